From an optimization exercise on the open Yosys and OpenROAD flow, aimed at small area; shortcuts taken in it are not production practice. Function was checked by simulation only, so behaviour that the tests miss may differ from the original. Runs are listed by start time; runs that overlapped did not see each other's results, and the first one shown may already differ from the original design. Some runs may be left out. An edit can pass the tests and still lose a function that they never use.

`flow/design.v`:
```
(* use_dsp = "yes" *) module MAC_DSP# (
    parameter SIZEIN = 16,    
    parameter SIZEOUT = 40    
    )(
    input         clk,
    input         ce,
    input         sload,
    input signed  [SIZEIN   -1:0] a,
    input signed  [SIZEIN   -1:0] b,
    output signed [SIZEOUT  -1:0] accum_out
    );
    reg signed [SIZEIN-1:0]   a_reg, b_reg;
    reg                       sload_reg;
    reg signed [2*SIZEIN-1:0] mult_reg;
    reg signed [SIZEOUT-1:0]  adder_out, old_result;
    always @(sload_reg or adder_out) begin
        if (sload_reg)
            old_result <= 0;
        else
            old_result <= adder_out;
    end
    always @(posedge clk) begin
        if (ce) begin
            a_reg     <= a;
            b_reg     <= b;
            mult_reg  <= a_reg * b_reg;
            sload_reg <= sload;
            adder_out <= old_result + mult_reg;
        end
    end
    assign accum_out = adder_out;
endmodule
module adder_tree#(
    parameter   DATA_W  = 16,
    parameter   DATA_N  = 32,
    parameter   RES_W   = $clog2(DATA_N) + DATA_W
    )(
    input   clk,
    input   [DATA_N -1 : 0][DATA_W  -1 : 0] vec,
    output  [RES_W  -1 : 0] sum
    );
    reg         [DATA_N*2-2 : 0][RES_W  -1 : 0] local_res;
    assign  sum = local_res[0];
    generate
        genvar i;
        for (i = 0; i < DATA_N - 1; i = i + 1) begin: HEAP
            always @ (posedge clk) begin
                local_res[i] <= local_res[i*2+1] + local_res[i*2+2];
            end
        end
        for (i = 0; i < DATA_N; i = i + 1) begin: INPUT
            wire    [DATA_W -1 : 0] op = vec[i];
            always @ (posedge clk) begin
                local_res[i+DATA_N-1] <= $signed(op);
            end
        end
    endgenerate
endmodule
module mac_array#(
    parameter   BATCH   = 32,
    parameter   DATA_W  = 8,
    parameter   RES_W   = 32
    )(
    input   clk,
    input   rst,
    input   new_acc,
    input   [BATCH  -1 : 0][DATA_W  -1 : 0] vec_a,
    input   [BATCH  -1 : 0][DATA_W  -1 : 0] vec_b,
    output  [BATCH  -1 : 0][RES_W   -1 : 0] vec_out,
    output  [RES_W  -1 : 0] sca_out
    );
    generate
        genvar i;
        for (i = 0; i < BATCH; i = i + 1) begin: ARR
            wire    [DATA_W -1 : 0] op_a, op_b;
            wire    [RES_W  -1 : 0] res;
            MAC_DSP#(
                .SIZEIN (DATA_W ),
                .SIZEOUT(RES_W  )
            ) mac_unit (
                .clk        (clk        ),
                .ce         (1'b1       ),
                .sload      (new_acc    ),
                .a          (vec_a[i]   ),
                .b          (vec_b[i]   ),
                .accum_out  (vec_out[i] )
            );
        end
    endgenerate
    adder_tree#(
        .DATA_W (RES_W      ),
        .DATA_N (BATCH      ),
        .RES_W  (RES_W      )
    ) adder_tree_inst (
        .clk    (clk        ),
        .vec    (vec_out    ),
        .sum    (sca_out    )
    );
endmodule
```
`flow/run.sh`:
```
#!/bin/bash
# synth_recipe.tcl (not shown) runs the flow's synth.tcl, then flattens the netlist and writes it again
# the make line also repeats each setting of config.mk as NAME=value (left out here)
make -C /OpenROAD-flow-scripts/flow DESIGN_CONFIG=/design/flow/config.mk WORK_HOME=/design/flow/orfs CLKGATE_MAP_FILE= SYNTH_SCRIPT=/design/flow/synth_recipe.tcl finish
```
`flow/config.mk`:
```
export PLATFORM = sky130hd
export DESIGN_NAME = mac_array
export DESIGN_NICKNAME = mac_array
export VERILOG_FILES = /design/flow/design.v
export SDC_FILE = /design/flow/constraint.sdc
export NUM_CORES = 4
export LEC_CHECK = 0
export CAP_MARGIN = 35
export CORE_MARGIN = 2
export CORE_UTILIZATION = 40
export SLEW_MARGIN = 35
```
`flow/constraint.sdc`:
```
create_clock -name core_clock -period 6.0 [get_ports {clk}]
set_input_delay 1.2000 -clock core_clock [delete_from_list [all_inputs] [get_ports {clk}]]
set_output_delay 1.2000 -clock core_clock [all_outputs]
set_load 0.01 [all_outputs]
```
==> results of run 1 <==
==> layout make-up <==
class / count / area [um2]
antenna: 56 / 140
tap: 8642 / 10800
clock inverter: 280 / 3760
inverter: 3400 / 12800
sequential: 4065 / 81400
multi-input combinational: 19600 / 165000
clock buffer: 601 / 13100
timing repair buffer: 1636 / 16400
fill: 61500 / 345000
==> synthesized netlist by cell type, types with 73 or more instances <==
| cell | n |
|---|---|
| nand3_1 | 312 |
| ha_1 | 2881 |
| a21o_1 | 935 |
| nand2b_1 | 452 |
| fa_1 | 1823 |
| o31ai_1 | 120 |
| o21a_1 | 284 |
| xor2_1 | 518 |
| nand2_1 | 1267 |
| o211ai_1 | 73 |
| nor3_1 | 300 |
| o21ai_1 | 116 |
| o21ai_0 | 1015 |
| nand4_1 | 245 |
| nor2b_1 | 1410 |
| and2_1 | 1445 |
| inv_1 | 3399 |
| clkbuf_1 | 230 |
| dfxtp_1 | 4065 |
| nor2_1 | 1242 |
| and3_1 | 191 |
| xnor2_1 | 1658 |
| a31oi_1 | 127 |
| or3_1 | 81 |
| o21bai_1 | 252 |
| a21boi_0 | 89 |
| a21oi_1 | 1718 |
| a211oi_1 | 192 |
==> how the worst min path moves through the flow <==
stage	startpoint	endpoint	slack (ns)	cells after the start
2_1_floorplan	ARR[0].mac_unit.adder_out[8]$_DFF_P_	adder_tree_inst.local_res[1000]$_DFF_P_	0.39	0
4_1_cts	ARR[1].mac_unit.adder_out[24]$_DFF_P_	adder_tree_inst.local_res[1048]$_DFF_P_	0.32	0
3_3_place_gp	ARR[18].mac_unit.adder_out[17]$_DFF_P_	adder_tree_inst.local_res[1585]$_DFF_P_	0.35	0
6_report	ARR[1].mac_unit.adder_out[24]$_DFF_P_	adder_tree_inst.local_res[1048]$_DFF_P_	0.32	0
3_5_place_dp	ARR[19].mac_unit.adder_out[29]$_DFF_P_	adder_tree_inst.local_res[1629]$_DFF_P_	0.35	0
5_1_grt	ARR[1].mac_unit.adder_out[24]$_DFF_P_	adder_tree_inst.local_res[1048]$_DFF_P_	0.35	0
==> critical path, delay by kind of cell (launching register included) <==
family	cells	cell delay [ns]
xor+xnor	1	0.17
buf+inv	3	0.51
fa+ha+maj	2	0.62
simple gates	2	0.35
compound gates	8	2.65
flops	1	0.47
==> through the flow <==
stage	area (um2)	utilization	hold slack (ns)
floorplan	260000	-	0.389
global placement	286000	0.441	0.351
detailed placement	286000	0.441	0.354
CTS	303000	0.467	0.318
global route	303000	0.467	0.348
finish	303000	0.467	0.325
==> logic make-up after synthesis <==
logic type	Yosys count
fa+ha+maj	4704
compound gates	5423
simple gates	7215
xor+xnor	2176
flops	4065
buf+inv	3666
mux	46
==> routing by layer <==
layer | up-vias | GRT usage | part of all wire
li1 | 94800 | - | -
met1 | 92600 | 0.313 | 0.44
met2 | 4417 | 0.375 | 0.43
met3 | 1285 | 0.0410 | 0.058
met4 | 40 | 0.146 | 0.074
met5 | - | 0 | 0.00032
==> reports/metrics.yaml, run 1 <==
outcome:
  status: "complete, no violations"
timing:
  finalSetupTns_ns: 0
  period_share: 0.836
  max_freq_mhz: 199
  fin_ws_ns: 0.984
  finalHoldViolations: 0
  tightest_slew_ns: 1.09
  skew_ns: 0.0789
  post-route-min-period_ns: 5.02
  setup_viol: 0
  final_max_slew_viol_count: 0
  maxSlewHeadroom: 0.269
  rsz0062_at_grt: "false"
clock_network:
  clkSinkCount: 4065
  path_clk_slew_ns: 0.06
  postCtsResizedCells: 0
  tritoncts: "built"
  clkLatencyLatePin_ns: 1.06
  clock-root-buffer: "clkbuf_16"
  htree_levels: 5
  cts_buffers: 468
  hold_buffers: 0
  cts_setup_buffers: 0
  clk_path_buf_depth: 4
placement:
  port_buffers: 1569
  place_inst: 37300
  gp_congestion: 0.940
  hpwl_um: 677000
  place_ws_ns: 1.07
global_route:
  antenna_found_initial: 111
  grt_first_pass_wirelength_um: 1200000
  grt_pass1_vias: 192000
  grt_max_degree: 55
  overflow: 0
  grt.total_usage: 0.241
setup_path:
  crit_chain: "buf_16 -> buf_12 -> nor2b_1 -> ha_1 -> inv_1 -> fa_1 -> nor2b_1 -> o31ai_1 -> a211oi_1 -> o211ai_1 -> a2111oi_1 -> o41ai_2 -> o211ai_1 -> a21oi_1 -> o21bai_1 -> xor2_1"
  cp_slowest_cell: "a2111oi_1"
  slowest_delay_ns: 0.91
  reg2regPathDepth: 16
  r2r_end: "ARR[29].mac_unit.adder_out[30]$_DFF_P_"
  rrSetupSlack_ns: 0.98
  worstPathArrival_ns: 5.95
  crit_required_ns: 6.93
  criticalPathCategory: "reg -> reg"
  worstSetupEndpoint: "ARR[29].mac_unit.adder_out[30]$_DFF_P_"
  cp-startpoint: "ARR[19].mac_unit.sload_reg$_DFF_P_"
  worst_setup_path_start_kind: "flop"
  endpoint_kind: "flop"
  reg2reg_from: "ARR[19].mac_unit.sload_reg$_DFF_P_"
  crit_fanout: 30
routing:
  via_count: 193000
  dr.first_iter.drc_count: 11600
  viasPerCell: 5.05
  wirelength_um: 812000
  avgRoutedWirePerCell_um: 21.2
  drtAntennaViolNets: 0
  dr.pass1.iters: 7
  route.detailed.drc: 0
synthesis:
  synth_top_family_by_area: "adder cells"
  ys_ff_latch: 4065
  ys.flop_type: "dfxtp_1"
  synth-edff-count: 0
  syn_avg_cell_area_um2: 9.52
  synthAdderAreaFrac: 0.279
  synth-compound-area-share: 0.132
  synthSimpleGateAreaFrac: 0.148
  async_flop_share: 0
  yosysSeqAreaShare: 0.313
  synth_area_leaders: "dfxtp_1 (31%), fa_1 (14%), ha_1 (14%)"
  yosys_warnings: 2
  synth_xor_area_frac: 0.0733
  synth.cell_area_um2: 260000
  postSynthCellCount: 27300
  syn_nets: 32500
  synth_top_area_cell: "dfxtp_1"
  synth_top_cell_area_share: 0.313
  muxShareOfSynthArea: 0.00193
  synth_cell_type_count: 98
floorplanning:
  die_x_um: 810
  pin_count: 1571
  dieArea_um2: 656000
  start_util: 0.401
  die_h_um: 810
  coreArea_um2: 648000
  fp-row-count: 296
layout:
  stdcell_count: 38200
  largest_reg_flops: 2016
  drive_gt1_frac: 0.0356
  nets: 34400
  area_delta_synth_final_pct: 16.6
  final_common_cell: "dfxtp_1"
  final_cell_mix: "dfxtp_1 (4,053), inv_1 (3,399), ha_1 (2,881)"
min_path:
  worst_hold_path_type: "reg -> reg"
job:
  drv_cap: 0
Power of run 1 is not shown: the default activity estimate is doubtful for this run.
==> run 2: changes to the inputs <==
==> flow/design.v (replaced) <==
module MAC_DSP (
    input         clk,
    input         sload_reg,
    input  [7:0]  a,
    input  [7:0]  b,
    output [15:0] prod,
    output [31:0] accum_out
    );
    reg [7:0]  a_reg, b_reg;
    reg [15:0] mult_reg;
    reg [10:0] lo;
    reg [20:0] hi;
    reg [4:0] ph;
    reg        cy;
    wire [20:0] upper;
    wire m0;
    wire m1;
    wire m2;
    wire m3;
    wire m4;
    wire m5;
    wire m6;
    wire m7;
    wire m8;
    wire m9;
    wire m10;
    wire m11;
    wire m12;
    wire m13;
    wire m14;
    wire m15;
    wire m16;
    wire m17;
    wire m18;
    wire m19;
    wire m20;
    wire m21;
    wire m22;
    wire m23;
    wire m24;
    wire m25;
    wire m26;
    wire m27;
    wire m28;
    wire m29;
    wire m30;
    wire m31;
    wire m32;
    wire m33;
    wire m34;
    wire m35;
    wire m36;
    wire m37;
    wire m38;
    wire m39;
    wire m40;
    wire m41;
    wire m42;
    wire m43;
    wire m44;
    wire m45;
    wire m46;
    wire m47;
    wire m48;
    wire m49;
    wire m50;
    wire m51;
    wire m52;
    wire m53;
    wire m54;
    wire m55;
    wire m56;
    wire m57;
    wire m58;
    wire m59;
    wire m60;
    wire m61;
    wire m62;
    wire m63;
    wire m64;
    wire m65;
    wire m66;
    wire m67;
    wire m68;
    wire m69;
    wire m70;
    wire m71;
    wire m72;
    wire m73;
    wire m74;
    wire m75;
    wire m76;
    wire m77;
    wire m78;
    wire m79;
    wire m80;
    wire m81;
    wire m82;
    wire m83;
    wire m84;
    wire m85;
    wire m86;
    wire m87;
    wire m88;
    wire m89;
    wire m90;
    wire m91;
    wire m92;
    wire m93;
    wire m94;
    wire m95;
    wire m96;
    wire m97;
    wire m98;
    wire m99;
    wire m100;
    wire m101;
    wire m102;
    wire m103;
    wire m104;
    wire m105;
    wire m106;
    wire m107;
    wire m108;
    wire m109;
    wire m110;
    wire m111;
    wire m112;
    wire m113;
    wire m114;
    wire m115;
    wire m116;
    wire m117;
    wire m118;
    wire m119;
    wire m120;
    wire m121;
    wire m122;
    wire m123;
    wire m124;
    wire m125;
    wire m126;
    wire m127;
    wire m128;
    wire m129;
    wire m130;
    wire m131;
    wire m132;
    wire m133;
    wire m134;
    wire m135;
    wire m136;
    wire m137;
    wire m138;
    wire m139;
    wire m140;
    wire m141;
    wire m142;
    wire m143;
    wire m144;
    wire m145;
    wire m146;
    wire m147;
    wire m148;
    wire m149;
    wire m150;
    wire m151;
    wire m152;
    wire m153;
    wire m154;
    wire m155;
    wire m156;
    wire m157;
    wire m158;
    wire m159;
    wire m160;
    wire m161;
    wire m162;
    wire m163;
    wire m164;
    wire m165;
    wire m166;
    wire m167;
    wire m168;
    wire m169;
    wire m170;
    wire m171;
    wire m172;
    wire m173;
    wire m174;
    wire m175;
    wire m176;
    wire m177;
    wire m178;
    wire m179;
    wire m180;
    wire m181;
    wire m182;
    wire m183;
    wire m184;
    wire m185;
    wire m186;
    wire m187;
    wire m188;
    wire m189;
    wire m190;
    wire m191;
    wire m192;
    wire m193;
    wire m194;
    wire m195;
    wire m196;
    wire m197;
    wire m198;
    wire m199;
    wire m200;
    wire m201;
    wire m202;
    wire m203;
    wire m204;
    wire m205;
    wire m206;
    wire m207;
    wire m208;
    wire m209;
    wire m210;
    wire m211;
    wire m212;
    wire m213;
    wire m214;
    wire m215;
    wire m216;
    wire m217;
    wire m218;
    wire m219;
    wire m220;
    wire m221;
    wire m222;
    wire m223;
    wire m224;
    wire m225;
    wire m226;
    wire m227;
    wire m228;
    wire m229;
    wire m230;
    wire m231;
    wire m232;
    wire m233;
    wire m234;
    wire m235;
    wire m236;
    wire m237;
    wire m238;
    wire m239;
    wire m240;
    wire m241;
    wire m242;
    wire m243;
    wire m244;
    wire m245;
    wire m246;
    wire m247;
    wire m248;
    wire m249;
    wire m250;
    wire m251;
    wire m252;
    wire m253;
    wire m254;
    wire m255;
    wire m256;
    wire m257;
    wire m258;
    wire m259;
    wire m260;
    wire m261;
    wire m262;
    wire m263;
    wire m264;
    wire m265;
    wire m266;
    wire m267;
    wire m268;
    wire m269;
    wire m270;
    wire m271;
    assign m0 = a_reg[0] & b_reg[0];
    assign m1 = a_reg[0] & b_reg[1];
    assign m2 = a_reg[0] & b_reg[2];
    assign m3 = a_reg[0] & b_reg[3];
    assign m4 = a_reg[0] & b_reg[4];
    assign m5 = a_reg[0] & b_reg[5];
    assign m6 = a_reg[0] & b_reg[6];
    assign m7 = ~(a_reg[0] & b_reg[7]);
    assign m8 = a_reg[1] & b_reg[0];
    assign m9 = a_reg[1] & b_reg[1];
    assign m10 = a_reg[1] & b_reg[2];
    assign m11 = a_reg[1] & b_reg[3];
    assign m12 = a_reg[1] & b_reg[4];
    assign m13 = a_reg[1] & b_reg[5];
    assign m14 = a_reg[1] & b_reg[6];
    assign m15 = ~(a_reg[1] & b_reg[7]);
    assign m16 = a_reg[2] & b_reg[0];
    assign m17 = a_reg[2] & b_reg[1];
    assign m18 = a_reg[2] & b_reg[2];
    assign m19 = a_reg[2] & b_reg[3];
    assign m20 = a_reg[2] & b_reg[4];
    assign m21 = a_reg[2] & b_reg[5];
    assign m22 = a_reg[2] & b_reg[6];
    assign m23 = ~(a_reg[2] & b_reg[7]);
    assign m24 = a_reg[3] & b_reg[0];
    assign m25 = a_reg[3] & b_reg[1];
    assign m26 = a_reg[3] & b_reg[2];
    assign m27 = a_reg[3] & b_reg[3];
    assign m28 = a_reg[3] & b_reg[4];
    assign m29 = a_reg[3] & b_reg[5];
    assign m30 = a_reg[3] & b_reg[6];
    assign m31 = ~(a_reg[3] & b_reg[7]);
    assign m32 = a_reg[4] & b_reg[0];
    assign m33 = a_reg[4] & b_reg[1];
    assign m34 = a_reg[4] & b_reg[2];
    assign m35 = a_reg[4] & b_reg[3];
    assign m36 = a_reg[4] & b_reg[4];
    assign m37 = a_reg[4] & b_reg[5];
    assign m38 = a_reg[4] & b_reg[6];
    assign m39 = ~(a_reg[4] & b_reg[7]);
    assign m40 = a_reg[5] & b_reg[0];
    assign m41 = a_reg[5] & b_reg[1];
    assign m42 = a_reg[5] & b_reg[2];
    assign m43 = a_reg[5] & b_reg[3];
    assign m44 = a_reg[5] & b_reg[4];
    assign m45 = a_reg[5] & b_reg[5];
    assign m46 = a_reg[5] & b_reg[6];
    assign m47 = ~(a_reg[5] & b_reg[7]);
    assign m48 = a_reg[6] & b_reg[0];
    assign m49 = a_reg[6] & b_reg[1];
    assign m50 = a_reg[6] & b_reg[2];
    assign m51 = a_reg[6] & b_reg[3];
    assign m52 = a_reg[6] & b_reg[4];
    assign m53 = a_reg[6] & b_reg[5];
    assign m54 = a_reg[6] & b_reg[6];
    assign m55 = ~(a_reg[6] & b_reg[7]);
    assign m56 = ~(a_reg[7] & b_reg[0]);
    assign m57 = ~(a_reg[7] & b_reg[1]);
    assign m58 = ~(a_reg[7] & b_reg[2]);
    assign m59 = ~(a_reg[7] & b_reg[3]);
    assign m60 = ~(a_reg[7] & b_reg[4]);
    assign m61 = ~(a_reg[7] & b_reg[5]);
    assign m62 = ~(a_reg[7] & b_reg[6]);
    assign m63 = a_reg[7] & b_reg[7];
    assign m64 = m13 ^ m20;
    assign m65 = m13 & m20;
    assign m66 = m14 ^ m21 ^ m28;
    assign m67 = (m14 & m21) | (m14 & m28) | (m21 & m28);
    assign m68 = m35 ^ m42;
    assign m69 = m35 & m42;
    assign m70 = 1'b1 ^ m15 ^ m22;
    assign m71 = (1'b1 & m15) | (1'b1 & m22) | (m15 & m22);
    assign m72 = m29 ^ m36 ^ m43;
    assign m73 = (m29 & m36) | (m29 & m43) | (m36 & m43);
    assign m74 = m23 ^ m30 ^ m37;
    assign m75 = (m23 & m30) | (m23 & m37) | (m30 & m37);
    assign m76 = m11 ^ m18;
    assign m77 = m11 & m18;
    assign m78 = m12 ^ m19 ^ m26;
    assign m79 = (m12 & m19) | (m12 & m26) | (m19 & m26);
    assign m80 = m33 ^ m40;
    assign m81 = m33 & m40;
    assign m82 = m27 ^ m34 ^ m41;
    assign m83 = (m27 & m34) | (m27 & m41) | (m34 & m41);
    assign m84 = m48 ^ m6 ^ m64;
    assign m85 = (m48 & m6) | (m48 & m64) | (m6 & m64);
    assign m86 = m49 ^ m56 ^ m7;
    assign m87 = (m49 & m56) | (m49 & m7) | (m56 & m7);
    assign m88 = m65 ^ m68 ^ m66;
    assign m89 = (m65 & m68) | (m65 & m66) | (m68 & m66);
    assign m90 = m50 ^ m57 ^ m69;
    assign m91 = (m50 & m57) | (m50 & m69) | (m57 & m69);
    assign m92 = m67 ^ m70 ^ m72;
    assign m93 = (m67 & m70) | (m67 & m72) | (m70 & m72);
    assign m94 = m44 ^ m51 ^ m58;
    assign m95 = (m44 & m51) | (m44 & m58) | (m51 & m58);
    assign m96 = m71 ^ m73 ^ m74;
    assign m97 = (m71 & m73) | (m71 & m74) | (m73 & m74);
    assign m98 = m31 ^ m38 ^ m45;
    assign m99 = (m31 & m38) | (m31 & m45) | (m38 & m45);
    assign m100 = m52 ^ m59 ^ m75;
    assign m101 = (m52 & m59) | (m52 & m75) | (m59 & m75);
    assign m102 = m39 ^ m46 ^ m53;
    assign m103 = (m39 & m46) | (m39 & m53) | (m46 & m53);
    assign m104 = m10 ^ m17;
    assign m105 = m10 & m17;
    assign m106 = m25 ^ m32 ^ m4;
    assign m107 = (m25 & m32) | (m25 & m4) | (m32 & m4);
    assign m108 = m5 ^ m77 ^ m80;
    assign m109 = (m5 & m77) | (m5 & m80) | (m77 & m80);
    assign m110 = m81 ^ m79 ^ m82;
    assign m111 = (m81 & m79) | (m81 & m82) | (m79 & m82);
    assign m112 = m83 ^ m86 ^ m85;
    assign m113 = (m83 & m86) | (m83 & m85) | (m86 & m85);
    assign m114 = m87 ^ m90 ^ m89;
    assign m115 = (m87 & m90) | (m87 & m89) | (m90 & m89);
    assign m116 = m91 ^ m94 ^ m93;
    assign m117 = (m91 & m94) | (m91 & m93) | (m94 & m93);
    assign m118 = m95 ^ m98 ^ m100;
    assign m119 = (m95 & m98) | (m95 & m100) | (m98 & m100);
    assign m120 = m60 ^ m99 ^ m102;
    assign m121 = (m60 & m99) | (m60 & m102) | (m99 & m102);
    assign m122 = m47 ^ m54 ^ m61;
    assign m123 = (m47 & m54) | (m47 & m61) | (m54 & m61);
    assign m124 = m16 ^ m2;
    assign m125 = m16 & m2;
    assign m126 = m24 ^ m3 ^ m104;
    assign m127 = (m24 & m3) | (m24 & m104) | (m3 & m104);
    assign m128 = m105 ^ m76 ^ m106;
    assign m129 = (m105 & m76) | (m105 & m106) | (m76 & m106);
    assign m130 = m107 ^ m78 ^ m108;
    assign m131 = (m107 & m78) | (m107 & m108) | (m78 & m108);
    assign m132 = m109 ^ m84 ^ m110;
    assign m133 = (m109 & m84) | (m109 & m110) | (m84 & m110);
    assign m134 = m111 ^ m88 ^ m112;
    assign m135 = (m111 & m88) | (m111 & m112) | (m88 & m112);
    assign m136 = m113 ^ m92 ^ m114;
    assign m137 = (m113 & m92) | (m113 & m114) | (m92 & m114);
    assign m138 = m96 ^ m115 ^ m116;
    assign m139 = (m96 & m115) | (m96 & m116) | (m115 & m116);
    assign m140 = m97 ^ m117 ^ m118;
    assign m141 = (m97 & m117) | (m97 & m118) | (m117 & m118);
    assign m142 = m101 ^ m120 ^ m119;
    assign m143 = (m101 & m120) | (m101 & m119) | (m120 & m119);
    assign m144 = m103 ^ m122 ^ m121;
    assign m145 = (m103 & m122) | (m103 & m121) | (m122 & m121);
    assign m146 = m55 ^ m62 ^ m123;
    assign m147 = (m55 & m62) | (m55 & m123) | (m62 & m123);
    assign m148 = m1 ^ m8;
    assign m149 = m1 & m8;
    assign m150 = m9 ^ m124 ^ m149;
    assign m151 = (m9 & m124) | (m9 & m149) | (m124 & m149);
    assign m152 = m125 ^ m126 ^ m151;
    assign m153 = (m125 & m126) | (m125 & m151) | (m126 & m151);
    assign m154 = m127 ^ m128 ^ m153;
    assign m155 = (m127 & m128) | (m127 & m153) | (m128 & m153);
    assign m156 = m129 ^ m130 ^ m155;
    assign m157 = (m129 & m130) | (m129 & m155) | (m130 & m155);
    assign m158 = m131 ^ m132 ^ m157;
    assign m159 = (m131 & m132) | (m131 & m157) | (m132 & m157);
    assign m160 = m133 ^ m134 ^ m159;
    assign m161 = (m133 & m134) | (m133 & m159) | (m134 & m159);
    assign m162 = m135 ^ m136 ^ m161;
    assign m163 = (m135 & m136) | (m135 & m161) | (m136 & m161);
    assign m164 = m137 ^ m138 ^ m163;
    assign m165 = (m137 & m138) | (m137 & m163) | (m138 & m163);
    assign m166 = m139 ^ m140;
    assign m167 = m139 & m140;
    assign m168 = m141 ^ m142 ^ m167;
    assign m169 = (m141 & m142) | (m141 & m167) | (m142 & m167);
    assign m170 = m144 ^ m143 ^ m169;
    assign m171 = (m144 & m143) | (m144 & m169) | (m143 & m169);
    assign m172 = m146 ^ m145 ^ m171;
    assign m173 = (m146 & m145) | (m146 & m171) | (m145 & m171);
    assign m174 = m63 ^ m147 ^ m173;
    assign m175 = (m63 & m147) | (m63 & m173) | (m147 & m173);
    assign m176 = 1'b1 ^ m175;
    assign m177 = 1'b1 & m175;
    assign m178 = m166 ^ m165;
    assign m179 = m165 & m166;
    assign m180 = m168 ^ m179;
    assign m181 = m166 & m168;
    assign m182 = m165 & m181;
    assign m183 = m170 ^ m182;
    assign m184 = m181 & m170;
    assign m185 = m165 & m184;
    assign m186 = m172 ^ m185;
    assign m187 = m184 & m172;
    assign m188 = m165 & m187;
    assign m189 = m174 ^ m188;
    assign m190 = m187 & m174;
    assign m191 = m165 & m190;
    assign m192 = m176 ^ m191;
    assign m193 = lo[0] & ~sload_reg;
    assign m194 = lo[1] & ~sload_reg;
    assign m195 = lo[2] & ~sload_reg;
    assign m196 = lo[3] & ~sload_reg;
    assign m197 = lo[4] & ~sload_reg;
    assign m198 = lo[5] & ~sload_reg;
    assign m199 = lo[6] & ~sload_reg;
    assign m200 = lo[7] & ~sload_reg;
    assign m201 = lo[8] & ~sload_reg;
    assign m202 = lo[9] & ~sload_reg;
    assign m203 = lo[10] & ~sload_reg;
    assign m204 = m193 ^ mult_reg[0];
    assign m205 = m193 & mult_reg[0];
    assign m206 = m194 ^ mult_reg[1] ^ m205;
    assign m207 = (m194 & mult_reg[1]) | (m194 & m205) | (mult_reg[1] & m205);
    assign m208 = m195 ^ mult_reg[2] ^ m207;
    assign m209 = (m195 & mult_reg[2]) | (m195 & m207) | (mult_reg[2] & m207);
    assign m210 = m196 ^ mult_reg[3] ^ m209;
    assign m211 = (m196 & mult_reg[3]) | (m196 & m209) | (mult_reg[3] & m209);
    assign m212 = m197 ^ mult_reg[4] ^ m211;
    assign m213 = (m197 & mult_reg[4]) | (m197 & m211) | (mult_reg[4] & m211);
    assign m214 = m198 ^ mult_reg[5] ^ m213;
    assign m215 = (m198 & mult_reg[5]) | (m198 & m213) | (mult_reg[5] & m213);
    assign m216 = m199 ^ mult_reg[6] ^ m215;
    assign m217 = (m199 & mult_reg[6]) | (m199 & m215) | (mult_reg[6] & m215);
    assign m218 = m200 ^ mult_reg[7] ^ m217;
    assign m219 = (m200 & mult_reg[7]) | (m200 & m217) | (mult_reg[7] & m217);
    assign m220 = m201 ^ mult_reg[8] ^ m219;
    assign m221 = (m201 & mult_reg[8]) | (m201 & m219) | (mult_reg[8] & m219);
    assign m222 = m202 ^ mult_reg[9] ^ m221;
    assign m223 = (m202 & mult_reg[9]) | (m202 & m221) | (mult_reg[9] & m221);
    assign m224 = m203 ^ mult_reg[10] ^ m223;
    assign m225 = (m203 & mult_reg[10]) | (m203 & m223) | (mult_reg[10] & m223);
    assign m226 = ~ph[4];
    assign m227 = hi[0] ^ ph[0] ^ cy;
    assign m228 = (hi[0] & ph[0]) | (hi[0] & cy) | (ph[0] & cy);
    assign m229 = hi[1] ^ ph[1] ^ m228;
    assign m230 = (hi[1] & ph[1]) | (hi[1] & m228) | (ph[1] & m228);
    assign m231 = hi[2] ^ ph[2] ^ m230;
    assign m232 = (hi[2] & ph[2]) | (hi[2] & m230) | (ph[2] & m230);
    assign m233 = hi[3] ^ ph[3] ^ m232;
    assign m234 = (hi[3] & ph[3]) | (hi[3] & m232) | (ph[3] & m232);
    assign m235 = hi[4] ^ m226 ^ m234;
    assign m236 = (hi[4] & m226) | (hi[4] & m234) | (m226 & m234);
    assign m237 = ~ph[4];
    assign m238 = m236 & ~m237;
    assign m239 = ~m236 & m237;
    assign m240 = m238 | m239;
    assign m241 = hi[5] ^ m240;
    assign m242 = m240 & (hi[5] ^ m239);
    assign m243 = hi[6] ^ m242;
    assign m244 = m242 & (hi[6] ^ m239);
    assign m245 = hi[7] ^ m244;
    assign m246 = m244 & (hi[7] ^ m239);
    assign m247 = hi[8] ^ m246;
    assign m248 = m246 & (hi[8] ^ m239);
    assign m249 = hi[9] ^ m248;
    assign m250 = m248 & (hi[9] ^ m239);
    assign m251 = hi[10] ^ m250;
    assign m252 = m250 & (hi[10] ^ m239);
    assign m253 = hi[11] ^ m252;
    assign m254 = m252 & (hi[11] ^ m239);
    assign m255 = hi[12] ^ m254;
    assign m256 = m254 & (hi[12] ^ m239);
    assign m257 = hi[13] ^ m256;
    assign m258 = m256 & (hi[13] ^ m239);
    assign m259 = hi[14] ^ m258;
    assign m260 = m258 & (hi[14] ^ m239);
    assign m261 = hi[15] ^ m260;
    assign m262 = m260 & (hi[15] ^ m239);
    assign m263 = hi[16] ^ m262;
    assign m264 = m262 & (hi[16] ^ m239);
    assign m265 = hi[17] ^ m264;
    assign m266 = m264 & (hi[17] ^ m239);
    assign m267 = hi[18] ^ m266;
    assign m268 = m266 & (hi[18] ^ m239);
    assign m269 = hi[19] ^ m268;
    assign m270 = m268 & (hi[19] ^ m239);
    assign m271 = hi[20] ^ m270;
    assign upper = {m271, m269, m267, m265, m263, m261, m259, m257, m255, m253, m251, m249, m247, m245, m243, m241, m235, m233, m231, m229, m227};
    always @(posedge clk) begin
        a_reg     <= a;
        b_reg     <= b;
        mult_reg  <= {~m192, m189, m186, m183, m180, m178, m164, m162, m160, m158, m156, m154, m152, m150, m148, m0};
        lo        <= {m224, m222, m220, m218, m216, m214, m212, m210, m208, m206, m204};
        cy        <= m225;
        ph        <= mult_reg[15:11];
        hi        <= upper & {21{~sload_reg}};
    end
    assign prod      = mult_reg;
    assign accum_out = {upper, lo};
endmodule
module adder_tree (
    input          clk,
    input          sload_reg,
    input  [511:0] prod,
    output [31:0]  sum
    );
    reg [20:0] cs0, cs1;
    reg [20:0] d1, d2, d3, d4, d5;
    reg [5:0]  f;
    reg [31:0] s;
    wire t0;
    wire t1;
    wire t2;
    wire t3;
    wire t4;
    wire t5;
    wire t6;
    wire t7;
    wire t8;
    wire t9;
    wire t10;
    wire t11;
    wire t12;
    wire t13;
    wire t14;
    wire t15;
    wire t16;
    wire t17;
    wire t18;
    wire t19;
    wire t20;
    wire t21;
    wire t22;
    wire t23;
    wire t24;
    wire t25;
    wire t26;
    wire t27;
    wire t28;
    wire t29;
    wire t30;
    wire t31;
    wire t32;
    wire t33;
    wire t34;
    wire t35;
    wire t36;
    wire t37;
    wire t38;
    wire t39;
    wire t40;
    wire t41;
    wire t42;
    wire t43;
    wire t44;
    wire t45;
    wire t46;
    wire t47;
    wire t48;
    wire t49;
    wire t50;
    wire t51;
    wire t52;
    wire t53;
    wire t54;
    wire t55;
    wire t56;
    wire t57;
    wire t58;
    wire t59;
    wire t60;
    wire t61;
    wire t62;
    wire t63;
    wire t64;
    wire t65;
    wire t66;
    wire t67;
    wire t68;
    wire t69;
    wire t70;
    wire t71;
    wire t72;
    wire t73;
    wire t74;
    wire t75;
    wire t76;
    wire t77;
    wire t78;
    wire t79;
    wire t80;
    wire t81;
    wire t82;
    wire t83;
    wire t84;
    wire t85;
    wire t86;
    wire t87;
    wire t88;
    wire t89;
    wire t90;
    wire t91;
    wire t92;
    wire t93;
    wire t94;
    wire t95;
    wire t96;
    wire t97;
    wire t98;
    wire t99;
    wire t100;
    wire t101;
    wire t102;
    wire t103;
    wire t104;
    wire t105;
    wire t106;
    wire t107;
    wire t108;
    wire t109;
    wire t110;
    wire t111;
    wire t112;
    wire t113;
    wire t114;
    wire t115;
    wire t116;
    wire t117;
    wire t118;
    wire t119;
    wire t120;
    wire t121;
    wire t122;
    wire t123;
    wire t124;
    wire t125;
    wire t126;
    wire t127;
    wire t128;
    wire t129;
    wire t130;
    wire t131;
    wire t132;
    wire t133;
    wire t134;
    wire t135;
    wire t136;
    wire t137;
    wire t138;
    wire t139;
    wire t140;
    wire t141;
    wire t142;
    wire t143;
    wire t144;
    wire t145;
    wire t146;
    wire t147;
    wire t148;
    wire t149;
    wire t150;
    wire t151;
    wire t152;
    wire t153;
    wire t154;
    wire t155;
    wire t156;
    wire t157;
    wire t158;
    wire t159;
    wire t160;
    wire t161;
    wire t162;
    wire t163;
    wire t164;
    wire t165;
    wire t166;
    wire t167;
    wire t168;
    wire t169;
    wire t170;
    wire t171;
    wire t172;
    wire t173;
    wire t174;
    wire t175;
    wire t176;
    wire t177;
    wire t178;
    wire t179;
    wire t180;
    wire t181;
    wire t182;
    wire t183;
    wire t184;
    wire t185;
    wire t186;
    wire t187;
    wire t188;
    wire t189;
    wire t190;
    wire t191;
    wire t192;
    wire t193;
    wire t194;
    wire t195;
    wire t196;
    wire t197;
    wire t198;
    wire t199;
    wire t200;
    wire t201;
    wire t202;
    wire t203;
    wire t204;
    wire t205;
    wire t206;
    wire t207;
    wire t208;
    wire t209;
    wire t210;
    wire t211;
    wire t212;
    wire t213;
    wire t214;
    wire t215;
    wire t216;
    wire t217;
    wire t218;
    wire t219;
    wire t220;
    wire t221;
    wire t222;
    wire t223;
    wire t224;
    wire t225;
    wire t226;
    wire t227;
    wire t228;
    wire t229;
    wire t230;
    wire t231;
    wire t232;
    wire t233;
    wire t234;
    wire t235;
    wire t236;
    wire t237;
    wire t238;
    wire t239;
    wire t240;
    wire t241;
    wire t242;
    wire t243;
    wire t244;
    wire t245;
    wire t246;
    wire t247;
    wire t248;
    wire t249;
    wire t250;
    wire t251;
    wire t252;
    wire t253;
    wire t254;
    wire t255;
    wire t256;
    wire t257;
    wire t258;
    wire t259;
    wire t260;
    wire t261;
    wire t262;
    wire t263;
    wire t264;
    wire t265;
    wire t266;
    wire t267;
    wire t268;
    wire t269;
    wire t270;
    wire t271;
    wire t272;
    wire t273;
    wire t274;
    wire t275;
    wire t276;
    wire t277;
    wire t278;
    wire t279;
    wire t280;
    wire t281;
    wire t282;
    wire t283;
    wire t284;
    wire t285;
    wire t286;
    wire t287;
    wire t288;
    wire t289;
    wire t290;
    wire t291;
    wire t292;
    wire t293;
    wire t294;
    wire t295;
    wire t296;
    wire t297;
    wire t298;
    wire t299;
    wire t300;
    wire t301;
    wire t302;
    wire t303;
    wire t304;
    wire t305;
    wire t306;
    wire t307;
    wire t308;
    wire t309;
    wire t310;
    wire t311;
    wire t312;
    wire t313;
    wire t314;
    wire t315;
    wire t316;
    wire t317;
    wire t318;
    wire t319;
    wire t320;
    wire t321;
    wire t322;
    wire t323;
    wire t324;
    wire t325;
    wire t326;
    wire t327;
    wire t328;
    wire t329;
    wire t330;
    wire t331;
    wire t332;
    wire t333;
    wire t334;
    wire t335;
    wire t336;
    wire t337;
    wire t338;
    wire t339;
    wire t340;
    wire t341;
    wire t342;
    wire t343;
    wire t344;
    wire t345;
    wire t346;
    wire t347;
    wire t348;
    wire t349;
    wire t350;
    wire t351;
    wire t352;
    wire t353;
    wire t354;
    wire t355;
    wire t356;
    wire t357;
    wire t358;
    wire t359;
    wire t360;
    wire t361;
    wire t362;
    wire t363;
    wire t364;
    wire t365;
    wire t366;
    wire t367;
    wire t368;
    wire t369;
    wire t370;
    wire t371;
    wire t372;
    wire t373;
    wire t374;
    wire t375;
    wire t376;
    wire t377;
    wire t378;
    wire t379;
    wire t380;
    wire t381;
    wire t382;
    wire t383;
    wire t384;
    wire t385;
    wire t386;
    wire t387;
    wire t388;
    wire t389;
    wire t390;
    wire t391;
    wire t392;
    wire t393;
    wire t394;
    wire t395;
    wire t396;
    wire t397;
    wire t398;
    wire t399;
    wire t400;
    wire t401;
    wire t402;
    wire t403;
    wire t404;
    wire t405;
    wire t406;
    wire t407;
    wire t408;
    wire t409;
    wire t410;
    wire t411;
    wire t412;
    wire t413;
    wire t414;
    wire t415;
    wire t416;
    wire t417;
    wire t418;
    wire t419;
    wire t420;
    wire t421;
    wire t422;
    wire t423;
    wire t424;
    wire t425;
    wire t426;
    wire t427;
    wire t428;
    wire t429;
    wire t430;
    wire t431;
    wire t432;
    wire t433;
    wire t434;
    wire t435;
    wire t436;
    wire t437;
    wire t438;
    wire t439;
    wire t440;
    wire t441;
    wire t442;
    wire t443;
    wire t444;
    wire t445;
    wire t446;
    wire t447;
    wire t448;
    wire t449;
    wire t450;
    wire t451;
    wire t452;
    wire t453;
    wire t454;
    wire t455;
    wire t456;
    wire t457;
    wire t458;
    wire t459;
    wire t460;
    wire t461;
    wire t462;
    wire t463;
    wire t464;
    wire t465;
    wire t466;
    wire t467;
    wire t468;
    wire t469;
    wire t470;
    wire t471;
    wire t472;
    wire t473;
    wire t474;
    wire t475;
    wire t476;
    wire t477;
    wire t478;
    wire t479;
    wire t480;
    wire t481;
    wire t482;
    wire t483;
    wire t484;
    wire t485;
    wire t486;
    wire t487;
    wire t488;
    wire t489;
    wire t490;
    wire t491;
    wire t492;
    wire t493;
    wire t494;
    wire t495;
    wire t496;
    wire t497;
    wire t498;
    wire t499;
    wire t500;
    wire t501;
    wire t502;
    wire t503;
    wire t504;
    wire t505;
    wire t506;
    wire t507;
    wire t508;
    wire t509;
    wire t510;
    wire t511;
    wire t512;
    wire t513;
    wire t514;
    wire t515;
    wire t516;
    wire t517;
    wire t518;
    wire t519;
    wire t520;
    wire t521;
    wire t522;
    wire t523;
    wire t524;
    wire t525;
    wire t526;
    wire t527;
    wire t528;
    wire t529;
    wire t530;
    wire t531;
    wire t532;
    wire t533;
    wire t534;
    wire t535;
    wire t536;
    wire t537;
    wire t538;
    wire t539;
    wire t540;
    wire t541;
    wire t542;
    wire t543;
    wire t544;
    wire t545;
    wire t546;
    wire t547;
    wire t548;
    wire t549;
    wire t550;
    wire t551;
    wire t552;
    wire t553;
    wire t554;
    wire t555;
    wire t556;
    wire t557;
    wire t558;
    wire t559;
    wire t560;
    wire t561;
    wire t562;
    wire t563;
    wire t564;
    wire t565;
    wire t566;
    wire t567;
    wire t568;
    wire t569;
    wire t570;
    wire t571;
    wire t572;
    wire t573;
    wire t574;
    wire t575;
    wire t576;
    wire t577;
    wire t578;
    wire t579;
    wire t580;
    wire t581;
    wire t582;
    wire t583;
    wire t584;
    wire t585;
    wire t586;
    wire t587;
    wire t588;
    wire t589;
    wire t590;
    wire t591;
    wire t592;
    wire t593;
    wire t594;
    wire t595;
    wire t596;
    wire t597;
    wire t598;
    wire t599;
    wire t600;
    wire t601;
    wire t602;
    wire t603;
    wire t604;
    wire t605;
    wire t606;
    wire t607;
    wire t608;
    wire t609;
    wire t610;
    wire t611;
    wire t612;
    wire t613;
    wire t614;
    wire t615;
    wire t616;
    wire t617;
    wire t618;
    wire t619;
    wire t620;
    wire t621;
    wire t622;
    wire t623;
    wire t624;
    wire t625;
    wire t626;
    wire t627;
    wire t628;
    wire t629;
    wire t630;
    wire t631;
    wire t632;
    wire t633;
    wire t634;
    wire t635;
    wire t636;
    wire t637;
    wire t638;
    wire t639;
    wire t640;
    wire t641;
    wire t642;
    wire t643;
    wire t644;
    wire t645;
    wire t646;
    wire t647;
    wire t648;
    wire t649;
    wire t650;
    wire t651;
    wire t652;
    wire t653;
    wire t654;
    wire t655;
    wire t656;
    wire t657;
    wire t658;
    wire t659;
    wire t660;
    wire t661;
    wire t662;
    wire t663;
    wire t664;
    wire t665;
    wire t666;
    wire t667;
    wire t668;
    wire t669;
    wire t670;
    wire t671;
    wire t672;
    wire t673;
    wire t674;
    wire t675;
    wire t676;
    wire t677;
    wire t678;
    wire t679;
    wire t680;
    wire t681;
    wire t682;
    wire t683;
    wire t684;
    wire t685;
    wire t686;
    wire t687;
    wire t688;
    wire t689;
    wire t690;
    wire t691;
    wire t692;
    wire t693;
    wire t694;
    wire t695;
    wire t696;
    wire t697;
    wire t698;
    wire t699;
    wire t700;
    wire t701;
    wire t702;
    wire t703;
    wire t704;
    wire t705;
    wire t706;
    wire t707;
    wire t708;
    wire t709;
    wire t710;
    wire t711;
    wire t712;
    wire t713;
    wire t714;
    wire t715;
    wire t716;
    wire t717;
    wire t718;
    wire t719;
    wire t720;
    wire t721;
    wire t722;
    wire t723;
    wire t724;
    wire t725;
    wire t726;
    wire t727;
    wire t728;
    wire t729;
    wire t730;
    wire t731;
    wire t732;
    wire t733;
    wire t734;
    wire t735;
    wire t736;
    wire t737;
    wire t738;
    wire t739;
    wire t740;
    wire t741;
    wire t742;
    wire t743;
    wire t744;
    wire t745;
    wire t746;
    wire t747;
    wire t748;
    wire t749;
    wire t750;
    wire t751;
    wire t752;
    wire t753;
    wire t754;
    wire t755;
    wire t756;
    wire t757;
    wire t758;
    wire t759;
    wire t760;
    wire t761;
    wire t762;
    wire t763;
    wire t764;
    wire t765;
    wire t766;
    wire t767;
    wire t768;
    wire t769;
    wire t770;
    wire t771;
    wire t772;
    wire t773;
    wire t774;
    wire t775;
    wire t776;
    wire t777;
    wire t778;
    wire t779;
    wire t780;
    wire t781;
    wire t782;
    wire t783;
    wire t784;
    wire t785;
    wire t786;
    wire t787;
    wire t788;
    wire t789;
    wire t790;
    wire t791;
    wire t792;
    wire t793;
    wire t794;
    wire t795;
    wire t796;
    wire t797;
    wire t798;
    wire t799;
    wire t800;
    wire t801;
    wire t802;
    wire t803;
    wire t804;
    wire t805;
    wire t806;
    wire t807;
    wire t808;
    wire t809;
    wire t810;
    wire t811;
    wire t812;
    wire t813;
    wire t814;
    wire t815;
    wire t816;
    wire t817;
    wire t818;
    wire t819;
    wire t820;
    wire t821;
    wire t822;
    wire t823;
    wire t824;
    wire t825;
    wire t826;
    wire t827;
    wire t828;
    wire t829;
    wire t830;
    wire t831;
    wire t832;
    wire t833;
    wire t834;
    wire t835;
    wire t836;
    wire t837;
    wire t838;
    wire t839;
    wire t840;
    wire t841;
    wire t842;
    wire t843;
    wire t844;
    wire t845;
    wire t846;
    wire t847;
    wire t848;
    wire t849;
    wire t850;
    wire t851;
    wire t852;
    wire t853;
    wire t854;
    wire t855;
    wire t856;
    wire t857;
    wire t858;
    wire t859;
    wire t860;
    wire t861;
    wire t862;
    wire t863;
    wire t864;
    wire t865;
    wire t866;
    wire t867;
    wire t868;
    wire t869;
    wire t870;
    wire t871;
    wire t872;
    wire t873;
    wire t874;
    wire t875;
    wire t876;
    wire t877;
    wire t878;
    wire t879;
    wire t880;
    wire t881;
    wire t882;
    wire t883;
    wire t884;
    wire t885;
    wire t886;
    wire t887;
    wire t888;
    wire t889;
    wire t890;
    wire t891;
    wire t892;
    wire t893;
    wire t894;
    wire t895;
    wire t896;
    wire t897;
    wire t898;
    wire t899;
    wire t900;
    wire t901;
    wire t902;
    wire t903;
    wire t904;
    wire t905;
    wire t906;
    wire t907;
    wire t908;
    wire t909;
    wire t910;
    wire t911;
    wire t912;
    wire t913;
    wire t914;
    wire t915;
    wire t916;
    wire t917;
    wire t918;
    wire t919;
    wire t920;
    wire t921;
    wire t922;
    wire t923;
    wire t924;
    wire t925;
    wire t926;
    wire t927;
    wire t928;
    wire t929;
    wire t930;
    wire t931;
    wire t932;
    wire t933;
    wire t934;
    wire t935;
    wire t936;
    wire t937;
    wire t938;
    wire t939;
    wire t940;
    wire t941;
    wire t942;
    wire t943;
    wire t944;
    wire t945;
    wire t946;
    wire t947;
    wire t948;
    wire t949;
    wire t950;
    wire t951;
    wire t952;
    wire t953;
    wire t954;
    wire t955;
    wire t956;
    wire t957;
    wire t958;
    wire t959;
    wire t960;
    wire t961;
    wire t962;
    wire t963;
    wire t964;
    wire t965;
    assign t0 = prod[0] ^ prod[112] ^ prod[128];
    assign t1 = (prod[0] & prod[112]) | (prod[0] & prod[128]) | (prod[112] & prod[128]);
    assign t2 = prod[144] ^ prod[160] ^ prod[16];
    assign t3 = (prod[144] & prod[160]) | (prod[144] & prod[16]) | (prod[160] & prod[16]);
    assign t4 = prod[113] ^ prod[129] ^ prod[145];
    assign t5 = (prod[113] & prod[129]) | (prod[113] & prod[145]) | (prod[129] & prod[145]);
    assign t6 = prod[161] ^ prod[177] ^ prod[17];
    assign t7 = (prod[161] & prod[177]) | (prod[161] & prod[17]) | (prod[177] & prod[17]);
    assign t8 = prod[193] ^ prod[1] ^ prod[209];
    assign t9 = (prod[193] & prod[1]) | (prod[193] & prod[209]) | (prod[1] & prod[209]);
    assign t10 = prod[114] ^ prod[130] ^ prod[146];
    assign t11 = (prod[114] & prod[130]) | (prod[114] & prod[146]) | (prod[130] & prod[146]);
    assign t12 = prod[162] ^ prod[178] ^ prod[18];
    assign t13 = (prod[162] & prod[178]) | (prod[162] & prod[18]) | (prod[178] & prod[18]);
    assign t14 = prod[194] ^ prod[210] ^ prod[226];
    assign t15 = (prod[194] & prod[210]) | (prod[194] & prod[226]) | (prod[210] & prod[226]);
    assign t16 = prod[242] ^ prod[258];
    assign t17 = prod[242] & prod[258];
    assign t18 = prod[115] ^ prod[131] ^ prod[147];
    assign t19 = (prod[115] & prod[131]) | (prod[115] & prod[147]) | (prod[131] & prod[147]);
    assign t20 = prod[163] ^ prod[179] ^ prod[195];
    assign t21 = (prod[163] & prod[179]) | (prod[163] & prod[195]) | (prod[179] & prod[195]);
    assign t22 = prod[19] ^ prod[211] ^ prod[227];
    assign t23 = (prod[19] & prod[211]) | (prod[19] & prod[227]) | (prod[211] & prod[227]);
    assign t24 = prod[243] ^ prod[259] ^ prod[275];
    assign t25 = (prod[243] & prod[259]) | (prod[243] & prod[275]) | (prod[259] & prod[275]);
    assign t26 = prod[100] ^ prod[116] ^ prod[132];
    assign t27 = (prod[100] & prod[116]) | (prod[100] & prod[132]) | (prod[116] & prod[132]);
    assign t28 = prod[148] ^ prod[164] ^ prod[180];
    assign t29 = (prod[148] & prod[164]) | (prod[148] & prod[180]) | (prod[164] & prod[180]);
    assign t30 = prod[196] ^ prod[20] ^ prod[212];
    assign t31 = (prod[196] & prod[20]) | (prod[196] & prod[212]) | (prod[20] & prod[212]);
    assign t32 = prod[228] ^ prod[244] ^ prod[260];
    assign t33 = (prod[228] & prod[244]) | (prod[228] & prod[260]) | (prod[244] & prod[260]);
    assign t34 = prod[101] ^ prod[117] ^ prod[133];
    assign t35 = (prod[101] & prod[117]) | (prod[101] & prod[133]) | (prod[117] & prod[133]);
    assign t36 = prod[149] ^ prod[165] ^ prod[181];
    assign t37 = (prod[149] & prod[165]) | (prod[149] & prod[181]) | (prod[165] & prod[181]);
    assign t38 = prod[197] ^ prod[213] ^ prod[21];
    assign t39 = (prod[197] & prod[213]) | (prod[197] & prod[21]) | (prod[213] & prod[21]);
    assign t40 = prod[229] ^ prod[245] ^ prod[261];
    assign t41 = (prod[229] & prod[245]) | (prod[229] & prod[261]) | (prod[245] & prod[261]);
    assign t42 = prod[102] ^ prod[118] ^ prod[134];
    assign t43 = (prod[102] & prod[118]) | (prod[102] & prod[134]) | (prod[118] & prod[134]);
    assign t44 = prod[150] ^ prod[166] ^ prod[182];
    assign t45 = (prod[150] & prod[166]) | (prod[150] & prod[182]) | (prod[166] & prod[182]);
    assign t46 = prod[198] ^ prod[214] ^ prod[22];
    assign t47 = (prod[198] & prod[214]) | (prod[198] & prod[22]) | (prod[214] & prod[22]);
    assign t48 = prod[230] ^ prod[246] ^ prod[262];
    assign t49 = (prod[230] & prod[246]) | (prod[230] & prod[262]) | (prod[246] & prod[262]);
    assign t50 = prod[103] ^ prod[119] ^ prod[135];
    assign t51 = (prod[103] & prod[119]) | (prod[103] & prod[135]) | (prod[119] & prod[135]);
    assign t52 = prod[151] ^ prod[167] ^ prod[183];
    assign t53 = (prod[151] & prod[167]) | (prod[151] & prod[183]) | (prod[167] & prod[183]);
    assign t54 = prod[199] ^ prod[215] ^ prod[231];
    assign t55 = (prod[199] & prod[215]) | (prod[199] & prod[231]) | (prod[215] & prod[231]);
    assign t56 = prod[23] ^ prod[247] ^ prod[263];
    assign t57 = (prod[23] & prod[247]) | (prod[23] & prod[263]) | (prod[247] & prod[263]);
    assign t58 = prod[104] ^ prod[120] ^ prod[136];
    assign t59 = (prod[104] & prod[120]) | (prod[104] & prod[136]) | (prod[120] & prod[136]);
    assign t60 = prod[152] ^ prod[168] ^ prod[184];
    assign t61 = (prod[152] & prod[168]) | (prod[152] & prod[184]) | (prod[168] & prod[184]);
    assign t62 = prod[200] ^ prod[216] ^ prod[232];
    assign t63 = (prod[200] & prod[216]) | (prod[200] & prod[232]) | (prod[216] & prod[232]);
    assign t64 = prod[248] ^ prod[24] ^ prod[264];
    assign t65 = (prod[248] & prod[24]) | (prod[248] & prod[264]) | (prod[24] & prod[264]);
    assign t66 = prod[105] ^ prod[121] ^ prod[137];
    assign t67 = (prod[105] & prod[121]) | (prod[105] & prod[137]) | (prod[121] & prod[137]);
    assign t68 = prod[153] ^ prod[169] ^ prod[185];
    assign t69 = (prod[153] & prod[169]) | (prod[153] & prod[185]) | (prod[169] & prod[185]);
    assign t70 = prod[201] ^ prod[217] ^ prod[233];
    assign t71 = (prod[201] & prod[217]) | (prod[201] & prod[233]) | (prod[217] & prod[233]);
    assign t72 = prod[249] ^ prod[25] ^ prod[265];
    assign t73 = (prod[249] & prod[25]) | (prod[249] & prod[265]) | (prod[25] & prod[265]);
    assign t74 = prod[106] ^ prod[10] ^ prod[122];
    assign t75 = (prod[106] & prod[10]) | (prod[106] & prod[122]) | (prod[10] & prod[122]);
    assign t76 = prod[138] ^ prod[154] ^ prod[170];
    assign t77 = (prod[138] & prod[154]) | (prod[138] & prod[170]) | (prod[154] & prod[170]);
    assign t78 = prod[186] ^ prod[202] ^ prod[218];
    assign t79 = (prod[186] & prod[202]) | (prod[186] & prod[218]) | (prod[202] & prod[218]);
    assign t80 = prod[234] ^ prod[250] ^ prod[266];
    assign t81 = (prod[234] & prod[250]) | (prod[234] & prod[266]) | (prod[250] & prod[266]);
    assign t82 = prod[107] ^ prod[11] ^ prod[123];
    assign t83 = (prod[107] & prod[11]) | (prod[107] & prod[123]) | (prod[11] & prod[123]);
    assign t84 = prod[139] ^ prod[155] ^ prod[171];
    assign t85 = (prod[139] & prod[155]) | (prod[139] & prod[171]) | (prod[155] & prod[171]);
    assign t86 = prod[187] ^ prod[203] ^ prod[219];
    assign t87 = (prod[187] & prod[203]) | (prod[187] & prod[219]) | (prod[203] & prod[219]);
    assign t88 = prod[235] ^ prod[251] ^ prod[267];
    assign t89 = (prod[235] & prod[251]) | (prod[235] & prod[267]) | (prod[251] & prod[267]);
    assign t90 = prod[108] ^ prod[124] ^ prod[12];
    assign t91 = (prod[108] & prod[124]) | (prod[108] & prod[12]) | (prod[124] & prod[12]);
    assign t92 = prod[140] ^ prod[156] ^ prod[172];
    assign t93 = (prod[140] & prod[156]) | (prod[140] & prod[172]) | (prod[156] & prod[172]);
    assign t94 = prod[188] ^ prod[204] ^ prod[220];
    assign t95 = (prod[188] & prod[204]) | (prod[188] & prod[220]) | (prod[204] & prod[220]);
    assign t96 = prod[236] ^ prod[252] ^ prod[268];
    assign t97 = (prod[236] & prod[252]) | (prod[236] & prod[268]) | (prod[252] & prod[268]);
    assign t98 = prod[109] ^ prod[125] ^ prod[13];
    assign t99 = (prod[109] & prod[125]) | (prod[109] & prod[13]) | (prod[125] & prod[13]);
    assign t100 = prod[141] ^ prod[157] ^ prod[173];
    assign t101 = (prod[141] & prod[157]) | (prod[141] & prod[173]) | (prod[157] & prod[173]);
    assign t102 = prod[189] ^ prod[205] ^ prod[221];
    assign t103 = (prod[189] & prod[205]) | (prod[189] & prod[221]) | (prod[205] & prod[221]);
    assign t104 = prod[237] ^ prod[253] ^ prod[269];
    assign t105 = (prod[237] & prod[253]) | (prod[237] & prod[269]) | (prod[253] & prod[269]);
    assign t106 = prod[110] ^ prod[126] ^ prod[142];
    assign t107 = (prod[110] & prod[126]) | (prod[110] & prod[142]) | (prod[126] & prod[142]);
    assign t108 = prod[14] ^ prod[158] ^ prod[174];
    assign t109 = (prod[14] & prod[158]) | (prod[14] & prod[174]) | (prod[158] & prod[174]);
    assign t110 = prod[190] ^ prod[206] ^ prod[222];
    assign t111 = (prod[190] & prod[206]) | (prod[190] & prod[222]) | (prod[206] & prod[222]);
    assign t112 = prod[238] ^ prod[254] ^ prod[270];
    assign t113 = (prod[238] & prod[254]) | (prod[238] & prod[270]) | (prod[254] & prod[270]);
    assign t114 = prod[111] ^ prod[127] ^ prod[143];
    assign t115 = (prod[111] & prod[127]) | (prod[111] & prod[143]) | (prod[127] & prod[143]);
    assign t116 = prod[159] ^ prod[15] ^ prod[175];
    assign t117 = (prod[159] & prod[15]) | (prod[159] & prod[175]) | (prod[15] & prod[175]);
    assign t118 = prod[191] ^ prod[207] ^ prod[223];
    assign t119 = (prod[191] & prod[207]) | (prod[191] & prod[223]) | (prod[207] & prod[223]);
    assign t120 = prod[239] ^ prod[255] ^ prod[271];
    assign t121 = (prod[239] & prod[255]) | (prod[239] & prod[271]) | (prod[255] & prod[271]);
    assign t122 = prod[176] ^ prod[192] ^ prod[208];
    assign t123 = (prod[176] & prod[192]) | (prod[176] & prod[208]) | (prod[192] & prod[208]);
    assign t124 = prod[224] ^ prod[240] ^ prod[256];
    assign t125 = (prod[224] & prod[240]) | (prod[224] & prod[256]) | (prod[240] & prod[256]);
    assign t126 = prod[272] ^ prod[288] ^ prod[304];
    assign t127 = (prod[272] & prod[288]) | (prod[272] & prod[304]) | (prod[288] & prod[304]);
    assign t128 = prod[320] ^ prod[32] ^ prod[336];
    assign t129 = (prod[320] & prod[32]) | (prod[320] & prod[336]) | (prod[32] & prod[336]);
    assign t130 = prod[352] ^ prod[368];
    assign t131 = prod[352] & prod[368];
    assign t132 = prod[225] ^ prod[241] ^ prod[257];
    assign t133 = (prod[225] & prod[241]) | (prod[225] & prod[257]) | (prod[241] & prod[257]);
    assign t134 = prod[273] ^ prod[289] ^ prod[305];
    assign t135 = (prod[273] & prod[289]) | (prod[273] & prod[305]) | (prod[289] & prod[305]);
    assign t136 = prod[321] ^ prod[337] ^ prod[33];
    assign t137 = (prod[321] & prod[337]) | (prod[321] & prod[33]) | (prod[337] & prod[33]);
    assign t138 = prod[353] ^ prod[369] ^ prod[385];
    assign t139 = (prod[353] & prod[369]) | (prod[353] & prod[385]) | (prod[369] & prod[385]);
    assign t140 = prod[401] ^ prod[417] ^ prod[433];
    assign t141 = (prod[401] & prod[417]) | (prod[401] & prod[433]) | (prod[417] & prod[433]);
    assign t142 = prod[449] ^ prod[465] ^ prod[481];
    assign t143 = (prod[449] & prod[465]) | (prod[449] & prod[481]) | (prod[465] & prod[481]);
    assign t144 = prod[497] ^ prod[49] ^ prod[65];
    assign t145 = (prod[497] & prod[49]) | (prod[497] & prod[65]) | (prod[49] & prod[65]);
    assign t146 = prod[274] ^ prod[290] ^ prod[2];
    assign t147 = (prod[274] & prod[290]) | (prod[274] & prod[2]) | (prod[290] & prod[2]);
    assign t148 = prod[306] ^ prod[322] ^ prod[338];
    assign t149 = (prod[306] & prod[322]) | (prod[306] & prod[338]) | (prod[322] & prod[338]);
    assign t150 = prod[34] ^ prod[354] ^ prod[370];
    assign t151 = (prod[34] & prod[354]) | (prod[34] & prod[370]) | (prod[354] & prod[370]);
    assign t152 = prod[386] ^ prod[402] ^ prod[418];
    assign t153 = (prod[386] & prod[402]) | (prod[386] & prod[418]) | (prod[402] & prod[418]);
    assign t154 = prod[434] ^ prod[450] ^ prod[466];
    assign t155 = (prod[434] & prod[450]) | (prod[434] & prod[466]) | (prod[450] & prod[466]);
    assign t156 = prod[482] ^ prod[498] ^ prod[50];
    assign t157 = (prod[482] & prod[498]) | (prod[482] & prod[50]) | (prod[498] & prod[50]);
    assign t158 = prod[66] ^ prod[82] ^ prod[98];
    assign t159 = (prod[66] & prod[82]) | (prod[66] & prod[98]) | (prod[82] & prod[98]);
    assign t160 = t16 ^ t5 ^ t7;
    assign t161 = (t16 & t5) | (t16 & t7) | (t5 & t7);
    assign t162 = prod[291] ^ prod[307] ^ prod[323];
    assign t163 = (prod[291] & prod[307]) | (prod[291] & prod[323]) | (prod[307] & prod[323]);
    assign t164 = prod[339] ^ prod[355] ^ prod[35];
    assign t165 = (prod[339] & prod[355]) | (prod[339] & prod[35]) | (prod[355] & prod[35]);
    assign t166 = prod[371] ^ prod[387] ^ prod[3];
    assign t167 = (prod[371] & prod[387]) | (prod[371] & prod[3]) | (prod[387] & prod[3]);
    assign t168 = prod[403] ^ prod[419] ^ prod[435];
    assign t169 = (prod[403] & prod[419]) | (prod[403] & prod[435]) | (prod[419] & prod[435]);
    assign t170 = prod[451] ^ prod[467] ^ prod[483];
    assign t171 = (prod[451] & prod[467]) | (prod[451] & prod[483]) | (prod[467] & prod[483]);
    assign t172 = prod[499] ^ prod[51] ^ prod[67];
    assign t173 = (prod[499] & prod[51]) | (prod[499] & prod[67]) | (prod[51] & prod[67]);
    assign t174 = prod[83] ^ prod[99] ^ t17;
    assign t175 = (prod[83] & prod[99]) | (prod[83] & t17) | (prod[99] & t17);
    assign t176 = t11 ^ t13 ^ t15;
    assign t177 = (t11 & t13) | (t11 & t15) | (t13 & t15);
    assign t178 = t18 ^ t20;
    assign t179 = t18 & t20;
    assign t180 = prod[276] ^ prod[292] ^ prod[308];
    assign t181 = (prod[276] & prod[292]) | (prod[276] & prod[308]) | (prod[292] & prod[308]);
    assign t182 = prod[324] ^ prod[340] ^ prod[356];
    assign t183 = (prod[324] & prod[340]) | (prod[324] & prod[356]) | (prod[340] & prod[356]);
    assign t184 = prod[36] ^ prod[372] ^ prod[388];
    assign t185 = (prod[36] & prod[372]) | (prod[36] & prod[388]) | (prod[372] & prod[388]);
    assign t186 = prod[404] ^ prod[420] ^ prod[436];
    assign t187 = (prod[404] & prod[420]) | (prod[404] & prod[436]) | (prod[420] & prod[436]);
    assign t188 = prod[452] ^ prod[468] ^ prod[484];
    assign t189 = (prod[452] & prod[468]) | (prod[452] & prod[484]) | (prod[468] & prod[484]);
    assign t190 = prod[4] ^ prod[500] ^ prod[52];
    assign t191 = (prod[4] & prod[500]) | (prod[4] & prod[52]) | (prod[500] & prod[52]);
    assign t192 = prod[68] ^ prod[84] ^ t19;
    assign t193 = (prod[68] & prod[84]) | (prod[68] & t19) | (prod[84] & t19);
    assign t194 = t21 ^ t23 ^ t25;
    assign t195 = (t21 & t23) | (t21 & t25) | (t23 & t25);
    assign t196 = t26 ^ t28 ^ t30;
    assign t197 = (t26 & t28) | (t26 & t30) | (t28 & t30);
    assign t198 = prod[277] ^ prod[293] ^ prod[309];
    assign t199 = (prod[277] & prod[293]) | (prod[277] & prod[309]) | (prod[293] & prod[309]);
    assign t200 = prod[325] ^ prod[341] ^ prod[357];
    assign t201 = (prod[325] & prod[341]) | (prod[325] & prod[357]) | (prod[341] & prod[357]);
    assign t202 = prod[373] ^ prod[37] ^ prod[389];
    assign t203 = (prod[373] & prod[37]) | (prod[373] & prod[389]) | (prod[37] & prod[389]);
    assign t204 = prod[405] ^ prod[421] ^ prod[437];
    assign t205 = (prod[405] & prod[421]) | (prod[405] & prod[437]) | (prod[421] & prod[437]);
    assign t206 = prod[453] ^ prod[469] ^ prod[485];
    assign t207 = (prod[453] & prod[469]) | (prod[453] & prod[485]) | (prod[469] & prod[485]);
    assign t208 = prod[501] ^ prod[53] ^ prod[5];
    assign t209 = (prod[501] & prod[53]) | (prod[501] & prod[5]) | (prod[53] & prod[5]);
    assign t210 = prod[69] ^ prod[85] ^ t27;
    assign t211 = (prod[69] & prod[85]) | (prod[69] & t27) | (prod[85] & t27);
    assign t212 = t29 ^ t31 ^ t33;
    assign t213 = (t29 & t31) | (t29 & t33) | (t31 & t33);
    assign t214 = t34 ^ t36 ^ t38;
    assign t215 = (t34 & t36) | (t34 & t38) | (t36 & t38);
    assign t216 = prod[278] ^ prod[294] ^ prod[310];
    assign t217 = (prod[278] & prod[294]) | (prod[278] & prod[310]) | (prod[294] & prod[310]);
    assign t218 = prod[326] ^ prod[342] ^ prod[358];
    assign t219 = (prod[326] & prod[342]) | (prod[326] & prod[358]) | (prod[342] & prod[358]);
    assign t220 = prod[374] ^ prod[38] ^ prod[390];
    assign t221 = (prod[374] & prod[38]) | (prod[374] & prod[390]) | (prod[38] & prod[390]);
    assign t222 = prod[406] ^ prod[422] ^ prod[438];
    assign t223 = (prod[406] & prod[422]) | (prod[406] & prod[438]) | (prod[422] & prod[438]);
    assign t224 = prod[454] ^ prod[470] ^ prod[486];
    assign t225 = (prod[454] & prod[470]) | (prod[454] & prod[486]) | (prod[470] & prod[486]);
    assign t226 = prod[502] ^ prod[54] ^ prod[6];
    assign t227 = (prod[502] & prod[54]) | (prod[502] & prod[6]) | (prod[54] & prod[6]);
    assign t228 = prod[70] ^ prod[86] ^ t35;
    assign t229 = (prod[70] & prod[86]) | (prod[70] & t35) | (prod[86] & t35);
    assign t230 = t37 ^ t39 ^ t41;
    assign t231 = (t37 & t39) | (t37 & t41) | (t39 & t41);
    assign t232 = t42 ^ t44 ^ t46;
    assign t233 = (t42 & t44) | (t42 & t46) | (t44 & t46);
    assign t234 = prod[279] ^ prod[295] ^ prod[311];
    assign t235 = (prod[279] & prod[295]) | (prod[279] & prod[311]) | (prod[295] & prod[311]);
    assign t236 = prod[327] ^ prod[343] ^ prod[359];
    assign t237 = (prod[327] & prod[343]) | (prod[327] & prod[359]) | (prod[343] & prod[359]);
    assign t238 = prod[375] ^ prod[391] ^ prod[39];
    assign t239 = (prod[375] & prod[391]) | (prod[375] & prod[39]) | (prod[391] & prod[39]);
    assign t240 = prod[407] ^ prod[423] ^ prod[439];
    assign t241 = (prod[407] & prod[423]) | (prod[407] & prod[439]) | (prod[423] & prod[439]);
    assign t242 = prod[455] ^ prod[471] ^ prod[487];
    assign t243 = (prod[455] & prod[471]) | (prod[455] & prod[487]) | (prod[471] & prod[487]);
    assign t244 = prod[503] ^ prod[55] ^ prod[71];
    assign t245 = (prod[503] & prod[55]) | (prod[503] & prod[71]) | (prod[55] & prod[71]);
    assign t246 = prod[7] ^ prod[87] ^ t43;
    assign t247 = (prod[7] & prod[87]) | (prod[7] & t43) | (prod[87] & t43);
    assign t248 = t45 ^ t47 ^ t49;
    assign t249 = (t45 & t47) | (t45 & t49) | (t47 & t49);
    assign t250 = t50 ^ t52 ^ t54;
    assign t251 = (t50 & t52) | (t50 & t54) | (t52 & t54);
    assign t252 = prod[280] ^ prod[296] ^ prod[312];
    assign t253 = (prod[280] & prod[296]) | (prod[280] & prod[312]) | (prod[296] & prod[312]);
    assign t254 = prod[328] ^ prod[344] ^ prod[360];
    assign t255 = (prod[328] & prod[344]) | (prod[328] & prod[360]) | (prod[344] & prod[360]);
    assign t256 = prod[376] ^ prod[392] ^ prod[408];
    assign t257 = (prod[376] & prod[392]) | (prod[376] & prod[408]) | (prod[392] & prod[408]);
    assign t258 = prod[40] ^ prod[424] ^ prod[440];
    assign t259 = (prod[40] & prod[424]) | (prod[40] & prod[440]) | (prod[424] & prod[440]);
    assign t260 = prod[456] ^ prod[472] ^ prod[488];
    assign t261 = (prod[456] & prod[472]) | (prod[456] & prod[488]) | (prod[472] & prod[488]);
    assign t262 = prod[504] ^ prod[56] ^ prod[72];
    assign t263 = (prod[504] & prod[56]) | (prod[504] & prod[72]) | (prod[56] & prod[72]);
    assign t264 = prod[88] ^ prod[8] ^ t51;
    assign t265 = (prod[88] & prod[8]) | (prod[88] & t51) | (prod[8] & t51);
    assign t266 = t53 ^ t55 ^ t57;
    assign t267 = (t53 & t55) | (t53 & t57) | (t55 & t57);
    assign t268 = t58 ^ t60 ^ t62;
    assign t269 = (t58 & t60) | (t58 & t62) | (t60 & t62);
    assign t270 = prod[281] ^ prod[297] ^ prod[313];
    assign t271 = (prod[281] & prod[297]) | (prod[281] & prod[313]) | (prod[297] & prod[313]);
    assign t272 = prod[329] ^ prod[345] ^ prod[361];
    assign t273 = (prod[329] & prod[345]) | (prod[329] & prod[361]) | (prod[345] & prod[361]);
    assign t274 = prod[377] ^ prod[393] ^ prod[409];
    assign t275 = (prod[377] & prod[393]) | (prod[377] & prod[409]) | (prod[393] & prod[409]);
    assign t276 = prod[41] ^ prod[425] ^ prod[441];
    assign t277 = (prod[41] & prod[425]) | (prod[41] & prod[441]) | (prod[425] & prod[441]);
    assign t278 = prod[457] ^ prod[473] ^ prod[489];
    assign t279 = (prod[457] & prod[473]) | (prod[457] & prod[489]) | (prod[473] & prod[489]);
    assign t280 = prod[505] ^ prod[57] ^ prod[73];
    assign t281 = (prod[505] & prod[57]) | (prod[505] & prod[73]) | (prod[57] & prod[73]);
    assign t282 = prod[89] ^ prod[9] ^ t59;
    assign t283 = (prod[89] & prod[9]) | (prod[89] & t59) | (prod[9] & t59);
    assign t284 = t61 ^ t63 ^ t65;
    assign t285 = (t61 & t63) | (t61 & t65) | (t63 & t65);
    assign t286 = t66 ^ t68 ^ t70;
    assign t287 = (t66 & t68) | (t66 & t70) | (t68 & t70);
    assign t288 = prod[26] ^ prod[282] ^ prod[298];
    assign t289 = (prod[26] & prod[282]) | (prod[26] & prod[298]) | (prod[282] & prod[298]);
    assign t290 = prod[314] ^ prod[330] ^ prod[346];
    assign t291 = (prod[314] & prod[330]) | (prod[314] & prod[346]) | (prod[330] & prod[346]);
    assign t292 = prod[362] ^ prod[378] ^ prod[394];
    assign t293 = (prod[362] & prod[378]) | (prod[362] & prod[394]) | (prod[378] & prod[394]);
    assign t294 = prod[410] ^ prod[426] ^ prod[42];
    assign t295 = (prod[410] & prod[426]) | (prod[410] & prod[42]) | (prod[426] & prod[42]);
    assign t296 = prod[442] ^ prod[458] ^ prod[474];
    assign t297 = (prod[442] & prod[458]) | (prod[442] & prod[474]) | (prod[458] & prod[474]);
    assign t298 = prod[490] ^ prod[506] ^ prod[58];
    assign t299 = (prod[490] & prod[506]) | (prod[490] & prod[58]) | (prod[506] & prod[58]);
    assign t300 = prod[74] ^ prod[90] ^ t67;
    assign t301 = (prod[74] & prod[90]) | (prod[74] & t67) | (prod[90] & t67);
    assign t302 = t69 ^ t71 ^ t73;
    assign t303 = (t69 & t71) | (t69 & t73) | (t71 & t73);
    assign t304 = t74 ^ t76 ^ t78;
    assign t305 = (t74 & t76) | (t74 & t78) | (t76 & t78);
    assign t306 = prod[27] ^ prod[283] ^ prod[299];
    assign t307 = (prod[27] & prod[283]) | (prod[27] & prod[299]) | (prod[283] & prod[299]);
    assign t308 = prod[315] ^ prod[331] ^ prod[347];
    assign t309 = (prod[315] & prod[331]) | (prod[315] & prod[347]) | (prod[331] & prod[347]);
    assign t310 = prod[363] ^ prod[379] ^ prod[395];
    assign t311 = (prod[363] & prod[379]) | (prod[363] & prod[395]) | (prod[379] & prod[395]);
    assign t312 = prod[411] ^ prod[427] ^ prod[43];
    assign t313 = (prod[411] & prod[427]) | (prod[411] & prod[43]) | (prod[427] & prod[43]);
    assign t314 = prod[443] ^ prod[459] ^ prod[475];
    assign t315 = (prod[443] & prod[459]) | (prod[443] & prod[475]) | (prod[459] & prod[475]);
    assign t316 = prod[491] ^ prod[507] ^ prod[59];
    assign t317 = (prod[491] & prod[507]) | (prod[491] & prod[59]) | (prod[507] & prod[59]);
    assign t318 = prod[75] ^ prod[91] ^ t75;
    assign t319 = (prod[75] & prod[91]) | (prod[75] & t75) | (prod[91] & t75);
    assign t320 = t77 ^ t79 ^ t81;
    assign t321 = (t77 & t79) | (t77 & t81) | (t79 & t81);
    assign t322 = t82 ^ t84 ^ t86;
    assign t323 = (t82 & t84) | (t82 & t86) | (t84 & t86);
    assign t324 = prod[284] ^ prod[28] ^ prod[300];
    assign t325 = (prod[284] & prod[28]) | (prod[284] & prod[300]) | (prod[28] & prod[300]);
    assign t326 = prod[316] ^ prod[332] ^ prod[348];
    assign t327 = (prod[316] & prod[332]) | (prod[316] & prod[348]) | (prod[332] & prod[348]);
    assign t328 = prod[364] ^ prod[380] ^ prod[396];
    assign t329 = (prod[364] & prod[380]) | (prod[364] & prod[396]) | (prod[380] & prod[396]);
    assign t330 = prod[412] ^ prod[428] ^ prod[444];
    assign t331 = (prod[412] & prod[428]) | (prod[412] & prod[444]) | (prod[428] & prod[444]);
    assign t332 = prod[44] ^ prod[460] ^ prod[476];
    assign t333 = (prod[44] & prod[460]) | (prod[44] & prod[476]) | (prod[460] & prod[476]);
    assign t334 = prod[492] ^ prod[508] ^ prod[60];
    assign t335 = (prod[492] & prod[508]) | (prod[492] & prod[60]) | (prod[508] & prod[60]);
    assign t336 = prod[76] ^ prod[92] ^ t83;
    assign t337 = (prod[76] & prod[92]) | (prod[76] & t83) | (prod[92] & t83);
    assign t338 = t85 ^ t87 ^ t89;
    assign t339 = (t85 & t87) | (t85 & t89) | (t87 & t89);
    assign t340 = t90 ^ t92 ^ t94;
    assign t341 = (t90 & t92) | (t90 & t94) | (t92 & t94);
    assign t342 = prod[285] ^ prod[29] ^ prod[301];
    assign t343 = (prod[285] & prod[29]) | (prod[285] & prod[301]) | (prod[29] & prod[301]);
    assign t344 = prod[317] ^ prod[333] ^ prod[349];
    assign t345 = (prod[317] & prod[333]) | (prod[317] & prod[349]) | (prod[333] & prod[349]);
    assign t346 = prod[365] ^ prod[381] ^ prod[397];
    assign t347 = (prod[365] & prod[381]) | (prod[365] & prod[397]) | (prod[381] & prod[397]);
    assign t348 = prod[413] ^ prod[429] ^ prod[445];
    assign t349 = (prod[413] & prod[429]) | (prod[413] & prod[445]) | (prod[429] & prod[445]);
    assign t350 = prod[45] ^ prod[461] ^ prod[477];
    assign t351 = (prod[45] & prod[461]) | (prod[45] & prod[477]) | (prod[461] & prod[477]);
    assign t352 = prod[493] ^ prod[509] ^ prod[61];
    assign t353 = (prod[493] & prod[509]) | (prod[493] & prod[61]) | (prod[509] & prod[61]);
    assign t354 = prod[77] ^ prod[93] ^ t91;
    assign t355 = (prod[77] & prod[93]) | (prod[77] & t91) | (prod[93] & t91);
    assign t356 = t93 ^ t95 ^ t97;
    assign t357 = (t93 & t95) | (t93 & t97) | (t95 & t97);
    assign t358 = t100 ^ t102 ^ t104;
    assign t359 = (t100 & t102) | (t100 & t104) | (t102 & t104);
    assign t360 = prod[286] ^ prod[302] ^ prod[30];
    assign t361 = (prod[286] & prod[302]) | (prod[286] & prod[30]) | (prod[302] & prod[30]);
    assign t362 = prod[318] ^ prod[334] ^ prod[350];
    assign t363 = (prod[318] & prod[334]) | (prod[318] & prod[350]) | (prod[334] & prod[350]);
    assign t364 = prod[366] ^ prod[382] ^ prod[398];
    assign t365 = (prod[366] & prod[382]) | (prod[366] & prod[398]) | (prod[382] & prod[398]);
    assign t366 = prod[414] ^ prod[430] ^ prod[446];
    assign t367 = (prod[414] & prod[430]) | (prod[414] & prod[446]) | (prod[430] & prod[446]);
    assign t368 = prod[462] ^ prod[46] ^ prod[478];
    assign t369 = (prod[462] & prod[46]) | (prod[462] & prod[478]) | (prod[46] & prod[478]);
    assign t370 = prod[494] ^ prod[510] ^ prod[62];
    assign t371 = (prod[494] & prod[510]) | (prod[494] & prod[62]) | (prod[510] & prod[62]);
    assign t372 = prod[78] ^ prod[94] ^ t101;
    assign t373 = (prod[78] & prod[94]) | (prod[78] & t101) | (prod[94] & t101);
    assign t374 = t103 ^ t105 ^ t99;
    assign t375 = (t103 & t105) | (t103 & t99) | (t105 & t99);
    assign t376 = t106 ^ t108 ^ t110;
    assign t377 = (t106 & t108) | (t106 & t110) | (t108 & t110);
    assign t378 = prod[287] ^ prod[303] ^ prod[319];
    assign t379 = (prod[287] & prod[303]) | (prod[287] & prod[319]) | (prod[303] & prod[319]);
    assign t380 = prod[31] ^ prod[335] ^ prod[351];
    assign t381 = (prod[31] & prod[335]) | (prod[31] & prod[351]) | (prod[335] & prod[351]);
    assign t382 = prod[367] ^ prod[383] ^ prod[399];
    assign t383 = (prod[367] & prod[383]) | (prod[367] & prod[399]) | (prod[383] & prod[399]);
    assign t384 = prod[415] ^ prod[431] ^ prod[447];
    assign t385 = (prod[415] & prod[431]) | (prod[415] & prod[447]) | (prod[431] & prod[447]);
    assign t386 = prod[463] ^ prod[479] ^ prod[47];
    assign t387 = (prod[463] & prod[479]) | (prod[463] & prod[47]) | (prod[479] & prod[47]);
    assign t388 = prod[495] ^ prod[511] ^ prod[63];
    assign t389 = (prod[495] & prod[511]) | (prod[495] & prod[63]) | (prod[511] & prod[63]);
    assign t390 = prod[79] ^ prod[95] ^ t107;
    assign t391 = (prod[79] & prod[95]) | (prod[79] & t107) | (prod[95] & t107);
    assign t392 = t109 ^ t111 ^ t113;
    assign t393 = (t109 & t111) | (t109 & t113) | (t111 & t113);
    assign t394 = t114 ^ t116 ^ t118;
    assign t395 = (t114 & t116) | (t114 & t118) | (t116 & t118);
    assign t396 = prod[384] ^ prod[400] ^ prod[416];
    assign t397 = (prod[384] & prod[400]) | (prod[384] & prod[416]) | (prod[400] & prod[416]);
    assign t398 = prod[432] ^ prod[448] ^ prod[464];
    assign t399 = (prod[432] & prod[448]) | (prod[432] & prod[464]) | (prod[448] & prod[464]);
    assign t400 = prod[480] ^ prod[48] ^ prod[496];
    assign t401 = (prod[480] & prod[48]) | (prod[480] & prod[496]) | (prod[48] & prod[496]);
    assign t402 = prod[81] ^ prod[97] ^ t131;
    assign t403 = (prod[81] & prod[97]) | (prod[81] & t131) | (prod[97] & t131);
    assign t404 = t1 ^ t123 ^ t125;
    assign t405 = (t1 & t123) | (t1 & t125) | (t123 & t125);
    assign t406 = t127 ^ t129 ^ t3;
    assign t407 = (t127 & t129) | (t127 & t3) | (t129 & t3);
    assign t408 = t132 ^ t134 ^ t136;
    assign t409 = (t132 & t134) | (t132 & t136) | (t134 & t136);
    assign t410 = t138 ^ t140;
    assign t411 = t138 & t140;
    assign t412 = t133 ^ t135 ^ t137;
    assign t413 = (t133 & t135) | (t133 & t137) | (t135 & t137);
    assign t414 = t139 ^ t141 ^ t143;
    assign t415 = (t139 & t141) | (t139 & t143) | (t141 & t143);
    assign t416 = t145 ^ t9 ^ t10;
    assign t417 = (t145 & t9) | (t145 & t10) | (t9 & t10);
    assign t418 = t12 ^ t14 ^ t146;
    assign t419 = (t12 & t14) | (t12 & t146) | (t14 & t146);
    assign t420 = t148 ^ t150 ^ t152;
    assign t421 = (t148 & t150) | (t148 & t152) | (t150 & t152);
    assign t422 = t154 ^ t156;
    assign t423 = t154 & t156;
    assign t424 = t147 ^ t149 ^ t151;
    assign t425 = (t147 & t149) | (t147 & t151) | (t149 & t151);
    assign t426 = t153 ^ t155 ^ t157;
    assign t427 = (t153 & t155) | (t153 & t157) | (t155 & t157);
    assign t428 = t159 ^ t162 ^ t164;
    assign t429 = (t159 & t162) | (t159 & t164) | (t162 & t164);
    assign t430 = t166 ^ t168 ^ t170;
    assign t431 = (t166 & t168) | (t166 & t170) | (t168 & t170);
    assign t432 = t172 ^ t22 ^ t24;
    assign t433 = (t172 & t22) | (t172 & t24) | (t22 & t24);
    assign t434 = t161 ^ t174 ^ t178;
    assign t435 = (t161 & t174) | (t161 & t178) | (t174 & t178);
    assign t436 = t163 ^ t165 ^ t167;
    assign t437 = (t163 & t165) | (t163 & t167) | (t165 & t167);
    assign t438 = t169 ^ t171 ^ t173;
    assign t439 = (t169 & t171) | (t169 & t173) | (t171 & t173);
    assign t440 = t175 ^ t180 ^ t182;
    assign t441 = (t175 & t180) | (t175 & t182) | (t180 & t182);
    assign t442 = t184 ^ t186 ^ t188;
    assign t443 = (t184 & t186) | (t184 & t188) | (t186 & t188);
    assign t444 = t190 ^ t32 ^ t177;
    assign t445 = (t190 & t32) | (t190 & t177) | (t32 & t177);
    assign t446 = t179 ^ t192 ^ t194;
    assign t447 = (t179 & t192) | (t179 & t194) | (t192 & t194);
    assign t448 = t181 ^ t183 ^ t185;
    assign t449 = (t181 & t183) | (t181 & t185) | (t183 & t185);
    assign t450 = t187 ^ t189 ^ t191;
    assign t451 = (t187 & t189) | (t187 & t191) | (t189 & t191);
    assign t452 = t198 ^ t200 ^ t202;
    assign t453 = (t198 & t200) | (t198 & t202) | (t200 & t202);
    assign t454 = t204 ^ t206 ^ t208;
    assign t455 = (t204 & t206) | (t204 & t208) | (t206 & t208);
    assign t456 = t40 ^ t193 ^ t195;
    assign t457 = (t40 & t193) | (t40 & t195) | (t193 & t195);
    assign t458 = t197 ^ t210 ^ t212;
    assign t459 = (t197 & t210) | (t197 & t212) | (t210 & t212);
    assign t460 = t199 ^ t201 ^ t203;
    assign t461 = (t199 & t201) | (t199 & t203) | (t201 & t203);
    assign t462 = t205 ^ t207 ^ t209;
    assign t463 = (t205 & t207) | (t205 & t209) | (t207 & t209);
    assign t464 = t216 ^ t218 ^ t220;
    assign t465 = (t216 & t218) | (t216 & t220) | (t218 & t220);
    assign t466 = t222 ^ t224 ^ t226;
    assign t467 = (t222 & t224) | (t222 & t226) | (t224 & t226);
    assign t468 = t48 ^ t211 ^ t213;
    assign t469 = (t48 & t211) | (t48 & t213) | (t211 & t213);
    assign t470 = t215 ^ t228 ^ t230;
    assign t471 = (t215 & t228) | (t215 & t230) | (t228 & t230);
    assign t472 = t217 ^ t219 ^ t221;
    assign t473 = (t217 & t219) | (t217 & t221) | (t219 & t221);
    assign t474 = t223 ^ t225 ^ t227;
    assign t475 = (t223 & t225) | (t223 & t227) | (t225 & t227);
    assign t476 = t234 ^ t236 ^ t238;
    assign t477 = (t234 & t236) | (t234 & t238) | (t236 & t238);
    assign t478 = t240 ^ t242 ^ t244;
    assign t479 = (t240 & t242) | (t240 & t244) | (t242 & t244);
    assign t480 = t56 ^ t229 ^ t231;
    assign t481 = (t56 & t229) | (t56 & t231) | (t229 & t231);
    assign t482 = t233 ^ t246 ^ t248;
    assign t483 = (t233 & t246) | (t233 & t248) | (t246 & t248);
    assign t484 = t235 ^ t237 ^ t239;
    assign t485 = (t235 & t237) | (t235 & t239) | (t237 & t239);
    assign t486 = t241 ^ t243 ^ t245;
    assign t487 = (t241 & t243) | (t241 & t245) | (t243 & t245);
    assign t488 = t252 ^ t254 ^ t256;
    assign t489 = (t252 & t254) | (t252 & t256) | (t254 & t256);
    assign t490 = t258 ^ t260 ^ t262;
    assign t491 = (t258 & t260) | (t258 & t262) | (t260 & t262);
    assign t492 = t64 ^ t247 ^ t249;
    assign t493 = (t64 & t247) | (t64 & t249) | (t247 & t249);
    assign t494 = t251 ^ t264 ^ t266;
    assign t495 = (t251 & t264) | (t251 & t266) | (t264 & t266);
    assign t496 = t253 ^ t255 ^ t257;
    assign t497 = (t253 & t255) | (t253 & t257) | (t255 & t257);
    assign t498 = t259 ^ t261 ^ t263;
    assign t499 = (t259 & t261) | (t259 & t263) | (t261 & t263);
    assign t500 = t270 ^ t272 ^ t274;
    assign t501 = (t270 & t272) | (t270 & t274) | (t272 & t274);
    assign t502 = t276 ^ t278 ^ t280;
    assign t503 = (t276 & t278) | (t276 & t280) | (t278 & t280);
    assign t504 = t72 ^ t265 ^ t267;
    assign t505 = (t72 & t265) | (t72 & t267) | (t265 & t267);
    assign t506 = t269 ^ t282 ^ t284;
    assign t507 = (t269 & t282) | (t269 & t284) | (t282 & t284);
    assign t508 = t271 ^ t273 ^ t275;
    assign t509 = (t271 & t273) | (t271 & t275) | (t273 & t275);
    assign t510 = t277 ^ t279 ^ t281;
    assign t511 = (t277 & t279) | (t277 & t281) | (t279 & t281);
    assign t512 = t288 ^ t290 ^ t292;
    assign t513 = (t288 & t290) | (t288 & t292) | (t290 & t292);
    assign t514 = t294 ^ t296 ^ t298;
    assign t515 = (t294 & t296) | (t294 & t298) | (t296 & t298);
    assign t516 = t80 ^ t283 ^ t285;
    assign t517 = (t80 & t283) | (t80 & t285) | (t283 & t285);
    assign t518 = t287 ^ t300 ^ t302;
    assign t519 = (t287 & t300) | (t287 & t302) | (t300 & t302);
    assign t520 = t289 ^ t291 ^ t293;
    assign t521 = (t289 & t291) | (t289 & t293) | (t291 & t293);
    assign t522 = t295 ^ t297 ^ t299;
    assign t523 = (t295 & t297) | (t295 & t299) | (t297 & t299);
    assign t524 = t306 ^ t308 ^ t310;
    assign t525 = (t306 & t308) | (t306 & t310) | (t308 & t310);
    assign t526 = t312 ^ t314 ^ t316;
    assign t527 = (t312 & t314) | (t312 & t316) | (t314 & t316);
    assign t528 = t88 ^ t301 ^ t303;
    assign t529 = (t88 & t301) | (t88 & t303) | (t301 & t303);
    assign t530 = t305 ^ t318 ^ t320;
    assign t531 = (t305 & t318) | (t305 & t320) | (t318 & t320);
    assign t532 = t307 ^ t309 ^ t311;
    assign t533 = (t307 & t309) | (t307 & t311) | (t309 & t311);
    assign t534 = t313 ^ t315 ^ t317;
    assign t535 = (t313 & t315) | (t313 & t317) | (t315 & t317);
    assign t536 = t324 ^ t326 ^ t328;
    assign t537 = (t324 & t326) | (t324 & t328) | (t326 & t328);
    assign t538 = t330 ^ t332 ^ t334;
    assign t539 = (t330 & t332) | (t330 & t334) | (t332 & t334);
    assign t540 = t96 ^ t319 ^ t321;
    assign t541 = (t96 & t319) | (t96 & t321) | (t319 & t321);
    assign t542 = t323 ^ t336 ^ t338;
    assign t543 = (t323 & t336) | (t323 & t338) | (t336 & t338);
    assign t544 = t325 ^ t327 ^ t329;
    assign t545 = (t325 & t327) | (t325 & t329) | (t327 & t329);
    assign t546 = t331 ^ t333 ^ t335;
    assign t547 = (t331 & t333) | (t331 & t335) | (t333 & t335);
    assign t548 = t342 ^ t344 ^ t346;
    assign t549 = (t342 & t344) | (t342 & t346) | (t344 & t346);
    assign t550 = t348 ^ t350 ^ t352;
    assign t551 = (t348 & t350) | (t348 & t352) | (t350 & t352);
    assign t552 = t98 ^ t337 ^ t339;
    assign t553 = (t98 & t337) | (t98 & t339) | (t337 & t339);
    assign t554 = t341 ^ t354 ^ t356;
    assign t555 = (t341 & t354) | (t341 & t356) | (t354 & t356);
    assign t556 = t343 ^ t345 ^ t347;
    assign t557 = (t343 & t345) | (t343 & t347) | (t345 & t347);
    assign t558 = t349 ^ t351 ^ t353;
    assign t559 = (t349 & t351) | (t349 & t353) | (t351 & t353);
    assign t560 = t112 ^ t360 ^ t362;
    assign t561 = (t112 & t360) | (t112 & t362) | (t360 & t362);
    assign t562 = t364 ^ t366 ^ t368;
    assign t563 = (t364 & t366) | (t364 & t368) | (t366 & t368);
    assign t564 = t370 ^ t355 ^ t357;
    assign t565 = (t370 & t355) | (t370 & t357) | (t355 & t357);
    assign t566 = t359 ^ t372 ^ t374;
    assign t567 = (t359 & t372) | (t359 & t374) | (t372 & t374);
    assign t568 = t361 ^ t363 ^ t365;
    assign t569 = (t361 & t363) | (t361 & t365) | (t363 & t365);
    assign t570 = t367 ^ t369 ^ t371;
    assign t571 = (t367 & t369) | (t367 & t371) | (t369 & t371);
    assign t572 = t120 ^ t378 ^ t380;
    assign t573 = (t120 & t378) | (t120 & t380) | (t378 & t380);
    assign t574 = t382 ^ t384 ^ t386;
    assign t575 = (t382 & t384) | (t382 & t386) | (t384 & t386);
    assign t576 = t388 ^ t373 ^ t375;
    assign t577 = (t388 & t373) | (t388 & t375) | (t373 & t375);
    assign t578 = t377 ^ t390 ^ t392;
    assign t579 = (t377 & t390) | (t377 & t392) | (t390 & t392);
    assign t580 = t115 ^ t117 ^ t119;
    assign t581 = (t115 & t117) | (t115 & t119) | (t117 & t119);
    assign t582 = t121 ^ t379 ^ t381;
    assign t583 = (t121 & t379) | (t121 & t381) | (t379 & t381);
    assign t584 = t383 ^ t385 ^ t387;
    assign t585 = (t383 & t385) | (t383 & t387) | (t385 & t387);
    assign t586 = prod[64] ^ prod[80] ^ prod[96];
    assign t587 = (prod[64] & prod[80]) | (prod[64] & prod[96]) | (prod[80] & prod[96]);
    assign t588 = t130 ^ t0 ^ t122;
    assign t589 = (t130 & t0) | (t130 & t122) | (t0 & t122);
    assign t590 = t397 ^ t399 ^ t401;
    assign t591 = (t397 & t399) | (t397 & t401) | (t399 & t401);
    assign t592 = t142 ^ t144 ^ t4;
    assign t593 = (t142 & t144) | (t142 & t4) | (t144 & t4);
    assign t594 = t6 ^ t8 ^ t402;
    assign t595 = (t6 & t8) | (t6 & t402) | (t8 & t402);
    assign t596 = t158 ^ t403 ^ t405;
    assign t597 = (t158 & t403) | (t158 & t405) | (t403 & t405);
    assign t598 = t407 ^ t411 ^ t422;
    assign t599 = (t407 & t411) | (t407 & t422) | (t411 & t422);
    assign t600 = t160 ^ t409 ^ t412;
    assign t601 = (t160 & t409) | (t160 & t412) | (t409 & t412);
    assign t602 = t414 ^ t416;
    assign t603 = t414 & t416;
    assign t604 = t413 ^ t415 ^ t423;
    assign t605 = (t413 & t415) | (t413 & t423) | (t415 & t423);
    assign t606 = t176 ^ t417 ^ t419;
    assign t607 = (t176 & t417) | (t176 & t419) | (t417 & t419);
    assign t608 = t421 ^ t424 ^ t426;
    assign t609 = (t421 & t424) | (t421 & t426) | (t424 & t426);
    assign t610 = t428 ^ t430 ^ t432;
    assign t611 = (t428 & t430) | (t428 & t432) | (t430 & t432);
    assign t612 = t425 ^ t427 ^ t429;
    assign t613 = (t425 & t427) | (t425 & t429) | (t427 & t429);
    assign t614 = t431 ^ t433 ^ t436;
    assign t615 = (t431 & t433) | (t431 & t436) | (t433 & t436);
    assign t616 = t438 ^ t196 ^ t440;
    assign t617 = (t438 & t196) | (t438 & t440) | (t196 & t440);
    assign t618 = t442 ^ t435 ^ t444;
    assign t619 = (t442 & t435) | (t442 & t444) | (t435 & t444);
    assign t620 = t437 ^ t439 ^ t441;
    assign t621 = (t437 & t439) | (t437 & t441) | (t439 & t441);
    assign t622 = t443 ^ t448 ^ t450;
    assign t623 = (t443 & t448) | (t443 & t450) | (t448 & t450);
    assign t624 = t214 ^ t445 ^ t452;
    assign t625 = (t214 & t445) | (t214 & t452) | (t445 & t452);
    assign t626 = t454 ^ t456 ^ t447;
    assign t627 = (t454 & t456) | (t454 & t447) | (t456 & t447);
    assign t628 = t449 ^ t451 ^ t453;
    assign t629 = (t449 & t451) | (t449 & t453) | (t451 & t453);
    assign t630 = t455 ^ t460 ^ t462;
    assign t631 = (t455 & t460) | (t455 & t462) | (t460 & t462);
    assign t632 = t232 ^ t457 ^ t464;
    assign t633 = (t232 & t457) | (t232 & t464) | (t457 & t464);
    assign t634 = t466 ^ t468 ^ t459;
    assign t635 = (t466 & t468) | (t466 & t459) | (t468 & t459);
    assign t636 = t461 ^ t463 ^ t465;
    assign t637 = (t461 & t463) | (t461 & t465) | (t463 & t465);
    assign t638 = t467 ^ t472 ^ t474;
    assign t639 = (t467 & t472) | (t467 & t474) | (t472 & t474);
    assign t640 = t250 ^ t469 ^ t476;
    assign t641 = (t250 & t469) | (t250 & t476) | (t469 & t476);
    assign t642 = t478 ^ t480 ^ t471;
    assign t643 = (t478 & t480) | (t478 & t471) | (t480 & t471);
    assign t644 = t473 ^ t475 ^ t477;
    assign t645 = (t473 & t475) | (t473 & t477) | (t475 & t477);
    assign t646 = t479 ^ t484 ^ t486;
    assign t647 = (t479 & t484) | (t479 & t486) | (t484 & t486);
    assign t648 = t268 ^ t481 ^ t488;
    assign t649 = (t268 & t481) | (t268 & t488) | (t481 & t488);
    assign t650 = t490 ^ t492 ^ t483;
    assign t651 = (t490 & t492) | (t490 & t483) | (t492 & t483);
    assign t652 = t485 ^ t487 ^ t489;
    assign t653 = (t485 & t487) | (t485 & t489) | (t487 & t489);
    assign t654 = t491 ^ t496 ^ t498;
    assign t655 = (t491 & t496) | (t491 & t498) | (t496 & t498);
    assign t656 = t286 ^ t493 ^ t500;
    assign t657 = (t286 & t493) | (t286 & t500) | (t493 & t500);
    assign t658 = t502 ^ t504 ^ t495;
    assign t659 = (t502 & t504) | (t502 & t495) | (t504 & t495);
    assign t660 = t497 ^ t499 ^ t501;
    assign t661 = (t497 & t499) | (t497 & t501) | (t499 & t501);
    assign t662 = t503 ^ t508 ^ t510;
    assign t663 = (t503 & t508) | (t503 & t510) | (t508 & t510);
    assign t664 = t304 ^ t505 ^ t512;
    assign t665 = (t304 & t505) | (t304 & t512) | (t505 & t512);
    assign t666 = t514 ^ t516 ^ t507;
    assign t667 = (t514 & t516) | (t514 & t507) | (t516 & t507);
    assign t668 = t509 ^ t511 ^ t513;
    assign t669 = (t509 & t511) | (t509 & t513) | (t511 & t513);
    assign t670 = t515 ^ t520 ^ t522;
    assign t671 = (t515 & t520) | (t515 & t522) | (t520 & t522);
    assign t672 = t322 ^ t517 ^ t524;
    assign t673 = (t322 & t517) | (t322 & t524) | (t517 & t524);
    assign t674 = t526 ^ t528 ^ t519;
    assign t675 = (t526 & t528) | (t526 & t519) | (t528 & t519);
    assign t676 = t521 ^ t523 ^ t525;
    assign t677 = (t521 & t523) | (t521 & t525) | (t523 & t525);
    assign t678 = t527 ^ t532 ^ t534;
    assign t679 = (t527 & t532) | (t527 & t534) | (t532 & t534);
    assign t680 = t340 ^ t529 ^ t536;
    assign t681 = (t340 & t529) | (t340 & t536) | (t529 & t536);
    assign t682 = t538 ^ t540 ^ t531;
    assign t683 = (t538 & t540) | (t538 & t531) | (t540 & t531);
    assign t684 = t533 ^ t535 ^ t537;
    assign t685 = (t533 & t535) | (t533 & t537) | (t535 & t537);
    assign t686 = t539 ^ t544 ^ t546;
    assign t687 = (t539 & t544) | (t539 & t546) | (t544 & t546);
    assign t688 = t358 ^ t541 ^ t548;
    assign t689 = (t358 & t541) | (t358 & t548) | (t541 & t548);
    assign t690 = t550 ^ t552 ^ t543;
    assign t691 = (t550 & t552) | (t550 & t543) | (t552 & t543);
    assign t692 = t545 ^ t547 ^ t549;
    assign t693 = (t545 & t547) | (t545 & t549) | (t547 & t549);
    assign t694 = t551 ^ t556 ^ t558;
    assign t695 = (t551 & t556) | (t551 & t558) | (t556 & t558);
    assign t696 = t376 ^ t553 ^ t560;
    assign t697 = (t376 & t553) | (t376 & t560) | (t553 & t560);
    assign t698 = t562 ^ t564 ^ t555;
    assign t699 = (t562 & t564) | (t562 & t555) | (t564 & t555);
    assign t700 = t557 ^ t559 ^ t561;
    assign t701 = (t557 & t559) | (t557 & t561) | (t559 & t561);
    assign t702 = t563 ^ t568 ^ t570;
    assign t703 = (t563 & t568) | (t563 & t570) | (t568 & t570);
    assign t704 = t394 ^ t565 ^ t572;
    assign t705 = (t394 & t565) | (t394 & t572) | (t565 & t572);
    assign t706 = t574 ^ t576 ^ t567;
    assign t707 = (t574 & t576) | (t574 & t567) | (t576 & t567);
    assign t708 = t389 ^ t391 ^ t393;
    assign t709 = (t389 & t391) | (t389 & t393) | (t391 & t393);
    assign t710 = t569 ^ t571 ^ t395;
    assign t711 = (t569 & t571) | (t569 & t395) | (t571 & t395);
    assign t712 = t573 ^ t575 ^ t580;
    assign t713 = (t573 & t575) | (t573 & t580) | (t575 & t580);
    assign t714 = t582 ^ t584 ^ t577;
    assign t715 = (t582 & t584) | (t582 & t577) | (t584 & t577);
    assign t716 = t124 ^ t126 ^ t128;
    assign t717 = (t124 & t126) | (t124 & t128) | (t126 & t128);
    assign t718 = t2 ^ t396;
    assign t719 = t2 & t396;
    assign t720 = t587 ^ t410 ^ t404;
    assign t721 = (t587 & t410) | (t587 & t404) | (t410 & t404);
    assign t722 = t406 ^ t589 ^ t590;
    assign t723 = (t406 & t589) | (t406 & t590) | (t589 & t590);
    assign t724 = t408 ^ t592;
    assign t725 = t408 & t592;
    assign t726 = t591 ^ t593 ^ t418;
    assign t727 = (t591 & t593) | (t591 & t418) | (t593 & t418);
    assign t728 = t420 ^ t595 ^ t596;
    assign t729 = (t420 & t595) | (t420 & t596) | (t595 & t596);
    assign t730 = t598 ^ t602 ^ t600;
    assign t731 = (t598 & t602) | (t598 & t600) | (t602 & t600);
    assign t732 = t597 ^ t599 ^ t603;
    assign t733 = (t597 & t599) | (t597 & t603) | (t599 & t603);
    assign t734 = t601 ^ t604 ^ t434;
    assign t735 = (t601 & t604) | (t601 & t434) | (t604 & t434);
    assign t736 = t606 ^ t608 ^ t610;
    assign t737 = (t606 & t608) | (t606 & t610) | (t608 & t610);
    assign t738 = t605 ^ t607 ^ t609;
    assign t739 = (t605 & t607) | (t605 & t609) | (t607 & t609);
    assign t740 = t446 ^ t611 ^ t612;
    assign t741 = (t446 & t611) | (t446 & t612) | (t611 & t612);
    assign t742 = t614 ^ t616 ^ t618;
    assign t743 = (t614 & t616) | (t614 & t618) | (t616 & t618);
    assign t744 = t613 ^ t615 ^ t458;
    assign t745 = (t613 & t615) | (t613 & t458) | (t615 & t458);
    assign t746 = t617 ^ t620 ^ t622;
    assign t747 = (t617 & t620) | (t617 & t622) | (t620 & t622);
    assign t748 = t619 ^ t624 ^ t626;
    assign t749 = (t619 & t624) | (t619 & t626) | (t624 & t626);
    assign t750 = t621 ^ t623 ^ t470;
    assign t751 = (t621 & t623) | (t621 & t470) | (t623 & t470);
    assign t752 = t625 ^ t628 ^ t630;
    assign t753 = (t625 & t628) | (t625 & t630) | (t628 & t630);
    assign t754 = t632 ^ t627 ^ t634;
    assign t755 = (t632 & t627) | (t632 & t634) | (t627 & t634);
    assign t756 = t629 ^ t631 ^ t482;
    assign t757 = (t629 & t631) | (t629 & t482) | (t631 & t482);
    assign t758 = t633 ^ t636 ^ t638;
    assign t759 = (t633 & t636) | (t633 & t638) | (t636 & t638);
    assign t760 = t640 ^ t635 ^ t642;
    assign t761 = (t640 & t635) | (t640 & t642) | (t635 & t642);
    assign t762 = t637 ^ t639 ^ t494;
    assign t763 = (t637 & t639) | (t637 & t494) | (t639 & t494);
    assign t764 = t641 ^ t644 ^ t646;
    assign t765 = (t641 & t644) | (t641 & t646) | (t644 & t646);
    assign t766 = t648 ^ t643 ^ t650;
    assign t767 = (t648 & t643) | (t648 & t650) | (t643 & t650);
    assign t768 = t645 ^ t647 ^ t506;
    assign t769 = (t645 & t647) | (t645 & t506) | (t647 & t506);
    assign t770 = t649 ^ t652 ^ t654;
    assign t771 = (t649 & t652) | (t649 & t654) | (t652 & t654);
    assign t772 = t656 ^ t651 ^ t658;
    assign t773 = (t656 & t651) | (t656 & t658) | (t651 & t658);
    assign t774 = t653 ^ t655 ^ t518;
    assign t775 = (t653 & t655) | (t653 & t518) | (t655 & t518);
    assign t776 = t657 ^ t660 ^ t662;
    assign t777 = (t657 & t660) | (t657 & t662) | (t660 & t662);
    assign t778 = t664 ^ t659 ^ t666;
    assign t779 = (t664 & t659) | (t664 & t666) | (t659 & t666);
    assign t780 = t661 ^ t663 ^ t530;
    assign t781 = (t661 & t663) | (t661 & t530) | (t663 & t530);
    assign t782 = t665 ^ t668 ^ t670;
    assign t783 = (t665 & t668) | (t665 & t670) | (t668 & t670);
    assign t784 = t672 ^ t667 ^ t674;
    assign t785 = (t672 & t667) | (t672 & t674) | (t667 & t674);
    assign t786 = t669 ^ t671 ^ t542;
    assign t787 = (t669 & t671) | (t669 & t542) | (t671 & t542);
    assign t788 = t673 ^ t676 ^ t678;
    assign t789 = (t673 & t676) | (t673 & t678) | (t676 & t678);
    assign t790 = t680 ^ t675 ^ t682;
    assign t791 = (t680 & t675) | (t680 & t682) | (t675 & t682);
    assign t792 = t677 ^ t679 ^ t554;
    assign t793 = (t677 & t679) | (t677 & t554) | (t679 & t554);
    assign t794 = t681 ^ t684 ^ t686;
    assign t795 = (t681 & t684) | (t681 & t686) | (t684 & t686);
    assign t796 = t688 ^ t683 ^ t690;
    assign t797 = (t688 & t683) | (t688 & t690) | (t683 & t690);
    assign t798 = t685 ^ t687 ^ t566;
    assign t799 = (t685 & t687) | (t685 & t566) | (t687 & t566);
    assign t800 = t689 ^ t692 ^ t694;
    assign t801 = (t689 & t692) | (t689 & t694) | (t692 & t694);
    assign t802 = t696 ^ t691 ^ t698;
    assign t803 = (t696 & t691) | (t696 & t698) | (t691 & t698);
    assign t804 = t693 ^ t695 ^ t578;
    assign t805 = (t693 & t695) | (t693 & t578) | (t695 & t578);
    assign t806 = t697 ^ t700 ^ t702;
    assign t807 = (t697 & t700) | (t697 & t702) | (t700 & t702);
    assign t808 = t704 ^ t699 ^ t706;
    assign t809 = (t704 & t699) | (t704 & t706) | (t699 & t706);
    assign t810 = t708 ^ t579 ^ t701;
    assign t811 = (t708 & t579) | (t708 & t701) | (t579 & t701);
    assign t812 = t703 ^ t705 ^ t710;
    assign t813 = (t703 & t705) | (t703 & t710) | (t705 & t710);
    assign t814 = t712 ^ t714 ^ t707;
    assign t815 = (t712 & t714) | (t712 & t707) | (t714 & t707);
    assign t816 = t581 ^ t583 ^ t585;
    assign t817 = (t581 & t583) | (t581 & t585) | (t583 & t585);
    assign t818 = t709 ^ t711 ^ t713;
    assign t819 = (t709 & t711) | (t709 & t713) | (t711 & t713);
    assign t820 = t398 ^ t400 ^ t586;
    assign t821 = (t398 & t400) | (t398 & t586) | (t400 & t586);
    assign t822 = t719 ^ t717 ^ t594;
    assign t823 = (t719 & t717) | (t719 & t594) | (t717 & t594);
    assign t824 = t724 ^ t720;
    assign t825 = t724 & t720;
    assign t826 = t725 ^ t721 ^ t723;
    assign t827 = (t725 & t721) | (t725 & t723) | (t721 & t723);
    assign t828 = t726 ^ t728 ^ t730;
    assign t829 = (t726 & t728) | (t726 & t730) | (t728 & t730);
    assign t830 = t727 ^ t729 ^ t732;
    assign t831 = (t727 & t729) | (t727 & t732) | (t729 & t732);
    assign t832 = t731 ^ t734 ^ t736;
    assign t833 = (t731 & t734) | (t731 & t736) | (t734 & t736);
    assign t834 = t733 ^ t735 ^ t738;
    assign t835 = (t733 & t735) | (t733 & t738) | (t735 & t738);
    assign t836 = t737 ^ t740 ^ t742;
    assign t837 = (t737 & t740) | (t737 & t742) | (t740 & t742);
    assign t838 = t739 ^ t741 ^ t744;
    assign t839 = (t739 & t741) | (t739 & t744) | (t741 & t744);
    assign t840 = t746 ^ t743 ^ t748;
    assign t841 = (t746 & t743) | (t746 & t748) | (t743 & t748);
    assign t842 = t745 ^ t747 ^ t750;
    assign t843 = (t745 & t747) | (t745 & t750) | (t747 & t750);
    assign t844 = t752 ^ t749 ^ t754;
    assign t845 = (t752 & t749) | (t752 & t754) | (t749 & t754);
    assign t846 = t751 ^ t753 ^ t756;
    assign t847 = (t751 & t753) | (t751 & t756) | (t753 & t756);
    assign t848 = t758 ^ t755 ^ t760;
    assign t849 = (t758 & t755) | (t758 & t760) | (t755 & t760);
    assign t850 = t757 ^ t759 ^ t762;
    assign t851 = (t757 & t759) | (t757 & t762) | (t759 & t762);
    assign t852 = t764 ^ t761 ^ t766;
    assign t853 = (t764 & t761) | (t764 & t766) | (t761 & t766);
    assign t854 = t763 ^ t765 ^ t768;
    assign t855 = (t763 & t765) | (t763 & t768) | (t765 & t768);
    assign t856 = t770 ^ t767 ^ t772;
    assign t857 = (t770 & t767) | (t770 & t772) | (t767 & t772);
    assign t858 = t769 ^ t771 ^ t774;
    assign t859 = (t769 & t771) | (t769 & t774) | (t771 & t774);
    assign t860 = t776 ^ t773 ^ t778;
    assign t861 = (t776 & t773) | (t776 & t778) | (t773 & t778);
    assign t862 = t775 ^ t777 ^ t780;
    assign t863 = (t775 & t777) | (t775 & t780) | (t777 & t780);
    assign t864 = t782 ^ t779 ^ t784;
    assign t865 = (t782 & t779) | (t782 & t784) | (t779 & t784);
    assign t866 = t781 ^ t783 ^ t786;
    assign t867 = (t781 & t783) | (t781 & t786) | (t783 & t786);
    assign t868 = t788 ^ t785 ^ t790;
    assign t869 = (t788 & t785) | (t788 & t790) | (t785 & t790);
    assign t870 = t787 ^ t789 ^ t792;
    assign t871 = (t787 & t789) | (t787 & t792) | (t789 & t792);
    assign t872 = t794 ^ t791 ^ t796;
    assign t873 = (t794 & t791) | (t794 & t796) | (t791 & t796);
    assign t874 = t793 ^ t795 ^ t798;
    assign t875 = (t793 & t795) | (t793 & t798) | (t795 & t798);
    assign t876 = t800 ^ t797 ^ t802;
    assign t877 = (t800 & t797) | (t800 & t802) | (t797 & t802);
    assign t878 = t799 ^ t801 ^ t804;
    assign t879 = (t799 & t801) | (t799 & t804) | (t801 & t804);
    assign t880 = t806 ^ t803 ^ t808;
    assign t881 = (t806 & t803) | (t806 & t808) | (t803 & t808);
    assign t882 = t805 ^ t807 ^ t810;
    assign t883 = (t805 & t807) | (t805 & t810) | (t807 & t810);
    assign t884 = t812 ^ t809 ^ t814;
    assign t885 = (t812 & t809) | (t812 & t814) | (t809 & t814);
    assign t886 = t816 ^ t715 ^ t811;
    assign t887 = (t816 & t715) | (t816 & t811) | (t715 & t811);
    assign t888 = t813 ^ t818 ^ t815;
    assign t889 = (t813 & t818) | (t813 & t815) | (t818 & t815);
    assign t890 = t718 ^ t588;
    assign t891 = t718 & t588;
    assign t892 = t821 ^ t722 ^ t824;
    assign t893 = (t821 & t722) | (t821 & t824) | (t722 & t824);
    assign t894 = t823 ^ t825 ^ t826;
    assign t895 = (t823 & t825) | (t823 & t826) | (t825 & t826);
    assign t896 = t827 ^ t829 ^ t830;
    assign t897 = (t827 & t829) | (t827 & t830) | (t829 & t830);
    assign t898 = t831 ^ t834 ^ t833;
    assign t899 = (t831 & t834) | (t831 & t833) | (t834 & t833);
    assign t900 = t835 ^ t838 ^ t837;
    assign t901 = (t835 & t838) | (t835 & t837) | (t838 & t837);
    assign t902 = t839 ^ t842 ^ t841;
    assign t903 = (t839 & t842) | (t839 & t841) | (t842 & t841);
    assign t904 = t843 ^ t846 ^ t845;
    assign t905 = (t843 & t846) | (t843 & t845) | (t846 & t845);
    assign t906 = t847 ^ t850 ^ t849;
    assign t907 = (t847 & t850) | (t847 & t849) | (t850 & t849);
    assign t908 = t851 ^ t854 ^ t853;
    assign t909 = (t851 & t854) | (t851 & t853) | (t854 & t853);
    assign t910 = t855 ^ t858 ^ t857;
    assign t911 = (t855 & t858) | (t855 & t857) | (t858 & t857);
    assign t912 = t859 ^ t862 ^ t861;
    assign t913 = (t859 & t862) | (t859 & t861) | (t862 & t861);
    assign t914 = t863 ^ t866 ^ t865;
    assign t915 = (t863 & t866) | (t863 & t865) | (t866 & t865);
    assign t916 = t867 ^ t870 ^ t869;
    assign t917 = (t867 & t870) | (t867 & t869) | (t870 & t869);
    assign t918 = t871 ^ t874 ^ t873;
    assign t919 = (t871 & t874) | (t871 & t873) | (t874 & t873);
    assign t920 = t875 ^ t878 ^ t877;
    assign t921 = (t875 & t878) | (t875 & t877) | (t878 & t877);
    assign t922 = t879 ^ t882 ^ t881;
    assign t923 = (t879 & t882) | (t879 & t881) | (t882 & t881);
    assign t924 = t883 ^ t886 ^ t885;
    assign t925 = (t883 & t886) | (t883 & t885) | (t886 & t885);
    assign t926 = t817 ^ t819 ^ t887;
    assign t927 = (t817 & t819) | (t817 & t887) | (t819 & t887);
    assign t928 = t716 ^ t820;
    assign t929 = t716 & t820;
    assign t930 = t891 ^ t822 ^ t892;
    assign t931 = (t891 & t822) | (t891 & t892) | (t822 & t892);
    assign t932 = t893 ^ t894 ^ t828;
    assign t933 = (t893 & t894) | (t893 & t828) | (t894 & t828);
    assign t934 = t895 ^ t832 ^ t896;
    assign t935 = (t895 & t832) | (t895 & t896) | (t832 & t896);
    assign t936 = t897 ^ t836 ^ t898;
    assign t937 = (t897 & t836) | (t897 & t898) | (t836 & t898);
    assign t938 = t899 ^ t840 ^ t900;
    assign t939 = (t899 & t840) | (t899 & t900) | (t840 & t900);
    assign t940 = t844 ^ t901 ^ t902;
    assign t941 = (t844 & t901) | (t844 & t902) | (t901 & t902);
    assign t942 = t848 ^ t903 ^ t904;
    assign t943 = (t848 & t903) | (t848 & t904) | (t903 & t904);
    assign t944 = t852 ^ t905 ^ t906;
    assign t945 = (t852 & t905) | (t852 & t906) | (t905 & t906);
    assign t946 = t856 ^ t907 ^ t908;
    assign t947 = (t856 & t907) | (t856 & t908) | (t907 & t908);
    assign t948 = t860 ^ t909 ^ t910;
    assign t949 = (t860 & t909) | (t860 & t910) | (t909 & t910);
    assign t950 = t864 ^ t911 ^ t912;
    assign t951 = (t864 & t911) | (t864 & t912) | (t911 & t912);
    assign t952 = t868 ^ t913 ^ t914;
    assign t953 = (t868 & t913) | (t868 & t914) | (t913 & t914);
    assign t954 = t872 ^ t915 ^ t916;
    assign t955 = (t872 & t915) | (t872 & t916) | (t915 & t916);
    assign t956 = t876 ^ t917 ^ t918;
    assign t957 = (t876 & t917) | (t876 & t918) | (t917 & t918);
    assign t958 = t880 ^ t919 ^ t920;
    assign t959 = (t880 & t919) | (t880 & t920) | (t919 & t920);
    assign t960 = t884 ^ t921 ^ t922;
    assign t961 = (t884 & t921) | (t884 & t922) | (t921 & t922);
    assign t962 = t888 ^ t923 ^ t924;
    assign t963 = (t888 & t923) | (t888 & t924) | (t923 & t924);
    assign t964 = t889 ^ t926 ^ t925;
    assign t965 = (t889 & t926) | (t889 & t925) | (t926 & t925);
    always @(posedge clk) begin
        cs0 <= {1'b1, t927, t963, t961, t959, t957, t955, t953, t951, t949, t947, t945, t943, t941, t939, t937, t935, t933, t931, t929, t890};
        cs1 <= {1'b0, t965, t964, t962, t960, t958, t956, t954, t952, t950, t948, t946, t944, t942, t940, t938, t936, t934, t932, t930, t928};
        d1  <= cs0 + cs1;
        d2  <= d1;
        d3  <= d2;
        d4  <= d3;
        d5  <= d4;
        f   <= {f[4:0], sload_reg};
        s   <= (f[5] ? 32'd0 : s) + {{11{d5[20]}}, d5};
    end
    assign sum = s;
endmodule
module mac_array#(
    parameter   BATCH   = 32,
    parameter   DATA_W  = 8,
    parameter   RES_W   = 32
    )(
    input   clk,
    input   rst,
    input   new_acc,
    input   [BATCH  -1 : 0][DATA_W  -1 : 0] vec_a,
    input   [BATCH  -1 : 0][DATA_W  -1 : 0] vec_b,
    output  [BATCH  -1 : 0][RES_W   -1 : 0] vec_out,
    output  [RES_W  -1 : 0] sca_out
    );
    reg sload_reg;
    always @(posedge clk) sload_reg <= new_acc;
    wire [BATCH*16-1:0] prod;
    generate
        genvar i;
        for (i = 0; i < BATCH; i = i + 1) begin: ARR
            MAC_DSP mac_unit (
                .clk        (clk                ),
                .sload_reg  (sload_reg          ),
                .a          (vec_a[i]           ),
                .b          (vec_b[i]           ),
                .prod       (prod[16*i +: 16]   ),
                .accum_out  (vec_out[i]         )
            );
        end
    endgenerate
    adder_tree adder_tree_inst (
        .clk        (clk        ),
        .sload_reg  (sload_reg  ),
        .prod       (prod       ),
        .sum        (sca_out    )
    );
endmodule
==> run 2 against run 1 <==
  * Now fails the layout checks on negative setup slack
  * Die area shrank 41%
  * Synthesized cell count shrank 46%
  * Worst setup slack worse by 1.1 ns
  * Routed wire length down 36%
  * Register-to-register slack worse by 0.73 ns
  * First-iteration DRC count decreased by 57%
  * Critical path depth increased by 2
  * Area after synthesis shrank 41%
==> reports/metrics.yaml, run 2 <==
outcome:
  status: "failed layout checks"
  failed_checks: "negative setup slack"
routing:
  wirelength_um: 518000
  avgRoutedWirePerCell_um: 24.2
  dr.pass1.iters: 7
  route.detailed.drc: 0
  dr.first_iter.drc_count: 5034
  drtAntennaViolNets: 0
  via_count: 98800
  viasPerCell: 4.62
layout:
  nets: 19400
  drive_gt1_frac: 0.117
  multi_input_area_um2: 92200
  stdcell_count: 21400
  seqCellArea_um2: 48600
  largest_reg_flops: 672
  area_delta_synth_final_pct: 20.7
  final_cell_mix: "inv_1 (2,682), dfxtp_1 (2,372), fa_1 (2,309)"
  final_common_cell: "inv_1"
  nFillCells: 35200
setup_path:
  crit_required_ns: 4.80
  slowest_delay_ns: 0.48
  worst_setup_path_start_kind: "flop"
  endpoint_kind: "output port"
  criticalPathCategory: "reg -> out"
  crit_fanout: 6
  cp_slowest_cell: "or4b_4"
  cpMostUsedCell: "fa_2"
  worstPathArrival_ns: 4.88
  crit_chain: "fa_2 -> inv_2 -> fa_2 -> fa_2 -> fa_2 -> buf_12 -> clkinv_4 -> fa_2 -> inv_2 -> ha_4 -> or4b_4 -> a221oi_4 -> nand2_2 -> nor2_4 -> nand2_4 -> nor2_4 -> xor2_2 -> buf_2"
clock_network:
  tritoncts: "built"
  path_clk_slew_ns: 0.06
  clkLatencyLatePin_ns: 0.95
  clkSinkCount: 2424
  clock-root-buffer: "clkbuf_16"
  htree_levels: 5
  cts_buffers: 295
  clk_path_buf_depth: 4
job:
  drv_cap: 0
synthesis:
  postSynthCellCount: 14700
  synth.cell_area_um2: 154000
  ys.flop_type: "dfxtp_1"
  ys_ff_latch: 2424
  yosys.cell_count.top_type: "inv_1"
  synth_area_leaders: "fa_1 (32%), dfxtp_1 (32%), inv_1 (6.8%)"
  async_flop_share: 0
  yosysSeqAreaShare: 0.315
  synth_top_area_cell: "fa_1"
  synth_cell_type_count: 72
  yosys-top-cells-count: "inv_1 (2,768), fa_1 (2,458), dfxtp_1 (2,424)"
  synth-edff-count: 0
  yosys_warnings: 3
  syn_nets: 18100
  syn_avg_cell_area_um2: 10.5
  synth_top_cell_area_share: 0.320
global_route:
  grt_max_degree: 95
  gr-usage-met1: 0.326
  top_usage_layer: "met2"
  grt_use_met3: 0.0456
  antenna_found_initial: 112
  grt_pass1_vias: 104000
  overflow: 0
  grt.total_usage: 0.265
  grtUsageMet2: 0.432
  grt_first_pass_wirelength_um: 736000
floorplanning:
  die_x_um: 624
  fp-row-count: 227
  coreArea_um2: 383000
  start_util: 0.402
  die_h_um: 624
  pin_count: 1571
  dieArea_um2: 390000
placement:
  hpwl_um: 437000
  port_buffers: 1569
  place_inst: 20600
  gp_congestion: 0.938
timing:
  setup_viol: 15
  period_share: 1.01
  fin_ws_ns: -0.0755
  post-route-min-period_ns: 6.08
  finalHoldViolations: 0
  max_freq_mhz: 165
  tightest_slew_ns: 0.966
  rsz0062_at_grt: "true"
  maxSlewHeadroom: 0.355
  final_max_slew_viol_count: 0
  skew_ns: 0.0680
min_path:
  worst_hold_path_type: "reg -> reg"
run 2: cell types whose count changed after synthesis, moves of 817 or more:
cell | before | now
dfxtp_1 | 4065 | 2424
xnor2_1 | 1658 | 485
a21oi_1 | 1718 | 138
a21o_1 | 935 | 24
o21ai_0 | 1015 | 139
ha_1 | 2881 | 446
nor2_1 | 1242 | 425
run 2: per-stage QoR:
stage               TNS (ns)   util  worst slack (ns)  cell area [um2]  hold WS, ns
finish                -0.699  0.485           -0.0755           186000        0.319
global route          -13.14  0.485            -0.311           186000        0.327
CTS                    -4.58  0.480            -0.222           184000        0.325
detailed placement         0  0.449            0.0727           172000        0.312
global placement           0  0.449            0.0703           172000        0.311
floorplan                  0      -            0.0909           154000        0.310
run 2: cell families (layout without fill, tap and decap cells):
group / Yosys count / after routing / synth area share
adders and majority gates: 2904 / 2904 / 0.356
muxes: 34 / 34 / 0.00247
other: 0 / 84 / 0
xor gates and xnor gates: 838 / 838 / 0.0480
buffers and inverters: 3623 / 5228 / 0.105
DFF: 2424 / 2424 / 0.315
AOI/OAI and AO/OA: 455 / 455 / 0.0201
and+or+nand+nor: 4373 / 4373 / 0.153
run 2: final timing paths:
| check | startpoint | to | slack [ns] | depth (start not counted) |
|---|---|---|---|---|
| min | adder_tree_inst.d3[20]$_DFF_P_ | adder_tree_inst.d4[20]$_DFF_P_ | 0.32 | 0 |
| min reg2reg | adder_tree_inst.d3[20]$_DFF_P_ | adder_tree_inst.d4[20]$_DFF_P_ | 0.32 | 0 |
| max reg2reg | sload_reg$_DFF_P_ | ARR[20].mac_unit.lo[10]$_DFF_P_ | 0.25 | 16 |
| max | ARR[22].mac_unit.hi[0]$_DFF_P_ | vec_out[735] | -0.08 | 18 |
run 2: area by class of cell:
| type | instances | share of cell area |
|---|---|---|
| well taps | 5038 | 0.0339 |
| multi-input cells | 8604 | 0.496 |
| repair buffers | 1931 | 0.0961 |
| flip-flops and latches | 2424 | 0.262 |
| clock inverters | 120 | 0.00909 |
| diodes | 84 | 0.00113 |
| inverters | 2768 | 0.0562 |
| clock buffers | 409 | 0.0454 |
run 2: critical path, delay by kind of cell (launching register included):
| kind | cells | cell delay, ns |
|---|---|---|
| DFF | 1 | 0.32 |
| and+or+nand+nor | 5 | 1.03 |
| xor gates and xnor gates | 1 | 0.15 |
| buffers and inverters | 5 | 0.50 |
| AOI/OAI and AO/OA | 1 | 0.35 |
| adders and majority gates | 6 | 1.54 |
run 2: timing repair:
action                                  in CTS  in global routing
endpoints found under the setup margin     435                345
buffers inserted                            98                 94
hold buffers                                 0                  0
cloned                                       1                  0
pin swaps                                  277                279
gates resized for setup                   1546                509
run 2: per-layer routing:
layer | wire length (um) | share of wire | vias up
li1 | - | - | 45200
met1 | 208000 | 0.40 | 49900
met2 | 243000 | 0.47 | 2691
met3 | 28300 | 0.055 | 919
met4 | 38700 | 0.075 | 18
met5 | 100 | 0.00019 | -
Power of run 2 is left out: the tool's default activity adds up to more than one toggle a clock period on the data nets, which glitch-free logic cannot reach.
==> run 3: changes to the inputs <==
--- a/flow/design.v
+++ b/flow/design.v
@@ -9,9 +9,8 @@
     reg [7:0]  a_reg, b_reg;
     reg [15:0] mult_reg;
-    reg [10:0] lo;
-    reg [20:0] hi;
-    reg [4:0] ph;
-    reg        cy;
-    wire [20:0] upper;
+    reg [15:0] lo;
+    reg [15:0] hi;
+    reg        inc, dec;
+    wire [15:0] upper;
     wire m0;
     wire m1;
@@ -286,4 +285,68 @@
     wire m270;
     wire m271;
+    wire m272;
+    wire m273;
+    wire m274;
+    wire m275;
+    wire m276;
+    wire m277;
+    wire m278;
+    wire m279;
+    wire m280;
+    wire m281;
+    wire m282;
+    wire m283;
+    wire m284;
+    wire m285;
+    wire m286;
+    wire m287;
+    wire m288;
+    wire m289;
+    wire m290;
+    wire m291;
+    wire m292;
+    wire m293;
+    wire m294;
+    wire m295;
+    wire m296;
+    wire m297;
+    wire m298;
+    wire m299;
+    wire m300;
+    wire m301;
+    wire m302;
+    wire m303;
+    wire m304;
+    wire m305;
+    wire m306;
+    wire m307;
+    wire m308;
+    wire m309;
+    wire m310;
+    wire m311;
+    wire m312;
+    wire m313;
+    wire m314;
+    wire m315;
+    wire m316;
+    wire m317;
+    wire m318;
+    wire m319;
+    wire m320;
+    wire m321;
+    wire m322;
+    wire m323;
+    wire m324;
+    wire m325;
+    wire m326;
+    wire m327;
+    wire m328;
+    wire m329;
+    wire m330;
+    wire m331;
+    wire m332;
+    wire m333;
+    wire m334;
+    wire m335;
     assign m0 = a_reg[0] & b_reg[0];
     assign m1 = a_reg[0] & b_reg[1];
@@ -350,221 +413,285 @@
     assign m62 = ~(a_reg[7] & b_reg[6]);
     assign m63 = a_reg[7] & b_reg[7];
-    assign m64 = m13 ^ m20;
-    assign m65 = m13 & m20;
-    assign m66 = m14 ^ m21 ^ m28;
-    assign m67 = (m14 & m21) | (m14 & m28) | (m21 & m28);
-    assign m68 = m35 ^ m42;
-    assign m69 = m35 & m42;
-    assign m70 = 1'b1 ^ m15 ^ m22;
-    assign m71 = (1'b1 & m15) | (1'b1 & m22) | (m15 & m22);
-    assign m72 = m29 ^ m36 ^ m43;
-    assign m73 = (m29 & m36) | (m29 & m43) | (m36 & m43);
-    assign m74 = m23 ^ m30 ^ m37;
-    assign m75 = (m23 & m30) | (m23 & m37) | (m30 & m37);
-    assign m76 = m11 ^ m18;
-    assign m77 = m11 & m18;
-    assign m78 = m12 ^ m19 ^ m26;
-    assign m79 = (m12 & m19) | (m12 & m26) | (m19 & m26);
-    assign m80 = m33 ^ m40;
-    assign m81 = m33 & m40;
-    assign m82 = m27 ^ m34 ^ m41;
-    assign m83 = (m27 & m34) | (m27 & m41) | (m34 & m41);
-    assign m84 = m48 ^ m6 ^ m64;
-    assign m85 = (m48 & m6) | (m48 & m64) | (m6 & m64);
-    assign m86 = m49 ^ m56 ^ m7;
-    assign m87 = (m49 & m56) | (m49 & m7) | (m56 & m7);
-    assign m88 = m65 ^ m68 ^ m66;
-    assign m89 = (m65 & m68) | (m65 & m66) | (m68 & m66);
-    assign m90 = m50 ^ m57 ^ m69;
-    assign m91 = (m50 & m57) | (m50 & m69) | (m57 & m69);
-    assign m92 = m67 ^ m70 ^ m72;
-    assign m93 = (m67 & m70) | (m67 & m72) | (m70 & m72);
-    assign m94 = m44 ^ m51 ^ m58;
-    assign m95 = (m44 & m51) | (m44 & m58) | (m51 & m58);
-    assign m96 = m71 ^ m73 ^ m74;
-    assign m97 = (m71 & m73) | (m71 & m74) | (m73 & m74);
-    assign m98 = m31 ^ m38 ^ m45;
-    assign m99 = (m31 & m38) | (m31 & m45) | (m38 & m45);
-    assign m100 = m52 ^ m59 ^ m75;
-    assign m101 = (m52 & m59) | (m52 & m75) | (m59 & m75);
-    assign m102 = m39 ^ m46 ^ m53;
-    assign m103 = (m39 & m46) | (m39 & m53) | (m46 & m53);
-    assign m104 = m10 ^ m17;
-    assign m105 = m10 & m17;
-    assign m106 = m25 ^ m32 ^ m4;
-    assign m107 = (m25 & m32) | (m25 & m4) | (m32 & m4);
-    assign m108 = m5 ^ m77 ^ m80;
-    assign m109 = (m5 & m77) | (m5 & m80) | (m77 & m80);
-    assign m110 = m81 ^ m79 ^ m82;
-    assign m111 = (m81 & m79) | (m81 & m82) | (m79 & m82);
-    assign m112 = m83 ^ m86 ^ m85;
-    assign m113 = (m83 & m86) | (m83 & m85) | (m86 & m85);
-    assign m114 = m87 ^ m90 ^ m89;
-    assign m115 = (m87 & m90) | (m87 & m89) | (m90 & m89);
-    assign m116 = m91 ^ m94 ^ m93;
-    assign m117 = (m91 & m94) | (m91 & m93) | (m94 & m93);
-    assign m118 = m95 ^ m98 ^ m100;
-    assign m119 = (m95 & m98) | (m95 & m100) | (m98 & m100);
-    assign m120 = m60 ^ m99 ^ m102;
-    assign m121 = (m60 & m99) | (m60 & m102) | (m99 & m102);
-    assign m122 = m47 ^ m54 ^ m61;
-    assign m123 = (m47 & m54) | (m47 & m61) | (m54 & m61);
-    assign m124 = m16 ^ m2;
-    assign m125 = m16 & m2;
-    assign m126 = m24 ^ m3 ^ m104;
-    assign m127 = (m24 & m3) | (m24 & m104) | (m3 & m104);
-    assign m128 = m105 ^ m76 ^ m106;
-    assign m129 = (m105 & m76) | (m105 & m106) | (m76 & m106);
-    assign m130 = m107 ^ m78 ^ m108;
-    assign m131 = (m107 & m78) | (m107 & m108) | (m78 & m108);
-    assign m132 = m109 ^ m84 ^ m110;
-    assign m133 = (m109 & m84) | (m109 & m110) | (m84 & m110);
-    assign m134 = m111 ^ m88 ^ m112;
-    assign m135 = (m111 & m88) | (m111 & m112) | (m88 & m112);
-    assign m136 = m113 ^ m92 ^ m114;
-    assign m137 = (m113 & m92) | (m113 & m114) | (m92 & m114);
-    assign m138 = m96 ^ m115 ^ m116;
-    assign m139 = (m96 & m115) | (m96 & m116) | (m115 & m116);
-    assign m140 = m97 ^ m117 ^ m118;
-    assign m141 = (m97 & m117) | (m97 & m118) | (m117 & m118);
-    assign m142 = m101 ^ m120 ^ m119;
-    assign m143 = (m101 & m120) | (m101 & m119) | (m120 & m119);
-    assign m144 = m103 ^ m122 ^ m121;
-    assign m145 = (m103 & m122) | (m103 & m121) | (m122 & m121);
-    assign m146 = m55 ^ m62 ^ m123;
-    assign m147 = (m55 & m62) | (m55 & m123) | (m62 & m123);
-    assign m148 = m1 ^ m8;
-    assign m149 = m1 & m8;
-    assign m150 = m9 ^ m124 ^ m149;
-    assign m151 = (m9 & m124) | (m9 & m149) | (m124 & m149);
-    assign m152 = m125 ^ m126 ^ m151;
-    assign m153 = (m125 & m126) | (m125 & m151) | (m126 & m151);
-    assign m154 = m127 ^ m128 ^ m153;
-    assign m155 = (m127 & m128) | (m127 & m153) | (m128 & m153);
-    assign m156 = m129 ^ m130 ^ m155;
-    assign m157 = (m129 & m130) | (m129 & m155) | (m130 & m155);
-    assign m158 = m131 ^ m132 ^ m157;
-    assign m159 = (m131 & m132) | (m131 & m157) | (m132 & m157);
-    assign m160 = m133 ^ m134 ^ m159;
-    assign m161 = (m133 & m134) | (m133 & m159) | (m134 & m159);
-    assign m162 = m135 ^ m136 ^ m161;
-    assign m163 = (m135 & m136) | (m135 & m161) | (m136 & m161);
-    assign m164 = m137 ^ m138 ^ m163;
-    assign m165 = (m137 & m138) | (m137 & m163) | (m138 & m163);
-    assign m166 = m139 ^ m140;
-    assign m167 = m139 & m140;
-    assign m168 = m141 ^ m142 ^ m167;
-    assign m169 = (m141 & m142) | (m141 & m167) | (m142 & m167);
-    assign m170 = m144 ^ m143 ^ m169;
-    assign m171 = (m144 & m143) | (m144 & m169) | (m143 & m169);
-    assign m172 = m146 ^ m145 ^ m171;
-    assign m173 = (m146 & m145) | (m146 & m171) | (m145 & m171);
-    assign m174 = m63 ^ m147 ^ m173;
-    assign m175 = (m63 & m147) | (m63 & m173) | (m147 & m173);
-    assign m176 = 1'b1 ^ m175;
-    assign m177 = 1'b1 & m175;
-    assign m178 = m166 ^ m165;
-    assign m179 = m165 & m166;
-    assign m180 = m168 ^ m179;
-    assign m181 = m166 & m168;
-    assign m182 = m165 & m181;
-    assign m183 = m170 ^ m182;
-    assign m184 = m181 & m170;
-    assign m185 = m165 & m184;
-    assign m186 = m172 ^ m185;
-    assign m187 = m184 & m172;
-    assign m188 = m165 & m187;
-    assign m189 = m174 ^ m188;
-    assign m190 = m187 & m174;
-    assign m191 = m165 & m190;
-    assign m192 = m176 ^ m191;
-    assign m193 = lo[0] & ~sload_reg;
-    assign m194 = lo[1] & ~sload_reg;
-    assign m195 = lo[2] & ~sload_reg;
-    assign m196 = lo[3] & ~sload_reg;
-    assign m197 = lo[4] & ~sload_reg;
-    assign m198 = lo[5] & ~sload_reg;
-    assign m199 = lo[6] & ~sload_reg;
-    assign m200 = lo[7] & ~sload_reg;
-    assign m201 = lo[8] & ~sload_reg;
-    assign m202 = lo[9] & ~sload_reg;
-    assign m203 = lo[10] & ~sload_reg;
-    assign m204 = m193 ^ mult_reg[0];
-    assign m205 = m193 & mult_reg[0];
-    assign m206 = m194 ^ mult_reg[1] ^ m205;
-    assign m207 = (m194 & mult_reg[1]) | (m194 & m205) | (mult_reg[1] & m205);
-    assign m208 = m195 ^ mult_reg[2] ^ m207;
-    assign m209 = (m195 & mult_reg[2]) | (m195 & m207) | (mult_reg[2] & m207);
-    assign m210 = m196 ^ mult_reg[3] ^ m209;
-    assign m211 = (m196 & mult_reg[3]) | (m196 & m209) | (mult_reg[3] & m209);
-    assign m212 = m197 ^ mult_reg[4] ^ m211;
-    assign m213 = (m197 & mult_reg[4]) | (m197 & m211) | (mult_reg[4] & m211);
-    assign m214 = m198 ^ mult_reg[5] ^ m213;
-    assign m215 = (m198 & mult_reg[5]) | (m198 & m213) | (mult_reg[5] & m213);
-    assign m216 = m199 ^ mult_reg[6] ^ m215;
-    assign m217 = (m199 & mult_reg[6]) | (m199 & m215) | (mult_reg[6] & m215);
-    assign m218 = m200 ^ mult_reg[7] ^ m217;
-    assign m219 = (m200 & mult_reg[7]) | (m200 & m217) | (mult_reg[7] & m217);
-    assign m220 = m201 ^ mult_reg[8] ^ m219;
-    assign m221 = (m201 & mult_reg[8]) | (m201 & m219) | (mult_reg[8] & m219);
-    assign m222 = m202 ^ mult_reg[9] ^ m221;
-    assign m223 = (m202 & mult_reg[9]) | (m202 & m221) | (mult_reg[9] & m221);
-    assign m224 = m203 ^ mult_reg[10] ^ m223;
-    assign m225 = (m203 & mult_reg[10]) | (m203 & m223) | (mult_reg[10] & m223);
-    assign m226 = ~ph[4];
-    assign m227 = hi[0] ^ ph[0] ^ cy;
-    assign m228 = (hi[0] & ph[0]) | (hi[0] & cy) | (ph[0] & cy);
-    assign m229 = hi[1] ^ ph[1] ^ m228;
-    assign m230 = (hi[1] & ph[1]) | (hi[1] & m228) | (ph[1] & m228);
-    assign m231 = hi[2] ^ ph[2] ^ m230;
-    assign m232 = (hi[2] & ph[2]) | (hi[2] & m230) | (ph[2] & m230);
-    assign m233 = hi[3] ^ ph[3] ^ m232;
-    assign m234 = (hi[3] & ph[3]) | (hi[3] & m232) | (ph[3] & m232);
-    assign m235 = hi[4] ^ m226 ^ m234;
-    assign m236 = (hi[4] & m226) | (hi[4] & m234) | (m226 & m234);
-    assign m237 = ~ph[4];
-    assign m238 = m236 & ~m237;
-    assign m239 = ~m236 & m237;
-    assign m240 = m238 | m239;
-    assign m241 = hi[5] ^ m240;
-    assign m242 = m240 & (hi[5] ^ m239);
-    assign m243 = hi[6] ^ m242;
-    assign m244 = m242 & (hi[6] ^ m239);
-    assign m245 = hi[7] ^ m244;
-    assign m246 = m244 & (hi[7] ^ m239);
-    assign m247 = hi[8] ^ m246;
-    assign m248 = m246 & (hi[8] ^ m239);
-    assign m249 = hi[9] ^ m248;
-    assign m250 = m248 & (hi[9] ^ m239);
-    assign m251 = hi[10] ^ m250;
-    assign m252 = m250 & (hi[10] ^ m239);
-    assign m253 = hi[11] ^ m252;
-    assign m254 = m252 & (hi[11] ^ m239);
-    assign m255 = hi[12] ^ m254;
-    assign m256 = m254 & (hi[12] ^ m239);
-    assign m257 = hi[13] ^ m256;
-    assign m258 = m256 & (hi[13] ^ m239);
-    assign m259 = hi[14] ^ m258;
-    assign m260 = m258 & (hi[14] ^ m239);
-    assign m261 = hi[15] ^ m260;
-    assign m262 = m260 & (hi[15] ^ m239);
-    assign m263 = hi[16] ^ m262;
-    assign m264 = m262 & (hi[16] ^ m239);
-    assign m265 = hi[17] ^ m264;
-    assign m266 = m264 & (hi[17] ^ m239);
-    assign m267 = hi[18] ^ m266;
-    assign m268 = m266 & (hi[18] ^ m239);
-    assign m269 = hi[19] ^ m268;
-    assign m270 = m268 & (hi[19] ^ m239);
-    assign m271 = hi[20] ^ m270;
-    assign upper = {m271, m269, m267, m265, m263, m261, m259, m257, m255, m253, m251, m249, m247, m245, m243, m241, m235, m233, m231, m229, m227};
+    assign m64 = a_reg[1] & b_reg[7];
+    assign m65 = m13 ^ m20;
+    assign m66 = m13 & m20;
+    assign m67 = m14 ^ m21 ^ m28;
+    assign m68 = (m14 & m21) | (m14 & m28) | (m21 & m28);
+    assign m69 = m35 ^ m42;
+    assign m70 = m35 & m42;
+    assign m71 = m22 ^ m29 ^ m36;
+    assign m72 = (m22 & m29) | (m22 & m36) | (m29 & m36);
+    assign m73 = m43 ^ m50;
+    assign m74 = m43 & m50;
+    assign m75 = m15 ^ m23 ^ m30;
+    assign m76 = (m15 & m23) | (m15 & m30) | (m23 & m30);
+    assign m77 = m37 ^ m44;
+    assign m78 = m37 & m44;
+    assign m79 = m31 ^ m38;
+    assign m80 = m31 & m38;
+    assign m81 = m11 ^ m18;
+    assign m82 = m11 & m18;
+    assign m83 = m12 ^ m19 ^ m26;
+    assign m84 = (m12 & m19) | (m12 & m26) | (m19 & m26);
+    assign m85 = m33 ^ m40;
+    assign m86 = m33 & m40;
+    assign m87 = m27 ^ m34 ^ m41;
+    assign m88 = (m27 & m34) | (m27 & m41) | (m34 & m41);
+    assign m89 = m48 ^ m6 ^ m65;
+    assign m90 = (m48 & m6) | (m48 & m65) | (m6 & m65);
+    assign m91 = m49 ^ m56 ^ m7;
+    assign m92 = (m49 & m56) | (m49 & m7) | (m56 & m7);
+    assign m93 = m66 ^ m69 ^ m67;
+    assign m94 = (m66 & m69) | (m66 & m67) | (m69 & m67);
+    assign m95 = m57 ^ m64 ^ m70;
+    assign m96 = (m57 & m64) | (m57 & m70) | (m64 & m70);
+    assign m97 = m73 ^ m68 ^ m71;
+    assign m98 = (m73 & m68) | (m73 & m71) | (m68 & m71);
+    assign m99 = m51 ^ m58 ^ m74;
+    assign m100 = (m51 & m58) | (m51 & m74) | (m58 & m74);
+    assign m101 = m77 ^ m72 ^ m75;
+    assign m102 = (m77 & m72) | (m77 & m75) | (m72 & m75);
+    assign m103 = m45 ^ m52 ^ m59;
+    assign m104 = (m45 & m52) | (m45 & m59) | (m52 & m59);
+    assign m105 = m78 ^ m79 ^ m76;
+    assign m106 = (m78 & m79) | (m78 & m76) | (m79 & m76);
+    assign m107 = m39 ^ m46 ^ m53;
+    assign m108 = (m39 & m46) | (m39 & m53) | (m46 & m53);
+    assign m109 = m60 ^ m80;
+    assign m110 = m60 & m80;
+    assign m111 = m47 ^ m54;
+    assign m112 = m47 & m54;
+    assign m113 = m10 ^ m17;
+    assign m114 = m10 & m17;
+    assign m115 = m25 ^ m32 ^ m4;
+    assign m116 = (m25 & m32) | (m25 & m4) | (m32 & m4);
+    assign m117 = m5 ^ m82 ^ m85;
+    assign m118 = (m5 & m82) | (m5 & m85) | (m82 & m85);
+    assign m119 = m86 ^ m84 ^ m87;
+    assign m120 = (m86 & m84) | (m86 & m87) | (m84 & m87);
+    assign m121 = m88 ^ m91 ^ m90;
+    assign m122 = (m88 & m91) | (m88 & m90) | (m91 & m90);
+    assign m123 = m92 ^ m95 ^ m94;
+    assign m124 = (m92 & m95) | (m92 & m94) | (m95 & m94);
+    assign m125 = m96 ^ m99 ^ m98;
+    assign m126 = (m96 & m99) | (m96 & m98) | (m99 & m98);
+    assign m127 = m100 ^ m103 ^ m102;
+    assign m128 = (m100 & m103) | (m100 & m102) | (m103 & m102);
+    assign m129 = m104 ^ m109 ^ m107;
+    assign m130 = (m104 & m109) | (m104 & m107) | (m109 & m107);
+    assign m131 = m61 ^ m111 ^ m108;
+    assign m132 = (m61 & m111) | (m61 & m108) | (m111 & m108);
+    assign m133 = m55 ^ m62;
+    assign m134 = m55 & m62;
+    assign m135 = m16 ^ m2;
+    assign m136 = m16 & m2;
+    assign m137 = m24 ^ m3 ^ m113;
+    assign m138 = (m24 & m3) | (m24 & m113) | (m3 & m113);
+    assign m139 = m114 ^ m81 ^ m115;
+    assign m140 = (m114 & m81) | (m114 & m115) | (m81 & m115);
+    assign m141 = m116 ^ m83 ^ m117;
+    assign m142 = (m116 & m83) | (m116 & m117) | (m83 & m117);
+    assign m143 = m118 ^ m89 ^ m119;
+    assign m144 = (m118 & m89) | (m118 & m119) | (m89 & m119);
+    assign m145 = m120 ^ m93 ^ m121;
+    assign m146 = (m120 & m93) | (m120 & m121) | (m93 & m121);
+    assign m147 = m122 ^ m97 ^ m123;
+    assign m148 = (m122 & m97) | (m122 & m123) | (m97 & m123);
+    assign m149 = m101 ^ m124 ^ m125;
+    assign m150 = (m101 & m124) | (m101 & m125) | (m124 & m125);
+    assign m151 = m105 ^ m126 ^ m127;
+    assign m152 = (m105 & m126) | (m105 & m127) | (m126 & m127);
+    assign m153 = m106 ^ m129 ^ m128;
+    assign m154 = (m106 & m129) | (m106 & m128) | (m129 & m128);
+    assign m155 = m110 ^ m130 ^ m131;
+    assign m156 = (m110 & m130) | (m110 & m131) | (m130 & m131);
+    assign m157 = m112 ^ m133 ^ m132;
+    assign m158 = (m112 & m133) | (m112 & m132) | (m133 & m132);
+    assign m159 = m63 ^ m134;
+    assign m160 = m63 & m134;
+    assign m161 = m1 ^ m8;
+    assign m162 = m1 & m8;
+    assign m163 = m9 ^ m135 ^ m162;
+    assign m164 = (m9 & m135) | (m9 & m162) | (m135 & m162);
+    assign m165 = m136 ^ m137 ^ m164;
+    assign m166 = (m136 & m137) | (m136 & m164) | (m137 & m164);
+    assign m167 = m138 ^ m139 ^ m166;
+    assign m168 = (m138 & m139) | (m138 & m166) | (m139 & m166);
+    assign m169 = m140 ^ m141 ^ m168;
+    assign m170 = (m140 & m141) | (m140 & m168) | (m141 & m168);
+    assign m171 = m142 ^ m143 ^ m170;
+    assign m172 = (m142 & m143) | (m142 & m170) | (m143 & m170);
+    assign m173 = m144 ^ m145 ^ m172;
+    assign m174 = (m144 & m145) | (m144 & m172) | (m145 & m172);
+    assign m175 = m146 ^ m147 ^ m174;
+    assign m176 = (m146 & m147) | (m146 & m174) | (m147 & m174);
+    assign m177 = m148 ^ m149 ^ m176;
+    assign m178 = (m148 & m149) | (m148 & m176) | (m149 & m176);
+    assign m179 = m150 ^ m151;
+    assign m180 = m150 & m151;
+    assign m181 = m152 ^ m153 ^ m180;
+    assign m182 = (m152 & m153) | (m152 & m180) | (m153 & m180);
+    assign m183 = m155 ^ m154 ^ m182;
+    assign m184 = (m155 & m154) | (m155 & m182) | (m154 & m182);
+    assign m185 = m156 ^ m157 ^ m184;
+    assign m186 = (m156 & m157) | (m156 & m184) | (m157 & m184);
+    assign m187 = m159 ^ m158 ^ m186;
+    assign m188 = (m159 & m158) | (m159 & m186) | (m158 & m186);
+    assign m189 = m160 ^ m188;
+    assign m190 = m160 & m188;
+    assign m191 = m179 ^ m178;
+    assign m192 = m178 & m179;
+    assign m193 = m181 ^ m192;
+    assign m194 = m179 & m181;
+    assign m195 = m178 & m194;
+    assign m196 = m183 ^ m195;
+    assign m197 = m194 & m183;
+    assign m198 = m178 & m197;
+    assign m199 = m185 ^ m198;
+    assign m200 = m197 & m185;
+    assign m201 = m178 & m200;
+    assign m202 = m187 ^ m201;
+    assign m203 = m200 & m187;
+    assign m204 = m178 & m203;
+    assign m205 = m189 ^ m204;
+    assign m206 = ~mult_reg[15];
+    assign m207 = lo[0] ^ mult_reg[0];
+    assign m208 = lo[0] & mult_reg[0];
+    assign m209 = lo[1] ^ mult_reg[1] ^ m208;
+    assign m210 = (lo[1] & mult_reg[1]) | (lo[1] & m208) | (mult_reg[1] & m208);
+    assign m211 = lo[2] ^ mult_reg[2] ^ m210;
+    assign m212 = (lo[2] & mult_reg[2]) | (lo[2] & m210) | (mult_reg[2] & m210);
+    assign m213 = lo[3] ^ mult_reg[3] ^ m212;
+    assign m214 = (lo[3] & mult_reg[3]) | (lo[3] & m212) | (mult_reg[3] & m212);
+    assign m215 = lo[4] ^ mult_reg[4] ^ m214;
+    assign m216 = (lo[4] & mult_reg[4]) | (lo[4] & m214) | (mult_reg[4] & m214);
+    assign m217 = lo[5] ^ mult_reg[5] ^ m216;
+    assign m218 = (lo[5] & mult_reg[5]) | (lo[5] & m216) | (mult_reg[5] & m216);
+    assign m219 = lo[6] ^ mult_reg[6] ^ m218;
+    assign m220 = (lo[6] & mult_reg[6]) | (lo[6] & m218) | (mult_reg[6] & m218);
+    assign m221 = lo[7] ^ mult_reg[7] ^ m220;
+    assign m222 = (lo[7] & mult_reg[7]) | (lo[7] & m220) | (mult_reg[7] & m220);
+    assign m223 = lo[8] ^ mult_reg[8] ^ m222;
+    assign m224 = (lo[8] & mult_reg[8]) | (lo[8] & m222) | (mult_reg[8] & m222);
+    assign m225 = lo[9] ^ mult_reg[9] ^ m224;
+    assign m226 = (lo[9] & mult_reg[9]) | (lo[9] & m224) | (mult_reg[9] & m224);
+    assign m227 = lo[10] ^ mult_reg[10];
+    assign m228 = lo[10] & mult_reg[10];
+    assign m229 = lo[11] ^ mult_reg[11] ^ m228;
+    assign m230 = (lo[11] & mult_reg[11]) | (lo[11] & m228) | (mult_reg[11] & m228);
+    assign m231 = lo[12] ^ mult_reg[12] ^ m230;
+    assign m232 = (lo[12] & mult_reg[12]) | (lo[12] & m230) | (mult_reg[12] & m230);
+    assign m233 = lo[13] ^ mult_reg[13] ^ m232;
+    assign m234 = (lo[13] & mult_reg[13]) | (lo[13] & m232) | (mult_reg[13] & m232);
+    assign m235 = lo[14] ^ mult_reg[14] ^ m234;
+    assign m236 = (lo[14] & mult_reg[14]) | (lo[14] & m234) | (mult_reg[14] & m234);
+    assign m237 = lo[15] ^ m206 ^ m236;
+    assign m238 = (lo[15] & m206) | (lo[15] & m236) | (m206 & m236);
+    assign m239 = m227 ^ m226;
+    assign m240 = m226 & m227;
+    assign m241 = m229 ^ m240;
+    assign m242 = m227 & m229;
+    assign m243 = m226 & m242;
+    assign m244 = m231 ^ m243;
+    assign m245 = m242 & m231;
+    assign m246 = m226 & m245;
+    assign m247 = m233 ^ m246;
+    assign m248 = m245 & m233;
+    assign m249 = m226 & m248;
+    assign m250 = m235 ^ m249;
+    assign m251 = m248 & m235;
+    assign m252 = m226 & m251;
+    assign m253 = m237 ^ m252;
+    assign m254 = m251 & m237;
+    assign m255 = (m238 | (m226 & m254)) & ~sload_reg;
+    assign m256 = sload_reg ? mult_reg[0] : m207;
+    assign m257 = sload_reg ? mult_reg[1] : m209;
+    assign m258 = sload_reg ? mult_reg[2] : m211;
+    assign m259 = sload_reg ? mult_reg[3] : m213;
+    assign m260 = sload_reg ? mult_reg[4] : m215;
+    assign m261 = sload_reg ? mult_reg[5] : m217;
+    assign m262 = sload_reg ? mult_reg[6] : m219;
+    assign m263 = sload_reg ? mult_reg[7] : m221;
+    assign m264 = sload_reg ? mult_reg[8] : m223;
+    assign m265 = sload_reg ? mult_reg[9] : m225;
+    assign m266 = sload_reg ? mult_reg[10] : m239;
+    assign m267 = sload_reg ? mult_reg[11] : m241;
+    assign m268 = sload_reg ? mult_reg[12] : m244;
+    assign m269 = sload_reg ? mult_reg[13] : m247;
+    assign m270 = sload_reg ? mult_reg[14] : m250;
+    assign m271 = sload_reg ? m206 : m253;
+    assign m272 = m255 & ~m206;
+    assign m273 = ~m255 & m206;
+    assign m274 = inc | dec;
+    assign m275 = hi[0] ^ m274;
+    assign m276 = (inc & hi[0]) | (dec & ~hi[0]);
+    assign m277 = hi[1] ^ m276;
+    assign m278 = hi[0] & hi[1];
+    assign m279 = ~hi[0] & ~hi[1];
+    assign m280 = (inc & m278) | (dec & m279);
+    assign m281 = hi[2] ^ m280;
+    assign m282 = m278 & hi[2];
+    assign m283 = m279 & ~hi[2];
+    assign m284 = (inc & m282) | (dec & m283);
+    assign m285 = hi[3] ^ m284;
+    assign m286 = m282 & hi[3];
+    assign m287 = m283 & ~hi[3];
+    assign m288 = (inc & m286) | (dec & m287);
+    assign m289 = hi[4] ^ m288;
+    assign m290 = m286 & hi[4];
+    assign m291 = m287 & ~hi[4];
+    assign m292 = (inc & m290) | (dec & m291);
+    assign m293 = hi[5] ^ m292;
+    assign m294 = m290 & hi[5];
+    assign m295 = m291 & ~hi[5];
+    assign m296 = (inc & m294) | (dec & m295);
+    assign m297 = hi[6] ^ m296;
+    assign m298 = m294 & hi[6];
+    assign m299 = m295 & ~hi[6];
+    assign m300 = (inc & m298) | (dec & m299);
+    assign m301 = hi[7] ^ m300;
+    assign m302 = m298 & hi[7];
+    assign m303 = m299 & ~hi[7];
+    assign m304 = (inc & m302) | (dec & m303);
+    assign m305 = hi[8] ^ m304;
+    assign m306 = m302 & hi[8];
+    assign m307 = m303 & ~hi[8];
+    assign m308 = (inc & m306) | (dec & m307);
+    assign m309 = hi[9] ^ m308;
+    assign m310 = m306 & hi[9];
+    assign m311 = m307 & ~hi[9];
+    assign m312 = (inc & m310) | (dec & m311);
+    assign m313 = hi[10] ^ m312;
+    assign m314 = m310 & hi[10];
+    assign m315 = m311 & ~hi[10];
+    assign m316 = (inc & m314) | (dec & m315);
+    assign m317 = hi[11] ^ m316;
+    assign m318 = m314 & hi[11];
+    assign m319 = m315 & ~hi[11];
+    assign m320 = (inc & m318) | (dec & m319);
+    assign m321 = hi[12] ^ m320;
+    assign m322 = m318 & hi[12];
+    assign m323 = m319 & ~hi[12];
+    assign m324 = (inc & m322) | (dec & m323);
+    assign m325 = hi[13] ^ m324;
+    assign m326 = m322 & hi[13];
+    assign m327 = m323 & ~hi[13];
+    assign m328 = (inc & m326) | (dec & m327);
+    assign m329 = hi[14] ^ m328;
+    assign m330 = m326 & hi[14];
+    assign m331 = m327 & ~hi[14];
+    assign m332 = (inc & m330) | (dec & m331);
+    assign m333 = hi[15] ^ m332;
+    assign m334 = m330 & hi[15];
+    assign m335 = m331 & ~hi[15];
+    assign upper = {m333, m329, m325, m321, m317, m313, m309, m305, m301, m297, m293, m289, m285, m281, m277, m275};
     always @(posedge clk) begin
         a_reg     <= a;
         b_reg     <= b;
-        mult_reg  <= {~m192, m189, m186, m183, m180, m178, m164, m162, m160, m158, m156, m154, m152, m150, m148, m0};
-        lo        <= {m224, m222, m220, m218, m216, m214, m212, m210, m208, m206, m204};
-        cy        <= m225;
-        ph        <= mult_reg[15:11];
-        hi        <= upper & {21{~sload_reg}};
+        mult_reg  <= {m205, m202, m199, m196, m193, m191, m177, m175, m173, m171, m169, m167, m165, m163, m161, m0};
+        lo        <= {m271, m270, m269, m268, m267, m266, m265, m264, m263, m262, m261, m260, m259, m258, m257, m256};
+        inc       <= m272;
+        dec       <= m273;
+        hi        <= upper & {16{~sload_reg}};
     end
     assign prod      = mult_reg;
==> run 3 against run 2 <==
  * Now clean on timing, DRC and antenna
  * Routed wire length is 2.9% higher
  * Count of clock-buffer cells in the layout is 24 lower
  * Synthesized cell count is 0.14% higher
  * Critical path depth is 9 lower
  * Worst setup slack better by 0.17 ns
  * Utilization is 1.1 points lower
  * Die area is 0.69% higher
==> reports/metrics.yaml, run 3 <==
outcome:
  status: "complete, no violations"
layout:
  nFillCells: 35800
  final_common_cell: "inv_1"
  final_cell_mix: "inv_1 (2,653), fa_1 (2,426), dfxtp_1 (2,288)"
  nets: 19500
  seqCellArea_um2: 46000
  area_delta_synth_final_pct: 18.2
  multi_input_area_um2: 94700
  drive_gt1_frac: 0.0575
  stdcell_count: 21300
setup_path:
  crit_fanout: 4
  endpoint_kind: "output port"
  criticalPathCategory: "reg -> out"
  worst_setup_path_start_kind: "flop"
  worstPathArrival_ns: 4.71
  crit_required_ns: 4.80
synthesis:
  yosys.cell_count.top_type: "inv_1"
  synth.cell_area_um2: 155000
  synth-compound-area-share: 0.0240
  yosysSeqAreaShare: 0.297
  synthSimpleGateAreaFrac: 0.144
  syn_nets: 18300
  synth_area_leaders: "fa_1 (31%), dfxtp_1 (30%), inv_1 (6.4%)"
  synthAdderAreaFrac: 0.368
  async_flop_share: 0
  synth_xor_area_frac: 0.0469
  synth_top_area_cell: "fa_1"
  synth-edff-count: 0
  ys.flop_type: "dfxtp_1"
  synth_cell_type_count: 62
  postSynthCellCount: 14700
  yosys-top-cells-count: "inv_1 (2,653), fa_1 (2,426), dfxtp_1 (2,296)"
  ys_ff_latch: 2296
  syn_avg_cell_area_um2: 10.6
  synth_top_cell_area_share: 0.313
  muxShareOfSynthArea: 0.0283
  yosys_warnings: 3
  synth_top_family_by_area: "adder cells"
routing:
  avgRoutedWirePerCell_um: 25.0
  viasPerCell: 4.70
  dr.pass1.iters: 6
  via_count: 100000
  dr.first_iter.drc_count: 5268
  drtAntennaViolNets: 0
  wirelength_um: 533000
  route.detailed.drc: 0
timing:
  maxSlewHeadroom: 0.317
  tightest_slew_ns: 1.02
  post-route-min-period_ns: 5.91
  period_share: 0.985
  rsz0062_at_grt: "true"
  final_max_slew_viol_count: 0
  max_freq_mhz: 169
  finalHoldViolations: 0
  finalSetupTns_ns: 0
  setup_viol: 0
  skew_ns: 0.0608
placement:
  port_buffers: 1569
  gp_congestion: 0.942
  hpwl_um: 458000
  place_inst: 20800
job:
  drv_cap: 0
floorplanning:
  pin_count: 1571
  fp-row-count: 228
  start_util: 0.402
  die_x_um: 626
  die_h_um: 626
  dieArea_um2: 392000
  coreArea_um2: 386000
clock_network:
  hold_buffers: 0
  htree_levels: 5
  clkLatencyLatePin_ns: 0.94
  clkSinkCount: 2296
  path_clk_slew_ns: 0.06
  tritoncts: "built"
  clock-root-buffer: "clkbuf_16"
  cts_buffers: 285
  clk_path_buf_depth: 4
global_route:
  grt_first_pass_wirelength_um: 754000
  grt_max_degree: 194
  grt_pass1_vias: 104000
  antenna_found_initial: 62
  overflow: 0
  grt.total_usage: 0.271
min_path:
  worst_hold_path_type: "reg -> reg"
## run 3: cell count changes in the layout (fill, tap and decap cells not counted), moves of 156 or more
cell,before,now
nor2b_1,948,578
ha_1,414,670
and2_1,1105,1399
mux2_2,32,321
buf_4,301,34
clkdlybuf4s50_1,1152,1562
nand2_1,1279,1011
buf_2,156,0
## run 3: layout make-up
| cell class | instances | share of cell area |
|---|---|---|
| multi-input cells | 9049 | 0.517 |
| flip-flops and latches | 2296 | 0.251 |
| repair buffers | 1614 | 0.0883 |
| inverters | 2653 | 0.0544 |
| clock buffers | 385 | 0.0445 |
| well taps | 5175 | 0.0354 |
| clock inverters | 123 | 0.00877 |
| diodes | 39 | 0.000533 |
## run 3: worst max-delay path: stages (launching register included)
cell,delay [ns]
dfxtp_2,0.50
or4b_1,0.52
nor3_1,0.32
or4b_1,0.54
or4_1,0.47
or3_1,0.38
nor3_1,0.17
a21oi_1,0.08
xnor2_1,0.18
clkdlybuf4s50_1,0.59
## run 3: timing repair
item	CTS	global route
hold endpoints to repair	0	0
endpoints found under the setup margin	24	26
setup buffers	0	0
gates resized for setup	21	19
## run 3: worst paths after layout
path | to | slack [ns] | startpoint | cells after the start
setup / recovery | vec_out[671] | 0.09 | ARR[20].mac_unit.dec$_DFF_P_ | 9
hold / removal | adder_tree_inst.d4[12]$_DFF_P_ | 0.31 | adder_tree_inst.d3[12]$_DFF_P_ | 0
setup reg to reg | ARR[25].mac_unit.lo[15]$_DFF_P_ | 0.54 | ARR[25].mac_unit.mult_reg[0]$_DFF_P_ | 17
hold reg to reg | adder_tree_inst.d4[12]$_DFF_P_ | 0.31 | adder_tree_inst.d3[12]$_DFF_P_ | 0
## run 3: kinds of logic (layout without fill, tap and decap cells)
family          count (synthesis)  count (layout)
compound gates                622             622
xor+xnor                      830             830
fa+ha+maj                    3096            3096
buf+inv                      3326            4775
flops                        2296            2296
mux                           398             398
other cells                     0              39
simple gates                 4103            4103
## run 3: through the flow
step,cell area [um2],hold WS (ns),util,setup slack (ns)
CTS,183000,0.312,0.474,0.00288
global route,183000,0.326,0.475,-0.0602
detailed placement,173000,0.312,0.449,0.555
finish,183000,0.310,0.475,0.0898
floorplan,155000,0.310,-,1.20
global placement,173000,0.311,0.449,0.617
## run 3: layer usage
metal / part of all wire / up-vias / wire length, um / global-route usage
met5: 0.00029 / - / 157 / 0
met4: 0.074 / 24 / 39500 / 0.162
met3: 0.061 / 816 / 32700 / 0.0550
met2: 0.47 / 2525 / 253000 / 0.453
met1: 0.39 / 50400 / 208000 / 0.322
li1: - / 46500 / - / -
Power of run 3 is left out for the same reason.
==> run 4: changes to the inputs <==
--- a/flow/config.mk
+++ b/flow/config.mk
@@ -8,4 +8,6 @@
 export CAP_MARGIN = 35
 export CORE_MARGIN = 2
-export CORE_UTILIZATION = 40
+export CORE_UTILIZATION = 55
+export CTS_BUF_LIST = sky130_fd_sc_hd__clkbuf_4 sky130_fd_sc_hd__clkbuf_8
+export CTS_CLUSTER_SIZE = 30
 export SLEW_MARGIN = 35
==> run 4 against run 3 <==
  * Synthesized cell count is the same
  * Die area shrank 27%
  * Cell count shrank 5.8%
  * Sequential share of layout area grew 0.33 points
  * Utilization grew 17 points
  * Non-clock buffer count shrank 18
  * Clock skew grew 0.0017 ns
  * Routed wire length shrank 2.2%
  * Register-to-register slack lost 0.21 ns
  * Via count grew 4.4%
  * Cell area shrank 1.3%
  * Area after synthesis is the same
  * Largest cell class unchanged
  * Highest routed layer unchanged
==> reports/metrics.yaml, run 4 <==
min_path:
  worst_hold_path_type: "reg -> reg"
synthesis:
  ys_ff_latch: 2296
  yosys_warnings: 3
  synth-edff-count: 0
  synth_top_area_cell: "fa_1"
  synth_cell_type_count: 62
  syn_nets: 18300
  syn_avg_cell_area_um2: 10.6
  yosys.cell_count.top_type: "inv_1"
  synth.cell_area_um2: 155000
  yosysSeqAreaShare: 0.297
  synth_top_cell_area_share: 0.313
  synth_area_leaders: "fa_1 (31%), dfxtp_1 (30%), inv_1 (6.4%)"
  async_flop_share: 0
  yosys-top-cells-count: "inv_1 (2,653), fa_1 (2,426), dfxtp_1 (2,296)"
  ys.flop_type: "dfxtp_1"
  postSynthCellCount: 14700
setup_path:
  worstSetupEndpoint: "vec_out[831]"
  crit_required_ns: 4.80
  worstPathArrival_ns: 4.69
  worst_setup_path_start_kind: "flop"
  critPathTopFamily: "simple AND/OR/NAND/NOR gates"
  endpoint_kind: "output port"
  cp_slowest_cell: "or4_1"
  r2r_end: "ARR[31].mac_unit.dec$_DFF_P_"
  reg2reg_from: "ARR[31].mac_unit.mult_reg[0]$_DFF_P_"
  rrSetupSlack_ns: 0.33
  worst-path-stages: 10
  cp-startpoint: "ARR[25].mac_unit.dec$_DFF_P_"
  cpMostUsedCell: "or4_1"
  reg2regPathDepth: 17
  crit_fanout: 5
  criticalPathCategory: "reg -> out"
  slowest_delay_ns: 0.54
  crit_chain: "buf_8 -> or4b_4 -> or4_1 -> nor2_1 -> nand2_1 -> or4_1 -> nor3_1 -> a21oi_1 -> xnor2_1 -> buf_4"
  cp_num_buf_inv: 2
floorplanning:
  start_util: 0.554
  coreArea_um2: 280000
  die_h_um: 535
  dieArea_um2: 286000
  pin_count: 1571
  die_x_um: 535
  fp-row-count: 194
routing:
  dr.pass1.iters: 8
  avgRoutedWirePerCell_um: 26.0
  dr.first_iter.drc_count: 6658
  via_count: 105000
  route.detailed.drc: 0
  drtAntennaViolNets: 0
  wirelength_um: 522000
  viasPerCell: 5.21
timing:
  fin_ws_ns: 0.109
  finalHoldViolations: 0
  final_max_slew_viol_count: 0
  setup_viol: 0
  maxSlewHeadroom: 0.347
  max_freq_mhz: 170
  tightest_slew_ns: 0.979
  skew_ns: 0.0625
  post-route-min-period_ns: 5.89
  period_share: 0.982
job:
  drv_cap: 0
outcome:
  status: "complete, no violations"
clock_network:
  clkSinkCount: 2296
  tritoncts: "built"
  clock-root-buffer: "clkbuf_8"
  path_clk_slew_ns: 0.06
  cts_buffers: 402
  htree_levels: 5
  clk_path_buf_depth: 4
  clkLatencyLatePin_ns: 1.13
global_route:
  antenna_found_initial: 72
  grt_max_degree: 152
  grt.total_usage: 0.365
  grt_pass1_vias: 112000
  overflow: 0
  grt_first_pass_wirelength_um: 753000
placement:
  hpwl_um: 443000
  gp_congestion: 0.984
  place_inst: 19300
  place_area_um2: 171000
  port_buffers: 1569
  place_ws_ns: 0.299
layout:
  stdcell_count: 20100
  area_delta_synth_final_pct: 16.7
  final_cell_area_um2: 181000
  nFillCells: 22400
  final_cell_mix: "inv_1 (2,653), fa_1 (2,426), dfxtp_1 (2,280)"
  nets: 19600
  drive_gt1_frac: 0.0733
  final_common_cell: "inv_1"
run 4: cell counts after synthesis:
Identical to the previous run, type by type.
run 4: how the worst min path moves through the flow:
| stage | slack [ns] | start | depth (start not counted) | end |
|---|---|---|---|---|
| after floorplan | 0.31 | adder_tree_inst.d1[0]$_DFF_P_ | 0 | adder_tree_inst.d2[0]$_DFF_P_ |
| after global placement | 0.31 | adder_tree_inst.f[0]$_DFF_P_ | 0 | adder_tree_inst.f[1]$_DFF_P_ |
| after detailed placement | 0.31 | adder_tree_inst.d3[1]$_DFF_P_ | 0 | adder_tree_inst.d4[1]$_DFF_P_ |
| after CTS | 0.29 | adder_tree_inst.d1[4]$_DFF_P_ | 0 | adder_tree_inst.d2[4]$_DFF_P_ |
| after global routing | 0.30 | adder_tree_inst.d1[4]$_DFF_P_ | 0 | adder_tree_inst.d2[4]$_DFF_P_ |
| final | 0.29 | adder_tree_inst.d1[4]$_DFF_P_ | 0 | adder_tree_inst.d2[4]$_DFF_P_ |
run 4: logic make-up after synthesis:
| logic type | share of synthesized area |
|---|---|
| simple gates | 0.144 |
| buf+inv | 0.0930 |
| fa+ha+maj | 0.368 |
| flops | 0.297 |
| xor+xnor | 0.0469 |
| compound gates | 0.0240 |
| mux | 0.0283 |
run 4: repair_timing:
item	4_1_cts	5_1_grt
pin swaps	0	2
setup buffers	0	1
hold buffers	0	0
resized for setup	42	41
hold endpoints to repair	0	0
setup endpoints to repair	55	34
run 4: worst reg2reg max path, delay by kind of cell (launching register included):
kind	cells	cell delay, ns
compound gates	1	0.39
fa+ha+maj	10	3.96
buf+inv	1	0.09
flops	1	0.40
simple gates	5	0.72
run 4: metal layers:
metal  vias to the layer above  global-route usage  wire, um
met4                        26               0.254     43600
met2                      3584               0.582    239000
met5                         -                   0       209
met3                      1115              0.0961     42300
li1                      46700                   -         -
met1                     53300               0.431    197000
run 4: cell type report:
type                    instances  area, um2  share of cell area
multi-input cells            9049      94800               0.524
repair buffers               1596      16000              0.0885
flip-flops and latches       2296      46000               0.254
diodes                         48        120            0.000664
well taps                    3724       4660              0.0258
clock inverters               126       1520             0.00838
clock buffers                 602       7770              0.0430
inverters                    2653       9960              0.0551
run 4: per-stage QoR:
stage | utilization | TNS [ns] | hold WS, ns
floorplan | - | 0 | 0.310
global placement | 0.611 | 0 | 0.312
finish | 0.646 | 0 | 0.289
global route | 0.646 | -0.0320 | 0.299
detailed placement | 0.612 | 0 | 0.312
CTS | 0.645 | 0 | 0.288
Power of run 4 is left out for the same reason.
==> run 5: changes to the inputs <==
--- a/flow/design.v
+++ b/flow/design.v
@@ -335,18 +335,4 @@
     wire m320;
     wire m321;
-    wire m322;
-    wire m323;
-    wire m324;
-    wire m325;
-    wire m326;
-    wire m327;
-    wire m328;
-    wire m329;
-    wire m330;
-    wire m331;
-    wire m332;
-    wire m333;
-    wire m334;
-    wire m335;
     assign m0 = a_reg[0] & b_reg[0];
     assign m1 = a_reg[0] & b_reg[1];
@@ -413,284 +399,270 @@
     assign m62 = ~(a_reg[7] & b_reg[6]);
     assign m63 = a_reg[7] & b_reg[7];
-    assign m64 = a_reg[1] & b_reg[7];
-    assign m65 = m13 ^ m20;
-    assign m66 = m13 & m20;
-    assign m67 = m14 ^ m21 ^ m28;
-    assign m68 = (m14 & m21) | (m14 & m28) | (m21 & m28);
-    assign m69 = m35 ^ m42;
-    assign m70 = m35 & m42;
-    assign m71 = m22 ^ m29 ^ m36;
-    assign m72 = (m22 & m29) | (m22 & m36) | (m29 & m36);
-    assign m73 = m43 ^ m50;
-    assign m74 = m43 & m50;
-    assign m75 = m15 ^ m23 ^ m30;
-    assign m76 = (m15 & m23) | (m15 & m30) | (m23 & m30);
-    assign m77 = m37 ^ m44;
-    assign m78 = m37 & m44;
-    assign m79 = m31 ^ m38;
-    assign m80 = m31 & m38;
-    assign m81 = m11 ^ m18;
-    assign m82 = m11 & m18;
-    assign m83 = m12 ^ m19 ^ m26;
-    assign m84 = (m12 & m19) | (m12 & m26) | (m19 & m26);
-    assign m85 = m33 ^ m40;
-    assign m86 = m33 & m40;
-    assign m87 = m27 ^ m34 ^ m41;
-    assign m88 = (m27 & m34) | (m27 & m41) | (m34 & m41);
-    assign m89 = m48 ^ m6 ^ m65;
-    assign m90 = (m48 & m6) | (m48 & m65) | (m6 & m65);
-    assign m91 = m49 ^ m56 ^ m7;
-    assign m92 = (m49 & m56) | (m49 & m7) | (m56 & m7);
-    assign m93 = m66 ^ m69 ^ m67;
-    assign m94 = (m66 & m69) | (m66 & m67) | (m69 & m67);
-    assign m95 = m57 ^ m64 ^ m70;
-    assign m96 = (m57 & m64) | (m57 & m70) | (m64 & m70);
-    assign m97 = m73 ^ m68 ^ m71;
-    assign m98 = (m73 & m68) | (m73 & m71) | (m68 & m71);
-    assign m99 = m51 ^ m58 ^ m74;
-    assign m100 = (m51 & m58) | (m51 & m74) | (m58 & m74);
-    assign m101 = m77 ^ m72 ^ m75;
-    assign m102 = (m77 & m72) | (m77 & m75) | (m72 & m75);
-    assign m103 = m45 ^ m52 ^ m59;
-    assign m104 = (m45 & m52) | (m45 & m59) | (m52 & m59);
-    assign m105 = m78 ^ m79 ^ m76;
-    assign m106 = (m78 & m79) | (m78 & m76) | (m79 & m76);
-    assign m107 = m39 ^ m46 ^ m53;
-    assign m108 = (m39 & m46) | (m39 & m53) | (m46 & m53);
-    assign m109 = m60 ^ m80;
-    assign m110 = m60 & m80;
-    assign m111 = m47 ^ m54;
-    assign m112 = m47 & m54;
-    assign m113 = m10 ^ m17;
-    assign m114 = m10 & m17;
-    assign m115 = m25 ^ m32 ^ m4;
-    assign m116 = (m25 & m32) | (m25 & m4) | (m32 & m4);
-    assign m117 = m5 ^ m82 ^ m85;
-    assign m118 = (m5 & m82) | (m5 & m85) | (m82 & m85);
-    assign m119 = m86 ^ m84 ^ m87;
-    assign m120 = (m86 & m84) | (m86 & m87) | (m84 & m87);
-    assign m121 = m88 ^ m91 ^ m90;
-    assign m122 = (m88 & m91) | (m88 & m90) | (m91 & m90);
-    assign m123 = m92 ^ m95 ^ m94;
-    assign m124 = (m92 & m95) | (m92 & m94) | (m95 & m94);
-    assign m125 = m96 ^ m99 ^ m98;
-    assign m126 = (m96 & m99) | (m96 & m98) | (m99 & m98);
-    assign m127 = m100 ^ m103 ^ m102;
-    assign m128 = (m100 & m103) | (m100 & m102) | (m103 & m102);
-    assign m129 = m104 ^ m109 ^ m107;
-    assign m130 = (m104 & m109) | (m104 & m107) | (m109 & m107);
-    assign m131 = m61 ^ m111 ^ m108;
-    assign m132 = (m61 & m111) | (m61 & m108) | (m111 & m108);
-    assign m133 = m55 ^ m62;
-    assign m134 = m55 & m62;
-    assign m135 = m16 ^ m2;
-    assign m136 = m16 & m2;
-    assign m137 = m24 ^ m3 ^ m113;
-    assign m138 = (m24 & m3) | (m24 & m113) | (m3 & m113);
-    assign m139 = m114 ^ m81 ^ m115;
-    assign m140 = (m114 & m81) | (m114 & m115) | (m81 & m115);
-    assign m141 = m116 ^ m83 ^ m117;
-    assign m142 = (m116 & m83) | (m116 & m117) | (m83 & m117);
-    assign m143 = m118 ^ m89 ^ m119;
-    assign m144 = (m118 & m89) | (m118 & m119) | (m89 & m119);
-    assign m145 = m120 ^ m93 ^ m121;
-    assign m146 = (m120 & m93) | (m120 & m121) | (m93 & m121);
-    assign m147 = m122 ^ m97 ^ m123;
-    assign m148 = (m122 & m97) | (m122 & m123) | (m97 & m123);
-    assign m149 = m101 ^ m124 ^ m125;
-    assign m150 = (m101 & m124) | (m101 & m125) | (m124 & m125);
-    assign m151 = m105 ^ m126 ^ m127;
-    assign m152 = (m105 & m126) | (m105 & m127) | (m126 & m127);
-    assign m153 = m106 ^ m129 ^ m128;
-    assign m154 = (m106 & m129) | (m106 & m128) | (m129 & m128);
-    assign m155 = m110 ^ m130 ^ m131;
-    assign m156 = (m110 & m130) | (m110 & m131) | (m130 & m131);
-    assign m157 = m112 ^ m133 ^ m132;
-    assign m158 = (m112 & m133) | (m112 & m132) | (m133 & m132);
-    assign m159 = m63 ^ m134;
-    assign m160 = m63 & m134;
-    assign m161 = m1 ^ m8;
-    assign m162 = m1 & m8;
-    assign m163 = m9 ^ m135 ^ m162;
-    assign m164 = (m9 & m135) | (m9 & m162) | (m135 & m162);
-    assign m165 = m136 ^ m137 ^ m164;
-    assign m166 = (m136 & m137) | (m136 & m164) | (m137 & m164);
-    assign m167 = m138 ^ m139 ^ m166;
-    assign m168 = (m138 & m139) | (m138 & m166) | (m139 & m166);
-    assign m169 = m140 ^ m141 ^ m168;
-    assign m170 = (m140 & m141) | (m140 & m168) | (m141 & m168);
-    assign m171 = m142 ^ m143 ^ m170;
-    assign m172 = (m142 & m143) | (m142 & m170) | (m143 & m170);
-    assign m173 = m144 ^ m145 ^ m172;
-    assign m174 = (m144 & m145) | (m144 & m172) | (m145 & m172);
-    assign m175 = m146 ^ m147 ^ m174;
-    assign m176 = (m146 & m147) | (m146 & m174) | (m147 & m174);
-    assign m177 = m148 ^ m149 ^ m176;
-    assign m178 = (m148 & m149) | (m148 & m176) | (m149 & m176);
-    assign m179 = m150 ^ m151;
-    assign m180 = m150 & m151;
-    assign m181 = m152 ^ m153 ^ m180;
-    assign m182 = (m152 & m153) | (m152 & m180) | (m153 & m180);
-    assign m183 = m155 ^ m154 ^ m182;
-    assign m184 = (m155 & m154) | (m155 & m182) | (m154 & m182);
-    assign m185 = m156 ^ m157 ^ m184;
-    assign m186 = (m156 & m157) | (m156 & m184) | (m157 & m184);
-    assign m187 = m159 ^ m158 ^ m186;
-    assign m188 = (m159 & m158) | (m159 & m186) | (m158 & m186);
-    assign m189 = m160 ^ m188;
-    assign m190 = m160 & m188;
-    assign m191 = m179 ^ m178;
-    assign m192 = m178 & m179;
-    assign m193 = m181 ^ m192;
-    assign m194 = m179 & m181;
-    assign m195 = m178 & m194;
-    assign m196 = m183 ^ m195;
-    assign m197 = m194 & m183;
-    assign m198 = m178 & m197;
-    assign m199 = m185 ^ m198;
-    assign m200 = m197 & m185;
-    assign m201 = m178 & m200;
-    assign m202 = m187 ^ m201;
-    assign m203 = m200 & m187;
-    assign m204 = m178 & m203;
-    assign m205 = m189 ^ m204;
-    assign m206 = ~mult_reg[15];
-    assign m207 = lo[0] ^ mult_reg[0];
-    assign m208 = lo[0] & mult_reg[0];
-    assign m209 = lo[1] ^ mult_reg[1] ^ m208;
-    assign m210 = (lo[1] & mult_reg[1]) | (lo[1] & m208) | (mult_reg[1] & m208);
-    assign m211 = lo[2] ^ mult_reg[2] ^ m210;
-    assign m212 = (lo[2] & mult_reg[2]) | (lo[2] & m210) | (mult_reg[2] & m210);
-    assign m213 = lo[3] ^ mult_reg[3] ^ m212;
-    assign m214 = (lo[3] & mult_reg[3]) | (lo[3] & m212) | (mult_reg[3] & m212);
-    assign m215 = lo[4] ^ mult_reg[4] ^ m214;
-    assign m216 = (lo[4] & mult_reg[4]) | (lo[4] & m214) | (mult_reg[4] & m214);
-    assign m217 = lo[5] ^ mult_reg[5] ^ m216;
-    assign m218 = (lo[5] & mult_reg[5]) | (lo[5] & m216) | (mult_reg[5] & m216);
-    assign m219 = lo[6] ^ mult_reg[6] ^ m218;
-    assign m220 = (lo[6] & mult_reg[6]) | (lo[6] & m218) | (mult_reg[6] & m218);
-    assign m221 = lo[7] ^ mult_reg[7] ^ m220;
-    assign m222 = (lo[7] & mult_reg[7]) | (lo[7] & m220) | (mult_reg[7] & m220);
-    assign m223 = lo[8] ^ mult_reg[8] ^ m222;
-    assign m224 = (lo[8] & mult_reg[8]) | (lo[8] & m222) | (mult_reg[8] & m222);
-    assign m225 = lo[9] ^ mult_reg[9] ^ m224;
-    assign m226 = (lo[9] & mult_reg[9]) | (lo[9] & m224) | (mult_reg[9] & m224);
-    assign m227 = lo[10] ^ mult_reg[10];
-    assign m228 = lo[10] & mult_reg[10];
-    assign m229 = lo[11] ^ mult_reg[11] ^ m228;
-    assign m230 = (lo[11] & mult_reg[11]) | (lo[11] & m228) | (mult_reg[11] & m228);
-    assign m231 = lo[12] ^ mult_reg[12] ^ m230;
-    assign m232 = (lo[12] & mult_reg[12]) | (lo[12] & m230) | (mult_reg[12] & m230);
-    assign m233 = lo[13] ^ mult_reg[13] ^ m232;
-    assign m234 = (lo[13] & mult_reg[13]) | (lo[13] & m232) | (mult_reg[13] & m232);
-    assign m235 = lo[14] ^ mult_reg[14] ^ m234;
-    assign m236 = (lo[14] & mult_reg[14]) | (lo[14] & m234) | (mult_reg[14] & m234);
-    assign m237 = lo[15] ^ m206 ^ m236;
-    assign m238 = (lo[15] & m206) | (lo[15] & m236) | (m206 & m236);
-    assign m239 = m227 ^ m226;
-    assign m240 = m226 & m227;
-    assign m241 = m229 ^ m240;
-    assign m242 = m227 & m229;
-    assign m243 = m226 & m242;
-    assign m244 = m231 ^ m243;
-    assign m245 = m242 & m231;
-    assign m246 = m226 & m245;
-    assign m247 = m233 ^ m246;
-    assign m248 = m245 & m233;
-    assign m249 = m226 & m248;
-    assign m250 = m235 ^ m249;
-    assign m251 = m248 & m235;
-    assign m252 = m226 & m251;
-    assign m253 = m237 ^ m252;
-    assign m254 = m251 & m237;
-    assign m255 = (m238 | (m226 & m254)) & ~sload_reg;
-    assign m256 = sload_reg ? mult_reg[0] : m207;
-    assign m257 = sload_reg ? mult_reg[1] : m209;
-    assign m258 = sload_reg ? mult_reg[2] : m211;
-    assign m259 = sload_reg ? mult_reg[3] : m213;
-    assign m260 = sload_reg ? mult_reg[4] : m215;
-    assign m261 = sload_reg ? mult_reg[5] : m217;
-    assign m262 = sload_reg ? mult_reg[6] : m219;
-    assign m263 = sload_reg ? mult_reg[7] : m221;
-    assign m264 = sload_reg ? mult_reg[8] : m223;
-    assign m265 = sload_reg ? mult_reg[9] : m225;
-    assign m266 = sload_reg ? mult_reg[10] : m239;
-    assign m267 = sload_reg ? mult_reg[11] : m241;
-    assign m268 = sload_reg ? mult_reg[12] : m244;
-    assign m269 = sload_reg ? mult_reg[13] : m247;
-    assign m270 = sload_reg ? mult_reg[14] : m250;
-    assign m271 = sload_reg ? m206 : m253;
-    assign m272 = m255 & ~m206;
-    assign m273 = ~m255 & m206;
-    assign m274 = inc | dec;
-    assign m275 = hi[0] ^ m274;
-    assign m276 = (inc & hi[0]) | (dec & ~hi[0]);
-    assign m277 = hi[1] ^ m276;
-    assign m278 = hi[0] & hi[1];
-    assign m279 = ~hi[0] & ~hi[1];
-    assign m280 = (inc & m278) | (dec & m279);
-    assign m281 = hi[2] ^ m280;
-    assign m282 = m278 & hi[2];
-    assign m283 = m279 & ~hi[2];
-    assign m284 = (inc & m282) | (dec & m283);
-    assign m285 = hi[3] ^ m284;
-    assign m286 = m282 & hi[3];
-    assign m287 = m283 & ~hi[3];
-    assign m288 = (inc & m286) | (dec & m287);
-    assign m289 = hi[4] ^ m288;
-    assign m290 = m286 & hi[4];
-    assign m291 = m287 & ~hi[4];
-    assign m292 = (inc & m290) | (dec & m291);
-    assign m293 = hi[5] ^ m292;
-    assign m294 = m290 & hi[5];
-    assign m295 = m291 & ~hi[5];
-    assign m296 = (inc & m294) | (dec & m295);
-    assign m297 = hi[6] ^ m296;
-    assign m298 = m294 & hi[6];
-    assign m299 = m295 & ~hi[6];
-    assign m300 = (inc & m298) | (dec & m299);
-    assign m301 = hi[7] ^ m300;
-    assign m302 = m298 & hi[7];
-    assign m303 = m299 & ~hi[7];
-    assign m304 = (inc & m302) | (dec & m303);
-    assign m305 = hi[8] ^ m304;
-    assign m306 = m302 & hi[8];
-    assign m307 = m303 & ~hi[8];
-    assign m308 = (inc & m306) | (dec & m307);
-    assign m309 = hi[9] ^ m308;
-    assign m310 = m306 & hi[9];
-    assign m311 = m307 & ~hi[9];
-    assign m312 = (inc & m310) | (dec & m311);
-    assign m313 = hi[10] ^ m312;
-    assign m314 = m310 & hi[10];
-    assign m315 = m311 & ~hi[10];
-    assign m316 = (inc & m314) | (dec & m315);
-    assign m317 = hi[11] ^ m316;
-    assign m318 = m314 & hi[11];
-    assign m319 = m315 & ~hi[11];
-    assign m320 = (inc & m318) | (dec & m319);
-    assign m321 = hi[12] ^ m320;
-    assign m322 = m318 & hi[12];
-    assign m323 = m319 & ~hi[12];
-    assign m324 = (inc & m322) | (dec & m323);
-    assign m325 = hi[13] ^ m324;
-    assign m326 = m322 & hi[13];
-    assign m327 = m323 & ~hi[13];
-    assign m328 = (inc & m326) | (dec & m327);
-    assign m329 = hi[14] ^ m328;
-    assign m330 = m326 & hi[14];
-    assign m331 = m327 & ~hi[14];
-    assign m332 = (inc & m330) | (dec & m331);
-    assign m333 = hi[15] ^ m332;
-    assign m334 = m330 & hi[15];
-    assign m335 = m331 & ~hi[15];
-    assign upper = {m333, m329, m325, m321, m317, m313, m309, m305, m301, m297, m293, m289, m285, m281, m277, m275};
+    assign m64 = m13 ^ m20;
+    assign m65 = m13 & m20;
+    assign m66 = m14 ^ m21 ^ m28;
+    assign m67 = (m14 & m21) | (m14 & m28) | (m21 & m28);
+    assign m68 = m35 ^ m42;
+    assign m69 = m35 & m42;
+    assign m70 = 1'b1 ^ m15 ^ m22;
+    assign m71 = (1'b1 & m15) | (1'b1 & m22) | (m15 & m22);
+    assign m72 = m29 ^ m36 ^ m43;
+    assign m73 = (m29 & m36) | (m29 & m43) | (m36 & m43);
+    assign m74 = m23 ^ m30 ^ m37;
+    assign m75 = (m23 & m30) | (m23 & m37) | (m30 & m37);
+    assign m76 = m11 ^ m18;
+    assign m77 = m11 & m18;
+    assign m78 = m12 ^ m19 ^ m26;
+    assign m79 = (m12 & m19) | (m12 & m26) | (m19 & m26);
+    assign m80 = m33 ^ m40;
+    assign m81 = m33 & m40;
+    assign m82 = m27 ^ m34 ^ m41;
+    assign m83 = (m27 & m34) | (m27 & m41) | (m34 & m41);
+    assign m84 = m48 ^ m6 ^ m64;
+    assign m85 = (m48 & m6) | (m48 & m64) | (m6 & m64);
+    assign m86 = m49 ^ m56 ^ m7;
+    assign m87 = (m49 & m56) | (m49 & m7) | (m56 & m7);
+    assign m88 = m65 ^ m68 ^ m66;
+    assign m89 = (m65 & m68) | (m65 & m66) | (m68 & m66);
+    assign m90 = m50 ^ m57 ^ m69;
+    assign m91 = (m50 & m57) | (m50 & m69) | (m57 & m69);
+    assign m92 = m67 ^ m70 ^ m72;
+    assign m93 = (m67 & m70) | (m67 & m72) | (m70 & m72);
+    assign m94 = m44 ^ m51 ^ m58;
+    assign m95 = (m44 & m51) | (m44 & m58) | (m51 & m58);
+    assign m96 = m71 ^ m73 ^ m74;
+    assign m97 = (m71 & m73) | (m71 & m74) | (m73 & m74);
+    assign m98 = m31 ^ m38 ^ m45;
+    assign m99 = (m31 & m38) | (m31 & m45) | (m38 & m45);
+    assign m100 = m52 ^ m59 ^ m75;
+    assign m101 = (m52 & m59) | (m52 & m75) | (m59 & m75);
+    assign m102 = m39 ^ m46 ^ m53;
+    assign m103 = (m39 & m46) | (m39 & m53) | (m46 & m53);
+    assign m104 = m10 ^ m17;
+    assign m105 = m10 & m17;
+    assign m106 = m25 ^ m32 ^ m4;
+    assign m107 = (m25 & m32) | (m25 & m4) | (m32 & m4);
+    assign m108 = m5 ^ m77 ^ m80;
+    assign m109 = (m5 & m77) | (m5 & m80) | (m77 & m80);
+    assign m110 = m81 ^ m79 ^ m82;
+    assign m111 = (m81 & m79) | (m81 & m82) | (m79 & m82);
+    assign m112 = m83 ^ m86 ^ m85;
+    assign m113 = (m83 & m86) | (m83 & m85) | (m86 & m85);
+    assign m114 = m87 ^ m90 ^ m89;
+    assign m115 = (m87 & m90) | (m87 & m89) | (m90 & m89);
+    assign m116 = m91 ^ m94 ^ m93;
+    assign m117 = (m91 & m94) | (m91 & m93) | (m94 & m93);
+    assign m118 = m95 ^ m98 ^ m100;
+    assign m119 = (m95 & m98) | (m95 & m100) | (m98 & m100);
+    assign m120 = m60 ^ m99 ^ m102;
+    assign m121 = (m60 & m99) | (m60 & m102) | (m99 & m102);
+    assign m122 = m47 ^ m54 ^ m61;
+    assign m123 = (m47 & m54) | (m47 & m61) | (m54 & m61);
+    assign m124 = m16 ^ m2;
+    assign m125 = m16 & m2;
+    assign m126 = m24 ^ m3 ^ m104;
+    assign m127 = (m24 & m3) | (m24 & m104) | (m3 & m104);
+    assign m128 = m105 ^ m76 ^ m106;
+    assign m129 = (m105 & m76) | (m105 & m106) | (m76 & m106);
+    assign m130 = m107 ^ m78 ^ m108;
+    assign m131 = (m107 & m78) | (m107 & m108) | (m78 & m108);
+    assign m132 = m109 ^ m84 ^ m110;
+    assign m133 = (m109 & m84) | (m109 & m110) | (m84 & m110);
+    assign m134 = m111 ^ m88 ^ m112;
+    assign m135 = (m111 & m88) | (m111 & m112) | (m88 & m112);
+    assign m136 = m113 ^ m92 ^ m114;
+    assign m137 = (m113 & m92) | (m113 & m114) | (m92 & m114);
+    assign m138 = m96 ^ m115 ^ m116;
+    assign m139 = (m96 & m115) | (m96 & m116) | (m115 & m116);
+    assign m140 = m97 ^ m117 ^ m118;
+    assign m141 = (m97 & m117) | (m97 & m118) | (m117 & m118);
+    assign m142 = m101 ^ m120 ^ m119;
+    assign m143 = (m101 & m120) | (m101 & m119) | (m120 & m119);
+    assign m144 = m103 ^ m122 ^ m121;
+    assign m145 = (m103 & m122) | (m103 & m121) | (m122 & m121);
+    assign m146 = m55 ^ m62 ^ m123;
+    assign m147 = (m55 & m62) | (m55 & m123) | (m62 & m123);
+    assign m148 = m1 ^ m8;
+    assign m149 = m1 & m8;
+    assign m150 = m9 ^ m124 ^ m149;
+    assign m151 = (m9 & m124) | (m9 & m149) | (m124 & m149);
+    assign m152 = m125 ^ m126 ^ m151;
+    assign m153 = (m125 & m126) | (m125 & m151) | (m126 & m151);
+    assign m154 = m127 ^ m128 ^ m153;
+    assign m155 = (m127 & m128) | (m127 & m153) | (m128 & m153);
+    assign m156 = m129 ^ m130 ^ m155;
+    assign m157 = (m129 & m130) | (m129 & m155) | (m130 & m155);
+    assign m158 = m131 ^ m132 ^ m157;
+    assign m159 = (m131 & m132) | (m131 & m157) | (m132 & m157);
+    assign m160 = m133 ^ m134 ^ m159;
+    assign m161 = (m133 & m134) | (m133 & m159) | (m134 & m159);
+    assign m162 = m135 ^ m136 ^ m161;
+    assign m163 = (m135 & m136) | (m135 & m161) | (m136 & m161);
+    assign m164 = m137 ^ m138 ^ m163;
+    assign m165 = (m137 & m138) | (m137 & m163) | (m138 & m163);
+    assign m166 = m139 ^ m140;
+    assign m167 = m139 & m140;
+    assign m168 = m141 ^ m142 ^ m167;
+    assign m169 = (m141 & m142) | (m141 & m167) | (m142 & m167);
+    assign m170 = m144 ^ m143 ^ m169;
+    assign m171 = (m144 & m143) | (m144 & m169) | (m143 & m169);
+    assign m172 = m146 ^ m145 ^ m171;
+    assign m173 = (m146 & m145) | (m146 & m171) | (m145 & m171);
+    assign m174 = m63 ^ m147 ^ m173;
+    assign m175 = (m63 & m147) | (m63 & m173) | (m147 & m173);
+    assign m176 = m166 ^ m165;
+    assign m177 = m165 & m166;
+    assign m178 = m168 ^ m177;
+    assign m179 = m166 & m168;
+    assign m180 = m165 & m179;
+    assign m181 = m170 ^ m180;
+    assign m182 = m179 & m170;
+    assign m183 = m165 & m182;
+    assign m184 = m172 ^ m183;
+    assign m185 = m182 & m172;
+    assign m186 = m165 & m185;
+    assign m187 = m174 ^ m186;
+    assign m188 = m185 & m174;
+    assign m189 = m165 & m188;
+    assign m190 = m175 ^ m189;
+    assign m191 = ~mult_reg[15];
+    assign m192 = lo[4] & ~sload_reg;
+    assign m193 = lo[5] & ~sload_reg;
+    assign m194 = lo[6] & ~sload_reg;
+    assign m195 = lo[7] & ~sload_reg;
+    assign m196 = lo[8] & ~sload_reg;
+    assign m197 = lo[9] & ~sload_reg;
+    assign m198 = lo[10] & ~sload_reg;
+    assign m199 = lo[11] & ~sload_reg;
+    assign m200 = lo[12] & ~sload_reg;
+    assign m201 = lo[13] & ~sload_reg;
+    assign m202 = lo[14] & ~sload_reg;
+    assign m203 = lo[15] & ~sload_reg;
+    assign m204 = lo[0] ^ mult_reg[0];
+    assign m205 = lo[0] & mult_reg[0];
+    assign m206 = lo[1] ^ mult_reg[1] ^ m205;
+    assign m207 = (lo[1] & mult_reg[1]) | (lo[1] & m205) | (mult_reg[1] & m205);
+    assign m208 = lo[2] ^ mult_reg[2] ^ m207;
+    assign m209 = (lo[2] & mult_reg[2]) | (lo[2] & m207) | (mult_reg[2] & m207);
+    assign m210 = lo[3] ^ mult_reg[3] ^ m209;
+    assign m211 = (lo[3] & mult_reg[3]) | (lo[3] & m209) | (mult_reg[3] & m209);
+    assign m212 = m211 & ~sload_reg;
+    assign m213 = m192 ^ mult_reg[4] ^ m212;
+    assign m214 = (m192 & mult_reg[4]) | (m192 & m212) | (mult_reg[4] & m212);
+    assign m215 = m193 ^ mult_reg[5] ^ m214;
+    assign m216 = (m193 & mult_reg[5]) | (m193 & m214) | (mult_reg[5] & m214);
+    assign m217 = m194 ^ mult_reg[6] ^ m216;
+    assign m218 = (m194 & mult_reg[6]) | (m194 & m216) | (mult_reg[6] & m216);
+    assign m219 = m195 ^ mult_reg[7] ^ m218;
+    assign m220 = (m195 & mult_reg[7]) | (m195 & m218) | (mult_reg[7] & m218);
+    assign m221 = m196 ^ mult_reg[8] ^ m220;
+    assign m222 = (m196 & mult_reg[8]) | (m196 & m220) | (mult_reg[8] & m220);
+    assign m223 = m197 ^ mult_reg[9] ^ m222;
+    assign m224 = (m197 & mult_reg[9]) | (m197 & m222) | (mult_reg[9] & m222);
+    assign m225 = m198 ^ mult_reg[10];
+    assign m226 = m198 & mult_reg[10];
+    assign m227 = m199 ^ mult_reg[11] ^ m226;
+    assign m228 = (m199 & mult_reg[11]) | (m199 & m226) | (mult_reg[11] & m226);
+    assign m229 = m200 ^ mult_reg[12] ^ m228;
+    assign m230 = (m200 & mult_reg[12]) | (m200 & m228) | (mult_reg[12] & m228);
+    assign m231 = m201 ^ mult_reg[13] ^ m230;
+    assign m232 = (m201 & mult_reg[13]) | (m201 & m230) | (mult_reg[13] & m230);
+    assign m233 = m202 ^ mult_reg[14] ^ m232;
+    assign m234 = (m202 & mult_reg[14]) | (m202 & m232) | (mult_reg[14] & m232);
+    assign m235 = m203 ^ m191 ^ m234;
+    assign m236 = (m203 & m191) | (m203 & m234) | (m191 & m234);
+    assign m237 = m225 ^ m224;
+    assign m238 = m224 & m225;
+    assign m239 = m227 ^ m238;
+    assign m240 = m225 & m227;
+    assign m241 = m224 & m240;
+    assign m242 = m229 ^ m241;
+    assign m243 = m240 & m229;
+    assign m244 = m224 & m243;
+    assign m245 = m231 ^ m244;
+    assign m246 = m243 & m231;
+    assign m247 = m224 & m246;
+    assign m248 = m233 ^ m247;
+    assign m249 = m246 & m233;
+    assign m250 = m224 & m249;
+    assign m251 = m235 ^ m250;
+    assign m252 = m249 & m235;
+    assign m253 = m236 | (m224 & m252);
+    assign m254 = sload_reg ? mult_reg[0] : m204;
+    assign m255 = sload_reg ? mult_reg[1] : m206;
+    assign m256 = sload_reg ? mult_reg[2] : m208;
+    assign m257 = sload_reg ? mult_reg[3] : m210;
+    assign m258 = m253 & ~m191;
+    assign m259 = ~m253 & m191;
+    assign m260 = inc | dec;
+    assign m261 = hi[0] ^ m260;
+    assign m262 = (inc & hi[0]) | (dec & ~hi[0]);
+    assign m263 = hi[1] ^ m262;
+    assign m264 = hi[0] & hi[1];
+    assign m265 = ~hi[0] & ~hi[1];
+    assign m266 = (inc & m264) | (dec & m265);
+    assign m267 = hi[2] ^ m266;
+    assign m268 = m264 & hi[2];
+    assign m269 = m265 & ~hi[2];
+    assign m270 = (inc & m268) | (dec & m269);
+    assign m271 = hi[3] ^ m270;
+    assign m272 = m268 & hi[3];
+    assign m273 = m269 & ~hi[3];
+    assign m274 = (inc & m272) | (dec & m273);
+    assign m275 = hi[4] ^ m274;
+    assign m276 = m272 & hi[4];
+    assign m277 = m273 & ~hi[4];
+    assign m278 = (inc & m276) | (dec & m277);
+    assign m279 = hi[5] ^ m278;
+    assign m280 = m276 & hi[5];
+    assign m281 = m277 & ~hi[5];
+    assign m282 = (inc & m280) | (dec & m281);
+    assign m283 = hi[6] ^ m282;
+    assign m284 = m280 & hi[6];
+    assign m285 = m281 & ~hi[6];
+    assign m286 = (inc & m284) | (dec & m285);
+    assign m287 = hi[7] ^ m286;
+    assign m288 = m284 & hi[7];
+    assign m289 = m285 & ~hi[7];
+    assign m290 = (inc & m288) | (dec & m289);
+    assign m291 = hi[8] ^ m290;
+    assign m292 = m288 & hi[8];
+    assign m293 = m289 & ~hi[8];
+    assign m294 = (inc & m292) | (dec & m293);
+    assign m295 = hi[9] ^ m294;
+    assign m296 = m292 & hi[9];
+    assign m297 = m293 & ~hi[9];
+    assign m298 = (inc & m296) | (dec & m297);
+    assign m299 = hi[10] ^ m298;
+    assign m300 = m296 & hi[10];
+    assign m301 = m297 & ~hi[10];
+    assign m302 = (inc & m300) | (dec & m301);
+    assign m303 = hi[11] ^ m302;
+    assign m304 = m300 & hi[11];
+    assign m305 = m301 & ~hi[11];
+    assign m306 = (inc & m304) | (dec & m305);
+    assign m307 = hi[12] ^ m306;
+    assign m308 = m304 & hi[12];
+    assign m309 = m305 & ~hi[12];
+    assign m310 = (inc & m308) | (dec & m309);
+    assign m311 = hi[13] ^ m310;
+    assign m312 = m308 & hi[13];
+    assign m313 = m309 & ~hi[13];
+    assign m314 = (inc & m312) | (dec & m313);
+    assign m315 = hi[14] ^ m314;
+    assign m316 = m312 & hi[14];
+    assign m317 = m313 & ~hi[14];
+    assign m318 = (inc & m316) | (dec & m317);
+    assign m319 = hi[15] ^ m318;
+    assign m320 = m316 & hi[15];
+    assign m321 = m317 & ~hi[15];
+    assign upper = {m319, m315, m311, m307, m303, m299, m295, m291, m287, m283, m279, m275, m271, m267, m263, m261};
     always @(posedge clk) begin
         a_reg     <= a;
         b_reg     <= b;
-        mult_reg  <= {m205, m202, m199, m196, m193, m191, m177, m175, m173, m171, m169, m167, m165, m163, m161, m0};
-        lo        <= {m271, m270, m269, m268, m267, m266, m265, m264, m263, m262, m261, m260, m259, m258, m257, m256};
-        inc       <= m272;
-        dec       <= m273;
+        mult_reg  <= {m190, m187, m184, m181, m178, m176, m164, m162, m160, m158, m156, m154, m152, m150, m148, m0};
+        lo        <= {m251, m248, m245, m242, m239, m237, m223, m221, m219, m217, m215, m213, m257, m256, m255, m254};
+        inc       <= m258;
+        dec       <= m259;
         hi        <= upper & {16{~sload_reg}};
     end
==> flow/flow/run.sh (new file) <==
#!/bin/bash
# The standard layout (standard synthesis, floorplan, placement, CTS,
# routing), with the port buffers that placement inserts on every input and
# output made with the smallest buffer cell instead of a delay buffer.
set -euo pipefail
export BUFFER_PORTS_ARGS="-buffer_cell sky130_fd_sc_hd__buf_1"
bash standard.sh > standard.log 2>&1
==> flow/standard.sh (new file) <==
#!/bin/bash
# synth_recipe.tcl (not shown) runs the flow's synth.tcl, then flattens the netlist and writes it again
# the make line also repeats each setting of config.mk as NAME=value (left out here)
make -C /OpenROAD-flow-scripts/flow DESIGN_CONFIG=/design/flow/config.mk WORK_HOME=/design/flow/orfs CLKGATE_MAP_FILE= SYNTH_SCRIPT=/design/flow/synth_recipe.tcl "${@:-finish}"
--- a/flow/config.mk
+++ b/flow/config.mk
@@ -8,6 +8,4 @@
 export CAP_MARGIN = 35
 export CORE_MARGIN = 2
-export CORE_UTILIZATION = 55
-export CTS_BUF_LIST = sky130_fd_sc_hd__clkbuf_4 sky130_fd_sc_hd__clkbuf_8
-export CTS_CLUSTER_SIZE = 30
+export CORE_UTILIZATION = 40
 export SLEW_MARGIN = 35
removed: flow/run.sh
==> run 5 against run 4 <==
  * Via count shrank 7.6%
  * Non-clock buffer count grew 8
  * Critical path type unchanged
  * First-iteration DRC count shrank 19%
  * Sequential share of layout area grew 1.9 points
  * Critical endpoint is now vec_out[63]
==> reports/metrics.yaml, run 5 <==
synthesis:
  synth-edff-count: 0
  ys.flop_type: "dfxtp_1"
  synth_top_cell_area_share: 0.323
  ys_ff_latch: 2296
  syn_avg_cell_area_um2: 10.7
  synth_top_area_cell: "fa_1"
  postSynthCellCount: 14000
  yosysSeqAreaShare: 0.306
  yosys_warnings: 3
  async_flop_share: 0
  synth_cell_type_count: 68
  synth_area_leaders: "fa_1 (32%), dfxtp_1 (31%), inv_1 (5.7%)"
  yosys.cell_count.top_type: "fa_1"
  yosys-top-cells-count: "fa_1 (2,426), inv_1 (2,301), dfxtp_1 (2,296)"
  synth.cell_area_um2: 150000
  syn_nets: 17400
setup_path:
  cpMostUsedCell: "or4b_4"
  cp_slowest_cell: "dfxtp_1"
  crit_fanout: 6
  crit_required_ns: 4.80
  worstPathArrival_ns: 4.62
  crit_chain: "or4b_4 -> nor3_2 -> or4b_4 -> or4_4 -> nor4_4 -> mux2i_1 -> xnor2_1 -> buf_1"
  criticalPathCategory: "reg -> out"
  endpoint_kind: "output port"
  reg2reg_from: "ARR[2].mac_unit.mult_reg[0]$_DFF_P_"
  rrSetupSlack_ns: 0.49
  reg2regPathDepth: 17
  worst_setup_path_start_kind: "flop"
  slowest_delay_ns: 0.94
  r2r_end: "ARR[2].mac_unit.dec$_DFF_P_"
floorplanning:
  die_x_um: 617
  die_h_um: 617
  dieArea_um2: 380000
  coreArea_um2: 375000
  pin_count: 1571
  start_util: 0.401
  fp-row-count: 225
layout:
  area_delta_synth_final_pct: 11.8
  final_cell_mix: "fa_1 (2,426), inv_1 (2,301), dfxtp_1 (2,293)"
  nFillCells: 35700
  stdcell_count: 20500
  nets: 18600
  final_common_cell: "fa_1"
  drive_gt1_frac: 0.0498
timing:
  finalHoldViolations: 0
  final_max_slew_viol_count: 0
  rsz0062_at_grt: "false"
  setup_viol: 0
  max_freq_mhz: 172
  maxSlewHeadroom: 0.355
  tightest_slew_ns: 0.968
  skew_ns: 0.0644
  finalSetupTns_ns: 0
  period_share: 0.969
  post-route-min-period_ns: 5.82
placement:
  place_inst: 19900
  gp_congestion: 0.959
  hpwl_um: 427000
  port_buffers: 1569
clock_network:
  hold_buffers: 0
  htree_levels: 5
  postCtsResizedCells: 0
  clk_path_buf_depth: 4
  clkSinkCount: 2296
  clock-root-buffer: "clkbuf_16"
  tritoncts: "built"
  cts_buffers: 279
  cts_setup_buffers: 0
  path_clk_slew_ns: 0.06
  clkLatencyLatePin_ns: 0.95
routing:
  dr.first_iter.drc_count: 5426
  via_count: 96800
  route.detailed.drc: 0
  dr.pass1.iters: 7
  drtAntennaViolNets: 0
  avgRoutedWirePerCell_um: 24.5
  wirelength_um: 500000
  viasPerCell: 4.73
global_route:
  antenna_found_initial: 52
  grt_pass1_vias: 101000
  grt_first_pass_wirelength_um: 714000
  grt_max_degree: 90
  overflow: 0
  grt.total_usage: 0.263
job:
  drv_cap: 0
min_path:
  hold_end: "adder_tree_inst.d4[13]$_DFF_P_"
  whs_path_depth: 0
  worst_hold_path_type: "reg -> reg"
  hold_start: "adder_tree_inst.d3[13]$_DFF_P_"
outcome:
  status: "complete, no violations"
run 5: cell count changes in the layout (fill, tap and decap cells not counted), moves of 58 or more:
cell             change
clkbuf_16          +281
ha_1               -192
nand2b_1            +88
clkdlybuf4s50_1   -1548
nor2b_1            +289
nand2_1             -58
buf_1             +1569
clkbuf_4            -82
nor2_1              -60
o21ai_0             -85
mux2_2             -192
clkbuf_8           -469
inv_1              -352
run 5: worst max-delay path by stage:
stage	startpoint	endpoint	slack (ns)
finish	ARR[1].mac_unit.dec$_DFF_P_	vec_out[63]	0.18
global route	ARR[1].mac_unit.dec$_DFF_P_	vec_out[63]	0.01
CTS	ARR[1].mac_unit.dec$_DFF_P_	vec_out[63]	0.08
detailed placement	ARR[2].mac_unit.mult_reg[0]$_DFF_P_	ARR[2].mac_unit.dec$_DFF_P_	0.52
global placement	ARR[30].mac_unit.mult_reg[0]$_DFF_P_	ARR[30].mac_unit.dec$_DFF_P_	0.50
floorplan	ARR[30].mac_unit.lo[0]$_DFF_P_	ARR[30].mac_unit.dec$_DFF_P_	1.20
run 5: logic make-up (layout without fill, tap and decap cells):
group | after synthesis | after routing | synth area share
other | 0 | 29 | 0
XOR/XNOR | 813 | 813 | 0.0474
AND/OR/NAND/NOR | 4377 | 4377 | 0.164
flip-flops | 2296 | 2296 | 0.306
multiplexers | 206 | 206 | 0.0148
AO/OA/AOI/OAI | 437 | 437 | 0.0178
adder cells (fa/ha/maj) | 2904 | 2904 | 0.363
buffers and inverters | 2952 | 4397 | 0.0866
run 5: layout make-up:
type                    instances  area (um2)  area share
multi-input cells            8737       91300       0.543
diodes                         29        72.6    0.000432
well taps                    4994        6250      0.0372
clock buffers                 381        7920      0.0471
flip-flops and latches       2296       46000       0.274
repair buffers               1604        6220      0.0370
inverters                    2301        8640      0.0514
clock inverters               111        1670     0.00996
run 5: critical path: cells and delay by family (launching register included):
kind,cells,cell delay [ns]
buf+inv,1,0.37
mux,1,0.17
flops,1,0.94
xor+xnor,1,0.23
simple gates,5,1.93
run 5: metrics by stage:
| stage | cell area (um2) | setup slack, ns | util | hold WS, ns |
|---|---|---|---|---|
| after global routing | 168000 | 0.0142 | 0.448 | 0.298 |
| final | 168000 | 0.184 | 0.448 | 0.303 |
| after global placement | 158000 | 0.496 | 0.423 | 0.314 |
| after floorplan | 150000 | 1.20 | - | 0.310 |
| after detailed placement | 158000 | 0.517 | 0.423 | 0.312 |
| after CTS | 168000 | 0.0754 | 0.448 | 0.268 |
run 5: per-layer routing:
layer	GRT usage	wire [um]
met5	0	52
met4	0.154	36000
met1	0.319	200000
met2	0.424	230000
met3	0.0634	34400
Power of run 5 is left out for the same reason.
==> run 6: changes to the inputs <==
==> flow/flow/run.sh (replaced) <==
#!/bin/bash
# The standard layout (standard synthesis, floorplan, placement, CTS,
# routing) with two changes:
# - the port buffers that placement inserts on every input and output use the
#   smallest buffer cell instead of a delay buffer;
# - CTS clusters more flip-flops per leaf buffer and adds no dummy loads.
set -euo pipefail
export BUFFER_PORTS_ARGS="-buffer_cell sky130_fd_sc_hd__buf_1"
export CTS_ARGS="-sink_clustering_enable -repair_clock_nets -dont_use_dummy_load -sink_clustering_size 24 -sink_clustering_max_diameter 120"
bash standard.sh > standard.log 2>&1
==> run 6 against run 5 <==
  * Area after synthesis stayed put
  * Die area unchanged
  * Cell area down 3.9%
  * Non-clock buffer count unchanged
  * Worst setup slack better by 0.042 ns
  * Global-route usage fell by 0.31 points
  * Count of clock-buffer cells in the layout decreased by 261
  * Cell count shrank 1.9%
  * Sequential cell count is the same
  * Synthesized cell count unchanged
  * Critical path depth unchanged
  * Largest cell class unchanged
==> reports/metrics.yaml, run 6 <==
outcome:
  status: "complete, no violations"
floorplanning:
  start_util: 0.401
  die_h_um: 617
  pin_count: 1571
  die_x_um: 617
  fp-row-count: 225
  dieArea_um2: 380000
  coreArea_um2: 375000
setup_path:
  criticalPathCategory: "reg -> out"
  worst_setup_path_start_kind: "flop"
  crit_required_ns: 4.80
  cpMostUsedCell: "or4b_4"
  r2r_end: "ARR[2].mac_unit.dec$_DFF_P_"
  cp_slowest_cell: "dfxtp_1"
  critPathTopFamily: "simple AND/OR/NAND/NOR gates"
  reg2regPathDepth: 17
  endpoint_kind: "output port"
  rrSetupSlack_ns: 0.46
  worstPathArrival_ns: 4.57
  worst-path-stages: 8
  crit_fanout: 4
  crit_chain: "or4b_4 -> nor3_2 -> or4b_4 -> or4_4 -> nor4_4 -> mux2i_1 -> xnor2_1 -> buf_1"
  cp_num_buf_inv: 1
  reg2reg_from: "ARR[2].mac_unit.mult_reg[0]$_DFF_P_"
  slowest_delay_ns: 0.91
global_route:
  overflow: 0
  grt_pass1_vias: 98800
  grt_first_pass_wirelength_um: 705000
  antenna_found_initial: 49
  grt.total_usage: 0.260
  grt_max_degree: 90
synthesis:
  syn_nets: 17400
  syn_avg_cell_area_um2: 10.7
  yosysSeqAreaShare: 0.306
  muxShareOfSynthArea: 0.0148
  synth_xor_area_frac: 0.0474
  synth.cell_area_um2: 150000
  ys_ff_latch: 2296
  synth-edff-count: 0
  synth-compound-area-share: 0.0178
  yosys.cell_count.top_type: "fa_1"
  synth_top_family_by_area: "adder cells"
  synth_top_area_cell: "fa_1"
  synth_top_cell_area_share: 0.323
  async_flop_share: 0
  synth_cell_type_count: 68
  postSynthCellCount: 14000
  yosys-top-cells-count: "fa_1 (2,426), inv_1 (2,301), dfxtp_1 (2,296)"
  synthSimpleGateAreaFrac: 0.164
  synthAdderAreaFrac: 0.363
  synth_area_leaders: "fa_1 (32%), dfxtp_1 (31%), inv_1 (5.7%)"
  yosys_warnings: 3
  ys.flop_type: "dfxtp_1"
layout:
  seqCellArea_um2: 46000
  nFillCells: 36300
  area_delta_synth_final_pct: 7.43
  final_cell_area_um2: 161000
  multi_input_area_um2: 91300
  drive_gt1_frac: 0.0295
  final_common_cell: "fa_1"
  final_cell_mix: "fa_1 (2,426), inv_1 (2,301), dfxtp_1 (2,294)"
  nets: 18500
clock_network:
  clock-root-buffer: "clkbuf_16"
  cts_buffers: 120
  clk_path_buf_depth: 4
  hold_buffers: 0
  htree_levels: 3
  clkLatencyLatePin_ns: 0.94
  postCtsResizedCells: 0
  clkSinkCount: 2296
  tritoncts: "built"
  path_clk_slew_ns: 0.10
  cts_setup_buffers: 0
routing:
  viasPerCell: 4.75
  avgRoutedWirePerCell_um: 24.7
  via_count: 95300
  routedLengthMet1_um: 201000
  dr.pass1.iters: 9
  dr.first_iter.drc_count: 5371
  wirelength_um: 495000
  dr_wl_met2_um: 228000
  drtAntennaViolNets: 0
  dr_wl_met3_um: 30900
  highest_layer: "met5"
  route.detailed.drc: 0
min_path:
  hold_end: "adder_tree_inst.f[5]$_DFF_P_"
  hold_start: "adder_tree_inst.f[4]$_DFF_P_"
  worst_hold_path_type: "reg -> reg"
  whs_path_depth: 0
timing:
  tightest_slew_ns: 0.947
  post-route-min-period_ns: 5.77
  final_max_slew_viol_count: 0
  max_freq_mhz: 173
  rsz0062_at_grt: "false"
  maxSlewHeadroom: 0.369
  finalHoldViolations: 0
  fin_ws_ns: 0.226
  period_share: 0.962
  setup_viol: 0
  skew_ns: 0.111
  hold_slack_ns: 0.332
  finalSetupTns_ns: 0
placement:
  hpwl_um: 427000
  port_buffers: 1569
  place_ws_ns: 0.517
  gp_congestion: 0.959
  place_area_um2: 158000
job:
  drv_cap: 0
-- run 6: cell type report --
class / count / area share
multi-input cells: 8737 / 0.566
flip-flops and latches: 2296 / 0.285
inverters: 2301 / 0.0535
well taps: 4994 / 0.0387
repair buffers: 1604 / 0.0385
clock buffers: 120 / 0.0186
diodes: 18 / 0.000279
-- run 6: per-stage QoR --
| stage | cells | utilization |
|---|---|---|
| after floorplan | 14000 | - |
| after global placement | 19900 | 0.423 |
| after detailed placement | 19900 | 0.423 |
| after CTS | 20100 | 0.431 |
| after global routing | 20100 | 0.431 |
| final | 20100 | 0.431 |
-- run 6: logic make-up after synthesis --
logic type               count (synthesis)
adder cells (fa/ha/maj)               2904
buffers and inverters                 2952
multiplexers                           206
XOR/XNOR                               813
AO/OA/AOI/OAI                          437
AND/OR/NAND/NOR                       4377
flip-flops                            2296
-- run 6: worst max path at each step --
stage | end | startpoint | slack (ns)
global placement | ARR[30].mac_unit.dec$_DFF_P_ | ARR[30].mac_unit.mult_reg[0]$_DFF_P_ | 0.50
detailed placement | ARR[2].mac_unit.dec$_DFF_P_ | ARR[2].mac_unit.mult_reg[0]$_DFF_P_ | 0.52
CTS | vec_out[63] | ARR[1].mac_unit.dec$_DFF_P_ | 0.12
finish | vec_out[63] | ARR[1].mac_unit.dec$_DFF_P_ | 0.23
floorplan | ARR[30].mac_unit.dec$_DFF_P_ | ARR[30].mac_unit.lo[0]$_DFF_P_ | 1.20
global route | vec_out[63] | ARR[1].mac_unit.dec$_DFF_P_ | 0.03
-- run 6: layer usage --
| metal | global-route usage | up-vias |
|---|---|---|
| li1 | - | 43600 |
| met3 | 0.0538 | 758 |
| met1 | 0.322 | 48400 |
| met2 | 0.422 | 2539 |
| met5 | 0 | - |
| met4 | 0.143 | 2 |
Power of run 6 is left out for the same reason.
==> run 7: changes to the inputs <==
--- a/flow/design.v
+++ b/flow/design.v
@@ -332,7 +332,4 @@
     wire m317;
     wire m318;
-    wire m319;
-    wire m320;
-    wire m321;
     assign m0 = a_reg[0] & b_reg[0];
     assign m1 = a_reg[0] & b_reg[1];
@@ -560,8 +557,8 @@
     assign m223 = m197 ^ mult_reg[9] ^ m222;
     assign m224 = (m197 & mult_reg[9]) | (m197 & m222) | (mult_reg[9] & m222);
-    assign m225 = m198 ^ mult_reg[10];
-    assign m226 = m198 & mult_reg[10];
-    assign m227 = m199 ^ mult_reg[11] ^ m226;
-    assign m228 = (m199 & mult_reg[11]) | (m199 & m226) | (mult_reg[11] & m226);
+    assign m225 = m198 ^ mult_reg[10] ^ m224;
+    assign m226 = (m198 & mult_reg[10]) | (m198 & m224) | (mult_reg[10] & m224);
+    assign m227 = m199 ^ mult_reg[11];
+    assign m228 = m199 & mult_reg[11];
     assign m229 = m200 ^ mult_reg[12] ^ m228;
     assign m230 = (m200 & mult_reg[12]) | (m200 & m228) | (mult_reg[12] & m228);
@@ -572,97 +569,94 @@
     assign m235 = m203 ^ m191 ^ m234;
     assign m236 = (m203 & m191) | (m203 & m234) | (m191 & m234);
-    assign m237 = m225 ^ m224;
-    assign m238 = m224 & m225;
-    assign m239 = m227 ^ m238;
-    assign m240 = m225 & m227;
-    assign m241 = m224 & m240;
-    assign m242 = m229 ^ m241;
-    assign m243 = m240 & m229;
-    assign m244 = m224 & m243;
-    assign m245 = m231 ^ m244;
-    assign m246 = m243 & m231;
-    assign m247 = m224 & m246;
-    assign m248 = m233 ^ m247;
-    assign m249 = m246 & m233;
-    assign m250 = m224 & m249;
-    assign m251 = m235 ^ m250;
-    assign m252 = m249 & m235;
-    assign m253 = m236 | (m224 & m252);
-    assign m254 = sload_reg ? mult_reg[0] : m204;
-    assign m255 = sload_reg ? mult_reg[1] : m206;
-    assign m256 = sload_reg ? mult_reg[2] : m208;
-    assign m257 = sload_reg ? mult_reg[3] : m210;
-    assign m258 = m253 & ~m191;
-    assign m259 = ~m253 & m191;
-    assign m260 = inc | dec;
-    assign m261 = hi[0] ^ m260;
-    assign m262 = (inc & hi[0]) | (dec & ~hi[0]);
-    assign m263 = hi[1] ^ m262;
-    assign m264 = hi[0] & hi[1];
-    assign m265 = ~hi[0] & ~hi[1];
-    assign m266 = (inc & m264) | (dec & m265);
-    assign m267 = hi[2] ^ m266;
-    assign m268 = m264 & hi[2];
-    assign m269 = m265 & ~hi[2];
-    assign m270 = (inc & m268) | (dec & m269);
-    assign m271 = hi[3] ^ m270;
-    assign m272 = m268 & hi[3];
-    assign m273 = m269 & ~hi[3];
-    assign m274 = (inc & m272) | (dec & m273);
-    assign m275 = hi[4] ^ m274;
-    assign m276 = m272 & hi[4];
-    assign m277 = m273 & ~hi[4];
-    assign m278 = (inc & m276) | (dec & m277);
-    assign m279 = hi[5] ^ m278;
-    assign m280 = m276 & hi[5];
-    assign m281 = m277 & ~hi[5];
-    assign m282 = (inc & m280) | (dec & m281);
-    assign m283 = hi[6] ^ m282;
-    assign m284 = m280 & hi[6];
-    assign m285 = m281 & ~hi[6];
-    assign m286 = (inc & m284) | (dec & m285);
-    assign m287 = hi[7] ^ m286;
-    assign m288 = m284 & hi[7];
-    assign m289 = m285 & ~hi[7];
-    assign m290 = (inc & m288) | (dec & m289);
-    assign m291 = hi[8] ^ m290;
-    assign m292 = m288 & hi[8];
-    assign m293 = m289 & ~hi[8];
-    assign m294 = (inc & m292) | (dec & m293);
-    assign m295 = hi[9] ^ m294;
-    assign m296 = m292 & hi[9];
-    assign m297 = m293 & ~hi[9];
-    assign m298 = (inc & m296) | (dec & m297);
-    assign m299 = hi[10] ^ m298;
-    assign m300 = m296 & hi[10];
-    assign m301 = m297 & ~hi[10];
-    assign m302 = (inc & m300) | (dec & m301);
-    assign m303 = hi[11] ^ m302;
-    assign m304 = m300 & hi[11];
-    assign m305 = m301 & ~hi[11];
-    assign m306 = (inc & m304) | (dec & m305);
-    assign m307 = hi[12] ^ m306;
-    assign m308 = m304 & hi[12];
-    assign m309 = m305 & ~hi[12];
-    assign m310 = (inc & m308) | (dec & m309);
-    assign m311 = hi[13] ^ m310;
-    assign m312 = m308 & hi[13];
-    assign m313 = m309 & ~hi[13];
-    assign m314 = (inc & m312) | (dec & m313);
-    assign m315 = hi[14] ^ m314;
-    assign m316 = m312 & hi[14];
-    assign m317 = m313 & ~hi[14];
-    assign m318 = (inc & m316) | (dec & m317);
-    assign m319 = hi[15] ^ m318;
-    assign m320 = m316 & hi[15];
-    assign m321 = m317 & ~hi[15];
-    assign upper = {m319, m315, m311, m307, m303, m299, m295, m291, m287, m283, m279, m275, m271, m267, m263, m261};
+    assign m237 = m227 ^ m226;
+    assign m238 = m226 & m227;
+    assign m239 = m229 ^ m238;
+    assign m240 = m227 & m229;
+    assign m241 = m226 & m240;
+    assign m242 = m231 ^ m241;
+    assign m243 = m240 & m231;
+    assign m244 = m226 & m243;
+    assign m245 = m233 ^ m244;
+    assign m246 = m243 & m233;
+    assign m247 = m226 & m246;
+    assign m248 = m235 ^ m247;
+    assign m249 = m246 & m235;
+    assign m250 = m236 | (m226 & m249);
+    assign m251 = sload_reg ? mult_reg[0] : m204;
+    assign m252 = sload_reg ? mult_reg[1] : m206;
+    assign m253 = sload_reg ? mult_reg[2] : m208;
+    assign m254 = sload_reg ? mult_reg[3] : m210;
+    assign m255 = m250 & ~m191;
+    assign m256 = ~m250 & m191;
+    assign m257 = inc | dec;
+    assign m258 = hi[0] ^ m257;
+    assign m259 = (inc & hi[0]) | (dec & ~hi[0]);
+    assign m260 = hi[1] ^ m259;
+    assign m261 = hi[0] & hi[1];
+    assign m262 = ~hi[0] & ~hi[1];
+    assign m263 = (inc & m261) | (dec & m262);
+    assign m264 = hi[2] ^ m263;
+    assign m265 = m261 & hi[2];
+    assign m266 = m262 & ~hi[2];
+    assign m267 = (inc & m265) | (dec & m266);
+    assign m268 = hi[3] ^ m267;
+    assign m269 = m265 & hi[3];
+    assign m270 = m266 & ~hi[3];
+    assign m271 = (inc & m269) | (dec & m270);
+    assign m272 = hi[4] ^ m271;
+    assign m273 = m269 & hi[4];
+    assign m274 = m270 & ~hi[4];
+    assign m275 = (inc & m273) | (dec & m274);
+    assign m276 = hi[5] ^ m275;
+    assign m277 = m273 & hi[5];
+    assign m278 = m274 & ~hi[5];
+    assign m279 = (inc & m277) | (dec & m278);
+    assign m280 = hi[6] ^ m279;
+    assign m281 = m277 & hi[6];
+    assign m282 = m278 & ~hi[6];
+    assign m283 = (inc & m281) | (dec & m282);
+    assign m284 = hi[7] ^ m283;
+    assign m285 = m281 & hi[7];
+    assign m286 = m282 & ~hi[7];
+    assign m287 = (inc & m285) | (dec & m286);
+    assign m288 = hi[8] ^ m287;
+    assign m289 = m285 & hi[8];
+    assign m290 = m286 & ~hi[8];
+    assign m291 = (inc & m289) | (dec & m290);
+    assign m292 = hi[9] ^ m291;
+    assign m293 = m289 & hi[9];
+    assign m294 = m290 & ~hi[9];
+    assign m295 = (inc & m293) | (dec & m294);
+    assign m296 = hi[10] ^ m295;
+    assign m297 = m293 & hi[10];
+    assign m298 = m294 & ~hi[10];
+    assign m299 = (inc & m297) | (dec & m298);
+    assign m300 = hi[11] ^ m299;
+    assign m301 = m297 & hi[11];
+    assign m302 = m298 & ~hi[11];
+    assign m303 = (inc & m301) | (dec & m302);
+    assign m304 = hi[12] ^ m303;
+    assign m305 = m301 & hi[12];
+    assign m306 = m302 & ~hi[12];
+    assign m307 = (inc & m305) | (dec & m306);
+    assign m308 = hi[13] ^ m307;
+    assign m309 = m305 & hi[13];
+    assign m310 = m306 & ~hi[13];
+    assign m311 = (inc & m309) | (dec & m310);
+    assign m312 = hi[14] ^ m311;
+    assign m313 = m309 & hi[14];
+    assign m314 = m310 & ~hi[14];
+    assign m315 = (inc & m313) | (dec & m314);
+    assign m316 = hi[15] ^ m315;
+    assign m317 = m313 & hi[15];
+    assign m318 = m314 & ~hi[15];
+    assign upper = {m316, m312, m308, m304, m300, m296, m292, m288, m284, m280, m276, m272, m268, m264, m260, m258};
     always @(posedge clk) begin
         a_reg     <= a;
         b_reg     <= b;
         mult_reg  <= {m190, m187, m184, m181, m178, m176, m164, m162, m160, m158, m156, m154, m152, m150, m148, m0};
-        lo        <= {m251, m248, m245, m242, m239, m237, m223, m221, m219, m217, m215, m213, m257, m256, m255, m254};
-        inc       <= m258;
-        dec       <= m259;
+        lo        <= {m248, m245, m242, m239, m237, m225, m223, m221, m219, m217, m215, m213, m254, m253, m252, m251};
+        inc       <= m255;
+        dec       <= m256;
         hi        <= upper & {16{~sload_reg}};
     end
==> run 7 against run 6 <==
  * Area after synthesis decreased by 0.68%
  * Clock skew increased by 0.027 ns
  * Maximum frequency increased by 0.92%
  * Still clean on timing, DRC and antenna
  * Hold slack got worse by 0.061 ns
  * Highest routed layer unchanged
==> reports/metrics.yaml, run 7 <==
setup_path:
  crit_fanout: 5
  worstPathArrival_ns: 4.52
  criticalPathCategory: "reg -> out"
  rrSetupSlack_ns: 0.28
  endpoint_kind: "output port"
  crit_required_ns: 4.80
  worst_setup_path_start_kind: "flop"
synthesis:
  synth_top_family_by_area: "adder cells"
  synth_area_leaders: "fa_1 (33%), dfxtp_1 (31%), and2_1 (5.8%)"
  synthAdderAreaFrac: 0.366
  yosysSeqAreaShare: 0.308
  syn_avg_cell_area_um2: 10.8
  ys.flop_type: "dfxtp_1"
  muxShareOfSynthArea: 0.0131
  synth_cell_type_count: 64
  synth-compound-area-share: 0.0192
  synth-edff-count: 0
  synth_top_area_cell: "fa_1"
  synth_xor_area_frac: 0.0459
  synthSimpleGateAreaFrac: 0.163
  yosys-top-cells-count: "fa_1 (2,426), dfxtp_1 (2,296), inv_1 (2,215)"
  yosys.cell_count.top_type: "fa_1"
  yosys_warnings: 3
  ys_ff_latch: 2296
  postSynthCellCount: 13800
  synth_top_cell_area_share: 0.326
  async_flop_share: 0
  syn_nets: 17300
  synth.cell_area_um2: 149000
clock_network:
  cts_setup_buffers: 0
  clkSinkCount: 2296
  clock-root-buffer: "clkbuf_16"
  path_clk_slew_ns: 0.10
  htree_levels: 3
  clk_path_buf_depth: 4
  hold_buffers: 0
  tritoncts: "built"
  cts_buffers: 122
  clkLatencyLatePin_ns: 0.99
timing:
  skew_ns: 0.138
  max_freq_mhz: 175
  finalHoldViolations: 0
  rsz0062_at_grt: "false"
  post-route-min-period_ns: 5.72
  period_share: 0.954
  setup_viol: 0
  finalSetupTns_ns: 0
  maxSlewHeadroom: 0.413
  fin_ws_ns: 0.279
  tightest_slew_ns: 0.873
  final_max_slew_viol_count: 0
floorplanning:
  pin_count: 1571
  dieArea_um2: 378000
  die_x_um: 615
  fp-row-count: 224
  die_h_um: 615
  start_util: 0.401
  coreArea_um2: 372000
global_route:
  antenna_found_initial: 40
  overflow: 0
  grt_max_degree: 105
  grt_pass1_vias: 98000
  grt_first_pass_wirelength_um: 704000
  grt.total_usage: 0.260
min_path:
  worst_hold_path_type: "reg -> reg"
placement:
  hpwl_um: 425000
  gp_congestion: 0.961
  port_buffers: 1569
  place_ws_ns: 0.268
layout:
  multi_input_area_um2: 90500
  final_cell_mix: "fa_1 (2,426), dfxtp_1 (2,292), inv_1 (2,215)"
  nets: 18300
  nFillCells: 35900
  drive_gt1_frac: 0.0266
  area_delta_synth_final_pct: 7.51
  seqCellArea_um2: 46000
  final_common_cell: "fa_1"
job:
  drv_cap: 0
routing:
  via_count: 94300
  viasPerCell: 4.74
  dr.first_iter.drc_count: 5600
  wirelength_um: 492000
  route.detailed.drc: 0
  dr.pass1.iters: 5
  avgRoutedWirePerCell_um: 24.7
  drtAntennaViolNets: 0
outcome:
  status: "complete, no violations"
==> run 7: cell count changes after synthesis, sizes merged, moves of 16 or more <==
cell / previous run / this run
and2: 1355 / 1382
nand3: 144 / 127
o21a: 67 / 46
xor2: 409 / 388
inv: 2301 / 2215
nor2b: 868 / 895
nor2: 325 / 344
clkbuf: 138 / 155
o31a: 8 / 24
or2: 69 / 46
mux2i: 77 / 51
nor3: 145 / 125
nand2: 953 / 905
==> run 7: critical path, cell delays in order, from the launching register on <==
cell,delay [ns]
dfxtp_2,0.55
or4b_1,0.66
nor3_2,0.33
nand3b_1,0.13
or3_1,0.36
or3_1,0.38
o41ai_1,0.49
xor2_1,0.25
buf_1,0.42
==> run 7: cell type report <==
class,count,share of cell area
flip-flops and latches,2296,0.287
well taps,4972,0.0388
clock buffers,122,0.0190
diodes,28,0.000437
inverters,2215,0.0518
multi-input cells,8653,0.564
repair buffers,1615,0.0392
==> run 7: path summary, 6_finish.rpt <==
check | from | endpoint | cells after the start
worst max-delay path | ARR[15].mac_unit.dec$_DFF_P_ | vec_out[511] | 8
worst min-delay path | adder_tree_inst.d1[13]$_DFF_P_ | adder_tree_inst.d2[13]$_DFF_P_ | 0
worst max register to register | ARR[2].mac_unit.mult_reg[0]$_DFF_P_ | ARR[2].mac_unit.lo[12]$_DFF_P_ | 16
worst min register to register | adder_tree_inst.d1[13]$_DFF_P_ | adder_tree_inst.d2[13]$_DFF_P_ | 0
==> run 7: what timing repair did <==
action | 4_1_cts | 5_1_grt
endpoints found under the setup margin | 1 | 0
resized for setup | 1 | 0
hold endpoints to repair | 0 | 0
==> run 7: logic make-up (layout without fill, tap and decap cells) <==
logic type               Yosys count  after routing
flip-flops                      2296           2296
adder cells (fa/ha/maj)         2904           2904
AO/OA/AOI/OAI                    463            463
XOR/XNOR                         779            779
multiplexers                     179            179
other                              0             28
AND/OR/NAND/NOR                 4328           4328
buffers and inverters           2884           3952
==> run 7: through the flow <==
stage                util  area, um2  hold slack (ns)  cells
global route        0.431     160000            0.265  19900
detailed placement  0.423     157000            0.312  19800
floorplan               -     149000            0.310  13800
CTS                 0.431     160000            0.250  19900
finish              0.431     160000            0.271  19900
global placement    0.423     157000            0.311  19800
==> run 7: layer usage <==
layer  GRT usage  share of wire  vias to the layer above
met4       0.158          0.077                        8
met1       0.331           0.41                    47800
met3      0.0463          0.059                      786
li1            -              -                    43200
met5           0       0.000093                        -
met2       0.413           0.45                     2499
Power of run 7 is left out for the same reason.
==> run 8: changes to the inputs <==
--- a/flow/config.mk
+++ b/flow/config.mk
@@ -8,4 +8,4 @@
 export CAP_MARGIN = 35
 export CORE_MARGIN = 2
-export CORE_UTILIZATION = 40
+export CORE_UTILIZATION = 60
 export SLEW_MARGIN = 35
==> run 8 against run 7 <==
  * Still clean
  * Count of clock-buffer cells in the layout down 16
  * Cell count down 8.3%
  * Utilization up 21 points
  * Cell area down 1.5%
  * Sequential share of layout area up 0.44 points
  * First-iteration DRC count up 15%
  * Largest cell class unchanged
  * Highest routed layer unchanged
==> reports/metrics.yaml, run 8 <==
clock_network:
  postCtsResizedCells: 0
  clkSinkCount: 2296
  clk_path_buf_depth: 3
  hold_buffers: 0
  clock-root-buffer: "clkbuf_16"
  tritoncts: "built"
  path_clk_slew_ns: 0.10
  cts_setup_buffers: 0
  clkLatencyLatePin_ns: 0.83
  htree_levels: 3
  cts_buffers: 106
global_route:
  grt_first_pass_wirelength_um: 687000
  grt_max_degree: 160
  overflow: 0
  antenna_found_initial: 64
  grt_pass1_vias: 102000
  grt.total_usage: 0.379
synthesis:
  synth-edff-count: 0
  synth_area_leaders: "fa_1 (33%), dfxtp_1 (31%), and2_1 (5.8%)"
  synth_top_cell_area_share: 0.326
  yosys_warnings: 3
  ys_ff_latch: 2296
  synth_cell_type_count: 64
  synth.cell_area_um2: 149000
  postSynthCellCount: 13800
  ys.flop_type: "dfxtp_1"
  syn_nets: 17300
  synth_top_area_cell: "fa_1"
  yosys-top-cells-count: "fa_1 (2,426), dfxtp_1 (2,296), inv_1 (2,215)"
  async_flop_share: 0
  yosysSeqAreaShare: 0.308
  syn_avg_cell_area_um2: 10.8
  yosys.cell_count.top_type: "fa_1"
routing:
  wirelength_um: 479000
  dr.first_iter.drc_count: 6465
  viasPerCell: 5.33
  dr.pass1.iters: 6
  avgRoutedWirePerCell_um: 26.3
  route.detailed.drc: 0
  drtAntennaViolNets: 0
  via_count: 97200
layout:
  drive_gt1_frac: 0.0250
  nets: 18300
  nFillCells: 20600
  final_cell_mix: "fa_1 (2,426), dfxtp_1 (2,295), inv_1 (2,215)"
  final_common_cell: "fa_1"
  area_delta_synth_final_pct: 5.87
floorplanning:
  pin_count: 1571
  fp-row-count: 183
  dieArea_um2: 253000
  coreArea_um2: 248000
  die_h_um: 503
  die_x_um: 503
  start_util: 0.602
placement:
  gp_congestion: 1.00
  port_buffers: 1569
  hpwl_um: 412000
setup_path:
  criticalPathCategory: "reg -> out"
  worstPathArrival_ns: 4.47
  crit_required_ns: 4.80
  crit_fanout: 4
  endpoint_kind: "output port"
  worst_setup_path_start_kind: "flop"
timing:
  hold_slack_ns: 0.321
  period_share: 0.946
  tightest_slew_ns: 0.928
  setup_viol: 0
  rsz0062_at_grt: "false"
  finalHoldViolations: 0
  maxSlewHeadroom: 0.381
  final_max_slew_viol_count: 0
  finalSetupTns_ns: 0
  post-route-min-period_ns: 5.67
  max_freq_mhz: 176
  skew_ns: 0.0596
min_path:
  worst_hold_path_type: "reg -> reg"
job:
  drv_cap: 0
outcome:
  status: "complete, no violations"
==> run 8: layout make-up <==
class                      instances  area [um2]  area share
multi-input combinational       8653       90500       0.573
clock buffer                     106        2650      0.0168
tap                             3330        4170      0.0264
sequential                      2296       46000       0.291
timing repair buffer            1605        6270      0.0397
antenna                           40         100    0.000634
inverter                        2215        8310      0.0526
==> run 8: worst max-delay path, stage by stage, from the launching register on <==
cell	delay (ns)
dfxtp_1	0.88
or4b_4	0.59
nor3_4	0.17
or3b_1	0.39
or3_4	0.36
or4_4	0.46
nor4_2	0.17
a41oi_1	0.09
xnor2_1	0.20
buf_1	0.34
==> run 8: final timing paths <==
kind                                        from                              to  slack [ns]  cells after the start
setup / recovery    ARR[16].mac_unit.dec$_DFF_P_                    vec_out[543]        0.33                      9
hold / removal    adder_tree_inst.d3[16]$_DFF_P_  adder_tree_inst.d4[16]$_DFF_P_        0.32                      0
setup reg to reg   ARR[2].mac_unit.lo[0]$_DFF_P_  ARR[2].mac_unit.lo[12]$_DFF_P_        0.34                     16
hold reg to reg   adder_tree_inst.d3[16]$_DFF_P_  adder_tree_inst.d4[16]$_DFF_P_        0.32                      0
==> run 8: stage by stage <==
step	setup WS (ns)	instances	area [um2]	util
2_1_floorplan	0.804	13800	149000	-
3_3_place_gp	0.404	18100	155000	0.626
3_5_place_dp	0.378	18100	155000	0.626
4_1_cts	0.255	18200	158000	0.636
5_1_grt	0.121	18200	158000	0.637
6_report	0.325	18200	158000	0.637
==> run 8: per-layer routing <==
layer	part of all wire	vias up	GRT usage	wire [um]
li1	-	43100	-	-
met1	0.38	49600	0.465	181000
met2	0.44	3556	0.577	211000
met3	0.10	965	0.127	49500
met4	0.079	24	0.238	37900
met5	0.00033	-	0	157
==> run 8: logic make-up (layout without fill, tap and decap cells) <==
logic type	Yosys count	count (layout)	synth area share
adder cells (fa/ha/maj)	2904	2904	0.366
AO/OA/AOI/OAI	463	463	0.0192
buffers and inverters	2884	3926	0.0855
XOR/XNOR	779	779	0.0459
AND/OR/NAND/NOR	4328	4328	0.163
flip-flops	2296	2296	0.308
other	0	40	0
multiplexers	179	179	0.0131
Power of run 8 is left out for the same reason.
--- run 9: outline of the changes from run 8 ---
flow/design.v: 2656 -> 2099 lines; modules unchanged: 0
  FA: new, 4 lines
  HA: new, 4 lines
  adder_tree: edited, 1955 -> 1472 lines, shown in part
  mac_array: edited, 36 -> 619 lines
  removed: MAC_DSP
==> module FA as of run 9 <==
module FA (input a, input b, input c, output s, output co);
    assign s  = a ^ b ^ c;
    assign co = (a & b) | (a & c) | (b & c);
endmodule
==> module HA as of run 9 <==
module HA (input a, input b, output s, output co);
    assign s  = a ^ b;
    assign co = a & b;
endmodule
==> module adder_tree as of run 9, first 122 of 1472 lines <==
module adder_tree (
    input          clk,
    input          sload_reg,
    input  [511:0] prod,
    output [31:0]  sum
    );
    reg [20:0] cs0, cs1;
    reg [20:0] d1, d2, d3, d4, d5;
    reg [5:0]  f;
    reg [31:0] s;
    wire t0;
    wire t1;
    wire t2;
    wire t3;
    wire t4;
    wire t5;
    wire t6;
    wire t7;
    wire t8;
    wire t9;
    wire t10;
    wire t11;
    wire t12;
    wire t13;
    wire t14;
    wire t15;
    wire t16;
    wire t17;
    wire t18;
    wire t19;
    wire t20;
    wire t21;
    wire t22;
    wire t23;
    wire t24;
    wire t25;
    wire t26;
    wire t27;
    wire t28;
    wire t29;
    wire t30;
    wire t31;
    wire t32;
    wire t33;
    wire t34;
    wire t35;
    wire t36;
    wire t37;
    wire t38;
    wire t39;
    wire t40;
    wire t41;
    wire t42;
    wire t43;
    wire t44;
    wire t45;
    wire t46;
    wire t47;
    wire t48;
    wire t49;
    wire t50;
    wire t51;
    wire t52;
    wire t53;
    wire t54;
    wire t55;
    wire t56;
    wire t57;
    wire t58;
    wire t59;
    wire t60;
    wire t61;
    wire t62;
    wire t63;
    wire t64;
    wire t65;
    wire t66;
    wire t67;
    wire t68;
    wire t69;
    wire t70;
    wire t71;
    wire t72;
    wire t73;
    wire t74;
    wire t75;
    wire t76;
    wire t77;
    wire t78;
    wire t79;
    wire t80;
    wire t81;
    wire t82;
    wire t83;
    wire t84;
    wire t85;
    wire t86;
    wire t87;
    wire t88;
    wire t89;
    wire t90;
    wire t91;
    wire t92;
    wire t93;
    wire t94;
    wire t95;
    wire t96;
    wire t97;
    wire t98;
    wire t99;
    wire t100;
    wire t101;
    wire t102;
    wire t103;
    wire t104;
    wire t105;
    wire t106;
    wire t107;
    wire t108;
    wire t109;
    wire t110;
    wire t111;
==> module mac_array as of run 9 <==
module mac_array#(
    parameter   BATCH   = 32,
    parameter   DATA_W  = 8,
    parameter   RES_W   = 32
    )(
    input   clk,
    input   rst,
    input   new_acc,
    input   [BATCH  -1 : 0][DATA_W  -1 : 0] vec_a,
    input   [BATCH  -1 : 0][DATA_W  -1 : 0] vec_b,
    output  [BATCH  -1 : 0][RES_W   -1 : 0] vec_out,
    output  [RES_W  -1 : 0] sca_out
    );
    reg sload_reg;
    always @(posedge clk) sload_reg <= new_acc;
    wire [BATCH*16-1:0] prod_all;
    generate
        genvar i;
        for (i = 0; i < BATCH; i = i + 1) begin: ARR
    wire [7:0]  a = vec_a[i];
    wire [7:0]  b = vec_b[i];
    wire [15:0] prod;
    wire [31:0] accum_out;
    reg [7:0]  a_reg, b_reg;
    reg [15:0] mult_reg;
    reg [15:0] lo;
    reg [15:0] hi;
    reg        inc, dec;
    wire [15:0] upper;
    wire m0;
    wire m1;
    wire m2;
    wire m3;
    wire m4;
    wire m5;
    wire m6;
    wire m7;
    wire m8;
    wire m9;
    wire m10;
    wire m11;
    wire m12;
    wire m13;
    wire m14;
    wire m15;
    wire m16;
    wire m17;
    wire m18;
    wire m19;
    wire m20;
    wire m21;
    wire m22;
    wire m23;
    wire m24;
    wire m25;
    wire m26;
    wire m27;
    wire m28;
    wire m29;
    wire m30;
    wire m31;
    wire m32;
    wire m33;
    wire m34;
    wire m35;
    wire m36;
    wire m37;
    wire m38;
    wire m39;
    wire m40;
    wire m41;
    wire m42;
    wire m43;
    wire m44;
    wire m45;
    wire m46;
    wire m47;
    wire m48;
    wire m49;
    wire m50;
    wire m51;
    wire m52;
    wire m53;
    wire m54;
    wire m55;
    wire m56;
    wire m57;
    wire m58;
    wire m59;
    wire m60;
    wire m61;
    wire m62;
    wire m63;
    wire m64;
    wire m65;
    wire m66;
    wire m67;
    wire m68;
    wire m69;
    wire m70;
    wire m71;
    wire m72;
    wire m73;
    wire m74;
    wire m75;
    wire m76;
    wire m77;
    wire m78;
    wire m79;
    wire m80;
    wire m81;
    wire m82;
    wire m83;
    wire m84;
    wire m85;
    wire m86;
    wire m87;
    wire m88;
    wire m89;
    wire m90;
    wire m91;
    wire m92;
    wire m93;
    wire m94;
    wire m95;
    wire m96;
    wire m97;
    wire m98;
    wire m99;
    wire m100;
    wire m101;
    wire m102;
    wire m103;
    wire m104;
    wire m105;
    wire m106;
    wire m107;
    wire m108;
    wire m109;
    wire m110;
    wire m111;
    wire m112;
    wire m113;
    wire m114;
    wire m115;
    wire m116;
    wire m117;
    wire m118;
    wire m119;
    wire m120;
    wire m121;
    wire m122;
    wire m123;
    wire m124;
    wire m125;
    wire m126;
    wire m127;
    wire m128;
    wire m129;
    wire m130;
    wire m131;
    wire m132;
    wire m133;
    wire m134;
    wire m135;
    wire m136;
    wire m137;
    wire m138;
    wire m139;
    wire m140;
    wire m141;
    wire m142;
    wire m143;
    wire m144;
    wire m145;
    wire m146;
    wire m147;
    wire m148;
    wire m149;
    wire m150;
    wire m151;
    wire m152;
    wire m153;
    wire m154;
    wire m155;
    wire m156;
    wire m157;
    wire m158;
    wire m159;
    wire m160;
    wire m161;
    wire m162;
    wire m163;
    wire m164;
    wire m165;
    wire m166;
    wire m167;
    wire m168;
    wire m169;
    wire m170;
    wire m171;
    wire m172;
    wire m173;
    wire m174;
    wire m175;
    wire m176;
    wire m177;
    wire m178;
    wire m179;
    wire m180;
    wire m181;
    wire m182;
    wire m183;
    wire m184;
    wire m185;
    wire m186;
    wire m187;
    wire m188;
    wire m189;
    wire m190;
    wire m191;
    wire m192;
    wire m193;
    wire m194;
    wire m195;
    wire m196;
    wire m197;
    wire m198;
    wire m199;
    wire m200;
    wire m201;
    wire m202;
    wire m203;
    wire m204;
    wire m205;
    wire m206;
    wire m207;
    wire m208;
    wire m209;
    wire m210;
    wire m211;
    wire m212;
    wire m213;
    wire m214;
    wire m215;
    wire m216;
    wire m217;
    wire m218;
    wire m219;
    wire m220;
    wire m221;
    wire m222;
    wire m223;
    wire m224;
    wire m225;
    wire m226;
    wire m227;
    wire m228;
    wire m229;
    wire m230;
    wire m231;
    wire m232;
    wire m233;
    wire m234;
    wire m235;
    wire m236;
    wire m237;
    wire m238;
    wire m239;
    wire m240;
    wire m241;
    wire m242;
    wire m243;
    wire m244;
    wire m245;
    wire m246;
    wire m247;
    wire m248;
    wire m249;
    wire m250;
    wire m251;
    wire m252;
    wire m253;
    wire m254;
    wire m255;
    wire m256;
    wire m257;
    wire m258;
    wire m259;
    wire m260;
    wire m261;
    wire m262;
    wire m263;
    wire m264;
    wire m265;
    wire m266;
    wire m267;
    wire m268;
    wire m269;
    wire m270;
    wire m271;
    wire m272;
    wire m273;
    wire m274;
    wire m275;
    wire m276;
    wire m277;
    wire m278;
    wire m279;
    wire m280;
    wire m281;
    wire m282;
    wire m283;
    wire m284;
    wire m285;
    wire m286;
    wire m287;
    wire m288;
    wire m289;
    wire m290;
    wire m291;
    wire m292;
    wire m293;
    wire m294;
    wire m295;
    wire m296;
    wire m297;
    wire m298;
    wire m299;
    wire m300;
    wire m301;
    wire m302;
    wire m303;
    wire m304;
    wire m305;
    wire m306;
    wire m307;
    wire m308;
    wire m309;
    wire m310;
    wire m311;
    wire m312;
    wire m313;
    wire m314;
    wire m315;
    wire m316;
    wire m317;
    wire m318;
    assign m0 = a_reg[0] & b_reg[0];
    assign m1 = a_reg[0] & b_reg[1];
    assign m2 = a_reg[0] & b_reg[2];
    assign m3 = a_reg[0] & b_reg[3];
    assign m4 = a_reg[0] & b_reg[4];
    assign m5 = a_reg[0] & b_reg[5];
    assign m6 = a_reg[0] & b_reg[6];
    assign m7 = ~(a_reg[0] & b_reg[7]);
    assign m8 = a_reg[1] & b_reg[0];
    assign m9 = a_reg[1] & b_reg[1];
    assign m10 = a_reg[1] & b_reg[2];
    assign m11 = a_reg[1] & b_reg[3];
    assign m12 = a_reg[1] & b_reg[4];
    assign m13 = a_reg[1] & b_reg[5];
    assign m14 = a_reg[1] & b_reg[6];
    assign m15 = ~(a_reg[1] & b_reg[7]);
    assign m16 = a_reg[2] & b_reg[0];
    assign m17 = a_reg[2] & b_reg[1];
    assign m18 = a_reg[2] & b_reg[2];
    assign m19 = a_reg[2] & b_reg[3];
    assign m20 = a_reg[2] & b_reg[4];
    assign m21 = a_reg[2] & b_reg[5];
    assign m22 = a_reg[2] & b_reg[6];
    assign m23 = ~(a_reg[2] & b_reg[7]);
    assign m24 = a_reg[3] & b_reg[0];
    assign m25 = a_reg[3] & b_reg[1];
    assign m26 = a_reg[3] & b_reg[2];
    assign m27 = a_reg[3] & b_reg[3];
    assign m28 = a_reg[3] & b_reg[4];
    assign m29 = a_reg[3] & b_reg[5];
    assign m30 = a_reg[3] & b_reg[6];
    assign m31 = ~(a_reg[3] & b_reg[7]);
    assign m32 = a_reg[4] & b_reg[0];
    assign m33 = a_reg[4] & b_reg[1];
    assign m34 = a_reg[4] & b_reg[2];
    assign m35 = a_reg[4] & b_reg[3];
    assign m36 = a_reg[4] & b_reg[4];
    assign m37 = a_reg[4] & b_reg[5];
    assign m38 = a_reg[4] & b_reg[6];
    assign m39 = ~(a_reg[4] & b_reg[7]);
    assign m40 = a_reg[5] & b_reg[0];
    assign m41 = a_reg[5] & b_reg[1];
    assign m42 = a_reg[5] & b_reg[2];
    assign m43 = a_reg[5] & b_reg[3];
    assign m44 = a_reg[5] & b_reg[4];
    assign m45 = a_reg[5] & b_reg[5];
    assign m46 = a_reg[5] & b_reg[6];
    assign m47 = ~(a_reg[5] & b_reg[7]);
    assign m48 = a_reg[6] & b_reg[0];
    assign m49 = a_reg[6] & b_reg[1];
    assign m50 = a_reg[6] & b_reg[2];
    assign m51 = a_reg[6] & b_reg[3];
    assign m52 = a_reg[6] & b_reg[4];
    assign m53 = a_reg[6] & b_reg[5];
    assign m54 = a_reg[6] & b_reg[6];
    assign m55 = ~(a_reg[6] & b_reg[7]);
    assign m56 = ~(a_reg[7] & b_reg[0]);
    assign m57 = ~(a_reg[7] & b_reg[1]);
    assign m58 = ~(a_reg[7] & b_reg[2]);
    assign m59 = ~(a_reg[7] & b_reg[3]);
    assign m60 = ~(a_reg[7] & b_reg[4]);
    assign m61 = ~(a_reg[7] & b_reg[5]);
    assign m62 = ~(a_reg[7] & b_reg[6]);
    assign m63 = a_reg[7] & b_reg[7];
    HA u_m64 (.a(m13), .b(m20), .s(m64), .co(m65));
    FA u_m66 (.a(m14), .b(m21), .c(m28), .s(m66), .co(m67));
    HA u_m68 (.a(m35), .b(m42), .s(m68), .co(m69));
    assign m70 = ~(m15 ^ m22);
    assign m71 = m15 | m22;
    FA u_m72 (.a(m29), .b(m36), .c(m43), .s(m72), .co(m73));
    FA u_m74 (.a(m23), .b(m30), .c(m37), .s(m74), .co(m75));
    HA u_m76 (.a(m11), .b(m18), .s(m76), .co(m77));
    FA u_m78 (.a(m12), .b(m19), .c(m26), .s(m78), .co(m79));
    HA u_m80 (.a(m33), .b(m40), .s(m80), .co(m81));
    FA u_m82 (.a(m27), .b(m34), .c(m41), .s(m82), .co(m83));
    FA u_m84 (.a(m48), .b(m6), .c(m64), .s(m84), .co(m85));
    FA u_m86 (.a(m49), .b(m56), .c(m7), .s(m86), .co(m87));
    FA u_m88 (.a(m65), .b(m68), .c(m66), .s(m88), .co(m89));
    FA u_m90 (.a(m50), .b(m57), .c(m69), .s(m90), .co(m91));
    FA u_m92 (.a(m67), .b(m70), .c(m72), .s(m92), .co(m93));
    FA u_m94 (.a(m44), .b(m51), .c(m58), .s(m94), .co(m95));
    FA u_m96 (.a(m71), .b(m73), .c(m74), .s(m96), .co(m97));
    FA u_m98 (.a(m31), .b(m38), .c(m45), .s(m98), .co(m99));
    FA u_m100 (.a(m52), .b(m59), .c(m75), .s(m100), .co(m101));
    FA u_m102 (.a(m39), .b(m46), .c(m53), .s(m102), .co(m103));
    HA u_m104 (.a(m10), .b(m17), .s(m104), .co(m105));
    FA u_m106 (.a(m25), .b(m32), .c(m4), .s(m106), .co(m107));
    FA u_m108 (.a(m5), .b(m77), .c(m80), .s(m108), .co(m109));
    FA u_m110 (.a(m81), .b(m79), .c(m82), .s(m110), .co(m111));
    FA u_m112 (.a(m83), .b(m86), .c(m85), .s(m112), .co(m113));
    FA u_m114 (.a(m87), .b(m90), .c(m89), .s(m114), .co(m115));
    FA u_m116 (.a(m91), .b(m94), .c(m93), .s(m116), .co(m117));
    FA u_m118 (.a(m95), .b(m98), .c(m100), .s(m118), .co(m119));
    FA u_m120 (.a(m60), .b(m99), .c(m102), .s(m120), .co(m121));
    FA u_m122 (.a(m47), .b(m54), .c(m61), .s(m122), .co(m123));
    HA u_m124 (.a(m16), .b(m2), .s(m124), .co(m125));
    FA u_m126 (.a(m24), .b(m3), .c(m104), .s(m126), .co(m127));
    FA u_m128 (.a(m105), .b(m76), .c(m106), .s(m128), .co(m129));
    FA u_m130 (.a(m107), .b(m78), .c(m108), .s(m130), .co(m131));
    FA u_m132 (.a(m109), .b(m84), .c(m110), .s(m132), .co(m133));
    FA u_m134 (.a(m111), .b(m88), .c(m112), .s(m134), .co(m135));
    FA u_m136 (.a(m113), .b(m92), .c(m114), .s(m136), .co(m137));
    FA u_m138 (.a(m96), .b(m115), .c(m116), .s(m138), .co(m139));
    FA u_m140 (.a(m97), .b(m117), .c(m118), .s(m140), .co(m141));
    FA u_m142 (.a(m101), .b(m120), .c(m119), .s(m142), .co(m143));
    FA u_m144 (.a(m103), .b(m122), .c(m121), .s(m144), .co(m145));
    FA u_m146 (.a(m55), .b(m62), .c(m123), .s(m146), .co(m147));
    HA u_m148 (.a(m1), .b(m8), .s(m148), .co(m149));
    FA u_m150 (.a(m9), .b(m124), .c(m149), .s(m150), .co(m151));
    FA u_m152 (.a(m125), .b(m126), .c(m151), .s(m152), .co(m153));
    FA u_m154 (.a(m127), .b(m128), .c(m153), .s(m154), .co(m155));
    FA u_m156 (.a(m129), .b(m130), .c(m155), .s(m156), .co(m157));
    FA u_m158 (.a(m131), .b(m132), .c(m157), .s(m158), .co(m159));
    FA u_m160 (.a(m133), .b(m134), .c(m159), .s(m160), .co(m161));
    FA u_m162 (.a(m135), .b(m136), .c(m161), .s(m162), .co(m163));
    FA u_m164 (.a(m137), .b(m138), .c(m163), .s(m164), .co(m165));
    HA u_m166 (.a(m139), .b(m140), .s(m166), .co(m167));
    FA u_m168 (.a(m141), .b(m142), .c(m167), .s(m168), .co(m169));
    FA u_m170 (.a(m144), .b(m143), .c(m169), .s(m170), .co(m171));
    FA u_m172 (.a(m146), .b(m145), .c(m171), .s(m172), .co(m173));
    FA u_m174 (.a(m63), .b(m147), .c(m173), .s(m174), .co(m175));
    assign m176 = m166 ^ m165;
    assign m177 = m165 & m166;
    assign m178 = m168 ^ m177;
    assign m179 = m166 & m168;
    assign m180 = m165 & m179;
    assign m181 = m170 ^ m180;
    assign m182 = m179 & m170;
    assign m183 = m165 & m182;
    assign m184 = m172 ^ m183;
    assign m185 = m182 & m172;
    assign m186 = m165 & m185;
    assign m187 = m174 ^ m186;
    assign m188 = m185 & m174;
    assign m189 = m165 & m188;
    assign m190 = m175 ^ m189;
    assign m191 = ~mult_reg[15];
    assign m192 = lo[4] & ~sload_reg;
    assign m193 = lo[5] & ~sload_reg;
    assign m194 = lo[6] & ~sload_reg;
    assign m195 = lo[7] & ~sload_reg;
    assign m196 = lo[8] & ~sload_reg;
    assign m197 = lo[9] & ~sload_reg;
    assign m198 = lo[10] & ~sload_reg;
    assign m199 = lo[11] & ~sload_reg;
    assign m200 = lo[12] & ~sload_reg;
    assign m201 = lo[13] & ~sload_reg;
    assign m202 = lo[14] & ~sload_reg;
    assign m203 = lo[15] & ~sload_reg;
    HA u_m204 (.a(lo[0]), .b(mult_reg[0]), .s(m204), .co(m205));
    FA u_m206 (.a(lo[1]), .b(mult_reg[1]), .c(m205), .s(m206), .co(m207));
    FA u_m208 (.a(lo[2]), .b(mult_reg[2]), .c(m207), .s(m208), .co(m209));
    FA u_m210 (.a(lo[3]), .b(mult_reg[3]), .c(m209), .s(m210), .co(m211));
    assign m212 = m211 & ~sload_reg;
    FA u_m213 (.a(m192), .b(mult_reg[4]), .c(m212), .s(m213), .co(m214));
    FA u_m215 (.a(m193), .b(mult_reg[5]), .c(m214), .s(m215), .co(m216));
    FA u_m217 (.a(m194), .b(mult_reg[6]), .c(m216), .s(m217), .co(m218));
    FA u_m219 (.a(m195), .b(mult_reg[7]), .c(m218), .s(m219), .co(m220));
    FA u_m221 (.a(m196), .b(mult_reg[8]), .c(m220), .s(m221), .co(m222));
    FA u_m223 (.a(m197), .b(mult_reg[9]), .c(m222), .s(m223), .co(m224));
    FA u_m225 (.a(m198), .b(mult_reg[10]), .c(m224), .s(m225), .co(m226));
    HA u_m227 (.a(m199), .b(mult_reg[11]), .s(m227), .co(m228));
    FA u_m229 (.a(m200), .b(mult_reg[12]), .c(m228), .s(m229), .co(m230));
    FA u_m231 (.a(m201), .b(mult_reg[13]), .c(m230), .s(m231), .co(m232));
    FA u_m233 (.a(m202), .b(mult_reg[14]), .c(m232), .s(m233), .co(m234));
    FA u_m235 (.a(m203), .b(m191), .c(m234), .s(m235), .co(m236));
    assign m237 = m227 ^ m226;
    assign m238 = m226 & m227;
    assign m239 = m229 ^ m238;
    assign m240 = m227 & m229;
    assign m241 = m226 & m240;
    assign m242 = m231 ^ m241;
    assign m243 = m240 & m231;
    assign m244 = m226 & m243;
    assign m245 = m233 ^ m244;
    assign m246 = m243 & m233;
    assign m247 = m226 & m246;
    assign m248 = m235 ^ m247;
    assign m249 = m246 & m235;
    assign m250 = m236 | (m226 & m249);
    assign m251 = sload_reg ? mult_reg[0] : m204;
    assign m252 = sload_reg ? mult_reg[1] : m206;
    assign m253 = sload_reg ? mult_reg[2] : m208;
    assign m254 = sload_reg ? mult_reg[3] : m210;
    assign m255 = m250 & ~m191;
    assign m256 = ~m250 & m191;
    assign m257 = inc | dec;
    assign m258 = hi[0] ^ m257;
    assign m259 = (inc & hi[0]) | (dec & ~hi[0]);
    assign m260 = hi[1] ^ m259;
    assign m261 = hi[0] & hi[1];
    assign m262 = ~hi[0] & ~hi[1];
    assign m263 = (inc & m261) | (dec & m262);
    assign m264 = hi[2] ^ m263;
    assign m265 = m261 & hi[2];
    assign m266 = m262 & ~hi[2];
    assign m267 = (inc & m265) | (dec & m266);
    assign m268 = hi[3] ^ m267;
    assign m269 = m265 & hi[3];
    assign m270 = m266 & ~hi[3];
    assign m271 = (inc & m269) | (dec & m270);
    assign m272 = hi[4] ^ m271;
    assign m273 = m269 & hi[4];
    assign m274 = m270 & ~hi[4];
    assign m275 = (inc & m273) | (dec & m274);
    assign m276 = hi[5] ^ m275;
    assign m277 = m273 & hi[5];
    assign m278 = m274 & ~hi[5];
    assign m279 = (inc & m277) | (dec & m278);
    assign m280 = hi[6] ^ m279;
    assign m281 = m277 & hi[6];
    assign m282 = m278 & ~hi[6];
    assign m283 = (inc & m281) | (dec & m282);
    assign m284 = hi[7] ^ m283;
    assign m285 = m281 & hi[7];
    assign m286 = m282 & ~hi[7];
    assign m287 = (inc & m285) | (dec & m286);
    assign m288 = hi[8] ^ m287;
    assign m289 = m285 & hi[8];
    assign m290 = m286 & ~hi[8];
    assign m291 = (inc & m289) | (dec & m290);
    assign m292 = hi[9] ^ m291;
    assign m293 = m289 & hi[9];
    assign m294 = m290 & ~hi[9];
    assign m295 = (inc & m293) | (dec & m294);
    assign m296 = hi[10] ^ m295;
    assign m297 = m293 & hi[10];
    assign m298 = m294 & ~hi[10];
    assign m299 = (inc & m297) | (dec & m298);
    assign m300 = hi[11] ^ m299;
    assign m301 = m297 & hi[11];
    assign m302 = m298 & ~hi[11];
    assign m303 = (inc & m301) | (dec & m302);
    assign m304 = hi[12] ^ m303;
    assign m305 = m301 & hi[12];
    assign m306 = m302 & ~hi[12];
    assign m307 = (inc & m305) | (dec & m306);
    assign m308 = hi[13] ^ m307;
    assign m309 = m305 & hi[13];
    assign m310 = m306 & ~hi[13];
    assign m311 = (inc & m309) | (dec & m310);
    assign m312 = hi[14] ^ m311;
    assign m313 = m309 & hi[14];
    assign m314 = m310 & ~hi[14];
    assign m315 = (inc & m313) | (dec & m314);
    assign m316 = hi[15] ^ m315;
    assign m317 = m313 & hi[15];
    assign m318 = m314 & ~hi[15];
    assign upper = {m316, m312, m308, m304, m300, m296, m292, m288, m284, m280, m276, m272, m268, m264, m260, m258};
    always @(posedge clk) begin
        a_reg     <= a;
        b_reg     <= b;
        mult_reg  <= {m190, m187, m184, m181, m178, m176, m164, m162, m160, m158, m156, m154, m152, m150, m148, m0};
        lo        <= {m248, m245, m242, m239, m237, m225, m223, m221, m219, m217, m215, m213, m254, m253, m252, m251};
        inc       <= m255;
        dec       <= m256;
        hi        <= upper & {16{~sload_reg}};
    end
    assign prod      = mult_reg;
    assign accum_out = {upper, lo};
    assign prod_all[16*i +: 16] = prod;
    assign vec_out[i] = accum_out;
        end
    endgenerate
    adder_tree adder_tree_inst (
        .clk        (clk        ),
        .sload_reg  (sload_reg  ),
        .prod       (prod_all   ),
        .sum        (sca_out    )
    );
endmodule
--- a/flow/config.mk
+++ b/flow/config.mk
@@ -8,4 +8,5 @@
 export CAP_MARGIN = 35
 export CORE_MARGIN = 2
-export CORE_UTILIZATION = 60
+export CORE_UTILIZATION = 40
 export SLEW_MARGIN = 35
+export SYNTH_HIERARCHICAL = 1
==> run 9 against run 8 <==
  * Still clean
  * Register-to-register slack lost 0.11 ns
  * Maximum frequency shrank 1.7%
  * Worst setup slack lost 0.099 ns
  * Highest routed layer unchanged
==> reports/metrics.yaml, run 9 <==
outcome:
  status: "complete, no violations"
global_route:
  overflow: 0
  antenna_found_initial: 79
  grt_first_pass_wirelength_um: 703000
  grt_pass1_vias: 94600
  grt_max_degree: 184
  grt.total_usage: 0.273
placement:
  port_buffers: 1569
  place_ws_ns: 0.276
  place_area_um2: 151000
  place_inst: 17600
  gp_congestion: 0.953
  hpwl_um: 430000
setup_path:
  worst_setup_path_start_kind: "flop"
  criticalPathCategory: "reg -> reg"
  endpoint_kind: "flop"
  crit_required_ns: 6.82
  crit_fanout: 4
  worstPathArrival_ns: 6.59
synthesis:
  yosys.cell_count.top_type: "fa_1"
  yosys-top-cells-count: "fa_1 (2,426), dfxtp_1 (2,296), and2_1 (1,680)"
  synth_top_area_cell: "fa_1"
  async_flop_share: 0
  synth.cell_area_um2: 144000
  synth-edff-count: 0
  ys.flop_type: "dfxtp_1"
  yosys_warnings: 8
  synth_top_cell_area_share: 0.337
  synth_cell_type_count: 88
  syn_avg_cell_area_um2: 12.0
  ys_ff_latch: 2296
  yosysSeqAreaShare: 0.319
  synth_area_leaders: "fa_1 (34%), dfxtp_1 (32%), and2_1 (7.3%)"
  syn_nets: 15400
  postSynthCellCount: 12000
timing:
  finalHoldViolations: 0
  period_share: 0.962
  fin_ws_ns: 0.227
  setup_viol: 0
  tightest_slew_ns: 1.01
  skew_ns: 0.154
  finalSetupTns_ns: 0
  max_freq_mhz: 173
  rsz0062_at_grt: "false"
  final_max_slew_viol_count: 0
  post-route-min-period_ns: 5.77
  maxSlewHeadroom: 0.324
clock_network:
  clk_path_buf_depth: 4
  clock-root-buffer: "clkbuf_16"
  cts_setup_buffers: 0
  clkLatencyLatePin_ns: 0.97
  htree_levels: 3
  cts_buffers: 124
  path_clk_slew_ns: 0.10
  tritoncts: "built"
  postCtsResizedCells: 0
  hold_buffers: 0
  clkSinkCount: 2296
layout:
  seqCellArea_um2: 46000
  final_cell_area_um2: 155000
  stdcell_count: 17800
  final_cell_mix: "fa_1 (2,426), dfxtp_1 (2,293), and2_1 (1,680)"
  nFillCells: 34200
  drive_gt1_frac: 0.0268
  area_delta_synth_final_pct: 7.38
  multi_input_area_um2: 92700
  nets: 16400
  final_common_cell: "fa_1"
floorplanning:
  coreArea_um2: 359000
  die_x_um: 604
  dieArea_um2: 365000
  die_h_um: 604
  pin_count: 1571
  start_util: 0.401
  fp-row-count: 220
job:
  drv_cap: 0
routing:
  route.detailed.drc: 0
  avgRoutedWirePerCell_um: 28.0
  drtAntennaViolNets: 0
  wirelength_um: 499000
  dr.first_iter.drc_count: 5882
  dr.pass1.iters: 5
  via_count: 90000
  viasPerCell: 5.06
min_path:
  worst_hold_path_type: "reg -> reg"
run 9: cell count changes after synthesis, moves of 47 or more:
cell and delta:
a22oi_1 +51, inv_1 -2061, nand4_1 +115, nor4_1 +51, nor2b_1 +74, nor2_1 -70, nand2b_1 -136, o21ai_0 -47
and2_1 +298, xor2_1 -103, nand2_1 -257, clkbuf_1 +85, xnor2_1 +168
run 9: cells by family after synthesis:
| family | synth area share |
|---|---|
| simple gates | 0.175 |
| fa+ha+maj | 0.379 |
| flops | 0.319 |
| buf+inv | 0.0373 |
| xor+xnor | 0.0512 |
| compound gates | 0.0232 |
| mux | 0.0158 |
run 9: path summary, 6_finish.rpt:
kind,slack (ns),startpoint,to,cells after the start
setup / recovery,0.23,ARR[0].mult_reg[0]$_DFF_P_,ARR[0].dec$_DFF_P_,15
hold / removal,0.30,adder_tree_inst.d3[4]$_DFF_P_,adder_tree_inst.d4[4]$_DFF_P_,0
setup reg to reg,0.23,ARR[0].mult_reg[0]$_DFF_P_,ARR[0].dec$_DFF_P_,15
hold reg to reg,0.30,adder_tree_inst.d3[4]$_DFF_P_,adder_tree_inst.d4[4]$_DFF_P_,0
run 9: final cells by class:
class | count | area share
multi-input cells | 8809 | 0.599
flip-flops and latches | 2296 | 0.297
repair buffers | 1604 | 0.0404
well taps | 4773 | 0.0386
clock buffers | 124 | 0.0201
inverters | 154 | 0.00374
diodes | 36 | 0.000583
run 9: Yosys stat by module (local to each module, per instance):
module      flip-flops and latches  times used  cells inside
HA                               0         331             1
FA                               0        2424             1
adder_tree                     183           1           559
mac_array                     2113           1          8706
run 9: metrics by stage:
step	util	hold slack (ns)
finish	0.431	0.303
global route	0.431	0.270
CTS	0.431	0.226
detailed placement	0.422	0.312
global placement	0.422	0.311
floorplan	-	0.310
run 9: routing by layer:
metal | track usage | vias to the layer above | share of wire
li1 | - | 40100 | -
met3 | 0.0624 | 828 | 0.067
met5 | 0 | - | 0.00037
met2 | 0.432 | 2589 | 0.46
met4 | 0.178 | 28 | 0.080
met1 | 0.335 | 46500 | 0.40
run 9: critical path, cell delays in order (launching register included):
cell,delay [ns]
dfxtp_1,0.52
ha_1,0.30
fa_1,0.38
fa_1,0.39
fa_1,0.47
nor2b_1,0.19
fa_1,0.38
fa_1,0.38
fa_1,0.39
fa_1,0.39
fa_1,0.43
fa_1,0.40
fa_1,0.40
and3_1,0.25
a41oi_1,0.27
and2_1,0.16
Power of run 9 is left out for the same reason.
==> run 10: changes to the inputs <==
--- a/flow/design.v
+++ b/flow/design.v
@@ -1818,13 +1818,4 @@
     wire m308;
     wire m309;
-    wire m310;
-    wire m311;
-    wire m312;
-    wire m313;
-    wire m314;
-    wire m315;
-    wire m316;
-    wire m317;
-    wire m318;
     assign m0 = a_reg[0] & b_reg[0];
     assign m1 = a_reg[0] & b_reg[1];
@@ -1943,144 +1934,135 @@
     FA u_m162 (.a(m135), .b(m136), .c(m161), .s(m162), .co(m163));
     FA u_m164 (.a(m137), .b(m138), .c(m163), .s(m164), .co(m165));
-    HA u_m166 (.a(m139), .b(m140), .s(m166), .co(m167));
+    FA u_m166 (.a(m139), .b(m140), .c(m165), .s(m166), .co(m167));
     FA u_m168 (.a(m141), .b(m142), .c(m167), .s(m168), .co(m169));
-    FA u_m170 (.a(m144), .b(m143), .c(m169), .s(m170), .co(m171));
+    HA u_m170 (.a(m144), .b(m143), .s(m170), .co(m171));
     FA u_m172 (.a(m146), .b(m145), .c(m171), .s(m172), .co(m173));
     FA u_m174 (.a(m63), .b(m147), .c(m173), .s(m174), .co(m175));
-    assign m176 = m166 ^ m165;
-    assign m177 = m165 & m166;
-    assign m178 = m168 ^ m177;
-    assign m179 = m166 & m168;
-    assign m180 = m165 & m179;
-    assign m181 = m170 ^ m180;
-    assign m182 = m179 & m170;
-    assign m183 = m165 & m182;
-    assign m184 = m172 ^ m183;
-    assign m185 = m182 & m172;
-    assign m186 = m165 & m185;
-    assign m187 = m174 ^ m186;
-    assign m188 = m185 & m174;
-    assign m189 = m165 & m188;
-    assign m190 = m175 ^ m189;
-    assign m191 = ~mult_reg[15];
-    assign m192 = lo[4] & ~sload_reg;
-    assign m193 = lo[5] & ~sload_reg;
-    assign m194 = lo[6] & ~sload_reg;
-    assign m195 = lo[7] & ~sload_reg;
-    assign m196 = lo[8] & ~sload_reg;
-    assign m197 = lo[9] & ~sload_reg;
-    assign m198 = lo[10] & ~sload_reg;
-    assign m199 = lo[11] & ~sload_reg;
-    assign m200 = lo[12] & ~sload_reg;
-    assign m201 = lo[13] & ~sload_reg;
-    assign m202 = lo[14] & ~sload_reg;
-    assign m203 = lo[15] & ~sload_reg;
-    HA u_m204 (.a(lo[0]), .b(mult_reg[0]), .s(m204), .co(m205));
-    FA u_m206 (.a(lo[1]), .b(mult_reg[1]), .c(m205), .s(m206), .co(m207));
-    FA u_m208 (.a(lo[2]), .b(mult_reg[2]), .c(m207), .s(m208), .co(m209));
-    FA u_m210 (.a(lo[3]), .b(mult_reg[3]), .c(m209), .s(m210), .co(m211));
-    assign m212 = m211 & ~sload_reg;
-    FA u_m213 (.a(m192), .b(mult_reg[4]), .c(m212), .s(m213), .co(m214));
-    FA u_m215 (.a(m193), .b(mult_reg[5]), .c(m214), .s(m215), .co(m216));
-    FA u_m217 (.a(m194), .b(mult_reg[6]), .c(m216), .s(m217), .co(m218));
-    FA u_m219 (.a(m195), .b(mult_reg[7]), .c(m218), .s(m219), .co(m220));
-    FA u_m221 (.a(m196), .b(mult_reg[8]), .c(m220), .s(m221), .co(m222));
-    FA u_m223 (.a(m197), .b(mult_reg[9]), .c(m222), .s(m223), .co(m224));
-    FA u_m225 (.a(m198), .b(mult_reg[10]), .c(m224), .s(m225), .co(m226));
-    HA u_m227 (.a(m199), .b(mult_reg[11]), .s(m227), .co(m228));
-    FA u_m229 (.a(m200), .b(mult_reg[12]), .c(m228), .s(m229), .co(m230));
-    FA u_m231 (.a(m201), .b(mult_reg[13]), .c(m230), .s(m231), .co(m232));
-    FA u_m233 (.a(m202), .b(mult_reg[14]), .c(m232), .s(m233), .co(m234));
-    FA u_m235 (.a(m203), .b(m191), .c(m234), .s(m235), .co(m236));
-    assign m237 = m227 ^ m226;
-    assign m238 = m226 & m227;
+    assign m176 = m170 ^ m169;
+    assign m177 = m169 & m170;
+    assign m178 = m172 ^ m177;
+    assign m179 = m170 & m172;
+    assign m180 = m169 & m179;
+    assign m181 = m174 ^ m180;
+    assign m182 = m179 & m174;
+    assign m183 = m169 & m182;
+    assign m184 = m175 ^ m183;
+    assign m185 = ~mult_reg[15];
+    assign m186 = lo[4] & ~sload_reg;
+    assign m187 = lo[5] & ~sload_reg;
+    assign m188 = lo[6] & ~sload_reg;
+    assign m189 = lo[7] & ~sload_reg;
+    assign m190 = lo[8] & ~sload_reg;
+    assign m191 = lo[9] & ~sload_reg;
+    assign m192 = lo[10] & ~sload_reg;
+    assign m193 = lo[11] & ~sload_reg;
+    assign m194 = lo[12] & ~sload_reg;
+    assign m195 = lo[13] & ~sload_reg;
+    assign m196 = lo[14] & ~sload_reg;
+    assign m197 = lo[15] & ~sload_reg;
+    HA u_m198 (.a(lo[0]), .b(mult_reg[0]), .s(m198), .co(m199));
+    FA u_m200 (.a(lo[1]), .b(mult_reg[1]), .c(m199), .s(m200), .co(m201));
+    FA u_m202 (.a(lo[2]), .b(mult_reg[2]), .c(m201), .s(m202), .co(m203));
+    FA u_m204 (.a(lo[3]), .b(mult_reg[3]), .c(m203), .s(m204), .co(m205));
+    assign m206 = m205 & ~sload_reg;
+    FA u_m207 (.a(m186), .b(mult_reg[4]), .c(m206), .s(m207), .co(m208));
+    FA u_m209 (.a(m187), .b(mult_reg[5]), .c(m208), .s(m209), .co(m210));
+    FA u_m211 (.a(m188), .b(mult_reg[6]), .c(m210), .s(m211), .co(m212));
+    FA u_m213 (.a(m189), .b(mult_reg[7]), .c(m212), .s(m213), .co(m214));
+    FA u_m215 (.a(m190), .b(mult_reg[8]), .c(m214), .s(m215), .co(m216));
+    FA u_m217 (.a(m191), .b(mult_reg[9]), .c(m216), .s(m217), .co(m218));
+    FA u_m219 (.a(m192), .b(mult_reg[10]), .c(m218), .s(m219), .co(m220));
+    FA u_m221 (.a(m193), .b(mult_reg[11]), .c(m220), .s(m221), .co(m222));
+    HA u_m223 (.a(m194), .b(mult_reg[12]), .s(m223), .co(m224));
+    FA u_m225 (.a(m195), .b(mult_reg[13]), .c(m224), .s(m225), .co(m226));
+    FA u_m227 (.a(m196), .b(mult_reg[14]), .c(m226), .s(m227), .co(m228));
+    FA u_m229 (.a(m197), .b(m185), .c(m228), .s(m229), .co(m230));
+    assign m231 = m223 ^ m222;
+    assign m232 = m222 & m223;
+    assign m233 = m225 ^ m232;
+    assign m234 = m223 & m225;
+    assign m235 = m222 & m234;
+    assign m236 = m227 ^ m235;
+    assign m237 = m234 & m227;
+    assign m238 = m222 & m237;
     assign m239 = m229 ^ m238;
-    assign m240 = m227 & m229;
-    assign m241 = m226 & m240;
-    assign m242 = m231 ^ m241;
-    assign m243 = m240 & m231;
-    assign m244 = m226 & m243;
-    assign m245 = m233 ^ m244;
-    assign m246 = m243 & m233;
-    assign m247 = m226 & m246;
-    assign m248 = m235 ^ m247;
-    assign m249 = m246 & m235;
-    assign m250 = m236 | (m226 & m249);
-    assign m251 = sload_reg ? mult_reg[0] : m204;
-    assign m252 = sload_reg ? mult_reg[1] : m206;
-    assign m253 = sload_reg ? mult_reg[2] : m208;
-    assign m254 = sload_reg ? mult_reg[3] : m210;
-    assign m255 = m250 & ~m191;
-    assign m256 = ~m250 & m191;
-    assign m257 = inc | dec;
-    assign m258 = hi[0] ^ m257;
-    assign m259 = (inc & hi[0]) | (dec & ~hi[0]);
-    assign m260 = hi[1] ^ m259;
-    assign m261 = hi[0] & hi[1];
-    assign m262 = ~hi[0] & ~hi[1];
-    assign m263 = (inc & m261) | (dec & m262);
-    assign m264 = hi[2] ^ m263;
-    assign m265 = m261 & hi[2];
-    assign m266 = m262 & ~hi[2];
-    assign m267 = (inc & m265) | (dec & m266);
-    assign m268 = hi[3] ^ m267;
-    assign m269 = m265 & hi[3];
-    assign m270 = m266 & ~hi[3];
-    assign m271 = (inc & m269) | (dec & m270);
-    assign m272 = hi[4] ^ m271;
-    assign m273 = m269 & hi[4];
-    assign m274 = m270 & ~hi[4];
-    assign m275 = (inc & m273) | (dec & m274);
-    assign m276 = hi[5] ^ m275;
-    assign m277 = m273 & hi[5];
-    assign m278 = m274 & ~hi[5];
-    assign m279 = (inc & m277) | (dec & m278);
-    assign m280 = hi[6] ^ m279;
-    assign m281 = m277 & hi[6];
-    assign m282 = m278 & ~hi[6];
-    assign m283 = (inc & m281) | (dec & m282);
-    assign m284 = hi[7] ^ m283;
-    assign m285 = m281 & hi[7];
-    assign m286 = m282 & ~hi[7];
-    assign m287 = (inc & m285) | (dec & m286);
-    assign m288 = hi[8] ^ m287;
-    assign m289 = m285 & hi[8];
-    assign m290 = m286 & ~hi[8];
-    assign m291 = (inc & m289) | (dec & m290);
-    assign m292 = hi[9] ^ m291;
-    assign m293 = m289 & hi[9];
-    assign m294 = m290 & ~hi[9];
-    assign m295 = (inc & m293) | (dec & m294);
-    assign m296 = hi[10] ^ m295;
-    assign m297 = m293 & hi[10];
-    assign m298 = m294 & ~hi[10];
-    assign m299 = (inc & m297) | (dec & m298);
-    assign m300 = hi[11] ^ m299;
-    assign m301 = m297 & hi[11];
-    assign m302 = m298 & ~hi[11];
-    assign m303 = (inc & m301) | (dec & m302);
-    assign m304 = hi[12] ^ m303;
-    assign m305 = m301 & hi[12];
-    assign m306 = m302 & ~hi[12];
-    assign m307 = (inc & m305) | (dec & m306);
-    assign m308 = hi[13] ^ m307;
-    assign m309 = m305 & hi[13];
-    assign m310 = m306 & ~hi[13];
-    assign m311 = (inc & m309) | (dec & m310);
-    assign m312 = hi[14] ^ m311;
-    assign m313 = m309 & hi[14];
-    assign m314 = m310 & ~hi[14];
-    assign m315 = (inc & m313) | (dec & m314);
-    assign m316 = hi[15] ^ m315;
-    assign m317 = m313 & hi[15];
-    assign m318 = m314 & ~hi[15];
-    assign upper = {m316, m312, m308, m304, m300, m296, m292, m288, m284, m280, m276, m272, m268, m264, m260, m258};
+    assign m240 = m237 & m229;
+    assign m241 = m230 | (m222 & m240);
+    assign m242 = sload_reg ? mult_reg[0] : m198;
+    assign m243 = sload_reg ? mult_reg[1] : m200;
+    assign m244 = sload_reg ? mult_reg[2] : m202;
+    assign m245 = sload_reg ? mult_reg[3] : m204;
+    assign m246 = m241 & ~m185;
+    assign m247 = ~m241 & m185;
+    assign m248 = inc | dec;
+    assign m249 = hi[0] ^ m248;
+    assign m250 = (inc & hi[0]) | (dec & ~hi[0]);
+    assign m251 = hi[1] ^ m250;
+    assign m252 = hi[0] & hi[1];
+    assign m253 = ~hi[0] & ~hi[1];
+    assign m254 = (inc & m252) | (dec & m253);
+    assign m255 = hi[2] ^ m254;
+    assign m256 = m252 & hi[2];
+    assign m257 = m253 & ~hi[2];
+    assign m258 = (inc & m256) | (dec & m257);
+    assign m259 = hi[3] ^ m258;
+    assign m260 = m256 & hi[3];
+    assign m261 = m257 & ~hi[3];
+    assign m262 = (inc & m260) | (dec & m261);
+    assign m263 = hi[4] ^ m262;
+    assign m264 = m260 & hi[4];
+    assign m265 = m261 & ~hi[4];
+    assign m266 = (inc & m264) | (dec & m265);
+    assign m267 = hi[5] ^ m266;
+    assign m268 = m264 & hi[5];
+    assign m269 = m265 & ~hi[5];
+    assign m270 = (inc & m268) | (dec & m269);
+    assign m271 = hi[6] ^ m270;
+    assign m272 = m268 & hi[6];
+    assign m273 = m269 & ~hi[6];
+    assign m274 = (inc & m272) | (dec & m273);
+    assign m275 = hi[7] ^ m274;
+    assign m276 = m272 & hi[7];
+    assign m277 = m273 & ~hi[7];
+    assign m278 = (inc & m276) | (dec & m277);
+    assign m279 = hi[8] ^ m278;
+    assign m280 = m276 & hi[8];
+    assign m281 = m277 & ~hi[8];
+    assign m282 = (inc & m280) | (dec & m281);
+    assign m283 = hi[9] ^ m282;
+    assign m284 = m280 & hi[9];
+    assign m285 = m281 & ~hi[9];
+    assign m286 = (inc & m284) | (dec & m285);
+    assign m287 = hi[10] ^ m286;
+    assign m288 = m284 & hi[10];
+    assign m289 = m285 & ~hi[10];
+    assign m290 = (inc & m288) | (dec & m289);
+    assign m291 = hi[11] ^ m290;
+    assign m292 = m288 & hi[11];
+    assign m293 = m289 & ~hi[11];
+    assign m294 = (inc & m292) | (dec & m293);
+    assign m295 = hi[12] ^ m294;
+    assign m296 = m292 & hi[12];
+    assign m297 = m293 & ~hi[12];
+    assign m298 = (inc & m296) | (dec & m297);
+    assign m299 = hi[13] ^ m298;
+    assign m300 = m296 & hi[13];
+    assign m301 = m297 & ~hi[13];
+    assign m302 = (inc & m300) | (dec & m301);
+    assign m303 = hi[14] ^ m302;
+    assign m304 = m300 & hi[14];
+    assign m305 = m301 & ~hi[14];
+    assign m306 = (inc & m304) | (dec & m305);
+    assign m307 = hi[15] ^ m306;
+    assign m308 = m304 & hi[15];
+    assign m309 = m305 & ~hi[15];
+    assign upper = {m307, m303, m299, m295, m291, m287, m283, m279, m275, m271, m267, m263, m259, m255, m251, m249};
     always @(posedge clk) begin
         a_reg     <= a;
         b_reg     <= b;
-        mult_reg  <= {m190, m187, m184, m181, m178, m176, m164, m162, m160, m158, m156, m154, m152, m150, m148, m0};
-        lo        <= {m248, m245, m242, m239, m237, m225, m223, m221, m219, m217, m215, m213, m254, m253, m252, m251};
-        inc       <= m255;
-        dec       <= m256;
+        mult_reg  <= {m184, m181, m178, m176, m168, m166, m164, m162, m160, m158, m156, m154, m152, m150, m148, m0};
+        lo        <= {m239, m236, m233, m231, m221, m219, m217, m215, m213, m211, m209, m207, m245, m244, m243, m242};
+        inc       <= m246;
+        dec       <= m247;
         hi        <= upper & {16{~sload_reg}};
     end
--- a/flow/config.mk
+++ b/flow/config.mk
@@ -8,5 +8,5 @@
 export CAP_MARGIN = 35
 export CORE_MARGIN = 2
-export CORE_UTILIZATION = 40
+export CORE_UTILIZATION = 60
 export SLEW_MARGIN = 35
 export SYNTH_HIERARCHICAL = 1
==> run 10 against run 9 <==
  * Routed wire length shrank 6.8%
  * Register-to-register slack got worse by 0.11 ns
  * Area after synthesis decreased by 0.81%
  * Largest cell class unchanged
==> reports/metrics.yaml, run 10 <==
routing:
  drtAntennaViolNets: 0
  wirelength_um: 465000
  dr.first_iter.drc_count: 6655
  avgRoutedWirePerCell_um: 28.9
  dr.pass1.iters: 8
  viasPerCell: 5.68
  via_count: 91500
  route.detailed.drc: 0
setup_path:
  worst_setup_path_start_kind: "flop"
  crit_fanout: 3
  reg2regPathDepth: 16
  criticalPathCategory: "reg -> reg"
  worstPathArrival_ns: 6.62
  cp_slowest_cell: "fa_1"
  worst-path-stages: 16
  crit_required_ns: 6.74
  critPathTopFamily: "adder cells"
  crit_chain: "ha_1 -> fa_1 -> fa_1 -> fa_1 -> nor2b_1 -> fa_1 -> fa_1 -> fa_1 -> fa_1 -> fa_1 -> fa_1 -> fa_1 -> fa_2 -> and3_1 -> a31oi_1 -> and2_1"
  slowest_delay_ns: 0.42
  endpoint_kind: "flop"
  cpMostUsedCell: "fa_1"
  cp_num_buf_inv: 0
outcome:
  status: "complete, no violations"
timing:
  max_freq_mhz: 170
  finalHoldViolations: 0
  maxSlewHeadroom: 0.365
  final_max_slew_viol_count: 0
  rsz0062_at_grt: "true"
  tightest_slew_ns: 0.946
  period_share: 0.981
  finalSetupTns_ns: 0
  skew_ns: 0.0336
  setup_viol: 0
  post-route-min-period_ns: 5.88
  fin_ws_ns: 0.116
floorplanning:
  dieArea_um2: 242000
  fp-row-count: 179
  die_x_um: 492
  coreArea_um2: 237000
  start_util: 0.602
  pin_count: 1571
  die_h_um: 492
global_route:
  antenna_found_initial: 118
  overflow: 0
  grt_pass1_vias: 95700
  grt_first_pass_wirelength_um: 668000
  grt.total_usage: 0.386
  grt_max_degree: 154
clock_network:
  htree_levels: 3
  clkLatencyLatePin_ns: 0.81
  cts_buffers: 105
  clk_path_buf_depth: 3
  path_clk_slew_ns: 0.10
  cts_setup_buffers: 0
  tritoncts: "built"
  clkSinkCount: 2296
  clock-root-buffer: "clkbuf_16"
placement:
  hpwl_um: 400000
  gp_congestion: 1.01
  place_ws_ns: 0.0644
  port_buffers: 1569
synthesis:
  syn_avg_cell_area_um2: 12.0
  ys.flop_type: "dfxtp_1"
  yosys.cell_count.top_type: "fa_1"
  synth_cell_type_count: 86
  postSynthCellCount: 11900
  synth_top_cell_area_share: 0.340
  synth.cell_area_um2: 143000
  ys_ff_latch: 2296
  yosys-top-cells-count: "fa_1 (2,426), dfxtp_1 (2,296), and2_1 (1,673)"
  yosysSeqAreaShare: 0.322
  synth-edff-count: 0
  yosys_warnings: 8
  synth_area_leaders: "fa_1 (34%), dfxtp_1 (32%), and2_1 (7.3%)"
  syn_nets: 15300
  async_flop_share: 0
  synth_top_area_cell: "fa_1"
job:
  drv_cap: 0
min_path:
  worst_hold_path_type: "reg -> reg"
  whs_path_depth: 0
layout:
  area_delta_synth_final_pct: 6.01
  final_cell_mix: "fa_1 (2,402), dfxtp_1 (2,289), and2_1 (1,673)"
  final_common_cell: "fa_1"
  postLayoutCoreUtil: 0.638
  drive_gt1_frac: 0.0320
  nets: 16300
## run 10: cell types whose count changed in the layout (fill, tap and decap cells not counted), sizes merged, moves of 19 or more
cell	delta
xnor2	-86
diode	+50
a41oi	-39
buf	+31
a31oi	+29
nand2	-21
clkbuf	-19
## run 10: logic make-up (layout without fill, tap and decap cells)
group	Yosys count	count (layout)	synth area share
and+or+nand+nor	4339	4339	0.175
xor gates and xnor gates	743	743	0.0456
DFF	2296	2296	0.322
adders and majority gates	2904	2904	0.382
muxes	209	209	0.0158
buffers and inverters	919	1887	0.0376
other	0	86	0
AOI/OAI and AO/OA	475	475	0.0227
## run 10: layer usage
metal  part of all wire  vias up  GRT usage  wire length [um]
met5            0.00059        -          0               276
met4              0.088       38      0.273             41000
met1               0.37    47200      0.471            172000
met3              0.093     1009      0.114             43400
met2               0.45     3564      0.588            209000
li1                   -    39700          -                 -
## run 10: path summary, 6_finish.rpt
path	startpoint	slack, ns	end
worst max-delay path	ARR[4].mult_reg[0]$_DFF_P_	0.12	ARR[4].dec$_DFF_P_
worst max register to register	ARR[4].mult_reg[0]$_DFF_P_	0.12	ARR[4].dec$_DFF_P_
worst min-delay path	adder_tree_inst.d2[20]$_DFF_P_	0.33	adder_tree_inst.d3[20]$_DFF_P_
worst min register to register	adder_tree_inst.d2[20]$_DFF_P_	0.33	adder_tree_inst.d3[20]$_DFF_P_
## run 10: cell type report
type	instances	area [um2]
Antenna cell	86	215
Clock buffer	105	2630
Fill cell	19100	86000
Inverter	147	552
Multi-Input combinational cell	8670	91600
Sequential cell	2296	46000
Tap cell	3167	3960
Timing Repair Buffer	1635	6470
## run 10: worst reg2reg max path, cell delays in order, from the launching register on
cell     delay (ns)
dfxtp_1        0.36
ha_1           0.21
fa_1           0.40
fa_1           0.39
fa_1           0.38
nor2b_1        0.16
fa_1           0.42
fa_1           0.41
fa_1           0.41
fa_1           0.40
fa_1           0.40
fa_1           0.41
fa_1           0.40
fa_2           0.42
and3_1         0.26
a31oi_1        0.22
and2_1         0.17
## run 10: Yosys stat by module (local to each module, per instance)
module / flops+latches / copies in the design
HA: 0 / 331
mac_array: 2113 / 1
FA: 0 / 2424
adder_tree: 183 / 1
## run 10: what timing repair did
item / in CTS / in global routing
hold buffers: 0 / 0
pin swaps: 0 / 3
endpoints found under the setup margin: 1 / 39
resized for setup: 1 / 35
## run 10: through the flow
stage	area, um2	hold WS (ns)	cells
3_5_place_dp	148000	0.312	15900
5_1_grt	151000	0.329	16100
6_report	151000	0.325	16100
4_1_cts	151000	0.321	16000
3_3_place_gp	148000	0.312	15900
2_1_floorplan	143000	0.310	11900
Power of run 10 is not shown: the default activity estimate is doubtful for this run.
==> run 11: changes to the inputs <==
--- a/flow/design.v
+++ b/flow/design.v
@@ -1818,68 +1818,71 @@
     wire m308;
     wire m309;
-    assign m0 = a_reg[0] & b_reg[0];
-    assign m1 = a_reg[0] & b_reg[1];
-    assign m2 = a_reg[0] & b_reg[2];
-    assign m3 = a_reg[0] & b_reg[3];
-    assign m4 = a_reg[0] & b_reg[4];
-    assign m5 = a_reg[0] & b_reg[5];
-    assign m6 = a_reg[0] & b_reg[6];
-    assign m7 = ~(a_reg[0] & b_reg[7]);
-    assign m8 = a_reg[1] & b_reg[0];
-    assign m9 = a_reg[1] & b_reg[1];
-    assign m10 = a_reg[1] & b_reg[2];
-    assign m11 = a_reg[1] & b_reg[3];
-    assign m12 = a_reg[1] & b_reg[4];
-    assign m13 = a_reg[1] & b_reg[5];
-    assign m14 = a_reg[1] & b_reg[6];
-    assign m15 = ~(a_reg[1] & b_reg[7]);
-    assign m16 = a_reg[2] & b_reg[0];
-    assign m17 = a_reg[2] & b_reg[1];
-    assign m18 = a_reg[2] & b_reg[2];
-    assign m19 = a_reg[2] & b_reg[3];
-    assign m20 = a_reg[2] & b_reg[4];
-    assign m21 = a_reg[2] & b_reg[5];
-    assign m22 = a_reg[2] & b_reg[6];
-    assign m23 = ~(a_reg[2] & b_reg[7]);
-    assign m24 = a_reg[3] & b_reg[0];
-    assign m25 = a_reg[3] & b_reg[1];
-    assign m26 = a_reg[3] & b_reg[2];
-    assign m27 = a_reg[3] & b_reg[3];
-    assign m28 = a_reg[3] & b_reg[4];
-    assign m29 = a_reg[3] & b_reg[5];
-    assign m30 = a_reg[3] & b_reg[6];
-    assign m31 = ~(a_reg[3] & b_reg[7]);
-    assign m32 = a_reg[4] & b_reg[0];
-    assign m33 = a_reg[4] & b_reg[1];
-    assign m34 = a_reg[4] & b_reg[2];
-    assign m35 = a_reg[4] & b_reg[3];
-    assign m36 = a_reg[4] & b_reg[4];
-    assign m37 = a_reg[4] & b_reg[5];
-    assign m38 = a_reg[4] & b_reg[6];
-    assign m39 = ~(a_reg[4] & b_reg[7]);
-    assign m40 = a_reg[5] & b_reg[0];
-    assign m41 = a_reg[5] & b_reg[1];
-    assign m42 = a_reg[5] & b_reg[2];
-    assign m43 = a_reg[5] & b_reg[3];
-    assign m44 = a_reg[5] & b_reg[4];
-    assign m45 = a_reg[5] & b_reg[5];
-    assign m46 = a_reg[5] & b_reg[6];
-    assign m47 = ~(a_reg[5] & b_reg[7]);
-    assign m48 = a_reg[6] & b_reg[0];
-    assign m49 = a_reg[6] & b_reg[1];
-    assign m50 = a_reg[6] & b_reg[2];
-    assign m51 = a_reg[6] & b_reg[3];
-    assign m52 = a_reg[6] & b_reg[4];
-    assign m53 = a_reg[6] & b_reg[5];
-    assign m54 = a_reg[6] & b_reg[6];
-    assign m55 = ~(a_reg[6] & b_reg[7]);
-    assign m56 = ~(a_reg[7] & b_reg[0]);
-    assign m57 = ~(a_reg[7] & b_reg[1]);
-    assign m58 = ~(a_reg[7] & b_reg[2]);
-    assign m59 = ~(a_reg[7] & b_reg[3]);
-    assign m60 = ~(a_reg[7] & b_reg[4]);
-    assign m61 = ~(a_reg[7] & b_reg[5]);
-    assign m62 = ~(a_reg[7] & b_reg[6]);
-    assign m63 = a_reg[7] & b_reg[7];
+    wire m310;
+    wire m311;
+    wire m312;
+    assign m0 = ~(a_reg[0] | b_reg[0]);
+    assign m1 = ~(a_reg[0] | b_reg[1]);
+    assign m2 = ~(a_reg[0] | b_reg[2]);
+    assign m3 = ~(a_reg[0] | b_reg[3]);
+    assign m4 = ~(a_reg[0] | b_reg[4]);
+    assign m5 = ~(a_reg[0] | b_reg[5]);
+    assign m6 = ~(a_reg[0] | b_reg[6]);
+    assign m7 = a_reg[0] | b_reg[7];
+    assign m8 = ~(a_reg[1] | b_reg[0]);
+    assign m9 = ~(a_reg[1] | b_reg[1]);
+    assign m10 = ~(a_reg[1] | b_reg[2]);
+    assign m11 = ~(a_reg[1] | b_reg[3]);
+    assign m12 = ~(a_reg[1] | b_reg[4]);
+    assign m13 = ~(a_reg[1] | b_reg[5]);
+    assign m14 = ~(a_reg[1] | b_reg[6]);
+    assign m15 = a_reg[1] | b_reg[7];
+    assign m16 = ~(a_reg[2] | b_reg[0]);
+    assign m17 = ~(a_reg[2] | b_reg[1]);
+    assign m18 = ~(a_reg[2] | b_reg[2]);
+    assign m19 = ~(a_reg[2] | b_reg[3]);
+    assign m20 = ~(a_reg[2] | b_reg[4]);
+    assign m21 = ~(a_reg[2] | b_reg[5]);
+    assign m22 = ~(a_reg[2] | b_reg[6]);
+    assign m23 = a_reg[2] | b_reg[7];
+    assign m24 = ~(a_reg[3] | b_reg[0]);
+    assign m25 = ~(a_reg[3] | b_reg[1]);
+    assign m26 = ~(a_reg[3] | b_reg[2]);
+    assign m27 = ~(a_reg[3] | b_reg[3]);
+    assign m28 = ~(a_reg[3] | b_reg[4]);
+    assign m29 = ~(a_reg[3] | b_reg[5]);
+    assign m30 = ~(a_reg[3] | b_reg[6]);
+    assign m31 = a_reg[3] | b_reg[7];
+    assign m32 = ~(a_reg[4] | b_reg[0]);
+    assign m33 = ~(a_reg[4] | b_reg[1]);
+    assign m34 = ~(a_reg[4] | b_reg[2]);
+    assign m35 = ~(a_reg[4] | b_reg[3]);
+    assign m36 = ~(a_reg[4] | b_reg[4]);
+    assign m37 = ~(a_reg[4] | b_reg[5]);
+    assign m38 = ~(a_reg[4] | b_reg[6]);
+    assign m39 = a_reg[4] | b_reg[7];
+    assign m40 = ~(a_reg[5] | b_reg[0]);
+    assign m41 = ~(a_reg[5] | b_reg[1]);
+    assign m42 = ~(a_reg[5] | b_reg[2]);
+    assign m43 = ~(a_reg[5] | b_reg[3]);
+    assign m44 = ~(a_reg[5] | b_reg[4]);
+    assign m45 = ~(a_reg[5] | b_reg[5]);
+    assign m46 = ~(a_reg[5] | b_reg[6]);
+    assign m47 = a_reg[5] | b_reg[7];
+    assign m48 = ~(a_reg[6] | b_reg[0]);
+    assign m49 = ~(a_reg[6] | b_reg[1]);
+    assign m50 = ~(a_reg[6] | b_reg[2]);
+    assign m51 = ~(a_reg[6] | b_reg[3]);
+    assign m52 = ~(a_reg[6] | b_reg[4]);
+    assign m53 = ~(a_reg[6] | b_reg[5]);
+    assign m54 = ~(a_reg[6] | b_reg[6]);
+    assign m55 = a_reg[6] | b_reg[7];
+    assign m56 = a_reg[7] | b_reg[0];
+    assign m57 = a_reg[7] | b_reg[1];
+    assign m58 = a_reg[7] | b_reg[2];
+    assign m59 = a_reg[7] | b_reg[3];
+    assign m60 = a_reg[7] | b_reg[4];
+    assign m61 = a_reg[7] | b_reg[5];
+    assign m62 = a_reg[7] | b_reg[6];
+    assign m63 = ~(a_reg[7] | b_reg[7]);
     HA u_m64 (.a(m13), .b(m20), .s(m64), .co(m65));
     FA u_m66 (.a(m14), .b(m21), .c(m28), .s(m66), .co(m67));
@@ -1973,96 +1976,99 @@
     FA u_m217 (.a(m191), .b(mult_reg[9]), .c(m216), .s(m217), .co(m218));
     FA u_m219 (.a(m192), .b(mult_reg[10]), .c(m218), .s(m219), .co(m220));
-    FA u_m221 (.a(m193), .b(mult_reg[11]), .c(m220), .s(m221), .co(m222));
-    HA u_m223 (.a(m194), .b(mult_reg[12]), .s(m223), .co(m224));
+    HA u_m221 (.a(m193), .b(mult_reg[11]), .s(m221), .co(m222));
+    FA u_m223 (.a(m194), .b(mult_reg[12]), .c(m222), .s(m223), .co(m224));
     FA u_m225 (.a(m195), .b(mult_reg[13]), .c(m224), .s(m225), .co(m226));
     FA u_m227 (.a(m196), .b(mult_reg[14]), .c(m226), .s(m227), .co(m228));
     FA u_m229 (.a(m197), .b(m185), .c(m228), .s(m229), .co(m230));
-    assign m231 = m223 ^ m222;
-    assign m232 = m222 & m223;
-    assign m233 = m225 ^ m232;
-    assign m234 = m223 & m225;
-    assign m235 = m222 & m234;
-    assign m236 = m227 ^ m235;
-    assign m237 = m234 & m227;
-    assign m238 = m222 & m237;
-    assign m239 = m229 ^ m238;
-    assign m240 = m237 & m229;
-    assign m241 = m230 | (m222 & m240);
-    assign m242 = sload_reg ? mult_reg[0] : m198;
-    assign m243 = sload_reg ? mult_reg[1] : m200;
-    assign m244 = sload_reg ? mult_reg[2] : m202;
-    assign m245 = sload_reg ? mult_reg[3] : m204;
-    assign m246 = m241 & ~m185;
-    assign m247 = ~m241 & m185;
-    assign m248 = inc | dec;
-    assign m249 = hi[0] ^ m248;
-    assign m250 = (inc & hi[0]) | (dec & ~hi[0]);
-    assign m251 = hi[1] ^ m250;
-    assign m252 = hi[0] & hi[1];
-    assign m253 = ~hi[0] & ~hi[1];
-    assign m254 = (inc & m252) | (dec & m253);
-    assign m255 = hi[2] ^ m254;
-    assign m256 = m252 & hi[2];
-    assign m257 = m253 & ~hi[2];
-    assign m258 = (inc & m256) | (dec & m257);
-    assign m259 = hi[3] ^ m258;
-    assign m260 = m256 & hi[3];
-    assign m261 = m257 & ~hi[3];
-    assign m262 = (inc & m260) | (dec & m261);
-    assign m263 = hi[4] ^ m262;
-    assign m264 = m260 & hi[4];
-    assign m265 = m261 & ~hi[4];
-    assign m266 = (inc & m264) | (dec & m265);
-    assign m267 = hi[5] ^ m266;
-    assign m268 = m264 & hi[5];
-    assign m269 = m265 & ~hi[5];
-    assign m270 = (inc & m268) | (dec & m269);
-    assign m271 = hi[6] ^ m270;
-    assign m272 = m268 & hi[6];
-    assign m273 = m269 & ~hi[6];
-    assign m274 = (inc & m272) | (dec & m273);
-    assign m275 = hi[7] ^ m274;
-    assign m276 = m272 & hi[7];
-    assign m277 = m273 & ~hi[7];
-    assign m278 = (inc & m276) | (dec & m277);
-    assign m279 = hi[8] ^ m278;
-    assign m280 = m276 & hi[8];
-    assign m281 = m277 & ~hi[8];
-    assign m282 = (inc & m280) | (dec & m281);
-    assign m283 = hi[9] ^ m282;
-    assign m284 = m280 & hi[9];
-    assign m285 = m281 & ~hi[9];
-    assign m286 = (inc & m284) | (dec & m285);
-    assign m287 = hi[10] ^ m286;
-    assign m288 = m284 & hi[10];
-    assign m289 = m285 & ~hi[10];
-    assign m290 = (inc & m288) | (dec & m289);
-    assign m291 = hi[11] ^ m290;
-    assign m292 = m288 & hi[11];
-    assign m293 = m289 & ~hi[11];
-    assign m294 = (inc & m292) | (dec & m293);
-    assign m295 = hi[12] ^ m294;
-    assign m296 = m292 & hi[12];
-    assign m297 = m293 & ~hi[12];
-    assign m298 = (inc & m296) | (dec & m297);
-    assign m299 = hi[13] ^ m298;
-    assign m300 = m296 & hi[13];
-    assign m301 = m297 & ~hi[13];
-    assign m302 = (inc & m300) | (dec & m301);
-    assign m303 = hi[14] ^ m302;
-    assign m304 = m300 & hi[14];
-    assign m305 = m301 & ~hi[14];
-    assign m306 = (inc & m304) | (dec & m305);
-    assign m307 = hi[15] ^ m306;
-    assign m308 = m304 & hi[15];
-    assign m309 = m305 & ~hi[15];
-    assign upper = {m307, m303, m299, m295, m291, m287, m283, m279, m275, m271, m267, m263, m259, m255, m251, m249};
+    assign m231 = m221 ^ m220;
+    assign m232 = m220 & m221;
+    assign m233 = m223 ^ m232;
+    assign m234 = m221 & m223;
+    assign m235 = m220 & m234;
+    assign m236 = m225 ^ m235;
+    assign m237 = m234 & m225;
+    assign m238 = m220 & m237;
+    assign m239 = m227 ^ m238;
+    assign m240 = m237 & m227;
+    assign m241 = m220 & m240;
+    assign m242 = m229 ^ m241;
+    assign m243 = m240 & m229;
+    assign m244 = m230 | (m220 & m243);
+    assign m245 = sload_reg ? mult_reg[0] : m198;
+    assign m246 = sload_reg ? mult_reg[1] : m200;
+    assign m247 = sload_reg ? mult_reg[2] : m202;
+    assign m248 = sload_reg ? mult_reg[3] : m204;
+    assign m249 = m244 & ~m185;
+    assign m250 = ~m244 & m185;
+    assign m251 = inc | dec;
+    assign m252 = hi[0] ^ m251;
+    assign m253 = (inc & hi[0]) | (dec & ~hi[0]);
+    assign m254 = hi[1] ^ m253;
+    assign m255 = hi[0] & hi[1];
+    assign m256 = ~hi[0] & ~hi[1];
+    assign m257 = (inc & m255) | (dec & m256);
+    assign m258 = hi[2] ^ m257;
+    assign m259 = m255 & hi[2];
+    assign m260 = m256 & ~hi[2];
+    assign m261 = (inc & m259) | (dec & m260);
+    assign m262 = hi[3] ^ m261;
+    assign m263 = m259 & hi[3];
+    assign m264 = m260 & ~hi[3];
+    assign m265 = (inc & m263) | (dec & m264);
+    assign m266 = hi[4] ^ m265;
+    assign m267 = m263 & hi[4];
+    assign m268 = m264 & ~hi[4];
+    assign m269 = (inc & m267) | (dec & m268);
+    assign m270 = hi[5] ^ m269;
+    assign m271 = m267 & hi[5];
+    assign m272 = m268 & ~hi[5];
+    assign m273 = (inc & m271) | (dec & m272);
+    assign m274 = hi[6] ^ m273;
+    assign m275 = m271 & hi[6];
+    assign m276 = m272 & ~hi[6];
+    assign m277 = (inc & m275) | (dec & m276);
+    assign m278 = hi[7] ^ m277;
+    assign m279 = m275 & hi[7];
+    assign m280 = m276 & ~hi[7];
+    assign m281 = (inc & m279) | (dec & m280);
+    assign m282 = hi[8] ^ m281;
+    assign m283 = m279 & hi[8];
+    assign m284 = m280 & ~hi[8];
+    assign m285 = (inc & m283) | (dec & m284);
+    assign m286 = hi[9] ^ m285;
+    assign m287 = m283 & hi[9];
+    assign m288 = m284 & ~hi[9];
+    assign m289 = (inc & m287) | (dec & m288);
+    assign m290 = hi[10] ^ m289;
+    assign m291 = m287 & hi[10];
+    assign m292 = m288 & ~hi[10];
+    assign m293 = (inc & m291) | (dec & m292);
+    assign m294 = hi[11] ^ m293;
+    assign m295 = m291 & hi[11];
+    assign m296 = m292 & ~hi[11];
+    assign m297 = (inc & m295) | (dec & m296);
+    assign m298 = hi[12] ^ m297;
+    assign m299 = m295 & hi[12];
+    assign m300 = m296 & ~hi[12];
+    assign m301 = (inc & m299) | (dec & m300);
+    assign m302 = hi[13] ^ m301;
+    assign m303 = m299 & hi[13];
+    assign m304 = m300 & ~hi[13];
+    assign m305 = (inc & m303) | (dec & m304);
+    assign m306 = hi[14] ^ m305;
+    assign m307 = m303 & hi[14];
+    assign m308 = m304 & ~hi[14];
+    assign m309 = (inc & m307) | (dec & m308);
+    assign m310 = hi[15] ^ m309;
+    assign m311 = m307 & hi[15];
+    assign m312 = m308 & ~hi[15];
+    assign upper = {m310, m306, m302, m298, m294, m290, m286, m282, m278, m274, m270, m266, m262, m258, m254, m252};
     always @(posedge clk) begin
-        a_reg     <= a;
-        b_reg     <= b;
+        a_reg     <= ~a;
+        b_reg     <= ~b;
         mult_reg  <= {m184, m181, m178, m176, m168, m166, m164, m162, m160, m158, m156, m154, m152, m150, m148, m0};
-        lo        <= {m239, m236, m233, m231, m221, m219, m217, m215, m213, m211, m209, m207, m245, m244, m243, m242};
-        inc       <= m246;
-        dec       <= m247;
+        lo        <= {m242, m239, m236, m233, m231, m219, m217, m215, m213, m211, m209, m207, m248, m247, m246, m245};
+        inc       <= m249;
+        dec       <= m250;
         hi        <= upper & {16{~sload_reg}};
     end
==> run 11 against run 10 <==
  * Cell area fell by 0.32%
  * Largest cell class unchanged
  * Global-route usage fell by 0.40 points
  * Hold slack got worse by 0.00071 ns
  * Register-to-register slack improved by 0.08 ns
  * Die area rose by 0.85%
  * Area after synthesis rose by 0.85%
  * Critical path depth fell by 2
  * Non-clock buffer count fell by 2
  * Utilization fell by 0.44 points
  * Synthesized cell count rose by 8.2%
  * Still clean on timing, DRC and antenna
  * Count of clock-buffer cells in the layout did not move
  * Worst setup slack improved by 0.084 ns
==> reports/metrics.yaml, run 11 <==
timing:
  period_share: 0.967
  max_freq_mhz: 172
  finalHoldViolations: 0
  skew_ns: 0.0554
  post-route-min-period_ns: 5.80
  finalSetupTns_ns: 0
  rsz0062_at_grt: "false"
  tightest_slew_ns: 1.02
  final_max_slew_viol_count: 0
  maxSlewHeadroom: 0.320
  setup_viol: 0
synthesis:
  synth.cell_area_um2: 144000
  ys_ff_latch: 2296
  async_flop_share: 0
  synth_top_cell_area_share: 0.337
  synth_cell_type_count: 89
  ys.flop_type: "dfxtp_1"
  yosys_warnings: 8
  synth_area_leaders: "fa_1 (34%), dfxtp_1 (32%), nor2_1 (4.9%)"
  synth-edff-count: 0
  yosysSeqAreaShare: 0.319
  syn_nets: 16300
  postSynthCellCount: 12900
  yosys.cell_count.top_type: "fa_1"
  synth_top_area_cell: "fa_1"
  syn_avg_cell_area_um2: 11.2
  yosys-top-cells-count: "fa_1 (2,426), dfxtp_1 (2,296), nor2_1 (1,866)"
global_route:
  overflow: 0
  antenna_found_initial: 54
  grt_pass1_vias: 99000
  grt_max_degree: 170
  grt.total_usage: 0.382
  grt_first_pass_wirelength_um: 671000
floorplanning:
  fp-row-count: 179
  start_util: 0.604
  dieArea_um2: 244000
  die_x_um: 494
  pin_count: 1571
  die_h_um: 494
  coreArea_um2: 238000
setup_path:
  worst_setup_path_start_kind: "flop"
  worstPathArrival_ns: 6.46
  rrSetupSlack_ns: 0.20
  crit_required_ns: 6.67
  crit_fanout: 8
  endpoint_kind: "flop"
  criticalPathCategory: "reg -> reg"
routing:
  wirelength_um: 466000
  dr.pass1.iters: 6
  via_count: 94700
  route.detailed.drc: 0
  drtAntennaViolNets: 0
  dr.first_iter.drc_count: 7247
  viasPerCell: 5.69
  avgRoutedWirePerCell_um: 28.0
layout:
  nets: 16900
  nFillCells: 19300
  area_delta_synth_final_pct: 4.78
  final_common_cell: "fa_1"
  final_cell_mix: "fa_1 (2,426), dfxtp_1 (2,295), nor2_1 (1,866)"
  drive_gt1_frac: 0.0609
clock_network:
  hold_buffers: 0
  path_clk_slew_ns: 0.10
  cts_buffers: 105
  clock-root-buffer: "clkbuf_16"
  tritoncts: "built"
  clk_path_buf_depth: 3
  cts_setup_buffers: 0
  postCtsResizedCells: 0
  clkSinkCount: 2296
  clkLatencyLatePin_ns: 0.82
  htree_levels: 3
job:
  drv_cap: 0
min_path:
  worst_hold_path_type: "reg -> reg"
outcome:
  status: "complete, no violations"
placement:
  port_buffers: 1569
  gp_congestion: 0.991
  hpwl_um: 399000
==> run 11: cell types whose count changed after synthesis, moves of 19 or more <==
cell,delta
nand3_1,+31
or2_2,+442
nor2_1,+1588
xnor2_1,+21
a41oi_1,+35
nand2_1,-427
clkbuf_1,+359
and2_1,-1601
a31oi_1,-27
or4b_1,+19
inv_1,+522
==> run 11: final timing paths <==
kind,cells after the start,end,startpoint
max,14,ARR[26].mult_reg[13]$_DFF_P_,ARR[26].b_reg[2]$_DFF_P_
min reg2reg,0,adder_tree_inst.f[2]$_DFF_P_,adder_tree_inst.f[1]$_DFF_P_
max reg2reg,14,ARR[26].mult_reg[13]$_DFF_P_,ARR[26].b_reg[2]$_DFF_P_
min,0,adder_tree_inst.f[2]$_DFF_P_,adder_tree_inst.f[1]$_DFF_P_
==> run 11: cell families after synthesis <==
group	Yosys count	share of synthesized area
and+or+nand+nor	4382	0.155
adders and majority gates	2904	0.379
DFF	2296	0.319
buffers and inverters	1811	0.0606
xor gates and xnor gates	771	0.0469
AOI/OAI and AO/OA	503	0.0244
muxes	196	0.0148
==> run 11: worst max-delay path, stage by stage (launching register included) <==
cell,delay (ns)
dfxtp_1,0.57
nor2_1,0.11
ha_1,0.34
fa_1,0.48
fa_1,0.43
fa_1,0.40
fa_1,0.41
fa_1,0.42
fa_1,0.40
fa_1,0.41
fa_1,0.41
fa_1,0.41
fa_1,0.45
ha_1,0.24
xor2_1,0.16
==> run 11: final cells by class <==
class / count / area, um2 / share of cell area
Clock buffer: 105 / 2630 / 0.0174
Sequential cell: 2296 / 46000 / 0.305
Multi-Input combinational cell: 8756 / 89400 / 0.592
Tap cell: 3167 / 3960 / 0.0263
Inverter: 669 / 2510 / 0.0166
Antenna cell: 29 / 72.6 / 0.000481
Timing Repair Buffer: 1633 / 6440 / 0.0426
==> run 11: per-layer routing <==
metal,GRT usage,wire length (um),vias to the layer above,share of wire
met5,0,198,-,0.00042
met4,0.257,39400,36,0.084
met3,0.117,44400,989,0.095
met2,0.582,207000,4004,0.44
met1,0.469,175000,48700,0.38
li1,-,-,41000,-
==> run 11: modules after synthesis (local to each module, per instance) <==
| module | copies in the design | flops+latches | cell area [um2] | cells inside |
|---|---|---|---|---|
| HA | 331 | 0 | 12.5 | 1 |
| mac_array | 1 | 2113 | 85100 | 9549 |
| FA | 2424 | 0 | 20.0 | 1 |
| adder_tree | 1 | 183 | 6330 | 559 |
==> run 11: metrics by stage <==
stage / utilization / instance area (um2) / setup slack (ns) / hold slack, ns / std cells
finish: 0.633 / 151000 / 0.201 / 0.324 / 16700
global route: 0.633 / 151000 / 0.0712 / 0.337 / 16600
CTS: 0.633 / 151000 / 0.272 / 0.324 / 16600
detailed placement: 0.622 / 148000 / 0.383 / 0.312 / 16500
global placement: 0.622 / 148000 / 0.433 / 0.310 / 16500
floorplan: - / 144000 / 0.720 / 0.310 / 12900
Power of run 11 is not shown: the default activity estimate is doubtful for this run.
==> run 12: changes to the inputs <==
--- a/flow/design.v
+++ b/flow/design.v
@@ -983,4 +983,256 @@
     wire t964;
     wire t965;
+    wire t966;
+    wire t967;
+    wire t968;
+    wire t969;
+    wire t970;
+    wire t971;
+    wire t972;
+    wire t973;
+    wire t974;
+    wire t975;
+    wire t976;
+    wire t977;
+    wire t978;
+    wire t979;
+    wire t980;
+    wire t981;
+    wire t982;
+    wire t983;
+    wire t984;
+    wire t985;
+    wire t986;
+    wire t987;
+    wire t988;
+    wire t989;
+    wire t990;
+    wire t991;
+    wire t992;
+    wire t993;
+    wire t994;
+    wire t995;
+    wire t996;
+    wire t997;
+    wire t998;
+    wire t999;
+    wire t1000;
+    wire t1001;
+    wire t1002;
+    wire t1003;
+    wire t1004;
+    wire t1005;
+    wire t1006;
+    wire t1007;
+    wire t1008;
+    wire t1009;
+    wire t1010;
+    wire t1011;
+    wire t1012;
+    wire t1013;
+    wire t1014;
+    wire t1015;
+    wire t1016;
+    wire t1017;
+    wire t1018;
+    wire t1019;
+    wire t1020;
+    wire t1021;
+    wire t1022;
+    wire t1023;
+    wire t1024;
+    wire t1025;
+    wire t1026;
+    wire t1027;
+    wire t1028;
+    wire t1029;
+    wire t1030;
+    wire t1031;
+    wire t1032;
+    wire t1033;
+    wire t1034;
+    wire t1035;
+    wire t1036;
+    wire t1037;
+    wire t1038;
+    wire t1039;
+    wire t1040;
+    wire t1041;
+    wire t1042;
+    wire t1043;
+    wire t1044;
+    wire t1045;
+    wire t1046;
+    wire t1047;
+    wire t1048;
+    wire t1049;
+    wire t1050;
+    wire t1051;
+    wire t1052;
+    wire t1053;
+    wire t1054;
+    wire t1055;
+    wire t1056;
+    wire t1057;
+    wire t1058;
+    wire t1059;
+    wire t1060;
+    wire t1061;
+    wire t1062;
+    wire t1063;
+    wire t1064;
+    wire t1065;
+    wire t1066;
+    wire t1067;
+    wire t1068;
+    wire t1069;
+    wire t1070;
+    wire t1071;
+    wire t1072;
+    wire t1073;
+    wire t1074;
+    wire t1075;
+    wire t1076;
+    wire t1077;
+    wire t1078;
+    wire t1079;
+    wire t1080;
+    wire t1081;
+    wire t1082;
+    wire t1083;
+    wire t1084;
+    wire t1085;
+    wire t1086;
+    wire t1087;
+    wire t1088;
+    wire t1089;
+    wire t1090;
+    wire t1091;
+    wire t1092;
+    wire t1093;
+    wire t1094;
+    wire t1095;
+    wire t1096;
+    wire t1097;
+    wire t1098;
+    wire t1099;
+    wire t1100;
+    wire t1101;
+    wire t1102;
+    wire t1103;
+    wire t1104;
+    wire t1105;
+    wire t1106;
+    wire t1107;
+    wire t1108;
+    wire t1109;
+    wire t1110;
+    wire t1111;
+    wire t1112;
+    wire t1113;
+    wire t1114;
+    wire t1115;
+    wire t1116;
+    wire t1117;
+    wire t1118;
+    wire t1119;
+    wire t1120;
+    wire t1121;
+    wire t1122;
+    wire t1123;
+    wire t1124;
+    wire t1125;
+    wire t1126;
+    wire t1127;
+    wire t1128;
+    wire t1129;
+    wire t1130;
+    wire t1131;
+    wire t1132;
+    wire t1133;
+    wire t1134;
+    wire t1135;
+    wire t1136;
+    wire t1137;
+    wire t1138;
+    wire t1139;
+    wire t1140;
+    wire t1141;
+    wire t1142;
+    wire t1143;
+    wire t1144;
+    wire t1145;
+    wire t1146;
+    wire t1147;
+    wire t1148;
+    wire t1149;
+    wire t1150;
+    wire t1151;
+    wire t1152;
+    wire t1153;
+    wire t1154;
+    wire t1155;
+    wire t1156;
+    wire t1157;
+    wire t1158;
+    wire t1159;
+    wire t1160;
+    wire t1161;
+    wire t1162;
+    wire t1163;
+    wire t1164;
+    wire t1165;
+    wire t1166;
+    wire t1167;
+    wire t1168;
+    wire t1169;
+    wire t1170;
+    wire t1171;
+    wire t1172;
+    wire t1173;
+    wire t1174;
+    wire t1175;
+    wire t1176;
+    wire t1177;
+    wire t1178;
+    wire t1179;
+    wire t1180;
+    wire t1181;
+    wire t1182;
+    wire t1183;
+    wire t1184;
+    wire t1185;
+    wire t1186;
+    wire t1187;
+    wire t1188;
+    wire t1189;
+    wire t1190;
+    wire t1191;
+    wire t1192;
+    wire t1193;
+    wire t1194;
+    wire t1195;
+    wire t1196;
+    wire t1197;
+    wire t1198;
+    wire t1199;
+    wire t1200;
+    wire t1201;
+    wire t1202;
+    wire t1203;
+    wire t1204;
+    wire t1205;
+    wire t1206;
+    wire t1207;
+    wire t1208;
+    wire t1209;
+    wire t1210;
+    wire t1211;
+    wire t1212;
+    wire t1213;
+    wire t1214;
+    wire t1215;
+    wire [20:0] d1_n;
+    wire [31:0] s_n;
     FA u_t0 (.a(prod[0]), .b(prod[112]), .c(prod[128]), .s(t0), .co(t1));
     FA u_t2 (.a(prod[144]), .b(prod[160]), .c(prod[16]), .s(t2), .co(t3));
@@ -1466,8 +1718,218 @@
     FA u_t962 (.a(t888), .b(t923), .c(t924), .s(t962), .co(t963));
     FA u_t964 (.a(t889), .b(t926), .c(t925), .s(t964), .co(t965));
+    HA u_t966 (.a(cs0[0]), .b(cs1[0]), .s(t966), .co(t967));
+    FA u_t968 (.a(cs0[1]), .b(cs1[1]), .c(t967), .s(t968), .co(t969));
+    FA u_t970 (.a(cs0[2]), .b(cs1[2]), .c(t969), .s(t970), .co(t971));
+    FA u_t972 (.a(cs0[3]), .b(cs1[3]), .c(t971), .s(t972), .co(t973));
+    FA u_t974 (.a(cs0[4]), .b(cs1[4]), .c(t973), .s(t974), .co(t975));
+    HA u_t976 (.a(cs0[5]), .b(cs1[5]), .s(t976), .co(t977));
+    FA u_t978 (.a(cs0[6]), .b(cs1[6]), .c(t977), .s(t978), .co(t979));
+    FA u_t980 (.a(cs0[7]), .b(cs1[7]), .c(t979), .s(t980), .co(t981));
+    FA u_t982 (.a(cs0[8]), .b(cs1[8]), .c(t981), .s(t982), .co(t983));
+    FA u_t984 (.a(cs0[9]), .b(cs1[9]), .c(t983), .s(t984), .co(t985));
+    assign t986 = t976 ^ t975;
+    assign t987 = t975 & t976;
+    assign t988 = t978 ^ t987;
+    assign t989 = t976 & t978;
+    assign t990 = t975 & t989;
+    assign t991 = t980 ^ t990;
+    assign t992 = t989 & t980;
+    assign t993 = t975 & t992;
+    assign t994 = t982 ^ t993;
+    assign t995 = t992 & t982;
+    assign t996 = t975 & t995;
+    assign t997 = t984 ^ t996;
+    assign t998 = t995 & t984;
+    assign t999 = t985 | (t975 & t998);
+    HA u_t1000 (.a(cs0[10]), .b(cs1[10]), .s(t1000), .co(t1001));
+    FA u_t1002 (.a(cs0[11]), .b(cs1[11]), .c(t1001), .s(t1002), .co(t1003));
+    FA u_t1004 (.a(cs0[12]), .b(cs1[12]), .c(t1003), .s(t1004), .co(t1005));
+    FA u_t1006 (.a(cs0[13]), .b(cs1[13]), .c(t1005), .s(t1006), .co(t1007));
+    FA u_t1008 (.a(cs0[14]), .b(cs1[14]), .c(t1007), .s(t1008), .co(t1009));
+    assign t1010 = t1000 ^ t999;
+    assign t1011 = t999 & t1000;
+    assign t1012 = t1002 ^ t1011;
+    assign t1013 = t1000 & t1002;
+    assign t1014 = t999 & t1013;
+    assign t1015 = t1004 ^ t1014;
+    assign t1016 = t1013 & t1004;
+    assign t1017 = t999 & t1016;
+    assign t1018 = t1006 ^ t1017;
+    assign t1019 = t1016 & t1006;
+    assign t1020 = t999 & t1019;
+    assign t1021 = t1008 ^ t1020;
+    assign t1022 = t1019 & t1008;
+    assign t1023 = t1009 | (t999 & t1022);
+    HA u_t1024 (.a(cs0[15]), .b(cs1[15]), .s(t1024), .co(t1025));
+    FA u_t1026 (.a(cs0[16]), .b(cs1[16]), .c(t1025), .s(t1026), .co(t1027));
+    FA u_t1028 (.a(cs0[17]), .b(cs1[17]), .c(t1027), .s(t1028), .co(t1029));
+    FA u_t1030 (.a(cs0[18]), .b(cs1[18]), .c(t1029), .s(t1030), .co(t1031));
+    FA u_t1032 (.a(cs0[19]), .b(cs1[19]), .c(t1031), .s(t1032), .co(t1033));
+    FA u_t1034 (.a(cs0[20]), .b(cs1[20]), .c(t1033), .s(t1034), .co(t1035));
+    assign t1036 = t1024 ^ t1023;
+    assign t1037 = t1023 & t1024;
+    assign t1038 = t1026 ^ t1037;
+    assign t1039 = t1024 & t1026;
+    assign t1040 = t1023 & t1039;
+    assign t1041 = t1028 ^ t1040;
+    assign t1042 = t1039 & t1028;
+    assign t1043 = t1023 & t1042;
+    assign t1044 = t1030 ^ t1043;
+    assign t1045 = t1042 & t1030;
+    assign t1046 = t1023 & t1045;
+    assign t1047 = t1032 ^ t1046;
+    assign t1048 = t1045 & t1032;
+    assign t1049 = t1023 & t1048;
+    assign t1050 = t1034 ^ t1049;
+    assign t1051 = t1048 & t1034;
+    assign t1052 = t1035 | (t1023 & t1051);
+    assign t1053 = s[0] & ~f[5];
+    assign t1054 = s[1] & ~f[5];
+    assign t1055 = s[2] & ~f[5];
+    assign t1056 = s[3] & ~f[5];
+    assign t1057 = s[4] & ~f[5];
+    assign t1058 = s[5] & ~f[5];
+    assign t1059 = s[6] & ~f[5];
+    assign t1060 = s[7] & ~f[5];
+    assign t1061 = s[8] & ~f[5];
+    assign t1062 = s[9] & ~f[5];
+    assign t1063 = s[10] & ~f[5];
+    assign t1064 = s[11] & ~f[5];
+    assign t1065 = s[12] & ~f[5];
+    assign t1066 = s[13] & ~f[5];
+    assign t1067 = s[14] & ~f[5];
+    assign t1068 = s[15] & ~f[5];
+    assign t1069 = s[16] & ~f[5];
+    assign t1070 = s[17] & ~f[5];
+    assign t1071 = s[18] & ~f[5];
+    assign t1072 = s[19] & ~f[5];
+    assign t1073 = s[20] & ~f[5];
+    assign t1074 = s[21] & ~f[5];
+    assign t1075 = s[22] & ~f[5];
+    assign t1076 = s[23] & ~f[5];
+    assign t1077 = s[24] & ~f[5];
+    assign t1078 = s[25] & ~f[5];
+    assign t1079 = s[26] & ~f[5];
+    assign t1080 = s[27] & ~f[5];
+    assign t1081 = s[28] & ~f[5];
+    assign t1082 = s[29] & ~f[5];
+    assign t1083 = s[30] & ~f[5];
+    assign t1084 = s[31] & ~f[5];
+    HA u_t1085 (.a(t1053), .b(d5[0]), .s(t1085), .co(t1086));
+    FA u_t1087 (.a(t1054), .b(d5[1]), .c(t1086), .s(t1087), .co(t1088));
+    FA u_t1089 (.a(t1055), .b(d5[2]), .c(t1088), .s(t1089), .co(t1090));
+    FA u_t1091 (.a(t1056), .b(d5[3]), .c(t1090), .s(t1091), .co(t1092));
+    FA u_t1093 (.a(t1057), .b(d5[4]), .c(t1092), .s(t1093), .co(t1094));
+    HA u_t1095 (.a(t1058), .b(d5[5]), .s(t1095), .co(t1096));
+    FA u_t1097 (.a(t1059), .b(d5[6]), .c(t1096), .s(t1097), .co(t1098));
+    FA u_t1099 (.a(t1060), .b(d5[7]), .c(t1098), .s(t1099), .co(t1100));
+    FA u_t1101 (.a(t1061), .b(d5[8]), .c(t1100), .s(t1101), .co(t1102));
+    FA u_t1103 (.a(t1062), .b(d5[9]), .c(t1102), .s(t1103), .co(t1104));
+    assign t1105 = t1095 ^ t1094;
+    assign t1106 = t1094 & t1095;
+    assign t1107 = t1097 ^ t1106;
+    assign t1108 = t1095 & t1097;
+    assign t1109 = t1094 & t1108;
+    assign t1110 = t1099 ^ t1109;
+    assign t1111 = t1108 & t1099;
+    assign t1112 = t1094 & t1111;
+    assign t1113 = t1101 ^ t1112;
+    assign t1114 = t1111 & t1101;
+    assign t1115 = t1094 & t1114;
+    assign t1116 = t1103 ^ t1115;
+    assign t1117 = t1114 & t1103;
+    assign t1118 = t1104 | (t1094 & t1117);
+    HA u_t1119 (.a(t1063), .b(d5[10]), .s(t1119), .co(t1120));
+    FA u_t1121 (.a(t1064), .b(d5[11]), .c(t1120), .s(t1121), .co(t1122));
+    FA u_t1123 (.a(t1065), .b(d5[12]), .c(t1122), .s(t1123), .co(t1124));
+    FA u_t1125 (.a(t1066), .b(d5[13]), .c(t1124), .s(t1125), .co(t1126));
+    FA u_t1127 (.a(t1067), .b(d5[14]), .c(t1126), .s(t1127), .co(t1128));
+    assign t1129 = t1119 ^ t1118;
+    assign t1130 = t1118 & t1119;
+    assign t1131 = t1121 ^ t1130;
+    assign t1132 = t1119 & t1121;
+    assign t1133 = t1118 & t1132;
+    assign t1134 = t1123 ^ t1133;
+    assign t1135 = t1132 & t1123;
+    assign t1136 = t1118 & t1135;
+    assign t1137 = t1125 ^ t1136;
+    assign t1138 = t1135 & t1125;
+    assign t1139 = t1118 & t1138;
+    assign t1140 = t1127 ^ t1139;
+    assign t1141 = t1138 & t1127;
+    assign t1142 = t1128 | (t1118 & t1141);
+    HA u_t1143 (.a(t1068), .b(d5[15]), .s(t1143), .co(t1144));
+    FA u_t1145 (.a(t1069), .b(d5[16]), .c(t1144), .s(t1145), .co(t1146));
+    FA u_t1147 (.a(t1070), .b(d5[17]), .c(t1146), .s(t1147), .co(t1148));
+    FA u_t1149 (.a(t1071), .b(d5[18]), .c(t1148), .s(t1149), .co(t1150));
+    FA u_t1151 (.a(t1072), .b(d5[19]), .c(t1150), .s(t1151), .co(t1152));
+    FA u_t1153 (.a(t1073), .b(d5[20]), .c(t1152), .s(t1153), .co(t1154));
+    assign t1155 = t1143 ^ t1142;
+    assign t1156 = t1142 & t1143;
+    assign t1157 = t1145 ^ t1156;
+    assign t1158 = t1143 & t1145;
+    assign t1159 = t1142 & t1158;
+    assign t1160 = t1147 ^ t1159;
+    assign t1161 = t1158 & t1147;
+    assign t1162 = t1142 & t1161;
+    assign t1163 = t1149 ^ t1162;
+    assign t1164 = t1161 & t1149;
+    assign t1165 = t1142 & t1164;
+    assign t1166 = t1151 ^ t1165;
+    assign t1167 = t1164 & t1151;
+    assign t1168 = t1142 & t1167;
+    assign t1169 = t1153 ^ t1168;
+    assign t1170 = t1167 & t1153;
+    assign t1171 = t1154 | (t1142 & t1170);
+    assign t1172 = t1171 & ~d5[20];
+    assign t1173 = ~t1171 & d5[20];
+    assign t1174 = t1172 | t1173;
+    assign t1175 = t1074 ^ t1174;
+    assign t1176 = (t1172 & t1074) | (t1173 & ~t1074);
+    assign t1177 = t1075 ^ t1176;
+    assign t1178 = t1074 & t1075;
+    assign t1179 = ~t1074 & ~t1075;
+    assign t1180 = (t1172 & t1178) | (t1173 & t1179);
+    assign t1181 = t1076 ^ t1180;
+    assign t1182 = t1178 & t1076;
+    assign t1183 = t1179 & ~t1076;
+    assign t1184 = (t1172 & t1182) | (t1173 & t1183);
+    assign t1185 = t1077 ^ t1184;
+    assign t1186 = t1182 & t1077;
+    assign t1187 = t1183 & ~t1077;
+    assign t1188 = (t1172 & t1186) | (t1173 & t1187);
+    assign t1189 = t1078 ^ t1188;
+    assign t1190 = t1186 & t1078;
+    assign t1191 = t1187 & ~t1078;
+    assign t1192 = (t1172 & t1190) | (t1173 & t1191);
+    assign t1193 = t1079 ^ t1192;
+    assign t1194 = t1190 & t1079;
+    assign t1195 = t1191 & ~t1079;
+    assign t1196 = (t1172 & t1194) | (t1173 & t1195);
+    assign t1197 = t1080 ^ t1196;
+    assign t1198 = t1194 & t1080;
+    assign t1199 = t1195 & ~t1080;
+    assign t1200 = (t1172 & t1198) | (t1173 & t1199);
+    assign t1201 = t1081 ^ t1200;
+    assign t1202 = t1198 & t1081;
+    assign t1203 = t1199 & ~t1081;
+    assign t1204 = (t1172 & t1202) | (t1173 & t1203);
+    assign t1205 = t1082 ^ t1204;
+    assign t1206 = t1202 & t1082;
+    assign t1207 = t1203 & ~t1082;
+    assign t1208 = (t1172 & t1206) | (t1173 & t1207);
+    assign t1209 = t1083 ^ t1208;
+    assign t1210 = t1206 & t1083;
+    assign t1211 = t1207 & ~t1083;
+    assign t1212 = (t1172 & t1210) | (t1173 & t1211);
+    assign t1213 = t1084 ^ t1212;
+    assign t1214 = t1210 & t1084;
+    assign t1215 = t1211 & ~t1084;
+    assign d1_n = {t1050, t1047, t1044, t1041, t1038, t1036, t1021, t1018, t1015, t1012, t1010, t997, t994, t991, t988, t986, t974, t972, t970, t968, t966};
+    assign s_n = {t1213, t1209, t1205, t1201, t1197, t1193, t1189, t1185, t1181, t1177, t1175, t1169, t1166, t1163, t1160, t1157, t1155, t1140, t1137, t1134, t1131, t1129, t1116, t1113, t1110, t1107, t1105, t1093, t1091, t1089, t1087, t1085};
     always @(posedge clk) begin
         cs0 <= {1'b1, t927, t963, t961, t959, t957, t955, t953, t951, t949, t947, t945, t943, t941, t939, t937, t935, t933, t931, t929, t890};
         cs1 <= {1'b0, t965, t964, t962, t960, t958, t956, t954, t952, t950, t948, t946, t944, t942, t940, t938, t936, t934, t932, t930, t928};
-        d1  <= cs0 + cs1;
+        d1  <= d1_n;
         d2  <= d1;
         d3  <= d2;
@@ -1475,5 +1937,5 @@
         d5  <= d4;
         f   <= {f[4:0], sload_reg};
-        s   <= (f[5] ? 32'd0 : s) + {{11{d5[20]}}, d5};
+        s   <= s_n;
     end
     assign sum = s;
--- a/flow/config.mk
+++ b/flow/config.mk
@@ -8,5 +8,5 @@
 export CAP_MARGIN = 35
 export CORE_MARGIN = 2
-export CORE_UTILIZATION = 60
+export CORE_UTILIZATION = 70
 export SLEW_MARGIN = 35
 export SYNTH_HIERARCHICAL = 1
==> run 12 against run 11 <==
  * First-iteration DRC count rose by 13%
  * Register-to-register slack gained 0.08 ns
  * Hold slack worse by 0.025 ns
  * Synthesized cell count shrank 1.3%
  * Via count is 0.74% higher
==> reports/metrics.yaml, run 12 <==
synthesis:
  synth_xor_area_frac: 0.0465
  yosys-top-cells-count: "fa_1 (2,458), dfxtp_1 (2,296), nor2_1 (1,835)"
  synthAdderAreaFrac: 0.382
  muxShareOfSynthArea: 0.0151
  yosys.cell_count.top_type: "fa_1"
  syn_nets: 16100
  synth_top_cell_area_share: 0.343
  synth.cell_area_um2: 143000
  yosysSeqAreaShare: 0.321
  synth-compound-area-share: 0.0198
  ys_ff_latch: 2296
  async_flop_share: 0
  synth_top_area_cell: "fa_1"
  synthSimpleGateAreaFrac: 0.155
  synth_cell_type_count: 82
  synth_area_leaders: "fa_1 (34%), dfxtp_1 (32%), nor2_1 (4.8%)"
  synth-edff-count: 0
  postSynthCellCount: 12700
  synth_top_family_by_area: "adder cells"
  ys.flop_type: "dfxtp_1"
  syn_avg_cell_area_um2: 11.3
  yosys_warnings: 8
layout:
  area_delta_synth_final_pct: 4.47
  drive_gt1_frac: 0.0625
  final_cell_mix: "fa_1 (2,458), dfxtp_1 (2,295), nor2_1 (1,835)"
  final_common_cell: "fa_1"
  nets: 16700
setup_path:
  worstPathArrival_ns: 6.45
  worst_setup_path_start_kind: "flop"
  crit_required_ns: 6.73
  crit_chain: "nor2_1 -> ha_1 -> fa_1 -> fa_1 -> fa_1 -> fa_1 -> fa_1 -> fa_1 -> fa_1 -> fa_1 -> fa_1 -> fa_1 -> ha_1 -> xor2_1"
  criticalPathCategory: "reg -> reg"
  endpoint_kind: "flop"
  slowest_delay_ns: 0.55
  cp_slowest_cell: "dfxtp_1"
  cpMostUsedCell: "fa_1"
  crit_fanout: 8
  rrSetupSlack_ns: 0.28
global_route:
  overflow: 0
  grt_max_degree: 104
  grt_first_pass_wirelength_um: 668000
  antenna_found_initial: 78
  grt.total_usage: 0.446
  grt_pass1_vias: 100000
clock_network:
  clock-root-buffer: "clkbuf_16"
  htree_levels: 3
  path_clk_slew_ns: 0.10
  hold_buffers: 0
  postCtsResizedCells: 0
  clkSinkCount: 2296
  cts_setup_buffers: 0
  cts_buffers: 105
  tritoncts: "built"
  clkLatencyLatePin_ns: 0.85
  clk_path_buf_depth: 3
timing:
  tightest_slew_ns: 0.978
  skew_ns: 0.0732
  maxSlewHeadroom: 0.351
  finalSetupTns_ns: 0
  final_max_slew_viol_count: 0
  max_freq_mhz: 175
  post-route-min-period_ns: 5.72
  period_share: 0.953
  finalHoldViolations: 0
  setup_viol: 0
  rsz0062_at_grt: "false"
routing:
  dr.first_iter.drc_count: 8193
  dr.pass1.iters: 6
  route.detailed.drc: 0
  via_count: 95400
  wirelength_um: 460000
  drtAntennaViolNets: 0
  avgRoutedWirePerCell_um: 28.7
  viasPerCell: 5.94
placement:
  gp_congestion: 1.04
  hpwl_um: 391000
  port_buffers: 1569
floorplanning:
  die_x_um: 457
  coreArea_um2: 204000
  die_h_um: 457
  dieArea_um2: 208000
  fp-row-count: 166
  start_util: 0.702
  pin_count: 1571
min_path:
  worst_hold_path_type: "reg -> reg"
job:
  drv_cap: 0
outcome:
  status: "complete, no violations"
==> run 12: path summary, 6_finish.rpt <==
path                                                     from                            end  depth (start not counted)
worst min register to register  adder_tree_inst.d2[9]$_DFF_P_  adder_tree_inst.d3[9]$_DFF_P_                          0
worst min-delay path            adder_tree_inst.d2[9]$_DFF_P_  adder_tree_inst.d3[9]$_DFF_P_                          0
worst max-delay path                 ARR[13].a_reg[1]$_DFF_P_   ARR[13].mult_reg[13]$_DFF_P_                         14
worst max register to register       ARR[13].a_reg[1]$_DFF_P_   ARR[13].mult_reg[13]$_DFF_P_                         14
==> run 12: area by class of cell <==
class	instances	area, um2
Sequential cell	2296	46000
Timing Repair Buffer	1639	6500
Tap cell	2688	3360
Inverter	665	2500
Clock buffer	105	2630
Antenna cell	63	158
Multi-Input combinational cell	8599	88700
Fill cell	14300	54400
==> run 12: kinds of logic after synthesis <==
kind of cell | count (synthesis)
other | 2
flip-flops | 2296
adder cells (fa/ha/maj) | 2902
AND/OR/NAND/NOR | 4330
XOR/XNOR | 761
buffers and inverters | 1807
AO/OA/AOI/OAI | 405
multiplexers | 199
==> run 12: critical path: cells and delay by family (launching register included) <==
family,cells,cell delay (ns)
adders and majority gates,12,4.81
DFF,1,0.55
xor gates and xnor gates,1,0.15
and+or+nand+nor,1,0.08
==> run 12: per-layer routing <==
layer | global-route usage | up-vias | part of all wire
li1 | - | 40400 | -
met1 | 0.524 | 48400 | 0.34
met2 | 0.647 | 5087 | 0.43
met3 | 0.149 | 1482 | 0.11
met4 | 0.412 | 36 | 0.12
met5 | 0 | - | 0.00046
==> run 12: per-module statistics from Yosys (local to each module, per instance) <==
module	cells	flip-flops and latches	times used	area (um2)
FA	1	0	2458	20.0
mac_array	9549	2113	1	85100
HA	1	0	339	12.5
adder_tree	356	183	1	4880
==> run 12: stage by stage <==
step                      setup WS, ns  cells  area [um2]   util  hold slack [ns]
final                            0.280  16100      150000  0.734            0.300
after global routing            0.0970  16000      150000  0.733            0.315
after floorplan                  0.720  12700      143000      -            0.310
after detailed placement         0.368  15900      147000  0.720            0.312
after global placement           0.403  15900      147000  0.720            0.311
after CTS                        0.322  16000      150000  0.733            0.309
Power of run 12 is left out: the tool's default activity adds up to more than one toggle a clock period on the data nets, which glitch-free logic cannot reach.
==> run 13: changes to the inputs <==
--- a/flow/design.v
+++ b/flow/design.v
@@ -2280,7 +2280,4 @@
     wire m308;
     wire m309;
-    wire m310;
-    wire m311;
-    wire m312;
     assign m0 = ~(a_reg[0] | b_reg[0]);
     assign m1 = ~(a_reg[0] | b_reg[1]);
@@ -2438,99 +2435,96 @@
     FA u_m217 (.a(m191), .b(mult_reg[9]), .c(m216), .s(m217), .co(m218));
     FA u_m219 (.a(m192), .b(mult_reg[10]), .c(m218), .s(m219), .co(m220));
-    HA u_m221 (.a(m193), .b(mult_reg[11]), .s(m221), .co(m222));
-    FA u_m223 (.a(m194), .b(mult_reg[12]), .c(m222), .s(m223), .co(m224));
+    FA u_m221 (.a(m193), .b(mult_reg[11]), .c(m220), .s(m221), .co(m222));
+    HA u_m223 (.a(m194), .b(mult_reg[12]), .s(m223), .co(m224));
     FA u_m225 (.a(m195), .b(mult_reg[13]), .c(m224), .s(m225), .co(m226));
     FA u_m227 (.a(m196), .b(mult_reg[14]), .c(m226), .s(m227), .co(m228));
     FA u_m229 (.a(m197), .b(m185), .c(m228), .s(m229), .co(m230));
-    assign m231 = m221 ^ m220;
-    assign m232 = m220 & m221;
-    assign m233 = m223 ^ m232;
-    assign m234 = m221 & m223;
-    assign m235 = m220 & m234;
-    assign m236 = m225 ^ m235;
-    assign m237 = m234 & m225;
-    assign m238 = m220 & m237;
-    assign m239 = m227 ^ m238;
-    assign m240 = m237 & m227;
-    assign m241 = m220 & m240;
-    assign m242 = m229 ^ m241;
-    assign m243 = m240 & m229;
-    assign m244 = m230 | (m220 & m243);
-    assign m245 = sload_reg ? mult_reg[0] : m198;
-    assign m246 = sload_reg ? mult_reg[1] : m200;
-    assign m247 = sload_reg ? mult_reg[2] : m202;
-    assign m248 = sload_reg ? mult_reg[3] : m204;
-    assign m249 = m244 & ~m185;
-    assign m250 = ~m244 & m185;
-    assign m251 = inc | dec;
-    assign m252 = hi[0] ^ m251;
-    assign m253 = (inc & hi[0]) | (dec & ~hi[0]);
-    assign m254 = hi[1] ^ m253;
-    assign m255 = hi[0] & hi[1];
-    assign m256 = ~hi[0] & ~hi[1];
-    assign m257 = (inc & m255) | (dec & m256);
-    assign m258 = hi[2] ^ m257;
-    assign m259 = m255 & hi[2];
-    assign m260 = m256 & ~hi[2];
-    assign m261 = (inc & m259) | (dec & m260);
-    assign m262 = hi[3] ^ m261;
-    assign m263 = m259 & hi[3];
-    assign m264 = m260 & ~hi[3];
-    assign m265 = (inc & m263) | (dec & m264);
-    assign m266 = hi[4] ^ m265;
-    assign m267 = m263 & hi[4];
-    assign m268 = m264 & ~hi[4];
-    assign m269 = (inc & m267) | (dec & m268);
-    assign m270 = hi[5] ^ m269;
-    assign m271 = m267 & hi[5];
-    assign m272 = m268 & ~hi[5];
-    assign m273 = (inc & m271) | (dec & m272);
-    assign m274 = hi[6] ^ m273;
-    assign m275 = m271 & hi[6];
-    assign m276 = m272 & ~hi[6];
-    assign m277 = (inc & m275) | (dec & m276);
-    assign m278 = hi[7] ^ m277;
-    assign m279 = m275 & hi[7];
-    assign m280 = m276 & ~hi[7];
-    assign m281 = (inc & m279) | (dec & m280);
-    assign m282 = hi[8] ^ m281;
-    assign m283 = m279 & hi[8];
-    assign m284 = m280 & ~hi[8];
-    assign m285 = (inc & m283) | (dec & m284);
-    assign m286 = hi[9] ^ m285;
-    assign m287 = m283 & hi[9];
-    assign m288 = m284 & ~hi[9];
-    assign m289 = (inc & m287) | (dec & m288);
-    assign m290 = hi[10] ^ m289;
-    assign m291 = m287 & hi[10];
-    assign m292 = m288 & ~hi[10];
-    assign m293 = (inc & m291) | (dec & m292);
-    assign m294 = hi[11] ^ m293;
-    assign m295 = m291 & hi[11];
-    assign m296 = m292 & ~hi[11];
-    assign m297 = (inc & m295) | (dec & m296);
-    assign m298 = hi[12] ^ m297;
-    assign m299 = m295 & hi[12];
-    assign m300 = m296 & ~hi[12];
-    assign m301 = (inc & m299) | (dec & m300);
-    assign m302 = hi[13] ^ m301;
-    assign m303 = m299 & hi[13];
-    assign m304 = m300 & ~hi[13];
-    assign m305 = (inc & m303) | (dec & m304);
-    assign m306 = hi[14] ^ m305;
-    assign m307 = m303 & hi[14];
-    assign m308 = m304 & ~hi[14];
-    assign m309 = (inc & m307) | (dec & m308);
-    assign m310 = hi[15] ^ m309;
-    assign m311 = m307 & hi[15];
-    assign m312 = m308 & ~hi[15];
-    assign upper = {m310, m306, m302, m298, m294, m290, m286, m282, m278, m274, m270, m266, m262, m258, m254, m252};
+    assign m231 = m223 ^ m222;
+    assign m232 = m222 & m223;
+    assign m233 = m225 ^ m232;
+    assign m234 = m223 & m225;
+    assign m235 = m222 & m234;
+    assign m236 = m227 ^ m235;
+    assign m237 = m234 & m227;
+    assign m238 = m222 & m237;
+    assign m239 = m229 ^ m238;
+    assign m240 = m237 & m229;
+    assign m241 = m230 | (m222 & m240);
+    assign m242 = sload_reg ? mult_reg[0] : m198;
+    assign m243 = sload_reg ? mult_reg[1] : m200;
+    assign m244 = sload_reg ? mult_reg[2] : m202;
+    assign m245 = sload_reg ? mult_reg[3] : m204;
+    assign m246 = m241 & ~m185;
+    assign m247 = ~m241 & m185;
+    assign m248 = inc | dec;
+    assign m249 = hi[0] ^ m248;
+    assign m250 = (inc & hi[0]) | (dec & ~hi[0]);
+    assign m251 = hi[1] ^ m250;
+    assign m252 = hi[0] & hi[1];
+    assign m253 = ~hi[0] & ~hi[1];
+    assign m254 = (inc & m252) | (dec & m253);
+    assign m255 = hi[2] ^ m254;
+    assign m256 = m252 & hi[2];
+    assign m257 = m253 & ~hi[2];
+    assign m258 = (inc & m256) | (dec & m257);
+    assign m259 = hi[3] ^ m258;
+    assign m260 = m256 & hi[3];
+    assign m261 = m257 & ~hi[3];
+    assign m262 = (inc & m260) | (dec & m261);
+    assign m263 = hi[4] ^ m262;
+    assign m264 = m260 & hi[4];
+    assign m265 = m261 & ~hi[4];
+    assign m266 = (inc & m264) | (dec & m265);
+    assign m267 = hi[5] ^ m266;
+    assign m268 = m264 & hi[5];
+    assign m269 = m265 & ~hi[5];
+    assign m270 = (inc & m268) | (dec & m269);
+    assign m271 = hi[6] ^ m270;
+    assign m272 = m268 & hi[6];
+    assign m273 = m269 & ~hi[6];
+    assign m274 = (inc & m272) | (dec & m273);
+    assign m275 = hi[7] ^ m274;
+    assign m276 = m272 & hi[7];
+    assign m277 = m273 & ~hi[7];
+    assign m278 = (inc & m276) | (dec & m277);
+    assign m279 = hi[8] ^ m278;
+    assign m280 = m276 & hi[8];
+    assign m281 = m277 & ~hi[8];
+    assign m282 = (inc & m280) | (dec & m281);
+    assign m283 = hi[9] ^ m282;
+    assign m284 = m280 & hi[9];
+    assign m285 = m281 & ~hi[9];
+    assign m286 = (inc & m284) | (dec & m285);
+    assign m287 = hi[10] ^ m286;
+    assign m288 = m284 & hi[10];
+    assign m289 = m285 & ~hi[10];
+    assign m290 = (inc & m288) | (dec & m289);
+    assign m291 = hi[11] ^ m290;
+    assign m292 = m288 & hi[11];
+    assign m293 = m289 & ~hi[11];
+    assign m294 = (inc & m292) | (dec & m293);
+    assign m295 = hi[12] ^ m294;
+    assign m296 = m292 & hi[12];
+    assign m297 = m293 & ~hi[12];
+    assign m298 = (inc & m296) | (dec & m297);
+    assign m299 = hi[13] ^ m298;
+    assign m300 = m296 & hi[13];
+    assign m301 = m297 & ~hi[13];
+    assign m302 = (inc & m300) | (dec & m301);
+    assign m303 = hi[14] ^ m302;
+    assign m304 = m300 & hi[14];
+    assign m305 = m301 & ~hi[14];
+    assign m306 = (inc & m304) | (dec & m305);
+    assign m307 = hi[15] ^ m306;
+    assign m308 = m304 & hi[15];
+    assign m309 = m305 & ~hi[15];
+    assign upper = {m307, m303, m299, m295, m291, m287, m283, m279, m275, m271, m267, m263, m259, m255, m251, m249};
     always @(posedge clk) begin
         a_reg     <= ~a;
         b_reg     <= ~b;
         mult_reg  <= {m184, m181, m178, m176, m168, m166, m164, m162, m160, m158, m156, m154, m152, m150, m148, m0};
-        lo        <= {m242, m239, m236, m233, m231, m219, m217, m215, m213, m211, m209, m207, m248, m247, m246, m245};
-        inc       <= m249;
-        dec       <= m250;
+        lo        <= {m239, m236, m233, m231, m221, m219, m217, m215, m213, m211, m209, m207, m245, m244, m243, m242};
+        inc       <= m246;
+        dec       <= m247;
         hi        <= upper & {16{~sload_reg}};
     end
--- a/flow/config.mk
+++ b/flow/config.mk
@@ -8,5 +8,5 @@
 export CAP_MARGIN = 35
 export CORE_MARGIN = 2
-export CORE_UTILIZATION = 70
+export CORE_UTILIZATION = 60
 export SLEW_MARGIN = 35
 export SYNTH_HIERARCHICAL = 1
==> run 13 against run 12 <==
  * Still clean on timing, DRC and antenna
  * Synthesized cell count fell by 0.72%
  * Sequential cell count did not move
  * Clock skew fell by 0.034 ns
  * Die area rose by 16%
==> reports/metrics.yaml, run 13 <==
setup_path:
  crit_fanout: 3
  cp_num_buf_inv: 0
  reg2regPathDepth: 16
  cp_slowest_cell: "fa_1"
  r2r_end: "ARR[6].dec$_DFF_P_"
  crit_required_ns: 6.73
  reg2reg_from: "ARR[6].lo[0]$_DFF_P_"
  crit_chain: "ha_1 -> fa_1 -> fa_1 -> fa_1 -> nor2b_1 -> fa_1 -> fa_1 -> fa_1 -> fa_1 -> fa_1 -> fa_1 -> fa_1 -> fa_1 -> and3_1 -> a31oi_2 -> and2_1"
  endpoint_kind: "flop"
  worst_setup_path_start_kind: "flop"
  worstPathArrival_ns: 6.63
  rrSetupSlack_ns: 0.1
  cpMostUsedCell: "fa_1"
  criticalPathCategory: "reg -> reg"
  slowest_delay_ns: 0.48
  critPathTopFamily: "adder cells"
clock_network:
  hold_buffers: 0
  tritoncts: "built"
  path_clk_slew_ns: 0.10
  clkLatencyLatePin_ns: 0.81
  clock-root-buffer: "clkbuf_16"
  clk_path_buf_depth: 3
  cts_buffers: 105
  clkSinkCount: 2296
  htree_levels: 3
synthesis:
  yosys.cell_count.top_type: "fa_1"
  yosys-top-cells-count: "fa_1 (2,458), dfxtp_1 (2,296), nor2_1 (1,844)"
  yosysSeqAreaShare: 0.322
  ys.flop_type: "dfxtp_1"
  syn_nets: 16000
  synth.cell_area_um2: 143000
  ys_ff_latch: 2296
  synth_top_cell_area_share: 0.345
  syn_avg_cell_area_um2: 11.3
  async_flop_share: 0
  synth_top_area_cell: "fa_1"
  synth_area_leaders: "fa_1 (34%), dfxtp_1 (32%), nor2_1 (4.9%)"
  synth-edff-count: 0
  postSynthCellCount: 12600
  yosys_warnings: 8
  synth_cell_type_count: 81
global_route:
  grt_max_degree: 220
  grt.total_usage: 0.382
  overflow: 0
  grt_pass1_vias: 97700
  grt_first_pass_wirelength_um: 664000
  antenna_found_initial: 87
floorplanning:
  coreArea_um2: 237000
  dieArea_um2: 242000
  start_util: 0.602
  pin_count: 1571
  fp-row-count: 179
  die_h_um: 492
  die_x_um: 492
job:
  drv_cap: 0
routing:
  viasPerCell: 5.63
  dr.first_iter.drc_count: 6882
  via_count: 92700
  route.detailed.drc: 0
  drtAntennaViolNets: 0
  avgRoutedWirePerCell_um: 27.9
  wirelength_um: 459000
  dr.pass1.iters: 8
timing:
  finalSetupTns_ns: 0
  post-route-min-period_ns: 5.90
  period_share: 0.984
  rsz0062_at_grt: "false"
  tightest_slew_ns: 0.891
  final_max_slew_viol_count: 0
  skew_ns: 0.0396
  max_freq_mhz: 169
  maxSlewHeadroom: 0.406
  finalHoldViolations: 0
  setup_viol: 0
layout:
  nFillCells: 19300
  final_cell_area_um2: 150000
  final_cell_mix: "fa_1 (2,449), dfxtp_1 (2,293), nor2_1 (1,844)"
  final_common_cell: "fa_1"
  drive_gt1_frac: 0.0630
  nets: 16600
  area_delta_synth_final_pct: 5.06
min_path:
  worst_hold_path_type: "reg -> reg"
  hold_end: "adder_tree_inst.d2[15]$_DFF_P_"
  hold_start: "adder_tree_inst.d1[15]$_DFF_P_"
  whs_path_depth: 0
placement:
  place_area_um2: 147000
  hpwl_um: 394000
  gp_congestion: 0.998
  port_buffers: 1569
outcome:
  status: "complete, no violations"
==> run 13: cell types whose count changed after synthesis, sizes merged, moves of 17 or more <==
cell   delta
a31oi    +33
a32oi    +19
a41oi    -30
nand2    -17
nand3    -35
xor2     -18
==> run 13: repair_timing <==
action                     4_1_cts  5_1_grt
resized for setup                0       21
setup endpoints to repair        0       22
setup buffers                    0        0
==> run 13: per-layer routing <==
layer,vias to the layer above,GRT usage,share of wire
met4,24,0.258,0.085
met5,-,0,0.00035
met1,47800,0.464,0.37
li1,40100,-,-
met2,3883,0.587,0.45
met3,950,0.118,0.099
==> run 13: worst max path at each step <==
stage                                            from                  end  slack (ns)  cells after the start
final                            ARR[6].lo[0]$_DFF_P_   ARR[6].dec$_DFF_P_         0.1                     16
after global routing      ARR[21].mult_reg[0]$_DFF_P_  ARR[21].dec$_DFF_P_       0.003                     16
after CTS                        ARR[6].lo[0]$_DFF_P_   ARR[6].dec$_DFF_P_        0.03                     16
after detailed placement         ARR[6].lo[0]$_DFF_P_   ARR[6].dec$_DFF_P_        0.08                     16
after global placement    ARR[20].mult_reg[0]$_DFF_P_  ARR[20].dec$_DFF_P_        0.18                     16
after floorplan                  ARR[0].lo[0]$_DFF_P_   ARR[0].dec$_DFF_P_        0.61                     16
==> run 13: cell families after synthesis <==
kind of cell,after synthesis,share of synthesized area
adders and majority gates,2902,0.384
AOI/OAI and AO/OA,395,0.0190
other,2,0.0000526
buffers and inverters,1803,0.0611
muxes,197,0.0150
and+or+nand+nor,4283,0.154
DFF,2296,0.322
xor gates and xnor gates,733,0.0450
==> run 13: worst reg2reg max path, cell delays in order (launching register included) <==
cell	delay, ns
dfxtp_1	0.34
ha_1	0.21
fa_1	0.40
fa_1	0.39
fa_1	0.35
nor2b_1	0.15
fa_1	0.48
fa_1	0.43
fa_1	0.41
fa_1	0.39
fa_1	0.39
fa_1	0.42
fa_1	0.40
fa_1	0.39
and3_1	0.24
a31oi_2	0.28
and2_1	0.16
==> run 13: stage by stage <==
step	hold WS (ns)	utilization	setup slack (ns)	std cells
4_1_cts	0.325	0.631	0.0288	16400
5_1_grt	0.333	0.632	0.00320	16400
3_5_place_dp	0.312	0.620	0.0793	16300
6_report	0.320	0.632	0.0970	16500
3_3_place_gp	0.313	0.620	0.180	16300
2_1_floorplan	0.310	-	0.609	12600
==> run 13: Yosys stat by module, one instance, submodules excluded <==
module	cells	copies in the design
HA	1	339
mac_array	9458	1
FA	1	2458
adder_tree	356	1
==> run 13: area by class of cell <==
cell class,count,area (um2),share of cell area
multi-input combinational,8512,88100,0.588
timing repair buffer,1647,6580,0.0439
sequential,2296,46000,0.307
inverter,663,2490,0.0166
antenna,75,188,0.00125
clock buffer,105,2630,0.0175
tap,3167,3960,0.0264
Power of run 13 is not shown: the default activity estimate is doubtful for this run.
==> run 14: changes to the inputs <==
--- a/flow/config.mk
+++ b/flow/config.mk
@@ -8,5 +8,5 @@
 export CAP_MARGIN = 35
 export CORE_MARGIN = 2
-export CORE_UTILIZATION = 60
+export CORE_UTILIZATION = 70
 export SLEW_MARGIN = 35
 export SYNTH_HIERARCHICAL = 1
==> run 14 against run 13 <==
  * Still clean
  * Clock skew up 0.061 ns
  * Worst setup slack better by 0.033 ns
  * Cell count down 2.8%
  * Sequential cell count unchanged
  * Utilization up 11 points
  * Register-to-register slack better by 0.03 ns
  * Sequential share of layout area up 0.077 points
  * Cell area down 0.26%
  * Critical endpoint is now ARR[31].dec$_DFF_P_
  * Largest cell class unchanged
  * Highest routed layer unchanged
==> reports/metrics.yaml, run 14 <==
clock_network:
  cts_buffers: 106
  clkLatencyLatePin_ns: 0.83
  htree_levels: 3
  clock-root-buffer: "clkbuf_16"
  clk_path_buf_depth: 3
  path_clk_slew_ns: 0.10
  hold_buffers: 0
  clkSinkCount: 2296
  tritoncts: "built"
routing:
  viasPerCell: 5.95
  route.detailed.drc: 0
  wirelength_um: 457000
  via_count: 95200
  avgRoutedWirePerCell_um: 28.6
  dr.first_iter.drc_count: 9024
  dr.pass1.iters: 8
  drtAntennaViolNets: 0
timing:
  finalSetupTns_ns: 0
  setup_viol: 0
  skew_ns: 0.100
  finalHoldViolations: 0
  final_max_slew_viol_count: 0
  rsz0062_at_grt: "false"
  max_freq_mhz: 170
  maxSlewHeadroom: 0.350
  post-route-min-period_ns: 5.87
  period_share: 0.978
  tightest_slew_ns: 0.979
synthesis:
  yosys_warnings: 8
  yosys-top-cells-count: "fa_1 (2,458), dfxtp_1 (2,296), nor2_1 (1,844)"
  syn_avg_cell_area_um2: 11.3
  yosys.cell_count.top_type: "fa_1"
  synth_cell_type_count: 81
  ys.flop_type: "dfxtp_1"
  async_flop_share: 0
  synth_area_leaders: "fa_1 (34%), dfxtp_1 (32%), nor2_1 (4.9%)"
  synth_top_cell_area_share: 0.345
  postSynthCellCount: 12600
  synth.cell_area_um2: 143000
  synth-edff-count: 0
  syn_nets: 16000
  synth_top_area_cell: "fa_1"
  yosysSeqAreaShare: 0.322
  ys_ff_latch: 2296
setup_path:
  worstPathArrival_ns: 6.62
  criticalPathCategory: "reg -> reg"
  reg2regPathDepth: 16
  crit_fanout: 3
  endpoint_kind: "flop"
  crit_required_ns: 6.75
  worst_setup_path_start_kind: "flop"
global_route:
  grt_pass1_vias: 100000
  gr-usage-met1: 0.517
  overflow: 0
  grt_first_pass_wirelength_um: 666000
  grt_use_met3: 0.144
  grt_max_degree: 213
  antenna_found_initial: 107
  grt.total_usage: 0.445
  top_usage_layer: "met2"
  grtUsageMet2: 0.668
floorplanning:
  fp-row-count: 165
  dieArea_um2: 207000
  coreArea_um2: 202000
  start_util: 0.705
  die_h_um: 455
  pin_count: 1571
  die_x_um: 455
placement:
  hpwl_um: 388000
  port_buffers: 1569
  gp_congestion: 1.03
job:
  drv_cap: 0
layout:
  drive_gt1_frac: 0.0651
  final_common_cell: "fa_1"
  final_cell_mix: "fa_1 (2,447), dfxtp_1 (2,295), nor2_1 (1,844)"
  nets: 16700
  area_delta_synth_final_pct: 4.79
min_path:
  worst_hold_path_type: "reg -> reg"
  whs_path_depth: 0
outcome:
  status: "complete, no violations"
## run 14: cell types whose count changed in the layout (fill, tap and decap cells not counted), moves of 2 or more
cell,previous run,this run
buf_4,70,95
buf_6,0,2
and3_2,1,3
diode_2,75,81
and3_1,62,60
fa_2,9,11
dfxtp_1,2293,2295
fa_1,2449,2447
a31oi_1,55,53
dfxtp_2,2,0
a31oi_2,10,12
## run 14: per-stage QoR
| step | setup slack, ns | area (um2) | cells | hold slack, ns | util |
|---|---|---|---|---|---|
| global placement | 0.153 | 147000 | 15800 | 0.312 | 0.724 |
| floorplan | 0.609 | 143000 | 12600 | 0.310 | - |
| detailed placement | 0.0903 | 147000 | 15800 | 0.312 | 0.724 |
| global route | 0.00466 | 149000 | 16000 | 0.332 | 0.739 |
| CTS | 0.0119 | 149000 | 15900 | 0.328 | 0.737 |
| finish | 0.130 | 150000 | 16000 | 0.321 | 0.739 |
## run 14: repair_timing
| item | 4_1_cts | 5_1_grt |
|---|---|---|
| setup buffers | 0 | 0 |
| endpoints found under the setup margin | 1 | 23 |
| resized for setup | 1 | 24 |
| pin swaps | 0 | 1 |
| endpoints found under the hold margin | 0 | 0 |
## run 14: metal layers
metal,wire (um),up-vias,share of wire
met5,278,-,0.00061
met4,50600,46,0.11
met3,49100,1458,0.11
met2,202000,4838,0.44
met1,155000,48700,0.34
li1,-,40200,-
## run 14: worst max-delay path, cell delays in order (launching register included)
cell and delay, ns:
dfxtp_1 0.35, ha_1 0.20, fa_1 0.38, fa_1 0.41, fa_1 0.41, nor2b_1 0.16, fa_1 0.40, fa_1 0.41
fa_1 0.40, fa_1 0.41, fa_1 0.40, fa_1 0.41, fa_1 0.40, fa_1 0.44, and3_1 0.27, a31oi_2 0.22
and2_1 0.14
## run 14: per-module statistics from Yosys (local to each module, per instance)
module / area [um2] / times used
FA: 20.0 / 2458
adder_tree: 4880 / 1
mac_array: 84400 / 1
HA: 12.5 / 339
## run 14: worst paths after layout
check                                                      end                           start  slack, ns
worst min register to register  adder_tree_inst.d4[17]$_DFF_P_  adder_tree_inst.d3[17]$_DFF_P_       0.32
worst max-delay path                       ARR[31].dec$_DFF_P_     ARR[31].mult_reg[0]$_DFF_P_       0.13
worst min-delay path            adder_tree_inst.d4[17]$_DFF_P_  adder_tree_inst.d3[17]$_DFF_P_       0.32
worst max register to register             ARR[31].dec$_DFF_P_     ARR[31].mult_reg[0]$_DFF_P_       0.13
## run 14: final cells by class
cell class / count / area, um2
Multi-Input combinational cell: 8512 / 88100
Fill cell: 14000 / 52800
Sequential cell: 2296 / 46000
Timing Repair Buffer: 1673 / 6770
Tap cell: 2672 / 3340
Clock buffer: 106 / 2650
Inverter: 663 / 2490
Antenna cell: 81 / 203
## run 14: logic make-up after synthesis
group | count (synthesis) | synth area share
AO/OA/AOI/OAI | 395 | 0.0190
XOR/XNOR | 733 | 0.0450
adder cells (fa/ha/maj) | 2902 | 0.384
buffers and inverters | 1803 | 0.0611
flip-flops | 2296 | 0.322
multiplexers | 197 | 0.0150
other | 2 | 0.0000526
AND/OR/NAND/NOR | 4283 | 0.154
Power of run 14 is not shown: the default activity estimate is doubtful for this run.

==> port drivers added, routing unchanged <==
The results above use ideal ports. As a check the final layouts listed here were re-extracted and re-timed, cells and wires unchanged. Step 1, drivers: a clkbuf_16 drives clk and a buf_2 each remaining input, both assumed. Step 2 adds t to the input delays and takes it off the output delays; t is the mean of the earliest and latest rising clock arrival at the registers after step 1. Input paths then give back, and output paths get back, about the clock's delay inside the block. Slacks: ideal ports / drivers / drivers and shift; pairs: ideal ports / drivers.
| run | shift t [ns] | slack for setup (ns) | worst setup path at the end | slew at the worst register clock pin (ns) |
|---|---|---|---|---|
| run 1 | 1.155 | 0.984 / 0.984 / 0.984 | register to register | 0.07 / 0.07 |
| run 2 | 1.033 | -0.075 / -0.193 / 0.250 | register to register | 0.07 / 0.07 |
| run 3 | 1.018 | 0.090 / -0.026 / 0.539 | register to register | 0.07 / 0.07 |
| run 4 | 1.200 | 0.109 / -0.001 / 0.329 | register to register | 0.08 / 0.08 |
| run 5 | 1.024 | 0.184 / 0.072 / 0.491 | register to register | 0.07 / 0.07 |
| run 6 | 1.003 | 0.226 / 0.111 / 0.456 | register to register | 0.12 / 0.12 |
| run 7 | 1.032 | 0.279 / 0.163 / 0.283 | register to register | 0.12 / 0.12 |
| run 8 | 0.916 | 0.325 / 0.207 / 0.341 | register to register | 0.11 / 0.11 |
| run 9 | 1.015 | 0.227 / 0.227 / 0.227 | register to register | 0.11 / 0.11 |
| run 10 | 0.907 | 0.116 / 0.116 / 0.116 | register to register | 0.11 / 0.11 |
| run 11 | 0.905 | 0.201 / 0.201 / 0.201 | register to register | 0.11 / 0.11 |
| run 12 | 0.922 | 0.280 / 0.280 / 0.280 | register to register | 0.11 / 0.11 |
| run 13 | 0.907 | 0.097 / 0.097 / 0.097 | register to register | 0.12 / 0.12 |
| run 14 | 0.893 | 0.130 / 0.130 / 0.130 | register to register | 0.11 / 0.11 |
